This design comes from an exercise in tuning for small area, a short achievable clock period and few clock cycles on the open sky130 flow, not from production work.
The RTL was checked by simulation tests, not by an equivalence proof against the original design.
The runs stand in the order in which they began. Some may have run side by side, so a run need not build on the results above it, and the first need not be the original design.
The series may have gaps, and a smaller design here may also do less where the tests do not look.
Power and IR drop assume default switching activity.

$ cat run.sh
#!/bin/bash
# synth_recipe.tcl (not shown) runs the flow's synth.tcl, then flattens the netlist and writes it again
# the make line also repeats each setting of config.mk as NAME=value (left out here)
make -C /OpenROAD-flow-scripts/flow DESIGN_CONFIG=/design/flow/config.mk WORK_HOME=/design/flow/orfs CLKGATE_MAP_FILE= SYNTH_SCRIPT=/design/flow/synth_recipe.tcl finish
$ cat config.mk
export PLATFORM = sky130hd
export DESIGN_NAME = booth_mul
export DESIGN_NICKNAME = booth_mul
export VERILOG_FILES = /design/flow/design.v
export SDC_FILE = /design/flow/constraint.sdc
export NUM_CORES = 4
export LEC_CHECK = 0
export CAP_MARGIN = 20
export CORE_MARGIN = 2
export CORE_UTILIZATION = 40
export SLEW_MARGIN = 20
$ cat constraint.sdc
create_clock -name core_clock -period 6.0 [get_ports {CLK}]
set_input_delay 1.2000 -clock core_clock [delete_from_list [all_inputs] [get_ports {CLK}]]
set_output_delay 1.2000 -clock core_clock [all_outputs]
set_load 0.01 [all_outputs]
$ cat design.v
module booth (res, m1, m2, CLK, BREQ, BACK, RSTn);
output [47:0] res;
input  [23:0] m1, m2;
input  CLK, BREQ, RSTn;
output BACK;
reg busy;
always @(posedge CLK) busy <= RSTn & BREQ;
assign BACK = busy;
wire one1;
wire two2;
wire pp3;
wire pp4;
wire pp5;
wire pp6;
wire pp7;
wire pp8;
wire pp9;
wire pp10;
wire pp11;
wire pp12;
wire pp13;
wire pp14;
wire pp15;
wire pp16;
wire pp17;
wire pp18;
wire pp19;
wire pp20;
wire pp21;
wire pp22;
wire pp23;
wire pp24;
wire pp25;
wire pp26;
wire pp27;
wire one28;
wire two29;
wire pp30;
wire pp31;
wire pp32;
wire pp33;
wire pp34;
wire pp35;
wire pp36;
wire pp37;
wire pp38;
wire pp39;
wire pp40;
wire pp41;
wire pp42;
wire pp43;
wire pp44;
wire pp45;
wire pp46;
wire pp47;
wire pp48;
wire pp49;
wire pp50;
wire pp51;
wire pp52;
wire pp53;
wire pp54;
wire one55;
wire two56;
wire pp57;
wire pp58;
wire pp59;
wire pp60;
wire pp61;
wire pp62;
wire pp63;
wire pp64;
wire pp65;
wire pp66;
wire pp67;
wire pp68;
wire pp69;
wire pp70;
wire pp71;
wire pp72;
wire pp73;
wire pp74;
wire pp75;
wire pp76;
wire pp77;
wire pp78;
wire pp79;
wire pp80;
wire pp81;
wire one82;
wire two83;
wire pp84;
wire pp85;
wire pp86;
wire pp87;
wire pp88;
wire pp89;
wire pp90;
wire pp91;
wire pp92;
wire pp93;
wire pp94;
wire pp95;
wire pp96;
wire pp97;
wire pp98;
wire pp99;
wire pp100;
wire pp101;
wire pp102;
wire pp103;
wire pp104;
wire pp105;
wire pp106;
wire pp107;
wire pp108;
wire one109;
wire two110;
wire pp111;
wire pp112;
wire pp113;
wire pp114;
wire pp115;
wire pp116;
wire pp117;
wire pp118;
wire pp119;
wire pp120;
wire pp121;
wire pp122;
wire pp123;
wire pp124;
wire pp125;
wire pp126;
wire pp127;
wire pp128;
wire pp129;
wire pp130;
wire pp131;
wire pp132;
wire pp133;
wire pp134;
wire pp135;
wire one136;
wire two137;
wire pp138;
wire pp139;
wire pp140;
wire pp141;
wire pp142;
wire pp143;
wire pp144;
wire pp145;
wire pp146;
wire pp147;
wire pp148;
wire pp149;
wire pp150;
wire pp151;
wire pp152;
wire pp153;
wire pp154;
wire pp155;
wire pp156;
wire pp157;
wire pp158;
wire pp159;
wire pp160;
wire pp161;
wire pp162;
wire one163;
wire two164;
wire pp165;
wire pp166;
wire pp167;
wire pp168;
wire pp169;
wire pp170;
wire pp171;
wire pp172;
wire pp173;
wire pp174;
wire pp175;
wire pp176;
wire pp177;
wire pp178;
wire pp179;
wire pp180;
wire pp181;
wire pp182;
wire pp183;
wire pp184;
wire pp185;
wire pp186;
wire pp187;
wire pp188;
wire pp189;
wire one190;
wire two191;
wire pp192;
wire pp193;
wire pp194;
wire pp195;
wire pp196;
wire pp197;
wire pp198;
wire pp199;
wire pp200;
wire pp201;
wire pp202;
wire pp203;
wire pp204;
wire pp205;
wire pp206;
wire pp207;
wire pp208;
wire pp209;
wire pp210;
wire pp211;
wire pp212;
wire pp213;
wire pp214;
wire pp215;
wire pp216;
wire one217;
wire two218;
wire pp219;
wire pp220;
wire pp221;
wire pp222;
wire pp223;
wire pp224;
wire pp225;
wire pp226;
wire pp227;
wire pp228;
wire pp229;
wire pp230;
wire pp231;
wire pp232;
wire pp233;
wire pp234;
wire pp235;
wire pp236;
wire pp237;
wire pp238;
wire pp239;
wire pp240;
wire pp241;
wire pp242;
wire pp243;
wire one244;
wire two245;
wire pp246;
wire pp247;
wire pp248;
wire pp249;
wire pp250;
wire pp251;
wire pp252;
wire pp253;
wire pp254;
wire pp255;
wire pp256;
wire pp257;
wire pp258;
wire pp259;
wire pp260;
wire pp261;
wire pp262;
wire pp263;
wire pp264;
wire pp265;
wire pp266;
wire pp267;
wire pp268;
wire pp269;
wire pp270;
wire one271;
wire two272;
wire pp273;
wire pp274;
wire pp275;
wire pp276;
wire pp277;
wire pp278;
wire pp279;
wire pp280;
wire pp281;
wire pp282;
wire pp283;
wire pp284;
wire pp285;
wire pp286;
wire pp287;
wire pp288;
wire pp289;
wire pp290;
wire pp291;
wire pp292;
wire pp293;
wire pp294;
wire pp295;
wire pp296;
wire pp297;
wire one298;
wire two299;
wire pp300;
wire pp301;
wire pp302;
wire pp303;
wire pp304;
wire pp305;
wire pp306;
wire pp307;
wire pp308;
wire pp309;
wire pp310;
wire pp311;
wire pp312;
wire pp313;
wire pp314;
wire pp315;
wire pp316;
wire pp317;
wire pp318;
wire pp319;
wire pp320;
wire pp321;
wire pp322;
wire pp323;
wire pp324;
wire s325;
wire c326;
wire s327;
wire c328;
wire s329;
wire c330;
wire s331;
wire c332;
wire s333;
wire c334;
wire s335;
wire c336;
wire s337;
wire c338;
wire s339;
wire c340;
wire s341;
wire c342;
wire s343;
wire c344;
wire s345;
wire c346;
wire s347;
wire c348;
wire s349;
wire c350;
wire s351;
wire c352;
wire s353;
wire c354;
wire s355;
wire c356;
wire s357;
wire c358;
wire s359;
wire c360;
wire s361;
wire c362;
wire s363;
wire c364;
wire s365;
wire c366;
wire s367;
wire c368;
wire s369;
wire c370;
wire s371;
wire c372;
wire s373;
wire c374;
wire s375;
wire c376;
wire s377;
wire c378;
wire s379;
wire c380;
wire s381;
wire c382;
wire s383;
wire c384;
wire s385;
wire c386;
wire s387;
wire c388;
wire s389;
wire c390;
wire s391;
wire c392;
wire s393;
wire c394;
wire s395;
wire c396;
wire s397;
wire c398;
wire s399;
wire c400;
wire s401;
wire c402;
wire s403;
wire c404;
wire s405;
wire c406;
wire s407;
wire c408;
wire s409;
wire c410;
wire s411;
wire c412;
wire s413;
wire c414;
wire s415;
wire c416;
wire s417;
wire c418;
wire s419;
wire c420;
wire s421;
wire c422;
wire s423;
wire c424;
wire s425;
wire c426;
wire s427;
wire c428;
wire s429;
wire c430;
wire s431;
wire c432;
wire s433;
wire c434;
wire s435;
wire c436;
wire s437;
wire c438;
wire s439;
wire c440;
wire s441;
wire c442;
wire s443;
wire c444;
wire s445;
wire c446;
wire s447;
wire c448;
wire s449;
wire c450;
wire s451;
wire c452;
wire s453;
wire c454;
wire s455;
wire c456;
wire s457;
wire c458;
wire s459;
wire c460;
wire s461;
wire c462;
wire s463;
wire c464;
wire s465;
wire c466;
wire s467;
wire c468;
wire s469;
wire c470;
wire s471;
wire c472;
wire s473;
wire c474;
wire s475;
wire c476;
wire s477;
wire c478;
wire s479;
wire c480;
wire s481;
wire c482;
wire s483;
wire c484;
wire s485;
wire c486;
wire s487;
wire c488;
wire s489;
wire c490;
wire s491;
wire c492;
wire s493;
wire c494;
wire s495;
wire c496;
wire s497;
wire c498;
wire s499;
wire c500;
wire s501;
wire c502;
wire s503;
wire c504;
wire s505;
wire c506;
wire s507;
wire c508;
wire s509;
wire c510;
wire s511;
wire c512;
wire s513;
wire c514;
wire s515;
wire c516;
wire s517;
wire c518;
wire s519;
wire c520;
wire s521;
wire c522;
wire s523;
wire c524;
wire s525;
wire c526;
wire s527;
wire c528;
wire s529;
wire c530;
wire s531;
wire c532;
wire s533;
wire c534;
wire s535;
wire c536;
wire s537;
wire c538;
wire s539;
wire c540;
wire s541;
wire c542;
wire s543;
wire c544;
wire s545;
wire c546;
wire s547;
wire c548;
wire s549;
wire c550;
wire s551;
wire c552;
wire s553;
wire c554;
wire s555;
wire c556;
wire s557;
wire c558;
wire s559;
wire c560;
wire s561;
wire c562;
wire s563;
wire c564;
wire s565;
wire c566;
wire s567;
wire c568;
wire s569;
wire c570;
wire s571;
wire c572;
wire s573;
wire c574;
wire s575;
wire c576;
wire s577;
wire c578;
wire s579;
wire c580;
wire s581;
wire c582;
wire s583;
wire c584;
wire s585;
wire c586;
wire s587;
wire c588;
wire s589;
wire c590;
wire s591;
wire c592;
wire s593;
wire c594;
wire s595;
wire c596;
wire s597;
wire c598;
wire s599;
wire c600;
wire s601;
wire c602;
wire s603;
wire c604;
wire s605;
wire c606;
wire s607;
wire c608;
wire s609;
wire c610;
wire s611;
wire c612;
wire s613;
wire c614;
wire s615;
wire c616;
wire s617;
wire c618;
wire s619;
wire c620;
wire s621;
wire c622;
wire s623;
wire c624;
wire s625;
wire c626;
wire s627;
wire c628;
wire s629;
wire c630;
wire s631;
wire c632;
wire s633;
wire c634;
wire s635;
wire c636;
wire s637;
wire c638;
wire s639;
wire c640;
wire s641;
wire c642;
wire s643;
wire c644;
wire s645;
wire c646;
wire s647;
wire c648;
wire s649;
wire c650;
wire s651;
wire c652;
wire s653;
wire c654;
wire s655;
wire c656;
wire s657;
wire c658;
wire s659;
wire c660;
wire s661;
wire c662;
wire s663;
wire c664;
wire s665;
wire c666;
wire s667;
wire c668;
wire s669;
wire c670;
wire s671;
wire c672;
wire s673;
wire c674;
wire s675;
wire c676;
wire s677;
wire c678;
wire s679;
wire c680;
wire s681;
wire c682;
wire s683;
wire c684;
wire s685;
wire c686;
wire s687;
wire c688;
wire s689;
wire c690;
wire s691;
wire c692;
wire s693;
wire c694;
wire s695;
wire c696;
wire s697;
wire c698;
wire s699;
wire c700;
wire s701;
wire c702;
wire s703;
wire c704;
wire s705;
wire c706;
wire s707;
wire c708;
wire s709;
wire c710;
wire s711;
wire c712;
wire s713;
wire c714;
wire s715;
wire c716;
wire s717;
wire c718;
wire s719;
wire c720;
wire s721;
wire c722;
wire s723;
wire c724;
wire s725;
wire c726;
wire s727;
wire c728;
wire s729;
wire c730;
wire s731;
wire c732;
wire s733;
wire c734;
wire s735;
wire c736;
wire s737;
wire c738;
wire s739;
wire c740;
wire s741;
wire c742;
wire s743;
wire c744;
wire s745;
wire c746;
wire s747;
wire c748;
wire s749;
wire c750;
wire s751;
wire c752;
wire s753;
wire c754;
wire s755;
wire c756;
wire s757;
wire c758;
wire s759;
wire c760;
wire s761;
wire c762;
wire s763;
wire c764;
wire s765;
wire c766;
wire s767;
wire c768;
wire s769;
wire c770;
wire s771;
wire c772;
wire s773;
wire c774;
wire s775;
wire c776;
wire s777;
wire c778;
wire s779;
wire c780;
wire s781;
wire c782;
wire s783;
wire c784;
wire s785;
wire c786;
wire s787;
wire c788;
wire s789;
wire c790;
wire s791;
wire c792;
wire s793;
wire c794;
wire s795;
wire c796;
wire s797;
wire c798;
wire s799;
wire c800;
wire s801;
wire c802;
wire s803;
wire c804;
wire s805;
wire c806;
wire s807;
wire c808;
wire s809;
wire c810;
wire s811;
wire c812;
wire s813;
wire c814;
wire s815;
wire c816;
wire s817;
wire c818;
wire s819;
wire c820;
wire s821;
wire c822;
wire s823;
wire c824;
wire s825;
wire c826;
wire s827;
wire c828;
wire s829;
wire c830;
wire s831;
wire c832;
wire s833;
wire c834;
wire s835;
wire c836;
wire s837;
wire c838;
wire s839;
wire c840;
wire s841;
wire c842;
wire s843;
wire c844;
wire s845;
wire c846;
wire s847;
wire c848;
wire s849;
wire c850;
wire s851;
wire c852;
wire g853;
wire p854;
wire g855;
wire p856;
wire g857;
wire p858;
wire g859;
wire p860;
wire g861;
wire p862;
wire g863;
wire p864;
wire g865;
wire p866;
wire g867;
wire p868;
wire g869;
wire p870;
wire g871;
wire p872;
wire g873;
wire p874;
wire g875;
wire p876;
wire g877;
wire p878;
wire g879;
wire p880;
wire g881;
wire p882;
wire g883;
wire p884;
wire g885;
wire p886;
wire g887;
wire p888;
wire g889;
wire p890;
wire g891;
wire p892;
wire g893;
wire p894;
wire g895;
wire p896;
wire g897;
wire p898;
wire g899;
wire p900;
wire g901;
wire p902;
wire g903;
wire p904;
wire g905;
wire p906;
wire g907;
wire p908;
wire g909;
wire p910;
wire g911;
wire p912;
wire g913;
wire p914;
wire g915;
wire p916;
wire g917;
wire p918;
wire g919;
wire p920;
wire g921;
wire p922;
wire g923;
wire p924;
wire g925;
wire p926;
wire g927;
wire p928;
wire g929;
wire p930;
wire g931;
wire p932;
wire g933;
wire p934;
wire g935;
wire p936;
wire g937;
wire p938;
wire g939;
wire p940;
wire g941;
wire p942;
wire g943;
wire p944;
wire G945;
wire P947;
wire G948;
wire P949;
wire G950;
wire P951;
wire G952;
wire P953;
wire G954;
wire P955;
wire G956;
wire P957;
wire G958;
wire P959;
wire G960;
wire P961;
wire G962;
wire P963;
wire G964;
wire P965;
wire G966;
wire P967;
wire G968;
wire P969;
wire G970;
wire P971;
wire G972;
wire P973;
wire G974;
wire P975;
wire G976;
wire P977;
wire G978;
wire P979;
wire G980;
wire P981;
wire G982;
wire P983;
wire G984;
wire P985;
wire G986;
wire P987;
wire G988;
wire P989;
wire G990;
wire P991;
wire G992;
wire P993;
wire G994;
wire P995;
wire G996;
wire P997;
wire G998;
wire P999;
wire G1000;
wire P1001;
wire G1002;
wire P1003;
wire G1004;
wire P1005;
wire G1006;
wire P1007;
wire G1008;
wire P1009;
wire G1010;
wire P1011;
wire G1012;
wire P1013;
wire G1014;
wire P1015;
wire G1016;
wire P1017;
wire G1018;
wire P1019;
wire G1020;
wire P1021;
wire G1022;
wire P1023;
wire G1024;
wire P1025;
wire G1026;
wire P1027;
wire G1028;
wire P1029;
wire G1030;
wire P1031;
wire G1032;
wire P1033;
wire G1034;
wire P1035;
wire G1038;
wire G1040;
wire G1042;
wire P1043;
wire G1044;
wire P1045;
wire G1046;
wire P1047;
wire G1048;
wire P1049;
wire G1050;
wire P1051;
wire G1052;
wire P1053;
wire G1054;
wire P1055;
wire G1056;
wire P1057;
wire G1058;
wire P1059;
wire G1060;
wire P1061;
wire G1062;
wire P1063;
wire G1064;
wire P1065;
wire G1066;
wire P1067;
wire G1068;
wire P1069;
wire G1070;
wire P1071;
wire G1072;
wire P1073;
wire G1074;
wire P1075;
wire G1076;
wire P1077;
wire G1078;
wire P1079;
wire G1080;
wire P1081;
wire G1082;
wire P1083;
wire G1084;
wire P1085;
wire G1086;
wire P1087;
wire G1088;
wire P1089;
wire G1090;
wire P1091;
wire G1092;
wire P1093;
wire G1094;
wire P1095;
wire G1096;
wire P1097;
wire G1098;
wire P1099;
wire G1100;
wire P1101;
wire G1102;
wire P1103;
wire G1104;
wire P1105;
wire G1106;
wire P1107;
wire G1108;
wire P1109;
wire G1110;
wire P1111;
wire G1112;
wire P1113;
wire G1114;
wire P1115;
wire G1116;
wire P1117;
wire G1118;
wire P1119;
wire G1120;
wire P1121;
wire G1122;
wire P1123;
wire G1124;
wire P1125;
wire G1126;
wire P1127;
wire G1130;
wire G1132;
wire G1134;
wire G1136;
wire G1138;
wire P1139;
wire G1140;
wire P1141;
wire G1142;
wire P1143;
wire G1144;
wire P1145;
wire G1146;
wire P1147;
wire G1148;
wire P1149;
wire G1150;
wire P1151;
wire G1152;
wire P1153;
wire G1154;
wire P1155;
wire G1156;
wire P1157;
wire G1158;
wire P1159;
wire G1160;
wire P1161;
wire G1162;
wire P1163;
wire G1164;
wire P1165;
wire G1166;
wire P1167;
wire G1168;
wire P1169;
wire G1170;
wire P1171;
wire G1172;
wire P1173;
wire G1174;
wire P1175;
wire G1176;
wire P1177;
wire G1178;
wire P1179;
wire G1180;
wire P1181;
wire G1182;
wire P1183;
wire G1184;
wire P1185;
wire G1186;
wire P1187;
wire G1188;
wire P1189;
wire G1190;
wire P1191;
wire G1192;
wire P1193;
wire G1194;
wire P1195;
wire G1196;
wire P1197;
wire G1198;
wire P1199;
wire G1200;
wire P1201;
wire G1202;
wire P1203;
wire G1204;
wire P1205;
wire G1206;
wire P1207;
wire G1208;
wire P1209;
wire G1210;
wire P1211;
wire G1212;
wire P1213;
wire G1214;
wire P1215;
wire G1218;
wire G1220;
wire G1222;
wire G1224;
wire G1226;
wire G1228;
wire G1230;
wire G1232;
wire G1234;
wire P1235;
wire G1236;
wire P1237;
wire G1238;
wire P1239;
wire G1240;
wire P1241;
wire G1242;
wire P1243;
wire G1244;
wire P1245;
wire G1246;
wire P1247;
wire G1248;
wire P1249;
wire G1250;
wire P1251;
wire G1252;
wire P1253;
wire G1254;
wire P1255;
wire G1256;
wire P1257;
wire G1258;
wire P1259;
wire G1260;
wire P1261;
wire G1262;
wire P1263;
wire G1264;
wire P1265;
wire G1266;
wire P1267;
wire G1268;
wire P1269;
wire G1270;
wire P1271;
wire G1272;
wire P1273;
wire G1274;
wire P1275;
wire G1276;
wire P1277;
wire G1278;
wire P1279;
wire G1280;
wire P1281;
wire G1282;
wire P1283;
wire G1284;
wire P1285;
wire G1286;
wire P1287;
wire G1288;
wire P1289;
wire G1290;
wire P1291;
wire G1292;
wire P1293;
wire G1294;
wire P1295;
wire G1298;
wire G1300;
wire G1302;
wire G1304;
wire G1306;
wire G1308;
wire G1310;
wire G1312;
wire G1314;
wire G1316;
wire G1318;
wire G1320;
wire G1322;
wire G1324;
wire G1326;
wire G1328;
wire G1330;
wire P1331;
wire G1332;
wire P1333;
wire G1334;
wire P1335;
wire G1336;
wire P1337;
wire G1338;
wire P1339;
wire G1340;
wire P1341;
wire G1342;
wire P1343;
wire G1344;
wire P1345;
wire G1346;
wire P1347;
wire G1348;
wire P1349;
wire G1350;
wire P1351;
wire G1352;
wire P1353;
wire G1354;
wire P1355;
wire G1356;
wire P1357;
wire G1358;
wire P1359;
wire G1362;
wire G1364;
wire G1366;
wire G1368;
wire G1370;
wire G1372;
wire G1374;
wire G1376;
wire G1378;
wire G1380;
wire G1382;
wire G1384;
wire G1386;
wire G1388;
wire G1390;
wire r1394;
wire r1395;
wire r1396;
wire r1397;
wire r1398;
wire r1399;
wire r1400;
wire r1401;
wire r1402;
wire r1403;
wire r1404;
wire r1405;
wire r1406;
wire r1407;
wire r1408;
wire r1409;
wire r1410;
wire r1411;
wire r1412;
wire r1413;
wire r1414;
wire r1415;
wire r1416;
wire r1417;
wire r1418;
wire r1419;
wire r1420;
wire r1421;
wire r1422;
wire r1423;
wire r1424;
wire r1425;
wire r1426;
wire r1427;
wire r1428;
wire r1429;
wire r1430;
wire r1431;
wire r1432;
wire r1433;
wire r1434;
wire r1435;
wire r1436;
wire r1437;
wire r1438;
wire r1439;
wire r1440;
reg q_m2_3;
reg q_pp5;
reg q_pp57;
reg q_c328;
reg q_c330;
reg q_s337;
reg q_c340;
reg q_c346;
reg q_s359;
reg q_c362;
reg q_c372;
reg q_c382;
reg q_s393;
reg q_c394;
reg q_c406;
reg q_c420;
reg q_s433;
reg q_c434;
reg q_s449;
reg q_c450;
reg q_s465;
reg q_c466;
reg q_s483;
reg q_c482;
reg q_s497;
reg q_s499;
reg q_c484;
reg q_s517;
reg q_c500;
reg q_s519;
reg q_s537;
reg q_c520;
reg q_s539;
reg q_s559;
reg q_c540;
reg q_s561;
reg q_s581;
reg q_c562;
reg q_s583;
reg q_c582;
reg q_s603;
reg q_c584;
reg q_s605;
reg q_s625;
reg q_c606;
reg q_s627;
reg q_c626;
reg q_s645;
reg q_c628;
reg q_s647;
reg q_s665;
reg q_c648;
reg q_s667;
reg q_c666;
reg q_s683;
reg q_s685;
reg q_c668;
reg q_s701;
reg q_c686;
reg q_s703;
reg q_c704;
reg q_s721;
reg q_c722;
reg q_s737;
reg q_s749;
reg q_c738;
reg q_s751;
reg q_c752;
reg q_s765;
reg q_c764;
reg q_s777;
reg q_c766;
reg q_c778;
reg q_s789;
reg q_c788;
reg q_s799;
reg q_c790;
reg q_c800;
reg q_s809;
reg q_c818;
reg q_s825;
reg q_c832;
reg q_s837;
reg q_s845;
reg q_c842;
reg q_pp323;
reg q_m2_1;
reg q_pp3;
reg q_pp30;
reg q_s327;
reg q_s329;
reg q_s333;
reg q_s339;
reg q_s345;
reg q_s353;
reg q_s361;
reg q_s371;
reg q_s381;
reg q_s405;
reg q_s419;
reg q_s819;
reg q_c820;
reg q_s833;
reg q_c834;
reg q_s843;
reg q_c844;
reg q_s849;
reg q_c850;
reg q_pp324;
reg q_pp4;
always @(posedge CLK) begin
	q_m2_3 <= m2[3];
	q_pp5 <= pp5;
	q_pp57 <= pp57;
	q_c328 <= c328;
	q_c330 <= c330;
	q_s337 <= s337;
	q_c340 <= c340;
	q_c346 <= c346;
	q_s359 <= s359;
	q_c362 <= c362;
	q_c372 <= c372;
	q_c382 <= c382;
	q_s393 <= s393;
	q_c394 <= c394;
	q_c406 <= c406;
	q_c420 <= c420;
	q_s433 <= s433;
	q_c434 <= c434;
	q_s449 <= s449;
	q_c450 <= c450;
	q_s465 <= s465;
	q_c466 <= c466;
	q_s483 <= s483;
	q_c482 <= c482;
	q_s497 <= s497;
	q_s499 <= s499;
	q_c484 <= c484;
	q_s517 <= s517;
	q_c500 <= c500;
	q_s519 <= s519;
	q_s537 <= s537;
	q_c520 <= c520;
	q_s539 <= s539;
	q_s559 <= s559;
	q_c540 <= c540;
	q_s561 <= s561;
	q_s581 <= s581;
	q_c562 <= c562;
	q_s583 <= s583;
	q_c582 <= c582;
	q_s603 <= s603;
	q_c584 <= c584;
	q_s605 <= s605;
	q_s625 <= s625;
	q_c606 <= c606;
	q_s627 <= s627;
	q_c626 <= c626;
	q_s645 <= s645;
	q_c628 <= c628;
	q_s647 <= s647;
	q_s665 <= s665;
	q_c648 <= c648;
	q_s667 <= s667;
	q_c666 <= c666;
	q_s683 <= s683;
	q_s685 <= s685;
	q_c668 <= c668;
	q_s701 <= s701;
	q_c686 <= c686;
	q_s703 <= s703;
	q_c704 <= c704;
	q_s721 <= s721;
	q_c722 <= c722;
	q_s737 <= s737;
	q_s749 <= s749;
	q_c738 <= c738;
	q_s751 <= s751;
	q_c752 <= c752;
	q_s765 <= s765;
	q_c764 <= c764;
	q_s777 <= s777;
	q_c766 <= c766;
	q_c778 <= c778;
	q_s789 <= s789;
	q_c788 <= c788;
	q_s799 <= s799;
	q_c790 <= c790;
	q_c800 <= c800;
	q_s809 <= s809;
	q_c818 <= c818;
	q_s825 <= s825;
	q_c832 <= c832;
	q_s837 <= s837;
	q_s845 <= s845;
	q_c842 <= c842;
	q_pp323 <= pp323;
	q_m2_1 <= m2[1];
	q_pp3 <= pp3;
	q_pp30 <= pp30;
	q_s327 <= s327;
	q_s329 <= s329;
	q_s333 <= s333;
	q_s339 <= s339;
	q_s345 <= s345;
	q_s353 <= s353;
	q_s361 <= s361;
	q_s371 <= s371;
	q_s381 <= s381;
	q_s405 <= s405;
	q_s419 <= s419;
	q_s819 <= s819;
	q_c820 <= c820;
	q_s833 <= s833;
	q_c834 <= c834;
	q_s843 <= s843;
	q_c844 <= c844;
	q_s849 <= s849;
	q_c850 <= c850;
	q_pp324 <= pp324;
	q_pp4 <= pp4;
end
assign one1 = m2[0];
assign two2 = m2[1] & ~m2[0];
assign pp3 = (one1 & m1[0]) ^ m2[1];
assign pp4 = ((one1 & m1[1]) | (two2 & m1[0])) ^ m2[1];
assign pp5 = ((one1 & m1[2]) | (two2 & m1[1])) ^ m2[1];
assign pp6 = ((one1 & m1[3]) | (two2 & m1[2])) ^ m2[1];
assign pp7 = ((one1 & m1[4]) | (two2 & m1[3])) ^ m2[1];
assign pp8 = ((one1 & m1[5]) | (two2 & m1[4])) ^ m2[1];
assign pp9 = ((one1 & m1[6]) | (two2 & m1[5])) ^ m2[1];
assign pp10 = ((one1 & m1[7]) | (two2 & m1[6])) ^ m2[1];
assign pp11 = ((one1 & m1[8]) | (two2 & m1[7])) ^ m2[1];
assign pp12 = ((one1 & m1[9]) | (two2 & m1[8])) ^ m2[1];
assign pp13 = ((one1 & m1[10]) | (two2 & m1[9])) ^ m2[1];
assign pp14 = ((one1 & m1[11]) | (two2 & m1[10])) ^ m2[1];
assign pp15 = ((one1 & m1[12]) | (two2 & m1[11])) ^ m2[1];
assign pp16 = ((one1 & m1[13]) | (two2 & m1[12])) ^ m2[1];
assign pp17 = ((one1 & m1[14]) | (two2 & m1[13])) ^ m2[1];
assign pp18 = ((one1 & m1[15]) | (two2 & m1[14])) ^ m2[1];
assign pp19 = ((one1 & m1[16]) | (two2 & m1[15])) ^ m2[1];
assign pp20 = ((one1 & m1[17]) | (two2 & m1[16])) ^ m2[1];
assign pp21 = ((one1 & m1[18]) | (two2 & m1[17])) ^ m2[1];
assign pp22 = ((one1 & m1[19]) | (two2 & m1[18])) ^ m2[1];
assign pp23 = ((one1 & m1[20]) | (two2 & m1[19])) ^ m2[1];
assign pp24 = ((one1 & m1[21]) | (two2 & m1[20])) ^ m2[1];
assign pp25 = ((one1 & m1[22]) | (two2 & m1[21])) ^ m2[1];
assign pp26 = ((one1 & m1[23]) | (two2 & m1[22])) ^ m2[1];
assign pp27 = ~(((one1 & m1[23]) | (two2 & m1[23])) ^ m2[1]);
assign one28 = m2[2] ^ m2[1];
assign two29 = (m2[3] & ~m2[2] & ~m2[1]) | (~m2[3] & m2[2] & m2[1]);
assign pp30 = (one28 & m1[0]) ^ m2[3];
assign pp31 = ((one28 & m1[1]) | (two29 & m1[0])) ^ m2[3];
assign pp32 = ((one28 & m1[2]) | (two29 & m1[1])) ^ m2[3];
assign pp33 = ((one28 & m1[3]) | (two29 & m1[2])) ^ m2[3];
assign pp34 = ((one28 & m1[4]) | (two29 & m1[3])) ^ m2[3];
assign pp35 = ((one28 & m1[5]) | (two29 & m1[4])) ^ m2[3];
assign pp36 = ((one28 & m1[6]) | (two29 & m1[5])) ^ m2[3];
assign pp37 = ((one28 & m1[7]) | (two29 & m1[6])) ^ m2[3];
assign pp38 = ((one28 & m1[8]) | (two29 & m1[7])) ^ m2[3];
assign pp39 = ((one28 & m1[9]) | (two29 & m1[8])) ^ m2[3];
assign pp40 = ((one28 & m1[10]) | (two29 & m1[9])) ^ m2[3];
assign pp41 = ((one28 & m1[11]) | (two29 & m1[10])) ^ m2[3];
assign pp42 = ((one28 & m1[12]) | (two29 & m1[11])) ^ m2[3];
assign pp43 = ((one28 & m1[13]) | (two29 & m1[12])) ^ m2[3];
assign pp44 = ((one28 & m1[14]) | (two29 & m1[13])) ^ m2[3];
assign pp45 = ((one28 & m1[15]) | (two29 & m1[14])) ^ m2[3];
assign pp46 = ((one28 & m1[16]) | (two29 & m1[15])) ^ m2[3];
assign pp47 = ((one28 & m1[17]) | (two29 & m1[16])) ^ m2[3];
assign pp48 = ((one28 & m1[18]) | (two29 & m1[17])) ^ m2[3];
assign pp49 = ((one28 & m1[19]) | (two29 & m1[18])) ^ m2[3];
assign pp50 = ((one28 & m1[20]) | (two29 & m1[19])) ^ m2[3];
assign pp51 = ((one28 & m1[21]) | (two29 & m1[20])) ^ m2[3];
assign pp52 = ((one28 & m1[22]) | (two29 & m1[21])) ^ m2[3];
assign pp53 = ((one28 & m1[23]) | (two29 & m1[22])) ^ m2[3];
assign pp54 = ~(((one28 & m1[23]) | (two29 & m1[23])) ^ m2[3]);
assign one55 = m2[4] ^ m2[3];
assign two56 = (m2[5] & ~m2[4] & ~m2[3]) | (~m2[5] & m2[4] & m2[3]);
assign pp57 = (one55 & m1[0]) ^ m2[5];
assign pp58 = ((one55 & m1[1]) | (two56 & m1[0])) ^ m2[5];
assign pp59 = ((one55 & m1[2]) | (two56 & m1[1])) ^ m2[5];
assign pp60 = ((one55 & m1[3]) | (two56 & m1[2])) ^ m2[5];
assign pp61 = ((one55 & m1[4]) | (two56 & m1[3])) ^ m2[5];
assign pp62 = ((one55 & m1[5]) | (two56 & m1[4])) ^ m2[5];
assign pp63 = ((one55 & m1[6]) | (two56 & m1[5])) ^ m2[5];
assign pp64 = ((one55 & m1[7]) | (two56 & m1[6])) ^ m2[5];
assign pp65 = ((one55 & m1[8]) | (two56 & m1[7])) ^ m2[5];
assign pp66 = ((one55 & m1[9]) | (two56 & m1[8])) ^ m2[5];
assign pp67 = ((one55 & m1[10]) | (two56 & m1[9])) ^ m2[5];
assign pp68 = ((one55 & m1[11]) | (two56 & m1[10])) ^ m2[5];
assign pp69 = ((one55 & m1[12]) | (two56 & m1[11])) ^ m2[5];
assign pp70 = ((one55 & m1[13]) | (two56 & m1[12])) ^ m2[5];
assign pp71 = ((one55 & m1[14]) | (two56 & m1[13])) ^ m2[5];
assign pp72 = ((one55 & m1[15]) | (two56 & m1[14])) ^ m2[5];
assign pp73 = ((one55 & m1[16]) | (two56 & m1[15])) ^ m2[5];
assign pp74 = ((one55 & m1[17]) | (two56 & m1[16])) ^ m2[5];
assign pp75 = ((one55 & m1[18]) | (two56 & m1[17])) ^ m2[5];
assign pp76 = ((one55 & m1[19]) | (two56 & m1[18])) ^ m2[5];
assign pp77 = ((one55 & m1[20]) | (two56 & m1[19])) ^ m2[5];
assign pp78 = ((one55 & m1[21]) | (two56 & m1[20])) ^ m2[5];
assign pp79 = ((one55 & m1[22]) | (two56 & m1[21])) ^ m2[5];
assign pp80 = ((one55 & m1[23]) | (two56 & m1[22])) ^ m2[5];
assign pp81 = ~(((one55 & m1[23]) | (two56 & m1[23])) ^ m2[5]);
assign one82 = m2[6] ^ m2[5];
assign two83 = (m2[7] & ~m2[6] & ~m2[5]) | (~m2[7] & m2[6] & m2[5]);
assign pp84 = (one82 & m1[0]) ^ m2[7];
assign pp85 = ((one82 & m1[1]) | (two83 & m1[0])) ^ m2[7];
assign pp86 = ((one82 & m1[2]) | (two83 & m1[1])) ^ m2[7];
assign pp87 = ((one82 & m1[3]) | (two83 & m1[2])) ^ m2[7];
assign pp88 = ((one82 & m1[4]) | (two83 & m1[3])) ^ m2[7];
assign pp89 = ((one82 & m1[5]) | (two83 & m1[4])) ^ m2[7];
assign pp90 = ((one82 & m1[6]) | (two83 & m1[5])) ^ m2[7];
assign pp91 = ((one82 & m1[7]) | (two83 & m1[6])) ^ m2[7];
assign pp92 = ((one82 & m1[8]) | (two83 & m1[7])) ^ m2[7];
assign pp93 = ((one82 & m1[9]) | (two83 & m1[8])) ^ m2[7];
assign pp94 = ((one82 & m1[10]) | (two83 & m1[9])) ^ m2[7];
assign pp95 = ((one82 & m1[11]) | (two83 & m1[10])) ^ m2[7];
assign pp96 = ((one82 & m1[12]) | (two83 & m1[11])) ^ m2[7];
assign pp97 = ((one82 & m1[13]) | (two83 & m1[12])) ^ m2[7];
assign pp98 = ((one82 & m1[14]) | (two83 & m1[13])) ^ m2[7];
assign pp99 = ((one82 & m1[15]) | (two83 & m1[14])) ^ m2[7];
assign pp100 = ((one82 & m1[16]) | (two83 & m1[15])) ^ m2[7];
assign pp101 = ((one82 & m1[17]) | (two83 & m1[16])) ^ m2[7];
assign pp102 = ((one82 & m1[18]) | (two83 & m1[17])) ^ m2[7];
assign pp103 = ((one82 & m1[19]) | (two83 & m1[18])) ^ m2[7];
assign pp104 = ((one82 & m1[20]) | (two83 & m1[19])) ^ m2[7];
assign pp105 = ((one82 & m1[21]) | (two83 & m1[20])) ^ m2[7];
assign pp106 = ((one82 & m1[22]) | (two83 & m1[21])) ^ m2[7];
assign pp107 = ((one82 & m1[23]) | (two83 & m1[22])) ^ m2[7];
assign pp108 = ~(((one82 & m1[23]) | (two83 & m1[23])) ^ m2[7]);
assign one109 = m2[8] ^ m2[7];
assign two110 = (m2[9] & ~m2[8] & ~m2[7]) | (~m2[9] & m2[8] & m2[7]);
assign pp111 = (one109 & m1[0]) ^ m2[9];
assign pp112 = ((one109 & m1[1]) | (two110 & m1[0])) ^ m2[9];
assign pp113 = ((one109 & m1[2]) | (two110 & m1[1])) ^ m2[9];
assign pp114 = ((one109 & m1[3]) | (two110 & m1[2])) ^ m2[9];
assign pp115 = ((one109 & m1[4]) | (two110 & m1[3])) ^ m2[9];
assign pp116 = ((one109 & m1[5]) | (two110 & m1[4])) ^ m2[9];
assign pp117 = ((one109 & m1[6]) | (two110 & m1[5])) ^ m2[9];
assign pp118 = ((one109 & m1[7]) | (two110 & m1[6])) ^ m2[9];
assign pp119 = ((one109 & m1[8]) | (two110 & m1[7])) ^ m2[9];
assign pp120 = ((one109 & m1[9]) | (two110 & m1[8])) ^ m2[9];
assign pp121 = ((one109 & m1[10]) | (two110 & m1[9])) ^ m2[9];
assign pp122 = ((one109 & m1[11]) | (two110 & m1[10])) ^ m2[9];
assign pp123 = ((one109 & m1[12]) | (two110 & m1[11])) ^ m2[9];
assign pp124 = ((one109 & m1[13]) | (two110 & m1[12])) ^ m2[9];
assign pp125 = ((one109 & m1[14]) | (two110 & m1[13])) ^ m2[9];
assign pp126 = ((one109 & m1[15]) | (two110 & m1[14])) ^ m2[9];
assign pp127 = ((one109 & m1[16]) | (two110 & m1[15])) ^ m2[9];
assign pp128 = ((one109 & m1[17]) | (two110 & m1[16])) ^ m2[9];
assign pp129 = ((one109 & m1[18]) | (two110 & m1[17])) ^ m2[9];
assign pp130 = ((one109 & m1[19]) | (two110 & m1[18])) ^ m2[9];
assign pp131 = ((one109 & m1[20]) | (two110 & m1[19])) ^ m2[9];
assign pp132 = ((one109 & m1[21]) | (two110 & m1[20])) ^ m2[9];
assign pp133 = ((one109 & m1[22]) | (two110 & m1[21])) ^ m2[9];
assign pp134 = ((one109 & m1[23]) | (two110 & m1[22])) ^ m2[9];
assign pp135 = ~(((one109 & m1[23]) | (two110 & m1[23])) ^ m2[9]);
assign one136 = m2[10] ^ m2[9];
assign two137 = (m2[11] & ~m2[10] & ~m2[9]) | (~m2[11] & m2[10] & m2[9]);
assign pp138 = (one136 & m1[0]) ^ m2[11];
assign pp139 = ((one136 & m1[1]) | (two137 & m1[0])) ^ m2[11];
assign pp140 = ((one136 & m1[2]) | (two137 & m1[1])) ^ m2[11];
assign pp141 = ((one136 & m1[3]) | (two137 & m1[2])) ^ m2[11];
assign pp142 = ((one136 & m1[4]) | (two137 & m1[3])) ^ m2[11];
assign pp143 = ((one136 & m1[5]) | (two137 & m1[4])) ^ m2[11];
assign pp144 = ((one136 & m1[6]) | (two137 & m1[5])) ^ m2[11];
assign pp145 = ((one136 & m1[7]) | (two137 & m1[6])) ^ m2[11];
assign pp146 = ((one136 & m1[8]) | (two137 & m1[7])) ^ m2[11];
assign pp147 = ((one136 & m1[9]) | (two137 & m1[8])) ^ m2[11];
assign pp148 = ((one136 & m1[10]) | (two137 & m1[9])) ^ m2[11];
assign pp149 = ((one136 & m1[11]) | (two137 & m1[10])) ^ m2[11];
assign pp150 = ((one136 & m1[12]) | (two137 & m1[11])) ^ m2[11];
assign pp151 = ((one136 & m1[13]) | (two137 & m1[12])) ^ m2[11];
assign pp152 = ((one136 & m1[14]) | (two137 & m1[13])) ^ m2[11];
assign pp153 = ((one136 & m1[15]) | (two137 & m1[14])) ^ m2[11];
assign pp154 = ((one136 & m1[16]) | (two137 & m1[15])) ^ m2[11];
assign pp155 = ((one136 & m1[17]) | (two137 & m1[16])) ^ m2[11];
assign pp156 = ((one136 & m1[18]) | (two137 & m1[17])) ^ m2[11];
assign pp157 = ((one136 & m1[19]) | (two137 & m1[18])) ^ m2[11];
assign pp158 = ((one136 & m1[20]) | (two137 & m1[19])) ^ m2[11];
assign pp159 = ((one136 & m1[21]) | (two137 & m1[20])) ^ m2[11];
assign pp160 = ((one136 & m1[22]) | (two137 & m1[21])) ^ m2[11];
assign pp161 = ((one136 & m1[23]) | (two137 & m1[22])) ^ m2[11];
assign pp162 = ~(((one136 & m1[23]) | (two137 & m1[23])) ^ m2[11]);
assign one163 = m2[12] ^ m2[11];
assign two164 = (m2[13] & ~m2[12] & ~m2[11]) | (~m2[13] & m2[12] & m2[11]);
assign pp165 = (one163 & m1[0]) ^ m2[13];
assign pp166 = ((one163 & m1[1]) | (two164 & m1[0])) ^ m2[13];
assign pp167 = ((one163 & m1[2]) | (two164 & m1[1])) ^ m2[13];
assign pp168 = ((one163 & m1[3]) | (two164 & m1[2])) ^ m2[13];
assign pp169 = ((one163 & m1[4]) | (two164 & m1[3])) ^ m2[13];
assign pp170 = ((one163 & m1[5]) | (two164 & m1[4])) ^ m2[13];
assign pp171 = ((one163 & m1[6]) | (two164 & m1[5])) ^ m2[13];
assign pp172 = ((one163 & m1[7]) | (two164 & m1[6])) ^ m2[13];
assign pp173 = ((one163 & m1[8]) | (two164 & m1[7])) ^ m2[13];
assign pp174 = ((one163 & m1[9]) | (two164 & m1[8])) ^ m2[13];
assign pp175 = ((one163 & m1[10]) | (two164 & m1[9])) ^ m2[13];
assign pp176 = ((one163 & m1[11]) | (two164 & m1[10])) ^ m2[13];
assign pp177 = ((one163 & m1[12]) | (two164 & m1[11])) ^ m2[13];
assign pp178 = ((one163 & m1[13]) | (two164 & m1[12])) ^ m2[13];
assign pp179 = ((one163 & m1[14]) | (two164 & m1[13])) ^ m2[13];
assign pp180 = ((one163 & m1[15]) | (two164 & m1[14])) ^ m2[13];
assign pp181 = ((one163 & m1[16]) | (two164 & m1[15])) ^ m2[13];
assign pp182 = ((one163 & m1[17]) | (two164 & m1[16])) ^ m2[13];
assign pp183 = ((one163 & m1[18]) | (two164 & m1[17])) ^ m2[13];
assign pp184 = ((one163 & m1[19]) | (two164 & m1[18])) ^ m2[13];
assign pp185 = ((one163 & m1[20]) | (two164 & m1[19])) ^ m2[13];
assign pp186 = ((one163 & m1[21]) | (two164 & m1[20])) ^ m2[13];
assign pp187 = ((one163 & m1[22]) | (two164 & m1[21])) ^ m2[13];
assign pp188 = ((one163 & m1[23]) | (two164 & m1[22])) ^ m2[13];
assign pp189 = ~(((one163 & m1[23]) | (two164 & m1[23])) ^ m2[13]);
assign one190 = m2[14] ^ m2[13];
assign two191 = (m2[15] & ~m2[14] & ~m2[13]) | (~m2[15] & m2[14] & m2[13]);
assign pp192 = (one190 & m1[0]) ^ m2[15];
assign pp193 = ((one190 & m1[1]) | (two191 & m1[0])) ^ m2[15];
assign pp194 = ((one190 & m1[2]) | (two191 & m1[1])) ^ m2[15];
assign pp195 = ((one190 & m1[3]) | (two191 & m1[2])) ^ m2[15];
assign pp196 = ((one190 & m1[4]) | (two191 & m1[3])) ^ m2[15];
assign pp197 = ((one190 & m1[5]) | (two191 & m1[4])) ^ m2[15];
assign pp198 = ((one190 & m1[6]) | (two191 & m1[5])) ^ m2[15];
assign pp199 = ((one190 & m1[7]) | (two191 & m1[6])) ^ m2[15];
assign pp200 = ((one190 & m1[8]) | (two191 & m1[7])) ^ m2[15];
assign pp201 = ((one190 & m1[9]) | (two191 & m1[8])) ^ m2[15];
assign pp202 = ((one190 & m1[10]) | (two191 & m1[9])) ^ m2[15];
assign pp203 = ((one190 & m1[11]) | (two191 & m1[10])) ^ m2[15];
assign pp204 = ((one190 & m1[12]) | (two191 & m1[11])) ^ m2[15];
assign pp205 = ((one190 & m1[13]) | (two191 & m1[12])) ^ m2[15];
assign pp206 = ((one190 & m1[14]) | (two191 & m1[13])) ^ m2[15];
assign pp207 = ((one190 & m1[15]) | (two191 & m1[14])) ^ m2[15];
assign pp208 = ((one190 & m1[16]) | (two191 & m1[15])) ^ m2[15];
assign pp209 = ((one190 & m1[17]) | (two191 & m1[16])) ^ m2[15];
assign pp210 = ((one190 & m1[18]) | (two191 & m1[17])) ^ m2[15];
assign pp211 = ((one190 & m1[19]) | (two191 & m1[18])) ^ m2[15];
assign pp212 = ((one190 & m1[20]) | (two191 & m1[19])) ^ m2[15];
assign pp213 = ((one190 & m1[21]) | (two191 & m1[20])) ^ m2[15];
assign pp214 = ((one190 & m1[22]) | (two191 & m1[21])) ^ m2[15];
assign pp215 = ((one190 & m1[23]) | (two191 & m1[22])) ^ m2[15];
assign pp216 = ~(((one190 & m1[23]) | (two191 & m1[23])) ^ m2[15]);
assign one217 = m2[16] ^ m2[15];
assign two218 = (m2[17] & ~m2[16] & ~m2[15]) | (~m2[17] & m2[16] & m2[15]);
assign pp219 = (one217 & m1[0]) ^ m2[17];
assign pp220 = ((one217 & m1[1]) | (two218 & m1[0])) ^ m2[17];
assign pp221 = ((one217 & m1[2]) | (two218 & m1[1])) ^ m2[17];
assign pp222 = ((one217 & m1[3]) | (two218 & m1[2])) ^ m2[17];
assign pp223 = ((one217 & m1[4]) | (two218 & m1[3])) ^ m2[17];
assign pp224 = ((one217 & m1[5]) | (two218 & m1[4])) ^ m2[17];
assign pp225 = ((one217 & m1[6]) | (two218 & m1[5])) ^ m2[17];
assign pp226 = ((one217 & m1[7]) | (two218 & m1[6])) ^ m2[17];
assign pp227 = ((one217 & m1[8]) | (two218 & m1[7])) ^ m2[17];
assign pp228 = ((one217 & m1[9]) | (two218 & m1[8])) ^ m2[17];
assign pp229 = ((one217 & m1[10]) | (two218 & m1[9])) ^ m2[17];
assign pp230 = ((one217 & m1[11]) | (two218 & m1[10])) ^ m2[17];
assign pp231 = ((one217 & m1[12]) | (two218 & m1[11])) ^ m2[17];
assign pp232 = ((one217 & m1[13]) | (two218 & m1[12])) ^ m2[17];
assign pp233 = ((one217 & m1[14]) | (two218 & m1[13])) ^ m2[17];
assign pp234 = ((one217 & m1[15]) | (two218 & m1[14])) ^ m2[17];
assign pp235 = ((one217 & m1[16]) | (two218 & m1[15])) ^ m2[17];
assign pp236 = ((one217 & m1[17]) | (two218 & m1[16])) ^ m2[17];
assign pp237 = ((one217 & m1[18]) | (two218 & m1[17])) ^ m2[17];
assign pp238 = ((one217 & m1[19]) | (two218 & m1[18])) ^ m2[17];
assign pp239 = ((one217 & m1[20]) | (two218 & m1[19])) ^ m2[17];
assign pp240 = ((one217 & m1[21]) | (two218 & m1[20])) ^ m2[17];
assign pp241 = ((one217 & m1[22]) | (two218 & m1[21])) ^ m2[17];
assign pp242 = ((one217 & m1[23]) | (two218 & m1[22])) ^ m2[17];
assign pp243 = ~(((one217 & m1[23]) | (two218 & m1[23])) ^ m2[17]);
assign one244 = m2[18] ^ m2[17];
assign two245 = (m2[19] & ~m2[18] & ~m2[17]) | (~m2[19] & m2[18] & m2[17]);
assign pp246 = (one244 & m1[0]) ^ m2[19];
assign pp247 = ((one244 & m1[1]) | (two245 & m1[0])) ^ m2[19];
assign pp248 = ((one244 & m1[2]) | (two245 & m1[1])) ^ m2[19];
assign pp249 = ((one244 & m1[3]) | (two245 & m1[2])) ^ m2[19];
assign pp250 = ((one244 & m1[4]) | (two245 & m1[3])) ^ m2[19];
assign pp251 = ((one244 & m1[5]) | (two245 & m1[4])) ^ m2[19];
assign pp252 = ((one244 & m1[6]) | (two245 & m1[5])) ^ m2[19];
assign pp253 = ((one244 & m1[7]) | (two245 & m1[6])) ^ m2[19];
assign pp254 = ((one244 & m1[8]) | (two245 & m1[7])) ^ m2[19];
assign pp255 = ((one244 & m1[9]) | (two245 & m1[8])) ^ m2[19];
assign pp256 = ((one244 & m1[10]) | (two245 & m1[9])) ^ m2[19];
assign pp257 = ((one244 & m1[11]) | (two245 & m1[10])) ^ m2[19];
assign pp258 = ((one244 & m1[12]) | (two245 & m1[11])) ^ m2[19];
assign pp259 = ((one244 & m1[13]) | (two245 & m1[12])) ^ m2[19];
assign pp260 = ((one244 & m1[14]) | (two245 & m1[13])) ^ m2[19];
assign pp261 = ((one244 & m1[15]) | (two245 & m1[14])) ^ m2[19];
assign pp262 = ((one244 & m1[16]) | (two245 & m1[15])) ^ m2[19];
assign pp263 = ((one244 & m1[17]) | (two245 & m1[16])) ^ m2[19];
assign pp264 = ((one244 & m1[18]) | (two245 & m1[17])) ^ m2[19];
assign pp265 = ((one244 & m1[19]) | (two245 & m1[18])) ^ m2[19];
assign pp266 = ((one244 & m1[20]) | (two245 & m1[19])) ^ m2[19];
assign pp267 = ((one244 & m1[21]) | (two245 & m1[20])) ^ m2[19];
assign pp268 = ((one244 & m1[22]) | (two245 & m1[21])) ^ m2[19];
assign pp269 = ((one244 & m1[23]) | (two245 & m1[22])) ^ m2[19];
assign pp270 = ~(((one244 & m1[23]) | (two245 & m1[23])) ^ m2[19]);
assign one271 = m2[20] ^ m2[19];
assign two272 = (m2[21] & ~m2[20] & ~m2[19]) | (~m2[21] & m2[20] & m2[19]);
assign pp273 = (one271 & m1[0]) ^ m2[21];
assign pp274 = ((one271 & m1[1]) | (two272 & m1[0])) ^ m2[21];
assign pp275 = ((one271 & m1[2]) | (two272 & m1[1])) ^ m2[21];
assign pp276 = ((one271 & m1[3]) | (two272 & m1[2])) ^ m2[21];
assign pp277 = ((one271 & m1[4]) | (two272 & m1[3])) ^ m2[21];
assign pp278 = ((one271 & m1[5]) | (two272 & m1[4])) ^ m2[21];
assign pp279 = ((one271 & m1[6]) | (two272 & m1[5])) ^ m2[21];
assign pp280 = ((one271 & m1[7]) | (two272 & m1[6])) ^ m2[21];
assign pp281 = ((one271 & m1[8]) | (two272 & m1[7])) ^ m2[21];
assign pp282 = ((one271 & m1[9]) | (two272 & m1[8])) ^ m2[21];
assign pp283 = ((one271 & m1[10]) | (two272 & m1[9])) ^ m2[21];
assign pp284 = ((one271 & m1[11]) | (two272 & m1[10])) ^ m2[21];
assign pp285 = ((one271 & m1[12]) | (two272 & m1[11])) ^ m2[21];
assign pp286 = ((one271 & m1[13]) | (two272 & m1[12])) ^ m2[21];
assign pp287 = ((one271 & m1[14]) | (two272 & m1[13])) ^ m2[21];
assign pp288 = ((one271 & m1[15]) | (two272 & m1[14])) ^ m2[21];
assign pp289 = ((one271 & m1[16]) | (two272 & m1[15])) ^ m2[21];
assign pp290 = ((one271 & m1[17]) | (two272 & m1[16])) ^ m2[21];
assign pp291 = ((one271 & m1[18]) | (two272 & m1[17])) ^ m2[21];
assign pp292 = ((one271 & m1[19]) | (two272 & m1[18])) ^ m2[21];
assign pp293 = ((one271 & m1[20]) | (two272 & m1[19])) ^ m2[21];
assign pp294 = ((one271 & m1[21]) | (two272 & m1[20])) ^ m2[21];
assign pp295 = ((one271 & m1[22]) | (two272 & m1[21])) ^ m2[21];
assign pp296 = ((one271 & m1[23]) | (two272 & m1[22])) ^ m2[21];
assign pp297 = ~(((one271 & m1[23]) | (two272 & m1[23])) ^ m2[21]);
assign one298 = m2[22] ^ m2[21];
assign two299 = (m2[23] & ~m2[22] & ~m2[21]) | (~m2[23] & m2[22] & m2[21]);
assign pp300 = (one298 & m1[0]) ^ m2[23];
assign pp301 = ((one298 & m1[1]) | (two299 & m1[0])) ^ m2[23];
assign pp302 = ((one298 & m1[2]) | (two299 & m1[1])) ^ m2[23];
assign pp303 = ((one298 & m1[3]) | (two299 & m1[2])) ^ m2[23];
assign pp304 = ((one298 & m1[4]) | (two299 & m1[3])) ^ m2[23];
assign pp305 = ((one298 & m1[5]) | (two299 & m1[4])) ^ m2[23];
assign pp306 = ((one298 & m1[6]) | (two299 & m1[5])) ^ m2[23];
assign pp307 = ((one298 & m1[7]) | (two299 & m1[6])) ^ m2[23];
assign pp308 = ((one298 & m1[8]) | (two299 & m1[7])) ^ m2[23];
assign pp309 = ((one298 & m1[9]) | (two299 & m1[8])) ^ m2[23];
assign pp310 = ((one298 & m1[10]) | (two299 & m1[9])) ^ m2[23];
assign pp311 = ((one298 & m1[11]) | (two299 & m1[10])) ^ m2[23];
assign pp312 = ((one298 & m1[12]) | (two299 & m1[11])) ^ m2[23];
assign pp313 = ((one298 & m1[13]) | (two299 & m1[12])) ^ m2[23];
assign pp314 = ((one298 & m1[14]) | (two299 & m1[13])) ^ m2[23];
assign pp315 = ((one298 & m1[15]) | (two299 & m1[14])) ^ m2[23];
assign pp316 = ((one298 & m1[16]) | (two299 & m1[15])) ^ m2[23];
assign pp317 = ((one298 & m1[17]) | (two299 & m1[16])) ^ m2[23];
assign pp318 = ((one298 & m1[18]) | (two299 & m1[17])) ^ m2[23];
assign pp319 = ((one298 & m1[19]) | (two299 & m1[18])) ^ m2[23];
assign pp320 = ((one298 & m1[20]) | (two299 & m1[19])) ^ m2[23];
assign pp321 = ((one298 & m1[21]) | (two299 & m1[20])) ^ m2[23];
assign pp322 = ((one298 & m1[22]) | (two299 & m1[21])) ^ m2[23];
assign pp323 = ((one298 & m1[23]) | (two299 & m1[22])) ^ m2[23];
assign pp324 = ~(((one298 & m1[23]) | (two299 & m1[23])) ^ m2[23]);
assign s325 = q_m2_3 ^ q_pp5;
assign c326 = q_m2_3 & q_pp5;
assign s327 = pp6 ^ pp31;
assign c328 = pp6 & pp31;
assign s329 = m2[5] ^ pp7 ^ pp32;
assign c330 = (m2[5] & pp7) | (pp32 & (m2[5] ^ pp7));
assign s331 = q_pp57 ^ q_c328;
assign c332 = q_pp57 & q_c328;
assign s333 = pp8 ^ pp33 ^ pp58;
assign c334 = (pp8 & pp33) | (pp58 & (pp8 ^ pp33));
assign s335 = c332 ^ q_c330;
assign c336 = c332 & q_c330;
assign s337 = m2[7] ^ pp9 ^ pp34;
assign c338 = (m2[7] & pp9) | (pp34 & (m2[7] ^ pp9));
assign s339 = pp59 ^ pp84 ^ c334;
assign c340 = (pp59 & pp84) | (c334 & (pp59 ^ pp84));
assign s341 = q_s337 ^ c336;
assign c342 = q_s337 & c336;
assign s343 = pp10 ^ pp35 ^ pp60;
assign c344 = (pp10 & pp35) | (pp60 & (pp10 ^ pp35));
assign s345 = pp85 ^ c338 ^ s343;
assign c346 = (pp85 & c338) | (s343 & (pp85 ^ c338));
assign s347 = c342 ^ q_c340;
assign c348 = c342 & q_c340;
assign s349 = m2[9] ^ pp11 ^ pp36;
assign c350 = (m2[9] & pp11) | (pp36 & (m2[9] ^ pp11));
assign s351 = pp61 ^ pp86 ^ pp111;
assign c352 = (pp61 & pp86) | (pp111 & (pp61 ^ pp86));
assign s353 = c344 ^ s349 ^ s351;
assign c354 = (c344 & s349) | (s351 & (c344 ^ s349));
assign s355 = q_c346 ^ c348;
assign c356 = q_c346 & c348;
assign s357 = pp12 ^ pp37 ^ pp62;
assign c358 = (pp12 & pp37) | (pp62 & (pp12 ^ pp37));
assign s359 = pp87 ^ pp112 ^ c350;
assign c360 = (pp87 & pp112) | (c350 & (pp87 ^ pp112));
assign s361 = c352 ^ s357 ^ c354;
assign c362 = (c352 & s357) | (c354 & (c352 ^ s357));
assign s363 = q_s359 ^ c356;
assign c364 = q_s359 & c356;
assign s365 = m2[11] ^ pp13 ^ pp38;
assign c366 = (m2[11] & pp13) | (pp38 & (m2[11] ^ pp13));
assign s367 = pp63 ^ pp88 ^ pp113;
assign c368 = (pp63 & pp88) | (pp113 & (pp63 ^ pp88));
assign s369 = pp138 ^ c358 ^ s365;
assign c370 = (pp138 & c358) | (s365 & (pp138 ^ c358));
assign s371 = s367 ^ c360 ^ s369;
assign c372 = (s367 & c360) | (s369 & (s367 ^ c360));
assign s373 = c364 ^ q_c362;
assign c374 = c364 & q_c362;
assign s375 = pp14 ^ pp39 ^ pp64;
assign c376 = (pp14 & pp39) | (pp64 & (pp14 ^ pp39));
assign s377 = pp89 ^ pp114 ^ pp139;
assign c378 = (pp89 & pp114) | (pp139 & (pp89 ^ pp114));
assign s379 = c366 ^ c368 ^ s375;
assign c380 = (c366 & c368) | (s375 & (c366 ^ c368));
assign s381 = s377 ^ c370 ^ s379;
assign c382 = (s377 & c370) | (s379 & (s377 ^ c370));
assign s383 = q_c372 ^ c374;
assign c384 = q_c372 & c374;
assign s385 = m2[13] ^ pp15 ^ pp40;
assign c386 = (m2[13] & pp15) | (pp40 & (m2[13] ^ pp15));
assign s387 = pp65 ^ pp90 ^ pp115;
assign c388 = (pp65 & pp90) | (pp115 & (pp65 ^ pp90));
assign s389 = pp140 ^ pp165 ^ c376;
assign c390 = (pp140 & pp165) | (c376 & (pp140 ^ pp165));
assign s391 = c378 ^ s385 ^ s387;
assign c392 = (c378 & s385) | (s387 & (c378 ^ s385));
assign s393 = c380 ^ s389 ^ s391;
assign c394 = (c380 & s389) | (s391 & (c380 ^ s389));
assign s395 = q_c382 ^ q_s393;
assign c396 = q_c382 & q_s393;
assign s397 = pp16 ^ pp41 ^ pp66;
assign c398 = (pp16 & pp41) | (pp66 & (pp16 ^ pp41));
assign s399 = pp91 ^ pp116 ^ pp141;
assign c400 = (pp91 & pp116) | (pp141 & (pp91 ^ pp116));
assign s401 = pp166 ^ c386 ^ c388;
assign c402 = (pp166 & c386) | (c388 & (pp166 ^ c386));
assign s403 = s397 ^ s399 ^ c390;
assign c404 = (s397 & s399) | (c390 & (s397 ^ s399));
assign s405 = c392 ^ s401 ^ s403;
assign c406 = (c392 & s401) | (s403 & (c392 ^ s401));
assign s407 = q_c394 ^ c396;
assign c408 = q_c394 & c396;
assign s409 = m2[15] ^ pp17 ^ pp42;
assign c410 = (m2[15] & pp17) | (pp42 & (m2[15] ^ pp17));
assign s411 = pp67 ^ pp92 ^ pp117;
assign c412 = (pp67 & pp92) | (pp117 & (pp67 ^ pp92));
assign s413 = pp142 ^ pp167 ^ pp192;
assign c414 = (pp142 & pp167) | (pp192 & (pp142 ^ pp167));
assign s415 = c398 ^ c400 ^ s409;
assign c416 = (c398 & c400) | (s409 & (c398 ^ c400));
assign s417 = s411 ^ s413 ^ c402;
assign c418 = (s411 & s413) | (c402 & (s411 ^ s413));
assign s419 = s415 ^ c404 ^ s417;
assign c420 = (s415 & c404) | (s417 & (s415 ^ c404));
assign s421 = q_c406 ^ c408;
assign c422 = q_c406 & c408;
assign s423 = pp18 ^ pp43 ^ pp68;
assign c424 = (pp18 & pp43) | (pp68 & (pp18 ^ pp43));
assign s425 = pp93 ^ pp118 ^ pp143;
assign c426 = (pp93 & pp118) | (pp143 & (pp93 ^ pp118));
assign s427 = pp168 ^ pp193 ^ c410;
assign c428 = (pp168 & pp193) | (c410 & (pp168 ^ pp193));
assign s429 = c412 ^ c414 ^ s423;
assign c430 = (c412 & c414) | (s423 & (c412 ^ c414));
assign s431 = s425 ^ c416 ^ s427;
assign c432 = (s425 & c416) | (s427 & (s425 ^ c416));
assign s433 = s429 ^ c418 ^ s431;
assign c434 = (s429 & c418) | (s431 & (s429 ^ c418));
assign s435 = q_c420 ^ q_s433;
assign c436 = q_c420 & q_s433;
assign s437 = m2[17] ^ pp19 ^ pp44;
assign c438 = (m2[17] & pp19) | (pp44 & (m2[17] ^ pp19));
assign s439 = pp69 ^ pp94 ^ pp119;
assign c440 = (pp69 & pp94) | (pp119 & (pp69 ^ pp94));
assign s441 = pp144 ^ pp169 ^ pp194;
assign c442 = (pp144 & pp169) | (pp194 & (pp144 ^ pp169));
assign s443 = pp219 ^ c424 ^ c426;
assign c444 = (pp219 & c424) | (c426 & (pp219 ^ c424));
assign s445 = s437 ^ s439 ^ s441;
assign c446 = (s437 & s439) | (s441 & (s437 ^ s439));
assign s447 = c428 ^ c430 ^ s443;
assign c448 = (c428 & c430) | (s443 & (c428 ^ c430));
assign s449 = s445 ^ c432 ^ s447;
assign c450 = (s445 & c432) | (s447 & (s445 ^ c432));
assign s451 = q_c434 ^ q_s449;
assign c452 = q_c434 & q_s449;
assign s453 = pp20 ^ pp45 ^ pp70;
assign c454 = (pp20 & pp45) | (pp70 & (pp20 ^ pp45));
assign s455 = pp95 ^ pp120 ^ pp145;
assign c456 = (pp95 & pp120) | (pp145 & (pp95 ^ pp120));
assign s457 = pp170 ^ pp195 ^ pp220;
assign c458 = (pp170 & pp195) | (pp220 & (pp170 ^ pp195));
assign s459 = c438 ^ c440 ^ c442;
assign c460 = (c438 & c440) | (c442 & (c438 ^ c440));
assign s461 = s453 ^ s455 ^ s457;
assign c462 = (s453 & s455) | (s457 & (s453 ^ s455));
assign s463 = c444 ^ c446 ^ s459;
assign c464 = (c444 & c446) | (s459 & (c444 ^ c446));
assign s465 = s461 ^ c448 ^ s463;
assign c466 = (s461 & c448) | (s463 & (s461 ^ c448));
assign s467 = q_c450 ^ q_s465;
assign c468 = q_c450 & q_s465;
assign s469 = m2[19] ^ pp21 ^ pp46;
assign c470 = (m2[19] & pp21) | (pp46 & (m2[19] ^ pp21));
assign s471 = pp71 ^ pp96 ^ pp121;
assign c472 = (pp71 & pp96) | (pp121 & (pp71 ^ pp96));
assign s473 = pp146 ^ pp171 ^ pp196;
assign c474 = (pp146 & pp171) | (pp196 & (pp146 ^ pp171));
assign s475 = pp221 ^ pp246 ^ c454;
assign c476 = (pp221 & pp246) | (c454 & (pp221 ^ pp246));
assign s477 = c456 ^ c458 ^ s469;
assign c478 = (c456 & c458) | (s469 & (c456 ^ c458));
assign s479 = s471 ^ s473 ^ c460;
assign c480 = (s471 & s473) | (c460 & (s471 ^ s473));
assign s481 = c462 ^ s475 ^ s477;
assign c482 = (c462 & s475) | (s477 & (c462 ^ s475));
assign s483 = c464 ^ s479 ^ s481;
assign c484 = (c464 & s479) | (s481 & (c464 ^ s479));
assign s485 = q_c466 ^ q_s483;
assign c486 = q_c466 & q_s483;
assign s487 = pp22 ^ pp47 ^ pp72;
assign c488 = (pp22 & pp47) | (pp72 & (pp22 ^ pp47));
assign s489 = pp97 ^ pp122 ^ pp147;
assign c490 = (pp97 & pp122) | (pp147 & (pp97 ^ pp122));
assign s491 = pp172 ^ pp197 ^ pp222;
assign c492 = (pp172 & pp197) | (pp222 & (pp172 ^ pp197));
assign s493 = pp247 ^ c470 ^ c472;
assign c494 = (pp247 & c470) | (c472 & (pp247 ^ c470));
assign s495 = c474 ^ s487 ^ s489;
assign c496 = (c474 & s487) | (s489 & (c474 ^ s487));
assign s497 = s491 ^ c476 ^ c478;
assign c498 = (s491 & c476) | (c478 & (s491 ^ c476));
assign s499 = s493 ^ s495 ^ c480;
assign c500 = (s493 & s495) | (c480 & (s493 ^ s495));
assign s501 = q_c482 ^ q_s497 ^ q_s499;
assign c502 = (q_c482 & q_s497) | (q_s499 & (q_c482 ^ q_s497));
assign s503 = q_c484 ^ c486;
assign c504 = q_c484 & c486;
assign s505 = m2[21] ^ pp23 ^ pp48;
assign c506 = (m2[21] & pp23) | (pp48 & (m2[21] ^ pp23));
assign s507 = pp73 ^ pp98 ^ pp123;
assign c508 = (pp73 & pp98) | (pp123 & (pp73 ^ pp98));
assign s509 = pp148 ^ pp173 ^ pp198;
assign c510 = (pp148 & pp173) | (pp198 & (pp148 ^ pp173));
assign s511 = pp223 ^ pp248 ^ pp273;
assign c512 = (pp223 & pp248) | (pp273 & (pp223 ^ pp248));
assign s513 = c488 ^ c490 ^ c492;
assign c514 = (c488 & c490) | (c492 & (c488 ^ c490));
assign s515 = s505 ^ s507 ^ s509;
assign c516 = (s505 & s507) | (s509 & (s505 ^ s507));
assign s517 = s511 ^ c494 ^ c496;
assign c518 = (s511 & c494) | (c496 & (s511 ^ c494));
assign s519 = s513 ^ s515 ^ c498;
assign c520 = (s513 & s515) | (c498 & (s513 ^ s515));
assign s521 = q_s517 ^ q_c500 ^ q_s519;
assign c522 = (q_s517 & q_c500) | (q_s519 & (q_s517 ^ q_c500));
assign s523 = c502 ^ c504;
assign c524 = c502 & c504;
assign s525 = pp24 ^ pp49 ^ pp74;
assign c526 = (pp24 & pp49) | (pp74 & (pp24 ^ pp49));
assign s527 = pp99 ^ pp124 ^ pp149;
assign c528 = (pp99 & pp124) | (pp149 & (pp99 ^ pp124));
assign s529 = pp174 ^ pp199 ^ pp224;
assign c530 = (pp174 & pp199) | (pp224 & (pp174 ^ pp199));
assign s531 = pp249 ^ pp274 ^ c506;
assign c532 = (pp249 & pp274) | (c506 & (pp249 ^ pp274));
assign s533 = c508 ^ c510 ^ c512;
assign c534 = (c508 & c510) | (c512 & (c508 ^ c510));
assign s535 = s525 ^ s527 ^ s529;
assign c536 = (s525 & s527) | (s529 & (s525 ^ s527));
assign s537 = c514 ^ c516 ^ s531;
assign c538 = (c514 & c516) | (s531 & (c514 ^ c516));
assign s539 = s533 ^ s535 ^ c518;
assign c540 = (s533 & s535) | (c518 & (s533 ^ s535));
assign s541 = q_s537 ^ q_c520 ^ q_s539;
assign c542 = (q_s537 & q_c520) | (q_s539 & (q_s537 ^ q_c520));
assign s543 = c522 ^ s541;
assign c544 = c522 & s541;
assign s545 = m2[23] ^ pp25 ^ pp50;
assign c546 = (m2[23] & pp25) | (pp50 & (m2[23] ^ pp25));
assign s547 = pp75 ^ pp100 ^ pp125;
assign c548 = (pp75 & pp100) | (pp125 & (pp75 ^ pp100));
assign s549 = pp150 ^ pp175 ^ pp200;
assign c550 = (pp150 & pp175) | (pp200 & (pp150 ^ pp175));
assign s551 = pp225 ^ pp250 ^ pp275;
assign c552 = (pp225 & pp250) | (pp275 & (pp225 ^ pp250));
assign s553 = pp300 ^ c526 ^ c528;
assign c554 = (pp300 & c526) | (c528 & (pp300 ^ c526));
assign s555 = c530 ^ s545 ^ s547;
assign c556 = (c530 & s545) | (s547 & (c530 ^ s545));
assign s557 = s549 ^ s551 ^ c532;
assign c558 = (s549 & s551) | (c532 & (s549 ^ s551));
assign s559 = c534 ^ c536 ^ s553;
assign c560 = (c534 & c536) | (s553 & (c534 ^ c536));
assign s561 = s555 ^ c538 ^ s557;
assign c562 = (s555 & c538) | (s557 & (s555 ^ c538));
assign s563 = q_s559 ^ q_c540 ^ q_s561;
assign c564 = (q_s559 & q_c540) | (q_s561 & (q_s559 ^ q_c540));
assign s565 = c542 ^ s563;
assign c566 = c542 & s563;
assign s567 = pp26 ^ pp51 ^ pp76;
assign c568 = (pp26 & pp51) | (pp76 & (pp26 ^ pp51));
assign s569 = pp101 ^ pp126 ^ pp151;
assign c570 = (pp101 & pp126) | (pp151 & (pp101 ^ pp126));
assign s571 = pp176 ^ pp201 ^ pp226;
assign c572 = (pp176 & pp201) | (pp226 & (pp176 ^ pp201));
assign s573 = pp251 ^ pp276 ^ pp301;
assign c574 = (pp251 & pp276) | (pp301 & (pp251 ^ pp276));
assign s575 = c546 ^ c548 ^ c550;
assign c576 = (c546 & c548) | (c550 & (c546 ^ c548));
assign s577 = c552 ^ s567 ^ s569;
assign c578 = (c552 & s567) | (s569 & (c552 ^ s567));
assign s579 = s571 ^ s573 ^ c554;
assign c580 = (s571 & s573) | (c554 & (s571 ^ s573));
assign s581 = c556 ^ s575 ^ s577;
assign c582 = (c556 & s575) | (s577 & (c556 ^ s575));
assign s583 = c558 ^ c560 ^ s579;
assign c584 = (c558 & c560) | (s579 & (c558 ^ c560));
assign s585 = q_s581 ^ q_c562 ^ q_s583;
assign c586 = (q_s581 & q_c562) | (q_s583 & (q_s581 ^ q_c562));
assign s587 = c564 ^ s585;
assign c588 = c564 & s585;
assign s589 = ~(pp27 ^ pp52);
assign c590 = pp27 | pp52;
assign s591 = pp77 ^ pp102 ^ pp127;
assign c592 = (pp77 & pp102) | (pp127 & (pp77 ^ pp102));
assign s593 = pp152 ^ pp177 ^ pp202;
assign c594 = (pp152 & pp177) | (pp202 & (pp152 ^ pp177));
assign s595 = pp227 ^ pp252 ^ pp277;
assign c596 = (pp227 & pp252) | (pp277 & (pp227 ^ pp252));
assign s597 = pp302 ^ s589 ^ c568;
assign c598 = (pp302 & s589) | (c568 & (pp302 ^ s589));
assign s599 = c570 ^ c572 ^ c574;
assign c600 = (c570 & c572) | (c574 & (c570 ^ c572));
assign s601 = s591 ^ s593 ^ s595;
assign c602 = (s591 & s593) | (s595 & (s591 ^ s593));
assign s603 = c576 ^ c578 ^ s597;
assign c604 = (c576 & c578) | (s597 & (c576 ^ c578));
assign s605 = s599 ^ s601 ^ c580;
assign c606 = (s599 & s601) | (c580 & (s599 ^ s601));
assign s607 = q_c582 ^ q_s603 ^ q_c584;
assign c608 = (q_c582 & q_s603) | (q_c584 & (q_c582 ^ q_s603));
assign s609 = q_s605 ^ c586 ^ s607;
assign c610 = (q_s605 & c586) | (s607 & (q_s605 ^ c586));
assign s611 = ~(pp53 ^ pp78);
assign c612 = pp53 | pp78;
assign s613 = pp103 ^ pp128 ^ pp153;
assign c614 = (pp103 & pp128) | (pp153 & (pp103 ^ pp128));
assign s615 = pp178 ^ pp203 ^ pp228;
assign c616 = (pp178 & pp203) | (pp228 & (pp178 ^ pp203));
assign s617 = pp253 ^ pp278 ^ pp303;
assign c618 = (pp253 & pp278) | (pp303 & (pp253 ^ pp278));
assign s619 = c590 ^ s611 ^ c592;
assign c620 = (c590 & s611) | (c592 & (c590 ^ s611));
assign s621 = c594 ^ c596 ^ s613;
assign c622 = (c594 & c596) | (s613 & (c594 ^ c596));
assign s623 = s615 ^ s617 ^ c598;
assign c624 = (s615 & s617) | (c598 & (s615 ^ s617));
assign s625 = c600 ^ c602 ^ s619;
assign c626 = (c600 & c602) | (s619 & (c600 ^ c602));
assign s627 = s621 ^ c604 ^ s623;
assign c628 = (s621 & c604) | (s623 & (s621 ^ c604));
assign s629 = q_s625 ^ q_c606 ^ q_s627;
assign c630 = (q_s625 & q_c606) | (q_s627 & (q_s625 ^ q_c606));
assign s631 = c608 ^ s629;
assign c632 = c608 & s629;
assign s633 = pp54 ^ pp79 ^ pp104;
assign c634 = (pp54 & pp79) | (pp104 & (pp54 ^ pp79));
assign s635 = pp129 ^ pp154 ^ pp179;
assign c636 = (pp129 & pp154) | (pp179 & (pp129 ^ pp154));
assign s637 = pp204 ^ pp229 ^ pp254;
assign c638 = (pp204 & pp229) | (pp254 & (pp204 ^ pp229));
assign s639 = pp279 ^ pp304 ^ c612;
assign c640 = (pp279 & pp304) | (c612 & (pp279 ^ pp304));
assign s641 = c614 ^ c616 ^ c618;
assign c642 = (c614 & c616) | (c618 & (c614 ^ c616));
assign s643 = s633 ^ s635 ^ s637;
assign c644 = (s633 & s635) | (s637 & (s633 ^ s635));
assign s645 = s639 ^ c620 ^ c622;
assign c646 = (s639 & c620) | (c622 & (s639 ^ c620));
assign s647 = s641 ^ s643 ^ c624;
assign c648 = (s641 & s643) | (c624 & (s641 ^ s643));
assign s649 = q_c626 ^ q_s645 ^ q_c628;
assign c650 = (q_c626 & q_s645) | (q_c628 & (q_c626 ^ q_s645));
assign s651 = q_s647 ^ c630 ^ s649;
assign c652 = (q_s647 & c630) | (s649 & (q_s647 ^ c630));
assign s653 = ~(pp80 ^ pp105);
assign c654 = pp80 | pp105;
assign s655 = pp130 ^ pp155 ^ pp180;
assign c656 = (pp130 & pp155) | (pp180 & (pp130 ^ pp155));
assign s657 = pp205 ^ pp230 ^ pp255;
assign c658 = (pp205 & pp230) | (pp255 & (pp205 ^ pp230));
assign s659 = pp280 ^ pp305 ^ s653;
assign c660 = (pp280 & pp305) | (s653 & (pp280 ^ pp305));
assign s661 = c634 ^ c636 ^ c638;
assign c662 = (c634 & c636) | (c638 & (c634 ^ c636));
assign s663 = s655 ^ s657 ^ c640;
assign c664 = (s655 & s657) | (c640 & (s655 ^ s657));
assign s665 = c642 ^ s659 ^ c644;
assign c666 = (c642 & s659) | (c644 & (c642 ^ s659));
assign s667 = s661 ^ s663 ^ c646;
assign c668 = (s661 & s663) | (c646 & (s661 ^ s663));
assign s669 = q_s665 ^ q_c648 ^ q_s667;
assign c670 = (q_s665 & q_c648) | (q_s667 & (q_s665 ^ q_c648));
assign s671 = c650 ^ s669;
assign c672 = c650 & s669;
assign s673 = pp81 ^ pp106 ^ pp131;
assign c674 = (pp81 & pp106) | (pp131 & (pp81 ^ pp106));
assign s675 = pp156 ^ pp181 ^ pp206;
assign c676 = (pp156 & pp181) | (pp206 & (pp156 ^ pp181));
assign s677 = pp231 ^ pp256 ^ pp281;
assign c678 = (pp231 & pp256) | (pp281 & (pp231 ^ pp256));
assign s679 = pp306 ^ c654 ^ c656;
assign c680 = (pp306 & c654) | (c656 & (pp306 ^ c654));
assign s681 = c658 ^ s673 ^ s675;
assign c682 = (c658 & s673) | (s675 & (c658 ^ s673));
assign s683 = s677 ^ c660 ^ c662;
assign c684 = (s677 & c660) | (c662 & (s677 ^ c660));
assign s685 = s679 ^ s681 ^ c664;
assign c686 = (s679 & s681) | (c664 & (s679 ^ s681));
assign s687 = q_c666 ^ q_s683 ^ q_s685;
assign c688 = (q_c666 & q_s683) | (q_s685 & (q_c666 ^ q_s683));
assign s689 = q_c668 ^ s687 ^ c670;
assign c690 = (q_c668 & s687) | (c670 & (q_c668 ^ s687));
assign s691 = ~(pp107 ^ pp132);
assign c692 = pp107 | pp132;
assign s693 = pp157 ^ pp182 ^ pp207;
assign c694 = (pp157 & pp182) | (pp207 & (pp157 ^ pp182));
assign s695 = pp232 ^ pp257 ^ pp282;
assign c696 = (pp232 & pp257) | (pp282 & (pp232 ^ pp257));
assign s697 = pp307 ^ s691 ^ c674;
assign c698 = (pp307 & s691) | (c674 & (pp307 ^ s691));
assign s699 = c676 ^ c678 ^ s693;
assign c700 = (c676 & c678) | (s693 & (c676 ^ c678));
assign s701 = s695 ^ c680 ^ c682;
assign c702 = (s695 & c680) | (c682 & (s695 ^ c680));
assign s703 = s697 ^ s699 ^ c684;
assign c704 = (s697 & s699) | (c684 & (s697 ^ s699));
assign s705 = q_s701 ^ q_c686 ^ q_s703;
assign c706 = (q_s701 & q_c686) | (q_s703 & (q_s701 ^ q_c686));
assign s707 = c688 ^ s705;
assign c708 = c688 & s705;
assign s709 = pp108 ^ pp133 ^ pp158;
assign c710 = (pp108 & pp133) | (pp158 & (pp108 ^ pp133));
assign s711 = pp183 ^ pp208 ^ pp233;
assign c712 = (pp183 & pp208) | (pp233 & (pp183 ^ pp208));
assign s713 = pp258 ^ pp283 ^ pp308;
assign c714 = (pp258 & pp283) | (pp308 & (pp258 ^ pp283));
assign s715 = c692 ^ c694 ^ c696;
assign c716 = (c692 & c694) | (c696 & (c692 ^ c694));
assign s717 = s709 ^ s711 ^ s713;
assign c718 = (s709 & s711) | (s713 & (s709 ^ s711));
assign s719 = c698 ^ c700 ^ s715;
assign c720 = (c698 & c700) | (s715 & (c698 ^ c700));
assign s721 = s717 ^ c702 ^ s719;
assign c722 = (s717 & c702) | (s719 & (s717 ^ c702));
assign s723 = q_c704 ^ q_s721 ^ c706;
assign c724 = (q_c704 & q_s721) | (c706 & (q_c704 ^ q_s721));
assign s725 = ~(pp134 ^ pp159);
assign c726 = pp134 | pp159;
assign s727 = pp184 ^ pp209 ^ pp234;
assign c728 = (pp184 & pp209) | (pp234 & (pp184 ^ pp209));
assign s729 = pp259 ^ pp284 ^ pp309;
assign c730 = (pp259 & pp284) | (pp309 & (pp259 ^ pp284));
assign s731 = s725 ^ c710 ^ c712;
assign c732 = (s725 & c710) | (c712 & (s725 ^ c710));
assign s733 = c714 ^ s727 ^ s729;
assign c734 = (c714 & s727) | (s729 & (c714 ^ s727));
assign s735 = c716 ^ c718 ^ s731;
assign c736 = (c716 & c718) | (s731 & (c716 ^ c718));
assign s737 = s733 ^ c720 ^ s735;
assign c738 = (s733 & c720) | (s735 & (s733 ^ c720));
assign s739 = q_c722 ^ q_s737;
assign c740 = q_c722 & q_s737;
assign s741 = pp135 ^ pp160 ^ pp185;
assign c742 = (pp135 & pp160) | (pp185 & (pp135 ^ pp160));
assign s743 = pp210 ^ pp235 ^ pp260;
assign c744 = (pp210 & pp235) | (pp260 & (pp210 ^ pp235));
assign s745 = pp285 ^ pp310 ^ c726;
assign c746 = (pp285 & pp310) | (c726 & (pp285 ^ pp310));
assign s747 = c728 ^ c730 ^ s741;
assign c748 = (c728 & c730) | (s741 & (c728 ^ c730));
assign s749 = s743 ^ s745 ^ c732;
assign c750 = (s743 & s745) | (c732 & (s743 ^ s745));
assign s751 = c734 ^ s747 ^ c736;
assign c752 = (c734 & s747) | (c736 & (c734 ^ s747));
assign s753 = q_s749 ^ q_c738 ^ q_s751;
assign c754 = (q_s749 & q_c738) | (q_s751 & (q_s749 ^ q_c738));
assign s755 = ~(pp161 ^ pp186);
assign c756 = pp161 | pp186;
assign s757 = pp211 ^ pp236 ^ pp261;
assign c758 = (pp211 & pp236) | (pp261 & (pp211 ^ pp236));
assign s759 = pp286 ^ pp311 ^ s755;
assign c760 = (pp286 & pp311) | (s755 & (pp286 ^ pp311));
assign s761 = c742 ^ c744 ^ s757;
assign c762 = (c742 & c744) | (s757 & (c742 ^ c744));
assign s763 = c746 ^ s759 ^ c748;
assign c764 = (c746 & s759) | (c748 & (c746 ^ s759));
assign s765 = s761 ^ c750 ^ s763;
assign c766 = (s761 & c750) | (s763 & (s761 ^ c750));
assign s767 = q_c752 ^ q_s765;
assign c768 = q_c752 & q_s765;
assign s769 = pp162 ^ pp187 ^ pp212;
assign c770 = (pp162 & pp187) | (pp212 & (pp162 ^ pp187));
assign s771 = pp237 ^ pp262 ^ pp287;
assign c772 = (pp237 & pp262) | (pp287 & (pp237 ^ pp262));
assign s773 = pp312 ^ c756 ^ c758;
assign c774 = (pp312 & c756) | (c758 & (pp312 ^ c756));
assign s775 = s769 ^ s771 ^ c760;
assign c776 = (s769 & s771) | (c760 & (s769 ^ s771));
assign s777 = c762 ^ s773 ^ s775;
assign c778 = (c762 & s773) | (s775 & (c762 ^ s773));
assign s779 = q_c764 ^ q_s777 ^ q_c766;
assign c780 = (q_c764 & q_s777) | (q_c766 & (q_c764 ^ q_s777));
assign s781 = ~(pp188 ^ pp213);
assign c782 = pp188 | pp213;
assign s783 = pp238 ^ pp263 ^ pp288;
assign c784 = (pp238 & pp263) | (pp288 & (pp238 ^ pp263));
assign s785 = pp313 ^ s781 ^ c770;
assign c786 = (pp313 & s781) | (c770 & (pp313 ^ s781));
assign s787 = c772 ^ s783 ^ c774;
assign c788 = (c772 & s783) | (c774 & (c772 ^ s783));
assign s789 = s785 ^ c776 ^ s787;
assign c790 = (s785 & c776) | (s787 & (s785 ^ c776));
assign s791 = q_c778 ^ q_s789;
assign c792 = q_c778 & q_s789;
assign s793 = pp189 ^ pp214 ^ pp239;
assign c794 = (pp189 & pp214) | (pp239 & (pp189 ^ pp214));
assign s795 = pp264 ^ pp289 ^ pp314;
assign c796 = (pp264 & pp289) | (pp314 & (pp264 ^ pp289));
assign s797 = c782 ^ c784 ^ s793;
assign c798 = (c782 & c784) | (s793 & (c782 ^ c784));
assign s799 = s795 ^ c786 ^ s797;
assign c800 = (s795 & c786) | (s797 & (s795 ^ c786));
assign s801 = q_c788 ^ q_s799 ^ q_c790;
assign c802 = (q_c788 & q_s799) | (q_c790 & (q_c788 ^ q_s799));
assign s803 = ~(pp215 ^ pp240);
assign c804 = pp215 | pp240;
assign s805 = pp265 ^ pp290 ^ pp315;
assign c806 = (pp265 & pp290) | (pp315 & (pp265 ^ pp290));
assign s807 = s803 ^ c794 ^ c796;
assign c808 = (s803 & c794) | (c796 & (s803 ^ c794));
assign s809 = s805 ^ c798 ^ s807;
assign c810 = (s805 & c798) | (s807 & (s805 ^ c798));
assign s811 = q_c800 ^ q_s809;
assign c812 = q_c800 & q_s809;
assign s813 = pp216 ^ pp241 ^ pp266;
assign c814 = (pp216 & pp241) | (pp266 & (pp216 ^ pp241));
assign s815 = pp291 ^ pp316 ^ c804;
assign c816 = (pp291 & pp316) | (c804 & (pp291 ^ pp316));
assign s817 = c806 ^ s813 ^ s815;
assign c818 = (c806 & s813) | (s815 & (c806 ^ s813));
assign s819 = c808 ^ s817 ^ c810;
assign c820 = (c808 & s817) | (c810 & (c808 ^ s817));
assign s821 = ~(pp242 ^ pp267);
assign c822 = pp242 | pp267;
assign s823 = pp292 ^ pp317 ^ s821;
assign c824 = (pp292 & pp317) | (s821 & (pp292 ^ pp317));
assign s825 = c814 ^ c816 ^ s823;
assign c826 = (c814 & c816) | (s823 & (c814 ^ c816));
assign s827 = q_c818 ^ q_s825;
assign c828 = q_c818 & q_s825;
assign s829 = pp243 ^ pp268 ^ pp293;
assign c830 = (pp243 & pp268) | (pp293 & (pp243 ^ pp268));
assign s831 = pp318 ^ c822 ^ s829;
assign c832 = (pp318 & c822) | (s829 & (pp318 ^ c822));
assign s833 = c824 ^ s831 ^ c826;
assign c834 = (c824 & s831) | (c826 & (c824 ^ s831));
assign s835 = ~(pp269 ^ pp294);
assign c836 = pp269 | pp294;
assign s837 = pp319 ^ s835 ^ c830;
assign c838 = (pp319 & s835) | (c830 & (pp319 ^ s835));
assign s839 = q_c832 ^ q_s837;
assign c840 = q_c832 & q_s837;
assign s841 = pp270 ^ pp295 ^ pp320;
assign c842 = (pp270 & pp295) | (pp320 & (pp270 ^ pp295));
assign s843 = c836 ^ s841 ^ c838;
assign c844 = (c836 & s841) | (c838 & (c836 ^ s841));
assign s845 = ~(pp296 ^ pp321);
assign c846 = pp296 | pp321;
assign s847 = q_s845 ^ q_c842;
assign c848 = q_s845 & q_c842;
assign s849 = pp297 ^ pp322 ^ c846;
assign c850 = (pp297 & pp322) | (c846 & (pp297 ^ pp322));
assign s851 = 1'b1 ^ q_pp323;
assign c852 = 1'b1 & q_pp323;
assign g853 = q_m2_1 & q_pp3;
assign p854 = q_m2_1 ^ q_pp3;
assign g855 = q_pp30 & s325;
assign p856 = q_pp30 ^ s325;
assign g857 = c326 & q_s327;
assign p858 = c326 ^ q_s327;
assign g859 = s331 & q_s329;
assign p860 = s331 ^ q_s329;
assign g861 = q_s333 & s335;
assign p862 = q_s333 ^ s335;
assign g863 = s341 & q_s339;
assign p864 = s341 ^ q_s339;
assign g865 = s347 & q_s345;
assign p866 = s347 ^ q_s345;
assign g867 = q_s353 & s355;
assign p868 = q_s353 ^ s355;
assign g869 = s363 & q_s361;
assign p870 = s363 ^ q_s361;
assign g871 = q_s371 & s373;
assign p872 = q_s371 ^ s373;
assign g873 = q_s381 & s383;
assign p874 = q_s381 ^ s383;
assign g875 = c384 & s395;
assign p876 = c384 ^ s395;
assign g877 = q_s405 & s407;
assign p878 = q_s405 ^ s407;
assign g879 = q_s419 & s421;
assign p880 = q_s419 ^ s421;
assign g881 = c422 & s435;
assign p882 = c422 ^ s435;
assign g883 = c436 & s451;
assign p884 = c436 ^ s451;
assign g885 = c452 & s467;
assign p886 = c452 ^ s467;
assign g887 = c468 & s485;
assign p888 = c468 ^ s485;
assign g889 = s501 & s503;
assign p890 = s501 ^ s503;
assign g891 = s521 & s523;
assign p892 = s521 ^ s523;
assign g893 = c524 & s543;
assign p894 = c524 ^ s543;
assign g895 = c544 & s565;
assign p896 = c544 ^ s565;
assign g897 = c566 & s587;
assign p898 = c566 ^ s587;
assign g899 = c588 & s609;
assign p900 = c588 ^ s609;
assign g901 = s631 & c610;
assign p902 = s631 ^ c610;
assign g903 = c632 & s651;
assign p904 = c632 ^ s651;
assign g905 = s671 & c652;
assign p906 = s671 ^ c652;
assign g907 = c672 & s689;
assign p908 = c672 ^ s689;
assign g909 = s707 & c690;
assign p910 = s707 ^ c690;
assign g911 = c708 & s723;
assign p912 = c708 ^ s723;
assign g913 = s739 & c724;
assign p914 = s739 ^ c724;
assign g915 = c740 & s753;
assign p916 = c740 ^ s753;
assign g917 = s767 & c754;
assign p918 = s767 ^ c754;
assign g919 = c768 & s779;
assign p920 = c768 ^ s779;
assign g921 = s791 & c780;
assign p922 = s791 ^ c780;
assign g923 = c792 & s801;
assign p924 = c792 ^ s801;
assign g925 = s811 & c802;
assign p926 = s811 ^ c802;
assign g927 = c812 & q_s819;
assign p928 = c812 ^ q_s819;
assign g929 = s827 & q_c820;
assign p930 = s827 ^ q_c820;
assign g931 = c828 & q_s833;
assign p932 = c828 ^ q_s833;
assign g933 = s839 & q_c834;
assign p934 = s839 ^ q_c834;
assign g935 = c840 & q_s843;
assign p936 = c840 ^ q_s843;
assign g937 = s847 & q_c844;
assign p938 = s847 ^ q_c844;
assign g939 = c848 & q_s849;
assign p940 = c848 ^ q_s849;
assign g941 = s851 & q_c850;
assign p942 = s851 ^ q_c850;
assign g943 = q_pp324 & c852;
assign p944 = q_pp324 ^ c852;
assign G945 = 1'b0 | (q_pp4 & g853);
assign P947 = p856 & q_pp4;
assign G948 = g857 | (p858 & g855);
assign P949 = p858 & p856;
assign G950 = g859 | (p860 & g857);
assign P951 = p860 & p858;
assign G952 = g861 | (p862 & g859);
assign P953 = p862 & p860;
assign G954 = g863 | (p864 & g861);
assign P955 = p864 & p862;
assign G956 = g865 | (p866 & g863);
assign P957 = p866 & p864;
assign G958 = g867 | (p868 & g865);
assign P959 = p868 & p866;
assign G960 = g869 | (p870 & g867);
assign P961 = p870 & p868;
assign G962 = g871 | (p872 & g869);
assign P963 = p872 & p870;
assign G964 = g873 | (p874 & g871);
assign P965 = p874 & p872;
assign G966 = g875 | (p876 & g873);
assign P967 = p876 & p874;
assign G968 = g877 | (p878 & g875);
assign P969 = p878 & p876;
assign G970 = g879 | (p880 & g877);
assign P971 = p880 & p878;
assign G972 = g881 | (p882 & g879);
assign P973 = p882 & p880;
assign G974 = g883 | (p884 & g881);
assign P975 = p884 & p882;
assign G976 = g885 | (p886 & g883);
assign P977 = p886 & p884;
assign G978 = g887 | (p888 & g885);
assign P979 = p888 & p886;
assign G980 = g889 | (p890 & g887);
assign P981 = p890 & p888;
assign G982 = g891 | (p892 & g889);
assign P983 = p892 & p890;
assign G984 = g893 | (p894 & g891);
assign P985 = p894 & p892;
assign G986 = g895 | (p896 & g893);
assign P987 = p896 & p894;
assign G988 = g897 | (p898 & g895);
assign P989 = p898 & p896;
assign G990 = g899 | (p900 & g897);
assign P991 = p900 & p898;
assign G992 = g901 | (p902 & g899);
assign P993 = p902 & p900;
assign G994 = g903 | (p904 & g901);
assign P995 = p904 & p902;
assign G996 = g905 | (p906 & g903);
assign P997 = p906 & p904;
assign G998 = g907 | (p908 & g905);
assign P999 = p908 & p906;
assign G1000 = g909 | (p910 & g907);
assign P1001 = p910 & p908;
assign G1002 = g911 | (p912 & g909);
assign P1003 = p912 & p910;
assign G1004 = g913 | (p914 & g911);
assign P1005 = p914 & p912;
assign G1006 = g915 | (p916 & g913);
assign P1007 = p916 & p914;
assign G1008 = g917 | (p918 & g915);
assign P1009 = p918 & p916;
assign G1010 = g919 | (p920 & g917);
assign P1011 = p920 & p918;
assign G1012 = g921 | (p922 & g919);
assign P1013 = p922 & p920;
assign G1014 = g923 | (p924 & g921);
assign P1015 = p924 & p922;
assign G1016 = g925 | (p926 & g923);
assign P1017 = p926 & p924;
assign G1018 = g927 | (p928 & g925);
assign P1019 = p928 & p926;
assign G1020 = g929 | (p930 & g927);
assign P1021 = p930 & p928;
assign G1022 = g931 | (p932 & g929);
assign P1023 = p932 & p930;
assign G1024 = g933 | (p934 & g931);
assign P1025 = p934 & p932;
assign G1026 = g935 | (p936 & g933);
assign P1027 = p936 & p934;
assign G1028 = g937 | (p938 & g935);
assign P1029 = p938 & p936;
assign G1030 = g939 | (p940 & g937);
assign P1031 = p940 & p938;
assign G1032 = g941 | (p942 & g939);
assign P1033 = p942 & p940;
assign G1034 = g943 | (p944 & g941);
assign P1035 = p944 & p942;
assign G1038 = g855 | (P947 & g853);
assign G1040 = G948 | (P949 & G945);
assign G1042 = G950 | (P951 & g855);
assign P1043 = P951 & P947;
assign G1044 = G952 | (P953 & G948);
assign P1045 = P953 & P949;
assign G1046 = G954 | (P955 & G950);
assign P1047 = P955 & P951;
assign G1048 = G956 | (P957 & G952);
assign P1049 = P957 & P953;
assign G1050 = G958 | (P959 & G954);
assign P1051 = P959 & P955;
assign G1052 = G960 | (P961 & G956);
assign P1053 = P961 & P957;
assign G1054 = G962 | (P963 & G958);
assign P1055 = P963 & P959;
assign G1056 = G964 | (P965 & G960);
assign P1057 = P965 & P961;
assign G1058 = G966 | (P967 & G962);
assign P1059 = P967 & P963;
assign G1060 = G968 | (P969 & G964);
assign P1061 = P969 & P965;
assign G1062 = G970 | (P971 & G966);
assign P1063 = P971 & P967;
assign G1064 = G972 | (P973 & G968);
assign P1065 = P973 & P969;
assign G1066 = G974 | (P975 & G970);
assign P1067 = P975 & P971;
assign G1068 = G976 | (P977 & G972);
assign P1069 = P977 & P973;
assign G1070 = G978 | (P979 & G974);
assign P1071 = P979 & P975;
assign G1072 = G980 | (P981 & G976);
assign P1073 = P981 & P977;
assign G1074 = G982 | (P983 & G978);
assign P1075 = P983 & P979;
assign G1076 = G984 | (P985 & G980);
assign P1077 = P985 & P981;
assign G1078 = G986 | (P987 & G982);
assign P1079 = P987 & P983;
assign G1080 = G988 | (P989 & G984);
assign P1081 = P989 & P985;
assign G1082 = G990 | (P991 & G986);
assign P1083 = P991 & P987;
assign G1084 = G992 | (P993 & G988);
assign P1085 = P993 & P989;
assign G1086 = G994 | (P995 & G990);
assign P1087 = P995 & P991;
assign G1088 = G996 | (P997 & G992);
assign P1089 = P997 & P993;
assign G1090 = G998 | (P999 & G994);
assign P1091 = P999 & P995;
assign G1092 = G1000 | (P1001 & G996);
assign P1093 = P1001 & P997;
assign G1094 = G1002 | (P1003 & G998);
assign P1095 = P1003 & P999;
assign G1096 = G1004 | (P1005 & G1000);
assign P1097 = P1005 & P1001;
assign G1098 = G1006 | (P1007 & G1002);
assign P1099 = P1007 & P1003;
assign G1100 = G1008 | (P1009 & G1004);
assign P1101 = P1009 & P1005;
assign G1102 = G1010 | (P1011 & G1006);
assign P1103 = P1011 & P1007;
assign G1104 = G1012 | (P1013 & G1008);
assign P1105 = P1013 & P1009;
assign G1106 = G1014 | (P1015 & G1010);
assign P1107 = P1015 & P1011;
assign G1108 = G1016 | (P1017 & G1012);
assign P1109 = P1017 & P1013;
assign G1110 = G1018 | (P1019 & G1014);
assign P1111 = P1019 & P1015;
assign G1112 = G1020 | (P1021 & G1016);
assign P1113 = P1021 & P1017;
assign G1114 = G1022 | (P1023 & G1018);
assign P1115 = P1023 & P1019;
assign G1116 = G1024 | (P1025 & G1020);
assign P1117 = P1025 & P1021;
assign G1118 = G1026 | (P1027 & G1022);
assign P1119 = P1027 & P1023;
assign G1120 = G1028 | (P1029 & G1024);
assign P1121 = P1029 & P1025;
assign G1122 = G1030 | (P1031 & G1026);
assign P1123 = P1031 & P1027;
assign G1124 = G1032 | (P1033 & G1028);
assign P1125 = P1033 & P1029;
assign G1126 = G1034 | (P1035 & G1030);
assign P1127 = P1035 & P1031;
assign G1130 = G1042 | (P1043 & g853);
assign G1132 = G1044 | (P1045 & G945);
assign G1134 = G1046 | (P1047 & G1038);
assign G1136 = G1048 | (P1049 & G1040);
assign G1138 = G1050 | (P1051 & G1042);
assign P1139 = P1051 & P1043;
assign G1140 = G1052 | (P1053 & G1044);
assign P1141 = P1053 & P1045;
assign G1142 = G1054 | (P1055 & G1046);
assign P1143 = P1055 & P1047;
assign G1144 = G1056 | (P1057 & G1048);
assign P1145 = P1057 & P1049;
assign G1146 = G1058 | (P1059 & G1050);
assign P1147 = P1059 & P1051;
assign G1148 = G1060 | (P1061 & G1052);
assign P1149 = P1061 & P1053;
assign G1150 = G1062 | (P1063 & G1054);
assign P1151 = P1063 & P1055;
assign G1152 = G1064 | (P1065 & G1056);
assign P1153 = P1065 & P1057;
assign G1154 = G1066 | (P1067 & G1058);
assign P1155 = P1067 & P1059;
assign G1156 = G1068 | (P1069 & G1060);
assign P1157 = P1069 & P1061;
assign G1158 = G1070 | (P1071 & G1062);
assign P1159 = P1071 & P1063;
assign G1160 = G1072 | (P1073 & G1064);
assign P1161 = P1073 & P1065;
assign G1162 = G1074 | (P1075 & G1066);
assign P1163 = P1075 & P1067;
assign G1164 = G1076 | (P1077 & G1068);
assign P1165 = P1077 & P1069;
assign G1166 = G1078 | (P1079 & G1070);
assign P1167 = P1079 & P1071;
assign G1168 = G1080 | (P1081 & G1072);
assign P1169 = P1081 & P1073;
assign G1170 = G1082 | (P1083 & G1074);
assign P1171 = P1083 & P1075;
assign G1172 = G1084 | (P1085 & G1076);
assign P1173 = P1085 & P1077;
assign G1174 = G1086 | (P1087 & G1078);
assign P1175 = P1087 & P1079;
assign G1176 = G1088 | (P1089 & G1080);
assign P1177 = P1089 & P1081;
assign G1178 = G1090 | (P1091 & G1082);
assign P1179 = P1091 & P1083;
assign G1180 = G1092 | (P1093 & G1084);
assign P1181 = P1093 & P1085;
assign G1182 = G1094 | (P1095 & G1086);
assign P1183 = P1095 & P1087;
assign G1184 = G1096 | (P1097 & G1088);
assign P1185 = P1097 & P1089;
assign G1186 = G1098 | (P1099 & G1090);
assign P1187 = P1099 & P1091;
assign G1188 = G1100 | (P1101 & G1092);
assign P1189 = P1101 & P1093;
assign G1190 = G1102 | (P1103 & G1094);
assign P1191 = P1103 & P1095;
assign G1192 = G1104 | (P1105 & G1096);
assign P1193 = P1105 & P1097;
assign G1194 = G1106 | (P1107 & G1098);
assign P1195 = P1107 & P1099;
assign G1196 = G1108 | (P1109 & G1100);
assign P1197 = P1109 & P1101;
assign G1198 = G1110 | (P1111 & G1102);
assign P1199 = P1111 & P1103;
assign G1200 = G1112 | (P1113 & G1104);
assign P1201 = P1113 & P1105;
assign G1202 = G1114 | (P1115 & G1106);
assign P1203 = P1115 & P1107;
assign G1204 = G1116 | (P1117 & G1108);
assign P1205 = P1117 & P1109;
assign G1206 = G1118 | (P1119 & G1110);
assign P1207 = P1119 & P1111;
assign G1208 = G1120 | (P1121 & G1112);
assign P1209 = P1121 & P1113;
assign G1210 = G1122 | (P1123 & G1114);
assign P1211 = P1123 & P1115;
assign G1212 = G1124 | (P1125 & G1116);
assign P1213 = P1125 & P1117;
assign G1214 = G1126 | (P1127 & G1118);
assign P1215 = P1127 & P1119;
assign G1218 = G1138 | (P1139 & g853);
assign G1220 = G1140 | (P1141 & G945);
assign G1222 = G1142 | (P1143 & G1038);
assign G1224 = G1144 | (P1145 & G1040);
assign G1226 = G1146 | (P1147 & G1130);
assign G1228 = G1148 | (P1149 & G1132);
assign G1230 = G1150 | (P1151 & G1134);
assign G1232 = G1152 | (P1153 & G1136);
assign G1234 = G1154 | (P1155 & G1138);
assign P1235 = P1155 & P1139;
assign G1236 = G1156 | (P1157 & G1140);
assign P1237 = P1157 & P1141;
assign G1238 = G1158 | (P1159 & G1142);
assign P1239 = P1159 & P1143;
assign G1240 = G1160 | (P1161 & G1144);
assign P1241 = P1161 & P1145;
assign G1242 = G1162 | (P1163 & G1146);
assign P1243 = P1163 & P1147;
assign G1244 = G1164 | (P1165 & G1148);
assign P1245 = P1165 & P1149;
assign G1246 = G1166 | (P1167 & G1150);
assign P1247 = P1167 & P1151;
assign G1248 = G1168 | (P1169 & G1152);
assign P1249 = P1169 & P1153;
assign G1250 = G1170 | (P1171 & G1154);
assign P1251 = P1171 & P1155;
assign G1252 = G1172 | (P1173 & G1156);
assign P1253 = P1173 & P1157;
assign G1254 = G1174 | (P1175 & G1158);
assign P1255 = P1175 & P1159;
assign G1256 = G1176 | (P1177 & G1160);
assign P1257 = P1177 & P1161;
assign G1258 = G1178 | (P1179 & G1162);
assign P1259 = P1179 & P1163;
assign G1260 = G1180 | (P1181 & G1164);
assign P1261 = P1181 & P1165;
assign G1262 = G1182 | (P1183 & G1166);
assign P1263 = P1183 & P1167;
assign G1264 = G1184 | (P1185 & G1168);
assign P1265 = P1185 & P1169;
assign G1266 = G1186 | (P1187 & G1170);
assign P1267 = P1187 & P1171;
assign G1268 = G1188 | (P1189 & G1172);
assign P1269 = P1189 & P1173;
assign G1270 = G1190 | (P1191 & G1174);
assign P1271 = P1191 & P1175;
assign G1272 = G1192 | (P1193 & G1176);
assign P1273 = P1193 & P1177;
assign G1274 = G1194 | (P1195 & G1178);
assign P1275 = P1195 & P1179;
assign G1276 = G1196 | (P1197 & G1180);
assign P1277 = P1197 & P1181;
assign G1278 = G1198 | (P1199 & G1182);
assign P1279 = P1199 & P1183;
assign G1280 = G1200 | (P1201 & G1184);
assign P1281 = P1201 & P1185;
assign G1282 = G1202 | (P1203 & G1186);
assign P1283 = P1203 & P1187;
assign G1284 = G1204 | (P1205 & G1188);
assign P1285 = P1205 & P1189;
assign G1286 = G1206 | (P1207 & G1190);
assign P1287 = P1207 & P1191;
assign G1288 = G1208 | (P1209 & G1192);
assign P1289 = P1209 & P1193;
assign G1290 = G1210 | (P1211 & G1194);
assign P1291 = P1211 & P1195;
assign G1292 = G1212 | (P1213 & G1196);
assign P1293 = P1213 & P1197;
assign G1294 = G1214 | (P1215 & G1198);
assign P1295 = P1215 & P1199;
assign G1298 = G1234 | (P1235 & g853);
assign G1300 = G1236 | (P1237 & G945);
assign G1302 = G1238 | (P1239 & G1038);
assign G1304 = G1240 | (P1241 & G1040);
assign G1306 = G1242 | (P1243 & G1130);
assign G1308 = G1244 | (P1245 & G1132);
assign G1310 = G1246 | (P1247 & G1134);
assign G1312 = G1248 | (P1249 & G1136);
assign G1314 = G1250 | (P1251 & G1218);
assign G1316 = G1252 | (P1253 & G1220);
assign G1318 = G1254 | (P1255 & G1222);
assign G1320 = G1256 | (P1257 & G1224);
assign G1322 = G1258 | (P1259 & G1226);
assign G1324 = G1260 | (P1261 & G1228);
assign G1326 = G1262 | (P1263 & G1230);
assign G1328 = G1264 | (P1265 & G1232);
assign G1330 = G1266 | (P1267 & G1234);
assign P1331 = P1267 & P1235;
assign G1332 = G1268 | (P1269 & G1236);
assign P1333 = P1269 & P1237;
assign G1334 = G1270 | (P1271 & G1238);
assign P1335 = P1271 & P1239;
assign G1336 = G1272 | (P1273 & G1240);
assign P1337 = P1273 & P1241;
assign G1338 = G1274 | (P1275 & G1242);
assign P1339 = P1275 & P1243;
assign G1340 = G1276 | (P1277 & G1244);
assign P1341 = P1277 & P1245;
assign G1342 = G1278 | (P1279 & G1246);
assign P1343 = P1279 & P1247;
assign G1344 = G1280 | (P1281 & G1248);
assign P1345 = P1281 & P1249;
assign G1346 = G1282 | (P1283 & G1250);
assign P1347 = P1283 & P1251;
assign G1348 = G1284 | (P1285 & G1252);
assign P1349 = P1285 & P1253;
assign G1350 = G1286 | (P1287 & G1254);
assign P1351 = P1287 & P1255;
assign G1352 = G1288 | (P1289 & G1256);
assign P1353 = P1289 & P1257;
assign G1354 = G1290 | (P1291 & G1258);
assign P1355 = P1291 & P1259;
assign G1356 = G1292 | (P1293 & G1260);
assign P1357 = P1293 & P1261;
assign G1358 = G1294 | (P1295 & G1262);
assign P1359 = P1295 & P1263;
assign G1362 = G1330 | (P1331 & g853);
assign G1364 = G1332 | (P1333 & G945);
assign G1366 = G1334 | (P1335 & G1038);
assign G1368 = G1336 | (P1337 & G1040);
assign G1370 = G1338 | (P1339 & G1130);
assign G1372 = G1340 | (P1341 & G1132);
assign G1374 = G1342 | (P1343 & G1134);
assign G1376 = G1344 | (P1345 & G1136);
assign G1378 = G1346 | (P1347 & G1218);
assign G1380 = G1348 | (P1349 & G1220);
assign G1382 = G1350 | (P1351 & G1222);
assign G1384 = G1352 | (P1353 & G1224);
assign G1386 = G1354 | (P1355 & G1226);
assign G1388 = G1356 | (P1357 & G1228);
assign G1390 = G1358 | (P1359 & G1230);
assign r1394 = q_pp4 ^ g853;
assign r1395 = p856 ^ G945;
assign r1396 = p858 ^ G1038;
assign r1397 = p860 ^ G1040;
assign r1398 = p862 ^ G1130;
assign r1399 = p864 ^ G1132;
assign r1400 = p866 ^ G1134;
assign r1401 = p868 ^ G1136;
assign r1402 = p870 ^ G1218;
assign r1403 = p872 ^ G1220;
assign r1404 = p874 ^ G1222;
assign r1405 = p876 ^ G1224;
assign r1406 = p878 ^ G1226;
assign r1407 = p880 ^ G1228;
assign r1408 = p882 ^ G1230;
assign r1409 = p884 ^ G1232;
assign r1410 = p886 ^ G1298;
assign r1411 = p888 ^ G1300;
assign r1412 = p890 ^ G1302;
assign r1413 = p892 ^ G1304;
assign r1414 = p894 ^ G1306;
assign r1415 = p896 ^ G1308;
assign r1416 = p898 ^ G1310;
assign r1417 = p900 ^ G1312;
assign r1418 = p902 ^ G1314;
assign r1419 = p904 ^ G1316;
assign r1420 = p906 ^ G1318;
assign r1421 = p908 ^ G1320;
assign r1422 = p910 ^ G1322;
assign r1423 = p912 ^ G1324;
assign r1424 = p914 ^ G1326;
assign r1425 = p916 ^ G1328;
assign r1426 = p918 ^ G1362;
assign r1427 = p920 ^ G1364;
assign r1428 = p922 ^ G1366;
assign r1429 = p924 ^ G1368;
assign r1430 = p926 ^ G1370;
assign r1431 = p928 ^ G1372;
assign r1432 = p930 ^ G1374;
assign r1433 = p932 ^ G1376;
assign r1434 = p934 ^ G1378;
assign r1435 = p936 ^ G1380;
assign r1436 = p938 ^ G1382;
assign r1437 = p940 ^ G1384;
assign r1438 = p942 ^ G1386;
assign r1439 = p944 ^ G1388;
assign r1440 = 1'b1 ^ G1390;
assign res = {r1440, r1439, r1438, r1437, r1436, r1435, r1434, r1433, r1432, r1431, r1430, r1429, r1428, r1427, r1426, r1425, r1424, r1423, r1422, r1421, r1420, r1419, r1418, r1417, r1416, r1415, r1414, r1413, r1412, r1411, r1410, r1409, r1408, r1407, r1406, r1405, r1404, r1403, r1402, r1401, r1400, r1399, r1398, r1397, r1396, r1395, r1394, p854};
endmodule
module booth_mul (
    input             CLK ,
    input             RSTn ,
    input      [23:0] m1 ,
    input      [23:0] m2 ,
    input             BREQ ,
    output     [47:0] res ,
    output            BACK
);
booth u_booth (
    .res  (res),
    .m1   (m1),
    .m2   (m2),
    .CLK  (CLK),
    .BREQ (BREQ),
    .BACK (BACK),
    .RSTn (RSTn)
);
endmodule
==> key figures, run 1 <==
Status
  – Outcome: no timing/DRC/antenna violations

Route
  – WL met3: 7.66 mm
  – Routed WL: 79.1 mm
  – Via density: 6.25
  – DRC errors left: 0
  – Routed length per placed instance: 22.3 µm
  – Antenna Violating Nets Remaining: 0
  – M1 WL: 34.8 mm
  – DR top layer: met4
  – Drt first pass iters: 8
  – DRT iter0 DRCs: 3076
  – Wire length on met2: 34.7 mm
  – Via count: 22200

Pwr
  – Leakage: 9.34 nW
  – PwrDens: 591 nW/µm²
  – Max VDD drop: 795 µV

Placement
  – Dpl cell area: 23100 µm²
  – Port bufs: 99
  – Pre-CTS setup slack: -0.282 ns
  – Dpl hpwl: 58.7 mm
  – Final Wtd Congestion: 0.915

STA
  – Worst-Margin Slew: 1.08 ns
  – Post-layout min period: 5.88 ns
  – Setup Viol. Count Final: 0
  – Final Max Tran Viols: 0
  – Setup_tns: 0 ns
  – Final Hold Vio Count: 0
  – Slew HR: 0.283
  – Final period util: 0.980
  – Highest clock rate: 170 MHz
  – Worst setup margin: 0.122 ns

Layout
  – Layout area overhead: 6.87%
  – Fillers: 5549
  – Final instance area: 23600 µm²
  – Antenna fix cells: 0
  – Share of post-route cells with drive strength above 1: 0.0769
  – Final layout net count: 3205
  – Final design utilization: 0.430
  – Multi-input gate area: 17500 µm²
  – Reg area: 2220 µm²

Worst setup path
  – WS Path Type: reg2out
  – Critical path cell sequence: ha_2 > ha_2 > ha_4 > ha_4 > ha_4 > ha_4 > ha_4 > ha_4 > ha_4 > nand2_4 > nor3_4 > a31oi_4 > o41a_1 > o31a_1 > o41ai_4 > buf_4 > a21oi_1 > xnor2_1 > buf_2
  – Delay-heaviest family, CP: adder cells
  – Cell mode on critical path: ha_4
  – CP max-delay cell: o41a_1
  – WP buf/inv: 2
  – Largest stage delay on the critical path: 0.50 ns
  – CP startpoint kind: flip-flop
  – Crit-path max FO: 5
  – Worst path arrival time: 4.68 ns
  – Crit. End Element: output port
  – Worst Path Required: 4.80 ns

Floorplanning
  – Total die area: 57100 µm²
  – Die Wd: 239 µm
  – Initial Util: 0.402
  – Die span in y: 239 µm
  – IO Pins: 100
  – Core box area: 54900 µm²
  – Standard-cell rows: 86

Synthesis
  – Mapped cell area: 22100 µm²
  – Mapped Nets: 3383
  – Yosys warns: 1
  – Avg Cell Area, Syn: 7.31 µm²
  – Sequential share of the synthesized area: 0.101
  – Netlist cell types: 66
  – Syn Inst Count: 3022
  – #FFs+latches synth: 111
  – Ys async rst share: 0
  – Synth Flop Type: dfxtp_1
  – Number of flops mapped to enable cells by yosys: 0

GRT
  – First-pass GRT wire length: 122 mm
  – Vias in the first global route: 20100
  – Total gr overflow: 0
  – GRT Util Overall: 0.273
  – Largest net degree at the start of global routing: 142
  – Initial antenna violation count: 0

Clock tree
  – Htree depth: 3
  – Clock sinks: 111
  – CTS Buffer Depth: 2
  – Clock-pin slew on the worst setup and hold paths: 0.07 ns
  – Number of CTS-inserted buffers: 9
  – Clock root buffer: clkbuf_16
  – CTS tree: built

Job
  – Max-Cap Viols: 0

Hold path
  – HP Class: in2reg
[cell type report]
type                    instances  share of cell area
flip-flops and latches        111              0.0942
well taps                     704              0.0373
inverters                     230              0.0366
clock inverters                 6             0.00345
multi-input cells            2263               0.740
repair buffers                229              0.0786
clock buffers                  10             0.00970
[power by group]
group	internal [mW]	switching [mW]
Combinational	5.50	6.56
Sequential	1.12	0.145
Clock	0.330	0.290
[repair_timing]
action,4_1_cts,5_1_grt
setup buffers,6,1
setup endpoints to repair,23,16
pin swaps,12,13
hold buffers,0,0
gates resized for setup,54,22
[cell usage after synthesis, types with 14 or more instances]
cell type | count | area share
a21oi_1 | 339 | 0.077
nand2_1 | 336 | 0.057
clkbuf_1 | 294 | 0.050
inv_1 | 221 | 0.038
fa_1 | 220 | 0.20
nor2_1 | 190 | 0.032
o21ai_0 | 169 | 0.038
o22ai_1 | 116 | 0.033
a22oi_1 | 112 | 0.038
a211oi_1 | 111 | 0.038
dfxtp_1 | 111 | 0.10
ha_1 | 90 | 0.051
maj3_1 | 79 | 0.036
buf_1 | 74 | 0.013
o311a_1 | 64 | 0.029
nor2b_1 | 57 | 0.016
buf_4 | 48 | 0.016
xnor2_1 | 48 | 0.019
a221oi_1 | 41 | 0.016
xor2_1 | 41 | 0.016
o221ai_1 | 37 | 0.015
o31ai_1 | 30 | 0.010
and2_1 | 26 | 0.0074
a21o_1 | 22 | 0.0075
nand3_1 | 16 | 0.0036
nor3_1 | 14 | 0.0032
[stage by stage]
step                power (mW)  hold slack (ns)  std cells
floorplan                 9.56             1.23       3022
global placement          13.1             1.58       3531
detailed placement        13.2             1.59       3531
CTS                       14.0             1.16       3552
global route              15.2             1.19       3553
finish                    13.9             1.19       3553
[per-layer routing]
layer | vias up | GRT usage
li1 | 10200 | -
met1 | 10700 | 0.398
met2 | 1171 | 0.414
met3 | 119 | 0.0430
met4 | 0 | 0.0814
met5 | - | 0
[logic make-up after synthesis]
family,Yosys count,synth area share
adder cells (fa/ha/maj),389,0.286
AND/OR/NAND/NOR,669,0.128
flip-flops,111,0.101
AO/OA/AOI/OAI,1116,0.331
XOR/XNOR,89,0.0353
buffers and inverters,648,0.118
[layout by cell type, fill, tap and decap left out, types with 26 or more instances in the layout]
| cell type | n |
|---|---|
| o311a_1 | 64 |
| xnor2_1 | 48 |
| a21oi_1 | 337 |
| nor2b_1 | 57 |
| a211oi_1 | 109 |
| maj3_1 | 79 |
| o221ai_1 | 37 |
| buf_4 | 130 |
| dfxtp_1 | 110 |
| xor2_1 | 41 |
| clkdlybuf4s50_1 | 60 |
| fa_1 | 220 |
| o22ai_1 | 116 |
| o31ai_1 | 29 |
| nor2_1 | 185 |
| a221oi_1 | 41 |
| and2_1 | 26 |
| inv_1 | 221 |
| ha_1 | 79 |
| a22oi_1 | 112 |
| o21ai_0 | 166 |
| nand2_1 | 335 |
[worst paths after layout]
kind	startpoint	to	cells past startpoint
worst max-delay path	u_booth.q_c328$_DFF_P_	res[43]	19
worst min-delay path	m2[3]	u_booth.q_m2_3$_DFF_P_	1
Testbench counts, summed over its fixed seeds: cycles 32,000.
==> run 2, diff against run 1 <==
--- a/design.v
+++ b/design.v
@@ -1390,10 +1390,8 @@
 wire r1440;
 reg q_m2_3;
 reg q_pp5;
-reg q_pp57;
-reg q_c328;
-reg q_c330;
 reg q_s337;
+reg q_c336;
 reg q_c340;
 reg q_c346;
 reg q_s359;
@@ -1411,60 +1409,38 @@
 reg q_s465;
 reg q_c466;
 reg q_s483;
-reg q_c482;
-reg q_s497;
-reg q_s499;
 reg q_c484;
-reg q_s517;
-reg q_c500;
-reg q_s519;
-reg q_s537;
-reg q_c520;
-reg q_s539;
-reg q_s559;
-reg q_c540;
-reg q_s561;
-reg q_s581;
-reg q_c562;
-reg q_s583;
-reg q_c582;
-reg q_s603;
-reg q_c584;
+reg q_c502;
+reg q_c522;
+reg q_s541;
+reg q_c542;
+reg q_s563;
+reg q_c564;
+reg q_s585;
 reg q_s605;
-reg q_s625;
-reg q_c606;
-reg q_s627;
-reg q_c626;
-reg q_s645;
-reg q_c628;
+reg q_c586;
+reg q_s607;
+reg q_c608;
+reg q_s629;
 reg q_s647;
-reg q_s665;
-reg q_c648;
-reg q_s667;
-reg q_c666;
-reg q_s683;
-reg q_s685;
+reg q_c630;
+reg q_s649;
+reg q_c650;
+reg q_s669;
 reg q_c668;
-reg q_s701;
-reg q_c686;
-reg q_s703;
+reg q_s687;
+reg q_c670;
+reg q_c688;
+reg q_s705;
 reg q_c704;
 reg q_s721;
+reg q_c706;
 reg q_c722;
 reg q_s737;
-reg q_s749;
-reg q_c738;
-reg q_s751;
 reg q_c752;
 reg q_s765;
-reg q_c764;
-reg q_s777;
-reg q_c766;
 reg q_c778;
 reg q_s789;
-reg q_c788;
-reg q_s799;
-reg q_c790;
 reg q_c800;
 reg q_s809;
 reg q_c818;
@@ -1478,8 +1454,10 @@
 reg q_pp3;
 reg q_pp30;
 reg q_s327;
+reg q_s331;
 reg q_s329;
 reg q_s333;
+reg q_s335;
 reg q_s339;
 reg q_s345;
 reg q_s353;
@@ -1488,6 +1466,14 @@
 reg q_s381;
 reg q_s405;
 reg q_s419;
+reg q_s501;
+reg q_s521;
+reg q_s753;
+reg q_c754;
+reg q_s779;
+reg q_c780;
+reg q_s801;
+reg q_c802;
 reg q_s819;
 reg q_c820;
 reg q_s833;
@@ -1501,10 +1487,8 @@
 always @(posedge CLK) begin
 	q_m2_3 <= m2[3];
 	q_pp5 <= pp5;
-	q_pp57 <= pp57;
-	q_c328 <= c328;
-	q_c330 <= c330;
 	q_s337 <= s337;
+	q_c336 <= c336;
 	q_c340 <= c340;
 	q_c346 <= c346;
 	q_s359 <= s359;
@@ -1522,60 +1506,38 @@
 	q_s465 <= s465;
 	q_c466 <= c466;
 	q_s483 <= s483;
-	q_c482 <= c482;
-	q_s497 <= s497;
-	q_s499 <= s499;
 	q_c484 <= c484;
-	q_s517 <= s517;
-	q_c500 <= c500;
-	q_s519 <= s519;
-	q_s537 <= s537;
-	q_c520 <= c520;
-	q_s539 <= s539;
-	q_s559 <= s559;
-	q_c540 <= c540;
-	q_s561 <= s561;
-	q_s581 <= s581;
-	q_c562 <= c562;
-	q_s583 <= s583;
-	q_c582 <= c582;
-	q_s603 <= s603;
-	q_c584 <= c584;
+	q_c502 <= c502;
+	q_c522 <= c522;
+	q_s541 <= s541;
+	q_c542 <= c542;
+	q_s563 <= s563;
+	q_c564 <= c564;
+	q_s585 <= s585;
 	q_s605 <= s605;
-	q_s625 <= s625;
-	q_c606 <= c606;
-	q_s627 <= s627;
-	q_c626 <= c626;
-	q_s645 <= s645;
-	q_c628 <= c628;
+	q_c586 <= c586;
+	q_s607 <= s607;
+	q_c608 <= c608;
+	q_s629 <= s629;
 	q_s647 <= s647;
-	q_s665 <= s665;
-	q_c648 <= c648;
-	q_s667 <= s667;
-	q_c666 <= c666;
-	q_s683 <= s683;
-	q_s685 <= s685;
+	q_c630 <= c630;
+	q_s649 <= s649;
+	q_c650 <= c650;
+	q_s669 <= s669;
 	q_c668 <= c668;
-	q_s701 <= s701;
-	q_c686 <= c686;
-	q_s703 <= s703;
+	q_s687 <= s687;
+	q_c670 <= c670;
+	q_c688 <= c688;
+	q_s705 <= s705;
 	q_c704 <= c704;
 	q_s721 <= s721;
+	q_c706 <= c706;
 	q_c722 <= c722;
 	q_s737 <= s737;
-	q_s749 <= s749;
-	q_c738 <= c738;
-	q_s751 <= s751;
 	q_c752 <= c752;
 	q_s765 <= s765;
-	q_c764 <= c764;
-	q_s777 <= s777;
-	q_c766 <= c766;
 	q_c778 <= c778;
 	q_s789 <= s789;
-	q_c788 <= c788;
-	q_s799 <= s799;
-	q_c790 <= c790;
 	q_c800 <= c800;
 	q_s809 <= s809;
 	q_c818 <= c818;
@@ -1589,8 +1551,10 @@
 	q_pp3 <= pp3;
 	q_pp30 <= pp30;
 	q_s327 <= s327;
+	q_s331 <= s331;
 	q_s329 <= s329;
 	q_s333 <= s333;
+	q_s335 <= s335;
 	q_s339 <= s339;
 	q_s345 <= s345;
 	q_s353 <= s353;
@@ -1599,6 +1563,14 @@
 	q_s381 <= s381;
 	q_s405 <= s405;
 	q_s419 <= s419;
+	q_s501 <= s501;
+	q_s521 <= s521;
+	q_s753 <= s753;
+	q_c754 <= c754;
+	q_s779 <= s779;
+	q_c780 <= c780;
+	q_s801 <= s801;
+	q_c802 <= c802;
 	q_s819 <= s819;
 	q_c820 <= c820;
 	q_s833 <= s833;
@@ -1940,18 +1912,18 @@
 assign c328 = pp6 & pp31;
 assign s329 = m2[5] ^ pp7 ^ pp32;
 assign c330 = (m2[5] & pp7) | (pp32 & (m2[5] ^ pp7));
-assign s331 = q_pp57 ^ q_c328;
-assign c332 = q_pp57 & q_c328;
+assign s331 = pp57 ^ c328;
+assign c332 = pp57 & c328;
 assign s333 = pp8 ^ pp33 ^ pp58;
 assign c334 = (pp8 & pp33) | (pp58 & (pp8 ^ pp33));
-assign s335 = c332 ^ q_c330;
-assign c336 = c332 & q_c330;
+assign s335 = c332 ^ c330;
+assign c336 = c332 & c330;
 assign s337 = m2[7] ^ pp9 ^ pp34;
 assign c338 = (m2[7] & pp9) | (pp34 & (m2[7] ^ pp9));
 assign s339 = pp59 ^ pp84 ^ c334;
 assign c340 = (pp59 & pp84) | (c334 & (pp59 ^ pp84));
-assign s341 = q_s337 ^ c336;
-assign c342 = q_s337 & c336;
+assign s341 = q_s337 ^ q_c336;
+assign c342 = q_s337 & q_c336;
 assign s343 = pp10 ^ pp35 ^ pp60;
 assign c344 = (pp10 & pp35) | (pp60 & (pp10 ^ pp35));
 assign s345 = pp85 ^ c338 ^ s343;
@@ -2110,8 +2082,8 @@
 assign c498 = (s491 & c476) | (c478 & (s491 ^ c476));
 assign s499 = s493 ^ s495 ^ c480;
 assign c500 = (s493 & s495) | (c480 & (s493 ^ s495));
-assign s501 = q_c482 ^ q_s497 ^ q_s499;
-assign c502 = (q_c482 & q_s497) | (q_s499 & (q_c482 ^ q_s497));
+assign s501 = c482 ^ s497 ^ s499;
+assign c502 = (c482 & s497) | (s499 & (c482 ^ s497));
 assign s503 = q_c484 ^ c486;
 assign c504 = q_c484 & c486;
 assign s505 = m2[21] ^ pp23 ^ pp48;
@@ -2130,10 +2102,10 @@
 assign c518 = (s511 & c494) | (c496 & (s511 ^ c494));
 assign s519 = s513 ^ s515 ^ c498;
 assign c520 = (s513 & s515) | (c498 & (s513 ^ s515));
-assign s521 = q_s517 ^ q_c500 ^ q_s519;
-assign c522 = (q_s517 & q_c500) | (q_s519 & (q_s517 ^ q_c500));
-assign s523 = c502 ^ c504;
-assign c524 = c502 & c504;
+assign s521 = s517 ^ c500 ^ s519;
+assign c522 = (s517 & c500) | (s519 & (s517 ^ c500));
+assign s523 = q_c502 ^ c504;
+assign c524 = q_c502 & c504;
 assign s525 = pp24 ^ pp49 ^ pp74;
 assign c526 = (pp24 & pp49) | (pp74 & (pp24 ^ pp49));
 assign s527 = pp99 ^ pp124 ^ pp149;
@@ -2150,10 +2122,10 @@
 assign c538 = (c514 & c516) | (s531 & (c514 ^ c516));
 assign s539 = s533 ^ s535 ^ c518;
 assign c540 = (s533 & s535) | (c518 & (s533 ^ s535));
-assign s541 = q_s537 ^ q_c520 ^ q_s539;
-assign c542 = (q_s537 & q_c520) | (q_s539 & (q_s537 ^ q_c520));
-assign s543 = c522 ^ s541;
-assign c544 = c522 & s541;
+assign s541 = s537 ^ c520 ^ s539;
+assign c542 = (s537 & c520) | (s539 & (s537 ^ c520));
+assign s543 = q_c522 ^ q_s541;
+assign c544 = q_c522 & q_s541;
 assign s545 = m2[23] ^ pp25 ^ pp50;
 assign c546 = (m2[23] & pp25) | (pp50 & (m2[23] ^ pp25));
 assign s547 = pp75 ^ pp100 ^ pp125;
@@ -2172,10 +2144,10 @@
 assign c560 = (c534 & c536) | (s553 & (c534 ^ c536));
 assign s561 = s555 ^ c538 ^ s557;
 assign c562 = (s555 & c538) | (s557 & (s555 ^ c538));
-assign s563 = q_s559 ^ q_c540 ^ q_s561;
-assign c564 = (q_s559 & q_c540) | (q_s561 & (q_s559 ^ q_c540));
-assign s565 = c542 ^ s563;
-assign c566 = c542 & s563;
+assign s563 = s559 ^ c540 ^ s561;
+assign c564 = (s559 & c540) | (s561 & (s559 ^ c540));
+assign s565 = q_c542 ^ q_s563;
+assign c566 = q_c542 & q_s563;
 assign s567 = pp26 ^ pp51 ^ pp76;
 assign c568 = (pp26 & pp51) | (pp76 & (pp26 ^ pp51));
 assign s569 = pp101 ^ pp126 ^ pp151;
@@ -2194,10 +2166,10 @@
 assign c582 = (c556 & s575) | (s577 & (c556 ^ s575));
 assign s583 = c558 ^ c560 ^ s579;
 assign c584 = (c558 & c560) | (s579 & (c558 ^ c560));
-assign s585 = q_s581 ^ q_c562 ^ q_s583;
-assign c586 = (q_s581 & q_c562) | (q_s583 & (q_s581 ^ q_c562));
-assign s587 = c564 ^ s585;
-assign c588 = c564 & s585;
+assign s585 = s581 ^ c562 ^ s583;
+assign c586 = (s581 & c562) | (s583 & (s581 ^ c562));
+assign s587 = q_c564 ^ q_s585;
+assign c588 = q_c564 & q_s585;
 assign s589 = ~(pp27 ^ pp52);
 assign c590 = pp27 | pp52;
 assign s591 = pp77 ^ pp102 ^ pp127;
@@ -2216,10 +2188,10 @@
 assign c604 = (c576 & c578) | (s597 & (c576 ^ c578));
 assign s605 = s599 ^ s601 ^ c580;
 assign c606 = (s599 & s601) | (c580 & (s599 ^ s601));
-assign s607 = q_c582 ^ q_s603 ^ q_c584;
-assign c608 = (q_c582 & q_s603) | (q_c584 & (q_c582 ^ q_s603));
-assign s609 = q_s605 ^ c586 ^ s607;
-assign c610 = (q_s605 & c586) | (s607 & (q_s605 ^ c586));
+assign s607 = c582 ^ s603 ^ c584;
+assign c608 = (c582 & s603) | (c584 & (c582 ^ s603));
+assign s609 = q_s605 ^ q_c586 ^ q_s607;
+assign c610 = (q_s605 & q_c586) | (q_s607 & (q_s605 ^ q_c586));
 assign s611 = ~(pp53 ^ pp78);
 assign c612 = pp53 | pp78;
 assign s613 = pp103 ^ pp128 ^ pp153;
@@ -2238,10 +2210,10 @@
 assign c626 = (c600 & c602) | (s619 & (c600 ^ c602));
 assign s627 = s621 ^ c604 ^ s623;
 assign c628 = (s621 & c604) | (s623 & (s621 ^ c604));
-assign s629 = q_s625 ^ q_c606 ^ q_s627;
-assign c630 = (q_s625 & q_c606) | (q_s627 & (q_s625 ^ q_c606));
-assign s631 = c608 ^ s629;
-assign c632 = c608 & s629;
+assign s629 = s625 ^ c606 ^ s627;
+assign c630 = (s625 & c606) | (s627 & (s625 ^ c606));
+assign s631 = q_c608 ^ q_s629;
+assign c632 = q_c608 & q_s629;
 assign s633 = pp54 ^ pp79 ^ pp104;
 assign c634 = (pp54 & pp79) | (pp104 & (pp54 ^ pp79));
 assign s635 = pp129 ^ pp154 ^ pp179;
@@ -2258,10 +2230,10 @@
 assign c646 = (s639 & c620) | (c622 & (s639 ^ c620));
 assign s647 = s641 ^ s643 ^ c624;
 assign c648 = (s641 & s643) | (c624 & (s641 ^ s643));
-assign s649 = q_c626 ^ q_s645 ^ q_c628;
-assign c650 = (q_c626 & q_s645) | (q_c628 & (q_c626 ^ q_s645));
-assign s651 = q_s647 ^ c630 ^ s649;
-assign c652 = (q_s647 & c630) | (s649 & (q_s647 ^ c630));
+assign s649 = c626 ^ s645 ^ c628;
+assign c650 = (c626 & s645) | (c628 & (c626 ^ s645));
+assign s651 = q_s647 ^ q_c630 ^ q_s649;
+assign c652 = (q_s647 & q_c630) | (q_s649 & (q_s647 ^ q_c630));
 assign s653 = ~(pp80 ^ pp105);
 assign c654 = pp80 | pp105;
 assign s655 = pp130 ^ pp155 ^ pp180;
@@ -2278,10 +2250,10 @@
 assign c666 = (c642 & s659) | (c644 & (c642 ^ s659));
 assign s667 = s661 ^ s663 ^ c646;
 assign c668 = (s661 & s663) | (c646 & (s661 ^ s663));
-assign s669 = q_s665 ^ q_c648 ^ q_s667;
-assign c670 = (q_s665 & q_c648) | (q_s667 & (q_s665 ^ q_c648));
-assign s671 = c650 ^ s669;
-assign c672 = c650 & s669;
+assign s669 = s665 ^ c648 ^ s667;
+assign c670 = (s665 & c648) | (s667 & (s665 ^ c648));
+assign s671 = q_c650 ^ q_s669;
+assign c672 = q_c650 & q_s669;
 assign s673 = pp81 ^ pp106 ^ pp131;
 assign c674 = (pp81 & pp106) | (pp131 & (pp81 ^ pp106));
 assign s675 = pp156 ^ pp181 ^ pp206;
@@ -2296,10 +2268,10 @@
 assign c684 = (s677 & c660) | (c662 & (s677 ^ c660));
 assign s685 = s679 ^ s681 ^ c664;
 assign c686 = (s679 & s681) | (c664 & (s679 ^ s681));
-assign s687 = q_c666 ^ q_s683 ^ q_s685;
-assign c688 = (q_c666 & q_s683) | (q_s685 & (q_c666 ^ q_s683));
-assign s689 = q_c668 ^ s687 ^ c670;
-assign c690 = (q_c668 & s687) | (c670 & (q_c668 ^ s687));
+assign s687 = c666 ^ s683 ^ s685;
+assign c688 = (c666 & s683) | (s685 & (c666 ^ s683));
+assign s689 = q_c668 ^ q_s687 ^ q_c670;
+assign c690 = (q_c668 & q_s687) | (q_c670 & (q_c668 ^ q_s687));
 assign s691 = ~(pp107 ^ pp132);
 assign c692 = pp107 | pp132;
 assign s693 = pp157 ^ pp182 ^ pp207;
@@ -2314,10 +2286,10 @@
 assign c702 = (s695 & c680) | (c682 & (s695 ^ c680));
 assign s703 = s697 ^ s699 ^ c684;
 assign c704 = (s697 & s699) | (c684 & (s697 ^ s699));
-assign s705 = q_s701 ^ q_c686 ^ q_s703;
-assign c706 = (q_s701 & q_c686) | (q_s703 & (q_s701 ^ q_c686));
-assign s707 = c688 ^ s705;
-assign c708 = c688 & s705;
+assign s705 = s701 ^ c686 ^ s703;
+assign c706 = (s701 & c686) | (s703 & (s701 ^ c686));
+assign s707 = q_c688 ^ q_s705;
+assign c708 = q_c688 & q_s705;
 assign s709 = pp108 ^ pp133 ^ pp158;
 assign c710 = (pp108 & pp133) | (pp158 & (pp108 ^ pp133));
 assign s711 = pp183 ^ pp208 ^ pp233;
@@ -2332,8 +2304,8 @@
 assign c720 = (c698 & c700) | (s715 & (c698 ^ c700));
 assign s721 = s717 ^ c702 ^ s719;
 assign c722 = (s717 & c702) | (s719 & (s717 ^ c702));
-assign s723 = q_c704 ^ q_s721 ^ c706;
-assign c724 = (q_c704 & q_s721) | (c706 & (q_c704 ^ q_s721));
+assign s723 = q_c704 ^ q_s721 ^ q_c706;
+assign c724 = (q_c704 & q_s721) | (q_c706 & (q_c704 ^ q_s721));
 assign s725 = ~(pp134 ^ pp159);
 assign c726 = pp134 | pp159;
 assign s727 = pp184 ^ pp209 ^ pp234;
@@ -2362,8 +2334,8 @@
 assign c750 = (s743 & s745) | (c732 & (s743 ^ s745));
 assign s751 = c734 ^ s747 ^ c736;
 assign c752 = (c734 & s747) | (c736 & (c734 ^ s747));
-assign s753 = q_s749 ^ q_c738 ^ q_s751;
-assign c754 = (q_s749 & q_c738) | (q_s751 & (q_s749 ^ q_c738));
+assign s753 = s749 ^ c738 ^ s751;
+assign c754 = (s749 & c738) | (s751 & (s749 ^ c738));
 assign s755 = ~(pp161 ^ pp186);
 assign c756 = pp161 | pp186;
 assign s757 = pp211 ^ pp236 ^ pp261;
@@ -2388,8 +2360,8 @@
 assign c776 = (s769 & s771) | (c760 & (s769 ^ s771));
 assign s777 = c762 ^ s773 ^ s775;
 assign c778 = (c762 & s773) | (s775 & (c762 ^ s773));
-assign s779 = q_c764 ^ q_s777 ^ q_c766;
-assign c780 = (q_c764 & q_s777) | (q_c766 & (q_c764 ^ q_s777));
+assign s779 = c764 ^ s777 ^ c766;
+assign c780 = (c764 & s777) | (c766 & (c764 ^ s777));
 assign s781 = ~(pp188 ^ pp213);
 assign c782 = pp188 | pp213;
 assign s783 = pp238 ^ pp263 ^ pp288;
@@ -2410,8 +2382,8 @@
 assign c798 = (c782 & c784) | (s793 & (c782 ^ c784));
 assign s799 = s795 ^ c786 ^ s797;
 assign c800 = (s795 & c786) | (s797 & (s795 ^ c786));
-assign s801 = q_c788 ^ q_s799 ^ q_c790;
-assign c802 = (q_c788 & q_s799) | (q_c790 & (q_c788 ^ q_s799));
+assign s801 = c788 ^ s799 ^ c790;
+assign c802 = (c788 & s799) | (c790 & (c788 ^ s799));
 assign s803 = ~(pp215 ^ pp240);
 assign c804 = pp215 | pp240;
 assign s805 = pp265 ^ pp290 ^ pp315;
@@ -2468,10 +2440,10 @@
 assign p856 = q_pp30 ^ s325;
 assign g857 = c326 & q_s327;
 assign p858 = c326 ^ q_s327;
-assign g859 = s331 & q_s329;
-assign p860 = s331 ^ q_s329;
-assign g861 = q_s333 & s335;
-assign p862 = q_s333 ^ s335;
+assign g859 = q_s331 & q_s329;
+assign p860 = q_s331 ^ q_s329;
+assign g861 = q_s333 & q_s335;
+assign p862 = q_s333 ^ q_s335;
 assign g863 = s341 & q_s339;
 assign p864 = s341 ^ q_s339;
 assign g865 = s347 & q_s345;
@@ -2498,10 +2470,10 @@
 assign p886 = c452 ^ s467;
 assign g887 = c468 & s485;
 assign p888 = c468 ^ s485;
-assign g889 = s501 & s503;
-assign p890 = s501 ^ s503;
-assign g891 = s521 & s523;
-assign p892 = s521 ^ s523;
+assign g889 = q_s501 & s503;
+assign p890 = q_s501 ^ s503;
+assign g891 = q_s521 & s523;
+assign p892 = q_s521 ^ s523;
 assign g893 = c524 & s543;
 assign p894 = c524 ^ s543;
 assign g895 = c544 & s565;
@@ -2524,18 +2496,18 @@
 assign p912 = c708 ^ s723;
 assign g913 = s739 & c724;
 assign p914 = s739 ^ c724;
-assign g915 = c740 & s753;
-assign p916 = c740 ^ s753;
-assign g917 = s767 & c754;
-assign p918 = s767 ^ c754;
-assign g919 = c768 & s779;
-assign p920 = c768 ^ s779;
-assign g921 = s791 & c780;
-assign p922 = s791 ^ c780;
-assign g923 = c792 & s801;
-assign p924 = c792 ^ s801;
-assign g925 = s811 & c802;
-assign p926 = s811 ^ c802;
+assign g915 = c740 & q_s753;
+assign p916 = c740 ^ q_s753;
+assign g917 = s767 & q_c754;
+assign p918 = s767 ^ q_c754;
+assign g919 = c768 & q_s779;
+assign p920 = c768 ^ q_s779;
+assign g921 = s791 & q_c780;
+assign p922 = s791 ^ q_c780;
+assign g923 = c792 & q_s801;
+assign p924 = c792 ^ q_s801;
+assign g925 = s811 & q_c802;
+assign p926 = s811 ^ q_c802;
 assign g927 = c812 & q_s819;
 assign p928 = c812 ^ q_s819;
 assign g929 = s827 & q_c820;
==> key figures, run 2 <==
Status
  – Outcome: no timing/DRC/antenna violations

Synthesis
  – Avg Cell Area, Syn: 7.25 µm² (-0.84%)
  – Top cell type by total area after synthesis: fa_1
  – Yosys warns: 1 (unchanged)
  – Post-synthesis mux area share: 0 (unchanged)
  – Netlist cell types: 67 (+1.5%)
  – Mapped Nets: 3369 (-0.41%)
  – Mapped cell area: 21800 µm² (-1.3%)
  – Commonest cells in the netlist: nand2_1, a21oi_1, clkbuf_1, inv_1, fa_1
  – Syn Inst Count: 3008 (-0.46%)
  – Post-Synth Adder-Cell Area: 0.291 (+0.00470)
  – Sequential share of the synthesized area: 0.0891 (-0.0115)
  – Synth Flop Type: dfxtp_1
  – Post-synth top area share: 0.202 (+0.00263)
  – Top cells by area, synth: fa_1, dfxtp_1, a21oi_1
  – Simple-Gate Fraction of Synth Area: 0.140 (+0.0113)
  – Most frequent cell after synthesis: nand2_1
  – #FFs+latches synth: 97 (-13%)
  – XOR/XNOR Fraction of Synth Area: 0.0358 (+0.000466)
  – Main combinational cell family by area after synthesis: compound AO/OA/AOI/OAI gates
  – Ys async rst share: 0 (unchanged)
  – Number of flops mapped to enable cells by yosys: 0 (unchanged)
  – Complex-gate fraction of the synthesized area: 0.322 (-0.00872)

Placement
  – Final Wtd Congestion: 0.940 (+2.8%)
  – Port bufs: 99 (unchanged)
  – Dpl hpwl: 61.5 mm (+4.8%)
  – Placed cell count: 3525 (-0.17%)

STA
  – RSZ-0062 raised after global routing: no
  – Hold Slack: 1.21 ns (+0.0211 ns)
  – Highest clock rate: 170 MHz (about the same)
  – Setup_tns: 0 ns (unchanged)
  – Slew HR: 0.360 (+0.0766)
  – Setup Viol. Count Final: 0 (unchanged)
  – Final Max Tran Viols: 0 (unchanged)
  – Final period util: 0.980 (about the same)
  – Final Hold Vio Count: 0 (unchanged)
  – Post-layout min period: 5.88 ns (+0.00455 ns)
  – Worst-Margin Slew: 0.960 ns (-0.115 ns)

Clock tree
  – Clock root buffer: clkbuf_16
  – CTS tree: built
  – Number of CTS-inserted buffers: 9 (unchanged)
  – Clock-pin slew on the worst setup and hold paths: 0.07 ns (about the same)
  – Clock sinks: 97 (-13%)
  – Htree depth: 3 (unchanged)
  – Post-CTS Hold Fix Bufs: 0 (unchanged)
  – CTS Buffer Depth: 2 (unchanged)

Floorplanning
  – Total die area: 56400 µm² (-1.3%)
  – Die span in y: 237 µm (-0.64%)
  – Initial Util: 0.405 (+0.00261)
  – Core box area: 53800 µm² (-1.9%)
  – Standard-cell rows: 85 (-1.2%)
  – Die Wd: 237 µm (-0.64%)
  – IO Pins: 100 (unchanged)

GRT
  – GRT Util Overall: 0.283 (+0.00951)
  – First-pass GRT wire length: 124 mm (+2.4%)
  – Initial antenna violation count: 3 (+3)
  – Largest net degree at the start of global routing: 144 (+1.4%)
  – Vias in the first global route: 20200 (+0.52%)
  – Total gr overflow: 0 (unchanged)

Layout
  – Share of post-route cells with drive strength above 1: 0.0738 (-0.00306)
  – Commonest non-fill, non-tap cell in the layout: nand2_1
  – Antenna fix cells: 0 (unchanged)
  – Final layout net count: 3201 (-0.12%)
  – Non-Filler Instances: 3541 (-0.34%)
  – Fillers: 5419 (-2.3%)
  – Final design utilization: 0.432 (+0.00190)
  – Layout area overhead: 6.65%
  – Most frequent cells in the layout: nand2_1, a21oi_1, inv_1, fa_1, nor2_1

Pwr
  – Power share of the combinational group: 0.848 (-0.017)
  – PwrDens: 481 nW/µm² (-19%)
  – Clock Power Share: 0.053 (+0.009)
  – Leakage: 9.28 nW (-0.68%)
  – Flop pwr share: 0.099 (+0.008)
  – Cell-internal power: 5.53 mW (-20%)
  – Switch Pwr: 5.65 mW (-19%)
  – Net Sw Frac: 0.505 (+0.00375)
  – Overall Power: 11.2 mW (-20%)
  – Max VDD drop: 384 µV (-52%)

Route
  – DRT iter0 DRCs: 3336 (+8.5%)
  – Routed WL: 81.6 mm (+3.2%)
  – Via density: 6.29 (+0.51%)
  – Drt first pass iters: 6 (-2)
  – DRC errors left: 0 (unchanged)
  – Routed length per placed instance: 23.0 µm (+3.5%)
  – Via count: 22300 (+0.17%)
  – Antenna Violating Nets Remaining: 0 (unchanged)

Worst setup path
  – Delay-heaviest family, CP: adder cells
  – Crit. End Element: output port
  – WP buf/inv: 2 (unchanged)
  – Critical path cell sequence: ha_1 > ha_1 > ha_1 > ha_1 > ha_1 > ha_1 > ha_1 > buf_4 > and2_1 > a2111oi_4 > or2_2 > o211ai_1 > a211oi_1 > xnor2_1 > clkdlybuf4s50_1
  – Worst path arrival time: 4.68 ns (about the same)
  – CP startpoint kind: flip-flop
  – Cell mode on critical path: ha_1
  – Worst Path Required: 4.80 ns (about the same)
  – CP max-delay cell: a2111oi_4
  – WS Path Type: reg2out
  – Largest stage delay on the critical path: 0.57 ns (+0.07 ns)
  – Worst path depth: 15 (-4)
  – Crit-path max FO: 5 (unchanged)

Job
  – Max-Cap Viols: 0 (unchanged)

Hold path
  – HP Class: in2reg
  – Worst Hold Depth: 1 (unchanged)
==> run 2: power groups by stage <==
stage,clock network (mW),logic (mW),registers (mW)
after CTS,0.612,9.41,1.11
after global placement,0,9.25,1.12
final,0.593,9.48,1.11
after detailed placement,0,9.34,1.13
after global routing,0.636,10.4,1.14
after floorplan,0,6.65,1.09
==> run 2: cell type report <==
class / count / area (µm²) / share of cell area
multi-input cells: 2252 / 17200 / 0.741
repair buffers: 241 / 2000 / 0.0860
flip-flops and latches: 97 / 1940 / 0.0835
inverters: 239 / 897 / 0.0386
well taps: 696 / 871 / 0.0375
clock buffers: 10 / 239 / 0.0103
clock inverters: 6 / 71.3 / 0.00307
==> run 2: kinds of logic after synthesis <==
logic type / after synthesis
AO/OA/AOI/OAI: 1072
AND/OR/NAND/NOR: 700
buffers and inverters: 659
adder cells (fa/ha/maj): 391
flip-flops: 97
XOR/XNOR: 89
==> run 2: path summary, 6_finish.rpt <==
check	from	endpoint	slack, ns
setup / recovery	u_booth.q_c336$_DFF_P_	res[42]	0.12
hold / removal	m2[3]	u_booth.q_m2_3$_DFF_P_	1.21
==> run 2: metrics by stage <==
step                      cell area (µm²)  worst slack (ns)
after global placement              22900             0.314
final                               23200             0.118
after CTS                           23200            0.0148
after global routing                23200           0.00910
after detailed placement            22900             0.314
after floorplan                     21800              1.03
==> run 2: what timing repair did <==
action / CTS / global route
gates resized for setup: 1 / 7
pin swaps: 0 / 1
buffers inserted: 0 / 0
setup endpoints to repair: 2 / 7
==> run 2: layer usage <==
layer | vias to the layer above | wire length [µm] | global-route usage
met2 | 1262 | 34100 | 0.416
li1 | 10200 | - | -
met4 | 4 | 2360 | 0.0846
met1 | 10700 | 35100 | 0.410
met5 | - | 24 | 0
met3 | 143 | 10000 | 0.0649
Testbench counts for the RTL of run 2, summed over its fixed seeds: cycles 32,000.
==> run 3, diff against run 2 <==
--- a/config.mk
+++ b/config.mk
@@ -8,4 +8,5 @@
 export CAP_MARGIN = 20
 export CORE_MARGIN = 2
 export CORE_UTILIZATION = 40
+export SETUP_SLACK_MARGIN = 1.0
 export SLEW_MARGIN = 20
==> key figures, run 3 <==
Status
  – Outcome: no timing/DRC/antenna violations

Layout
  – Final instance area: 23900 µm² (+2.9%)
  – Fillers: 5375 (-0.81%)
  – Antenna fix cells: 0 (unchanged)
  – Non-Filler Instances: 3560 (+0.54%)
  – Share of post-route cells with drive strength above 1: 0.112 (+0.0383)
  – Most frequent cells in the layout: nand2_1, a21oi_1, inv_1, fa_1, nor2_1
  – Commonest non-fill, non-tap cell in the layout: nand2_1
  – Final layout net count: 3220 (+0.59%)
  – Layout area overhead: 9.74%

GRT
  – Initial antenna violation count: 3 (unchanged)
  – GRT Util Overall: 0.285 (+0.00190)
  – Largest net degree at the start of global routing: 144 (unchanged)
  – Total gr overflow: 0 (unchanged)
  – First-pass GRT wire length: 125 mm (+0.60%)
  – Vias in the first global route: 20400 (+0.58%)

Clock tree
  – Number of CTS-inserted buffers: 9 (unchanged)
  – Clock-pin slew on the worst setup and hold paths: 0.07 ns (about the same)
  – CTS Buffer Depth: 2 (unchanged)
  – CTS tree: built
  – Clock sinks: 97 (unchanged)
  – Clock root buffer: clkbuf_16
  – Htree depth: 3 (unchanged)

Route
  – Via count: 22400 (+0.70%)
  – Routed WL: 82.7 mm (+1.4%)
  – Routed length per placed instance: 23.2 µm (+0.81%)
  – DRC errors left: 0 (unchanged)
  – Antenna Violating Nets Remaining: 0 (unchanged)
  – Via density: 6.30 (+0.16%)
  – Drt first pass iters: 6 (unchanged)
  – DRT iter0 DRCs: 3336 (unchanged)

Synthesis
  – Ys async rst share: 0 (unchanged)
  – Synth Flop Type: dfxtp_1
  – Avg Cell Area, Syn: 7.25 µm² (unchanged)
  – Yosys warns: 1 (unchanged)
  – Sequential share of the synthesized area: 0.0891 (unchanged)
  – Number of flops mapped to enable cells by yosys: 0 (unchanged)
  – Post-synth top area share: 0.202 (unchanged)
  – Top cell type by total area after synthesis: fa_1
  – Syn Inst Count: 3008 (unchanged)
  – Mapped Nets: 3369 (unchanged)
  – #FFs+latches synth: 97 (unchanged)
  – Netlist cell types: 67 (unchanged)
  – Top cells by area, synth: fa_1, dfxtp_1, a21oi_1
  – Mapped cell area: 21800 µm² (unchanged)
  – Commonest cells in the netlist: nand2_1, a21oi_1, clkbuf_1, inv_1, fa_1
  – Most frequent cell after synthesis: nand2_1

Placement
  – Port bufs: 99 (unchanged)
  – Dpl cell area: 22900 µm² (unchanged)
  – Dpl hpwl: 61.5 mm (unchanged)
  – Placed cell count: 3525 (unchanged)
  – Final Wtd Congestion: 0.940 (unchanged)
  – Pre-CTS setup slack: 0.314 ns (unchanged)

Worst setup path
  – Setup crit start: u_booth.q_s607$_DFF_P_
  – Crit. End Element: output port
  – CP startpoint kind: flip-flop
  – Worst path arrival time: 3.72 ns (-0.96 ns)
  – WS Path Type: reg2out
  – Worst Path Required: 4.80 ns (about the same)
  – Crit-path max FO: 8 (+3)

Floorplanning
  – Total die area: 56400 µm² (unchanged)
  – Standard-cell rows: 85 (unchanged)
  – Core box area: 53800 µm² (unchanged)
  – Initial Util: 0.405 (unchanged)
  – Die span in y: 237 µm (unchanged)
  – Die Wd: 237 µm (unchanged)
  – IO Pins: 100 (unchanged)

Pwr
  – PwrDens: 483 nW/µm² (+0.44%)
  – Max VDD drop: 386 µV (+0.49%)
  – Leakage: 9.57 nW (+3.1%)
  – Overall Power: 11.6 mW (+3.4%)

STA
  – Worst-Margin Slew: 0.971 ns (+0.0104 ns)
  – Setup_tns: 0 ns (unchanged)
  – Final Hold Vio Count: 0 (unchanged)
  – Highest clock rate: 203 MHz (+20%)
  – Final period util: 0.819 (-0.161)
  – Setup Viol. Count Final: 0 (unchanged)
  – Final Max Tran Viols: 0 (unchanged)
  – Worst setup margin: 1.08 ns (+0.966 ns)
  – Slew HR: 0.353 (-0.00696)
  – RSZ-0062 raised after global routing: yes
  – Post-layout min period: 4.92 ns (-0.966 ns)

Hold path
  – Min-delay src: m2[3]
  – HP Class: in2reg

Job
  – Max-Cap Viols: 0 (unchanged)
==> run 3: area by class of cell <==
| type | instances | area, µm² | area share |
|---|---|---|---|
| repair buffers | 260 | 2180 | 0.0910 |
| well taps | 696 | 871 | 0.0364 |
| clock inverters | 6 | 71.3 | 0.00298 |
| inverters | 239 | 912 | 0.0381 |
| flip-flops and latches | 97 | 1940 | 0.0813 |
| clock buffers | 10 | 239 | 0.00999 |
| multi-input cells | 2252 | 17700 | 0.740 |
==> run 3: cell families after synthesis <==
family / Yosys count / share of synthesized area
xor+xnor: 89 / 0.0358
compound gates: 1072 / 0.322
fa+ha+maj: 391 / 0.291
flops: 97 / 0.0891
simple gates: 700 / 0.140
buf+inv: 659 / 0.122
==> run 3: path summary, 6_finish.rpt <==
| path | endpoint | cells past startpoint | slack (ns) |
|---|---|---|---|
| max | res[43] | 10 | 1.08 |
| min | u_booth.q_m2_3$_DFF_P_ | 1 | 1.21 |
==> run 3: critical path, stage by stage (launching register included) <==
cell and delay (ns):
dfxtp_1 0.32, fa_1 0.43, ha_2 0.45, nand4_1 0.22, or4_4 0.51, or4_4 0.55
o21ai_4 0.12, a2bb2oi_4 0.18, a311o_1 0.28, xor2_1 0.16, buf_2 0.15
==> run 3: report_power, final <==
group | total, mW | leakage [nW] | switching [mW] | internal (mW)
logic | 9.84 | 8.60 | 5.60 | 4.23
clock network | 0.595 | 0.151 | 0.255 | 0.340
registers | 1.12 | 0.818 | 0.116 | 1.01
==> run 3: timing repair <==
action / 4_1_cts / 5_1_grt
gates cloned: 0 / 0
setup buffers: 13 / 6
endpoints found under the setup margin: 46 / 52
hold buffers: 0 / 0
pin swaps: 29 / 16
gates resized for setup: 121 / 83
==> run 3: routing by layer <==
layer / global-route usage / part of all wire / up-vias
met5: 0 / 0.00029 / -
met4: 0.0877 / 0.031 / 4
met3: 0.0650 / 0.12 / 168
met2: 0.420 / 0.42 / 1310
met1: 0.411 / 0.43 / 10700
li1: - / - / 10200
==> run 3: stage by stage <==
step	util	hold WS, ns
after CTS	0.438	1.18
after global placement	0.426	1.57
after global routing	0.445	1.19
after floorplan	-	1.23
final	0.445	1.21
after detailed placement	0.426	1.57
==> run 4, diff against run 3 <==
--- a/config.mk
+++ b/config.mk
@@ -8,5 +8,5 @@
 export CAP_MARGIN = 20
 export CORE_MARGIN = 2
 export CORE_UTILIZATION = 40
-export SETUP_SLACK_MARGIN = 1.0
+export SETUP_SLACK_MARGIN = 2.0
 export SLEW_MARGIN = 20
==> key figures, run 4 <==
Clock tree
  – CTS Buffer Depth: 2 (unchanged)
  – CTS tree: built
  – Htree depth: 3 (unchanged)
  – Clock sinks: 97 (unchanged)
  – Clock-pin slew on the worst setup and hold paths: 0.07 ns (about the same)
  – Number of CTS-inserted buffers: 9 (unchanged)
  – Post-CTS Hold Fix Bufs: 0 (unchanged)
  – Clock root buffer: clkbuf_16

STA
  – Setup Viol. Count Final: 0 (unchanged)
  – Final period util: 0.823 (+0.00371)
  – Final Hold Vio Count: 0 (unchanged)
  – Final Max Tran Viols: 0 (unchanged)
  – RSZ-0062 raised after global routing: yes
  – Worst-Margin Slew: 0.869 ns (-0.102 ns)
  – Post-layout min period: 4.94 ns (+0.0223 ns)
  – Highest clock rate: 202 MHz (-0.45%)
  – Setup_tns: 0 ns (unchanged)
  – Slew HR: 0.415 (+0.0621)

Floorplanning
  – Initial Util: 0.405 (unchanged)
  – Core box area: 53800 µm² (unchanged)
  – Standard-cell rows: 85 (unchanged)
  – IO Pins: 100 (unchanged)
  – Die Wd: 237 µm (unchanged)
  – Total die area: 56400 µm² (unchanged)
  – Die span in y: 237 µm (unchanged)

Synthesis
  – Ys async rst share: 0 (unchanged)
  – Main combinational cell family by area after synthesis: compound AO/OA/AOI/OAI gates
  – Sequential share of the synthesized area: 0.0891 (unchanged)
  – Post-synth top area share: 0.202 (unchanged)
  – Top cells by area, synth: fa_1, dfxtp_1, a21oi_1
  – Synth Flop Type: dfxtp_1
  – Post-Synth Adder-Cell Area: 0.291 (unchanged)
  – Simple-Gate Fraction of Synth Area: 0.140 (unchanged)
  – #FFs+latches synth: 97 (unchanged)
  – Yosys warns: 1 (unchanged)
  – Avg Cell Area, Syn: 7.25 µm² (unchanged)
  – Mapped Nets: 3369 (unchanged)
  – XOR/XNOR Fraction of Synth Area: 0.0358 (unchanged)
  – Netlist cell types: 67 (unchanged)
  – Mapped cell area: 21800 µm² (unchanged)
  – Most frequent cell after synthesis: nand2_1
  – Commonest cells in the netlist: nand2_1, a21oi_1, clkbuf_1, inv_1, fa_1
  – Top cell type by total area after synthesis: fa_1
  – Complex-gate fraction of the synthesized area: 0.322 (unchanged)
  – Post-synthesis mux area share: 0 (unchanged)
  – Number of flops mapped to enable cells by yosys: 0 (unchanged)
  – Syn Inst Count: 3008 (unchanged)

Pwr
  – PwrDens: 445 nW/µm² (-8.0%)
  – Max VDD drop: 385 µV (-0.30%)
  – Leakage: 11.8 nW (+23%)

Route
  – Via count: 24800 (+11%)
  – Routed length per placed instance: 26.1 µm (+13%)
  – DRT iter0 DRCs: 3909 (+17%)
  – DRC errors left: 0 (unchanged)
  – Routed WL: 98.2 mm (+19%)
  – Antenna Violating Nets Remaining: 0 (unchanged)
  – Via density: 6.59 (+4.7%)
  – Drt first pass iters: 10 (+4)

Layout
  – Final layout net count: 3414 (+6.0%)
  – Commonest non-fill, non-tap cell in the layout: nand2_1
  – Layout area overhead: 36.2%
  – Fillers: 4756 (-12%)
  – Share of post-route cells with drive strength above 1: 0.325 (+0.213)
  – Final design utilization: 0.552 (+0.107)
  – Non-Filler Instances: 3758 (+5.6%)
  – Most frequent cells in the layout: nand2_1, a21oi_1, buf_4, inv_1, nor2_1

Worst setup path
  – CP startpoint kind: flip-flop
  – Worst Path Required: 4.80 ns (about the same)
  – Crit-path max FO: 6 (-2)
  – Crit. End Element: output port
  – WS Path Type: reg2out
  – Worst path arrival time: 3.74 ns (+0.02 ns)

Job
  – Max-Cap Viols: 0 (unchanged)

GRT
  – First-pass GRT wire length: 144 mm (+15%)
  – Total gr overflow: 0 (unchanged)
  – Largest net degree at the start of global routing: 72 (-50%)
  – Vias in the first global route: 22500 (+11%)
  – Initial antenna violation count: 3 (unchanged)
  – GRT Util Overall: 0.332 (+0.0469)

Hold path
  – HP Class: in2reg

Placement
  – Final Wtd Congestion: 0.935 (-0.61%)
  – Placed cell count: 3477 (-1.4%)
  – Dpl hpwl: 60.4 mm (-1.8%)
  – Port bufs: 99 (unchanged)

Status
  – Outcome: no timing/DRC/antenna violations
run 4: cell counts after synthesis:
No cell type changed its count.
run 4: critical path, cell delays in order, from the launching register on:
cell	delay (ns)
dfxtp_2	0.33
ha_4	0.16
ha_4	0.15
ha_4	0.15
ha_4	0.15
ha_4	0.15
ha_4	0.26
ha_4	0.22
a21oi_4	0.18
inv_2	0.06
a2111oi_4	0.31
buf_4	0.20
or2_4	0.17
o211ai_1	0.13
buf_4	0.18
a211oi_2	0.24
xnor2_1	0.16
buf_2	0.16
run 4: routing by layer:
layer  share of wire  vias up  GRT usage  wire length (µm)
met3            0.14      376     0.0986             13700
met5         0.00013        -          0                13
li1                -    10700          -                 -
met2            0.42     1881      0.491             40800
met4           0.051        2      0.120              5030
met1            0.39    11900      0.457             38700
run 4: what timing repair did:
| action | in CTS | in global routing |
|---|---|---|
| setup endpoints to repair | 108 | 82 |
| cloned | 50 | 4 |
| pin swaps | 204 | 169 |
| setup buffers | 163 | 44 |
| gates resized for setup | 863 | 258 |
run 4: logic make-up (layout without fill, tap and decap cells):
kind of cell               count (synthesis)  count (layout)
AOI/OAI and AO/OA                       1072            1072
DFF                                       97              97
xor gates and xnor gates                  89              89
buffers and inverters                    659             702
adders and majority gates                391             391
and+or+nand+nor                          700             706
other                                      0               5
run 4: stage by stage:
step	hold WS (ns)	setup slack, ns	area [µm²]	total power [mW]
5_1_grt	1.18	0.953	29700	14.2
6_report	1.19	1.06	29700	13.2
3_3_place_gp	1.67	0.577	23000	10.4
4_1_cts	1.18	1.08	28300	12.3
3_5_place_dp	1.69	0.536	23000	10.6
2_1_floorplan	1.23	1.60	22900	8.10
run 4: final cells by class:
cell class | count | area [µm²] | share of cell area
Clock buffer | 12 | 267 | 0.00897
Multi-Input combinational cell | 2258 | 19900 | 0.671
Antenna cell | 5 | 12.5 | 0.000421
Inverter | 239 | 1000 | 0.0337
Tap cell | 696 | 871 | 0.0293
Timing Repair inverter | 2 | 16.3 | 0.000548
Timing Repair Buffer | 446 | 5600 | 0.188
Clock inverter | 3 | 47.5 | 0.00160
Sequential cell | 97 | 1950 | 0.0656
run 4: path summary, 6_finish.rpt:
check,startpoint,end,slack (ns),cells past startpoint
max,u_booth.q_s337$_DFF_P_,res[42],1.06,17
min,m1[23],u_booth.q_pp323$_DFF_P_,1.19,2
run 4: where the power goes:
part / internal (mW) / switching [mW]
clock network: 0.357 / 0.262
registers: 1.01 / 0.159
logic: 5.16 / 6.26
==> run 5, diff against run 4 <==
==> design.v (replaced) <==
module booth (res, m1 , m2, CLK,  BREQ, BACK, RSTn);
parameter R = 2;
localparam STEPS = 12 / R;
localparam AW = 25;                   
output [47:0] res;
input  [23:0] m1, m2;
input  CLK, BREQ, RSTn;
output BACK;
reg busy, done;
reg [3:0] count;
reg signed [AW-1:0] A;
reg [23:0] M, Q;
reg qm1;
wire [2*R:0] qb = {Q[2*R-1:0], qm1};
reg signed [AW+2*R-1:0] acc;
reg signed [AW+2*R-1:0] row;
reg one, two, neg;
integer r;
always @(*) begin
	acc = A;
	for (r = 0; r < R; r = r + 1) begin
		one = qb[2*r+1] ^ qb[2*r];
		two = (qb[2*r+2] & ~qb[2*r+1] & ~qb[2*r]) | (~qb[2*r+2] & qb[2*r+1] & qb[2*r]);
		neg = qb[2*r+2];
		row = 0;
		if (one) row = {{(AW+2*R-24){M[23]}}, M};
		if (two) row = {{(AW+2*R-25){M[23]}}, M, 1'b0};
		if (neg) row = ~row;
		acc = acc + (row <<< (2 * r)) + (neg << (2 * r));
	end
end
wire [AW-1:0] A_next = acc[AW+2*R-1:2*R];
wire [23:0]   Q_next = {acc[2*R-1:0], Q[23:2*R]};
always @(posedge CLK) begin
	if (!RSTn) begin
		busy <= 1'b0;
		done <= 1'b0;
		count <= 4'd0;
	end else begin
		done <= 1'b0;
		if (!busy) begin
			if (BREQ) begin
				busy <= 1'b1;
				count <= 4'd0;
			end
		end else begin
			count <= count + 4'd1;
			if (count == STEPS - 1) begin
				busy <= 1'b0;
				done <= 1'b1;
			end
		end
	end
end
always @(posedge CLK) begin
	if (!busy) begin
		M <= m1;
		Q <= m2;
		qm1 <= 1'b0;
		A <= 0;
	end else begin
		A <= A_next;
		Q <= Q_next;
		qm1 <= Q[2*R-1];
	end
end
assign res  = {A[23:0], Q};
assign BACK = done;
endmodule
module booth_mul (
    input             CLK ,
    input             RSTn ,
    input      [23:0] m1 ,
    input      [23:0] m2 ,
    input             BREQ ,
    output     [47:0] res ,
    output            BACK
);
booth u_booth (
    .res  (res),
    .m1   (m1),
    .m2   (m2),
    .CLK  (CLK),
    .BREQ (BREQ),
    .BACK (BACK),
    .RSTn (RSTn)
);
endmodule
--- a/config.mk
+++ b/config.mk
@@ -8,5 +8,5 @@
 export CAP_MARGIN = 20
 export CORE_MARGIN = 2
 export CORE_UTILIZATION = 40
-export SETUP_SLACK_MARGIN = 2.0
+export SETUP_SLACK_MARGIN = 2.5
 export SLEW_MARGIN = 20
==> key figures, run 5 <==
Placement
  – Placed cell count: 982 (-72%)
  – Port bufs: 99 (unchanged)
  – Final Wtd Congestion: 0.851 (-9.0%)
  – Dpl hpwl: 13.0 mm (-78%)

Floorplanning
  – Core box area: 15900 µm² (-70%)
  – Standard-cell rows: 46 (-46%)
  – Die Wd: 132 µm (-45%)
  – Die span in y: 132 µm (-45%)
  – Initial Util: 0.410 (+0.00527)
  – IO Pins: 100 (unchanged)
  – Total die area: 17300 µm² (-69%)

Layout
  – Largest Register: u_booth.A
  – Non-Filler Instances: 1114 (-70%)
  – Antenna fix cells: 0 (-5)
  – Share of post-route cells with drive strength above 1: 0.355 (+0.0304)
  – Layout area overhead: 54.9%
  – Final layout net count: 1025 (-70%)
  – Most frequent cells in the layout: nor2_1, clkdlybuf4s50_1, buf_4, a21oi_1, dfxtp_1
  – Reg area: 1860 µm² (-4.6%)
  – Commonest non-fill, non-tap cell in the layout: nor2_1
  – Multi-input gate area: 5470 µm² (-73%)
  – Registers with the most flip-flops: u_booth.A (25), u_booth.M (24), u_booth.Q (24)
  – Max FFs per register: 25
  – Fillers: 1211 (-75%)

Clock tree
  – CTS tree: built
  – Clock-pin slew on the worst setup and hold paths: 0.07 ns (about the same)
  – CTS Buffer Depth: 2 (unchanged)
  – Clock root buffer: clkbuf_16
  – Post-CTS Hold Fix Bufs: 0 (unchanged)
  – Clock sinks: 80 (-18%)
  – Htree depth: 3 (unchanged)
  – Skew-Pair Late Insertion Delay: 0.36 ns
  – Number of CTS-inserted buffers: 9 (unchanged)

Hold path
  – HP Class: reg2reg
  – Min-delay src: u_booth.Q[14]$_DFF_P_
  – Worst Hold Depth: 1 (-1)
  – Min-Delay Endpoint: u_booth.Q[10]$_DFF_P_

Pwr
  – Max VDD drop: 251 µV (-35%)
  – Leakage: 3.96 nW (-66%)
  – PwrDens: 537 nW/µm² (+21%)

STA
  – Final Max Tran Viols: 0 (unchanged)
  – RSZ-0062 raised after global routing: yes
  – Slew HR: 0.410 (-0.00475)
  – Final period util: 0.649 (-0.174)
  – Post-layout min period: 3.89 ns (-1.04 ns)
  – Hold Slack: 0.489 ns (-0.704 ns)
  – Clock skew: 0.0103 ns
  – Worst-Margin Slew: 0.885 ns (+0.0163 ns)
  – Highest clock rate: 257 MHz (+27%)
  – Setup_tns: 0 ns (unchanged)
  – Final Hold Vio Count: 0 (unchanged)
  – Setup Viol. Count Final: 0 (unchanged)

Synthesis
  – Sequential share of the synthesized area: 0.283 (+0.193)
  – Mapped Nets: 889 (-74%)
  – Netlist cell types: 62 (-7.5%)
  – Synth Flop Type: dfxtp_1
  – Syn Inst Count: 757 (-75%)
  – #FFs+latches synth: 80 (-18%)
  – Number of flops mapped to enable cells by yosys: 24 (+24)
  – Post-synth top area share: 0.172 (-0.0301)
  – Commonest cells in the netlist: nor2_1, a21oi_1, clkbuf_1, dfxtp_1, ha_1
  – Ys async rst share: 0 (unchanged)
  – Top cells by area, synth: dfxtp_1, edfxtp_1, ha_1
  – Most frequent cell after synthesis: nor2_1
  – Avg Cell Area, Syn: 8.61 µm² (+19%)
  – Mapped cell area: 6520 µm² (-70%)
  – Yosys warns: 1 (unchanged)
  – Top cell type by total area after synthesis: dfxtp_1

Route
  – Via count: 6637 (-73%)
  – Via density: 5.96 (-9.6%)
  – Drt first pass iters: 6 (-4)
  – Antenna Violating Nets Remaining: 0 (unchanged)
  – DRT iter0 DRCs: 745 (-81%)
  – DRC errors left: 0 (unchanged)
  – Routed WL: 22.4 mm (-77%)
  – Routed length per placed instance: 20.1 µm (-23%)

GRT
  – Initial antenna violation count: 0 (-3)
  – Total gr overflow: 0 (unchanged)
  – Vias in the first global route: 6505 (-71%)
  – First-pass GRT wire length: 34.1 mm (-76%)
  – Largest net degree at the start of global routing: 52 (-28%)
  – GRT Util Overall: 0.244 (-0.0874)

Worst setup path
  – RR Startpoint: u_booth.Q[0]$_DFF_P_
  – Worst path arrival time: 4.14 ns (+0.40 ns)
  – Critical path cell sequence: buf_12 > xor2_4 > and2_4 > buf_4 > a221oi_4 > fa_1 > ha_1 > ha_4 > nand4_1 > nor4_4 > a211oi_4 > o211ai_4 > a21oi_1 > a311o_1
  – Delay-heaviest family, CP: adder cells
  – WP buf/inv: 2 (-2)
  – CP max-delay cell: fa_1
  – WS Path Type: reg2reg
  – Largest stage delay on the critical path: 0.48 ns (+0.15 ns)
  – FF-to-FF End: u_booth.A[24]$_SDFF_PN0_
  – CP startpoint kind: flip-flop
  – R2r setup slk: 2.11 ns
  – R2R depth: 14
  – Crit-path max FO: 7 (+1)
  – Worst Path Required: 6.24 ns (+1.44 ns)
  – Crit. End Element: flip-flop

Job
  – Max-Cap Viols: 0 (unchanged)

Status
  – Outcome: no timing/DRC/antenna violations
==> run 5: cell count changes in the layout (fill, tap and decap cells not counted), sizes merged, moves of 89 or more <==
cell           change
nand2            -305
buf              -277
a21oi            -246
inv              -206
fa               -194
o21ai            -147
a22oi            -111
a211oi           -103
clkdlybuf4s50     +89
==> run 5: repair_timing <==
item | CTS | global route
setup buffers | 76 | 32
pin swaps | 52 | 52
setup endpoints to repair | 26 | 20
hold endpoints to repair | 0 | 0
resized for setup | 144 | 63
gates cloned | 8 | 0
==> run 5: report_power, final <==
part / switching, mW / internal (mW)
combinational: 2.05 / 1.98
sequential: 0.113 / 0.663
clock: 0.265 / 0.357
==> run 5: layout make-up <==
| cell class | instances | area share |
|---|---|---|
| Inverter | 17 | 0.00644 |
| Tap cell | 216 | 0.0268 |
| Clock inverter | 6 | 0.00756 |
| Timing Repair Buffer | 217 | 0.209 |
| Sequential cell | 80 | 0.184 |
| Multi-Input combinational cell | 568 | 0.541 |
| Clock buffer | 10 | 0.0248 |
==> run 5: routing by layer <==
metal	vias to the layer above	wire (µm)	GRT usage
met5	-	0	0
met2	353	10700	0.398
li1	2986	-	-
met3	73	1820	0.0664
met4	0	724	0.0972
met1	3225	9200	0.307
==> run 5: kinds of logic after synthesis <==
logic type | share of synthesized area
compound gates | 0.224
buf+inv | 0.0858
xor+xnor | 0.0296
simple gates | 0.147
flops | 0.283
fa+ha+maj | 0.185
mux | 0.0459
==> run 5: worst max-delay path by stage <==
stage | from | to | slack, ns | cells after the start
floorplan | u_booth.Q[0]$_DFF_P_ | u_booth.A[22]$_SDFF_PN0_ | 2.30 | 18
global placement | u_booth.qm1$_SDFF_PN0_ | u_booth.A[24]$_SDFF_PN0_ | 1.51 | 14
detailed placement | u_booth.qm1$_SDFF_PN0_ | u_booth.A[12]$_SDFF_PN0_ | 1.38 | 15
CTS | u_booth.qm1$_SDFF_PN0_ | u_booth.A[22]$_SDFF_PN0_ | 2.30 | 15
global route | u_booth.Q[0]$_DFF_P_ | u_booth.A[24]$_SDFF_PN0_ | 2.01 | 14
finish | u_booth.Q[0]$_DFF_P_ | u_booth.A[24]$_SDFF_PN0_ | 2.11 | 14
==> run 5: through the flow <==
step                instance area [µm²]  total power [mW]  setup WS, ns   util
floorplan                          6910              2.84          2.30      -
global placement                   7530              3.29          1.51  0.474
detailed placement                 7530              3.32          1.38  0.474
CTS                                9480              4.75          2.30  0.597
global route                      10100              5.78          2.01  0.636
finish                            10100              5.42          2.11  0.636
==> run 5: worst reg2reg max path: stages, from the launching register on <==
cell and delay (ns):
dfxtp_4 0.40, buf_12 0.15, xor2_4 0.16, and2_4 0.20
buf_4 0.15, a221oi_4 0.28, fa_1 0.48, ha_1 0.36
ha_4 0.32, nand4_1 0.24, nor4_4 0.29, a211oi_4 0.14
o211ai_4 0.25, a21oi_1 0.09, a311o_1 0.29
Testbench counts for the RTL of run 5, summed over its fixed seeds: cycles 128,000.
--- run 6: outline of the changes from run 5 ---
design.v: 88 -> 3013 lines; modules unchanged: 1
  booth: edited, 69 -> 2994 lines, shown in part
==> module booth, changes in run 6, first 89 of 3057 lines <==
@@ -1,69 +1,2994 @@
-module booth (res, m1 , m2, CLK,  BREQ, BACK, RSTn);
-parameter R = 2;
-localparam STEPS = 12 / R;
-localparam AW = 25;                   
+module booth (res, m1, m2, CLK, BREQ, BACK, RSTn);
 output [47:0] res;
 input  [23:0] m1, m2;
 input  CLK, BREQ, RSTn;
 output BACK;
-reg busy, done;
-reg [3:0] count;
-reg signed [AW-1:0] A;
-reg [23:0] M, Q;
-reg qm1;
-wire [2*R:0] qb = {Q[2*R-1:0], qm1};
-reg signed [AW+2*R-1:0] acc;
-reg signed [AW+2*R-1:0] row;
-reg one, two, neg;
-integer r;
-always @(*) begin
-	acc = A;
-	for (r = 0; r < R; r = r + 1) begin
-		one = qb[2*r+1] ^ qb[2*r];
-		two = (qb[2*r+2] & ~qb[2*r+1] & ~qb[2*r]) | (~qb[2*r+2] & qb[2*r+1] & qb[2*r]);
-		neg = qb[2*r+2];
-		row = 0;
-		if (one) row = {{(AW+2*R-24){M[23]}}, M};
-		if (two) row = {{(AW+2*R-25){M[23]}}, M, 1'b0};
-		if (neg) row = ~row;
-		acc = acc + (row <<< (2 * r)) + (neg << (2 * r));
-	end
-end
-wire [AW-1:0] A_next = acc[AW+2*R-1:2*R];
-wire [23:0]   Q_next = {acc[2*R-1:0], Q[23:2*R]};
-always @(posedge CLK) begin
-	if (!RSTn) begin
-		busy <= 1'b0;
-		done <= 1'b0;
-		count <= 4'd0;
-	end else begin
-		done <= 1'b0;
-		if (!busy) begin
-			if (BREQ) begin
-				busy <= 1'b1;
-				count <= 4'd0;
-			end
-		end else begin
-			count <= count + 4'd1;
-			if (count == STEPS - 1) begin
-				busy <= 1'b0;
-				done <= 1'b1;
-			end
-		end
-	end
-end
+reg busy;
+always @(posedge CLK) busy <= RSTn & BREQ;
+assign BACK = busy;
+wire one1;
+wire two2;
+wire pp3;
+wire pp4;
+wire pp5;
+wire pp6;
+wire pp7;
+wire pp8;
+wire pp9;
+wire pp10;
+wire pp11;
+wire pp12;
+wire pp13;
+wire pp14;
+wire pp15;
+wire pp16;
+wire pp17;
+wire pp18;
+wire pp19;
+wire pp20;
+wire pp21;
+wire pp22;
+wire pp23;
+wire pp24;
+wire pp25;
+wire pp26;
+wire pp27;
+wire one28;
+wire two29;
+wire pp30;
--- a/config.mk
+++ b/config.mk
@@ -8,5 +8,5 @@
 export CAP_MARGIN = 20
 export CORE_MARGIN = 2
 export CORE_UTILIZATION = 40
-export SETUP_SLACK_MARGIN = 2.5
+export SETUP_SLACK_MARGIN = 1.5
 export SLEW_MARGIN = 20
==> key figures, run 6 <==
Route
  – Via count: 22200 (+240%)
  – Drt first pass iters: 6 (unchanged)
  – Via density: 6.23 (+4.5%)
  – Routed length per placed instance: 23.0 µm (+15%)
  – Routed WL: 82.3 mm (+270%)
  – Antenna Violating Nets Remaining: 0 (unchanged)
  – DRC errors left: 0 (unchanged)
  – DRT iter0 DRCs: 2869 (+290%)

Hold path
  – Min-delay src: m2[2]
  – Worst Hold Depth: 4 (+3)
  – HP Class: in2reg
  – Min-Delay Endpoint: u_booth.q_pp30$_DFF_P_

Floorplanning
  – Total die area: 56100 µm² (+220%)
  – Initial Util: 0.404 (-0.00654)
  – IO Pins: 100 (unchanged)
  – Die Wd: 237 µm (+80%)
  – Core box area: 53700 µm² (+240%)
  – Die span in y: 237 µm (+80%)
  – Standard-cell rows: 85 (+85%)

Status
  – Outcome: no timing/DRC/antenna violations

Synthesis
  – Netlist cell types: 67 (+8.1%)
  – Sequential share of the synthesized area: 0.102 (-0.181)
  – Number of flops mapped to enable cells by yosys: 0 (-100%)
  – Most frequent cell after synthesis: nand2_1
  – Mapped cell area: 21700 µm² (+230%)
  – #FFs+latches synth: 110 (+38%)
  – Mapped Nets: 3384 (+280%)
  – Syn Inst Count: 3027 (+300%)
  – Synth Flop Type: dfxtp_1
  – Top cell type by total area after synthesis: fa_1
  – Commonest cells in the netlist: nand2_1, a21oi_1, clkbuf_1, inv_1, fa_1
  – Avg Cell Area, Syn: 7.16 µm² (-17%)
  – Ys async rst share: 0 (unchanged)
  – Yosys warns: 1 (unchanged)
  – Top cells by area, synth: fa_1, dfxtp_1, a21oi_1
  – Post-synth top area share: 0.207 (+0.0348)

STA
  – RSZ-0062 raised after global routing: yes
  – Post-layout min period: 4.60 ns (+0.706 ns)
  – Setup Viol. Count Final: 0 (unchanged)
  – Final Hold Vio Count: 0 (unchanged)
  – Setup_tns: 0 ns (unchanged)
  – Final Max Tran Viols: 0 (unchanged)
  – Final period util: 0.767 (+0.118)
  – Slew HR: 0.283 (-0.127)
  – Worst setup margin: 1.40 ns (-0.706 ns)
  – Worst-Margin Slew: 1.08 ns (+0.191 ns)
  – Highest clock rate: 217 MHz (-15%)

Pwr
  – Leakage: 9.56 nW (+140%)
  – Max VDD drop: 706 µV (+180%)
  – PwrDens: 574 nW/µm² (+6.9%)

Clock tree
  – CTS Buffer Depth: 2 (unchanged)
  – Number of CTS-inserted buffers: 9 (unchanged)
  – Clock-pin slew on the worst setup and hold paths: 0.08 ns (about the same)
  – Clock sinks: 110 (+38%)
  – CTS tree: built
  – Htree depth: 3 (unchanged)
  – Post-CTS Hold Fix Bufs: 0 (unchanged)
  – Clock root buffer: clkbuf_16

Layout
  – Share of post-route cells with drive strength above 1: 0.119 (-0.236)
  – Final instance area: 23700 µm² (+140%)
  – Layout area overhead: 9.50%
  – Most frequent cells in the layout: nand2_1, a21oi_1, inv_1, fa_1, o21ai_0
  – Final layout net count: 3228 (+210%)
  – Fillers: 5348 (+340%)
  – Commonest non-fill, non-tap cell in the layout: nand2_1
  – Antenna fix cells: 0 (unchanged)

Worst setup path
  – Worst Path Required: 4.80 ns (-1.44 ns)
  – Setup crit start: u_booth.q_s727$_DFF_P_
  – CP startpoint kind: flip-flop
  – Worst path arrival time: 3.40 ns (-0.74 ns)
  – Crit-path max FO: 6 (-1)
  – Crit. End Element: output port
  – WS Path Type: reg2out

GRT
  – Largest net degree at the start of global routing: 98 (+88%)
  – GRT Util Overall: 0.287 (+0.0424)
  – First-pass GRT wire length: 125 mm (+270%)
  – Total gr overflow: 0 (unchanged)
  – Initial antenna violation count: 3 (+3)
  – Vias in the first global route: 20500 (+220%)

Placement
  – Port bufs: 99 (unchanged)
  – Dpl cell area: 22500 µm² (+200%)
  – Final Wtd Congestion: 0.914 (+7.4%)
  – Dpl hpwl: 60.5 mm (+360%)
  – Pre-CTS setup slack: 0.625 ns (-0.759 ns)

Job
  – Max-Cap Viols: 0 (unchanged)
[run 6: cell count changes after synthesis, moves of 73 or more]
cell / delta
fa_1: +198
nand2_1: +343
clkbuf_1: +239
a22oi_1: +118
maj3_1: +86
nor2_1: +73
o22ai_1: +96
inv_1: +228
o21ai_0: +180
a21oi_1: +276
[run 6: stage by stage]
| stage | total power [mW] | utilization | instances | hold WS, ns |
|---|---|---|---|---|
| after floorplan | 8.64 | - | 3027 | 1.23 |
| after CTS | 12.9 | 0.435 | 3555 | 1.38 |
| after detailed placement | 11.5 | 0.419 | 3515 | 1.79 |
| after global routing | 14.7 | 0.442 | 3571 | 1.38 |
| after global placement | 11.4 | 0.419 | 3515 | 1.77 |
| final | 13.6 | 0.442 | 3571 | 1.34 |
[run 6: worst max-delay path by stage]
stage,slack (ns),end,cells past startpoint
after floorplan,1.51,u_booth.q_s725$_DFF_P_,10
after global placement,0.70,u_booth.q_s739$_DFF_P_,10
after detailed placement,0.62,u_booth.q_s723$_DFF_P_,10
after CTS,1.31,res[43],12
after global routing,1.26,res[43],12
final,1.40,res[43],12
[run 6: per-layer routing]
layer,global-route usage,part of all wire,vias to the layer above
met1,0.415,0.43,10800
met2,0.425,0.42,1225
met3,0.0567,0.11,157
li1,-,-,10100
met4,0.0951,0.034,0
met5,0,0,-
[run 6: repair_timing]
| action | CTS | global route |
|---|---|---|
| gates cloned | 0 | 2 |
| pin swaps | 33 | 24 |
| setup buffers | 25 | 14 |
| resized for setup | 173 | 102 |
| endpoints found under the setup margin | 102 | 68 |
[run 6: power by group]
part           internal (mW)  total (mW)  switching, mW
Clock                  0.285       0.586          0.301
Combinational           5.31        11.7           6.39
Sequential              1.13        1.34          0.211
Total                   6.72        13.6           6.90
[run 6: cell families (layout without fill, tap and decap cells)]
group / count (synthesis) / after routing / synth area share
DFF: 110 / 110 / 0.102
buffers and inverters: 659 / 507 / 0.123
muxes: 1 / 1 / 0.000519
xor gates and xnor gates: 89 / 89 / 0.0359
and+or+nand+nor: 714 / 714 / 0.139
AOI/OAI and AO/OA: 1062 / 1062 / 0.307
adders and majority gates: 392 / 392 / 0.294
[run 6: critical path: stages (launching register included)]
cell and delay [ns]:
dfxtp_1 0.32, fa_1 0.52, ha_4 0.35, nand2_2 0.09
o21ai_2 0.20, nor2_1 0.08, o21ai_0 0.18, a21bo_2 0.29
o41a_1 0.35, buf_4 0.16, o211ai_2 0.17, xor2_1 0.18
clkbuf_2 0.16
[run 6: cell type report]
type	instances	area, µm²	share of cell area
inverters	249	952	0.0401
multi-input cells	2258	17500	0.737
well taps	696	871	0.0367
repair buffers	242	1930	0.0811
repair inverters	1	7.51	0.000316
clock buffers	10	229	0.00964
clock inverters	5	43.8	0.00184
flip-flops and latches	110	2210	0.0930
Testbench counts for the RTL of run 6, summed over its fixed seeds: cycles 32,000.
==> run 7: too many edits to list; what changed since run 6 <==
design.v: 3013 -> 4469 lines; modules unchanged: 1
  booth: edited, 2994 -> 4450 lines, shown in part
==> module booth, changes in run 7, first 131 of 6366 lines <==
@@ -6,8 +6,8 @@
 reg busy;
 always @(posedge CLK) busy <= RSTn & BREQ;
 assign BACK = busy;
-wire one1;
-wire two2;
+wire pp1;
+wire pp2;
 wire pp3;
 wire pp4;
 wire pp5;
@@ -33,8 +33,8 @@
 wire pp25;
 wire pp26;
 wire pp27;
-wire one28;
-wire two29;
+wire pp28;
+wire pp29;
 wire pp30;
 wire pp31;
 wire pp32;
@@ -60,8 +60,8 @@
 wire pp52;
 wire pp53;
 wire pp54;
-wire one55;
-wire two56;
+wire pp55;
+wire pp56;
 wire pp57;
 wire pp58;
 wire pp59;
@@ -87,8 +87,8 @@
 wire pp79;
 wire pp80;
 wire pp81;
-wire one82;
-wire two83;
+wire pp82;
+wire pp83;
 wire pp84;
 wire pp85;
 wire pp86;
@@ -114,8 +114,8 @@
 wire pp106;
 wire pp107;
 wire pp108;
-wire one109;
-wire two110;
+wire pp109;
+wire pp110;
 wire pp111;
 wire pp112;
 wire pp113;
@@ -141,8 +141,8 @@
 wire pp133;
 wire pp134;
 wire pp135;
-wire one136;
-wire two137;
+wire pp136;
+wire pp137;
 wire pp138;
 wire pp139;
 wire pp140;
@@ -168,8 +168,8 @@
 wire pp160;
 wire pp161;
 wire pp162;
-wire one163;
-wire two164;
+wire pp163;
+wire pp164;
 wire pp165;
 wire pp166;
 wire pp167;
@@ -195,8 +195,8 @@
 wire pp187;
 wire pp188;
 wire pp189;
-wire one190;
-wire two191;
+wire pp190;
+wire pp191;
 wire pp192;
 wire pp193;
 wire pp194;
@@ -222,8 +222,8 @@
 wire pp214;
 wire pp215;
 wire pp216;
-wire one217;
-wire two218;
+wire pp217;
+wire pp218;
 wire pp219;
 wire pp220;
 wire pp221;
@@ -249,8 +249,8 @@
 wire pp241;
 wire pp242;
 wire pp243;
-wire one244;
-wire two245;
+wire pp244;
+wire pp245;
 wire pp246;
 wire pp247;
 wire pp248;
@@ -276,8 +276,8 @@
 wire pp268;
 wire pp269;
 wire pp270;
-wire one271;
-wire two272;
+wire pp271;
+wire pp272;
 wire pp273;
 wire pp274;
 wire pp275;
@@ -303,8 +303,8 @@
 wire pp295;
 wire pp296;
 wire pp297;
-wire one298;
-wire two299;
+wire pp298;
+wire pp299;
 wire pp300;
 wire pp301;
==> key figures, run 7 <==
Status
  – Outcome: no timing/DRC/antenna violations

GRT
  – Vias in the first global route: 16500 (-19%)
  – GRT Util Overall: 0.250 (-0.0371)
  – Total gr overflow: 0 (unchanged)
  – First-pass GRT wire length: 96.7 mm (-22%)
  – Initial antenna violation count: 2 (-1)
  – Largest net degree at the start of global routing: 25 (-74%)

Hold path
  – Min-delay src: m1[2]
  – HP Class: in2reg
  – Worst Hold Depth: 2 (-2)
  – Min-Delay Endpoint: u_booth.q_m1_2$_DFF_P_

Worst setup path
  – WS Path Type: reg2out
  – Crit. End Element: output port
  – Worst path arrival time: 3.69 ns (+0.29 ns)
  – Cell mode on critical path: nor2_1
  – Worst path depth: 13 (+1)
  – Delay-heaviest family, CP: simple AND/OR/NAND/NOR gates
  – CP startpoint kind: flip-flop
  – Worst Path Required: 4.80 ns (about the same)
  – CP max-delay cell: fa_1
  – Largest stage delay on the critical path: 0.57 ns (+0.05 ns)
  – WP buf/inv: 3 (+1)
  – Critical path cell sequence: fa_1 > ha_4 > o211ai_1 > nor2_1 > a221o_1 > buf_4 > or4b_4 > nand2_8 > buf_6 > o21ai_4 > a311oi_2 > nor2_1 > buf_2
  – Crit-path max FO: 4 (-2)

Synthesis
  – Top cells by area, synth: fa_1, dfxtp_1, inv_1
  – Synth Flop Type: dfxtp_1
  – Sequential share of the synthesized area: 0.113 (+0.0115)
  – Post-synth top area share: 0.484 (+0.277)
  – Number of flops mapped to enable cells by yosys: 0 (unchanged)
  – Commonest cells in the netlist: fa_1, inv_1, nand2_1, and2_1, dfxtp_1
  – #FFs+latches synth: 113 (+2.7%)
  – Mapped cell area: 20000 µm² (-7.7%)
  – Mapped Nets: 2747 (-19%)
  – Most frequent cell after synthesis: fa_1
  – Yosys warns: 1 (unchanged)
  – Top cell type by total area after synthesis: fa_1
  – Syn Inst Count: 2143 (-29%)
  – Ys async rst share: 0 (unchanged)
  – Netlist cell types: 52 (-22%)
  – Avg Cell Area, Syn: 9.34 µm² (+30%)

STA
  – Setup_tns: 0 ns (unchanged)
  – Final Hold Vio Count: 0 (unchanged)
  – Final Max Tran Viols: 0 (unchanged)
  – Post-layout min period: 4.89 ns (+0.286 ns)
  – RSZ-0062 raised after global routing: yes
  – Slew HR: 0.419 (+0.136)
  – Setup Viol. Count Final: 0 (unchanged)
  – Worst setup margin: 1.11 ns (-0.286 ns)
  – Worst-Margin Slew: 0.872 ns (-0.204 ns)
  – Highest clock rate: 205 MHz (-5.9%)
  – Final period util: 0.814 (+0.0477)

Clock tree
  – Post-CTS Hold Fix Bufs: 0 (unchanged)
  – Clock root buffer: clkbuf_16
  – Htree depth: 4 (+1)
  – CTS tree: built
  – CTS Buffer Depth: 2 (unchanged)
  – Number of CTS-inserted buffers: 17 (+8)
  – Clock sinks: 113 (+2.7%)
  – Clock-pin slew on the worst setup and hold paths: 0.06 ns (-0.02 ns)

Route
  – Via count: 14800 (-33%)
  – Routed length per placed instance: 21.5 µm (-6.7%)
  – DRC errors left: 0 (unchanged)
  – Antenna Violating Nets Remaining: 0 (unchanged)
  – Routed WL: 62.5 mm (-24%)
  – Drt first pass iters: 5 (-1)
  – Via density: 5.09 (-18%)
  – DRT iter0 DRCs: 1087 (-62%)

Pwr
  – Leakage: 11.0 nW (+16%)
  – Overall Power: 14.6 mW (+6.9%)
  – PwrDens: 626 nW/µm² (+9.2%)
  – Max VDD drop: 418 µV (-41%)

Layout
  – Final layout net count: 2835 (-12%)
  – Non-Filler Instances: 2907 (-19%)
  – Most frequent cells in the layout: fa_1, inv_1, nand2_1, and2_1, dfxtp_1
  – Layout area overhead: 16.2%
  – Commonest non-fill, non-tap cell in the layout: fa_1
  – Share of post-route cells with drive strength above 1: 0.131 (+0.0117)

Floorplanning
  – IO Pins: 100 (unchanged)
  – Initial Util: 0.407 (+0.00343)
  – Core box area: 49200 µm² (-8.5%)
  – Total die area: 51800 µm² (-7.6%)
  – Die span in y: 228 µm (-3.9%)
  – Standard-cell rows: 81 (-4.7%)
  – Die Wd: 228 µm (-3.9%)

Placement
  – Placed cell count: 2829 (-20%)
  – Dpl hpwl: 47.1 mm (-22%)
  – Final Wtd Congestion: 0.951 (+4.0%)
  – Pre-CTS setup slack: 0.530 ns (-0.0950 ns)
  – Port bufs: 99 (unchanged)

Job
  – Max-Cap Viols: 0 (unchanged)
-- run 7: cell types whose count changed after synthesis, sizes merged, moves of 119 or more --
cell | previous run | this run
inv | 246 | 455
o21ai | 203 | 16
and2 | 20 | 263
o22ai | 126 | 0
nor2 | 195 | 23
clkbuf | 296 | 109
fa | 224 | 484
a21oi | 346 | 39
a22oi | 121 | 2
-- run 7: final cells by class --
| class | instances | area (µm²) |
|---|---|---|
| Sequential cell | 113 | 2270 |
| Tap cell | 664 | 831 |
| Clock buffer | 20 | 467 |
| Antenna cell | 1 | 2.50 |
| Fill cell | 4663 | 25900 |
| Inverter | 455 | 1710 |
| Multi-Input combinational cell | 1417 | 15800 |
| Timing Repair Buffer | 227 | 2050 |
| Clock inverter | 10 | 111 |
-- run 7: through the flow --
step / hold slack [ns] / util / area, µm²
finish: 1.29 / 0.473 / 23300
global route: 1.25 / 0.473 / 23300
CTS: 1.29 / 0.466 / 22900
detailed placement: 1.78 / 0.441 / 21700
global placement: 1.78 / 0.441 / 21700
floorplan: 1.23 / - / 20000
-- run 7: power by group --
part           internal, mW  switching, mW
Clock                 0.633          0.376
Sequential             1.18          0.184
Combinational          5.35           6.85
-- run 7: timing repair --
action / 4_1_cts / 5_1_grt
resized for setup: 256 / 96
setup buffers: 25 / 17
gates cloned: 4 / 1
endpoints found under the setup margin: 94 / 54
pin swaps: 37 / 26
-- run 7: how the worst max path moves through the flow --
stage / startpoint / endpoint / slack [ns]
3_5_place_dp: m2[16] / u_booth.q_s1461$_DFF_P_ / 0.53
6_report: u_booth.q_s1445$_DFF_P_ / res[34] / 1.11
5_1_grt: u_booth.q_s1445$_DFF_P_ / res[42] / 1.00
4_1_cts: u_booth.q_s1309$_DFF_P_ / res[42] / 1.03
3_3_place_gp: m2[16] / u_booth.q_s1461$_DFF_P_ / 0.58
2_1_floorplan: m2[17] / u_booth.q_s1461$_DFF_P_ / 1.52
-- run 7: layer usage --
| metal | GRT usage | wire, µm | vias up |
|---|---|---|---|
| met5 | 0 | 0 | - |
| met4 | 0.112 | 3100 | 0 |
| met3 | 0.0621 | 5350 | 150 |
| li1 | - | - | 6357 |
| met2 | 0.405 | 29200 | 637 |
| met1 | 0.316 | 24900 | 7653 |
-- run 7: logic make-up after synthesis --
group / synth area share
flip-flops: 0.113
AO/OA/AOI/OAI: 0.0548
buffers and inverters: 0.124
AND/OR/NAND/NOR: 0.163
adder cells (fa/ha/maj): 0.527
XOR/XNOR: 0.0184
Testbench counts for the RTL of run 7, summed over its fixed seeds: cycles 32,000.
==> run 8, diff against run 7 <==
--- a/config.mk
+++ b/config.mk
@@ -5,6 +5,7 @@
 export SDC_FILE = /design/flow/constraint.sdc
 export NUM_CORES = 4
 export LEC_CHECK = 0
+export ABC_AREA = 1
 export CAP_MARGIN = 20
 export CORE_MARGIN = 2
 export CORE_UTILIZATION = 40
==> key figures, run 8 <==
Clock tree
  – Clock sinks: 113 (unchanged)
  – Clock-pin slew on the worst setup and hold paths: 0.06 ns (about the same)
  – CTS tree: built
  – Clock root buffer: clkbuf_16
  – CTS Buffer Depth: 2 (unchanged)
  – Number of CTS-inserted buffers: 17 (unchanged)
  – Htree depth: 4 (unchanged)
  – Post-CTS Hold Fix Bufs: 0 (unchanged)

Synthesis
  – Ys async rst share: 0 (unchanged)
  – Top cells by area, synth: fa_1, nand2_1, inv_1
  – Sequential share of the synthesized area: 0.104 (-0.00868)
  – #FFs+latches synth: 113 (unchanged)
  – Number of flops mapped to enable cells by yosys: 0 (unchanged)
  – Top cell type by total area after synthesis: fa_1
  – Netlist cell types: 27 (-48%)
  – Mapped Nets: 3471 (+26%)
  – Yosys warns: 1 (unchanged)
  – Syn Inst Count: 2867 (+34%)
  – Most frequent cell after synthesis: nand2_1
  – Avg Cell Area, Syn: 7.56 µm² (-19%)
  – Synth Flop Type: dfxtp_1
  – Mapped cell area: 21700 µm² (+8.3%)
  – Post-synth top area share: 0.447 (-0.0372)
  – Commonest cells in the netlist: nand2_1, inv_1, fa_1, dfxtp_1, clkbuf_1

GRT
  – Initial antenna violation count: 1 (-1)
  – Largest net degree at the start of global routing: 19 (-24%)
  – Vias in the first global route: 18500 (+12%)
  – First-pass GRT wire length: 100 mm (+3.6%)
  – Total gr overflow: 0 (unchanged)
  – GRT Util Overall: 0.233 (-0.0165)

Floorplanning
  – Initial Util: 0.404 (-0.00353)
  – IO Pins: 100 (unchanged)
  – Core box area: 53700 µm² (+9.3%)
  – Standard-cell rows: 85 (+4.9%)
  – Total die area: 56100 µm² (+8.2%)
  – Die Wd: 237 µm (+4.0%)
  – Die span in y: 237 µm (+4.0%)

Pwr
  – PwrDens: 571 nW/µm² (-8.8%)
  – Max VDD drop: 644 µV (+54%)
  – Leakage: 14.0 nW (+27%)
  – Overall Power: 13.9 mW (-4.8%)

Worst setup path
  – Worst path arrival time: 4.68 ns (+0.99 ns)
  – Setup crit start: m1[23]
  – Worst Path Required: 6.26 ns (+1.46 ns)
  – Crit. End Element: flip-flop
  – Crit-path max FO: 13 (+9)
  – End point of the critical path: u_booth.q_s1469$_DFF_P_
  – CP startpoint kind: primary input
  – WS Path Type: in2reg

Layout
  – Fillers: 5332 (+14%)
  – Final design utilization: 0.452 (-0.0212)
  – Commonest non-fill, non-tap cell in the layout: nand2_1
  – Share of post-route cells with drive strength above 1: 0.0804 (-0.0503)
  – Most frequent cells in the layout: nand2_1, inv_1, fa_1, dfxtp_1, buf_4
  – Antenna fix cells: 0 (-1)
  – Multi-input gate area: 15600 µm² (-1.3%)
  – Reg area: 2260 µm² (-0.11%)
  – Final layout net count: 3526 (+24%)
  – Layout area overhead: 11.9%

Route
  – Via density: 4.72 (-7.2%)
  – Routed WL: 62.5 mm (-0.15%)
  – Routed length per placed instance: 17.2 µm (-20%)
  – DRC errors left: 0 (unchanged)
  – DRT iter0 DRCs: 1211 (+11%)
  – Antenna Violating Nets Remaining: 0 (unchanged)
  – Via count: 17200 (+16%)
  – Drt first pass iters: 6 (+1)

STA
  – RSZ-0062 raised after global routing: yes
  – Final Hold Vio Count: 0 (unchanged)
  – Final Max Tran Viols: 0 (unchanged)
  – Post-layout min period: 4.42 ns (-0.467 ns)
  – Setup_tns: 0 ns (unchanged)
  – Setup Viol. Count Final: 0 (unchanged)
  – Slew HR: 0.495 (+0.0764)
  – Final period util: 0.737 (-0.0778)
  – Highest clock rate: 226 MHz (+11%)
  – Worst-Margin Slew: 0.757 ns (-0.115 ns)

Status
  – Outcome: no timing/DRC/antenna violations

Hold path
  – HP Class: in2reg

Placement
  – Dpl hpwl: 52.6 mm (+12%)
  – Port bufs: 99 (unchanged)
  – Final Wtd Congestion: 0.940 (-1.1%)

Job
  – Max-Cap Viols: 0 (unchanged)
run 8: cell types whose count changed after synthesis, moves of 13 or more:
| cell | change |
|---|---|
| nand3_1 | +33 |
| clkbuf_1 | -13 |
| nor2_1 | +40 |
| nand2_1 | +599 |
| inv_1 | +433 |
| xnor2_1 | -23 |
| nor2_2 | +15 |
| and2_1 | -261 |
| a21o_1 | -29 |
| o21ai_0 | -13 |
run 8: worst min-delay path by stage:
stage | end | cells past startpoint | start
after CTS | u_booth.busy$_DFF_P_ | 3 | BREQ
final | u_booth.busy$_DFF_P_ | 3 | BREQ
after floorplan | u_booth.q_m1_0$_DFF_P_ | 0 | m1[0]
after global routing | u_booth.q_m1_0$_DFF_P_ | 2 | m1[0]
after global placement | u_booth.busy$_DFF_P_ | 3 | BREQ
after detailed placement | u_booth.busy$_DFF_P_ | 3 | BREQ
run 8: critical path: stages:
cell and delay [ns]:
clkdlybuf4s50_1 0.51, buf_4 0.28, nand2_1 0.09, inv_1 0.09, fa_1 0.42, fa_1 0.49, inv_1 0.07, fa_1 0.49
fa_1 0.54, fa_1 0.48
run 8: area by class of cell:
type / count / share of cell area
inverters: 892 / 0.138
well taps: 696 / 0.0359
multi-input cells: 1718 / 0.643
clock buffers: 17 / 0.0175
flip-flops and latches: 113 / 0.0933
repair buffers: 180 / 0.0639
clock inverters: 15 / 0.00820
run 8: kinds of logic (layout without fill, tap and decap cells):
| family | count (synthesis) | in the layout | synth area share |
|---|---|---|---|
| compound gates | 36 | 36 | 0.00912 |
| xor+xnor | 25 | 25 | 0.0101 |
| fa+ha+maj | 553 | 553 | 0.487 |
| buf+inv | 1036 | 1104 | 0.188 |
| flops | 113 | 113 | 0.104 |
| simple gates | 1104 | 1104 | 0.202 |
run 8: metal layers:
metal | wire (µm) | global-route usage | vias to the layer above | share of wire
met5 | 0 | 0 | - | 0
met4 | 2230 | 0.0825 | 0 | 0.036
met1 | 26100 | 0.306 | 8477 | 0.42
met2 | 28900 | 0.379 | 683 | 0.46
met3 | 5300 | 0.0536 | 101 | 0.085
li1 | - | - | 7895 | -
run 8: repair_timing:
item | 4_1_cts | 5_1_grt
setup endpoints to repair | 71 | 53
pin swaps | 1 | 3
gates resized for setup | 98 | 109
endpoints found under the hold margin | 0 | 0
gates cloned | 2 | 1
setup buffers | 0 | 1
run 8: report_power, final:
part           leakage [nW]  switching [mW]  internal [mW]
Clock                 0.303           0.382          0.667
Combinational          12.8            6.65           4.82
Sequential            0.951           0.174           1.18
Total                  14.0            7.21           6.66
run 8: metrics by stage:
stage	hold WS, ns	setup slack, ns	std cells	cell area, µm²
after floorplan	1.23	1.52	2867	21700
after global placement	1.73	0.509	3595	23400
after detailed placement	1.74	0.463	3595	23400
after CTS	1.29	1.48	3629	24100
after global routing	1.27	1.42	3631	24300
final	1.31	1.58	3631	24300
==> run 9, diff against run 8 <==
==> design.v: back to that of run 6 <==
==> key figures, run 9 <==
Status
  – Outcome: no timing/DRC/antenna violations

Job
  – Max-Cap Viols: 0 (unchanged)

Hold path
  – Min-delay src: m2[1]
  – HP Class: in2reg
  – Worst Hold Depth: 2 (-1)
  – Min-Delay Endpoint: u_booth.q_m2_1$_DFF_P_

Synthesis
  – Post-synth top area share: 0.247 (-0.200)
  – #FFs+latches synth: 110 (-2.7%)
  – Main combinational cell family by area after synthesis: adder cells
  – Top cell type by total area after synthesis: fa_1
  – Post-Synth Adder-Cell Area: 0.304 (-0.183)
  – Sequential share of the synthesized area: 0.121 (+0.0171)
  – Netlist cell types: 35 (+30%)
  – Synth Flop Type: dfxtp_1
  – Syn Inst Count: 2331 (-19%)
  – Avg Cell Area, Syn: 7.78 µm² (+2.9%)
  – Commonest cells in the netlist: inv_1, nand2_1, xor2_1, o22ai_1, fa_1
  – XOR/XNOR Fraction of Synth Area: 0.151 (+0.141)
  – Ys async rst share: 0 (unchanged)
  – Most frequent cell after synthesis: inv_1
  – Simple-Gate Fraction of Synth Area: 0.138 (-0.0639)
  – Yosys warns: 1 (unchanged)
  – Mapped cell area: 18100 µm² (-16%)
  – Post-synthesis mux area share: 0 (unchanged)
  – Complex-gate fraction of the synthesized area: 0.130 (+0.121)
  – Top cells by area, synth: fa_1, xor2_1, dfxtp_1
  – Number of flops mapped to enable cells by yosys: 0 (unchanged)
  – Mapped Nets: 2688 (-23%)

Placement
  – Dpl hpwl: 48.0 mm (-8.6%)
  – Port bufs: 99 (unchanged)
  – Final Wtd Congestion: 0.971 (+3.3%)

STA
  – Worst-Margin Slew: 0.851 ns (+0.0933 ns)
  – Setup_tns: 0 ns (unchanged)
  – Slew HR: 0.432 (-0.0628)
  – Post-layout min period: 4.45 ns (+0.0279 ns)
  – Final Hold Vio Count: 0 (unchanged)
  – RSZ-0062 raised after global routing: yes
  – Setup Viol. Count Final: 0 (unchanged)
  – Highest clock rate: 225 MHz (-0.63%)
  – Final Max Tran Viols: 0 (unchanged)
  – Final period util: 0.741 (+0.00465)

Layout
  – Layout area overhead: 15.9%
  – Fillers: 4448 (-17%)
  – Commonest non-fill, non-tap cell in the layout: inv_1
  – Final layout net count: 2764 (-22%)
  – Antenna fix cells: 0 (unchanged)
  – Share of post-route cells with drive strength above 1: 0.138 (+0.0577)
  – Most frequent cells in the layout: inv_1, nand2_1, xor2_1, o22ai_1, fa_1

Floorplanning
  – IO Pins: 100 (unchanged)
  – Total die area: 47100 µm² (-16%)
  – Standard-cell rows: 78 (-8.2%)
  – Die span in y: 217 µm (-8.4%)
  – Initial Util: 0.402 (-0.00146)
  – Die Wd: 217 µm (-8.4%)
  – Core box area: 45100 µm² (-16%)

Pwr
  – Overall Power: 14.0 mW (+1.3%)
  – Max VDD drop: 942 µV (+46%)
  – Cell-internal power: 6.56 mW (-1.4%)
  – Flop pwr share: 0.097 (about the same)
  – Clock Power Share: 0.042 (-0.034)
  – Power share of the combinational group: 0.862 (+0.035)
  – Net Sw Frac: 0.533 (+0.0128)
  – Switch Pwr: 7.48 mW (+3.8%)
  – Leakage: 10.3 nW (-27%)
  – PwrDens: 668 nW/µm² (+17%)

GRT
  – Largest net degree at the start of global routing: 25 (+6)
  – Total gr overflow: 0 (unchanged)
  – First-pass GRT wire length: 92.2 mm (-8.0%)
  – Initial antenna violation count: 1 (unchanged)
  – Vias in the first global route: 15600 (-15%)
  – GRT Util Overall: 0.256 (+0.0227)

Clock tree
  – Clock root buffer: clkbuf_16
  – Number of CTS-inserted buffers: 9 (-8)
  – Post-CTS Hold Fix Bufs: 0 (unchanged)
  – Htree depth: 3 (-1)
  – Clock-pin slew on the worst setup and hold paths: 0.09 ns (+0.03 ns)
  – CTS Buffer Depth: 2 (unchanged)
  – Clock sinks: 110 (-2.7%)
  – CTS tree: built

Route
  – Antenna Violating Nets Remaining: 0 (unchanged)
  – Via density: 5.29 (+12%)
  – Routed WL: 60.8 mm (-2.6%)
  – Routed length per placed instance: 20.2 µm (+17%)
  – Via count: 15900 (-7.1%)
  – Drt first pass iters: 8 (+2)
  – DRC errors left: 0 (unchanged)
  – DRT iter0 DRCs: 1448 (+20%)

Worst setup path
  – WS Path Type: in2reg
  – Worst Path Required: 6.22 ns (-0.04 ns)
  – Crit-path max FO: 12 (-1)
  – CP startpoint kind: primary input
  – Crit. End Element: flip-flop
  – Worst path arrival time: 4.67 ns (about the same)
## run 9: cells by family (layout without fill, tap and decap cells)
group | count (synthesis) | after routing
buf+inv | 649 | 728
simple gates | 615 | 616
compound gates | 338 | 339
xor+xnor | 313 | 313
fa+ha+maj | 306 | 306
flops | 110 | 110
## run 9: layout make-up
cell class              count  area (µm²)  share of cell area
clock inverters             5        42.5             0.00202
inverters                 471        1840              0.0877
repair buffers            241        2360               0.112
well taps                 600         751              0.0357
multi-input cells        1574       13600               0.646
flip-flops and latches    110        2200               0.105
clock buffers              11         243              0.0115
## run 9: power by group through the flow
stage | combinational, mW | clock, mW | sequential, mW
2_1_floorplan | 7.96 | 0 | 1.30
3_3_place_gp | 11.1 | 0 | 1.36
3_5_place_dp | 11.3 | 0 | 1.37
4_1_cts | 11.3 | 0.593 | 1.35
5_1_grt | 13.5 | 0.620 | 1.39
6_report | 12.1 | 0.584 | 1.36
## run 9: layer usage
layer / share of wire / vias to the layer above / routed length [µm] / track usage
met5: 0 / - / 0 / 0
met4: 0.035 / 0 / 2130 / 0.0895
met3: 0.080 / 139 / 4850 / 0.0351
met2: 0.44 / 759 / 26900 / 0.399
met1: 0.44 / 7699 / 27000 / 0.363
li1: - / 7334 / - / -
## run 9: repair_timing
action | CTS | global route
pin swaps | 0 | 10
setup endpoints to repair | 65 | 56
resized for setup | 55 | 111
cloned | 0 | 4
buffers inserted | 8 | 49
endpoints found under the hold margin | 0 | 0
## run 9: metrics by stage
step	cell area [µm²]	util	cells	setup WS (ns)	hold slack, ns
finish	21000	0.466	3012	1.55	1.33
global placement	19500	0.432	2935	0.709	1.73
global route	21000	0.466	3012	1.47	1.34
floorplan	18100	-	2331	1.85	1.23
CTS	20000	0.444	2959	1.51	1.35
detailed placement	19500	0.432	2935	0.678	1.73
## run 9: worst max path at each step
stage               cells after the start                     end                   start
global route                           13                 res[44]  u_booth.q_c740$_DFF_P_
CTS                                    12  u_booth.q_s735$_DFF_P_                   m2[9]
detailed placement                     12  u_booth.q_s787$_DFF_P_                   m2[3]
global placement                       12  u_booth.q_s787$_DFF_P_                   m2[3]
finish                                 11  u_booth.q_s735$_DFF_P_                  m2[11]
floorplan                              12  u_booth.q_s829$_DFF_P_                  m2[11]
## run 9: worst max-delay path, stage by stage
cell	delay, ns
dlygate4sd2_1	0.45
clkinvlp_4	0.23
o21ai_4	0.27
buf_12	0.18
o22ai_1	0.08
xor2_1	0.20
fa_1	0.44
fa_1	0.53
fa_1	0.43
inv_1	0.17
fa_1	0.46
Testbench counts for the RTL of run 9, summed over its fixed seeds: cycles 32,000.
==> run 10, diff against run 9 <==
==> design.v: back to that of run 7 <==
--- a/config.mk
+++ b/config.mk
@@ -9,5 +9,5 @@
 export CAP_MARGIN = 20
 export CORE_MARGIN = 2
 export CORE_UTILIZATION = 40
-export SETUP_SLACK_MARGIN = 1.5
+export SETUP_SLACK_MARGIN = 2.0
 export SLEW_MARGIN = 20
==> key figures, run 10 <==
Status
  – Outcome: no timing/DRC/antenna violations

Layout
  – Non-Filler Instances: 3718 (+23%)
  – Fillers: 5006 (+13%)
  – Final layout net count: 3614 (+31%)
  – Layout area overhead: 24.4%
  – Antenna fix cells: 0 (unchanged)
  – Commonest non-fill, non-tap cell in the layout: nand2_1
  – Share of post-route cells with drive strength above 1: 0.204 (+0.0654)
  – Most frequent cells in the layout: nand2_1, inv_1, fa_1, dfxtp_1, fa_2

Floorplanning
  – Initial Util: 0.404 (+0.00146)
  – IO Pins: 100 (unchanged)
  – Standard-cell rows: 85 (+9.0%)
  – Total die area: 56100 µm² (+19%)
  – Die span in y: 237 µm (+9.2%)
  – Die Wd: 237 µm (+9.2%)
  – Core box area: 53700 µm² (+19%)

Pwr
  – Overall Power: 15.3 mW (+8.7%)
  – Clock Power Share: 0.071 (+0.029)
  – PwrDens: 566 nW/µm² (-15%)
  – Max VDD drop: 398 µV (-58%)
  – Power share of the combinational group: 0.840 (-0.022)
  – Switch Pwr: 8.09 mW (+8.2%)
  – Leakage: 15.0 nW (+47%)
  – Cell-internal power: 7.18 mW (+9.3%)
  – Flop pwr share: 0.089 (-0.008)
  – Net Sw Frac: 0.530 (-0.00262)

Hold path
  – Worst Hold Depth: 2 (unchanged)
  – Min-delay src: m1[0]
  – HP Class: in2reg
  – Min-Delay Endpoint: u_booth.q_m1_0$_DFF_P_

Synthesis
  – Top cell type by total area after synthesis: fa_1
  – Number of flops mapped to enable cells by yosys: 0 (unchanged)
  – Commonest cells in the netlist: nand2_1, inv_1, fa_1, dfxtp_1, clkbuf_1
  – Sequential share of the synthesized area: 0.104 (-0.0171)
  – Avg Cell Area, Syn: 7.56 µm² (-2.8%)
  – #FFs+latches synth: 113 (+2.7%)
  – Ys async rst share: 0 (unchanged)
  – Netlist cell types: 27 (-23%)
  – Yosys warns: 1 (unchanged)
  – Top cells by area, synth: fa_1, nand2_1, inv_1
  – Most frequent cell after synthesis: nand2_1
  – Mapped cell area: 21700 µm² (+20%)
  – Syn Inst Count: 2867 (+23%)
  – Mapped Nets: 3471 (+29%)
  – Synth Flop Type: dfxtp_1
  – Post-synth top area share: 0.447 (+0.200)

Clock tree
  – Clock sinks: 113 (+2.7%)
  – CTS Buffer Depth: 2 (unchanged)
  – Clock-pin slew on the worst setup and hold paths: 0.06 ns (-0.03 ns)
  – Htree depth: 4 (+1)
  – CTS tree: built
  – Number of CTS-inserted buffers: 17 (+8)
  – Clock root buffer: clkbuf_16

GRT
  – Vias in the first global route: 19100 (+22%)
  – Largest net degree at the start of global routing: 20 (-20%)
  – First-pass GRT wire length: 109 mm (+18%)
  – GRT Util Overall: 0.259 (+0.00309)
  – Initial antenna violation count: 0 (-1)
  – Total gr overflow: 0 (unchanged)

Worst setup path
  – CP max-delay cell: fa_2
  – Worst path arrival time: 4.47 ns (-0.20 ns)
  – Delay-heaviest family, CP: adder cells
  – WS Path Type: in2reg
  – WP buf/inv: 8 (+4)
  – Crit-path max FO: 6 (-6)
  – Crit. End Element: flip-flop
  – Critical path cell sequence: buf_12 > buf_12 > buf_4 > nand2_1 > inv_1 > fa_2 > inv_2 > fa_2 > fa_1 > inv_1 > fa_1 > inv_2 > fa_2 > inv_1 > fa_2
  – Cell mode on critical path: fa_2
  – Largest stage delay on the critical path: 0.52 ns (about the same)
  – CP startpoint kind: primary input
  – Worst Path Required: 6.37 ns (+0.15 ns)

STA
  – Highest clock rate: 244 MHz (+8.4%)
  – Post-layout min period: 4.10 ns (-0.344 ns)
  – Setup Viol. Count Final: 0 (unchanged)
  – Slew HR: 0.767 (+0.335)
  – Setup_tns: 0 ns (unchanged)
  – Final Hold Vio Count: 0 (unchanged)
  – Final Max Tran Viols: 0 (unchanged)
  – Worst setup margin: 1.90 ns (+0.344 ns)
  – Worst-Margin Slew: 0.349 ns (-0.502 ns)
  – Final period util: 0.684 (-0.0573)
  – RSZ-0062 raised after global routing: yes

Placement
  – Dpl hpwl: 51.6 mm (+7.4%)
  – Port bufs: 99 (unchanged)
  – Pre-CTS setup slack: 0.584 ns (-0.0943 ns)
  – Placed cell count: 3584 (+22%)
  – Final Wtd Congestion: 0.902 (-7.1%)

Route
  – Wire length on met2: 33.4 mm (+24%)
  – Via count: 17900 (+12%)
  – DR top layer: met4
  – WL met3: 6.23 mm (+28%)
  – Drt first pass iters: 7 (-1)
  – DRT iter0 DRCs: 1353 (-6.6%)
  – Routed WL: 70.9 mm (+17%)
  – Antenna Violating Nets Remaining: 0 (unchanged)
  – DRC errors left: 0 (unchanged)
  – M1 WL: 28.7 mm (+6.6%)
  – Routed length per placed instance: 19.1 µm (-5.6%)
  – Via density: 4.81 (-9.0%)

Job
  – Max-Cap Viols: 0 (unchanged)
-- run 10: cell count changes after synthesis, sizes merged, moves of 3 or more --
cell,before,now
nand2,430,954
inv,471,892
xor2,312,23
o22ai,275,0
fa,224,484
buf,168,48
clkbuf,10,96
nor2,111,83
o21ai,22,2
ha,82,69
nand3,54,48
a211oi,5,0
a21oi,29,26
dfxtp,110,113
-- run 10: metal layers --
metal / vias up / track usage
met1: 8880 / 0.337
met5: - / 0
met2: 805 / 0.431
met4: 0 / 0.0934
li1: 8080 / -
met3: 130 / 0.0492
-- run 10: repair_timing --
action                                  4_1_cts  5_1_grt
gates cloned                                 23        2
pin swaps                                    71      102
hold buffers                                  0        0
gates resized for setup                     570      222
buffers inserted                             48       30
endpoints found under the setup margin      131       71
-- run 10: final cells by class --
type / count / area (µm²) / area share
repair buffers: 268 / 3350 / 0.124
inverters: 892 / 3350 / 0.124
clock buffers: 22 / 484 / 0.0179
well taps: 696 / 871 / 0.0323
flip-flops and latches: 113 / 2270 / 0.0841
clock inverters: 9 / 154 / 0.00571
multi-input cells: 1718 / 16500 / 0.612
-- run 10: how the worst max path moves through the flow --
stage | from | end | slack [ns] | cells past startpoint
floorplan | m2[13] | u_booth.q_s1461$_DFF_P_ | 1.72 | 11
global placement | m2[19] | u_booth.q_s1469$_DFF_P_ | 0.61 | 12
detailed placement | m2[20] | u_booth.q_s1467$_DFF_P_ | 0.58 | 14
CTS | u_booth.q_s1325$_DFF_P_ | res[34] | 1.81 | 12
global route | u_booth.q_c1460$_DFF_P_ | res[35] | 1.83 | 12
finish | m2[18] | u_booth.q_s1567$_DFF_P_ | 1.90 | 15
-- run 10: per-stage QoR --
step | utilization | hold slack (ns) | area (µm²)
floorplan | - | 1.23 | 22700
global placement | 0.440 | 1.73 | 23600
detailed placement | 0.440 | 1.74 | 23600
CTS | 0.488 | 1.14 | 26200
global route | 0.502 | 1.13 | 27000
finish | 0.502 | 1.14 | 27000
-- run 10: power by group through the flow --
stage / Combinational, mW / Sequential (mW) / Clock [mW]
6_report: 12.8 / 1.36 / 1.08
5_1_grt: 14.2 / 1.40 / 1.13
4_1_cts: 12.1 / 1.37 / 1.10
3_5_place_dp: 11.1 / 1.37 / 0
3_3_place_gp: 11.0 / 1.37 / 0
2_1_floorplan: 7.79 / 1.31 / 0
-- run 10: logic make-up (layout without fill, tap and decap cells) --
| kind of cell | Yosys count | in the layout | share of synthesized area |
|---|---|---|---|
| AO/OA/AOI/OAI | 36 | 36 | 0.00912 |
| flip-flops | 113 | 113 | 0.104 |
| XOR/XNOR | 25 | 25 | 0.0101 |
| adder cells (fa/ha/maj) | 553 | 553 | 0.487 |
| buffers and inverters | 1036 | 1191 | 0.188 |
| AND/OR/NAND/NOR | 1104 | 1104 | 0.202 |
Testbench counts for the RTL of run 10, summed over its fixed seeds: cycles 32,000.
==> run 11, diff against run 10 <==
==> design.v: back to that of run 6 <==
==> key figures, run 11 <==
Status
  – Outcome: no timing/DRC/antenna violations

Worst setup path
  – Crit-path max FO: 15 (+9)
  – Worst path arrival time: 4.27 ns (-0.20 ns)
  – Worst Path Required: 6.25 ns (-0.12 ns)
  – Crit. End Element: flip-flop
  – CP startpoint kind: primary input
  – WS Path Type: in2reg

Layout
  – Fillers: 4224 (-16%)
  – Multi-input gate area: 14900 µm² (-10%)
  – Final layout net count: 2895 (-20%)
  – Most frequent cells in the layout: inv_1, nand2_1, xor2_1, fa_1, o22ai_1
  – Antenna fix cells: 0 (unchanged)
  – Reg area: 2210 µm² (-2.4%)
  – Share of post-route cells with drive strength above 1: 0.276 (+0.0729)
  – Layout area overhead: 31.1%
  – Commonest non-fill, non-tap cell in the layout: inv_1

STA
  – Final Max Tran Viols: 0 (unchanged)
  – Final Hold Vio Count: 0 (unchanged)
  – Highest clock rate: 249 MHz (+2.2%)
  – Setup Viol. Count Final: 0 (unchanged)
  – Worst-Margin Slew: 0.556 ns (+0.207 ns)
  – RSZ-0062 raised after global routing: yes
  – Final period util: 0.669 (-0.0147)
  – Slew HR: 0.626 (-0.142)
  – Setup_tns: 0 ns (unchanged)
  – Post-layout min period: 4.02 ns (-0.0884 ns)

Floorplanning
  – Core box area: 45100 µm² (-16%)
  – Die Wd: 217 µm (-8.4%)
  – Standard-cell rows: 78 (-8.2%)
  – Die span in y: 217 µm (-8.4%)
  – Initial Util: 0.402 (-0.00146)
  – IO Pins: 100 (unchanged)
  – Total die area: 47100 µm² (-16%)

Route
  – DRT iter0 DRCs: 1768 (+31%)
  – M1 WL: 28.1 mm (-2.4%)
  – Via density: 5.42 (+13%)
  – Antenna Violating Nets Remaining: 0 (unchanged)
  – Via count: 17000 (-4.7%)
  – Routed WL: 71.2 mm (+0.39%)
  – Drt first pass iters: 7 (unchanged)
  – Wire length on met2: 30.8 mm (-7.6%)
  – Routed length per placed instance: 22.6 µm (+19%)
  – DRC errors left: 0 (unchanged)
  – WL met3: 7.61 mm (+22%)
  – DR top layer: met5

Clock tree
  – CTS tree: built
  – Clock root buffer: clkbuf_16
  – Number of CTS-inserted buffers: 9 (-8)
  – Clock sinks: 110 (-2.7%)
  – Htree depth: 3 (-1)
  – CTS Buffer Depth: 2 (unchanged)
  – Post-CTS Hold Fix Bufs: 0 (unchanged)
  – Clock-pin slew on the worst setup and hold paths: 0.09 ns (+0.03 ns)

Synthesis
  – Mapped cell area: 18100 µm² (-16%)
  – Top cell type by total area after synthesis: fa_1
  – Syn Inst Count: 2331 (-19%)
  – Avg Cell Area, Syn: 7.78 µm² (+2.9%)
  – Most frequent cell after synthesis: inv_1
  – Yosys warns: 1 (unchanged)
  – #FFs+latches synth: 110 (-2.7%)
  – Mapped Nets: 2688 (-23%)
  – Top cells by area, synth: fa_1, xor2_1, dfxtp_1
  – Sequential share of the synthesized area: 0.121 (+0.0171)
  – Ys async rst share: 0 (unchanged)
  – Post-synth top area share: 0.247 (-0.200)
  – Netlist cell types: 35 (+30%)
  – Commonest cells in the netlist: inv_1, nand2_1, xor2_1, o22ai_1, fa_1
  – Synth Flop Type: dfxtp_1
  – Number of flops mapped to enable cells by yosys: 0 (unchanged)

GRT
  – Vias in the first global route: 17000 (-11%)
  – First-pass GRT wire length: 103 mm (-5.3%)
  – Total gr overflow: 0 (unchanged)
  – Initial antenna violation count: 2 (+2)
  – Largest net degree at the start of global routing: 25 (+25%)
  – GRT Util Overall: 0.292 (+0.0336)

Placement
  – Dpl hpwl: 48.1 mm (-6.7%)
  – Port bufs: 99 (unchanged)
  – Final Wtd Congestion: 0.951 (+5.5%)

Pwr
  – PwrDens: 635 nW/µm² (+12%)
  – Leakage: 11.5 nW (-24%)
  – Max VDD drop: 727 µV (+83%)
  – Overall Power: 15.1 mW (-1.2%)

Hold path
  – HP Class: in2reg

Job
  – Max-Cap Viols: 0 (unchanged)
[run 11: changes by cell type after synthesis, sizes merged, moves of 86 or more]
cell	change
nand2	-524
inv	-421
xor2	+289
o22ai	+275
fa	-260
buf	+120
clkbuf	-86
[run 11: timing repair]
| action | in CTS | in global routing |
|---|---|---|
| endpoints found under the setup margin | 122 | 71 |
| buffers inserted | 130 | 45 |
| cloned | 13 | 8 |
| pin swaps | 68 | 103 |
| gates resized for setup | 401 | 227 |
[run 11: cell type report]
| class | count | share of cell area |
|---|---|---|
| inverter | 471 | 0.0812 |
| timing repair inverter | 2 | 0.000632 |
| timing repair buffer | 362 | 0.156 |
| clock inverter | 6 | 0.00263 |
| clock buffer | 10 | 0.0101 |
| multi-input combinational | 1582 | 0.625 |
| sequential | 110 | 0.0932 |
| tap | 600 | 0.0316 |
[run 11: metal layers]
| layer | vias up | track usage |
|---|---|---|
| met5 | - | 0 |
| met3 | 318 | 0.0646 |
| met1 | 8064 | 0.382 |
| li1 | 7603 | - |
| met4 | 2 | 0.153 |
| met2 | 1059 | 0.454 |
[run 11: cells by family after synthesis]
family	count (synthesis)	synth area share
AOI/OAI and AO/OA	338	0.130
and+or+nand+nor	615	0.138
DFF	110	0.121
adders and majority gates	306	0.304
buffers and inverters	649	0.155
xor gates and xnor gates	313	0.151
[run 11: worst paths after layout]
path	start	end	slack, ns	cells after the start
worst max-delay path	m2[7]	u_booth.q_s735$_DFF_P_	1.98	14
worst min-delay path	m2[0]	u_booth.q_pp3$_DFF_P_	1.16	3
[run 11: worst max-delay path, cell delays in order]
cell and delay [ns]:
buf_4 0.13, buf_12 0.13, nand2_1 0.07, inv_1 0.08, nor2_4 0.13, inv_2 0.06, buf_12 0.16, o22ai_2 0.17
xor2_1 0.24, fa_1 0.50, fa_1 0.42, fa_1 0.49, inv_1 0.05, fa_1 0.44
[run 11: report_power, final]
group	switching [mW]	internal [mW]
Sequential	0.235	1.17
Clock	0.307	0.305
Combinational	7.70	5.37
Total	8.24	6.85
[run 11: stage by stage]
stage                     utilization  worst slack, ns  instances  cell area (µm²)  hold WS (ns)
after CTS                       0.503             1.96       3090            22700          1.27
after global routing            0.527             1.89       3143            23800          1.17
after detailed placement        0.436            0.491       2931            19700          1.73
final                           0.527             1.98       3143            23800          1.16
after floorplan                     -             1.98       2331            18500          1.23
after global placement          0.436            0.555       2931            19700          1.72
Testbench counts for the RTL of run 11, summed over its fixed seeds: cycles 32,000.
==> run 12, diff against run 11 <==
--- a/config.mk
+++ b/config.mk
@@ -8,6 +8,6 @@
 export ABC_AREA = 1
 export CAP_MARGIN = 20
 export CORE_MARGIN = 2
-export CORE_UTILIZATION = 40
-export SETUP_SLACK_MARGIN = 2.0
+export CORE_UTILIZATION = 55
+export SETUP_SLACK_MARGIN = 1.5
 export SLEW_MARGIN = 20
==> key figures, run 12 <==
Route
  – Antenna Violating Nets Remaining: 0 (unchanged)
  – Via density: 5.60 (+3.3%)
  – Via count: 15900 (-6.6%)
  – DRC errors left: 0 (unchanged)
  – Routed length per placed instance: 20.9 µm (-7.7%)
  – Routed WL: 59.4 mm (-17%)
  – Wire length on met2: 25.5 mm (-17%)
  – DR top layer: met4
  – M1 WL: 25.1 mm (-11%)
  – DRT iter0 DRCs: 1500 (-15%)
  – Drt first pass iters: 6 (-1)
  – WL met3: 6.45 mm (-15%)

Pwr
  – Switch Pwr: 7.26 mW (-12%)
  – PwrDens: 670 nW/µm² (+5.6%)
  – Leakage: 10.1 nW (-12%)
  – Clock Power Share: 0.041 (about the same)
  – Cell-internal power: 6.41 mW (-6.5%)
  – Flop pwr share: 0.099 (+0.006)
  – Max VDD drop: 783 µV (+7.7%)
  – Net Sw Frac: 0.531 (-0.0149)
  – Power share of the combinational group: 0.860 (-0.006)

Layout
  – Most frequent cells in the layout: inv_1, nand2_1, xor2_1, o22ai_1, fa_1
  – Share of post-route cells with drive strength above 1: 0.126 (-0.150)
  – Commonest non-fill, non-tap cell in the layout: inv_1
  – Layout area overhead: 12.4%
  – Reg area: 2200 µm² (-0.56%)
  – Fillers: 3022 (-28%)
  – Multi-input gate area: 13400 µm² (-9.8%)
  – Antenna fix cells: 0 (unchanged)
  – Non-Filler Instances: 2841 (-9.6%)
  – Final layout net count: 2751 (-5.0%)

Floorplanning
  – Total die area: 34400 µm² (-27%)
  – Die Wd: 186 µm (-14%)
  – Die span in y: 186 µm (-14%)
  – IO Pins: 100 (unchanged)
  – Core box area: 32500 µm² (-28%)
  – Initial Util: 0.557 (+0.155)
  – Standard-cell rows: 66 (-15%)

Clock tree
  – Clock-pin slew on the worst setup and hold paths: 0.08 ns (about the same)
  – Htree depth: 3 (unchanged)
  – Post-CTS Hold Fix Bufs: 0 (unchanged)
  – Number of CTS-inserted buffers: 9 (unchanged)
  – CTS Buffer Depth: 2 (unchanged)
  – Clock root buffer: clkbuf_16
  – CTS tree: built
  – Clock sinks: 110 (unchanged)

Synthesis
  – Syn Inst Count: 2331 (unchanged)
  – Top cell type by total area after synthesis: fa_1
  – #FFs+latches synth: 110 (unchanged)
  – Number of flops mapped to enable cells by yosys: 0 (unchanged)
  – Most frequent cell after synthesis: inv_1
  – Post-synth top area share: 0.247 (unchanged)
  – Top cells by area, synth: fa_1, xor2_1, dfxtp_1
  – Mapped cell area: 18100 µm² (unchanged)
  – Ys async rst share: 0 (unchanged)
  – Yosys warns: 1 (unchanged)
  – Netlist cell types: 35 (unchanged)
  – Synth Flop Type: dfxtp_1
  – Mapped Nets: 2688 (unchanged)
  – Commonest cells in the netlist: inv_1, nand2_1, xor2_1, o22ai_1, fa_1
  – Avg Cell Area, Syn: 7.78 µm² (unchanged)
  – Sequential share of the synthesized area: 0.121 (unchanged)

Worst setup path
  – Worst Path Required: 6.21 ns (-0.04 ns)
  – CP startpoint kind: primary input
  – CP max-delay cell: fa_1
  – Largest stage delay on the critical path: 0.48 ns (-0.02 ns)
  – Crit-path max FO: 13 (-2)
  – WS Path Type: in2reg
  – Critical path cell sequence: clkdlybuf4s15_1 > buf_6 > inv_6 > nand2_1 > o21ai_2 > buf_4 > o22ai_1 > xor2_1 > fa_1 > fa_1 > inv_1 > fa_1 > inv_1 > fa_1
  – Worst path arrival time: 4.71 ns (+0.44 ns)
  – Cell mode on critical path: fa_1
  – Crit. End Element: flip-flop

Hold path
  – Min-delay src: BREQ
  – HP Class: in2reg
  – Min-Delay Endpoint: u_booth.busy$_DFF_P_
  – Worst Hold Depth: 3 (unchanged)

Placement
  – Dpl hpwl: 47.4 mm (-1.5%)
  – Final Wtd Congestion: 1.02 (+6.7%)
  – Port bufs: 99 (unchanged)
  – Placed cell count: 2773 (-5.4%)

GRT
  – Initial antenna violation count: 0 (-2)
  – Vias in the first global route: 15300 (-9.7%)
  – Total gr overflow: 0 (unchanged)
  – Largest net degree at the start of global routing: 25 (unchanged)
  – First-pass GRT wire length: 88.9 mm (-14%)
  – GRT Util Overall: 0.347 (+0.0547)

STA
  – Final period util: 0.749 (+0.0800)
  – Post-layout min period: 4.50 ns (+0.480 ns)
  – Setup Viol. Count Final: 0 (unchanged)
  – RSZ-0062 raised after global routing: yes
  – Slew HR: 0.415 (-0.210)
  – Setup_tns: 0 ns (unchanged)
  – Highest clock rate: 222 MHz (-11%)
  – Worst-Margin Slew: 0.868 ns (+0.312 ns)
  – Final Max Tran Viols: 0 (unchanged)
  – Final Hold Vio Count: 0 (unchanged)

Job
  – Max-Cap Viols: 0 (unchanged)

Status
  – Outcome: no timing/DRC/antenna violations
[run 12: what timing repair did]
item / 4_1_cts / 5_1_grt
pin swaps: 0 / 6
gates resized for setup: 39 / 78
buffers inserted: 3 / 48
cloned: 0 / 1
setup endpoints to repair: 62 / 55
[run 12: power groups by stage]
stage	sequential, mW	combinational (mW)	clock, mW
finish	1.35	11.7	0.567
global route	1.38	13.1	0.603
CTS	1.35	11.2	0.579
detailed placement	1.37	11.1	0
global placement	1.36	11.0	0
floorplan	1.30	7.96	0
[run 12: worst max-delay path by stage]
stage,from,to
2_1_floorplan,m2[11],u_booth.q_s829$_DFF_P_
3_3_place_gp,m2[3],u_booth.q_s727$_DFF_P_
3_5_place_dp,m2[3],u_booth.q_s727$_DFF_P_
4_1_cts,m2[19],u_booth.q_s727$_DFF_P_
5_1_grt,u_booth.q_s715$_DFF_P_,res[37]
6_report,m2[3],u_booth.q_s787$_DFF_P_
[run 12: layout make-up]
class	count	share of cell area
clock buffer	10	0.0112
clock inverter	6	0.00264
sequential	110	0.108
timing repair buffer	229	0.103
tap	442	0.0271
timing repair inverter	1	0.000245
inverter	471	0.0902
multi-input combinational	1572	0.657
[run 12: worst max-delay path, delay by kind of cell]
family | cells | cell delay [ns]
AO/OA/AOI/OAI | 2 | 0.19
XOR/XNOR | 1 | 0.26
adder cells (fa/ha/maj) | 4 | 1.79
buffers and inverters | 6 | 1.17
AND/OR/NAND/NOR | 1 | 0.09
[run 12: routing by layer]
metal	track usage	vias to the layer above
met3	0.0867	152
met2	0.529	878
met1	0.476	7569
met4	0.130	0
li1	-	7323
met5	0	-
[run 12: cells by family (layout without fill, tap and decap cells)]
| kind of cell | after synthesis | in the layout | share of synthesized area |
|---|---|---|---|
| AOI/OAI and AO/OA | 338 | 338 | 0.130 |
| xor gates and xnor gates | 313 | 313 | 0.151 |
| adders and majority gates | 306 | 306 | 0.304 |
| buffers and inverters | 649 | 717 | 0.155 |
| DFF | 110 | 110 | 0.121 |
| and+or+nand+nor | 615 | 615 | 0.138 |
[run 12: metrics by stage]
| step | hold WS (ns) | worst slack, ns | utilization | cell area (µm²) | total power [mW] |
|---|---|---|---|---|---|
| CTS | 1.35 | 1.48 | 0.604 | 19600 | 13.1 |
| finish | 1.36 | 1.50 | 0.627 | 20400 | 13.7 |
| detailed placement | 1.73 | 0.723 | 0.591 | 19200 | 12.5 |
| global route | 1.38 | 1.45 | 0.627 | 20400 | 15.1 |
| floorplan | 1.23 | 1.85 | - | 18100 | 9.26 |
| global placement | 1.72 | 0.745 | 0.591 | 19200 | 12.3 |
==> run 13, diff against run 12 <==
--- a/design.v
+++ b/design.v
@@ -951,447 +951,252 @@
 wire g943;
 wire p944;
 wire G945;
-wire P947;
-wire G948;
-wire P949;
-wire G950;
-wire P951;
-wire G952;
-wire P953;
-wire G954;
-wire P955;
-wire G956;
-wire P957;
-wire G958;
-wire P959;
-wire G960;
-wire P961;
-wire G962;
-wire P963;
-wire G964;
-wire P965;
-wire G966;
-wire P967;
-wire G968;
-wire P969;
-wire G970;
-wire P971;
-wire G972;
-wire P973;
-wire G974;
-wire P975;
-wire G976;
-wire P977;
-wire G978;
-wire P979;
-wire G980;
-wire P981;
-wire G982;
-wire P983;
-wire G984;
-wire P985;
-wire G986;
-wire P987;
-wire G988;
-wire P989;
-wire G990;
-wire P991;
-wire G992;
-wire P993;
-wire G994;
-wire P995;
-wire G996;
-wire P997;
-wire G998;
-wire P999;
-wire G1000;
-wire P1001;
-wire G1002;
-wire P1003;
-wire G1004;
-wire P1005;
-wire G1006;
-wire P1007;
-wire G1008;
-wire P1009;
-wire G1010;
-wire P1011;
-wire G1012;
-wire P1013;
-wire G1014;
-wire P1015;
-wire G1016;
-wire P1017;
-wire G1018;
-wire P1019;
-wire G1020;
-wire P1021;
-wire G1022;
-wire P1023;
-wire G1024;
-wire P1025;
-wire G1026;
-wire P1027;
-wire G1028;
-wire P1029;
-wire G1030;
-wire P1031;
-wire G1032;
-wire P1033;
-wire G1034;
-wire P1035;
-wire G1038;
-wire G1040;
-wire G1042;
-wire P1043;
-wire G1044;
-wire P1045;
-wire G1046;
-wire P1047;
-wire G1048;
-wire P1049;
-wire G1050;
-wire P1051;
-wire G1052;
-wire P1053;
-wire G1054;
-wire P1055;
-wire G1056;
-wire P1057;
-wire G1058;
-wire P1059;
-wire G1060;
-wire P1061;
-wire G1062;
-wire P1063;
-wire G1064;
-wire P1065;
-wire G1066;
-wire P1067;
-wire G1068;
-wire P1069;
-wire G1070;
-wire P1071;
-wire G1072;
-wire P1073;
-wire G1074;
-wire P1075;
-wire G1076;
-wire P1077;
-wire G1078;
-wire P1079;
-wire G1080;
-wire P1081;
-wire G1082;
-wire P1083;
-wire G1084;
-wire P1085;
-wire G1086;
-wire P1087;
-wire G1088;
-wire P1089;
-wire G1090;
-wire P1091;
-wire G1092;
-wire P1093;
-wire G1094;
-wire P1095;
-wire G1096;
-wire P1097;
-wire G1098;
-wire P1099;
-wire G1100;
-wire P1101;
-wire G1102;
-wire P1103;
-wire G1104;
-wire P1105;
-wire G1106;
-wire P1107;
-wire G1108;
-wire P1109;
-wire G1110;
-wire P1111;
-wire G1112;
-wire P1113;
-wire G1114;
-wire P1115;
-wire G1116;
-wire P1117;
-wire G1118;
-wire P1119;
-wire G1120;
-wire P1121;
-wire G1122;
-wire P1123;
-wire G1124;
-wire P1125;
-wire G1126;
-wire P1127;
-wire G1130;
-wire G1132;
-wire G1134;
-wire G1136;
-wire G1138;
-wire P1139;
-wire G1140;
-wire P1141;
-wire G1142;
-wire P1143;
-wire G1144;
-wire P1145;
-wire G1146;
-wire P1147;
-wire G1148;
-wire P1149;
-wire G1150;
-wire P1151;
-wire G1152;
-wire P1153;
-wire G1154;
-wire P1155;
-wire G1156;
-wire P1157;
-wire G1158;
-wire P1159;
-wire G1160;
-wire P1161;
-wire G1162;
-wire P1163;
-wire G1164;
-wire P1165;
-wire G1166;
-wire P1167;
-wire G1168;
-wire P1169;
-wire G1170;
-wire P1171;
-wire G1172;
-wire P1173;
-wire G1174;
-wire P1175;
-wire G1176;
-wire P1177;
-wire G1178;
-wire P1179;
-wire G1180;
-wire P1181;
-wire G1182;
-wire P1183;
-wire G1184;
-wire P1185;
-wire G1186;
-wire P1187;
-wire G1188;
-wire P1189;
-wire G1190;
-wire P1191;
-wire G1192;
-wire P1193;
-wire G1194;
-wire P1195;
-wire G1196;
-wire P1197;
-wire G1198;
-wire P1199;
-wire G1200;
-wire P1201;
-wire G1202;
-wire P1203;
-wire G1204;
-wire P1205;
-wire G1206;
-wire P1207;
-wire G1208;
-wire P1209;
-wire G1210;
-wire P1211;
-wire G1212;
-wire P1213;
-wire G1214;
-wire P1215;
-wire G1218;
-wire G1220;
-wire G1222;
-wire G1224;
-wire G1226;
-wire G1228;
-wire G1230;
-wire G1232;
-wire G1234;
-wire P1235;
-wire G1236;
-wire P1237;
-wire G1238;
-wire P1239;
-wire G1240;
-wire P1241;
-wire G1242;
-wire P1243;
-wire G1244;
-wire P1245;
-wire G1246;
-wire P1247;
-wire G1248;
-wire P1249;
-wire G1250;
-wire P1251;
-wire G1252;
-wire P1253;
-wire G1254;
-wire P1255;
-wire G1256;
-wire P1257;
-wire G1258;
-wire P1259;
-wire G1260;
-wire P1261;
-wire G1262;
-wire P1263;
-wire G1264;
-wire P1265;
-wire G1266;
-wire P1267;
-wire G1268;
-wire P1269;
-wire G1270;
-wire P1271;
-wire G1272;
-wire P1273;
-wire G1274;
-wire P1275;
-wire G1276;
-wire P1277;
-wire G1278;
-wire P1279;
-wire G1280;
-wire P1281;
-wire G1282;
-wire P1283;
-wire G1284;
-wire P1285;
-wire G1286;
-wire P1287;
-wire G1288;
-wire P1289;
-wire G1290;
-wire P1291;
-wire G1292;
-wire P1293;
-wire G1294;
-wire P1295;
-wire G1298;
-wire G1300;
-wire G1302;
-wire G1304;
-wire G1306;
-wire G1308;
-wire G1310;
-wire G1312;
-wire G1314;
-wire G1316;
-wire G1318;
-wire G1320;
-wire G1322;
-wire G1324;
-wire G1326;
-wire G1328;
-wire G1330;
-wire P1331;
-wire G1332;
-wire P1333;
-wire G1334;
-wire P1335;
-wire G1336;
-wire P1337;
-wire G1338;
-wire P1339;
-wire G1340;
-wire P1341;
-wire G1342;
-wire P1343;
-wire G1344;
-wire P1345;
-wire G1346;
-wire P1347;
-wire G1348;
-wire P1349;
-wire G1350;
-wire P1351;
-wire G1352;
-wire P1353;
-wire G1354;
-wire P1355;
-wire G1356;
-wire P1357;
-wire G1358;
-wire P1359;
-wire G1362;
-wire G1364;
-wire G1366;
-wire G1368;
-wire G1370;
-wire G1372;
-wire G1374;
-wire G1376;
-wire G1378;
-wire G1380;
-wire G1382;
-wire G1384;
-wire G1386;
-wire G1388;
-wire G1390;
-wire r1394;
-wire r1395;
-wire r1396;
-wire r1397;
-wire r1398;
-wire r1399;
-wire r1400;
-wire r1401;
-wire r1402;
-wire r1403;
-wire r1404;
-wire r1405;
-wire r1406;
-wire r1407;
-wire r1408;
-wire r1409;
-wire r1410;
-wire r1411;
-wire r1412;
-wire r1413;
-wire r1414;
-wire r1415;
-wire r1416;
-wire r1417;
-wire r1418;
-wire r1419;
-wire r1420;
-wire r1421;
-wire r1422;
-wire r1423;
-wire r1424;
-wire r1425;
-wire r1426;
-wire r1427;
-wire r1428;
-wire r1429;
-wire r1430;
-wire r1431;
-wire r1432;
-wire r1433;
-wire r1434;
-wire r1435;
-wire r1436;
-wire r1437;
-wire r1438;
-wire r1439;
-wire r1440;
-reg q_m2_3;
-reg q_pp5;
-reg q_pp6;
-reg q_pp31;
+wire G947;
+wire P948;
+wire G949;
+wire P950;
+wire G951;
+wire P952;
+wire G953;
+wire P954;
+wire G955;
+wire P956;
+wire G957;
+wire P958;
+wire G959;
+wire P960;
+wire G961;
+wire P962;
+wire G963;
+wire P964;
+wire G965;
+wire P966;
+wire G967;
+wire P968;
+wire G969;
+wire P970;
+wire G971;
+wire P972;
+wire G973;
+wire P974;
+wire G975;
+wire P976;
+wire G977;
+wire P978;
+wire G979;
+wire P980;
+wire G981;
+wire P982;
+wire G983;
+wire P984;
+wire G985;
+wire P986;
+wire G987;
+wire P988;
+wire G989;
+wire P990;
+wire G993;
+wire G995;
+wire G997;
+wire P998;
+wire G999;
+wire P1000;
+wire G1001;
+wire P1002;
+wire G1003;
+wire P1004;
+wire G1005;
+wire P1006;
+wire G1007;
+wire P1008;
+wire G1009;
+wire P1010;
+wire G1011;
+wire P1012;
+wire G1013;
+wire P1014;
+wire G1015;
+wire P1016;
+wire G1017;
+wire P1018;
+wire G1019;
+wire P1020;
+wire G1021;
+wire P1022;
+wire G1023;
+wire P1024;
+wire G1025;
+wire P1026;
+wire G1027;
+wire P1028;
+wire G1029;
+wire P1030;
+wire G1031;
+wire P1032;
+wire G1033;
+wire P1034;
+wire G1035;
+wire P1036;
+wire G1037;
+wire P1038;
+wire G1041;
+wire G1043;
+wire G1045;
+wire G1047;
+wire G1049;
+wire P1050;
+wire G1051;
+wire P1052;
+wire G1053;
+wire P1054;
+wire G1055;
+wire P1056;
+wire G1057;
+wire P1058;
+wire G1059;
+wire P1060;
+wire G1061;
+wire P1062;
+wire G1063;
+wire P1064;
+wire G1065;
+wire P1066;
+wire G1067;
+wire P1068;
+wire G1069;
+wire P1070;
+wire G1071;
+wire P1072;
+wire G1073;
+wire P1074;
+wire G1075;
+wire P1076;
+wire G1077;
+wire P1078;
+wire G1079;
+wire P1080;
+wire G1081;
+wire P1082;
+wire G1083;
+wire P1084;
+wire G1085;
+wire P1086;
+wire G1089;
+wire G1091;
+wire G1093;
+wire G1095;
+wire G1097;
+wire G1099;
+wire G1101;
+wire G1103;
+wire G1105;
+wire P1106;
+wire G1107;
+wire P1108;
+wire G1109;
+wire P1110;
+wire G1111;
+wire P1112;
+wire G1113;
+wire P1114;
+wire G1115;
+wire P1116;
+wire G1117;
+wire P1118;
+wire G1119;
+wire P1120;
+wire G1121;
+wire P1122;
+wire G1123;
+wire P1124;
+wire G1125;
+wire P1126;
+wire G1127;
+wire P1128;
+wire G1129;
+wire P1130;
+wire G1131;
+wire P1132;
+wire G1133;
+wire P1134;
+wire G1137;
+wire G1139;
+wire G1141;
+wire G1143;
+wire G1145;
+wire G1147;
+wire G1149;
+wire G1151;
+wire G1153;
+wire G1155;
+wire G1157;
+wire G1159;
+wire G1161;
+wire G1163;
+wire G1165;
+wire G1167;
+wire G1169;
+wire G1171;
+wire G1173;
+wire G1175;
+wire G1177;
+wire G1179;
+wire G1181;
+wire G1183;
+wire G1185;
+wire G1187;
+wire G1189;
+wire G1191;
+wire G1193;
+wire G1195;
+wire G1197;
+wire r1201;
+wire r1202;
+wire r1203;
+wire r1204;
+wire r1205;
+wire r1206;
+wire r1207;
+wire r1208;
+wire r1209;
+wire r1210;
+wire r1211;
+wire r1212;
+wire r1213;
+wire r1214;
+wire r1215;
+wire r1216;
+wire r1217;
+wire r1218;
+wire r1219;
+wire r1220;
+wire r1221;
+wire r1222;
+wire r1223;
+wire r1224;
+wire r1225;
+wire r1226;
+wire r1227;
+wire r1228;
+wire r1229;
+wire r1230;
+wire r1231;
+wire r1232;
+wire r1233;
+wire r1234;
+wire r1235;
+wire r1236;
+wire r1237;
+wire r1238;
+wire r1239;
+wire r1240;
+wire r1241;
+wire r1242;
+wire r1243;
+wire r1244;
+wire r1245;
+wire r1246;
+wire r1247;
 reg q_c710;
 reg q_s591;
 reg q_s711;
@@ -1444,16 +1249,6 @@
 reg q_s743;
 reg q_c742;
 reg q_pp323;
-reg q_m2_1;
-reg q_pp3;
-reg q_pp30;
-reg q_s769;
-reg q_c770;
-reg q_s771;
-reg q_c772;
-reg q_s773;
-reg q_c774;
-reg q_s775;
 reg q_c776;
 reg q_s777;
 reg q_c778;
@@ -1496,12 +1291,16 @@
 reg q_c848;
 reg q_c850;
 reg q_pp324;
-reg q_pp4;
+reg q_G1047;
+reg q_p854;
+reg q_r1201;
+reg q_r1202;
+reg q_r1203;
+reg q_r1204;
+reg q_r1205;
+reg q_r1206;
+reg q_r1207;
 always @(posedge CLK) begin
-	q_m2_3 <= m2[3];
-	q_pp5 <= pp5;
-	q_pp6 <= pp6;
-	q_pp31 <= pp31;
 	q_c710 <= c710;
 	q_s591 <= s591;
 	q_s711 <= s711;
@@ -1554,16 +1353,6 @@
 	q_s743 <= s743;
 	q_c742 <= c742;
 	q_pp323 <= pp323;
-	q_m2_1 <= m2[1];
-	q_pp3 <= pp3;
-	q_pp30 <= pp30;
-	q_s769 <= s769;
-	q_c770 <= c770;
-	q_s771 <= s771;
-	q_c772 <= c772;
-	q_s773 <= s773;
-	q_c774 <= c774;
-	q_s775 <= s775;
 	q_c776 <= c776;
 	q_s777 <= s777;
 	q_c778 <= c778;
@@ -1606,7 +1395,15 @@
 	q_c848 <= c848;
 	q_c850 <= c850;
 	q_pp324 <= pp324;
-	q_pp4 <= pp4;
+	q_G1047 <= G1047;
+	q_p854 <= p854;
+	q_r1201 <= r1201;
+	q_r1202 <= r1202;
+	q_r1203 <= r1203;
+	q_r1204 <= r1204;
+	q_r1205 <= r1205;
+	q_r1206 <= r1206;
+	q_r1207 <= r1207;
 end
 assign one1 = m2[0];
 assign two2 = m2[1] & ~m2[0];
@@ -2372,10 +2169,10 @@
 assign c762 = (pp270 & pp295) | (pp320 & (pp270 ^ pp295));
 assign s763 = 1'b1 ^ pp296;
 assign c764 = 1'b1 & pp296;
-assign s765 = q_m2_3 ^ q_pp5;
-assign c766 = q_m2_3 & q_pp5;
-assign s767 = q_pp6 ^ q_pp31;
-assign c768 = q_pp6 & q_pp31;
+assign s765 = m2[3] ^ pp5;
+assign c766 = m2[3] & pp5;
+assign s767 = pp6 ^ pp31;
+assign c768 = pp6 & pp31;
 assign s769 = pp32 ^ pp57 ^ s685;
 assign c770 = (pp32 & pp57) | (s685 & (pp32 ^ pp57));
 assign s771 = pp58 ^ c686 ^ s687;
@@ -2460,20 +2257,20 @@
 assign c850 = (pp297 & pp322) | (c764 & (pp297 ^ pp322));
 assign s851 = 1'b1 ^ q_pp323;
 assign c852 = 1'b1 & q_pp323;
-assign g853 = q_m2_1 & q_pp3;
-assign p854 = q_m2_1 ^ q_pp3;
-assign g855 = q_pp30 & s765;
-assign p856 = q_pp30 ^ s765;
+assign g853 = m2[1] & pp3;
+assign p854 = m2[1] ^ pp3;
+assign g855 = pp30 & s765;
+assign p856 = pp30 ^ s765;
 assign g857 = c766 & s767;
 assign p858 = c766 ^ s767;
-assign g859 = c768 & q_s769;
-assign p860 = c768 ^ q_s769;
-assign g861 = q_c770 & q_s771;
-assign p862 = q_c770 ^ q_s771;
-assign g863 = q_c772 & q_s773;
-assign p864 = q_c772 ^ q_s773;
-assign g865 = q_c774 & q_s775;
-assign p866 = q_c774 ^ q_s775;
+assign g859 = c768 & s769;
+assign p860 = c768 ^ s769;
+assign g861 = c770 & s771;
+assign p862 = c770 ^ s771;
+assign g863 = c772 & s773;
+assign p864 = c772 ^ s773;
+assign g865 = c774 & s775;
+assign p866 = c774 ^ s775;
 assign g867 = q_c776 & q_s777;
 assign p868 = q_c776 ^ q_s777;
 assign g869 = q_c778 & q_s779;
@@ -2552,445 +2349,254 @@
 assign p942 = s851 ^ q_c850;
 assign g943 = q_pp324 & c852;
 assign p944 = q_pp324 ^ c852;
-assign G945 = 1'b0 | (q_pp4 & g853);
-assign P947 = p856 & q_pp4;
-assign G948 = g857 | (p858 & g855);
-assign P949 = p858 & p856;
-assign G950 = g859 | (p860 & g857);
-assign P951 = p860 & p858;
-assign G952 = g861 | (p862 & g859);
-assign P953 = p862 & p860;
-assign G954 = g863 | (p864 & g861);
-assign P955 = p864 & p862;
-assign G956 = g865 | (p866 & g863);
-assign P957 = p866 & p864;
-assign G958 = g867 | (p868 & g865);
-assign P959 = p868 & p866;
-assign G960 = g869 | (p870 & g867);
-assign P961 = p870 & p868;
-assign G962 = g871 | (p872 & g869);
-assign P963 = p872 & p870;
-assign G964 = g873 | (p874 & g871);
-assign P965 = p874 & p872;
-assign G966 = g875 | (p876 & g873);
-assign P967 = p876 & p874;
-assign G968 = g877 | (p878 & g875);
-assign P969 = p878 & p876;
-assign G970 = g879 | (p880 & g877);
-assign P971 = p880 & p878;
-assign G972 = g881 | (p882 & g879);
-assign P973 = p882 & p880;
-assign G974 = g883 | (p884 & g881);
-assign P975 = p884 & p882;
-assign G976 = g885 | (p886 & g883);
-assign P977 = p886 & p884;
-assign G978 = g887 | (p888 & g885);
-assign P979 = p888 & p886;
-assign G980 = g889 | (p890 & g887);
-assign P981 = p890 & p888;
-assign G982 = g891 | (p892 & g889);
-assign P983 = p892 & p890;
-assign G984 = g893 | (p894 & g891);
-assign P985 = p894 & p892;
-assign G986 = g895 | (p896 & g893);
-assign P987 = p896 & p894;
-assign G988 = g897 | (p898 & g895);
-assign P989 = p898 & p896;
-assign G990 = g899 | (p900 & g897);
-assign P991 = p900 & p898;
-assign G992 = g901 | (p902 & g899);
-assign P993 = p902 & p900;
-assign G994 = g903 | (p904 & g901);
-assign P995 = p904 & p902;
-assign G996 = g905 | (p906 & g903);
-assign P997 = p906 & p904;
-assign G998 = g907 | (p908 & g905);
-assign P999 = p908 & p906;
-assign G1000 = g909 | (p910 & g907);
-assign P1001 = p910 & p908;
-assign G1002 = g911 | (p912 & g909);
-assign P1003 = p912 & p910;
-assign G1004 = g913 | (p914 & g911);
-assign P1005 = p914 & p912;
-assign G1006 = g915 | (p916 & g913);
-assign P1007 = p916 & p914;
-assign G1008 = g917 | (p918 & g915);
-assign P1009 = p918 & p916;
-assign G1010 = g919 | (p920 & g917);
-assign P1011 = p920 & p918;
-assign G1012 = g921 | (p922 & g919);
-assign P1013 = p922 & p920;
-assign G1014 = g923 | (p924 & g921);
-assign P1015 = p924 & p922;
-assign G1016 = g925 | (p926 & g923);
-assign P1017 = p926 & p924;
-assign G1018 = g927 | (p928 & g925);
-assign P1019 = p928 & p926;
-assign G1020 = g929 | (p930 & g927);
-assign P1021 = p930 & p928;
-assign G1022 = g931 | (p932 & g929);
-assign P1023 = p932 & p930;
-assign G1024 = g933 | (p934 & g931);
-assign P1025 = p934 & p932;
-assign G1026 = g935 | (p936 & g933);
-assign P1027 = p936 & p934;
-assign G1028 = g937 | (p938 & g935);
-assign P1029 = p938 & p936;
-assign G1030 = g939 | (p940 & g937);
-assign P1031 = p940 & p938;
-assign G1032 = g941 | (p942 & g939);
-assign P1033 = p942 & p940;
-assign G1034 = g943 | (p944 & g941);
-assign P1035 = p944 & p942;
-assign G1038 = g855 | (P947 & g853);
-assign G1040 = G948 | (P949 & G945);
-assign G1042 = G950 | (P951 & g855);
-assign P1043 = P951 & P947;
-assign G1044 = G952 | (P953 & G948);
-assign P1045 = P953 & P949;
-assign G1046 = G954 | (P955 & G950);
-assign P1047 = P955 & P951;
-assign G1048 = G956 | (P957 & G952);
-assign P1049 = P957 & P953;
-assign G1050 = G958 | (P959 & G954);
-assign P1051 = P959 & P955;
-assign G1052 = G960 | (P961 & G956);
-assign P1053 = P961 & P957;
-assign G1054 = G962 | (P963 & G958);
-assign P1055 = P963 & P959;
-assign G1056 = G964 | (P965 & G960);
-assign P1057 = P965 & P961;
-assign G1058 = G966 | (P967 & G962);
-assign P1059 = P967 & P963;
-assign G1060 = G968 | (P969 & G964);
-assign P1061 = P969 & P965;
-assign G1062 = G970 | (P971 & G966);
-assign P1063 = P971 & P967;
-assign G1064 = G972 | (P973 & G968);
-assign P1065 = P973 & P969;
-assign G1066 = G974 | (P975 & G970);
-assign P1067 = P975 & P971;
-assign G1068 = G976 | (P977 & G972);
-assign P1069 = P977 & P973;
-assign G1070 = G978 | (P979 & G974);
-assign P1071 = P979 & P975;
-assign G1072 = G980 | (P981 & G976);
-assign P1073 = P981 & P977;
-assign G1074 = G982 | (P983 & G978);
-assign P1075 = P983 & P979;
-assign G1076 = G984 | (P985 & G980);
-assign P1077 = P985 & P981;
-assign G1078 = G986 | (P987 & G982);
-assign P1079 = P987 & P983;
-assign G1080 = G988 | (P989 & G984);
-assign P1081 = P989 & P985;
-assign G1082 = G990 | (P991 & G986);
-assign P1083 = P991 & P987;
-assign G1084 = G992 | (P993 & G988);
-assign P1085 = P993 & P989;
-assign G1086 = G994 | (P995 & G990);
-assign P1087 = P995 & P991;
-assign G1088 = G996 | (P997 & G992);
-assign P1089 = P997 & P993;
-assign G1090 = G998 | (P999 & G994);
-assign P1091 = P999 & P995;
-assign G1092 = G1000 | (P1001 & G996);
-assign P1093 = P1001 & P997;
-assign G1094 = G1002 | (P1003 & G998);
-assign P1095 = P1003 & P999;
-assign G1096 = G1004 | (P1005 & G1000);
-assign P1097 = P1005 & P1001;
-assign G1098 = G1006 | (P1007 & G1002);
-assign P1099 = P1007 & P1003;
-assign G1100 = G1008 | (P1009 & G1004);
-assign P1101 = P1009 & P1005;
-assign G1102 = G1010 | (P1011 & G1006);
-assign P1103 = P1011 & P1007;
-assign G1104 = G1012 | (P1013 & G1008);
-assign P1105 = P1013 & P1009;
-assign G1106 = G1014 | (P1015 & G1010);
-assign P1107 = P1015 & P1011;
-assign G1108 = G1016 | (P1017 & G1012);
-assign P1109 = P1017 & P1013;
-assign G1110 = G1018 | (P1019 & G1014);
-assign P1111 = P1019 & P1015;
-assign G1112 = G1020 | (P1021 & G1016);
-assign P1113 = P1021 & P1017;
-assign G1114 = G1022 | (P1023 & G1018);
-assign P1115 = P1023 & P1019;
-assign G1116 = G1024 | (P1025 & G1020);
-assign P1117 = P1025 & P1021;
-assign G1118 = G1026 | (P1027 & G1022);
-assign P1119 = P1027 & P1023;
-assign G1120 = G1028 | (P1029 & G1024);
-assign P1121 = P1029 & P1025;
-assign G1122 = G1030 | (P1031 & G1026);
-assign P1123 = P1031 & P1027;
-assign G1124 = G1032 | (P1033 & G1028);
-assign P1125 = P1033 & P1029;
-assign G1126 = G1034 | (P1035 & G1030);
-assign P1127 = P1035 & P1031;
-assign G1130 = G1042 | (P1043 & g853);
-assign G1132 = G1044 | (P1045 & G945);
-assign G1134 = G1046 | (P1047 & G1038);
-assign G1136 = G1048 | (P1049 & G1040);
-assign G1138 = G1050 | (P1051 & G1042);
-assign P1139 = P1051 & P1043;
-assign G1140 = G1052 | (P1053 & G1044);
-assign P1141 = P1053 & P1045;
-assign G1142 = G1054 | (P1055 & G1046);
-assign P1143 = P1055 & P1047;
-assign G1144 = G1056 | (P1057 & G1048);
-assign P1145 = P1057 & P1049;
-assign G1146 = G1058 | (P1059 & G1050);
-assign P1147 = P1059 & P1051;
-assign G1148 = G1060 | (P1061 & G1052);
-assign P1149 = P1061 & P1053;
-assign G1150 = G1062 | (P1063 & G1054);
-assign P1151 = P1063 & P1055;
-assign G1152 = G1064 | (P1065 & G1056);
-assign P1153 = P1065 & P1057;
-assign G1154 = G1066 | (P1067 & G1058);
-assign P1155 = P1067 & P1059;
-assign G1156 = G1068 | (P1069 & G1060);
-assign P1157 = P1069 & P1061;
-assign G1158 = G1070 | (P1071 & G1062);
-assign P1159 = P1071 & P1063;
-assign G1160 = G1072 | (P1073 & G1064);
-assign P1161 = P1073 & P1065;
-assign G1162 = G1074 | (P1075 & G1066);
-assign P1163 = P1075 & P1067;
-assign G1164 = G1076 | (P1077 & G1068);
-assign P1165 = P1077 & P1069;
-assign G1166 = G1078 | (P1079 & G1070);
-assign P1167 = P1079 & P1071;
-assign G1168 = G1080 | (P1081 & G1072);
-assign P1169 = P1081 & P1073;
-assign G1170 = G1082 | (P1083 & G1074);
-assign P1171 = P1083 & P1075;
-assign G1172 = G1084 | (P1085 & G1076);
-assign P1173 = P1085 & P1077;
-assign G1174 = G1086 | (P1087 & G1078);
-assign P1175 = P1087 & P1079;
-assign G1176 = G1088 | (P1089 & G1080);
-assign P1177 = P1089 & P1081;
-assign G1178 = G1090 | (P1091 & G1082);
-assign P1179 = P1091 & P1083;
-assign G1180 = G1092 | (P1093 & G1084);
-assign P1181 = P1093 & P1085;
-assign G1182 = G1094 | (P1095 & G1086);
-assign P1183 = P1095 & P1087;
-assign G1184 = G1096 | (P1097 & G1088);
-assign P1185 = P1097 & P1089;
-assign G1186 = G1098 | (P1099 & G1090);
-assign P1187 = P1099 & P1091;
-assign G1188 = G1100 | (P1101 & G1092);
-assign P1189 = P1101 & P1093;
-assign G1190 = G1102 | (P1103 & G1094);
-assign P1191 = P1103 & P1095;
-assign G1192 = G1104 | (P1105 & G1096);
-assign P1193 = P1105 & P1097;
-assign G1194 = G1106 | (P1107 & G1098);
-assign P1195 = P1107 & P1099;
-assign G1196 = G1108 | (P1109 & G1100);
-assign P1197 = P1109 & P1101;
-assign G1198 = G1110 | (P1111 & G1102);
-assign P1199 = P1111 & P1103;
-assign G1200 = G1112 | (P1113 & G1104);
-assign P1201 = P1113 & P1105;
-assign G1202 = G1114 | (P1115 & G1106);
-assign P1203 = P1115 & P1107;
-assign G1204 = G1116 | (P1117 & G1108);
-assign P1205 = P1117 & P1109;
-assign G1206 = G1118 | (P1119 & G1110);
-assign P1207 = P1119 & P1111;
-assign G1208 = G1120 | (P1121 & G1112);
-assign P1209 = P1121 & P1113;
-assign G1210 = G1122 | (P1123 & G1114);
-assign P1211 = P1123 & P1115;
-assign G1212 = G1124 | (P1125 & G1116);
-assign P1213 = P1125 & P1117;
-assign G1214 = G1126 | (P1127 & G1118);
-assign P1215 = P1127 & P1119;
-assign G1218 = G1138 | (P1139 & g853);
-assign G1220 = G1140 | (P1141 & G945);
-assign G1222 = G1142 | (P1143 & G1038);
-assign G1224 = G1144 | (P1145 & G1040);
-assign G1226 = G1146 | (P1147 & G1130);
-assign G1228 = G1148 | (P1149 & G1132);
-assign G1230 = G1150 | (P1151 & G1134);
-assign G1232 = G1152 | (P1153 & G1136);
-assign G1234 = G1154 | (P1155 & G1138);
-assign P1235 = P1155 & P1139;
-assign G1236 = G1156 | (P1157 & G1140);
-assign P1237 = P1157 & P1141;
-assign G1238 = G1158 | (P1159 & G1142);
-assign P1239 = P1159 & P1143;
-assign G1240 = G1160 | (P1161 & G1144);
-assign P1241 = P1161 & P1145;
-assign G1242 = G1162 | (P1163 & G1146);
-assign P1243 = P1163 & P1147;
-assign G1244 = G1164 | (P1165 & G1148);
-assign P1245 = P1165 & P1149;
-assign G1246 = G1166 | (P1167 & G1150);
-assign P1247 = P1167 & P1151;
-assign G1248 = G1168 | (P1169 & G1152);
-assign P1249 = P1169 & P1153;
-assign G1250 = G1170 | (P1171 & G1154);
-assign P1251 = P1171 & P1155;
-assign G1252 = G1172 | (P1173 & G1156);
-assign P1253 = P1173 & P1157;
-assign G1254 = G1174 | (P1175 & G1158);
-assign P1255 = P1175 & P1159;
-assign G1256 = G1176 | (P1177 & G1160);
-assign P1257 = P1177 & P1161;
-assign G1258 = G1178 | (P1179 & G1162);
-assign P1259 = P1179 & P1163;
-assign G1260 = G1180 | (P1181 & G1164);
-assign P1261 = P1181 & P1165;
-assign G1262 = G1182 | (P1183 & G1166);
-assign P1263 = P1183 & P1167;
-assign G1264 = G1184 | (P1185 & G1168);
-assign P1265 = P1185 & P1169;
-assign G1266 = G1186 | (P1187 & G1170);
-assign P1267 = P1187 & P1171;
-assign G1268 = G1188 | (P1189 & G1172);
-assign P1269 = P1189 & P1173;
-assign G1270 = G1190 | (P1191 & G1174);
-assign P1271 = P1191 & P1175;
-assign G1272 = G1192 | (P1193 & G1176);
-assign P1273 = P1193 & P1177;
-assign G1274 = G1194 | (P1195 & G1178);
-assign P1275 = P1195 & P1179;
-assign G1276 = G1196 | (P1197 & G1180);
-assign P1277 = P1197 & P1181;
-assign G1278 = G1198 | (P1199 & G1182);
-assign P1279 = P1199 & P1183;
-assign G1280 = G1200 | (P1201 & G1184);
-assign P1281 = P1201 & P1185;
-assign G1282 = G1202 | (P1203 & G1186);
-assign P1283 = P1203 & P1187;
-assign G1284 = G1204 | (P1205 & G1188);
-assign P1285 = P1205 & P1189;
-assign G1286 = G1206 | (P1207 & G1190);
-assign P1287 = P1207 & P1191;
-assign G1288 = G1208 | (P1209 & G1192);
-assign P1289 = P1209 & P1193;
-assign G1290 = G1210 | (P1211 & G1194);
-assign P1291 = P1211 & P1195;
-assign G1292 = G1212 | (P1213 & G1196);
-assign P1293 = P1213 & P1197;
-assign G1294 = G1214 | (P1215 & G1198);
-assign P1295 = P1215 & P1199;
-assign G1298 = G1234 | (P1235 & g853);
-assign G1300 = G1236 | (P1237 & G945);
-assign G1302 = G1238 | (P1239 & G1038);
-assign G1304 = G1240 | (P1241 & G1040);
-assign G1306 = G1242 | (P1243 & G1130);
-assign G1308 = G1244 | (P1245 & G1132);
-assign G1310 = G1246 | (P1247 & G1134);
-assign G1312 = G1248 | (P1249 & G1136);
-assign G1314 = G1250 | (P1251 & G1218);
-assign G1316 = G1252 | (P1253 & G1220);
-assign G1318 = G1254 | (P1255 & G1222);
-assign G1320 = G1256 | (P1257 & G1224);
-assign G1322 = G1258 | (P1259 & G1226);
-assign G1324 = G1260 | (P1261 & G1228);
-assign G1326 = G1262 | (P1263 & G1230);
-assign G1328 = G1264 | (P1265 & G1232);
-assign G1330 = G1266 | (P1267 & G1234);
-assign P1331 = P1267 & P1235;
-assign G1332 = G1268 | (P1269 & G1236);
-assign P1333 = P1269 & P1237;
-assign G1334 = G1270 | (P1271 & G1238);
-assign P1335 = P1271 & P1239;
-assign G1336 = G1272 | (P1273 & G1240);
-assign P1337 = P1273 & P1241;
-assign G1338 = G1274 | (P1275 & G1242);
-assign P1339 = P1275 & P1243;
-assign G1340 = G1276 | (P1277 & G1244);
-assign P1341 = P1277 & P1245;
-assign G1342 = G1278 | (P1279 & G1246);
-assign P1343 = P1279 & P1247;
-assign G1344 = G1280 | (P1281 & G1248);
-assign P1345 = P1281 & P1249;
-assign G1346 = G1282 | (P1283 & G1250);
-assign P1347 = P1283 & P1251;
-assign G1348 = G1284 | (P1285 & G1252);
-assign P1349 = P1285 & P1253;
-assign G1350 = G1286 | (P1287 & G1254);
-assign P1351 = P1287 & P1255;
-assign G1352 = G1288 | (P1289 & G1256);
-assign P1353 = P1289 & P1257;
-assign G1354 = G1290 | (P1291 & G1258);
-assign P1355 = P1291 & P1259;
-assign G1356 = G1292 | (P1293 & G1260);
-assign P1357 = P1293 & P1261;
-assign G1358 = G1294 | (P1295 & G1262);
-assign P1359 = P1295 & P1263;
-assign G1362 = G1330 | (P1331 & g853);
-assign G1364 = G1332 | (P1333 & G945);
-assign G1366 = G1334 | (P1335 & G1038);
-assign G1368 = G1336 | (P1337 & G1040);
-assign G1370 = G1338 | (P1339 & G1130);
-assign G1372 = G1340 | (P1341 & G1132);
-assign G1374 = G1342 | (P1343 & G1134);
-assign G1376 = G1344 | (P1345 & G1136);
-assign G1378 = G1346 | (P1347 & G1218);
-assign G1380 = G1348 | (P1349 & G1220);
-assign G1382 = G1350 | (P1351 & G1222);
-assign G1384 = G1352 | (P1353 & G1224);
-assign G1386 = G1354 | (P1355 & G1226);
-assign G1388 = G1356 | (P1357 & G1228);
-assign G1390 = G1358 | (P1359 & G1230);
-assign r1394 = q_pp4 ^ g853;
-assign r1395 = p856 ^ G945;
-assign r1396 = p858 ^ G1038;
-assign r1397 = p860 ^ G1040;
-assign r1398 = p862 ^ G1130;
-assign r1399 = p864 ^ G1132;
-assign r1400 = p866 ^ G1134;
-assign r1401 = p868 ^ G1136;
-assign r1402 = p870 ^ G1218;
-assign r1403 = p872 ^ G1220;
-assign r1404 = p874 ^ G1222;
-assign r1405 = p876 ^ G1224;
-assign r1406 = p878 ^ G1226;
-assign r1407 = p880 ^ G1228;
-assign r1408 = p882 ^ G1230;
-assign r1409 = p884 ^ G1232;
-assign r1410 = p886 ^ G1298;
-assign r1411 = p888 ^ G1300;
-assign r1412 = p890 ^ G1302;
-assign r1413 = p892 ^ G1304;
-assign r1414 = p894 ^ G1306;
-assign r1415 = p896 ^ G1308;
-assign r1416 = p898 ^ G1310;
-assign r1417 = p900 ^ G1312;
-assign r1418 = p902 ^ G1314;
-assign r1419 = p904 ^ G1316;
-assign r1420 = p906 ^ G1318;
-assign r1421 = p908 ^ G1320;
-assign r1422 = p910 ^ G1322;
-assign r1423 = p912 ^ G1324;
-assign r1424 = p914 ^ G1326;
-assign r1425 = p916 ^ G1328;
-assign r1426 = p918 ^ G1362;
-assign r1427 = p920 ^ G1364;
-assign r1428 = p922 ^ G1366;
-assign r1429 = p924 ^ G1368;
-assign r1430 = p926 ^ G1370;
-assign r1431 = p928 ^ G1372;
-assign r1432 = p930 ^ G1374;
-assign r1433 = p932 ^ G1376;
-assign r1434 = p934 ^ G1378;
-assign r1435 = p936 ^ G1380;
-assign r1436 = p938 ^ G1382;
-assign r1437 = p940 ^ G1384;
-assign r1438 = p942 ^ G1386;
-assign r1439 = p944 ^ G1388;
-assign r1440 = 1'b1 ^ G1390;
-assign res = {r1440, r1439, r1438, r1437, r1436, r1435, r1434, r1433, r1432, r1431, r1430, r1429, r1428, r1427, r1426, r1425, r1424, r1423, r1422, r1421, r1420, r1419, r1418, r1417, r1416, r1415, r1414, r1413, r1412, r1411, r1410, r1409, r1408, r1407, r1406, r1405, r1404, r1403, r1402, r1401, r1400, r1399, r1398, r1397, r1396, r1395, r1394, p854};
+assign G945 = 1'b0 | (pp4 & g853);
+assign G947 = g857 | (p858 & g855);
+assign P948 = p858 & p856;
+assign G949 = g861 | (p862 & g859);
+assign P950 = p862 & p860;
+assign G951 = g865 | (p866 & g863);
+assign P952 = p866 & p864;
+assign G953 = g869 | (p870 & g867);
+assign P954 = p870 & p868;
+assign G955 = g873 | (p874 & g871);
+assign P956 = p874 & p872;
+assign G957 = g877 | (p878 & g875);
+assign P958 = p878 & p876;
+assign G959 = g881 | (p882 & g879);
+assign P960 = p882 & p880;
+assign G961 = g885 | (p886 & g883);
+assign P962 = p886 & p884;
+assign G963 = g889 | (p890 & g887);
+assign P964 = p890 & p888;
+assign G965 = g893 | (p894 & g891);
+assign P966 = p894 & p892;
+assign G967 = g897 | (p898 & g895);
+assign P968 = p898 & p896;
+assign G969 = g901 | (p902 & g899);
+assign P970 = p902 & p900;
+assign G971 = g905 | (p906 & g903);
+assign P972 = p906 & p904;
+assign G973 = g909 | (p910 & g907);
+assign P974 = p910 & p908;
+assign G975 = g913 | (p914 & g911);
+assign P976 = p914 & p912;
+assign G977 = g917 | (p918 & g915);
+assign P978 = p918 & p916;
+assign G979 = g921 | (p922 & g919);
+assign P980 = p922 & p920;
+assign G981 = g925 | (p926 & g923);
+assign P982 = p926 & p924;
+assign G983 = g929 | (p930 & g927);
+assign P984 = p930 & p928;
+assign G985 = g933 | (p934 & g931);
+assign P986 = p934 & p932;
+assign G987 = g937 | (p938 & g935);
+assign P988 = p938 & p936;
+assign G989 = g941 | (p942 & g939);
+assign P990 = p942 & p940;
+assign G993 = g855 | (p856 & G945);
+assign G995 = G947 | (P948 & G945);
+assign G997 = g863 | (p864 & G949);
+assign P998 = p864 & P950;
+assign G999 = G951 | (P952 & G949);
+assign P1000 = P952 & P950;
+assign G1001 = g871 | (p872 & G953);
+assign P1002 = p872 & P954;
+assign G1003 = G955 | (P956 & G953);
+assign P1004 = P956 & P954;
+assign G1005 = g879 | (p880 & G957);
+assign P1006 = p880 & P958;
+assign G1007 = G959 | (P960 & G957);
+assign P1008 = P960 & P958;
+assign G1009 = g887 | (p888 & G961);
+assign P1010 = p888 & P962;
+assign G1011 = G963 | (P964 & G961);
+assign P1012 = P964 & P962;
+assign G1013 = g895 | (p896 & G965);
+assign P1014 = p896 & P966;
+assign G1015 = G967 | (P968 & G965);
+assign P1016 = P968 & P966;
+assign G1017 = g903 | (p904 & G969);
+assign P1018 = p904 & P970;
+assign G1019 = G971 | (P972 & G969);
+assign P1020 = P972 & P970;
+assign G1021 = g911 | (p912 & G973);
+assign P1022 = p912 & P974;
+assign G1023 = G975 | (P976 & G973);
+assign P1024 = P976 & P974;
+assign G1025 = g919 | (p920 & G977);
+assign P1026 = p920 & P978;
+assign G1027 = G979 | (P980 & G977);
+assign P1028 = P980 & P978;
+assign G1029 = g927 | (p928 & G981);
+assign P1030 = p928 & P982;
+assign G1031 = G983 | (P984 & G981);
+assign P1032 = P984 & P982;
+assign G1033 = g935 | (p936 & G985);
+assign P1034 = p936 & P986;
+assign G1035 = G987 | (P988 & G985);
+assign P1036 = P988 & P986;
+assign G1037 = g943 | (p944 & G989);
+assign P1038 = p944 & P990;
+assign G1041 = g859 | (p860 & G995);
+assign G1043 = G949 | (P950 & G995);
+assign G1045 = G997 | (P998 & G995);
+assign G1047 = G999 | (P1000 & G995);
+assign G1049 = g875 | (p876 & G1003);
+assign P1050 = p876 & P1004;
+assign G1051 = G957 | (P958 & G1003);
+assign P1052 = P958 & P1004;
+assign G1053 = G1005 | (P1006 & G1003);
+assign P1054 = P1006 & P1004;
+assign G1055 = G1007 | (P1008 & G1003);
+assign P1056 = P1008 & P1004;
+assign G1057 = g891 | (p892 & G1011);
+assign P1058 = p892 & P1012;
+assign G1059 = G965 | (P966 & G1011);
+assign P1060 = P966 & P1012;
+assign G1061 = G1013 | (P1014 & G1011);
+assign P1062 = P1014 & P1012;
+assign G1063 = G1015 | (P1016 & G1011);
+assign P1064 = P1016 & P1012;
+assign G1065 = g907 | (p908 & G1019);
+assign P1066 = p908 & P1020;
+assign G1067 = G973 | (P974 & G1019);
+assign P1068 = P974 & P1020;
+assign G1069 = G1021 | (P1022 & G1019);
+assign P1070 = P1022 & P1020;
+assign G1071 = G1023 | (P1024 & G1019);
+assign P1072 = P1024 & P1020;
+assign G1073 = g923 | (p924 & G1027);
+assign P1074 = p924 & P1028;
+assign G1075 = G981 | (P982 & G1027);
+assign P1076 = P982 & P1028;
+assign G1077 = G1029 | (P1030 & G1027);
+assign P1078 = P1030 & P1028;
+assign G1079 = G1031 | (P1032 & G1027);
+assign P1080 = P1032 & P1028;
+assign G1081 = g939 | (p940 & G1035);
+assign P1082 = p940 & P1036;
+assign G1083 = G989 | (P990 & G1035);
+assign P1084 = P990 & P1036;
+assign G1085 = G1037 | (P1038 & G1035);
+assign P1086 = P1038 & P1036;
+assign G1089 = g867 | (p868 & q_G1047);
+assign G1091 = G953 | (P954 & q_G1047);
+assign G1093 = G1001 | (P1002 & q_G1047);
+assign G1095 = G1003 | (P1004 & q_G1047);
+assign G1097 = G1049 | (P1050 & q_G1047);
+assign G1099 = G1051 | (P1052 & q_G1047);
+assign G1101 = G1053 | (P1054 & q_G1047);
+assign G1103 = G1055 | (P1056 & q_G1047);
+assign G1105 = g899 | (p900 & G1063);
+assign P1106 = p900 & P1064;
+assign G1107 = G969 | (P970 & G1063);
+assign P1108 = P970 & P1064;
+assign G1109 = G1017 | (P1018 & G1063);
+assign P1110 = P1018 & P1064;
+assign G1111 = G1019 | (P1020 & G1063);
+assign P1112 = P1020 & P1064;
+assign G1113 = G1065 | (P1066 & G1063);
+assign P1114 = P1066 & P1064;
+assign G1115 = G1067 | (P1068 & G1063);
+assign P1116 = P1068 & P1064;
+assign G1117 = G1069 | (P1070 & G1063);
+assign P1118 = P1070 & P1064;
+assign G1119 = G1071 | (P1072 & G1063);
+assign P1120 = P1072 & P1064;
+assign G1121 = g931 | (p932 & G1079);
+assign P1122 = p932 & P1080;
+assign G1123 = G985 | (P986 & G1079);
+assign P1124 = P986 & P1080;
+assign G1125 = G1033 | (P1034 & G1079);
+assign P1126 = P1034 & P1080;
+assign G1127 = G1035 | (P1036 & G1079);
+assign P1128 = P1036 & P1080;
+assign G1129 = G1081 | (P1082 & G1079);
+assign P1130 = P1082 & P1080;
+assign G1131 = G1083 | (P1084 & G1079);
+assign P1132 = P1084 & P1080;
+assign G1133 = G1085 | (P1086 & G1079);
+assign P1134 = P1086 & P1080;
+assign G1137 = g883 | (p884 & G1103);
+assign G1139 = G961 | (P962 & G1103);
+assign G1141 = G1009 | (P1010 & G1103);
+assign G1143 = G1011 | (P1012 & G1103);
+assign G1145 = G1057 | (P1058 & G1103);
+assign G1147 = G1059 | (P1060 & G1103);
+assign G1149 = G1061 | (P1062 & G1103);
+assign G1151 = G1063 | (P1064 & G1103);
+assign G1153 = G1105 | (P1106 & G1103);
+assign G1155 = G1107 | (P1108 & G1103);
+assign G1157 = G1109 | (P1110 & G1103);
+assign G1159 = G1111 | (P1112 & G1103);
+assign G1161 = G1113 | (P1114 & G1103);
+assign G1163 = G1115 | (P1116 & G1103);
+assign G1165 = G1117 | (P1118 & G1103);
+assign G1167 = G1119 | (P1120 & G1103);
+assign G1169 = g915 | (p916 & G1167);
+assign G1171 = G977 | (P978 & G1167);
+assign G1173 = G1025 | (P1026 & G1167);
+assign G1175 = G1027 | (P1028 & G1167);
+assign G1177 = G1073 | (P1074 & G1167);
+assign G1179 = G1075 | (P1076 & G1167);
+assign G1181 = G1077 | (P1078 & G1167);
+assign G1183 = G1079 | (P1080 & G1167);
+assign G1185 = G1121 | (P1122 & G1167);
+assign G1187 = G1123 | (P1124 & G1167);
+assign G1189 = G1125 | (P1126 & G1167);
+assign G1191 = G1127 | (P1128 & G1167);
+assign G1193 = G1129 | (P1130 & G1167);
+assign G1195 = G1131 | (P1132 & G1167);
+assign G1197 = G1133 | (P1134 & G1167);
+assign r1201 = pp4 ^ g853;
+assign r1202 = p856 ^ G945;
+assign r1203 = p858 ^ G993;
+assign r1204 = p860 ^ G995;
+assign r1205 = p862 ^ G1041;
+assign r1206 = p864 ^ G1043;
+assign r1207 = p866 ^ G1045;
+assign r1208 = p868 ^ q_G1047;
+assign r1209 = p870 ^ G1089;
+assign r1210 = p872 ^ G1091;
+assign r1211 = p874 ^ G1093;
+assign r1212 = p876 ^ G1095;
+assign r1213 = p878 ^ G1097;
+assign r1214 = p880 ^ G1099;
+assign r1215 = p882 ^ G1101;
+assign r1216 = p884 ^ G1103;
+assign r1217 = p886 ^ G1137;
+assign r1218 = p888 ^ G1139;
+assign r1219 = p890 ^ G1141;
+assign r1220 = p892 ^ G1143;
+assign r1221 = p894 ^ G1145;
+assign r1222 = p896 ^ G1147;
+assign r1223 = p898 ^ G1149;
+assign r1224 = p900 ^ G1151;
+assign r1225 = p902 ^ G1153;
+assign r1226 = p904 ^ G1155;
+assign r1227 = p906 ^ G1157;
+assign r1228 = p908 ^ G1159;
+assign r1229 = p910 ^ G1161;
+assign r1230 = p912 ^ G1163;
+assign r1231 = p914 ^ G1165;
+assign r1232 = p916 ^ G1167;
+assign r1233 = p918 ^ G1169;
+assign r1234 = p920 ^ G1171;
+assign r1235 = p922 ^ G1173;
+assign r1236 = p924 ^ G1175;
+assign r1237 = p926 ^ G1177;
+assign r1238 = p928 ^ G1179;
+assign r1239 = p930 ^ G1181;
+assign r1240 = p932 ^ G1183;
+assign r1241 = p934 ^ G1185;
+assign r1242 = p936 ^ G1187;
+assign r1243 = p938 ^ G1189;
+assign r1244 = p940 ^ G1191;
+assign r1245 = p942 ^ G1193;
+assign r1246 = p944 ^ G1195;
+assign r1247 = 1'b1 ^ G1197;
+assign res = {r1247, r1246, r1245, r1244, r1243, r1242, r1241, r1240, r1239, r1238, r1237, r1236, r1235, r1234, r1233, r1232, r1231, r1230, r1229, r1228, r1227, r1226, r1225, r1224, r1223, r1222, r1221, r1220, r1219, r1218, r1217, r1216, r1215, r1214, r1213, r1212, r1211, r1210, r1209, r1208, q_r1207, q_r1206, q_r1205, q_r1204, q_r1203, q_r1202, q_r1201, q_p854};
 endmodule
 module booth_mul (
     input             CLK ,
--- a/config.mk
+++ b/config.mk
@@ -8,6 +8,6 @@
 export ABC_AREA = 1
 export CAP_MARGIN = 20
 export CORE_MARGIN = 2
-export CORE_UTILIZATION = 55
+export CORE_UTILIZATION = 40
 export SETUP_SLACK_MARGIN = 1.5
 export SLEW_MARGIN = 20
==> key figures, run 13 <==
Status
  – Outcome: no timing/DRC/antenna violations

Floorplanning
  – Initial Util: 0.404 (-0.154)
  – IO Pins: 100 (unchanged)
  – Total die area: 41600 µm² (+21%)
  – Core box area: 39600 µm² (+22%)
  – Die span in y: 204 µm (+9.9%)
  – Standard-cell rows: 73 (+11%)
  – Die Wd: 204 µm (+9.9%)

Clock tree
  – Number of CTS-inserted buffers: 9 (unchanged)
  – Clock-pin slew on the worst setup and hold paths: 0.07 ns (about the same)
  – Post-CTS Hold Fix Bufs: 0 (unchanged)
  – Clock sinks: 104 (-5.5%)
  – CTS Buffer Depth: 2 (unchanged)
  – Htree depth: 3 (unchanged)
  – CTS tree: built
  – Clock root buffer: clkbuf_16

Worst setup path
  – WP buf/inv: 5 (-1)
  – Largest stage delay on the critical path: 0.54 ns (+0.06 ns)
  – CP max-delay cell: fa_1
  – Cell mode on critical path: fa_1
  – Delay-heaviest family, CP: adder cells
  – Crit-path max FO: 24 (+11)
  – Critical path cell sequence: clkdlybuf4s50_1 > clkinvlp_4 > o22ai_1 > xor2_1 > fa_1 > inv_1 > fa_1 > inv_1 > fa_1 > inv_1 > fa_1
  – Worst path arrival time: 4.77 ns (+0.06 ns)
  – Crit. End Element: flip-flop
  – WS Path Type: in2reg
  – Worst Path Required: 6.25 ns (+0.04 ns)
  – Worst path depth: 11 (-3)
  – CP startpoint kind: primary input

Layout
  – Final design utilization: 0.456 (-0.170)
  – Share of post-route cells with drive strength above 1: 0.104 (-0.0221)
  – Final layout net count: 2267 (-18%)
  – Commonest non-fill, non-tap cell in the layout: inv_1
  – Layout area overhead: 13.1%
  – Most frequent cells in the layout: inv_1, xor2_1, o22ai_1, fa_1, nand2_1

Synthesis
  – Commonest cells in the netlist: inv_1, xor2_1, o22ai_1, fa_1, nand2_1
  – Netlist cell types: 38 (+8.6%)
  – Mapped cell area: 16000 µm² (-12%)
  – Sequential share of the synthesized area: 0.130 (+0.00872)
  – Number of flops mapped to enable cells by yosys: 0 (unchanged)
  – Ys async rst share: 0 (unchanged)
  – Top cells by area, synth: fa_1, xor2_1, dfxtp_1
  – #FFs+latches synth: 104 (-5.5%)
  – Avg Cell Area, Syn: 8.54 µm² (+9.8%)
  – Syn Inst Count: 1873 (-20%)
  – Post-synth top area share: 0.287 (+0.0393)
  – Synth Flop Type: dfxtp_1
  – Most frequent cell after synthesis: inv_1
  – Top cell type by total area after synthesis: fa_1
  – Mapped Nets: 2235 (-17%)
  – Yosys warns: 1 (unchanged)

Placement
  – Port bufs: 99 (unchanged)
  – Pre-CTS setup slack: 0.698 ns (-0.0248 ns)
  – Final Wtd Congestion: 0.925 (-8.9%)
  – Dpl hpwl: 37.1 mm (-22%)

Route
  – Via count: 13400 (-16%)
  – Drt first pass iters: 6 (unchanged)
  – Antenna Violating Nets Remaining: 0 (unchanged)
  – DRT iter0 DRCs: 1212 (-19%)
  – Routed WL: 50.7 mm (-15%)
  – Routed length per placed instance: 20.8 µm (-0.42%)
  – DRC errors left: 0 (unchanged)
  – Via density: 5.52 (-1.5%)

STA
  – Post-layout min period: 4.52 ns (+0.0262 ns)
  – RSZ-0062 raised after global routing: yes
  – Worst setup margin: 1.48 ns (-0.0262 ns)
  – Setup_tns: 0 ns (unchanged)
  – Worst-Margin Slew: 0.992 ns (+0.124 ns)
  – Final Hold Vio Count: 0 (unchanged)
  – Final period util: 0.754 (+0.00437)
  – Setup Viol. Count Final: 0 (unchanged)
  – Final Max Tran Viols: 0 (unchanged)
  – Slew HR: 0.338 (-0.0770)
  – Highest clock rate: 221 MHz (-0.58%)

Job
  – Max-Cap Viols: 0 (unchanged)

GRT
  – Largest net degree at the start of global routing: 25 (unchanged)
  – Total gr overflow: 0 (unchanged)
  – Initial antenna violation count: 2 (+2)
  – First-pass GRT wire length: 79.0 mm (-11%)
  – GRT Util Overall: 0.248 (-0.0993)
  – Vias in the first global route: 14000 (-9.0%)

Pwr
  – Max VDD drop: 403 µV (-48%)
  – Leakage: 8.66 nW (-14%)
  – PwrDens: 620 nW/µm² (-7.4%)

Hold path
  – HP Class: in2reg
  – Worst Hold Depth: 3 (unchanged)
==> run 13: changes by cell type after synthesis, moves of 13 or more <==
cell	previous run	this run
a21oi_1	29	50
clkbuf_1	10	40
o22ai_1	234	275
buf_4	68	53
buf_2	66	53
inv_1	456	328
nor2_2	17	3
nand2_1	425	146
nor2_1	94	47
o22ai_2	41	0
==> run 13: routing by layer <==
| layer | part of all wire | vias up | track usage |
|---|---|---|---|
| li1 | - | 6002 | - |
| met1 | 0.41 | 6529 | 0.327 |
| met2 | 0.45 | 761 | 0.392 |
| met3 | 0.10 | 151 | 0.0572 |
| met4 | 0.042 | 0 | 0.103 |
| met5 | 0 | - | 0 |
==> run 13: path summary, 6_finish.rpt <==
check | from | to | slack [ns]
worst min-delay path | BREQ | u_booth.busy$_DFF_P_ | 1.35
worst max-delay path | m1[19] | u_booth.q_s717$_DFF_P_ | 1.48
==> run 13: final cells by class <==
cell class              instances  area, µm²
repair inverters                2       15.0
multi-input cells            1251      11900
repair buffers                198       1800
inverters                     339       1320
flip-flops and latches        104       2080
fillers                      3866      21600
clock buffers                  12        256
diodes                          2       5.00
well taps                     525        657
clock inverters                 3       65.1
==> run 13: where the power goes <==
group | total [mW] | switching (mW) | internal, mW
Combinational | 9.27 | 5.01 | 4.26
Sequential | 1.29 | 0.161 | 1.13
Clock | 0.658 | 0.273 | 0.386
Total | 11.2 | 5.45 | 5.77
==> run 13: kinds of logic after synthesis <==
family / after synthesis / synth area share
xor+xnor: 313 / 0.171
flops: 104 / 0.130
buf+inv: 518 / 0.139
simple gates: 263 / 0.0706
fa+ha+maj: 311 / 0.351
compound gates: 364 / 0.138
==> run 13: what timing repair did <==
item / in CTS / in global routing
gates cloned: 2 / 3
pin swaps: 4 / 4
resized for setup: 52 / 56
setup buffers: 5 / 12
endpoints found under the setup margin: 77 / 57
endpoints found under the hold margin: 0 / 0
==> run 13: metrics by stage <==
| step | area, µm² | hold slack (ns) | cells | power [mW] |
|---|---|---|---|---|
| finish | 18100 | 1.35 | 2436 | 11.2 |
| global route | 18100 | 1.34 | 2435 | 12.5 |
| CTS | 17800 | 1.33 | 2419 | 11.1 |
| detailed placement | 17300 | 1.74 | 2397 | 10.2 |
| global placement | 17300 | 1.73 | 2397 | 9.97 |
| floorplan | 16000 | 1.29 | 1873 | 7.92 |
Testbench counts for the RTL of run 13, summed over its fixed seeds: cycles 32,000.
==> run 14, diff against run 13 <==
--- a/design.v
+++ b/design.v
@@ -1197,66 +1197,7 @@
 wire r1245;
 wire r1246;
 wire r1247;
-reg q_c710;
-reg q_s591;
-reg q_s711;
-reg q_s595;
-reg q_c712;
-reg q_s713;
-reg q_s599;
-reg q_c714;
-reg q_s715;
-reg q_s603;
-reg q_c716;
-reg q_s717;
-reg q_s607;
-reg q_c718;
-reg q_s719;
-reg q_s611;
-reg q_c720;
-reg q_s721;
-reg q_s615;
-reg q_c722;
-reg q_s723;
-reg q_s619;
-reg q_c724;
-reg q_s725;
-reg q_s623;
-reg q_c726;
-reg q_s727;
-reg q_s627;
-reg q_c728;
-reg q_s729;
-reg q_s631;
-reg q_c730;
-reg q_s731;
-reg q_s635;
-reg q_c732;
-reg q_s733;
-reg q_c636;
-reg q_c734;
-reg q_s735;
-reg q_s643;
-reg q_s737;
-reg q_c736;
-reg q_c644;
-reg q_c738;
-reg q_s739;
-reg q_c648;
-reg q_s741;
-reg q_c740;
-reg q_c652;
-reg q_s743;
-reg q_c742;
 reg q_pp323;
-reg q_c776;
-reg q_s777;
-reg q_c778;
-reg q_s779;
-reg q_c780;
-reg q_s781;
-reg q_c782;
-reg q_s783;
 reg q_c784;
 reg q_s785;
 reg q_c786;
@@ -1268,7 +1209,41 @@
 reg q_c792;
 reg q_s793;
 reg q_c794;
+reg q_s795;
+reg q_c796;
+reg q_s797;
+reg q_c798;
+reg q_s799;
+reg q_c800;
+reg q_s801;
+reg q_c802;
+reg q_s803;
+reg q_c804;
+reg q_s805;
+reg q_c806;
+reg q_s807;
+reg q_c808;
+reg q_s809;
+reg q_c810;
+reg q_s811;
+reg q_c812;
+reg q_s813;
+reg q_c814;
+reg q_s815;
+reg q_c816;
+reg q_s817;
+reg q_c818;
+reg q_s819;
+reg q_s821;
+reg q_c820;
+reg q_c822;
+reg q_s823;
+reg q_s825;
+reg q_c824;
+reg q_s827;
+reg q_c826;
 reg q_s829;
+reg q_c828;
 reg q_s831;
 reg q_c830;
 reg q_s833;
@@ -1291,7 +1266,10 @@
 reg q_c848;
 reg q_c850;
 reg q_pp324;
+reg q_G1003;
+reg q_P1004;
 reg q_G1047;
+reg q_p868;
 reg q_p854;
 reg q_r1201;
 reg q_r1202;
@@ -1300,67 +1278,11 @@
 reg q_r1205;
 reg q_r1206;
 reg q_r1207;
+reg q_r1209;
+reg q_r1210;
+reg q_r1211;
 always @(posedge CLK) begin
-	q_c710 <= c710;
-	q_s591 <= s591;
-	q_s711 <= s711;
-	q_s595 <= s595;
-	q_c712 <= c712;
-	q_s713 <= s713;
-	q_s599 <= s599;
-	q_c714 <= c714;
-	q_s715 <= s715;
-	q_s603 <= s603;
-	q_c716 <= c716;
-	q_s717 <= s717;
-	q_s607 <= s607;
-	q_c718 <= c718;
-	q_s719 <= s719;
-	q_s611 <= s611;
-	q_c720 <= c720;
-	q_s721 <= s721;
-	q_s615 <= s615;
-	q_c722 <= c722;
-	q_s723 <= s723;
-	q_s619 <= s619;
-	q_c724 <= c724;
-	q_s725 <= s725;
-	q_s623 <= s623;
-	q_c726 <= c726;
-	q_s727 <= s727;
-	q_s627 <= s627;
-	q_c728 <= c728;
-	q_s729 <= s729;
-	q_s631 <= s631;
-	q_c730 <= c730;
-	q_s731 <= s731;
-	q_s635 <= s635;
-	q_c732 <= c732;
-	q_s733 <= s733;
-	q_c636 <= c636;
-	q_c734 <= c734;
-	q_s735 <= s735;
-	q_s643 <= s643;
-	q_s737 <= s737;
-	q_c736 <= c736;
-	q_c644 <= c644;
-	q_c738 <= c738;
-	q_s739 <= s739;
-	q_c648 <= c648;
-	q_s741 <= s741;
-	q_c740 <= c740;
-	q_c652 <= c652;
-	q_s743 <= s743;
-	q_c742 <= c742;
 	q_pp323 <= pp323;
-	q_c776 <= c776;
-	q_s777 <= s777;
-	q_c778 <= c778;
-	q_s779 <= s779;
-	q_c780 <= c780;
-	q_s781 <= s781;
-	q_c782 <= c782;
-	q_s783 <= s783;
 	q_c784 <= c784;
 	q_s785 <= s785;
 	q_c786 <= c786;
@@ -1372,7 +1294,41 @@
 	q_c792 <= c792;
 	q_s793 <= s793;
 	q_c794 <= c794;
+	q_s795 <= s795;
+	q_c796 <= c796;
+	q_s797 <= s797;
+	q_c798 <= c798;
+	q_s799 <= s799;
+	q_c800 <= c800;
+	q_s801 <= s801;
+	q_c802 <= c802;
+	q_s803 <= s803;
+	q_c804 <= c804;
+	q_s805 <= s805;
+	q_c806 <= c806;
+	q_s807 <= s807;
+	q_c808 <= c808;
+	q_s809 <= s809;
+	q_c810 <= c810;
+	q_s811 <= s811;
+	q_c812 <= c812;
+	q_s813 <= s813;
+	q_c814 <= c814;
+	q_s815 <= s815;
+	q_c816 <= c816;
+	q_s817 <= s817;
+	q_c818 <= c818;
+	q_s819 <= s819;
+	q_s821 <= s821;
+	q_c820 <= c820;
+	q_c822 <= c822;
+	q_s823 <= s823;
+	q_s825 <= s825;
+	q_c824 <= c824;
+	q_s827 <= s827;
+	q_c826 <= c826;
 	q_s829 <= s829;
+	q_c828 <= c828;
 	q_s831 <= s831;
 	q_c830 <= c830;
 	q_s833 <= s833;
@@ -1395,7 +1351,10 @@
 	q_c848 <= c848;
 	q_c850 <= c850;
 	q_pp324 <= pp324;
+	q_G1003 <= G1003;
+	q_P1004 <= P1004;
 	q_G1047 <= G1047;
+	q_p868 <= p868;
 	q_p854 <= p854;
 	q_r1201 <= r1201;
 	q_r1202 <= r1202;
@@ -1404,6 +1363,9 @@
 	q_r1205 <= r1205;
 	q_r1206 <= r1206;
 	q_r1207 <= r1207;
+	q_r1209 <= r1209;
+	q_r1210 <= r1210;
+	q_r1211 <= r1211;
 end
 assign one1 = m2[0];
 assign two2 = m2[1] & ~m2[0];
@@ -2199,40 +2161,40 @@
 assign c792 = (s583 & c706) | (s707 & (s583 ^ c706));
 assign s793 = c708 ^ s587 ^ s709;
 assign c794 = (c708 & s587) | (s709 & (c708 ^ s587));
-assign s795 = q_c710 ^ q_s591 ^ q_s711;
-assign c796 = (q_c710 & q_s591) | (q_s711 & (q_c710 ^ q_s591));
-assign s797 = q_s595 ^ q_c712 ^ q_s713;
-assign c798 = (q_s595 & q_c712) | (q_s713 & (q_s595 ^ q_c712));
-assign s799 = q_s599 ^ q_c714 ^ q_s715;
-assign c800 = (q_s599 & q_c714) | (q_s715 & (q_s599 ^ q_c714));
-assign s801 = q_s603 ^ q_c716 ^ q_s717;
-assign c802 = (q_s603 & q_c716) | (q_s717 & (q_s603 ^ q_c716));
-assign s803 = q_s607 ^ q_c718 ^ q_s719;
-assign c804 = (q_s607 & q_c718) | (q_s719 & (q_s607 ^ q_c718));
-assign s805 = q_s611 ^ q_c720 ^ q_s721;
-assign c806 = (q_s611 & q_c720) | (q_s721 & (q_s611 ^ q_c720));
-assign s807 = q_s615 ^ q_c722 ^ q_s723;
-assign c808 = (q_s615 & q_c722) | (q_s723 & (q_s615 ^ q_c722));
-assign s809 = q_s619 ^ q_c724 ^ q_s725;
-assign c810 = (q_s619 & q_c724) | (q_s725 & (q_s619 ^ q_c724));
-assign s811 = q_s623 ^ q_c726 ^ q_s727;
-assign c812 = (q_s623 & q_c726) | (q_s727 & (q_s623 ^ q_c726));
-assign s813 = q_s627 ^ q_c728 ^ q_s729;
-assign c814 = (q_s627 & q_c728) | (q_s729 & (q_s627 ^ q_c728));
-assign s815 = q_s631 ^ q_c730 ^ q_s731;
-assign c816 = (q_s631 & q_c730) | (q_s731 & (q_s631 ^ q_c730));
-assign s817 = q_s635 ^ q_c732 ^ q_s733;
-assign c818 = (q_s635 & q_c732) | (q_s733 & (q_s635 ^ q_c732));
-assign s819 = q_c636 ^ q_c734 ^ q_s735;
-assign c820 = (q_c636 & q_c734) | (q_s735 & (q_c636 ^ q_c734));
-assign s821 = q_s643 ^ q_s737 ^ q_c736;
-assign c822 = (q_s643 & q_s737) | (q_c736 & (q_s643 ^ q_s737));
-assign s823 = q_c644 ^ q_c738 ^ q_s739;
-assign c824 = (q_c644 & q_c738) | (q_s739 & (q_c644 ^ q_c738));
-assign s825 = q_c648 ^ q_s741 ^ q_c740;
-assign c826 = (q_c648 & q_s741) | (q_c740 & (q_c648 ^ q_s741));
-assign s827 = q_c652 ^ q_s743 ^ q_c742;
-assign c828 = (q_c652 & q_s743) | (q_c742 & (q_c652 ^ q_s743));
+assign s795 = c710 ^ s591 ^ s711;
+assign c796 = (c710 & s591) | (s711 & (c710 ^ s591));
+assign s797 = s595 ^ c712 ^ s713;
+assign c798 = (s595 & c712) | (s713 & (s595 ^ c712));
+assign s799 = s599 ^ c714 ^ s715;
+assign c800 = (s599 & c714) | (s715 & (s599 ^ c714));
+assign s801 = s603 ^ c716 ^ s717;
+assign c802 = (s603 & c716) | (s717 & (s603 ^ c716));
+assign s803 = s607 ^ c718 ^ s719;
+assign c804 = (s607 & c718) | (s719 & (s607 ^ c718));
+assign s805 = s611 ^ c720 ^ s721;
+assign c806 = (s611 & c720) | (s721 & (s611 ^ c720));
+assign s807 = s615 ^ c722 ^ s723;
+assign c808 = (s615 & c722) | (s723 & (s615 ^ c722));
+assign s809 = s619 ^ c724 ^ s725;
+assign c810 = (s619 & c724) | (s725 & (s619 ^ c724));
+assign s811 = s623 ^ c726 ^ s727;
+assign c812 = (s623 & c726) | (s727 & (s623 ^ c726));
+assign s813 = s627 ^ c728 ^ s729;
+assign c814 = (s627 & c728) | (s729 & (s627 ^ c728));
+assign s815 = s631 ^ c730 ^ s731;
+assign c816 = (s631 & c730) | (s731 & (s631 ^ c730));
+assign s817 = s635 ^ c732 ^ s733;
+assign c818 = (s635 & c732) | (s733 & (s635 ^ c732));
+assign s819 = c636 ^ c734 ^ s735;
+assign c820 = (c636 & c734) | (s735 & (c636 ^ c734));
+assign s821 = s643 ^ s737 ^ c736;
+assign c822 = (s643 & s737) | (c736 & (s643 ^ s737));
+assign s823 = c644 ^ c738 ^ s739;
+assign c824 = (c644 & c738) | (s739 & (c644 ^ c738));
+assign s825 = c648 ^ s741 ^ c740;
+assign c826 = (c648 & s741) | (c740 & (c648 ^ s741));
+assign s827 = c652 ^ s743 ^ c742;
+assign c828 = (c652 & s743) | (c742 & (c652 ^ s743));
 assign s829 = c656 ^ s745 ^ c744;
 assign c830 = (c656 & s745) | (c744 & (c656 ^ s745));
 assign s831 = c660 ^ s747 ^ c746;
@@ -2271,14 +2233,14 @@
 assign p864 = c772 ^ s773;
 assign g865 = c774 & s775;
 assign p866 = c774 ^ s775;
-assign g867 = q_c776 & q_s777;
-assign p868 = q_c776 ^ q_s777;
-assign g869 = q_c778 & q_s779;
-assign p870 = q_c778 ^ q_s779;
-assign g871 = q_c780 & q_s781;
-assign p872 = q_c780 ^ q_s781;
-assign g873 = q_c782 & q_s783;
-assign p874 = q_c782 ^ q_s783;
+assign g867 = c776 & s777;
+assign p868 = c776 ^ s777;
+assign g869 = c778 & s779;
+assign p870 = c778 ^ s779;
+assign g871 = c780 & s781;
+assign p872 = c780 ^ s781;
+assign g873 = c782 & s783;
+assign p874 = c782 ^ s783;
 assign g875 = q_c784 & q_s785;
 assign p876 = q_c784 ^ q_s785;
 assign g877 = q_c786 & q_s787;
@@ -2289,42 +2251,42 @@
 assign p882 = q_c790 ^ q_s791;
 assign g883 = q_c792 & q_s793;
 assign p884 = q_c792 ^ q_s793;
-assign g885 = q_c794 & s795;
-assign p886 = q_c794 ^ s795;
-assign g887 = c796 & s797;
-assign p888 = c796 ^ s797;
-assign g889 = c798 & s799;
-assign p890 = c798 ^ s799;
-assign g891 = c800 & s801;
-assign p892 = c800 ^ s801;
-assign g893 = c802 & s803;
-assign p894 = c802 ^ s803;
-assign g895 = c804 & s805;
-assign p896 = c804 ^ s805;
-assign g897 = c806 & s807;
-assign p898 = c806 ^ s807;
-assign g899 = c808 & s809;
-assign p900 = c808 ^ s809;
-assign g901 = c810 & s811;
-assign p902 = c810 ^ s811;
-assign g903 = c812 & s813;
-assign p904 = c812 ^ s813;
-assign g905 = c814 & s815;
-assign p906 = c814 ^ s815;
-assign g907 = c816 & s817;
-assign p908 = c816 ^ s817;
-assign g909 = c818 & s819;
-assign p910 = c818 ^ s819;
-assign g911 = s821 & c820;
-assign p912 = s821 ^ c820;
-assign g913 = c822 & s823;
-assign p914 = c822 ^ s823;
-assign g915 = s825 & c824;
-assign p916 = s825 ^ c824;
-assign g917 = s827 & c826;
-assign p918 = s827 ^ c826;
-assign g919 = q_s829 & c828;
-assign p920 = q_s829 ^ c828;
+assign g885 = q_c794 & q_s795;
+assign p886 = q_c794 ^ q_s795;
+assign g887 = q_c796 & q_s797;
+assign p888 = q_c796 ^ q_s797;
+assign g889 = q_c798 & q_s799;
+assign p890 = q_c798 ^ q_s799;
+assign g891 = q_c800 & q_s801;
+assign p892 = q_c800 ^ q_s801;
+assign g893 = q_c802 & q_s803;
+assign p894 = q_c802 ^ q_s803;
+assign g895 = q_c804 & q_s805;
+assign p896 = q_c804 ^ q_s805;
+assign g897 = q_c806 & q_s807;
+assign p898 = q_c806 ^ q_s807;
+assign g899 = q_c808 & q_s809;
+assign p900 = q_c808 ^ q_s809;
+assign g901 = q_c810 & q_s811;
+assign p902 = q_c810 ^ q_s811;
+assign g903 = q_c812 & q_s813;
+assign p904 = q_c812 ^ q_s813;
+assign g905 = q_c814 & q_s815;
+assign p906 = q_c814 ^ q_s815;
+assign g907 = q_c816 & q_s817;
+assign p908 = q_c816 ^ q_s817;
+assign g909 = q_c818 & q_s819;
+assign p910 = q_c818 ^ q_s819;
+assign g911 = q_s821 & q_c820;
+assign p912 = q_s821 ^ q_c820;
+assign g913 = q_c822 & q_s823;
+assign p914 = q_c822 ^ q_s823;
+assign g915 = q_s825 & q_c824;
+assign p916 = q_s825 ^ q_c824;
+assign g917 = q_s827 & q_c826;
+assign p918 = q_s827 ^ q_c826;
+assign g919 = q_s829 & q_c828;
+assign p920 = q_s829 ^ q_c828;
 assign g921 = q_s831 & q_c830;
 assign p922 = q_s831 ^ q_c830;
 assign g923 = q_s833 & q_c832;
@@ -2442,14 +2404,14 @@
 assign G1043 = G949 | (P950 & G995);
 assign G1045 = G997 | (P998 & G995);
 assign G1047 = G999 | (P1000 & G995);
-assign G1049 = g875 | (p876 & G1003);
-assign P1050 = p876 & P1004;
-assign G1051 = G957 | (P958 & G1003);
-assign P1052 = P958 & P1004;
-assign G1053 = G1005 | (P1006 & G1003);
-assign P1054 = P1006 & P1004;
-assign G1055 = G1007 | (P1008 & G1003);
-assign P1056 = P1008 & P1004;
+assign G1049 = g875 | (p876 & q_G1003);
+assign P1050 = p876 & q_P1004;
+assign G1051 = G957 | (P958 & q_G1003);
+assign P1052 = P958 & q_P1004;
+assign G1053 = G1005 | (P1006 & q_G1003);
+assign P1054 = P1006 & q_P1004;
+assign G1055 = G1007 | (P1008 & q_G1003);
+assign P1056 = P1008 & q_P1004;
 assign G1057 = g891 | (p892 & G1011);
 assign P1058 = p892 & P1012;
 assign G1059 = G965 | (P966 & G1011);
@@ -2480,10 +2442,10 @@
 assign P1084 = P990 & P1036;
 assign G1085 = G1037 | (P1038 & G1035);
 assign P1086 = P1038 & P1036;
-assign G1089 = g867 | (p868 & q_G1047);
-assign G1091 = G953 | (P954 & q_G1047);
-assign G1093 = G1001 | (P1002 & q_G1047);
-assign G1095 = G1003 | (P1004 & q_G1047);
+assign G1089 = g867 | (p868 & G1047);
+assign G1091 = G953 | (P954 & G1047);
+assign G1093 = G1001 | (P1002 & G1047);
+assign G1095 = q_G1003 | (q_P1004 & q_G1047);
 assign G1097 = G1049 | (P1050 & q_G1047);
 assign G1099 = G1051 | (P1052 & q_G1047);
 assign G1101 = G1053 | (P1054 & q_G1047);
@@ -2556,7 +2518,7 @@
 assign r1205 = p862 ^ G1041;
 assign r1206 = p864 ^ G1043;
 assign r1207 = p866 ^ G1045;
-assign r1208 = p868 ^ q_G1047;
+assign r1208 = q_p868 ^ q_G1047;
 assign r1209 = p870 ^ G1089;
 assign r1210 = p872 ^ G1091;
 assign r1211 = p874 ^ G1093;
@@ -2596,7 +2558,7 @@
 assign r1245 = p942 ^ G1193;
 assign r1246 = p944 ^ G1195;
 assign r1247 = 1'b1 ^ G1197;
-assign res = {r1247, r1246, r1245, r1244, r1243, r1242, r1241, r1240, r1239, r1238, r1237, r1236, r1235, r1234, r1233, r1232, r1231, r1230, r1229, r1228, r1227, r1226, r1225, r1224, r1223, r1222, r1221, r1220, r1219, r1218, r1217, r1216, r1215, r1214, r1213, r1212, r1211, r1210, r1209, r1208, q_r1207, q_r1206, q_r1205, q_r1204, q_r1203, q_r1202, q_r1201, q_p854};
+assign res = {r1247, r1246, r1245, r1244, r1243, r1242, r1241, r1240, r1239, r1238, r1237, r1236, r1235, r1234, r1233, r1232, r1231, r1230, r1229, r1228, r1227, r1226, r1225, r1224, r1223, r1222, r1221, r1220, r1219, r1218, r1217, r1216, r1215, r1214, r1213, r1212, q_r1211, q_r1210, q_r1209, r1208, q_r1207, q_r1206, q_r1205, q_r1204, q_r1203, q_r1202, q_r1201, q_p854};
 endmodule
 module booth_mul (
     input             CLK ,
--- a/config.mk
+++ b/config.mk
@@ -8,6 +8,6 @@
 export ABC_AREA = 1
 export CAP_MARGIN = 20
 export CORE_MARGIN = 2
-export CORE_UTILIZATION = 40
+export CORE_UTILIZATION = 55
 export SETUP_SLACK_MARGIN = 1.5
 export SLEW_MARGIN = 20
==> key figures, run 14 <==
Route
  – DRT iter0 DRCs: 1432 (+18%)
  – Routed length per placed instance: 21.5 µm (+3.1%)
  – Drt first pass iters: 8 (+2)
  – Antenna Violating Nets Remaining: 0 (unchanged)
  – Via count: 14100 (+5.0%)
  – Via density: 5.88 (+6.6%)
  – DRC errors left: 0 (unchanged)
  – Routed WL: 51.5 mm (+1.6%)

GRT
  – First-pass GRT wire length: 77.4 mm (-2.0%)
  – Largest net degree at the start of global routing: 25 (unchanged)
  – Initial antenna violation count: 0 (-2)
  – GRT Util Overall: 0.333 (+0.0851)
  – Total gr overflow: 0 (unchanged)
  – Vias in the first global route: 13900 (-0.52%)

STA
  – Final Max Tran Viols: 0 (unchanged)
  – Hold Slack: 1.20 ns (-0.149 ns)
  – Slew HR: 0.436 (+0.0976)
  – Highest clock rate: 224 MHz (+1.1%)
  – Worst-Margin Slew: 0.837 ns (-0.154 ns)
  – Final Hold Vio Count: 0 (unchanged)
  – Post-layout min period: 4.47 ns (-0.0491 ns)
  – Setup Viol. Count Final: 0 (unchanged)
  – Final period util: 0.745 (-0.00818)
  – Setup_tns: 0 ns (unchanged)
  – RSZ-0062 raised after global routing: yes

Placement
  – Final Wtd Congestion: 0.924 (about the same)
  – Port bufs: 99 (unchanged)
  – Dpl hpwl: 34.6 mm (-6.8%)
  – Dpl cell area: 17000 µm² (-1.8%)

Floorplanning
  – Core box area: 27900 µm² (-30%)
  – Total die area: 29900 µm² (-28%)
  – Standard-cell rows: 61 (-16%)
  – IO Pins: 100 (unchanged)
  – Initial Util: 0.561 (+0.158)
  – Die span in y: 173 µm (-15%)
  – Die Wd: 173 µm (-15%)

Worst setup path
  – CP startpoint kind: primary input
  – WS Path Type: in2reg
  – Critical path cell sequence: buf_4 > buf_6 > inv_8 > buf_12 > nand2_8 > o21ai_4 > buf_12 > o22ai_2 > xor2_1 > fa_1 > fa_1 > inv_1 > fa_1 > inv_2 > fa_1 > inv_1 > fa_1
  – CP max-delay cell: fa_1
  – Largest stage delay on the critical path: 0.58 ns (+0.04 ns)
  – Worst Path Required: 6.25 ns (about the same)
  – Crit. End Element: flip-flop
  – Worst path arrival time: 4.72 ns (-0.05 ns)
  – Cell mode on critical path: fa_1
  – Crit-path max FO: 7 (-71%)

Layout
  – Final layout net count: 2378 (+4.9%)
  – Final instance area: 19700 µm² (+9.1%)
  – Commonest non-fill, non-tap cell in the layout: inv_1
  – Antenna fix cells: 0 (-2)
  – Layout area overhead: 25.9%
  – Share of post-route cells with drive strength above 1: 0.225 (+0.120)
  – Most frequent cells in the layout: inv_1, xor2_1, fa_1, o22ai_1, nand2_1
  – Final design utilization: 0.707 (+0.250)

Synthesis
  – Number of flops mapped to enable cells by yosys: 0 (unchanged)
  – Mapped cell area: 15700 µm² (-2.0%)
  – Netlist cell types: 33 (-13%)
  – #FFs+latches synth: 85 (-18%)
  – Post-synth top area share: 0.291 (+0.00448)
  – Most frequent cell after synthesis: inv_1
  – Ys async rst share: 0 (unchanged)
  – Top cells by area, synth: fa_1, xor2_1, o22ai_1
  – Synth Flop Type: dfxtp_1
  – Top cell type by total area after synthesis: fa_1
  – Sequential share of the synthesized area: 0.108 (-0.0216)
  – Avg Cell Area, Syn: 8.31 µm² (-2.7%)
  – Commonest cells in the netlist: inv_1, xor2_1, o22ai_1, fa_1, nand2_1
  – Mapped Nets: 2249 (+0.63%)
  – Syn Inst Count: 1888 (+0.80%)
  – Yosys warns: 1 (unchanged)

Clock tree
  – CTS Buffer Depth: 2 (unchanged)
  – CTS tree: built
  – Clock-pin slew on the worst setup and hold paths: 0.07 ns (about the same)
  – Clock root buffer: clkbuf_16
  – Clock sinks: 85 (-18%)
  – Htree depth: 3 (unchanged)
  – Number of CTS-inserted buffers: 9 (unchanged)

Job
  – Max-Cap Viols: 0 (unchanged)

Pwr
  – Leakage: 9.34 nW (+7.9%)
  – Max VDD drop: 515 µV (+28%)
  – PwrDens: 490 nW/µm² (-21%)

Status
  – Outcome: no timing/DRC/antenna violations

Hold path
  – HP Class: in2reg
## run 14: cell count changes in the layout (fill, tap and decap cells not counted), sizes merged, moves of 5 or more
| cell | previous run | this run |
|---|---|---|
| buf | 101 | 194 |
| nand2 | 159 | 186 |
| clkdlybuf4s50 | 75 | 54 |
| clkinvlp | 11 | 30 |
| dfxtp | 104 | 85 |
| a21oi | 51 | 41 |
| clkbuf | 14 | 24 |
| xor2 | 309 | 300 |
| o21ai | 24 | 30 |
| xnor2 | 4 | 9 |
## run 14: repair_timing
action | 4_1_cts | 5_1_grt
cloned | 10 | 7
pin swaps | 55 | 85
setup buffers | 82 | 16
gates resized for setup | 198 | 189
hold buffers | 0 | 0
setup endpoints to repair | 61 | 50
## run 14: final timing paths
kind / startpoint / to / slack, ns / depth (start not counted)
worst min-delay path: m2[1] / u_booth.q_p854$_DFF_P_ / 1.20 / 2
worst max-delay path: m2[3] / u_booth.q_s809$_DFF_P_ / 1.53 / 17
## run 14: power breakdown
part	internal, mW	switching [mW]
clock	0.283	0.273
sequential	0.979	0.112
combinational	3.62	4.41
## run 14: area by class of cell
| cell class | count | area (µm²) |
|---|---|---|
| clock buffer | 11 | 233 |
| sequential | 85 | 1700 |
| timing repair buffer | 289 | 2970 |
| multi-input combinational | 1273 | 12900 |
| inverter | 356 | 1450 |
| tap | 378 | 473 |
| clock inverter | 5 | 36.3 |
| timing repair inverter | 3 | 20.0 |
| fill | 2221 | 8190 |
## run 14: cells by family (layout without fill, tap and decap cells)
| logic type | after synthesis | in the layout | synth area share |
|---|---|---|---|
| compound gates | 360 | 364 | 0.139 |
| simple gates | 286 | 290 | 0.0759 |
| xor+xnor | 309 | 309 | 0.173 |
| flops | 85 | 85 | 0.108 |
| buf+inv | 538 | 664 | 0.147 |
| fa+ha+maj | 310 | 310 | 0.356 |
## run 14: through the flow
step / setup WS (ns) / instances / power, mW
2_1_floorplan: 1.47 / 1888 / 6.78
3_3_place_gp: 0.330 / 2269 / 8.41
3_5_place_dp: 0.293 / 2269 / 8.61
4_1_cts: 1.48 / 2377 / 9.53
5_1_grt: 1.41 / 2400 / 10.9
6_report: 1.53 / 2400 / 9.68
## run 14: critical path, delay by kind of cell
| family | cells | cell delay [ns] |
|---|---|---|
| and+or+nand+nor | 1 | 0.06 |
| adders and majority gates | 5 | 2.30 |
| AOI/OAI and AO/OA | 2 | 0.15 |
| xor gates and xnor gates | 1 | 0.19 |
| buffers and inverters | 8 | 0.80 |
## run 14: layer usage
layer  global-route usage  vias up  share of wire  wire, µm
li1                     -     6231              -         -
met5                    0        -              0         0
met4                0.136        0          0.049      2510
met2                0.503      887           0.43     22300
met3               0.0827      197           0.11      5840
met1                0.458     6799           0.40     20800
Testbench counts for the RTL of run 14, summed over its fixed seeds: cycles 32,000.
==> run 15, diff against run 14 <==
==> design.v: back to that of run 13 <==
==> key figures, run 15 <==
Synthesis
  – Netlist cell types: 38 (+15%)
  – Sequential share of the synthesized area: 0.130 (+0.0216)
  – Synth Flop Type: dfxtp_1
  – Top cell type by total area after synthesis: fa_1
  – #FFs+latches synth: 104 (+22%)
  – Top cells by area, synth: fa_1, xor2_1, dfxtp_1
  – Ys async rst share: 0 (unchanged)
  – Yosys warns: 1 (unchanged)
  – Mapped cell area: 16000 µm² (+2.0%)
  – Simple-Gate Fraction of Synth Area: 0.0706 (-0.00525)
  – Mapped Nets: 2235 (-0.62%)
  – Most frequent cell after synthesis: inv_1
  – Complex-gate fraction of the synthesized area: 0.138 (-0.00150)
  – XOR/XNOR Fraction of Synth Area: 0.171 (-0.00121)
  – Syn Inst Count: 1873 (-0.79%)
  – Commonest cells in the netlist: inv_1, xor2_1, o22ai_1, fa_1, nand2_1
  – Avg Cell Area, Syn: 8.54 µm² (+2.8%)
  – Post-synthesis mux area share: 0 (unchanged)
  – Number of flops mapped to enable cells by yosys: 0 (unchanged)
  – Post-synth top area share: 0.287 (-0.00448)
  – Post-Synth Adder-Cell Area: 0.351 (-0.00577)
  – Main combinational cell family by area after synthesis: adder cells

Floorplanning
  – Die Wd: 175 µm (+0.98%)
  – Total die area: 30500 µm² (+2.0%)
  – Die span in y: 175 µm (+0.98%)
  – IO Pins: 100 (unchanged)
  – Initial Util: 0.557 (-0.00404)
  – Core box area: 28700 µm² (+2.8%)
  – Standard-cell rows: 62 (+1.6%)

STA
  – Setup_tns: 0 ns (unchanged)
  – Final Hold Vio Count: 0 (unchanged)
  – Worst setup margin: 1.52 ns (-0.00313 ns)
  – Slew HR: 0.399 (-0.0368)
  – Highest clock rate: 223 MHz (about the same)
  – Post-layout min period: 4.48 ns (+0.00313 ns)
  – RSZ-0062 raised after global routing: yes
  – Final Max Tran Viols: 0 (unchanged)
  – Final period util: 0.746 (about the same)
  – Worst-Margin Slew: 0.901 ns (+0.0631 ns)
  – Setup Viol. Count Final: 0 (unchanged)

Route
  – Antenna Violating Nets Remaining: 0 (unchanged)
  – Routed WL: 47.1 mm (-8.5%)
  – Via density: 5.74 (-2.3%)
  – Via count: 13200 (-6.2%)
  – Drt first pass iters: 5 (-3)
  – DRT iter0 DRCs: 1346 (-6.0%)
  – DRC errors left: 0 (unchanged)
  – Routed length per placed instance: 20.4 µm (-4.7%)

Clock tree
  – Clock root buffer: clkbuf_16
  – Htree depth: 3 (unchanged)
  – Clock sinks: 104 (+22%)
  – CTS tree: built
  – Clock-pin slew on the worst setup and hold paths: 0.09 ns (+0.02 ns)
  – Number of CTS-inserted buffers: 9 (unchanged)
  – CTS Buffer Depth: 2 (unchanged)

GRT
  – Vias in the first global route: 13200 (-5.0%)
  – First-pass GRT wire length: 72.9 mm (-5.8%)
  – GRT Util Overall: 0.310 (-0.0224)
  – Initial antenna violation count: 0 (unchanged)
  – Largest net degree at the start of global routing: 25 (unchanged)
  – Total gr overflow: 0 (unchanged)

Pwr
  – Overall Power: 11.6 mW (+19%)
  – Max VDD drop: 730 µV (+42%)
  – PwrDens: 641 nW/µm² (+31%)
  – Leakage: 8.71 nW (-6.8%)

Job
  – Max-Cap Viols: 0 (unchanged)

Layout
  – Share of post-route cells with drive strength above 1: 0.113 (-0.111)
  – Antenna fix cells: 0 (unchanged)
  – Final layout net count: 2278 (-4.2%)
  – Layout area overhead: 12.8%
  – Commonest non-fill, non-tap cell in the layout: inv_1
  – Most frequent cells in the layout: inv_1, xor2_1, o22ai_1, fa_1, nand2_1

Worst setup path
  – Crit. End Element: flip-flop
  – Worst path arrival time: 4.72 ns (about the same)
  – WS Path Type: in2reg
  – CP startpoint kind: primary input
  – Worst Path Required: 6.24 ns (about the same)
  – Crit-path max FO: 21 (+14)

Placement
  – Pre-CTS setup slack: 0.744 ns (+0.452 ns)
  – Port bufs: 99 (unchanged)
  – Final Wtd Congestion: 0.921 (-0.32%)
  – Dpl hpwl: 34.5 mm (-0.19%)

Hold path
  – Min-Delay Endpoint: u_booth.busy$_DFF_P_
  – Min-delay src: BREQ
  – HP Class: in2reg
  – Worst Hold Depth: 3 (+1)

Status
  – Outcome: no timing/DRC/antenna violations
==> run 15: changes by cell type in the layout (fill, tap and decap cells not counted), moves of 13 or more <==
| cell | previous run | this run |
|---|---|---|
| o22ai_1 | 211 | 275 |
| o22ai_2 | 59 | 0 |
| buf_4 | 134 | 92 |
| buf_12 | 34 | 5 |
| xor2_1 | 286 | 309 |
| clkdlybuf4s50_1 | 54 | 76 |
| dfxtp_1 | 85 | 104 |
| clkinvlp_4 | 29 | 11 |
| inv_1 | 305 | 320 |
| xor2_2 | 14 | 0 |
| o21ai_4 | 13 | 0 |
==> run 15: worst max-delay path by stage <==
stage / from / endpoint / slack, ns
3_5_place_dp: m2[19] / u_booth.q_s829$_DFF_P_ / 0.74
5_1_grt: m1[15] / u_booth.q_s735$_DFF_P_ / 1.46
3_3_place_gp: m2[19] / u_booth.q_s829$_DFF_P_ / 0.78
6_report: m1[15] / u_booth.q_s735$_DFF_P_ / 1.52
4_1_cts: u_booth.q_s715$_DFF_P_ / res[33] / 1.36
2_1_floorplan: m2[17] / u_booth.q_s829$_DFF_P_ / 1.80
==> run 15: timing repair <==
item / CTS / global route
resized for setup: 45 / 77
buffers inserted: 8 / 20
gates cloned: 2 / 4
endpoints found under the setup margin: 63 / 58
pin swaps: 1 / 8
hold buffers: 0 / 0
==> run 15: layout make-up <==
cell class / instances / area [µm²]
fillers: 2592 / 10700
repair inverters: 4 / 27.5
multi-input cells: 1252 / 12000
well taps: 384 / 480
repair buffers: 206 / 1880
clock inverters: 7 / 70.1
flip-flops and latches: 104 / 2080
clock buffers: 9 / 225
inverters: 339 / 1320
==> run 15: layer usage <==
layer  global-route usage  part of all wire
met5                    0                 0
met4                0.111             0.035
met3               0.0586             0.094
met2                0.468              0.44
met1                0.447              0.43
==> run 15: logic make-up after synthesis <==
| group | Yosys count |
|---|---|
| AOI/OAI and AO/OA | 364 |
| xor gates and xnor gates | 313 |
| DFF | 104 |
| and+or+nand+nor | 263 |
| adders and majority gates | 311 |
| buffers and inverters | 518 |
==> run 15: critical path: stages <==
cell and delay [ns]:
clkdlybuf4s50_1 0.40, inv_1 0.65, buf_4 0.26, o22ai_1 0.09, xor2_1 0.18, fa_1 0.42
fa_1 0.46, fa_1 0.56, inv_1 0.06, fa_1 0.42
==> run 15: per-stage QoR <==
| stage | area (µm²) | util | hold WS [ns] | cells |
|---|---|---|---|---|
| after detailed placement | 17100 | 0.596 | 1.74 | 2255 |
| after floorplan | 16000 | - | 1.29 | 1873 |
| final | 18000 | 0.629 | 1.35 | 2305 |
| after CTS | 17600 | 0.612 | 1.34 | 2281 |
| after global routing | 18000 | 0.629 | 1.36 | 2305 |
| after global placement | 17100 | 0.596 | 1.73 | 2255 |
==> run 15: power breakdown <==
part / total, mW / leakage [nW] / switching [mW] / internal, mW
Sequential: 1.29 / 0.877 / 0.160 / 1.13
Combinational: 9.65 / 7.68 / 5.08 / 4.57
Clock: 0.622 / 0.147 / 0.326 / 0.296
Testbench counts for the RTL of run 15, summed over its fixed seeds: cycles 32,000.
==> run 16, diff against run 15 <==
==> flow/run.sh (new file) <==
#!/bin/bash
# The standard layout (standard.sh, which runs ORFS with the standard flow's settings), with one
# change: the ports get plain buffers (buf_2, which the resizer may size up) instead
# of the delay cells buffer_ports picks on its own.
set -euo pipefail
bash standard.sh 'BUFFER_PORTS_ARGS=-buffer_cell sky130_fd_sc_hd__buf_2' finish > standard_make.log 2>&1
==> standard.sh (new file) <==
#!/bin/bash
# synth_recipe.tcl (not shown) runs the flow's synth.tcl, then flattens the netlist and writes it again
# the make line also repeats each setting of config.mk as NAME=value (left out here)
make -C /OpenROAD-flow-scripts/flow DESIGN_CONFIG=/design/flow/config.mk WORK_HOME=/design/flow/orfs CLKGATE_MAP_FILE= SYNTH_SCRIPT=/design/flow/synth_recipe.tcl "${@:-finish}"
removed: run.sh
==> key figures, run 16 <==
Status
  – Outcome: no timing/DRC/antenna violations

Placement
  – Pre-CTS setup slack: 0.965 ns (+0.221 ns)
  – Dpl hpwl: 34.9 mm (+1.2%)
  – Dpl cell area: 16500 µm² (-3.4%)
  – Port bufs: 99 (unchanged)
  – Final Wtd Congestion: 0.932 (+1.2%)
  – Placed cell count: 2245 (-0.44%)

Route
  – Via count: 13200 (-0.60%)
  – Antenna Violating Nets Remaining: 0 (unchanged)
  – DRC errors left: 0 (unchanged)
  – Routed WL: 46.9 mm (-0.45%)
  – Via density: 5.80 (+0.89%)
  – Routed length per placed instance: 20.7 µm (+1.0%)
  – Drt first pass iters: 6 (+1)
  – DRT iter0 DRCs: 1444 (+7.3%)

Synthesis
  – Most frequent cell after synthesis: inv_1
  – Synth Flop Type: dfxtp_1
  – Post-synth top area share: 0.287 (unchanged)
  – Avg Cell Area, Syn: 8.54 µm² (unchanged)
  – Mapped Nets: 2235 (unchanged)
  – Syn Inst Count: 1873 (unchanged)
  – Yosys warns: 1 (unchanged)
  – Number of flops mapped to enable cells by yosys: 0 (unchanged)
  – Ys async rst share: 0 (unchanged)
  – Mapped cell area: 16000 µm² (unchanged)
  – Sequential share of the synthesized area: 0.130 (unchanged)
  – Top cells by area, synth: fa_1, xor2_1, dfxtp_1
  – Top cell type by total area after synthesis: fa_1
  – Netlist cell types: 38 (unchanged)
  – #FFs+latches synth: 104 (unchanged)
  – Commonest cells in the netlist: inv_1, xor2_1, o22ai_1, fa_1, nand2_1

Layout
  – Most frequent cells in the layout: inv_1, xor2_1, o22ai_1, fa_1, nand2_1
  – Commonest non-fill, non-tap cell in the layout: inv_1
  – Antenna fix cells: 0 (unchanged)
  – Multi-input gate area: 11800 µm² (-1.6%)
  – Layout area overhead: 6.05%
  – Final layout net count: 2244 (-1.5%)
  – Non-Filler Instances: 2271 (-1.5%)
  – Final instance area: 17000 µm² (-6.0%)
  – Final design utilization: 0.591 (-0.0376)
  – Share of post-route cells with drive strength above 1: 0.128 (+0.0142)
  – Fillers: 2709 (+4.5%)
  – Reg area: 2080 µm² (unchanged)

Clock tree
  – CTS Buffer Depth: 2 (unchanged)
  – Post-CTS Hold Fix Bufs: 0 (unchanged)
  – Clock sinks: 104 (unchanged)
  – Clock root buffer: clkbuf_16
  – Htree depth: 3 (unchanged)
  – Clock-pin slew on the worst setup and hold paths: 0.08 ns (about the same)
  – Number of CTS-inserted buffers: 9 (unchanged)
  – CTS tree: built

Pwr
  – PwrDens: 596 nW/µm² (-7.0%)
  – Leakage: 8.44 nW (-3.0%)
  – Max VDD drop: 804 µV (+10%)
  – Overall Power: 10.1 mW (-13%)

Floorplanning
  – Die span in y: 175 µm (unchanged)
  – Total die area: 30500 µm² (unchanged)
  – IO Pins: 100 (unchanged)
  – Standard-cell rows: 62 (unchanged)
  – Initial Util: 0.557 (unchanged)
  – Core box area: 28700 µm² (unchanged)
  – Die Wd: 175 µm (unchanged)

Worst setup path
  – Worst path arrival time: 4.64 ns (-0.08 ns)
  – WS Path Type: in2reg
  – CP startpoint kind: primary input
  – Worst Path Required: 6.22 ns (-0.02 ns)
  – Crit-path max FO: 23 (+9.5%)
  – Crit. End Element: flip-flop
  – End point of the critical path: u_booth.q_c736$_DFF_P_
  – Setup crit start: m2[9]

STA
  – Worst setup margin: 1.57 ns (+0.0501 ns)
  – Final period util: 0.738 (-0.00835)
  – Setup Viol. Count Final: 0 (unchanged)
  – Slew HR: 0.302 (-0.0975)
  – Final Hold Vio Count: 0 (unchanged)
  – Post-layout min period: 4.43 ns (-0.0501 ns)
  – Highest clock rate: 226 MHz (+1.1%)
  – Hold Slack: 1.00 ns (-0.341 ns)
  – RSZ-0062 raised after global routing: yes
  – Setup_tns: 0 ns (unchanged)
  – Worst-Margin Slew: 1.05 ns (+0.146 ns)
  – Final Max Tran Viols: 0 (unchanged)

GRT
  – Total gr overflow: 0 (unchanged)
  – Largest net degree at the start of global routing: 25 (unchanged)
  – First-pass GRT wire length: 74.0 mm (+1.5%)
  – Vias in the first global route: 13300 (+1.2%)
  – Initial antenna violation count: 0 (unchanged)
  – GRT Util Overall: 0.312 (+0.00199)

Job
  – Max-Cap Viols: 0 (unchanged)

Hold path
  – Min-delay src: BREQ
  – HP Class: in2reg
## run 16: cell type report
cell class,instances,area share
inverter,339,0.0754
clock buffer,10,0.0135
sequential,104,0.123
clock inverter,6,0.00295
multi-input combinational,1252,0.693
tap,384,0.0283
timing repair buffer,176,0.0636
## run 16: kinds of logic (layout without fill, tap and decap cells)
group                    after synthesis  in the layout  share of synthesized area
adder cells (fa/ha/maj)              311            311                      0.351
buffers and inverters                518            531                      0.139
AO/OA/AOI/OAI                        364            364                      0.138
XOR/XNOR                             313            313                      0.171
flip-flops                           104            104                      0.130
AND/OR/NAND/NOR                      263            264                     0.0706
## run 16: how the worst min path moves through the flow
stage	endpoint	slack, ns	depth (start not counted)
after floorplan	u_booth.busy$_DFF_P_	1.29	2
after global placement	u_booth.busy$_DFF_P_	1.38	3
after detailed placement	u_booth.busy$_DFF_P_	1.39	3
after CTS	u_booth.busy$_DFF_P_	1.00	3
after global routing	u_booth.busy$_DFF_P_	1.02	3
final	u_booth.busy$_DFF_P_	1.00	3
## run 16: worst max-delay path, stage by stage
cell and delay, ns:
buf_2 0.34, inv_1 0.11, buf_4 0.24, o21ai_1 0.19
buf_6 0.26, o22ai_1 0.12, xor2_1 0.21, fa_1 0.40
fa_1 0.50, fa_1 0.53, inv_1 0.05, fa_1 0.46
## run 16: routing by layer
metal / wire length [µm] / track usage / vias up / part of all wire
met2: 20500 / 0.478 / 716 / 0.44
li1: - / - / 5945 / -
met3: 4560 / 0.0516 / 121 / 0.097
met1: 20400 / 0.455 / 6381 / 0.43
met4: 1490 / 0.0983 / 0 / 0.032
met5: 0 / 0 / - / 0
## run 16: repair_timing
action                                  in CTS  in global routing
cloned                                       0                  1
setup buffers                                0                  9
gates resized for setup                      3                 21
endpoints found under the setup margin      17                 36
pin swaps                                    0                  4
## run 16: power by group
| group | switching (mW) | total, mW | internal (mW) |
|---|---|---|---|
| Clock | 0.316 | 0.605 | 0.289 |
| Sequential | 0.161 | 1.29 | 1.13 |
| Combinational | 4.83 | 8.21 | 3.39 |
==> run 17, diff against run 16 <==
--- a/config.mk
+++ b/config.mk
@@ -9,5 +9,5 @@
 export CAP_MARGIN = 20
 export CORE_MARGIN = 2
 export CORE_UTILIZATION = 55
-export SETUP_SLACK_MARGIN = 1.5
+export SETUP_SLACK_MARGIN = 1.25
 export SLEW_MARGIN = 20
==> key figures, run 17 <==
Status
  – Outcome: no timing/DRC/antenna violations

Floorplanning
  – Standard-cell rows: 62 (unchanged)
  – Total die area: 30500 µm² (unchanged)
  – Core box area: 28700 µm² (unchanged)
  – Die Wd: 175 µm (unchanged)
  – IO Pins: 100 (unchanged)
  – Die span in y: 175 µm (unchanged)
  – Initial Util: 0.557 (unchanged)

Route
  – Via density: 5.80 (about the same)
  – Routed length per placed instance: 20.5 µm (-0.67%)
  – DRC errors left: 0 (unchanged)
  – Via count: 13100 (-0.36%)
  – Drt first pass iters: 6 (unchanged)
  – Routed WL: 46.4 mm (-1.1%)
  – DRT iter0 DRCs: 1436 (-0.55%)
  – Antenna Violating Nets Remaining: 0 (unchanged)

Synthesis
  – #FFs+latches synth: 104 (unchanged)
  – Post-synth top area share: 0.287 (unchanged)
  – Yosys warns: 1 (unchanged)
  – Ys async rst share: 0 (unchanged)
  – Number of flops mapped to enable cells by yosys: 0 (unchanged)
  – Syn Inst Count: 1873 (unchanged)
  – Mapped Nets: 2235 (unchanged)
  – Most frequent cell after synthesis: inv_1
  – Avg Cell Area, Syn: 8.54 µm² (unchanged)
  – Mapped cell area: 16000 µm² (unchanged)
  – Netlist cell types: 38 (unchanged)
  – Top cell type by total area after synthesis: fa_1
  – Commonest cells in the netlist: inv_1, xor2_1, o22ai_1, fa_1, nand2_1
  – Top cells by area, synth: fa_1, xor2_1, dfxtp_1
  – Sequential share of the synthesized area: 0.130 (unchanged)
  – Synth Flop Type: dfxtp_1

Clock tree
  – CTS Buffer Depth: 2 (unchanged)
  – Number of CTS-inserted buffers: 9 (unchanged)
  – Clock root buffer: clkbuf_16
  – CTS tree: built
  – Htree depth: 3 (unchanged)
  – Clock-pin slew on the worst setup and hold paths: 0.08 ns (about the same)
  – Clock sinks: 104 (unchanged)

GRT
  – Total gr overflow: 0 (unchanged)
  – First-pass GRT wire length: 74.0 mm (unchanged)
  – Vias in the first global route: 13400 (+0.082%)
  – Initial antenna violation count: 0 (unchanged)
  – Largest net degree at the start of global routing: 25 (unchanged)
  – GRT Util Overall: 0.312 (unchanged)

Worst setup path
  – Worst Path Required: 6.25 ns (+0.03 ns)
  – CP max-delay cell: fa_1
  – Delay-heaviest family, CP: adder cells
  – Crit-path max FO: 18 (-22%)
  – Worst path arrival time: 4.84 ns (+0.20 ns)
  – Cell mode on critical path: fa_1
  – Critical path cell sequence: buf_2 > nor2_1 > inv_1 > nand2_1 > o22ai_1 > xor2_1 > fa_1 > inv_1 > fa_1 > fa_1 > fa_1
  – WP buf/inv: 3 (-2)
  – WS Path Type: in2reg
  – CP startpoint kind: primary input
  – Largest stage delay on the critical path: 0.58 ns (+0.05 ns)
  – Crit. End Element: flip-flop

Layout
  – Reg area: 2080 µm² (unchanged)
  – Commonest non-fill, non-tap cell in the layout: inv_1
  – Non-Filler Instances: 2261 (-0.44%)
  – Final instance area: 16800 µm² (-0.90%)
  – Antenna fix cells: 0 (unchanged)
  – Fillers: 2724 (+0.55%)
  – Final layout net count: 2234 (-0.45%)
  – Multi-input gate area: 11700 µm² (-0.61%)
  – Share of post-route cells with drive strength above 1: 0.117 (-0.0110)
  – Most frequent cells in the layout: inv_1, xor2_1, o22ai_1, fa_1, nand2_1
  – Layout area overhead: 5.10%

STA
  – Highest clock rate: 218 MHz (-3.5%)
  – Slew HR: 0.322 (+0.0209)
  – Final Hold Vio Count: 0 (unchanged)
  – Final period util: 0.764 (+0.0269)
  – Post-layout min period: 4.59 ns (+0.161 ns)
  – RSZ-0062 raised after global routing: no
  – Worst-Margin Slew: 1.02 ns (-0.0314 ns)
  – Setup_tns: 0 ns (unchanged)
  – Setup Viol. Count Final: 0 (unchanged)
  – Final Max Tran Viols: 0 (unchanged)

Hold path
  – Worst Hold Depth: 3 (unchanged)
  – HP Class: in2reg
  – Min-delay src: BREQ
  – Min-Delay Endpoint: u_booth.busy$_DFF_P_

Placement
  – Placed cell count: 2245 (unchanged)
  – Port bufs: 99 (unchanged)
  – Dpl hpwl: 34.9 mm (unchanged)
  – Dpl cell area: 16500 µm² (unchanged)
  – Final Wtd Congestion: 0.932 (unchanged)

Pwr
  – Max VDD drop: 744 µV (-7.5%)
  – PwrDens: 576 nW/µm² (-3.4%)
  – Leakage: 8.37 nW (-0.80%)
  – Overall Power: 9.68 mW (-4.3%)

Job
  – Max-Cap Viols: 0 (unchanged)
## run 17: cells by family (layout without fill, tap and decap cells)
logic type	after synthesis	after routing	synth area share
buf+inv	518	522	0.139
compound gates	364	364	0.138
flops	104	104	0.130
xor+xnor	313	313	0.171
simple gates	263	263	0.0706
fa+ha+maj	311	311	0.351
## run 17: metal layers
layer	wire length [µm]	track usage	part of all wire
met5	0	0	0
met1	20200	0.454	0.44
met2	20100	0.478	0.43
met3	4500	0.0516	0.097
met4	1540	0.0990	0.033
## run 17: worst max-delay path by stage
stage / start / end / slack [ns] / depth (start not counted)
after CTS: m2[19] / u_booth.q_s731$_DFF_P_ / 1.35 / 11
after detailed placement: m2[19] / u_booth.q_s727$_DFF_P_ / 0.97 / 11
final: m2[1] / u_booth.q_s723$_DFF_P_ / 1.41 / 11
after global routing: m2[13] / u_booth.q_s829$_DFF_P_ / 1.27 / 13
after global placement: m2[19] / u_booth.q_s727$_DFF_P_ / 1.03 / 11
after floorplan: m2[17] / u_booth.q_s829$_DFF_P_ / 1.80 / 11
## run 17: metrics by stage
stage / util / hold slack (ns) / setup slack, ns
after floorplan: - / 1.29 / 1.80
after global placement: 0.576 / 1.38 / 1.03
after detailed placement: 0.576 / 1.39 / 0.965
after CTS: 0.586 / 1.00 / 1.35
after global routing: 0.586 / 1.02 / 1.27
final: 0.586 / 1.00 / 1.41
## run 17: area by class of cell
class	instances	area share
Multi-Input combinational cell	1251	0.696
Clock buffer	10	0.0136
Clock inverter	6	0.00298
Timing Repair Buffer	167	0.0598
Tap cell	384	0.0286
Sequential cell	104	0.124
Inverter	339	0.0757
## run 17: report_power, final
group	internal, mW	total [mW]	switching [mW]
logic	3.15	7.78	4.64
clock network	0.289	0.604	0.315
registers	1.13	1.29	0.161
## run 17: timing repair
item                                   in CTS  in global routing
hold buffers                                0                  0
buffers inserted                            0                  0
setup endpoints to repair                   0                 12
resized for setup                           0                  2
endpoints found under the hold margin       0                  0
==> run 18, diff against run 17 <==
--- a/config.mk
+++ b/config.mk
@@ -9,5 +9,5 @@
 export CAP_MARGIN = 20
 export CORE_MARGIN = 2
 export CORE_UTILIZATION = 55
-export SETUP_SLACK_MARGIN = 1.25
+export SETUP_SLACK_MARGIN = 1.75
 export SLEW_MARGIN = 20
==> key figures, run 18 <==
Synthesis
  – #FFs+latches synth: 104 (unchanged)
  – Mapped cell area: 16000 µm² (unchanged)
  – Top cells by area, synth: fa_1, xor2_1, dfxtp_1
  – Syn Inst Count: 1873 (unchanged)
  – Yosys warns: 1 (unchanged)
  – Top cell type by total area after synthesis: fa_1
  – Commonest cells in the netlist: inv_1, xor2_1, o22ai_1, fa_1, nand2_1
  – Number of flops mapped to enable cells by yosys: 0 (unchanged)
  – Ys async rst share: 0 (unchanged)
  – Mapped Nets: 2235 (unchanged)
  – Netlist cell types: 38 (unchanged)
  – Avg Cell Area, Syn: 8.54 µm² (unchanged)
  – Most frequent cell after synthesis: inv_1
  – Post-synth top area share: 0.287 (unchanged)
  – Synth Flop Type: dfxtp_1
  – Sequential share of the synthesized area: 0.130 (unchanged)

Route
  – Via density: 5.82 (+0.37%)
  – Routed WL: 47.5 mm (+2.3%)
  – Routed length per placed instance: 20.8 µm (+1.5%)
  – Antenna Violating Nets Remaining: 0 (unchanged)
  – Drt first pass iters: 6 (unchanged)
  – Via count: 13300 (+1.2%)
  – DRC errors left: 0 (unchanged)
  – DRT iter0 DRCs: 1476 (+2.8%)

Worst setup path
  – Crit-path max FO: 19 (+1)
  – CP startpoint kind: primary input
  – WS Path Type: in2reg
  – Cell mode on critical path: fa_1
  – Worst Path Required: 6.22 ns (-0.03 ns)
  – Worst path arrival time: 4.41 ns (-0.43 ns)
  – Largest stage delay on the critical path: 0.58 ns (about the same)
  – Critical path cell sequence: buf_2 > inv_1 > buf_4 > o22ai_1 > xor2_1 > fa_1 > fa_1 > fa_1 > inv_1 > fa_1
  – WP buf/inv: 4 (+1)
  – Delay-heaviest family, CP: adder cells
  – CP max-delay cell: inv_1
  – Crit. End Element: flip-flop

Placement
  – Final Wtd Congestion: 0.932 (unchanged)
  – Dpl hpwl: 34.9 mm (unchanged)
  – Dpl cell area: 16500 µm² (unchanged)
  – Port bufs: 99 (unchanged)
  – Pre-CTS setup slack: 0.965 ns (unchanged)

GRT
  – Total gr overflow: 0 (unchanged)
  – GRT Util Overall: 0.315 (+0.00250)
  – Largest net degree at the start of global routing: 25 (unchanged)
  – Initial antenna violation count: 0 (unchanged)
  – Vias in the first global route: 13400 (+0.65%)
  – First-pass GRT wire length: 74.6 mm (+0.85%)

STA
  – Setup Viol. Count Final: 0 (unchanged)
  – Worst-Margin Slew: 0.912 ns (-0.103 ns)
  – Slew HR: 0.391 (+0.0688)
  – Worst setup margin: 1.81 ns (+0.394 ns)
  – Post-layout min period: 4.19 ns (-0.394 ns)
  – RSZ-0062 raised after global routing: yes
  – Highest clock rate: 239 MHz (+9.4%)
  – Final Hold Vio Count: 0 (unchanged)
  – Setup_tns: 0 ns (unchanged)
  – Final period util: 0.699 (-0.0657)
  – Final Max Tran Viols: 0 (unchanged)

Layout
  – Share of post-route cells with drive strength above 1: 0.150 (+0.0331)
  – Layout area overhead: 8.52%
  – Final instance area: 17400 µm² (+3.3%)
  – Commonest non-fill, non-tap cell in the layout: inv_1
  – Fillers: 2682 (-1.5%)
  – Final layout net count: 2253 (+0.85%)
  – Antenna fix cells: 0 (unchanged)
  – Most frequent cells in the layout: inv_1, xor2_1, o22ai_1, fa_1, nand2_1

Pwr
  – Overall Power: 10.5 mW (+8.5%)
  – Net Sw Frac: 0.517 (-0.0116)
  – Leakage: 8.53 nW (+1.8%)
  – Power share of the combinational group: 0.819 (+0.015)
  – PwrDens: 605 nW/µm² (+5.0%)
  – Flop pwr share: 0.123 (-0.010)
  – Max VDD drop: 731 µV (-1.7%)
  – Clock Power Share: 0.058 (-0.004)
  – Switch Pwr: 5.42 mW (+6.1%)
  – Cell-internal power: 5.07 mW (+11%)

Floorplanning
  – Die Wd: 175 µm (unchanged)
  – Die span in y: 175 µm (unchanged)
  – IO Pins: 100 (unchanged)
  – Standard-cell rows: 62 (unchanged)
  – Total die area: 30500 µm² (unchanged)
  – Core box area: 28700 µm² (unchanged)
  – Initial Util: 0.557 (unchanged)

Clock tree
  – Htree depth: 3 (unchanged)
  – CTS tree: built
  – Number of CTS-inserted buffers: 9 (unchanged)
  – CTS Buffer Depth: 2 (unchanged)
  – Clock root buffer: clkbuf_16
  – Post-CTS Hold Fix Bufs: 0 (unchanged)
  – Clock-pin slew on the worst setup and hold paths: 0.08 ns (about the same)
  – Clock sinks: 104 (unchanged)

Status
  – Outcome: no timing/DRC/antenna violations

Job
  – Max-Cap Viols: 0 (unchanged)

Hold path
  – HP Class: in2reg
run 18: layout make-up:
cell class                 count  area, µm²  share of cell area
inverter                     339       1330              0.0768
timing repair buffer         185       1230              0.0708
timing repair inverter         1       5.00            0.000288
multi-input combinational   1251      12000               0.688
clock inverter                 6       50.0             0.00288
clock buffer                  10        229              0.0132
tap                          384        480              0.0277
sequential                   104       2080               0.120
run 18: final timing paths:
path,start,to,slack (ns),cells past startpoint
worst min-delay path,BREQ,u_booth.busy$_DFF_P_,1.00,3
worst max-delay path,m1[15],u_booth.q_c736$_DFF_P_,1.81,10
run 18: per-stage QoR:
| stage | utilization | cells | hold slack, ns |
|---|---|---|---|
| after floorplan | - | 1873 | 1.29 |
| final | 0.605 | 2280 | 1.00 |
| after detailed placement | 0.576 | 2245 | 1.39 |
| after CTS | 0.591 | 2266 | 1.00 |
| after global placement | 0.576 | 2245 | 1.38 |
| after global routing | 0.605 | 2280 | 1.02 |
run 18: layer usage:
layer  GRT usage  vias to the layer above  share of wire
met5           0                        -              0
met4      0.0983                        0          0.034
met3      0.0494                      119          0.095
met2       0.481                      729           0.44
met1       0.461                     6460           0.43
li1            -                     5967              -
run 18: tightest hold or removal path: stages:
cell	delay, ns
buf_2	0.07
nand2_1	0.04
inv_1	0.04
run 18: logic make-up after synthesis:
logic type,count (synthesis),synth area share
flip-flops,104,0.130
XOR/XNOR,313,0.171
AND/OR/NAND/NOR,263,0.0706
AO/OA/AOI/OAI,364,0.138
buffers and inverters,518,0.139
adder cells (fa/ha/maj),311,0.351
run 18: power groups by stage:
stage | Clock (mW) | Combinational [mW] | Sequential, mW
finish | 0.605 | 8.60 | 1.29
global route | 0.643 | 9.79 | 1.33
CTS | 0.619 | 8.16 | 1.29
detailed placement | 0 | 7.80 | 1.31
global placement | 0 | 7.63 | 1.30
floorplan | 0 | 6.66 | 1.26
run 18: repair_timing:
item                                    in CTS  in global routing
gates cloned                                 0                  2
endpoints found under the setup margin      50                 42
pin swaps                                    6                 13
gates resized for setup                     36                 68
buffers inserted                             5                 12
hold endpoints to repair                     0                  0
==> run 19, diff against run 18 <==
--- a/config.mk
+++ b/config.mk
@@ -9,5 +9,5 @@
 export CAP_MARGIN = 20
 export CORE_MARGIN = 2
 export CORE_UTILIZATION = 55
-export SETUP_SLACK_MARGIN = 1.75
+export SETUP_SLACK_MARGIN = 2.0
 export SLEW_MARGIN = 20
==> key figures, run 19 <==
GRT
  – GRT Util Overall: 0.330 (+0.0150)
  – First-pass GRT wire length: 77.4 mm (+3.8%)
  – Vias in the first global route: 13800 (+2.7%)
  – Largest net degree at the start of global routing: 25 (unchanged)
  – Initial antenna violation count: 1 (+1)
  – Total gr overflow: 0 (unchanged)

STA
  – Setup Viol. Count Final: 0 (unchanged)
  – Setup_tns: 0 ns (unchanged)
  – Highest clock rate: 242 MHz (+1.6%)
  – RSZ-0062 raised after global routing: yes
  – Worst-Margin Slew: 0.699 ns (-0.213 ns)
  – Post-layout min period: 4.13 ns (-0.0644 ns)
  – Slew HR: 0.533 (+0.142)
  – Final period util: 0.688 (-0.0107)
  – Final Max Tran Viols: 0 (unchanged)
  – Final Hold Vio Count: 0 (unchanged)

Clock tree
  – Htree depth: 3 (unchanged)
  – CTS Buffer Depth: 2 (unchanged)
  – CTS tree: built
  – Clock root buffer: clkbuf_16
  – Clock-pin slew on the worst setup and hold paths: 0.08 ns (about the same)
  – Number of CTS-inserted buffers: 9 (unchanged)
  – Clock sinks: 104 (unchanged)
  – Post-CTS Hold Fix Bufs: 0 (unchanged)

Synthesis
  – Avg Cell Area, Syn: 8.54 µm² (unchanged)
  – Top cells by area, synth: fa_1, xor2_1, dfxtp_1
  – Most frequent cell after synthesis: inv_1
  – #FFs+latches synth: 104 (unchanged)
  – Mapped cell area: 16000 µm² (unchanged)
  – Ys async rst share: 0 (unchanged)
  – Post-synth top area share: 0.287 (unchanged)
  – Top cell type by total area after synthesis: fa_1
  – Syn Inst Count: 1873 (unchanged)
  – Yosys warns: 1 (unchanged)
  – Commonest cells in the netlist: inv_1, xor2_1, o22ai_1, fa_1, nand2_1
  – Sequential share of the synthesized area: 0.130 (unchanged)
  – Netlist cell types: 38 (unchanged)
  – Synth Flop Type: dfxtp_1
  – Mapped Nets: 2235 (unchanged)
  – Number of flops mapped to enable cells by yosys: 0 (unchanged)

Layout
  – Layout area overhead: 19.5%
  – Antenna fix cells: 0 (unchanged)
  – Reg area: 2090 µm² (+0.12%)
  – Commonest non-fill, non-tap cell in the layout: xor2_1
  – Share of post-route cells with drive strength above 1: 0.244 (+0.0940)
  – Final layout net count: 2320 (+3.0%)
  – Fillers: 2406 (-10%)
  – Final instance area: 19100 µm² (+10%)
  – Most frequent cells in the layout: xor2_1, inv_1, o22ai_1, fa_1
  – Multi-input gate area: 12800 µm² (+6.9%)

Placement
  – Port bufs: 99 (unchanged)
  – Dpl hpwl: 34.3 mm (-1.8%)
  – Dpl cell area: 16700 µm² (+0.74%)
  – Final Wtd Congestion: 0.892 (-4.2%)

Worst setup path
  – Worst path arrival time: 2.93 ns (-1.48 ns)
  – Cell mode on critical path: nand2_4
  – Critical path cell sequence: fa_1 > ha_4 > a21oi_2 > nor2_1 > nor2_2 > nand2_4 > nand2_4 > nand3_4 > fa_2 > buf_6
  – Largest stage delay on the critical path: 0.59 ns (about the same)
  – WS Path Type: reg2out
  – Crit-path max FO: 4 (-15)
  – CP max-delay cell: fa_2
  – CP startpoint kind: flip-flop
  – Crit. End Element: output port
  – Worst Path Required: 4.80 ns (-1.42 ns)

Route
  – Antenna Violating Nets Remaining: 0 (unchanged)
  – DRT iter0 DRCs: 1591 (+7.8%)
  – Routed WL: 53.4 mm (+12%)
  – Via density: 6.00 (+3.0%)
  – DRC errors left: 0 (unchanged)
  – WL met3: 6.12 mm (+35%)
  – Drt first pass iters: 9 (+3)
  – M1 WL: 21.2 mm (+3.6%)
  – Via count: 14100 (+5.9%)
  – DR top layer: met5
  – Routed length per placed instance: 22.8 µm (+9.4%)
  – Wire length on met2: 22.6 mm (+8.7%)

Floorplanning
  – Die Wd: 175 µm (unchanged)
  – IO Pins: 100 (unchanged)
  – Standard-cell rows: 62 (unchanged)
  – Die span in y: 175 µm (unchanged)
  – Total die area: 30500 µm² (unchanged)
  – Initial Util: 0.557 (unchanged)
  – Core box area: 28700 µm² (unchanged)

Pwr
  – PwrDens: 590 nW/µm² (-2.3%)
  – Leakage: 9.02 nW (+5.8%)
  – Max VDD drop: 686 µV (-6.1%)

Hold path
  – HP Class: in2reg

Status
  – Outcome: no timing/DRC/antenna violations

Job
  – Max-Cap Viols: 0 (unchanged)
[run 19: cell counts after synthesis]
Identical to the previous run, type by type.
[run 19: worst max-delay path, delay by kind of cell (launching register included)]
| family | cells | cell delay (ns) |
|---|---|---|
| adder cells (fa/ha/maj) | 3 | 1.39 |
| buffers and inverters | 1 | 0.10 |
| AND/OR/NAND/NOR | 5 | 0.57 |
| flip-flops | 1 | 0.32 |
| AO/OA/AOI/OAI | 1 | 0.17 |
[run 19: layer usage]
| metal | up-vias | global-route usage |
|---|---|---|
| met3 | 259 | 0.0577 |
| met4 | 2 | 0.136 |
| met1 | 6763 | 0.460 |
| met2 | 926 | 0.510 |
| met5 | - | 0 |
| li1 | 6110 | - |
[run 19: metrics by stage]
stage | util | setup slack, ns | total power, mW | hold WS [ns] | cells
3_5_place_dp | 0.580 | 0.984 | 9.11 | 1.38 | 2227
2_1_floorplan | - | 1.99 | 7.96 | 1.29 | 1873
3_3_place_gp | 0.580 | 1.08 | 8.97 | 1.38 | 2227
4_1_cts | 0.625 | 1.85 | 10.7 | 0.991 | 2290
6_report | 0.666 | 1.87 | 11.3 | 1.00 | 2345
5_1_grt | 0.666 | 1.80 | 12.5 | 1.03 | 2345
[run 19: kinds of logic after synthesis]
logic type               after synthesis  synth area share
flip-flops                           104             0.130
adder cells (fa/ha/maj)              311             0.351
AND/OR/NAND/NOR                      263            0.0706
XOR/XNOR                             313             0.171
buffers and inverters                518             0.139
AO/OA/AOI/OAI                        364             0.138
[run 19: final timing paths]
kind / depth (start not counted) / from / endpoint
min: 3 / BREQ / u_booth.busy$_DFF_P_
max: 10 / u_booth.q_s719$_DFF_P_ / res[32]
[run 19: cell type report]
type                       count  share of cell area
multi-input combinational   1259               0.668
sequential                   104               0.109
timing repair buffer         230               0.103
inverter                     339              0.0753
tap                          384              0.0251
clock buffer                  11              0.0122
timing repair inverter        15             0.00537
clock inverter                 3             0.00236
[run 19: report_power, final]
part	internal, mW	switching (mW)	total (mW)
clock	0.320	0.291	0.611
combinational	4.06	5.33	9.38
sequential	1.13	0.165	1.30
total	5.51	5.78	11.3
[run 19: what timing repair did]
action / CTS / global route
cloned: 7 / 20
endpoints found under the setup margin: 97 / 64
gates resized for setup: 126 / 167
buffers inserted: 42 / 35
pin swaps: 27 / 38
==> run 20, diff against run 19 <==
==> flow/run.sh (replaced) <==
#!/bin/bash
# The standard layout (standard.sh, which runs ORFS with the standard flow's settings), with two
# changes: the ports get plain buffers (buf_2, which the resizer may size up) instead
# of the delay cells buffer_ports picks on its own, and after the timing repair at
# global route the resizer downsizes gates on paths that are not critical.
set -euo pipefail
bash standard.sh 'BUFFER_PORTS_ARGS=-buffer_cell sky130_fd_sc_hd__buf_2' 'RECOVER_POWER=100' finish > standard_make.log 2>&1
==> key figures, run 20 <==
Status
  – Outcome: failed layout checks
  – Fail Reasons: capacitance limit, slew limit

Clock tree
  – CTS tree: built
  – Number of CTS-inserted buffers: 9 (unchanged)
  – Htree depth: 3 (unchanged)
  – Clock root buffer: clkbuf_16
  – CTS Buffer Depth: 2 (unchanged)
  – Clock sinks: 104 (unchanged)
  – Clock-pin slew on the worst setup and hold paths: 0.08 ns (about the same)

Layout
  – Fillers: 2436 (+1.2%)
  – Antenna fix cells: 0 (unchanged)
  – Share of post-route cells with drive strength above 1: 0.213 (-0.0306)
  – Final layout net count: 2320 (unchanged)
  – Commonest non-fill, non-tap cell in the layout: xor2_1
  – Non-Filler Instances: 2345 (unchanged)
  – Most frequent cells in the layout: xor2_1, inv_1, o22ai_1, fa_1, nand2_1
  – Layout area overhead: 18.4%
  – Final instance area: 18900 µm² (-0.90%)

Route
  – Via density: 5.99 (-0.17%)
  – DR top layer: met5
  – M1 WL: 21.2 mm (-0.27%)
  – Routed WL: 53.6 mm (+0.31%)
  – DRC errors left: 0 (unchanged)
  – Antenna Violating Nets Remaining: 0 (unchanged)
  – DRT iter0 DRCs: 1528 (-4.0%)
  – Drt first pass iters: 6 (-3)
  – Via count: 14000 (-0.17%)
  – Wire length on met2: 22.7 mm (+0.30%)
  – WL met3: 6.32 mm (+3.4%)
  – Routed length per placed instance: 22.8 µm (+0.31%)

Worst setup path
  – Worst Path Required: 6.28 ns (+1.48 ns)
  – CP max-delay cell: o21ai_0
  – Largest stage delay on the critical path: 1.04 ns (+0.45 ns)
  – End point of the critical path: u_booth.q_s789$_DFF_P_
  – Crit-path max FO: 6 (+2)
  – Worst path arrival time: 5.30 ns (+2.37 ns)
  – Crit. End Element: flip-flop
  – WP buf/inv: 5 (+4)
  – CP startpoint kind: primary input
  – Setup crit start: m2[1]
  – WS Path Type: in2reg
  – Critical path cell sequence: clkbuf_1 > nor2_4 > buf_4 > o21ai_0 > o22ai_1 > xor2_1 > fa_1 > inv_1 > fa_1 > fa_1 > inv_1 > fa_1 > inv_1
  – Delay-heaviest family, CP: adder cells
  – Cell mode on critical path: fa_1
  – Worst path depth: 13 (+3)

Synthesis
  – Mapped Nets: 2235 (unchanged)
  – Yosys warns: 1 (unchanged)
  – Avg Cell Area, Syn: 8.54 µm² (unchanged)
  – Netlist cell types: 38 (unchanged)
  – Top cell type by total area after synthesis: fa_1
  – Top cells by area, synth: fa_1, xor2_1, dfxtp_1
  – #FFs+latches synth: 104 (unchanged)
  – Most frequent cell after synthesis: inv_1
  – Commonest cells in the netlist: inv_1, xor2_1, o22ai_1, fa_1, nand2_1
  – Ys async rst share: 0 (unchanged)
  – Number of flops mapped to enable cells by yosys: 0 (unchanged)
  – Synth Flop Type: dfxtp_1
  – Post-synth top area share: 0.287 (unchanged)
  – Sequential share of the synthesized area: 0.130 (unchanged)
  – Syn Inst Count: 1873 (unchanged)
  – Mapped cell area: 16000 µm² (unchanged)

Floorplanning
  – Die span in y: 175 µm (unchanged)
  – Initial Util: 0.557 (unchanged)
  – Standard-cell rows: 62 (unchanged)
  – Core box area: 28700 µm² (unchanged)
  – Total die area: 30500 µm² (unchanged)
  – IO Pins: 100 (unchanged)
  – Die Wd: 175 µm (unchanged)

STA
  – Slew HR: -0.134 (-0.667)
  – Final Max Tran Viols: 12 (+12)
  – Post-layout min period: 5.03 ns (+0.898 ns)
  – Final period util: 0.838 (+0.150)
  – Setup Viol. Count Final: 0 (unchanged)
  – Setup_tns: 0 ns (unchanged)
  – Highest clock rate: 199 MHz (-18%)
  – Worst-Margin Slew: 1.68 ns (+0.984 ns)
  – Final Hold Vio Count: 0 (unchanged)
  – RSZ-0062 raised after global routing: yes

GRT
  – First-pass GRT wire length: 77.4 mm (unchanged)
  – Largest net degree at the start of global routing: 25 (unchanged)
  – Initial antenna violation count: 1 (unchanged)
  – Total gr overflow: 0 (unchanged)
  – Vias in the first global route: 13800 (unchanged)
  – GRT Util Overall: 0.330 (unchanged)

Pwr
  – Leakage: 8.86 nW (-1.8%)
  – PwrDens: 581 nW/µm² (-1.6%)
  – Max VDD drop: 687 µV (+0.12%)

Placement
  – Final Wtd Congestion: 0.892 (unchanged)
  – Port bufs: 99 (unchanged)
  – Dpl hpwl: 34.3 mm (unchanged)
  – Dpl cell area: 16700 µm² (unchanged)
  – Placed cell count: 2227 (unchanged)

Hold path
  – HP Class: in2reg

Job
  – Max-Cap Viols: 1 (+1)
==> run 20: cell counts after synthesis <==
Identical to the previous run, type by type.
==> run 20: kinds of logic (layout without fill, tap and decap cells) <==
logic type               count (synthesis)  in the layout  share of synthesized area
flip-flops                             104            104                      0.130
buffers and inverters                  518            598                      0.139
AND/OR/NAND/NOR                        263            268                     0.0706
XOR/XNOR                               313            313                      0.171
AO/OA/AOI/OAI                          364            367                      0.138
adder cells (fa/ha/maj)                311            311                      0.351
==> run 20: how the worst min path moves through the flow <==
| stage | from | to | slack, ns | depth (start not counted) |
|---|---|---|---|---|
| floorplan | BREQ | u_booth.busy$_DFF_P_ | 1.29 | 2 |
| global placement | BREQ | u_booth.busy$_DFF_P_ | 1.38 | 3 |
| detailed placement | BREQ | u_booth.busy$_DFF_P_ | 1.38 | 3 |
| CTS | BREQ | u_booth.busy$_DFF_P_ | 0.99 | 3 |
| global route | BREQ | u_booth.busy$_DFF_P_ | 1.03 | 3 |
| finish | BREQ | u_booth.busy$_DFF_P_ | 1.0 | 3 |
==> run 20: cell type report <==
| type | count | area (µm²) | area share |
|---|---|---|---|
| clock inverters | 3 | 45.0 | 0.00238 |
| repair inverters | 15 | 103 | 0.00541 |
| repair buffers | 230 | 1860 | 0.0984 |
| inverters | 339 | 1440 | 0.0760 |
| multi-input cells | 1259 | 12700 | 0.670 |
| clock buffers | 11 | 233 | 0.0123 |
| well taps | 384 | 480 | 0.0254 |
| flip-flops and latches | 104 | 2090 | 0.110 |
==> run 20: timing repair <==
action	in CTS	in global routing
resized for setup	126	167
gates cloned	7	20
pin swaps	27	38
setup buffers	42	35
hold buffers	0	0
setup endpoints to repair	97	64
==> run 20: per-layer routing <==
layer | global-route usage | up-vias
li1 | - | 6118
met1 | 0.460 | 6732
met2 | 0.510 | 932
met3 | 0.0577 | 252
met4 | 0.136 | 2
met5 | 0 | -
==> run 20: metrics by stage <==
step / utilization / hold slack (ns) / worst slack [ns] / power (mW)
after CTS: 0.625 / 0.991 / 1.85 / 10.7
final: 0.660 / 0.998 / 0.973 / 11.0
after global routing: 0.660 / 1.03 / 0.917 / 12.2
after global placement: 0.580 / 1.38 / 1.08 / 8.97
after floorplan: - / 1.29 / 1.99 / 7.96
after detailed placement: 0.580 / 1.38 / 0.984 / 9.11
==> run 20: power breakdown <==
part | internal [mW] | switching [mW] | total (mW)
Sequential | 1.13 | 0.165 | 1.30
Combinational | 3.78 | 5.32 | 9.10
Clock | 0.320 | 0.292 | 0.612
Total | 5.23 | 5.78 | 11.0
==> run 21, diff against run 20 <==
==> flow/run.sh (replaced) <==
#!/bin/bash
# The standard layout (standard.sh, which runs ORFS with the standard flow's settings), with one
# change: the ports get plain buffers (buf_2, which the resizer may size up) instead
# of the delay cells buffer_ports picks on its own.
set -euo pipefail
bash standard.sh 'BUFFER_PORTS_ARGS=-buffer_cell sky130_fd_sc_hd__buf_2' finish > standard_make.log 2>&1
--- a/config.mk
+++ b/config.mk
@@ -8,6 +8,6 @@
 export ABC_AREA = 1
 export CAP_MARGIN = 20
 export CORE_MARGIN = 2
-export CORE_UTILIZATION = 55
-export SETUP_SLACK_MARGIN = 2.0
+export CORE_UTILIZATION = 70
+export SETUP_SLACK_MARGIN = 1.75
 export SLEW_MARGIN = 20
==> key figures, run 21 <==
Status
  – Outcome: no timing/DRC/antenna violations

GRT
  – First-pass GRT wire length: 72.5 mm (-6.4%)
  – Vias in the first global route: 13600 (-1.6%)
  – Initial antenna violation count: 0 (-1)
  – Largest net degree at the start of global routing: 25 (unchanged)
  – Total gr overflow: 0 (unchanged)
  – GRT Util Overall: 0.391 (+0.0607)

Floorplanning
  – Standard-cell rows: 55 (-11%)
  – IO Pins: 100 (unchanged)
  – Core box area: 22600 µm² (-21%)
  – Initial Util: 0.709 (+0.151)
  – Die span in y: 155 µm (-11%)
  – Total die area: 24100 µm² (-21%)
  – Die Wd: 155 µm (-11%)

Route
  – DRC errors left: 0 (unchanged)
  – DRT iter0 DRCs: 1725 (+13%)
  – Antenna Violating Nets Remaining: 0 (unchanged)
  – Routed WL: 45.8 mm (-15%)
  – Via count: 13400 (-4.3%)
  – Via density: 6.22 (+3.9%)
  – Drt first pass iters: 6 (unchanged)
  – Routed length per placed instance: 21.2 µm (-7.2%)

STA
  – RSZ-0062 raised after global routing: no
  – Setup_tns: 0 ns (unchanged)
  – Post-layout min period: 4.19 ns (-0.832 ns)
  – Worst-Margin Slew: 0.970 ns (-0.713 ns)
  – Final Max Tran Viols: 0 (-12)
  – Setup Viol. Count Final: 0 (unchanged)
  – Slew HR: 0.352 (+0.486)
  – Highest clock rate: 238 MHz (+20%)
  – Final Hold Vio Count: 0 (unchanged)
  – Final period util: 0.699 (-0.139)

Synthesis
  – Yosys warns: 1 (unchanged)
  – Top cell type by total area after synthesis: fa_1
  – Mapped Nets: 2235 (unchanged)
  – Netlist cell types: 38 (unchanged)
  – Commonest cells in the netlist: inv_1, xor2_1, o22ai_1, fa_1, nand2_1
  – Sequential share of the synthesized area: 0.130 (unchanged)
  – Syn Inst Count: 1873 (unchanged)
  – Ys async rst share: 0 (unchanged)
  – Number of flops mapped to enable cells by yosys: 0 (unchanged)
  – #FFs+latches synth: 104 (unchanged)
  – Top cells by area, synth: fa_1, xor2_1, dfxtp_1
  – Avg Cell Area, Syn: 8.54 µm² (unchanged)
  – Most frequent cell after synthesis: inv_1
  – Synth Flop Type: dfxtp_1
  – Mapped cell area: 16000 µm² (unchanged)
  – Post-synth top area share: 0.287 (unchanged)

Clock tree
  – Htree depth: 3 (unchanged)
  – Clock-pin slew on the worst setup and hold paths: 0.07 ns (about the same)
  – CTS tree: built
  – Clock sinks: 104 (unchanged)
  – CTS Buffer Depth: 2 (unchanged)
  – Number of CTS-inserted buffers: 9 (unchanged)
  – Clock root buffer: clkbuf_16

Placement
  – Dpl cell area: 16300 µm² (-2.4%)
  – Port bufs: 99 (unchanged)
  – Dpl hpwl: 32.6 mm (-5.1%)
  – Final Wtd Congestion: 0.951 (+6.6%)

Worst setup path
  – Worst Path Required: 4.80 ns (-1.48 ns)
  – Worst path arrival time: 2.99 ns (-2.31 ns)
  – Largest stage delay on the critical path: 0.61 ns (-0.43 ns)
  – Crit-path max FO: 5 (-1)
  – CP max-delay cell: fa_2
  – Crit. End Element: output port
  – CP startpoint kind: flip-flop
  – Critical path cell sequence: inv_2 > fa_1 > inv_2 > ha_4 > a21oi_2 > nand2_4 > nand2_2 > nand2_4 > nand2_4 > nand3_4 > fa_2 > buf_6
  – Cell mode on critical path: nand2_4
  – Delay-heaviest family, CP: adder cells
  – Setup crit start: u_booth.q_s599$_DFF_P_
  – WS Path Type: reg2out
  – WP buf/inv: 3 (-2)

Hold path
  – Min-delay src: BREQ
  – Min-Delay Endpoint: u_booth.busy$_DFF_P_
  – Worst Hold Depth: 3 (unchanged)
  – HP Class: in2reg

Pwr
  – Leakage: 8.38 nW (-5.4%)
  – PwrDens: 611 nW/µm² (+5.2%)
  – Max VDD drop: 808 µV (+18%)

Layout
  – Final instance area: 17100 µm² (-9.6%)
  – Layout area overhead: 7.11%
  – Fillers: 1772 (-27%)
  – Commonest non-fill, non-tap cell in the layout: inv_1
  – Share of post-route cells with drive strength above 1: 0.145 (-0.0681)
  – Final layout net count: 2233 (-3.8%)
  – Antenna fix cells: 0 (unchanged)
  – Most frequent cells in the layout: inv_1, xor2_1, o22ai_1, fa_1, nand2_1

Job
  – Max-Cap Viols: 0 (-1)
==> run 21: changes by cell type in the layout (fill, tap and decap cells not counted), sizes merged <==
cell      change
o21ai         -3
inv          +11
clkinvlp     -24
buf          -18
clkbuf       -48
bufinv        +1
nand2         -5
==> run 21: how the worst max path moves through the flow <==
stage          depth (start not counted)                endpoint
6_report                              12                 res[32]
3_3_place_gp                          11  u_booth.q_s727$_DFF_P_
2_1_floorplan                         11  u_booth.q_s829$_DFF_P_
3_5_place_dp                          11  u_booth.q_s727$_DFF_P_
5_1_grt                               11                 res[33]
4_1_cts                               12  u_booth.q_s735$_DFF_P_
==> run 21: cell families (layout without fill, tap and decap cells) <==
group / after synthesis / after routing / synth area share
xor gates and xnor gates: 313 / 313 / 0.171
adders and majority gates: 311 / 311 / 0.351
AOI/OAI and AO/OA: 364 / 364 / 0.138
DFF: 104 / 104 / 0.130
and+or+nand+nor: 263 / 263 / 0.0706
buffers and inverters: 518 / 520 / 0.139
==> run 21: through the flow <==
step           std cells  hold slack [ns]   util  setup slack (ns)  total power, mW
5_1_grt             2160             1.00  0.759              1.72             11.6
6_report            2160             1.01  0.759              1.81             10.5
3_5_place_dp        2126             1.38  0.720             0.839             9.03
4_1_cts             2144             1.01  0.742              1.75             9.98
2_1_floorplan       1873             1.29      -              1.80             7.92
3_3_place_gp        2126             1.38  0.720             0.909             8.76
==> run 21: cell type report <==
cell class              instances  area [µm²]  share of cell area
repair buffers                164        1050              0.0610
clock buffers                  11         243              0.0142
inverters                     339        1350              0.0789
multi-input cells            1251       12000               0.698
repair inverters                2        10.0            0.000584
clock inverters                 4        77.6             0.00453
flip-flops and latches        104        2080               0.122
well taps                     285         357              0.0208
==> run 21: per-layer routing <==
layer / part of all wire / track usage / vias to the layer above
met1: 0.39 / 0.529 / 6406
met5: 0 / 0 / -
met2: 0.44 / 0.604 / 893
li1: - / - / 5934
met4: 0.053 / 0.177 / 0
met3: 0.12 / 0.0891 / 197
==> run 21: tightest hold or removal path: stages <==
cell and delay, ns:
buf_2 0.07, nand2_1 0.04, inv_1 0.04
==> run 21: power breakdown <==
group / total [mW] / switching, mW / internal, mW
clock network: 0.686 / 0.307 / 0.379
registers: 1.29 / 0.163 / 1.13
logic: 8.50 / 4.91 / 3.59
total: 10.5 / 5.38 / 5.10
==> run 21: timing repair <==
item                       in CTS  in global routing
hold buffers                    0                  0
gates resized for setup        37                 72
setup endpoints to repair      53                 44
setup buffers                   3                 13
pin swaps                       2                 19
gates cloned                    0                  3
==> run 22, diff against run 21 <==
--- a/config.mk
+++ b/config.mk
@@ -8,6 +8,6 @@
 export ABC_AREA = 1
 export CAP_MARGIN = 20
 export CORE_MARGIN = 2
-export CORE_UTILIZATION = 70
-export SETUP_SLACK_MARGIN = 1.75
+export CORE_UTILIZATION = 55
+export SETUP_SLACK_MARGIN = 1.9
 export SLEW_MARGIN = 20
==> key figures, run 22 <==
Pwr
  – Max VDD drop: 615 µV (-24%)
  – PwrDens: 605 nW/µm² (-1.1%)
  – Leakage: 8.76 nW (+4.5%)

Route
  – Antenna Violating Nets Remaining: 0 (unchanged)
  – Drt first pass iters: 6 (unchanged)
  – Via count: 13600 (+0.95%)
  – DRT iter0 DRCs: 1449 (-16%)
  – DRC errors left: 0 (unchanged)
  – Via density: 5.84 (-6.1%)
  – Routed length per placed instance: 21.4 µm (+1.1%)
  – Routed WL: 49.7 mm (+8.7%)

STA
  – Highest clock rate: 243 MHz (+1.9%)
  – RSZ-0062 raised after global routing: yes
  – Setup_tns: 0 ns (unchanged)
  – Final Hold Vio Count: 0 (unchanged)
  – Post-layout min period: 4.11 ns (-0.0799 ns)
  – Setup Viol. Count Final: 0 (unchanged)
  – Worst-Margin Slew: 0.702 ns (-0.268 ns)
  – Final period util: 0.686 (-0.0133)
  – Slew HR: 0.531 (+0.179)
  – Final Max Tran Viols: 0 (unchanged)

Floorplanning
  – Total die area: 30500 µm² (+27%)
  – Initial Util: 0.557 (-0.151)
  – IO Pins: 100 (unchanged)
  – Core box area: 28700 µm² (+27%)
  – Die Wd: 175 µm (+12%)
  – Die span in y: 175 µm (+12%)
  – Standard-cell rows: 62 (+13%)

Worst setup path
  – Crit-path max FO: 7 (+2)
  – CP max-delay cell: fa_2
  – WS Path Type: reg2out
  – Largest stage delay on the critical path: 0.59 ns (-0.02 ns)
  – Worst Path Required: 4.80 ns (about the same)
  – Critical path cell sequence: inv_2 > fa_1 > inv_2 > ha_4 > a21o_1 > nor2_2 > nand2_4 > nand2_4 > nand3_4 > fa_2 > buf_6
  – Worst path arrival time: 2.91 ns (-0.08 ns)
  – Delay-heaviest family, CP: adder cells
  – WP buf/inv: 3 (unchanged)
  – Crit. End Element: output port
  – CP startpoint kind: flip-flop

Synthesis
  – Avg Cell Area, Syn: 8.54 µm² (unchanged)
  – Yosys warns: 1 (unchanged)
  – Top cell type by total area after synthesis: fa_1
  – #FFs+latches synth: 104 (unchanged)
  – Commonest cells in the netlist: inv_1, xor2_1, o22ai_1, fa_1, nand2_1
  – Most frequent cell after synthesis: inv_1
  – XOR/XNOR Fraction of Synth Area: 0.171 (unchanged)
  – Mapped cell area: 16000 µm² (unchanged)
  – Complex-gate fraction of the synthesized area: 0.138 (unchanged)
  – Sequential share of the synthesized area: 0.130 (unchanged)
  – Synth Flop Type: dfxtp_1
  – Simple-Gate Fraction of Synth Area: 0.0706 (unchanged)
  – Netlist cell types: 38 (unchanged)
  – Main combinational cell family by area after synthesis: adder cells
  – Post-Synth Adder-Cell Area: 0.351 (unchanged)
  – Post-synth top area share: 0.287 (unchanged)
  – Ys async rst share: 0 (unchanged)
  – Post-synthesis mux area share: 0 (unchanged)
  – Top cells by area, synth: fa_1, xor2_1, dfxtp_1
  – Syn Inst Count: 1873 (unchanged)
  – Number of flops mapped to enable cells by yosys: 0 (unchanged)
  – Mapped Nets: 2235 (unchanged)

Clock tree
  – Clock-pin slew on the worst setup and hold paths: 0.08 ns (about the same)
  – Number of CTS-inserted buffers: 9 (unchanged)
  – CTS Buffer Depth: 2 (unchanged)
  – Clock root buffer: clkbuf_16
  – CTS tree: built
  – Htree depth: 3 (unchanged)
  – Clock sinks: 104 (unchanged)

Status
  – Outcome: no timing/DRC/antenna violations

Hold path
  – Min-Delay Endpoint: u_booth.busy$_DFF_P_
  – Min-delay src: BREQ
  – Worst Hold Depth: 3 (unchanged)
  – HP Class: in2reg

Layout
  – Antenna fix cells: 0 (unchanged)
  – Most frequent cells in the layout: xor2_1, inv_1, o22ai_1, fa_1, nand2_1
  – Share of post-route cells with drive strength above 1: 0.205 (+0.0598)
  – Layout area overhead: 13.9%
  – Non-Filler Instances: 2322 (+7.5%)
  – Commonest non-fill, non-tap cell in the layout: xor2_1
  – Final layout net count: 2295 (+2.8%)

Placement
  – Placed cell count: 2235 (+5.1%)
  – Dpl hpwl: 34.7 mm (+6.7%)
  – Final Wtd Congestion: 0.898 (-5.6%)
  – Port bufs: 99 (unchanged)

Job
  – Max-Cap Viols: 0 (unchanged)

GRT
  – Largest net degree at the start of global routing: 25 (unchanged)
  – First-pass GRT wire length: 75.4 mm (+4.1%)
  – Initial antenna violation count: 0 (unchanged)
  – GRT Util Overall: 0.321 (-0.0699)
  – Vias in the first global route: 13500 (-1.0%)
  – Total gr overflow: 0 (unchanged)
==> run 22: cells by family after synthesis <==
family / count (synthesis)
buffers and inverters: 518
AOI/OAI and AO/OA: 364
DFF: 104
and+or+nand+nor: 263
xor gates and xnor gates: 313
adders and majority gates: 311
==> run 22: layer usage <==
layer / part of all wire / vias to the layer above / wire length, µm / GRT usage
li1: - / 6046 / - / -
met1: 0.42 / 6550 / 20800 / 0.458
met2: 0.43 / 792 / 21400 / 0.492
met3: 0.11 / 170 / 5350 / 0.0547
met4: 0.044 / 0 / 2200 / 0.116
met5: 0 / - / 0 / 0
==> run 22: through the flow <==
stage | hold WS (ns) | setup slack [ns] | total power [mW] | instance area [µm²] | utilization
4_1_cts | 1.01 | 1.84 | 10.6 | 17500 | 0.610
3_3_place_gp | 1.38 | 0.909 | 8.95 | 16500 | 0.575
5_1_grt | 1.03 | 1.78 | 12.3 | 18200 | 0.635
6_report | 1.01 | 1.89 | 11.0 | 18200 | 0.635
2_1_floorplan | 1.29 | 1.88 | 7.93 | 16100 | -
3_5_place_dp | 1.39 | 0.919 | 9.06 | 16500 | 0.575
==> run 22: worst max path at each step <==
stage | from | endpoint | slack, ns | cells past startpoint
finish | u_booth.q_s615$_DFF_P_ | res[32] | 1.89 | 11
global route | u_booth.q_s631$_DFF_P_ | res[33] | 1.78 | 13
CTS | u_booth.q_s615$_DFF_P_ | res[33] | 1.84 | 12
detailed placement | m2[7] | u_booth.q_s793$_DFF_P_ | 0.92 | 11
global placement | m2[7] | u_booth.q_s793$_DFF_P_ | 0.91 | 11
floorplan | m2[11] | u_booth.q_s829$_DFF_P_ | 1.88 | 12
==> run 22: power by group <==
| part | total (mW) | switching [mW] | leakage [nW] | internal, mW |
|---|---|---|---|---|
| Clock | 0.618 | 0.318 | 0.145 | 0.300 |
| Sequential | 1.30 | 0.169 | 0.877 | 1.13 |
| Combinational | 9.11 | 5.15 | 7.73 | 3.96 |
==> run 22: area by class of cell <==
type / count / area [µm²]
multi-input cells: 1252 / 12300
clock inverters: 6 / 51.3
flip-flops and latches: 104 / 2090
well taps: 384 / 480
repair buffers: 222 / 1670
inverters: 339 / 1370
repair inverters: 5 / 35.0
clock buffers: 10 / 239
fillers: 2547 / 10500
==> run 22: what timing repair did <==
item                                    4_1_cts  5_1_grt
pin swaps                                    26       26
gates cloned                                  2        5
resized for setup                            95      104
hold buffers                                  0        0
endpoints found under the setup margin       89       54
setup buffers                                31       33
==> run 23, diff against run 22 <==
==> flow/run.sh (replaced) <==
#!/bin/bash
# The standard layout (standard.sh: ORFS with the standard flow's settings) with two changes:
#  - the ports get plain buffers (buf_2, which the resizer may size up) instead of
#    the delay cells buffer_ports picks on its own;
#  - after the standard synthesis, fa_polarity.py removes inverters between full
#    adders (it flips full adders' polarity, same function and registers), and the
#    netlist is read in again before the floorplan.
set -euo pipefail
A='BUFFER_PORTS_ARGS=-buffer_cell sky130_fd_sc_hd__buf_2'
bash standard.sh "$A" synth > make_synth.log 2>&1
net=orfs/results/$FLOW_PLATFORM/booth_mul/base/1_2_yosys.v
python3 flow/fa_polarity.py "$net" > fa_polarity.log 2>&1
bash standard.sh "$A" do-1_synth > make_synth_odb.log 2>&1
bash standard.sh "$A" finish > make_finish.log 2>&1
==> flow/fa_polarity.py (new file) <==
#!/usr/bin/env python3
"""Remove inverters between full adders in a Yosys netlist of sky130hd cells.

FA(~a, ~b, ~c) = (~SUM, ~COUT): a full adder may take all of its inputs inverted if its
outputs are read inverted.  An XOR2/XNOR2 takes its inputs in either polarity and gives
its output in either polarity by becoming the other of the two (same size).  This picks
by local search which full adders to flip and which polarities the XOR2/XNOR2 cells give,
so that the fewest inverters are needed, and rewrites the netlist in place with the same
function and the same registers.  Usage: fa_polarity.py NETLIST
"""
import re
import sys
import random
import collections

path = sys.argv[1]
text = open(path).read()
head_end = text.index('\n  sky130_fd_sc_hd__')
head = text[:head_end + 1]
body = text[head_end + 1:]
tail_idx = body.rindex('endmodule')
tail = body[tail_idx:]
cell_re = re.compile(r'  (\S+) (\S+)\s+\((.*?)\n  \);\n', re.S)
cells = []
for mm in cell_re.finditer(body[:tail_idx]):
    typ, name, pins = mm.group(1), mm.group(2), mm.group(3)
    pl = [[pm.group(1), pm.group(2)] for pm in re.finditer(r'\.(\w+)\((.*?)\)(?=,?\n|,?\s*$)', pins)]
    cells.append({'type': typ, 'name': name, 'pins': pl})
assert len(cells) == len(re.findall(r'^  sky130_fd_sc_hd__\w+ ', body, re.M)), 'netlist parse'
assert len(cells) == body[:tail_idx].count(');\n'), 'netlist parse'
OUTP = {'X', 'Y', 'Q', 'Q_N', 'SUM', 'COUT', 'HI', 'LO'}
ports = set()
for dm in re.finditer(r'^\s*(input|output|inout)\s*(\[\d+:\d+\])?\s*(\S+);', head, re.M):
    rng, nm = dm.group(2), dm.group(3)
    if rng:
        hi, lo = map(int, rng[1:-1].split(':'))
        for i in range(min(hi, lo), max(hi, lo) + 1):
            ports.add('%s[%d]' % (nm, i))
    else:
        ports.add(nm)


def is_fa(c): return re.match(r'sky130_fd_sc_hd__fa_\d+$', c['type']) is not None
def is_x(c): return re.match(r'sky130_fd_sc_hd__x(n)?or2_\d+$', c['type']) is not None
def is_inv(c): return re.match(r'sky130_fd_sc_hd__(clk)?inv_\d+$', c['type']) is not None


FA = [is_fa(c) for c in cells]
XO = [is_x(c) for c in cells]
driver = {}
loads = collections.defaultdict(list)
for ci, c in enumerate(cells):
    for pi, (p, n) in enumerate(c['pins']):
        if p in OUTP:
            driver[n] = (ci, pi)
        else:
            loads[n].append((ci, pi))

groups = []
for n in sorted(set(list(driver.keys()) + list(loads.keys()))):
    if n in driver and is_inv(cells[driver[n][0]]):
        continue
    g = {'root': n, 'loads': [], 'invs': [], 'port': n in ports}
    stack = [(n, 0)]
    while stack:
        net, par = stack.pop()
        for (ci, pi) in loads[net]:
            c = cells[ci]
            if is_inv(c):
                y = dict(c['pins'])['Y']
                g['invs'].append((ci, net, y, par))
                if y in ports:
                    g['port'] = True
                stack.append((y, par ^ 1))
            else:
                g['loads'].append((ci, pi, par))
    d = driver.get(n)
    g['drv'] = d[0] if d is not None and not g['port'] and (FA[d[0]] or XO[d[0]]) else None
    groups.append(g)

flip = [0] * len(cells)     # FA: inputs and outputs inverted; XOR: output inverted


def need(g):
    p = flip[g['drv']] if g['drv'] is not None else 0
    for (ci, pi, par) in g['loads']:
        if XO[ci]:
            continue
        q = par ^ (flip[ci] if FA[ci] else 0)
        if q != p:
            return 1
    return 0


gof = collections.defaultdict(set)
for gi, g in enumerate(groups):
    if g['drv'] is not None:
        gof[g['drv']].add(gi)
    for (ci, pi, par) in g['loads']:
        if FA[ci]:
            gof[ci].add(gi)
vars_ = sorted(gof.keys())
gof = {k: sorted(v) for k, v in gof.items()}


def descend(rng):
    cur = [need(g) for g in groups]
    order = list(vars_)
    for _ in range(100):
        rng.shuffle(order)
        better = False
        for v in order:
            gs = gof[v]
            old = sum(cur[gi] for gi in gs)
            flip[v] ^= 1
            new = [need(groups[gi]) for gi in gs]
            if sum(new) < old or (sum(new) == old and rng.random() < 0.3):
                if sum(new) < old:
                    better = True
                for gi, x in zip(gs, new):
                    cur[gi] = x
            else:
                flip[v] ^= 1
        if not better:
            break
    return sum(cur)


before = sum(need(g) for g in groups)
rng = random.Random(1)
best = None
for trial in range(12):
    for v in vars_:
        flip[v] = 0 if trial == 0 else rng.randint(0, 1)
    cost = descend(rng)
    if best is None or cost < best[0]:
        best = (cost, list(flip))
flip = best[1]
after = best[0]

newnets = []
newcells = []
kill = set()
inpol = collections.defaultdict(dict)     # XOR cell -> pin index -> polarity of what it now reads
cnt = [0]
for gi, g in enumerate(groups):
    p = flip[g['drv']] if g['drv'] is not None else 0
    root = g['root']
    if g['port']:
        # nets that are ports stay as they are; only full adder loads may move
        true_net = {0: root}
        for (ci, net, y, par) in g['invs']:
            true_net.setdefault(par ^ 1, y)
        for (ci, pi, par) in g['loads']:
            if FA[ci] and flip[ci]:
                q = par ^ 1
                if q not in true_net:
                    cnt[0] += 1
                    other = '_polnet%d_' % cnt[0]
                    newnets.append(other)
                    newcells.append('  sky130_fd_sc_hd__inv_1 _polinv%d_ (\n    .A(%s),\n    .Y(%s)\n  );\n' % (cnt[0], root, other))
                    true_net[1] = other
                cells[ci]['pins'][pi][1] = true_net[q]
        continue
    if not g['invs'] and not need(g):
        for (ci, pi, par) in g['loads']:
            if XO[ci]:
                inpol[ci][pi] = par ^ p
        continue
    for (ci, net, y, par) in g['invs']:
        kill.add(ci)
    net_of = {p: root}
    if need(g):
        reuse = [(ci, y) for (ci, net, y, par) in g['invs'] if net == root]
        if reuse:
            ci, y = reuse[0]
            kill.discard(ci)
            other = y
        else:
            cnt[0] += 1
            other = '_polnet%d_' % cnt[0]
            newnets.append(other)
            newcells.append('  sky130_fd_sc_hd__inv_1 _polinv%d_ (\n    .A(%s),\n    .Y(%s)\n  );\n' % (cnt[0], root, other))
        net_of[p ^ 1] = other
    for (ci, pi, par) in g['loads']:
        if XO[ci]:
            cells[ci]['pins'][pi][1] = root
            inpol[ci][pi] = par ^ p
            continue
        q = par ^ (flip[ci] if FA[ci] else 0)
        cells[ci]['pins'][pi][1] = net_of[q]
for ci, c in enumerate(cells):
    if not XO[ci]:
        continue
    k = 1 if 'xnor2' in c['type'] else 0
    k2 = k ^ flip[ci] ^ sum(inpol[ci].values()) % 2
    if k2 != k:
        if k2:
            c['type'] = c['type'].replace('xor2', 'xnor2')
            c['pins'] = [[('Y' if p == 'X' else p), n] for p, n in c['pins']]
        else:
            c['type'] = c['type'].replace('xnor2', 'xor2')
            c['pins'] = [[('X' if p == 'Y' else p), n] for p, n in c['pins']]

out = [head]
for nn in newnets:
    out.append('  wire %s;\n' % nn)
for ci, c in enumerate(cells):
    if ci in kill:
        continue
    pins = ',\n'.join('    .%s(%s)' % (p, n) for p, n in c['pins'])
    out.append('  %s %s (\n%s\n  );\n' % (c['type'], c['name'], pins))
out.extend(newcells)
out.append(tail)
open(path, 'w').write(''.join(out))
ninv = sum(1 for ci, c in enumerate(cells) if is_inv(c) and ci not in kill) + len(newcells)
print('inverters: %d before, %d after; groups needing one: %d before, %d after; %d full adders flipped' % (
    sum(1 for c in cells if is_inv(c)), ninv, before, after, sum(flip[v] for v in vars_ if FA[v])))
--- a/config.mk
+++ b/config.mk
@@ -8,6 +8,6 @@
 export ABC_AREA = 1
 export CAP_MARGIN = 20
 export CORE_MARGIN = 2
-export CORE_UTILIZATION = 55
-export SETUP_SLACK_MARGIN = 1.9
+export CORE_UTILIZATION = 70
+export SETUP_SLACK_MARGIN = 1.75
 export SLEW_MARGIN = 20
==> key figures, run 23 <==
Placement
  – Final Wtd Congestion: 1.00 (+12%)
  – Placed cell count: 1956 (-12%)
  – Dpl hpwl: 32.8 mm (-5.7%)
  – Port bufs: 99 (unchanged)

STA
  – Final period util: 0.704 (+0.0185)
  – RSZ-0062 raised after global routing: yes
  – Final Max Tran Viols: 0 (unchanged)
  – Final Hold Vio Count: 0 (unchanged)
  – Highest clock rate: 237 MHz (-2.6%)
  – Post-layout min period: 4.23 ns (+0.111 ns)
  – Setup_tns: 0 ns (unchanged)
  – Slew HR: 0.339 (-0.193)
  – Setup Viol. Count Final: 0 (unchanged)
  – Worst-Margin Slew: 0.991 ns (+0.289 ns)
  – Hold Slack: 1.01 ns (+0.00252 ns)

Pwr
  – PwrDens: 614 nW/µm² (+1.5%)
  – Leakage: 7.20 nW (-18%)
  – Max VDD drop: 811 µV (+32%)

Worst setup path
  – WS Path Type: in2reg
  – CP startpoint kind: primary input
  – Crit. End Element: flip-flop
  – Crit-path max FO: 26 (+19)
  – Worst path arrival time: 4.47 ns (+1.56 ns)
  – Worst Path Required: 6.24 ns (+1.44 ns)

Route
  – Drt first pass iters: 8 (+2)
  – DRC errors left: 0 (unchanged)
  – Via density: 6.45 (+11%)
  – DRT iter0 DRCs: 1534 (+5.9%)
  – Via count: 12800 (-5.8%)
  – Routed length per placed instance: 22.4 µm (+4.4%)
  – Routed WL: 44.3 mm (-11%)
  – Antenna Violating Nets Remaining: 0 (unchanged)

Floorplanning
  – Core box area: 21700 µm² (-24%)
  – Standard-cell rows: 54 (-13%)
  – IO Pins: 100 (unchanged)
  – Total die area: 23100 µm² (-24%)
  – Die span in y: 152 µm (-13%)
  – Die Wd: 152 µm (-13%)
  – Initial Util: 0.708 (+0.151)

GRT
  – First-pass GRT wire length: 71.1 mm (-5.8%)
  – Total gr overflow: 0 (unchanged)
  – GRT Util Overall: 0.390 (+0.0694)
  – Largest net degree at the start of global routing: 27 (+8.0%)
  – Initial antenna violation count: 0 (unchanged)
  – Vias in the first global route: 13100 (-2.6%)

Layout
  – Final layout net count: 2057 (-10%)
  – Non-Filler Instances: 1980 (-15%)
  – Layout area overhead: 6.31%
  – Reg area: 2080 µm² (-0.30%)
  – Final design utilization: 0.753 (+0.118)
  – Antenna fix cells: 0 (unchanged)
  – Commonest non-fill, non-tap cell in the layout: o22ai_1
  – Multi-input gate area: 11900 µm² (-3.3%)
  – Share of post-route cells with drive strength above 1: 0.145 (-0.0596)
  – Fillers: 1634 (-36%)
  – Most frequent cells in the layout: o22ai_1, fa_1, xor2_1, inv_1, nand2_1

Clock tree
  – Post-CTS Hold Fix Bufs: 0 (unchanged)
  – Clock-pin slew on the worst setup and hold paths: 0.08 ns (about the same)
  – CTS tree: built
  – Clock root buffer: clkbuf_16
  – Number of CTS-inserted buffers: 9 (unchanged)
  – CTS Buffer Depth: 2 (unchanged)
  – Htree depth: 3 (unchanged)
  – Clock sinks: 104 (unchanged)

Synthesis
  – Avg Cell Area, Syn: 9.02 µm² (+5.6%)
  – Yosys warns: 1 (unchanged)
  – Mapped cell area: 15400 µm² (-4.0%)
  – Mapped Nets: 2065 (-7.6%)
  – Syn Inst Count: 1703 (-9.1%)

Job
  – Max-Cap Viols: 0 (unchanged)

Status
  – Outcome: no timing/DRC/antenna violations

Hold path
  – HP Class: in2reg
-- run 23: area by class of cell --
type                            count  area share
Clock buffer                       10      0.0146
Clock inverter                      6     0.00452
Inverter                          169      0.0420
Multi-Input combinational cell   1251       0.728
Sequential cell                   104       0.127
Tap cell                          280      0.0215
Timing Repair Buffer              159      0.0620
Timing Repair inverter              1    0.000306
-- run 23: report_power, final --
group	leakage, nW	switching, mW	internal [mW]
logic	6.17	4.63	3.45
clock network	0.153	0.304	0.342
registers	0.877	0.172	1.13
-- run 23: stage by stage --
stage,worst slack [ns],area [µm²],power (mW)
final,1.77,16300,10.0
after global routing,1.72,16300,11.1
after CTS,1.75,16100,9.76
after detailed placement,0.883,15600,8.96
after global placement,0.977,15600,8.71
after floorplan,1.75,15400,7.84
-- run 23: per-layer routing --
layer	wire length, µm	part of all wire	GRT usage	vias to the layer above
met1	16800	0.38	0.517	6094
met2	19700	0.45	0.609	897
li1	-	-	-	5574
met5	0	0	0	-
met3	5060	0.11	0.0754	213
met4	2760	0.062	0.213	0
-- run 23: worst max-delay path, stage by stage --
cell and delay (ns):
buf_2 0.11, buf_4 0.40, inv_2 0.07, nand2_1 0.08, a21boi_0 0.66, fa_1 0.56, fa_1 0.52, fa_1 0.39
fa_1 0.45
-- run 23: final timing paths --
check / from / to / cells past startpoint
setup / recovery: m2[1] / u_booth.q_s725$_DFF_P_ / 9
hold / removal: BREQ / u_booth.busy$_DFF_P_ / 3
-- run 23: timing repair --
item	in CTS	in global routing
cloned	0	2
buffers inserted	6	0
gates resized for setup	26	54
pin swaps	2	2
endpoints found under the setup margin	53	42
==> run 24, diff against run 23 <==
--- a/config.mk
+++ b/config.mk
@@ -9,5 +9,5 @@
 export CAP_MARGIN = 20
 export CORE_MARGIN = 2
 export CORE_UTILIZATION = 70
-export SETUP_SLACK_MARGIN = 1.75
+export SETUP_SLACK_MARGIN = 2.0
 export SLEW_MARGIN = 20
==> key figures, run 24 <==
STA
  – Highest clock rate: 245 MHz (+3.6%)
  – RSZ-0062 raised after global routing: yes
  – Worst setup margin: 1.92 ns (+0.146 ns)
  – Final Hold Vio Count: 0 (unchanged)
  – Final Max Tran Viols: 0 (unchanged)
  – Final period util: 0.680 (-0.0243)
  – Setup Viol. Count Final: 0 (unchanged)
  – Post-layout min period: 4.08 ns (-0.146 ns)
  – Hold Slack: 0.996 ns (-0.0122 ns)
  – Slew HR: 0.294 (-0.0447)
  – Setup_tns: 0 ns (unchanged)
  – Worst-Margin Slew: 1.05 ns (+0.0570 ns)

GRT
  – Total gr overflow: 0 (unchanged)
  – GRT Util Overall: 0.401 (+0.0111)
  – Vias in the first global route: 13400 (+1.9%)
  – Largest net degree at the start of global routing: 25 (-7.4%)
  – First-pass GRT wire length: 73.0 mm (+2.7%)
  – Initial antenna violation count: 0 (unchanged)

Hold path
  – Min-Delay Endpoint: u_booth.busy$_DFF_P_
  – Worst Hold Depth: 3 (unchanged)
  – Min-delay src: BREQ
  – HP Class: in2reg

Pwr
  – PwrDens: 617 nW/µm² (+0.55%)
  – Leakage: 7.70 nW (+6.8%)
  – Clock Power Share: 0.055 (-0.009)
  – Max VDD drop: 541 µV (-33%)
  – Net Sw Frac: 0.504 (-0.00562)
  – Overall Power: 11.0 mW (+10%)
  – Switch Pwr: 5.55 mW (+8.8%)
  – Flop pwr share: 0.118 (-0.012)
  – Power share of the combinational group: 0.827 (+0.021)
  – Cell-internal power: 5.47 mW (+11%)

Layout
  – Most frequent cells in the layout: o22ai_1, fa_1, xor2_1, inv_1, xnor2_1
  – Share of post-route cells with drive strength above 1: 0.243 (+0.0973)
  – Fillers: 1313 (-20%)
  – Commonest non-fill, non-tap cell in the layout: o22ai_1
  – Final layout net count: 2121 (+3.1%)
  – Layout area overhead: 16.3%
  – Reg area: 2090 µm² (+0.18%)
  – Multi-input gate area: 12700 µm² (+6.5%)
  – Final design utilization: 0.823 (+0.0705)
  – Non-Filler Instances: 2044 (+3.2%)
  – Final instance area: 17900 µm² (+9.4%)
  – Antenna fix cells: 0 (unchanged)

Worst setup path
  – CP startpoint kind: primary input
  – Crit-path max FO: 10 (-62%)
  – Cell mode on critical path: fa_1
  – Crit. End Element: flip-flop
  – Worst path arrival time: 4.36 ns (-0.11 ns)
  – Critical path cell sequence: buf_8 > inv_2 > buf_8 > nand2_2 > o21ai_4 > buf_6 > buf_4 > o22ai_2 > xor2_1 > fa_1 > fa_1 > inv_1 > fa_2 > fa_1 > inv_1
  – Worst Path Required: 6.28 ns (+0.04 ns)
  – CP max-delay cell: fa_1
  – WS Path Type: in2reg
  – Largest stage delay on the critical path: 0.51 ns (-0.15 ns)

Route
  – Routed WL: 50.6 mm (+14%)
  – DRT iter0 DRCs: 2500 (+63%)
  – Drt first pass iters: 14 (+6)
  – Via density: 6.80 (+5.3%)
  – Via count: 13900 (+8.7%)
  – Antenna Violating Nets Remaining: 0 (unchanged)
  – DRC errors left: 0 (unchanged)
  – Routed length per placed instance: 24.8 µm (+11%)

Placement
  – Final Wtd Congestion: 0.987 (-1.6%)
  – Port bufs: 99 (unchanged)
  – Pre-CTS setup slack: 0.861 ns (-0.0218 ns)
  – Dpl hpwl: 31.7 mm (-3.3%)
  – Dpl cell area: 15800 µm² (+0.72%)
  – Placed cell count: 1943 (-0.66%)

Status
  – Outcome: no timing/DRC/antenna violations

Clock tree
  – Clock-pin slew on the worst setup and hold paths: 0.08 ns (about the same)
  – Clock root buffer: clkbuf_16
  – Clock sinks: 104 (unchanged)
  – Htree depth: 3 (unchanged)
  – Number of CTS-inserted buffers: 9 (unchanged)
  – CTS tree: built
  – Post-CTS Hold Fix Bufs: 0 (unchanged)
  – CTS Buffer Depth: 2 (unchanged)

Floorplanning
  – Core box area: 21700 µm² (unchanged)
  – IO Pins: 100 (unchanged)
  – Die span in y: 152 µm (unchanged)
  – Total die area: 23100 µm² (unchanged)
  – Standard-cell rows: 54 (unchanged)
  – Die Wd: 152 µm (unchanged)
  – Initial Util: 0.708 (unchanged)

Synthesis
  – Mapped Nets: 2065 (unchanged)
  – Yosys warns: 1 (unchanged)
  – Syn Inst Count: 1703 (unchanged)
  – Mapped cell area: 15400 µm² (unchanged)
  – Avg Cell Area, Syn: 9.02 µm² (unchanged)

Job
  – Max-Cap Viols: 0 (unchanged)
==> run 24: worst max path at each step <==
stage,start,endpoint,slack (ns),depth (start not counted)
after floorplan,m2[6],u_booth.q_s731$_DFF_P_,1.98,12
after global placement,m2[5],u_booth.q_s731$_DFF_P_,0.99,12
after detailed placement,m2[5],u_booth.q_s727$_DFF_P_,0.86,9
after CTS,m2[13],u_booth.q_s791$_DFF_P_,2.00,12
after global routing,m2[7],u_booth.q_s739$_DFF_P_,1.84,10
final,m2[9],u_booth.q_s731$_DFF_P_,1.92,15
==> run 24: critical path: cells and delay by family <==
family / cells / cell delay (ns)
adders and majority gates: 4 / 1.81
buffers and inverters: 7 / 0.80
xor gates and xnor gates: 1 / 0.23
AOI/OAI and AO/OA: 2 / 0.20
and+or+nand+nor: 1 / 0.10
==> run 24: power groups by stage <==
stage	sequential, mW	combinational, mW	clock (mW)
global placement	1.31	7.28	0
detailed placement	1.32	7.54	0
floorplan	1.27	6.61	0
CTS	1.31	8.25	0.610
finish	1.31	9.12	0.605
global route	1.34	10.0	0.633
==> run 24: layout make-up <==
cell class / count / share of cell area
Clock inverter: 6 / 0.00287
Clock buffer: 10 / 0.0134
Multi-Input combinational cell: 1257 / 0.709
Tap cell: 280 / 0.0196
Timing Repair inverter: 7 / 0.00266
Timing Repair Buffer: 211 / 0.0922
Inverter: 169 / 0.0436
Sequential cell: 104 / 0.117
==> run 24: repair_timing <==
item,CTS,global route
setup buffers,35,34
pin swaps,18,42
setup endpoints to repair,97,52
cloned,5,11
gates resized for setup,118,122
==> run 24: per-layer routing <==
metal / global-route usage / share of wire / vias up
met5: 0 / 0 / -
met2: 0.616 / 0.43 / 1208
met4: 0.181 / 0.073 / 0
met3: 0.110 / 0.15 / 396
li1: - / - / 5709
met1: 0.536 / 0.35 / 6577
==> run 25, diff against run 24 <==
--- a/config.mk
+++ b/config.mk
@@ -9,5 +9,5 @@
 export CAP_MARGIN = 20
 export CORE_MARGIN = 2
 export CORE_UTILIZATION = 70
-export SETUP_SLACK_MARGIN = 2.0
+export SETUP_SLACK_MARGIN = 1.5
 export SLEW_MARGIN = 20
==> key figures, run 25 <==
Pwr
  – Max VDD drop: 707 µV (+31%)
  – Leakage: 7.17 nW (-6.9%)
  – Switch Pwr: 4.90 mW (-12%)
  – Flop pwr share: 0.135 (+0.017)
  – Net Sw Frac: 0.512 (+0.00819)
  – Clock Power Share: 0.065 (+0.010)
  – Power share of the combinational group: 0.800 (-0.027)
  – Overall Power: 9.57 mW (-13%)
  – PwrDens: 597 nW/µm² (-3.3%)
  – Cell-internal power: 4.67 mW (-15%)

Worst setup path
  – WP buf/inv: 5 (-2)
  – CP startpoint kind: primary input
  – WS Path Type: in2reg
  – Worst Path Required: 6.27 ns (about the same)
  – Crit-path max FO: 20 (+10)
  – Delay-heaviest family, CP: adder cells
  – Crit. End Element: flip-flop
  – Cell mode on critical path: fa_1
  – Largest stage delay on the critical path: 0.52 ns (about the same)
  – Critical path cell sequence: buf_4 > inv_2 > o21ai_2 > buf_4 > o22ai_1 > xnor2_1 > fa_1 > fa_1 > inv_1 > fa_1 > fa_1 > inv_1
  – CP max-delay cell: fa_1
  – Worst path arrival time: 4.71 ns (+0.35 ns)

Synthesis
  – Avg Cell Area, Syn: 9.02 µm² (unchanged)
  – Mapped Nets: 2065 (unchanged)
  – Syn Inst Count: 1703 (unchanged)
  – Mapped cell area: 15400 µm² (unchanged)
  – Yosys warns: 1 (unchanged)

Placement
  – Dpl hpwl: 32.6 mm (+2.8%)
  – Port bufs: 99 (unchanged)
  – Final Wtd Congestion: 1.01 (+2.0%)

STA
  – Setup_tns: 0 ns (unchanged)
  – Final Hold Vio Count: 0 (unchanged)
  – Worst-Margin Slew: 1.01 ns (-0.0354 ns)
  – Post-layout min period: 4.44 ns (+0.361 ns)
  – Final period util: 0.740 (+0.0602)
  – Slew HR: 0.324 (+0.0303)
  – Final Max Tran Viols: 0 (unchanged)
  – Highest clock rate: 225 MHz (-8.1%)
  – RSZ-0062 raised after global routing: yes
  – Setup Viol. Count Final: 0 (unchanged)

Layout
  – Share of post-route cells with drive strength above 1: 0.125 (-0.117)
  – Layout area overhead: 4.33%
  – Final layout net count: 2051 (-3.3%)
  – Fillers: 1634 (+24%)
  – Commonest non-fill, non-tap cell in the layout: o22ai_1
  – Antenna fix cells: 0 (unchanged)
  – Most frequent cells in the layout: o22ai_1, fa_1, xor2_1, inv_1, nand2_1

Clock tree
  – CTS tree: built
  – CTS Buffer Depth: 2 (unchanged)
  – Clock-pin slew on the worst setup and hold paths: 0.07 ns (about the same)
  – Clock root buffer: clkbuf_16
  – Clock sinks: 104 (unchanged)
  – Htree depth: 3 (unchanged)
  – Post-CTS Hold Fix Bufs: 0 (unchanged)
  – Number of CTS-inserted buffers: 9 (unchanged)

GRT
  – First-pass GRT wire length: 69.3 mm (-5.0%)
  – Largest net degree at the start of global routing: 28 (+12%)
  – Initial antenna violation count: 0 (unchanged)
  – GRT Util Overall: 0.382 (-0.0193)
  – Total gr overflow: 0 (unchanged)
  – Vias in the first global route: 12700 (-4.9%)

Route
  – DRC errors left: 0 (unchanged)
  – Via density: 6.38 (-6.0%)
  – Drt first pass iters: 6 (-8)
  – Via count: 12600 (-9.3%)
  – Routed length per placed instance: 21.9 µm (-12%)
  – Antenna Violating Nets Remaining: 0 (unchanged)
  – Routed WL: 43.2 mm (-15%)
  – DRT iter0 DRCs: 1893 (-24%)

Status
  – Outcome: no timing/DRC/antenna violations

Floorplanning
  – IO Pins: 100 (unchanged)
  – Die span in y: 152 µm (unchanged)
  – Total die area: 23100 µm² (unchanged)
  – Standard-cell rows: 54 (unchanged)
  – Die Wd: 152 µm (unchanged)
  – Core box area: 21700 µm² (unchanged)
  – Initial Util: 0.708 (unchanged)

Hold path
  – HP Class: in2reg

Job
  – Max-Cap Viols: 0 (unchanged)
run 25: stage by stage:
stage,worst slack (ns),instance area [µm²],util,cells,hold slack [ns]
2_1_floorplan,1.75,15400,-,1703,1.29
5_1_grt,1.42,16000,0.739,1973,1.05
6_report,1.56,16000,0.739,1973,1.01
3_3_place_gp,0.951,15600,0.721,1955,1.38
3_5_place_dp,0.882,15600,0.721,1955,1.38
4_1_cts,1.49,16000,0.736,1971,1.01
run 25: repair_timing:
action | in CTS | in global routing
pin swaps | 0 | 1
setup endpoints to repair | 14 | 27
gates cloned | 0 | 0
buffers inserted | 1 | 2
gates resized for setup | 5 | 17
run 25: area by class of cell:
class	instances	area, µm²	area share
clock buffer	11	243	0.0151
clock inverter	4	53.8	0.00336
tap	280	350	0.0219
multi-input combinational	1251	11700	0.732
timing repair buffer	154	923	0.0576
inverter	169	646	0.0403
sequential	104	2080	0.130
run 25: final timing paths:
check  startpoint                      to  slack, ns  cells after the start
max        m2[17]  u_booth.q_s731$_DFF_P_       1.56                     12
min          BREQ    u_booth.busy$_DFF_P_       1.01                      3
run 25: power by group through the flow:
| stage | Combinational, mW | Clock (mW) | Sequential, mW |
|---|---|---|---|
| final | 7.66 | 0.618 | 1.29 |
| after global routing | 8.69 | 0.650 | 1.33 |
| after CTS | 7.65 | 0.620 | 1.30 |
| after detailed placement | 7.61 | 0 | 1.31 |
| after global placement | 7.38 | 0 | 1.30 |
| after floorplan | 6.57 | 0 | 1.27 |
run 25: routing by layer:
layer | wire length [µm] | GRT usage | vias up
met3 | 4970 | 0.0956 | 216
met1 | 16600 | 0.510 | 5961
met2 | 19000 | 0.590 | 849
met4 | 2580 | 0.180 | 0
li1 | - | - | 5571
met5 | 0 | 0 | -
run 25: worst min-delay path, stage by stage:
cell	delay, ns
buf_2	0.07
nand2_1	0.04
inv_1	0.04
==> run 26, diff against run 25 <==
==> flow/run.sh (replaced) <==
#!/bin/bash
# The standard layout (standard.sh: ORFS with the standard flow's settings) with two changes:
#  - the ports get plain buffers (buf_1, which the resizer may size up) instead of
#    the delay cells buffer_ports picks on its own;
#  - after the standard synthesis, fa_polarity.py removes inverters between full
#    adders (it flips full adders' polarity, same function and registers), and the
#    netlist is read in again before the floorplan.
set -euo pipefail
A='BUFFER_PORTS_ARGS=-buffer_cell sky130_fd_sc_hd__buf_1'
bash standard.sh "$A" synth > make_synth.log 2>&1
net=orfs/results/$FLOW_PLATFORM/booth_mul/base/1_2_yosys.v
python3 flow/fa_polarity.py "$net" > fa_polarity.log 2>&1
bash standard.sh "$A" do-1_synth > make_synth_odb.log 2>&1
bash standard.sh "$A" finish > make_finish.log 2>&1
--- a/config.mk
+++ b/config.mk
@@ -9,5 +9,6 @@
 export CAP_MARGIN = 20
 export CORE_MARGIN = 2
 export CORE_UTILIZATION = 70
-export SETUP_SLACK_MARGIN = 1.5
+export CTS_BUF_LIST = sky130_fd_sc_hd__clkbuf_4 sky130_fd_sc_hd__clkbuf_8
+export SETUP_SLACK_MARGIN = 1.75
 export SLEW_MARGIN = 20
==> key figures, run 26 <==
Clock tree
  – Post-CTS Hold Fix Bufs: 0 (unchanged)
  – Clock root buffer: clkbuf_8
  – Clock-pin slew on the worst setup and hold paths: 0.11 ns (+0.04 ns)
  – Clock sinks: 104 (unchanged)
  – Number of CTS-inserted buffers: 9 (unchanged)
  – CTS tree: built
  – Htree depth: 3 (unchanged)
  – CTS Buffer Depth: 2 (unchanged)

Placement
  – Placed cell count: 1960 (+0.26%)
  – Port bufs: 99 (unchanged)
  – Final Wtd Congestion: 0.976 (-3.1%)
  – Dpl hpwl: 32.6 mm (about the same)

Pwr
  – Flop pwr share: 0.127 (-0.008)
  – Net Sw Frac: 0.523 (+0.0106)
  – Switch Pwr: 5.41 mW (+10%)
  – Cell-internal power: 4.94 mW (+5.9%)
  – PwrDens: 625 nW/µm² (+4.8%)
  – Max VDD drop: 753 µV (+6.6%)
  – Leakage: 7.06 nW (-1.5%)
  – Power share of the combinational group: 0.827 (+0.027)
  – Clock Power Share: 0.046 (-0.019)

Synthesis
  – Syn Inst Count: 1703 (unchanged)
  – Yosys warns: 1 (unchanged)
  – Mapped Nets: 2065 (unchanged)
  – Mapped cell area: 15400 µm² (unchanged)
  – Avg Cell Area, Syn: 9.02 µm² (unchanged)

Route
  – Via density: 6.53 (+2.3%)
  – Via count: 13000 (+3.6%)
  – Routed length per placed instance: 23.1 µm (+5.8%)
  – DRT iter0 DRCs: 1834 (-3.1%)
  – Antenna Violating Nets Remaining: 0 (unchanged)
  – Drt first pass iters: 8 (+2)
  – Routed WL: 46.2 mm (+7.1%)
  – DRC errors left: 0 (unchanged)

GRT
  – GRT Util Overall: 0.389 (+0.00700)
  – Largest net degree at the start of global routing: 25 (-11%)
  – Initial antenna violation count: 1 (+1)
  – Total gr overflow: 0 (unchanged)
  – Vias in the first global route: 12800 (+0.82%)
  – First-pass GRT wire length: 70.5 mm (+1.6%)

Floorplanning
  – Core box area: 21700 µm² (unchanged)
  – IO Pins: 100 (unchanged)
  – Die Wd: 152 µm (unchanged)
  – Initial Util: 0.708 (unchanged)
  – Standard-cell rows: 54 (unchanged)
  – Total die area: 23100 µm² (unchanged)
  – Die span in y: 152 µm (unchanged)

STA
  – Highest clock rate: 239 MHz (+6.1%)
  – Setup_tns: 0 ns (unchanged)
  – Final Hold Vio Count: 0 (unchanged)
  – Setup Viol. Count Final: 0 (unchanged)
  – Worst-Margin Slew: 0.964 ns (-0.0484 ns)
  – Slew HR: 0.357 (+0.0323)
  – Final Max Tran Viols: 0 (unchanged)
  – RSZ-0062 raised after global routing: yes
  – Post-layout min period: 4.19 ns (-0.254 ns)
  – Final period util: 0.698 (-0.0423)

Layout
  – Multi-input gate area: 12100 µm² (+3.3%)
  – Commonest non-fill, non-tap cell in the layout: o22ai_1
  – Final layout net count: 2075 (+1.2%)
  – Fillers: 1603 (-1.9%)
  – Share of post-route cells with drive strength above 1: 0.121 (-0.00459)
  – Non-Filler Instances: 1997 (+1.2%)
  – Most frequent cells in the layout: o22ai_1, fa_1, xor2_1, inv_1, nand2_1
  – Reg area: 2080 µm² (+0.12%)
  – Layout area overhead: 7.77%

Status
  – Outcome: no timing/DRC/antenna violations

Worst setup path
  – CP startpoint kind: flip-flop
  – Crit. End Element: output port
  – Crit-path max FO: 5 (-75%)
  – Cell mode on critical path: nand2_2
  – Largest stage delay on the critical path: 0.52 ns (about the same)
  – CP max-delay cell: fa_1
  – Delay-heaviest family, CP: adder cells
  – Worst Path Required: 4.80 ns (-1.47 ns)
  – Worst path arrival time: 2.99 ns (-1.72 ns)
  – WS Path Type: reg2out
  – WP buf/inv: 1 (-4)
  – Critical path cell sequence: fa_1 > ha_4 > nand2_2 > nor2_4 > nand2_1 > nor2_1 > nand2_2 > nand3_4 > fa_2 > buf_6

Job
  – Max-Cap Viols: 0 (unchanged)

Hold path
  – HP Class: in2reg
==> run 26: cell count changes in the layout (fill, tap and decap cells not counted), moves of 10 or more <==
cell	delta
nand2_1	-15
buf_1	+88
a21oi_1	-10
buf_2	-85
buf_6	+11
ha_4	+15
ha_1	-15
==> run 26: tightest hold or removal path, cell delays in order <==
cell and delay (ns):
buf_1 0.06, nand2_1 0.04, inv_1 0.04
==> run 26: through the flow <==
stage               utilization  cell area [µm²]  setup slack [ns]  hold slack, ns  total power [mW]
global placement          0.717            15600              1.03            1.37              8.49
floorplan                     -            15400              1.75            1.29              7.84
CTS                       0.731            15900              1.76           0.955              9.39
global route              0.763            16600              1.70            1.00              11.4
detailed placement        0.717            15600             0.963            1.38              8.75
finish                    0.763            16600              1.81           0.958              10.4
==> run 26: path summary, 6_finish.rpt <==
kind	from	endpoint	slack [ns]	cells after the start
worst max-delay path	u_booth.q_s715$_DFF_P_	res[32]	1.81	10
worst min-delay path	BREQ	u_booth.busy$_DFF_P_	0.96	3
==> run 26: power groups by stage <==
stage / sequential (mW) / clock, mW / combinational (mW)
4_1_cts: 1.31 / 0.478 / 7.60
6_report: 1.31 / 0.475 / 8.56
5_1_grt: 1.35 / 0.506 / 9.56
2_1_floorplan: 1.27 / 0 / 6.57
3_5_place_dp: 1.33 / 0 / 7.43
3_3_place_gp: 1.31 / 0 / 7.18
==> run 26: cell type report <==
cell class	instances	share of cell area
multi-input combinational	1251	0.732
tap	280	0.0212
sequential	104	0.126
timing repair buffer	178	0.0679
antenna	1	0.000151
clock inverter	4	0.00333
inverter	169	0.0416
clock buffer	10	0.00831
==> run 26: per-layer routing <==
layer | wire (µm) | global-route usage
met3 | 5190 | 0.0626
met1 | 17500 | 0.528
met2 | 20800 | 0.602
met5 | 0 | 0.0124
met4 | 2700 | 0.212
==> run 26: repair_timing <==
item	4_1_cts	5_1_grt
gates resized for setup	27	108
hold endpoints to repair	0	0
pin swaps	1	16
setup endpoints to repair	41	45
buffers inserted	3	13
cloned	0	6
==> run 27, diff against run 26 <==
==> flow/run.sh (replaced) <==
#!/bin/bash
# The standard layout (standard.sh: ORFS with the standard flow's settings) with two changes:
#  - the ports get plain buffers (buf_2, which the resizer may size up) instead of
#    the delay cells buffer_ports picks on its own;
#  - after the standard synthesis, fa_polarity.py removes inverters between full
#    adders (it flips full adders' polarity, same function and registers), and the
#    netlist is read in again before the floorplan.
set -euo pipefail
A='BUFFER_PORTS_ARGS=-buffer_cell sky130_fd_sc_hd__buf_2'
bash standard.sh "$A" synth > make_synth.log 2>&1
net=orfs/results/$FLOW_PLATFORM/booth_mul/base/1_2_yosys.v
python3 flow/fa_polarity.py "$net" > fa_polarity.log 2>&1
bash standard.sh "$A" do-1_synth > make_synth_odb.log 2>&1
bash standard.sh "$A" finish > make_finish.log 2>&1
==> key figures, run 27 <==
Layout
  – Layout area overhead: 6.29%
  – Share of post-route cells with drive strength above 1: 0.153 (+0.0320)
  – Antenna fix cells: 0 (-1)
  – Final design utilization: 0.753 (-0.0105)
  – Commonest non-fill, non-tap cell in the layout: o22ai_1
  – Fillers: 1631 (+1.7%)
  – Final layout net count: 2060 (-0.72%)
  – Most frequent cells in the layout: o22ai_1, fa_1, xor2_1, inv_1, nand2_1

Synthesis
  – Avg Cell Area, Syn: 9.02 µm² (unchanged)
  – Yosys warns: 1 (unchanged)
  – Mapped cell area: 15400 µm² (unchanged)
  – Mapped Nets: 2065 (unchanged)
  – Syn Inst Count: 1703 (unchanged)

Floorplanning
  – Core box area: 21700 µm² (unchanged)
  – Die span in y: 152 µm (unchanged)
  – IO Pins: 100 (unchanged)
  – Die Wd: 152 µm (unchanged)
  – Standard-cell rows: 54 (unchanged)
  – Total die area: 23100 µm² (unchanged)
  – Initial Util: 0.708 (unchanged)

Pwr
  – Max VDD drop: 973 µV (+29%)
  – Leakage: 7.19 nW (+1.8%)
  – PwrDens: 629 nW/µm² (+0.58%)

STA
  – Final Hold Vio Count: 0 (unchanged)
  – RSZ-0062 raised after global routing: yes
  – Worst-Margin Slew: 1.02 ns (+0.0529 ns)
  – Final Max Tran Viols: 0 (unchanged)
  – Setup_tns: 0 ns (unchanged)
  – Final period util: 0.705 (+0.00686)
  – Slew HR: 0.321 (-0.0353)
  – Setup Viol. Count Final: 0 (unchanged)
  – Hold Slack: 0.963 ns (+0.00594 ns)
  – Post-layout min period: 4.23 ns (+0.0411 ns)
  – Highest clock rate: 236 MHz (-0.97%)

Worst setup path
  – WP buf/inv: 3 (+2)
  – Worst path depth: 10 (unchanged)
  – Crit. End Element: flip-flop
  – CP max-delay cell: fa_1
  – Largest stage delay on the critical path: 0.52 ns (about the same)
  – WS Path Type: in2reg
  – CP startpoint kind: primary input
  – Setup crit start: m2[5]
  – Worst Path Required: 6.29 ns (+1.49 ns)
  – Delay-heaviest family, CP: adder cells
  – Cell mode on critical path: fa_1
  – Critical path cell sequence: buf_4 > inv_6 > o21ai_1 > buf_4 > o22ai_1 > xor2_1 > fa_1 > fa_1 > fa_1 > fa_1
  – Crit-path max FO: 21 (+16)
  – Worst path arrival time: 4.52 ns (+1.53 ns)

Route
  – Routed length per placed instance: 22.1 µm (-4.5%)
  – Antenna Violating Nets Remaining: 0 (unchanged)
  – Routed WL: 43.9 mm (-5.1%)
  – Via density: 6.40 (-2.0%)
  – Via count: 12700 (-2.7%)
  – DRT iter0 DRCs: 1515 (-17%)
  – DRC errors left: 0 (unchanged)
  – Drt first pass iters: 7 (-1)

Clock tree
  – Post-CTS Hold Fix Bufs: 0 (unchanged)
  – CTS tree: built
  – Htree depth: 3 (unchanged)
  – CTS Buffer Depth: 2 (unchanged)
  – Clock-pin slew on the worst setup and hold paths: 0.11 ns (about the same)
  – Clock root buffer: clkbuf_8
  – Number of CTS-inserted buffers: 9 (unchanged)
  – Clock sinks: 104 (unchanged)

Placement
  – Final Wtd Congestion: 1.00 (+2.8%)
  – Port bufs: 99 (unchanged)
  – Dpl hpwl: 32.8 mm (+0.57%)

Status
  – Outcome: no timing/DRC/antenna violations

Hold path
  – HP Class: in2reg
  – Min-delay src: BREQ
  – Worst Hold Depth: 3 (unchanged)

GRT
  – First-pass GRT wire length: 70.7 mm (+0.36%)
  – Largest net degree at the start of global routing: 27 (+8.0%)
  – Vias in the first global route: 13000 (+1.8%)
  – GRT Util Overall: 0.388 (-0.00103)
  – Initial antenna violation count: 0 (-1)
  – Total gr overflow: 0 (unchanged)

Job
  – Max-Cap Viols: 0 (unchanged)
-- run 27: final timing paths --
check / end / slack, ns
worst max-delay path: u_booth.q_s725$_DFF_P_ / 1.77
worst min-delay path: u_booth.busy$_DFF_P_ / 0.96
-- run 27: what timing repair did --
item / CTS / global route
buffers inserted: 6 / 5
endpoints found under the setup margin: 55 / 44
resized for setup: 24 / 60
pin swaps: 1 / 8
-- run 27: cell type report --
type	count	area, µm²	share of cell area
repair buffers	163	1030	0.0628
multi-input cells	1251	12000	0.734
flip-flops and latches	104	2080	0.128
clock buffers	10	138	0.00843
inverters	169	676	0.0414
well taps	280	350	0.0215
clock inverters	6	73.8	0.00452
-- run 27: report_power, final --
part | internal, mW | total, mW | switching [mW]
logic | 3.72 | 8.47 | 4.75
clock network | 0.211 | 0.497 | 0.285
registers | 1.13 | 1.30 | 0.173
total | 5.06 | 10.3 | 5.21
-- run 27: metal layers --
metal,vias to the layer above,track usage,share of wire
met4,0,0.201,0.058
met5,-,0,0
met2,853,0.604,0.45
li1,5573,-,-
met3,200,0.0757,0.11
met1,6068,0.520,0.38
-- run 27: stage by stage --
| stage | setup slack (ns) | cell area, µm² | cells | total power, mW |
|---|---|---|---|---|
| 2_1_floorplan | 1.75 | 15400 | 1703 | 7.84 |
| 3_3_place_gp | 0.977 | 15600 | 1956 | 8.71 |
| 3_5_place_dp | 0.883 | 15600 | 1956 | 8.96 |
| 4_1_cts | 1.75 | 16000 | 1978 | 9.67 |
| 5_1_grt | 1.66 | 16300 | 1983 | 11.4 |
| 6_report | 1.77 | 16300 | 1983 | 10.3 |
==> run 28, diff against run 27 <==
--- a/design.v
+++ b/design.v
@@ -1248,6 +1248,9 @@
 reg q_c652;
 reg q_s743;
 reg q_c742;
+reg q_c656;
+reg q_s745;
+reg q_c744;
 reg q_pp323;
 reg q_c776;
 reg q_s777;
@@ -1268,9 +1271,7 @@
 reg q_c792;
 reg q_s793;
 reg q_c794;
-reg q_s829;
 reg q_s831;
-reg q_c830;
 reg q_s833;
 reg q_c832;
 reg q_c834;
@@ -1352,6 +1353,9 @@
 	q_c652 <= c652;
 	q_s743 <= s743;
 	q_c742 <= c742;
+	q_c656 <= c656;
+	q_s745 <= s745;
+	q_c744 <= c744;
 	q_pp323 <= pp323;
 	q_c776 <= c776;
 	q_s777 <= s777;
@@ -1372,9 +1376,7 @@
 	q_c792 <= c792;
 	q_s793 <= s793;
 	q_c794 <= c794;
-	q_s829 <= s829;
 	q_s831 <= s831;
-	q_c830 <= c830;
 	q_s833 <= s833;
 	q_c832 <= c832;
 	q_c834 <= c834;
@@ -2233,8 +2235,8 @@
 assign c826 = (q_c648 & q_s741) | (q_c740 & (q_c648 ^ q_s741));
 assign s827 = q_c652 ^ q_s743 ^ q_c742;
 assign c828 = (q_c652 & q_s743) | (q_c742 & (q_c652 ^ q_s743));
-assign s829 = c656 ^ s745 ^ c744;
-assign c830 = (c656 & s745) | (c744 & (c656 ^ s745));
+assign s829 = q_c656 ^ q_s745 ^ q_c744;
+assign c830 = (q_c656 & q_s745) | (q_c744 & (q_c656 ^ q_s745));
 assign s831 = c660 ^ s747 ^ c746;
 assign c832 = (c660 & s747) | (c746 & (c660 ^ s747));
 assign s833 = s667 ^ s749 ^ c748;
@@ -2323,10 +2325,10 @@
 assign p916 = s825 ^ c824;
 assign g917 = s827 & c826;
 assign p918 = s827 ^ c826;
-assign g919 = q_s829 & c828;
-assign p920 = q_s829 ^ c828;
-assign g921 = q_s831 & q_c830;
-assign p922 = q_s831 ^ q_c830;
+assign g919 = s829 & c828;
+assign p920 = s829 ^ c828;
+assign g921 = q_s831 & c830;
+assign p922 = q_s831 ^ c830;
 assign g923 = q_s833 & q_c832;
 assign p924 = q_s833 ^ q_c832;
 assign g925 = q_c834 & q_s835;
--- a/config.mk
+++ b/config.mk
@@ -9,6 +9,5 @@
 export CAP_MARGIN = 20
 export CORE_MARGIN = 2
 export CORE_UTILIZATION = 70
-export CTS_BUF_LIST = sky130_fd_sc_hd__clkbuf_4 sky130_fd_sc_hd__clkbuf_8
 export SETUP_SLACK_MARGIN = 1.75
 export SLEW_MARGIN = 20
==> key figures, run 28 <==
Status
  – Outcome: no timing/DRC/antenna violations

Worst setup path
  – WS Path Type: in2reg
  – Largest stage delay on the critical path: 0.52 ns (about the same)
  – CP startpoint kind: primary input
  – WP buf/inv: 4 (+1)
  – CP max-delay cell: fa_1
  – Delay-heaviest family, CP: adder cells
  – Critical path cell sequence: buf_2 > inv_2 > nand2_1 > o21ai_1 > buf_4 > o22ai_1 > xor2_1 > fa_1 > fa_1 > inv_1 > fa_1 > fa_1
  – Worst Path Required: 6.24 ns (-0.05 ns)
  – Setup crit start: m2[7]
  – Crit-path max FO: 23 (+9.5%)
  – Crit. End Element: flip-flop
  – Cell mode on critical path: fa_1
  – Worst path arrival time: 4.47 ns (-0.05 ns)

Pwr
  – Max VDD drop: 725 µV (-26%)
  – Leakage: 7.26 nW (+0.89%)
  – Overall Power: 9.87 mW (-3.9%)
  – PwrDens: 607 nW/µm² (-3.5%)

Clock tree
  – Htree depth: 3 (unchanged)
  – Clock root buffer: clkbuf_16
  – CTS Buffer Depth: 2 (unchanged)
  – Post-CTS Hold Fix Bufs: 0 (unchanged)
  – Number of CTS-inserted buffers: 9 (unchanged)
  – Clock sinks: 105 (+0.96%)
  – CTS tree: built
  – Clock-pin slew on the worst setup and hold paths: 0.07 ns (-0.04 ns)

Layout
  – Multi-input gate area: 11900 µm² (-1.1%)
  – Final instance area: 16300 µm² (-0.42%)
  – Layout area overhead: 5.60%
  – Final layout net count: 2060 (unchanged)
  – Reg area: 2100 µm² (+0.90%)
  – Share of post-route cells with drive strength above 1: 0.137 (-0.0152)
  – Commonest non-fill, non-tap cell in the layout: o22ai_1
  – Antenna fix cells: 0 (unchanged)
  – Final design utilization: 0.750 (-0.00317)
  – Most frequent cells in the layout: o22ai_1, fa_1, xor2_1, inv_1, nand2_1
  – Fillers: 1603 (-1.7%)

Floorplanning
  – Total die area: 23200 µm² (+0.22%)
  – IO Pins: 100 (unchanged)
  – Core box area: 21700 µm² (unchanged)
  – Initial Util: 0.710 (+0.00162)
  – Standard-cell rows: 54 (unchanged)
  – Die Wd: 152 µm (+0.11%)
  – Die span in y: 152 µm (+0.11%)

Route
  – DRC errors left: 0 (unchanged)
  – Routed WL: 44.1 mm (+0.59%)
  – Wire length on met2: 19.5 mm (-0.79%)
  – Via count: 12700 (+0.38%)
  – DRT iter0 DRCs: 1594 (+5.2%)
  – M1 WL: 17.0 mm (+1.4%)
  – Antenna Violating Nets Remaining: 0 (unchanged)
  – Via density: 6.43 (+0.43%)
  – DR top layer: met4
  – Routed length per placed instance: 22.3 µm (+0.64%)
  – WL met3: 5.03 mm (+3.7%)
  – Drt first pass iters: 6 (-1)

STA
  – Final Hold Vio Count: 0 (unchanged)
  – RSZ-0062 raised after global routing: yes
  – Setup_tns: 0 ns (unchanged)
  – Post-layout min period: 4.24 ns (+0.00729 ns)
  – Hold Slack: 1.01 ns (+0.0459 ns)
  – Final Max Tran Viols: 0 (unchanged)
  – Slew HR: 0.273 (-0.0486)
  – Worst-Margin Slew: 1.09 ns (+0.0728 ns)
  – Setup Viol. Count Final: 0 (unchanged)
  – Highest clock rate: 236 MHz (-0.17%)
  – Final period util: 0.706 (+0.00122)

Hold path
  – Worst Hold Depth: 3 (unchanged)
  – Min-Delay Endpoint: u_booth.busy$_DFF_P_
  – Min-delay src: BREQ
  – HP Class: in2reg

Placement
  – Dpl cell area: 15700 µm² (about the same)
  – Dpl hpwl: 32.2 mm (-1.8%)
  – Final Wtd Congestion: 0.943 (-6.0%)
  – Port bufs: 99 (unchanged)

GRT
  – First-pass GRT wire length: 70.1 mm (-0.81%)
  – Vias in the first global route: 12900 (-1.2%)
  – Initial antenna violation count: 0 (unchanged)
  – GRT Util Overall: 0.386 (-0.00177)
  – Largest net degree at the start of global routing: 28 (+3.7%)
  – Total gr overflow: 0 (unchanged)

Synthesis
  – Avg Cell Area, Syn: 9.01 µm² (-0.12%)
  – Mapped cell area: 15400 µm² (+0.23%)
  – Yosys warns: 1 (unchanged)
  – Mapped Nets: 2071 (+0.29%)
  – Syn Inst Count: 1709 (+0.35%)

Job
  – Max-Cap Viols: 0 (unchanged)
run 28: changes by cell type in the layout (fill, tap and decap cells not counted), sizes merged, moves of 3 or more:
cell	before	now
xnor2	120	113
xor2	193	196
clkbuf	12	15
a21oi	51	45
nand2	159	174
buf	161	151
run 28: how the worst max path moves through the flow:
stage / to / slack [ns] / cells past startpoint
after floorplan: u_booth.q_s727$_DFF_P_ / 1.81 / 11
after global placement: u_booth.q_s793$_DFF_P_ / 1.14 / 10
after detailed placement: u_booth.q_s725$_DFF_P_ / 1.07 / 13
after CTS: u_booth.q_s725$_DFF_P_ / 1.68 / 12
after global routing: u_booth.q_s835$_DFF_P_ / 1.74 / 13
final: u_booth.q_s725$_DFF_P_ / 1.76 / 12
run 28: power breakdown:
group          internal (mW)  switching, mW
combinational           3.37           4.58
sequential              1.14          0.173
clock                  0.334          0.273
run 28: layout make-up:
| cell class | count | area share |
|---|---|---|
| clock buffers | 11 | 0.0149 |
| multi-input cells | 1256 | 0.729 |
| flip-flops and latches | 105 | 0.129 |
| clock inverters | 4 | 0.00331 |
| repair buffers | 155 | 0.0607 |
| inverters | 171 | 0.0411 |
| well taps | 280 | 0.0215 |
run 28: timing repair:
| item | in CTS | in global routing |
|---|---|---|
| gates cloned | 0 | 2 |
| setup endpoints to repair | 44 | 49 |
| setup buffers | 3 | 2 |
| gates resized for setup | 18 | 46 |
| endpoints found under the hold margin | 0 | 0 |
| pin swaps | 0 | 5 |
run 28: through the flow:
step / setup slack [ns] / cells
after floorplan: 1.81 / 1709
after global placement: 1.14 / 1960
after detailed placement: 1.07 / 1960
after CTS: 1.68 / 1978
after global routing: 1.74 / 1982
final: 1.76 / 1982
run 28: routing by layer:
metal  vias to the layer above  global-route usage
met3                       213              0.0859
li1                       5575                   -
met1                      6068               0.521
met5                         -                   0
met4                         0               0.190
met2                       886               0.594
Testbench counts for the RTL of run 28, summed over its fixed seeds: cycles 32,000.

[static timing again, ports no longer ideal]
The flow's constraints put no driver on any port. The routed layouts listed below were extracted and timed again, unchanged, in two steps. Step 1 sets driving cells, clkbuf_16 on the clock port and buf_2 on the other inputs (assumed; they add their load-dependent delay and slew). Step 2 moves the port delays by t, midway between the first and last clock arrival at a register: inputs arrive t later, outputs are due t later. That takes back most of the time a late clock gives input paths. Slacks: ideal / step 1 / step 2; pairs: ideal / step 1.
run	t, ns	setup slack, ns	clock arrival spread, ns	slew at the worst register clock pin (ns)	cell pins on the clock port's net
run 1	0.441	0.122 / 0.069 / 0.510	0.010 / 0.010	0.08 / 0.08	1
run 2	0.392	0.118 / 0.071 / 0.428	0.013 / 0.014	0.07 / 0.07	1
run 3	0.393	1.083 / 1.039 / 0.732	0.014 / 0.013	0.07 / 0.07	1
run 4	0.416	1.061 / 1.009 / 1.327	0.023 / 0.023	0.08 / 0.08	1
run 5	0.398	2.105 / 2.105 / 2.105	0.011 / 0.011	0.07 / 0.07	1
run 6	0.426	1.400 / 1.348 / 1.177	0.016 / 0.017	0.08 / 0.08	1
run 7	0.510	1.113 / 1.057 / 1.063	0.015 / 0.015	0.06 / 0.06	1
run 8	0.476	1.580 / 1.521 / 1.146	0.010 / 0.011	0.06 / 0.06	1
run 9	0.412	1.552 / 1.572 / 1.180	0.021 / 0.020	0.09 / 0.09	1
run 10	0.461	1.896 / 1.798 / 1.337	0.016 / 0.016	0.06 / 0.06	1
run 11	0.419	1.984 / 1.987 / 1.568	0.018 / 0.018	0.09 / 0.09	1
run 12	0.408	1.504 / 1.541 / 1.133	0.016 / 0.017	0.08 / 0.08	1
run 13	0.422	1.478 / 1.504 / 1.082	0.013 / 0.013	0.08 / 0.08	1
run 14	0.414	1.527 / 1.555 / 1.140	0.011 / 0.011	0.08 / 0.08	1
run 15	0.419	1.524 / 1.558 / 1.138	0.022 / 0.021	0.09 / 0.09	1
run 16	0.418	1.574 / 1.582 / 1.187	0.007 / 0.008	0.08 / 0.08	1
run 17	0.420	1.413 / 1.444 / 1.023	0.009 / 0.009	0.08 / 0.08	1
run 18	0.421	1.807 / 1.805 / 1.417	0.007 / 0.007	0.08 / 0.08	1
run 19	0.424	1.872 / 1.817 / 1.526	0.013 / 0.013	0.08 / 0.08	1
run 20	0.425	0.973 / 1.003 / 0.578	0.013 / 0.014	0.08 / 0.08	1
run 21	0.422	1.805 / 1.753 / 1.424	0.013 / 0.014	0.08 / 0.08	1
run 22	0.421	1.885 / 1.833 / 1.502	0.009 / 0.009	0.08 / 0.08	1
run 23	0.414	1.774 / 1.788 / 1.374	0.015 / 0.015	0.08 / 0.08	1
run 24	0.416	1.920 / 1.901 / 1.501	0.015 / 0.015	0.08 / 0.08	1
run 25	0.413	1.558 / 1.578 / 1.165	0.017 / 0.017	0.08 / 0.08	1
run 26	0.448	1.813 / 1.769 / 1.379	0.016 / 0.016	0.11 / 0.11	1
run 27	0.449	1.771 / 1.779 / 1.330	0.023 / 0.023	0.12 / 0.12	1
run 28	0.410	1.764 / 1.796 / 1.386	0.011 / 0.011	0.07 / 0.07	1
For run 10, which loses most, drivers alone change the setup slack by -0.098 ns; drivers and shift together by -0.559 ns.
